Background: an optimization exercise with open tools, aiming at small area, a short achievable clock period and few clock cycles. Do not read the settings as production practice.
RTL that was checked went through simulation tests only; none was proved equivalent to the original.
Order is by start time. A run may have started before the one above it ended, and the first run may already hold edits.
The series may have gaps, and a smaller design here may also do less where the tests do not look.
For runs 2, 6, 7, 9, 10, 12, 13, 18, 21, 27 and 28, only the layout was checked, not whether the RTL still works.

--- flow/run.sh ---
#!/bin/bash
# synth_recipe.tcl (not shown) runs the flow's synth.tcl, then flattens the netlist and writes it again
# the make line also repeats each setting of config.mk as NAME=value (left out here)
make -C /OpenROAD-flow-scripts/flow DESIGN_CONFIG=/design/flow/config.mk WORK_HOME=/design/flow/orfs CLKGATE_MAP_FILE= SYNTH_SCRIPT=/design/flow/synth_recipe.tcl finish
--- flow/config.mk ---
export PLATFORM = sky130hd
export DESIGN_NAME = LCD_CTRL
export DESIGN_NICKNAME = LCD_CTRL
export VERILOG_FILES = /design/flow/design.v
export SDC_FILE = /design/flow/constraint.sdc
export NUM_CORES = 8
export LEC_CHECK = 0
export CAP_MARGIN = 20
export CORE_MARGIN = 2
export CORE_UTILIZATION = 30
export SLEW_MARGIN = 20
--- flow/constraint.sdc ---
create_clock -name core_clock -period 11.0 [get_ports {clk}]
set_input_delay 2.2000 -clock core_clock [delete_from_list [all_inputs] [get_ports {clk}]]
set_output_delay 2.2000 -clock core_clock [all_outputs]
set_load 0.01 [all_outputs]
--- flow/design.v ---
module LCD_CTRL(clk, reset, IROM_Q, cmd, cmd_valid, IROM_EN, IROM_A, IRB_RW, IRB_D, IRB_A, busy, done);
input clk;
input reset;
input [7:0] IROM_Q;
input [2:0] cmd;
input cmd_valid;
output IROM_EN;
output [5:0] IROM_A;
output IRB_RW;
output [7:0] IRB_D;
output [5:0] IRB_A;
output busy;
output done;
reg busy;
reg IROM_EN;
reg IRB_RW;
reg done;
wire [5:0] IROM_A;
wire [5:0] IRB_A;
wire [7:0] IRB_D;
parameter	[1:0]	INIT=2'b00;
parameter	[1:0]	WORK=2'b01;
parameter	[1:0]	WRIT=2'b11;
parameter	[1:0]	DONE=2'b10;
parameter	[2:0]	WRTBK=3'd0;
parameter	[2:0]	OP_UP=3'd1;
parameter	[2:0]	OP_DN=3'd2;
parameter	[2:0]	OP_LF=3'd3;
parameter	[2:0]	OP_RT=3'd4;
parameter	[2:0]	AVRGE=3'd5;
parameter	[2:0]	MRR_X=3'd6;
parameter	[2:0]	MRR_Y=3'd7;
reg [6:0]pcnt;
reg [1:0]cs;
reg [1:0]ns;
always@(posedge clk or posedge reset)begin
	if(reset)	cs<=INIT;
	else		cs<=ns;
end
wire ini_done;
wire wrt_done;
assign ini_done=pcnt[6];	 
assign wrt_done=(pcnt[5:0]==6'd63)?1'b1:1'b0;		 
wire enterws;
assign enterws=(~|cmd)&cmd_valid;
always@(*)begin
	case(cs)
	INIT:	begin	ns=(ini_done)?WORK:INIT;
					busy=1'b1;
					IROM_EN=1'b0;
					IRB_RW=1'b1;
					done=1'b0;
			end
	WORK:	begin	ns=(enterws)?WRIT:WORK;
					busy=1'b0;
					IROM_EN=1'b1;
					IRB_RW=1'b1;
					done=1'b0;
			end
	WRIT:	begin	ns=(wrt_done)?DONE:WRIT;
					busy=1'b1;
					IROM_EN=1'b1;
					IRB_RW=1'b0;
					done=1'b0;
			end
	default:	begin	ns=DONE;
					busy=1'b0;
					IROM_EN=1'b1;
					IRB_RW=1'b1;
					done=1'b1;
			end
	endcase
end
wire cntzero;
wire workstate;
assign workstate=(~cs[1])&cs[0];
assign cntzero=workstate;
wire [6:0]pcnt1;
add1_7	a1(pcnt,pcnt1);
always@(posedge clk or posedge reset)begin
	if(reset)		begin pcnt<=0;			end
	else if(cntzero)	begin pcnt<=0;			end
	else 			begin pcnt<=pcnt1;		end
end
reg [2:0] 	opX,opY;
wire [2:0]	opXa1,opXs1,opYa1,opYs1;
add1_3	a2(opX,opXa1);
add1_3	a3(opY,opYa1);
sub1_3	a4(opX,opXs1);
sub1_3	a5(opY,opYs1);
wire op_valid;
assign op_valid=(~cs[1])&cs[0]&cmd_valid;
always@(posedge clk or posedge reset)begin
	if(reset)begin
		opX<=3'd4;
		opY<=3'd4;
		end
	else if(op_valid)begin
			case(cmd)
			OP_DN:	opY<=(&opY)?	opY:opYa1;
			OP_UP:	opY<=(opY==3'd1)?	opY:opYs1;
			OP_RT:	opX<=(&opX)?	opX:opXa1;
			OP_LF:	opX<=(opX==3'd1)?	opX:opXs1;
			default:	begin	opX<=opX;	opY<=opY;	end
			endcase
		end
end
reg  [7:0] img [0:63];
wire [5:0]pos1,pos2,pos3,pos4;
assign pos1={opY,opX}-6'd9;		 
assign pos2={opY,opX}-6'd8;		 
assign pos3={opY,opX}-6'd1;		 
assign pos4={opY,opX};
wire [9:0]sum;
assign sum=img[pos1]+img[pos2]+img[pos3]+img[pos4];
wire [6:0]pcnts1;
assign pcnts1=pcnt-7'd1;
always@(posedge clk)begin
	case(cs)
	INIT:	begin
			if(pcnt>7'd0 && pcnt<7'd65) begin img[pcnts1[5:0]]<=IROM_Q; end
			end
	WORK:	if (cmd_valid)begin
				case(cmd)
				MRR_X:	begin
				img[pos1]<=img[pos3];
				img[pos2]<=img[pos4];
				img[pos3]<=img[pos1];
				img[pos4]<=img[pos2];
				end
				MRR_Y:	begin
				img[pos1]<=img[pos2];
				img[pos2]<=img[pos1];
				img[pos3]<=img[pos4];
				img[pos4]<=img[pos3];
				end
				AVRGE:	begin
				img[pos1]<=sum[9:2];
				img[pos2]<=sum[9:2];
				img[pos3]<=sum[9:2];
				img[pos4]<=sum[9:2];
				end
				default:;
				endcase
			end
	default:	;
	endcase
end
assign IROM_A=pcnt[5:0];
assign IRB_A=pcnt[5:0];
assign IRB_D=img[pcnt[5:0]];
endmodule
module add1_7(A,S);
input [6:0]A;
output [6:0]S;
wire [6:0]C;
assign C[0]=1'b1;
assign C[1]=A[0];
assign C[2]=C[1]&A[1];
assign C[3]=C[2]&A[2];
assign C[4]=C[3]&A[3];
assign C[5]=C[4]&A[4];
assign C[6]=C[5]&A[5];
assign S=A^C;
endmodule
module add1_3(A,S);
input [2:0]A;
output [2:0]S;
wire [2:0]C;
assign C[0]=1'b1;
assign C[1]=A[0];
assign C[2]=C[1]&A[1];
assign S=A^C;
endmodule
module sub1_3(A,S);
input [2:0]A;
output [2:0]S;
wire [2:0]C;
assign C[0]=0;
assign C[1]=A[0];
assign C[2]=C[1]|A[1];
assign S=~(A^C);
endmodule
==> results of run 1 <==
==> through the flow <==
step                      hold slack [ns]  cell area (sq um)  setup slack [ns]
final                               0.658              56100              1.56
after global routing                0.661              55900              1.77
after CTS                           0.655              55800              2.06
after detailed placement            0.638              53500              2.07
after global placement              0.597              53500              2.14
after floorplan                     0.540              50300              3.12
==> sequential cells by signal, summed over array words and instances (netlist names) <==
signal and count:
opX 3, img 512, opY 3, cs 2, pcnt 7
==> Yosys cell counts (17+ instances only) <==
cell type,number
nand2b_1,28
mux4_2,232
o22a_1,87
nor3b_1,21
o21ai_1,21
mux2i_1,325
o221ai_1,120
buf_6,49
a21oi_1,250
ha_1,27
a2bb2oi_1,27
clkbuf_1,195
a21o_1,20
o211ai_1,93
buf_2,150
nand4_1,21
nand3_1,155
nor3_1,69
a32oi_1,30
nand2_1,652
nor2_1,567
buf_1,34
a221o_1,93
a211oi_1,31
a22oi_1,331
a22o_1,24
o22ai_1,166
and2_1,17
and3_1,18
buf_4,66
inv_1,47
a222oi_1,28
nand3b_1,41
edfxtp_1,512
nor2b_1,29
mux2_2,55
o21ai_0,191
a31oi_1,71
a221oi_1,147
==> cells in the final DEF (no fill, tap or decap), types with 153 or more instances in the layout <==
| master | n |
|---|---|
| nor2_1 | 539 |
| buf_4 | 200 |
| o22ai_1 | 166 |
| nand2_1 | 635 |
| mux2i_1 | 323 |
| a22oi_1 | 331 |
| mux4_2 | 232 |
| a21oi_1 | 247 |
| nand3_1 | 153 |
| o21ai_0 | 186 |
| edfxtp_1 | 512 |
==> layout make-up <==
cell class	count	area, sq um
antenna	75	188
clock buffer	75	1750
fill	17000	111000
inverter	51	193
timing repair buffer	278	2690
sequential	527	15800
multi-input combinational	4271	32200
clock inverter	47	512
tap	2204	2760
==> worst paths after layout <==
path / start / endpoint / slack [ns] / depth (start not counted)
worst min register to register: cs[0] / cs[1] / 0.66 / 1
worst min-delay path: cs[0] / cs[1] / 0.66 / 1
max in group asynchronous: reset / opX[1] / 8.49 / 2
worst max-delay path: opX[1] / img[18][2] / 1.56 / 23
min in group asynchronous: reset / opY[0] / 1.92 / 2
worst max register to register: opX[1] / img[18][2] / 1.56 / 23
==> metal layers <==
layer,vias up,global-route usage
met4,38,0.324
met3,1952,0.210
met5,-,0.0119
met1,28900,0.498
li1,21400,-
met2,6839,0.564
==> cell families after synthesis <==
kind of cell | after synthesis | share of synthesized area
AOI/OAI and AO/OA | 1889 | 0.278
xor gates and xnor gates | 21 | 0.00411
adders and majority gates | 43 | 0.0131
buffers and inverters | 552 | 0.0585
DFF | 527 | 0.313
muxes | 617 | 0.182
and+or+nand+nor | 1701 | 0.151
==> flow_summary_export.csv, run 1 <==
group,metric,value,unit
status,status,"timing/DRC/antenna clean",
finish,nNetsFinal,5254,
placement,dp_hpwl,257000,um
drt,highest_layer,"met5",
logic_synthesis,synth_seq_area_share,0.313,
worst_setup_path,critPathBufInv,6,
timing,worst_pin_slew,1.33,ns
clock_network,cts.clk_slew.worst_paths,0.06,ns
worst_setup_path,cp_top_family,"simple AND/OR/NAND/NOR gates",
timing,max_slew_margin,0.108,
drt,routed_wl,370000,um
finish,synthToLayoutAreaGrowth,11.5,%
placement,gp_congestion,1.14,
logic_synthesis,async_flop_share,0.0285,
worst_setup_path,worstPathCellList,"clkinv_1, ha_4, xor2_4, buf_12, mux2_2, a22oi_1, a21oi_1, nor4_1, nor2_1, fa_1, inv_1, fa_1, inv_1, ha_1, nand4b_1, a21boi_0, or3_1, mux2i_4, buf_4, nor3_4, buf_4, mux2i_1, a221o_1",
timing,setup_tns,0,ns
drt,via_per_inst,7.86,
global_route,grt_max_degree,111,
hold_path,hold_path_class,"flip-flop to flip-flop",
logic_synthesis,synth_area_leaders,"edfxtp_1 (31%), mux4_2 (10%), mux2i_1 (6.5%)",
worst_setup_path,critPathRequiredTime,11.46,ns
clock_network,cts_hold_buf,0,
logic_synthesis,synth_enable_flop_cells,512,
timing,final.setup_skew,0.0446,ns
drt,via_count,59100,
die,die-area,0.171,sq mm
drt,met3_wirelength,61600,um
run,drv_cap,0,
clock_network,htreeDepth,3,
timing,rsz0062_at_grt,"no",
logic_synthesis,yosys.area.top_type_share,0.306,
global_route,grt_pass1_vias,51200,
clock_network,cts_tree,"yes",
timing,hold_viol,0,
finish,drive_gt1_frac,0.157,
die,die_width,413,um
clock_network,worstSkewPairLatency,0.73,ns
global_route,grt-ovfl-total,0,
die,core_area,0.167,sq mm
timing,setup_viol,0,
clock_network,clk_path_buf_depth,3,
logic_synthesis,synth_seq_cells,527,
logic_synthesis,synth_area,0.0503,sq mm
logic_synthesis,syn-num-nets,5407,
drt,drt_iter0_drc,13700,
die,initial_core_util,0.301,
drt,wl_met1,129000,um
logic_synthesis,synth_top_flop_cell,"edfxtp_1",
die,die_h,413,um
clock_network,cts-root-buf,"clkbuf_16",
worst_setup_path,crit_type,"flip-flop to flip-flop",
timing,fin_crit,9.44,ns
worst_setup_path,slowest_stage,"dfrtp_4",
worst_setup_path,cp-end-kind,"flip-flop",
finish,fin_cells,7528,
global_route,gr-usage-all-layers,0.418,
logic_synthesis,yosysWarnings,1,
clock_network,ctsResizeCount,0,
timing,report.final.slew_viol_count,0,
drt,wire_per_inst,49.2,um
clock_network,post_cts_buffers,0,
logic_synthesis,netlist_instances,5350,
timing,min_period_over_period,0.858,
placement,dpl.cell_count,7327,
worst_setup_path,cp.arrival,9.89,ns
logic_synthesis,avgSynthCellArea,9.40,sq um
worst_setup_path,crit_fanout,50,
worst_setup_path,cp_slowest_stage_delay,0.83,ns
clock_network,cts_made_buffers,68,
worst_setup_path,cp-start-kind,"flip-flop",
drt,route.met2.wl,142000,um
timing,fmax,106,MHz
die,num_rows,150,
finish,utilization,0.336,
logic_synthesis,synth_cell_types,113,
logic_synthesis,synth_area_leader_cell,"edfxtp_1",
clock_network,cts.sinks,527,
global_route,grt_pass1_wl,482000,um
global_route,antenna_found_initial,49,
placement,io_buffers,37,
die,ios,38,
drt,first_pass_iters,14,
drt,drtAntennaViolNets,0,
drt,route.detailed.drc,0,
Testbench counts, summed over its fixed seeds: cycles 11,296.
Power of run 1 is not shown: the default activity estimate is doubtful for this run.
==> inputs of run 2 (changes only) <==
==> flow/design.v (replaced) <==
module LCD_CTRL(clk, reset, IROM_Q, cmd, cmd_valid, IROM_EN, IROM_A, IRB_RW, IRB_D, IRB_A, busy, done);
input clk;
input reset;
input [7:0] IROM_Q;
input [2:0] cmd;
input cmd_valid;
output IROM_EN;
output [5:0] IROM_A;
output IRB_RW;
output [7:0] IRB_D;
output [5:0] IRB_A;
output busy;
output done;
reg        IROM_EN;
reg  [5:0] IROM_A;
reg        IRB_RW;
reg  [7:0] IRB_D;
reg  [5:0] IRB_A;
reg        done;
localparam [383:0] SPIRAL = 384'hff81c0fb9df03c8181f7abe85d0142f3b9e07d8103db1389d72ba959134ad339a179930bb6a552b2b96275a51392371b;
reg  [511:0] img;         
reg  [63:0]  req;         
reg  [63:0]  pend;        
reg  [6:0]   rt;          
reg  [6:0]   cl;          
reg  [2:0]   c_r;         
reg          v_r;
reg          ok;          
reg          flush;       
reg  [5:0]   land_a;      
reg          land_v;
wire [7:0] rt8 = {1'b0, rt};
wire [7:0] rb8 = {rt, 1'b0};
wire [7:0] cl8 = {1'b0, cl};
wire [7:0] cr8 = {cl, 1'b0};
wire is_data = c_r[2] & (c_r[0] | c_r[1]);             
wire is_wr   = (c_r == 3'd0);
wire exec    = v_r & (~is_data | ok);
wire exec_d  = v_r & is_data & ok;
assign busy  = flush | (v_r & is_wr) | (v_r & is_data & ~ok);
wire accept  = cmd_valid & ~busy & ~done;
wire mv_up = exec & (c_r == 3'd1) & ~rt[0];
wire mv_dn = exec & (c_r == 3'd2) & ~rt[6];
wire mv_lf = exec & (c_r == 3'd3) & ~cl[0];
wire mv_rt = exec & (c_r == 3'd4) & ~cl[6];
wire [6:0] rt_n = mv_up ? {1'b0, rt[6:1]} : mv_dn ? {rt[5:0], 1'b0} : rt;
wire [6:0] cl_n = mv_lf ? {1'b0, cl[6:1]} : mv_rt ? {cl[5:0], 1'b0} : cl;
wire [7:0] rt8n = {1'b0, rt_n};
wire [7:0] rb8n = {rt_n, 1'b0};
wire [7:0] cl8n = {1'b0, cl_n};
wire [7:0] cr8n = {cl_n, 1'b0};
wire [63:0] rowT, rowB;   
genvar gr, gc, gi;
generate
for (gc = 0; gc < 8; gc = gc + 1) begin : rd
    wire [7:0] t [0:7];
    wire [7:0] b [0:7];
    for (gr = 0; gr < 8; gr = gr + 1) begin : rr
        if (gr == 0) begin : f
            assign t[gr] = {8{rt8[gr]}} & img[(gr*8+gc)*8 +: 8];
            assign b[gr] = {8{rb8[gr]}} & img[(gr*8+gc)*8 +: 8];
        end else begin : n
            assign t[gr] = t[gr-1] | ({8{rt8[gr]}} & img[(gr*8+gc)*8 +: 8]);
            assign b[gr] = b[gr-1] | ({8{rb8[gr]}} & img[(gr*8+gc)*8 +: 8]);
        end
    end
    assign rowT[gc*8 +: 8] = t[7];
    assign rowB[gc*8 +: 8] = b[7];
end
endgenerate
reg [7:0] w00, w01, w10, w11;
integer k;
always @(*) begin
    w00 = 8'd0; w01 = 8'd0; w10 = 8'd0; w11 = 8'd0;
    for (k = 0; k < 8; k = k + 1) begin
        w00 = w00 | ({8{cl8[k]}} & rowT[k*8 +: 8]);
        w01 = w01 | ({8{cr8[k]}} & rowT[k*8 +: 8]);
        w10 = w10 | ({8{cl8[k]}} & rowB[k*8 +: 8]);
        w11 = w11 | ({8{cr8[k]}} & rowB[k*8 +: 8]);
    end
end
wire [9:0] sum = {2'b00, w00} + {2'b00, w01} + {2'b00, w10} + {2'b00, w11};
wire [7:0] avg = sum[9:2];
wire m_x = c_r[1];                   
wire m_y = c_r[0];
reg [7:0] nv00, nv01, nv10, nv11;
always @(*) begin
    case (c_r[1:0])
    2'b10:   begin nv00 = w10; nv01 = w11; nv10 = w00; nv11 = w01; end    
    2'b11:   begin nv00 = w01; nv01 = w00; nv10 = w11; nv11 = w10; end    
    default: begin nv00 = avg; nv01 = avg; nv10 = avg; nv11 = avg; end    
    endcase
end
wire [63:0] win_c, win_n00, win_n01, win_n10, win_n11, land_dec, irom_dec;
generate
for (gi = 0; gi < 64; gi = gi + 1) begin : msk
    assign win_c[gi]   = (rt8[gi/8] | rb8[gi/8]) & (cl8[gi%8] | cr8[gi%8]);
    assign win_n00[gi] = rt8n[gi/8] & cl8n[gi%8];
    assign win_n01[gi] = rt8n[gi/8] & cr8n[gi%8];
    assign win_n10[gi] = rb8n[gi/8] & cl8n[gi%8];
    assign win_n11[gi] = rb8n[gi/8] & cr8n[gi%8];
    assign land_dec[gi] = land_v & (land_a == gi);
    assign irom_dec[gi] = ~IROM_EN & (IROM_A == gi);
end
endgenerate
wire [63:0] have = req & ~irom_dec;
wire ok_n = |(win_n00 & have) & |(win_n01 & have) & |(win_n10 & have) & |(win_n11 & have);
wire [63:0] win_n = win_n00 | win_n01 | win_n10 | win_n11;
wire [63:0] dem   = win_n & ~req;
wire [63:0] lc    = (|dem) ? dem : ~req;
wire [63:0] lc_p;         
wire [63:0] lg;           
wire [5:0]  la;
generate
for (gi = 0; gi < 64; gi = gi + 1) begin : lp
    assign lc_p[gi] = lc[SPIRAL[gi*6 +: 6]];
end
endgenerate
wire [63:0] lg_p = lc_p & ~pre_or(lc_p);
reg  [5:0]  la_r;
reg  [63:0] lg_r;
integer j;
always @(*) begin
    la_r = 6'd0; lg_r = 64'd0;
    for (j = 0; j < 64; j = j + 1) begin
        la_r = la_r | ({6{lg_p[j]}} & SPIRAL[j*6 +: 6]);
        lg_r[SPIRAL[j*6 +: 6]] = lg_p[j];
    end
end
wire issue = |lc;
wire [63:0] wc   = pend & ~(flush ? 64'd0 : win_c);
wire [63:0] wc_p;
generate
for (gi = 0; gi < 64; gi = gi + 1) begin : wp
    assign wc_p[gi] = wc[SPIRAL[(63-gi)*6 +: 6]];
end
endgenerate
wire [63:0] wg_p = wc_p & ~pre_or(wc_p);
reg  [5:0]  wa_r;
reg  [63:0] wg_r;
reg  [7:0]  wd_r;
integer j2;
always @(*) begin
    wa_r = 6'd0; wg_r = 64'd0; wd_r = 8'd0;
    for (j2 = 0; j2 < 64; j2 = j2 + 1) begin
        wa_r = wa_r | ({6{wg_p[j2]}} & SPIRAL[(63-j2)*6 +: 6]);
        wg_r[SPIRAL[(63-j2)*6 +: 6]] = wg_p[j2];
    end
    for (j2 = 0; j2 < 64; j2 = j2 + 1)
        wd_r = wd_r | ({8{wg_r[j2]}} & img[j2*8 +: 8]);
end
wire wany = |wc;
function [63:0] pre_or;
    input [63:0] v;
    reg [63:0] s;
    integer d, i;
    begin
        s = v;
        for (d = 1; d < 64; d = d * 2)
            for (i = 63; i >= 0; i = i - 1)
                if (i >= d) s[i] = s[i] | s[i-d];
        pre_or = {s[62:0], 1'b0};
    end
endfunction
always @(posedge clk or posedge reset) begin
    if (reset) begin
        rt <= 7'b0001000; cl <= 7'b0001000;
        c_r <= 3'd0; v_r <= 1'b0; ok <= 1'b0; flush <= 1'b0; done <= 1'b0;
        req <= 64'd1 << 27; pend <= 64'd0;
        IROM_A <= 6'd27; IROM_EN <= 1'b0;
        land_a <= 6'd0; land_v <= 1'b0;
        IRB_RW <= 1'b1; IRB_A <= 6'd0; IRB_D <= 8'd0;
    end else begin
        if (accept) begin c_r <= cmd; v_r <= 1'b1; end
        else if (exec) v_r <= 1'b0;
        rt <= rt_n; cl <= cl_n;
        ok <= ok_n;
        if (exec & is_wr) flush <= 1'b1;
        req <= req | (issue ? lg_r : 64'd0);
        IROM_A <= la_r; IROM_EN <= ~issue;
        land_a <= IROM_A; land_v <= ~IROM_EN;
        pend <= (pend & ~wg_r) | land_dec | (exec_d ? win_c : 64'd0);
        IRB_RW <= ~wany; IRB_A <= wa_r; IRB_D <= wd_r;
        done <= done | (flush & ~|pend & &req & IROM_EN & ~land_v);
    end
end
integer q;
always @(posedge clk) begin
    for (q = 0; q < 64; q = q + 1)
        if (land_dec[q]) img[q*8 +: 8] <= IROM_Q;
        else if (exec_d & win_c[q])
            img[q*8 +: 8] <= rt8[q/8] ? (cl8[q%8] ? nv00 : nv01) : (cl8[q%8] ? nv10 : nv11);
end
endmodule
==> flow_summary_export.csv, run 2 <==
group,metric,value,unit
status,status,"timing/DRC/antenna clean",
global_route,antenna_found_initial,68,
clock_network,worstSkewPairLatency,0.80,ns
die,num_rows,151,
clock_network,ctsResizeCount,0,
finish,synthToLayoutAreaGrowth,15.3,%
drt,first_pass_iters,13,
logic_synthesis,yosys.area.top_type_share,0.302,
finish,nFillCells,17500,
worst_setup_path,cp_slowest_stage_delay,1.29,ns
logic_synthesis,synth_seq_cells,690,
worst_setup_path,slowest_stage,"dfstp_4",
finish,multi_input_area,0.0293,sq mm
global_route,gr-usage-all-layers,0.468,
global_route,grt-ovfl-total,0,
logic_synthesis,yosysMostFrequentCell,"nor2_1",
clock_network,cts-root-buf,"clkbuf_16",
hold_path,hold_path_class,"flip-flop to flip-flop",
global_route,grt_pass1_wl,543000,um
worst_setup_path,critPathRequiredTime,11.39,ns
timing,fmax,124,MHz
logic_synthesis,avgSynthCellArea,8.33,sq um
logic_synthesis,synth_area,0.0510,sq mm
finish,nNetsFinal,6134,
logic_synthesis,synth_enable_flop_cells,512,
timing,setup_tns,0,ns
logic_synthesis,netlist_instances,6118,
drt,via_count,60700,
logic_synthesis,synth_cell_types,111,
logic_synthesis,synth_area_leaders,"edfxtp_1 (30%), dfrtp_1 (8.3%), nor2_1 (7.2%)",
clock_network,clk_path_buf_depth,3,
finish,final_common_cell,"nor2_1",
drt,met3_wirelength,61400,um
timing,fin_crit,8.07,ns
timing,final.setup_skew,0.0604,ns
worst_setup_path,cp_top_family,"compound AO/OA/AOI/OAI gates",
timing,min_period_over_period,0.733,
clock_network,cts_hold_buf,0,
timing,max_slew_margin,0.137,
global_route,grt_max_degree,113,
timing,worst_pin_slew,1.29,ns
worst_setup_path,crit_fanout,51,
logic_synthesis,syn-num-nets,6155,
drt,via_per_inst,7.20,
finish,largest_registers,"img (512), pend (64), req (64)",
timing,whs,0.488,ns
drt,route.detailed.drc,0,
timing,setup_viol,0,
finish,utilization,0.347,
drt,highest_layer,"met5",
die,core_area,0.169,sq mm
clock_network,cts_tree,"yes",
drt,route.met2.wl,166000,um
die,die_width,416,um
drt,wire_per_inst,49.9,um
die,die_h,416,um
worst_setup_path,cp-end-kind,"flip-flop",
run,drv_cap,0,
logic_synthesis,synth_common_cells,"nor2_1 (979), nand2_1 (659), edfxtp_1 (512)",
finish,largest_register,"img",
die,initial_core_util,0.301,
logic_synthesis,synth_seq_area_share,0.389,
worst_setup_path,critPathBufInv,5,
die,ios,38,
placement,gp_congestion,1.13,
logic_synthesis,async_flop_share,0.258,
logic_synthesis,yosysWarnings,1,
drt,drtAntennaViolNets,0,
clock_network,htreeDepth,3,
worst_setup_path,worstPathCellList,"buf_4, buf_4, a222oi_1, nand3_1, a21oi_1, nand3_1, inv_1, fa_1, inv_1, fa_1, ha_1, nor2b_1, o21ai_0, nand2b_1, a21o_1, a21o_1, a21o_1, a21oi_1, or2_2, nand2_1, buf_4, mux2i_1, mux2_2, o21ai_0",
drt,wl_met1,154000,um
global_route,grt_pass1_vias,53600,
timing,hold_viol,0,
clock_network,cts.sinks,690,
finish,register_area,0.0199,sq mm
timing,report.final.slew_viol_count,0,
clock_network,post_cts_buffers,0,
clock_network,cts_made_buffers,92,
finish,largest_register_ffs,512,
die,die-area,0.173,sq mm
placement,io_buffers,37,
timing,rsz0062_at_grt,"no",
drt,routed_wl,421000,um
worst_setup_path,cp-start-kind,"flip-flop",
finish,drive_gt1_frac,0.133,
worst_setup_path,cp.arrival,8.45,ns
logic_synthesis,synth_top_flop_cell,"edfxtp_1",
drt,drt_iter0_drc,14000,
placement,dp_hpwl,316000,um
clock_network,cts.clk_slew.worst_paths,0.06,ns
worst_setup_path,crit_type,"flip-flop to flip-flop",
logic_synthesis,synth_area_leader_cell,"edfxtp_1",
finish,final_cell_mix,"nor2_1 (963), nand2_1 (657), edfxtp_1 (512), a22oi_1 (407), o21ai_0 (362)",
[run 2: cells by family (layout without fill, tap and decap cells)]
| logic type | Yosys count | count (layout) | synth area share |
|---|---|---|---|
| buffers and inverters | 619 | 676 | 0.0472 |
| other | 0 | 41 | 0 |
| xor gates and xnor gates | 5 | 5 | 0.000859 |
| and+or+nand+nor | 2438 | 2438 | 0.215 |
| DFF | 690 | 690 | 0.389 |
| AOI/OAI and AO/OA | 1987 | 1987 | 0.267 |
| adders and majority gates | 23 | 23 | 0.00800 |
| muxes | 356 | 356 | 0.0729 |
[run 2: final timing paths]
| path | start | to | slack (ns) | depth (start not counted) |
|---|---|---|---|---|
| min in group asynchronous | reset | IRB_A[5] | 1.90 | 2 |
| min | IROM_A[4] | land_a[4] | 0.49 | 0 |
| min reg2reg | IROM_A[4] | land_a[4] | 0.49 | 0 |
| max reg2reg | rt[3] | img[367] | 2.93 | 24 |
| max in group asynchronous | reset | rt[0] | 7.59 | 3 |
| max | rt[3] | img[367] | 2.93 | 24 |
[run 2: metal layers]
metal  track usage  vias to the layer above
met4         0.341                       52
met1         0.577                    29800
met5             0                        -
li1              -                    23400
met3         0.199                     1493
met2         0.647                     5978
[run 2: through the flow]
step	cell area, sq um	cells	setup slack [ns]
floorplan	51000	6118	3.98
global placement	55200	8205	3.16
detailed placement	55300	8215	3.41
CTS	58600	8387	3.35
global route	58600	8393	2.97
finish	58700	8434	2.93
[run 2: final cells by class]
class,instances,share of cell area
multi-input cells,4809,0.498
flip-flops and latches,690,0.338
repair buffers,371,0.0508
well taps,2218,0.0472
clock buffers,112,0.0424
clock inverters,60,0.0126
inverters,133,0.00863
diodes,41,0.00175
Power of run 2 is left out: the tool's default activity adds up to more than one toggle a clock period on the data nets, which glitch-free logic cannot reach.
==> inputs of run 3 (changes only) <==
==> flow/design.v (replaced) <==
module LCD_CTRL(clk, reset, IROM_Q, cmd, cmd_valid, IROM_EN, IROM_A, IRB_RW, IRB_D, IRB_A, busy, done);
input clk;
input reset;
input [7:0] IROM_Q;
input [2:0] cmd;
input cmd_valid;
output IROM_EN;
output [5:0] IROM_A;
output IRB_RW;
output [7:0] IRB_D;
output [5:0] IRB_A;
output busy;
output done;
reg        IROM_EN;
reg  [5:0] IROM_A;
reg        IRB_RW;
reg  [7:0] IRB_D;
reg  [5:0] IRB_A;
reg        busy;
reg        done;
localparam [383:0] SPIRAL = 384'hff81c0fb9df03c8181f7abe85d0142f3b9e07d8103db1389d72ba959134ad339a179930bb6a552b2b96275a51392371b;
genvar gi, gj;
integer i, j;
reg  [511:0] img;         
reg  [6:0]   n;           
reg  [6:0]   ln;          
reg  [63:0]  pend;        
reg  [2:0]   X, Y;        
reg  [6:0]   rt;          
reg  [6:0]   cl;          
reg  [7:0]   wv [0:3];    
reg  [2:0]   c_r;         
reg          v_r;
reg          ok;          
reg          flush;       
reg  [5:0]   land_a;      
reg          land_v;
wire is_data = c_r[2] & (c_r[1] | c_r[0]);               
wire is_wr   = (c_r == 3'd0);
wire exec    = v_r & (~is_data | ok);
wire exec_d  = v_r & is_data & ok;
wire accept  = cmd_valid & ~busy & ~done;
wire mv_up = exec & (c_r == 3'd1) & ~rt[0];
wire mv_dn = exec & (c_r == 3'd2) & ~rt[6];
wire mv_lf = exec & (c_r == 3'd3) & ~cl[0];
wire mv_rt = exec & (c_r == 3'd4) & ~cl[6];
wire [6:0] rt_n = mv_up ? {1'b0, rt[6:1]} : mv_dn ? {rt[5:0], 1'b0} : rt;
wire [6:0] cl_n = mv_lf ? {1'b0, cl[6:1]} : mv_rt ? {cl[5:0], 1'b0} : cl;
wire [2:0] Y_n  = mv_up ? Y - 3'd1 : mv_dn ? Y + 3'd1 : Y;
wire [2:0] X_n  = mv_lf ? X - 3'd1 : mv_rt ? X + 3'd1 : X;
wire [7:0] rw  = {1'b0, rt} | {rt, 1'b0};                
wire [7:0] cw  = {1'b0, cl} | {cl, 1'b0};
wire [7:0] rwn = {1'b0, rt_n} | {rt_n, 1'b0};
wire [7:0] cwn = {1'b0, cl_n} | {cl_n, 1'b0};
wire [63:0] win_c, win_n, land_dec;
generate
for (gi = 0; gi < 64; gi = gi + 1) begin : msk
    assign win_c[gi]    = rw[gi/8] & cw[gi%8];
    assign win_n[gi]    = rwn[gi/8] & cwn[gi%8];
    assign land_dec[gi] = land_v & (land_a == gi);
end
endgenerate
function [3:0] cls_or;
    input [63:0] m;
    integer p;
    begin
        cls_or = 4'd0;
        for (p = 0; p < 64; p = p + 1)
            cls_or[{p[3], p[0]}] = cls_or[{p[3], p[0]}] | m[p];
    end
endfunction
wire [9:0] sum = {2'b00, wv[0]} + {2'b00, wv[1]} + {2'b00, wv[2]} + {2'b00, wv[3]};
reg  [7:0] nv [0:3];      
always @(*) begin
    for (i = 0; i < 4; i = i + 1)
        case (c_r[1:0])
        2'b10:   nv[i] = wv[i ^ 2];           
        2'b11:   nv[i] = wv[i ^ 1];           
        default: nv[i] = sum[9:2];            
        endcase
end
reg [7:0] rd [0:3];
always @(*) begin
    for (i = 0; i < 4; i = i + 1) rd[i] = 8'd0;
    for (j = 0; j < 64; j = j + 1)
        rd[{j[3], j[0]}] = rd[{j[3], j[0]}] | ({8{win_n[j]}} & img[j*8 +: 8]);
end
function [5:0] sp_addr;
    input [5:0] n;
    case (n)
    6'd0: sp_addr = 6'd27;
    6'd1: sp_addr = 6'd28;
    6'd2: sp_addr = 6'd35;
    6'd3: sp_addr = 6'd36;
    6'd4: sp_addr = 6'd19;
    6'd5: sp_addr = 6'd20;
    6'd6: sp_addr = 6'd26;
    6'd7: sp_addr = 6'd29;
    6'd8: sp_addr = 6'd34;
    6'd9: sp_addr = 6'd37;
    6'd10: sp_addr = 6'd43;
    6'd11: sp_addr = 6'd44;
    6'd12: sp_addr = 6'd18;
    6'd13: sp_addr = 6'd21;
    6'd14: sp_addr = 6'd42;
    6'd15: sp_addr = 6'd45;
    6'd16: sp_addr = 6'd11;
    6'd17: sp_addr = 6'd12;
    6'd18: sp_addr = 6'd25;
    6'd19: sp_addr = 6'd30;
    6'd20: sp_addr = 6'd33;
    6'd21: sp_addr = 6'd38;
    6'd22: sp_addr = 6'd51;
    6'd23: sp_addr = 6'd52;
    6'd24: sp_addr = 6'd10;
    6'd25: sp_addr = 6'd13;
    6'd26: sp_addr = 6'd17;
    6'd27: sp_addr = 6'd22;
    6'd28: sp_addr = 6'd41;
    6'd29: sp_addr = 6'd46;
    6'd30: sp_addr = 6'd50;
    6'd31: sp_addr = 6'd53;
    6'd32: sp_addr = 6'd9;
    6'd33: sp_addr = 6'd14;
    6'd34: sp_addr = 6'd49;
    6'd35: sp_addr = 6'd54;
    6'd36: sp_addr = 6'd3;
    6'd37: sp_addr = 6'd4;
    6'd38: sp_addr = 6'd24;
    6'd39: sp_addr = 6'd31;
    6'd40: sp_addr = 6'd32;
    6'd41: sp_addr = 6'd39;
    6'd42: sp_addr = 6'd59;
    6'd43: sp_addr = 6'd60;
    6'd44: sp_addr = 6'd2;
    6'd45: sp_addr = 6'd5;
    6'd46: sp_addr = 6'd16;
    6'd47: sp_addr = 6'd23;
    6'd48: sp_addr = 6'd40;
    6'd49: sp_addr = 6'd47;
    6'd50: sp_addr = 6'd58;
    6'd51: sp_addr = 6'd61;
    6'd52: sp_addr = 6'd1;
    6'd53: sp_addr = 6'd6;
    6'd54: sp_addr = 6'd8;
    6'd55: sp_addr = 6'd15;
    6'd56: sp_addr = 6'd48;
    6'd57: sp_addr = 6'd55;
    6'd58: sp_addr = 6'd57;
    6'd59: sp_addr = 6'd62;
    6'd60: sp_addr = 6'd0;
    6'd61: sp_addr = 6'd7;
    6'd62: sp_addr = 6'd56;
    6'd63: sp_addr = 6'd63;
    endcase
endfunction
function [5:0] rk_s;
    input [2:0] y, x;
    case ({y, x})
    {3'd1, 3'd1}: rk_s = 6'd60;
    {3'd1, 3'd2}: rk_s = 6'd52;
    {3'd1, 3'd3}: rk_s = 6'd44;
    {3'd1, 3'd4}: rk_s = 6'd37;
    {3'd1, 3'd5}: rk_s = 6'd45;
    {3'd1, 3'd6}: rk_s = 6'd53;
    {3'd1, 3'd7}: rk_s = 6'd61;
    {3'd2, 3'd1}: rk_s = 6'd54;
    {3'd2, 3'd2}: rk_s = 6'd32;
    {3'd2, 3'd3}: rk_s = 6'd24;
    {3'd2, 3'd4}: rk_s = 6'd17;
    {3'd2, 3'd5}: rk_s = 6'd25;
    {3'd2, 3'd6}: rk_s = 6'd33;
    {3'd2, 3'd7}: rk_s = 6'd55;
    {3'd3, 3'd1}: rk_s = 6'd46;
    {3'd3, 3'd2}: rk_s = 6'd26;
    {3'd3, 3'd3}: rk_s = 6'd12;
    {3'd3, 3'd4}: rk_s = 6'd5;
    {3'd3, 3'd5}: rk_s = 6'd13;
    {3'd3, 3'd6}: rk_s = 6'd27;
    {3'd3, 3'd7}: rk_s = 6'd47;
    {3'd4, 3'd1}: rk_s = 6'd40;
    {3'd4, 3'd2}: rk_s = 6'd20;
    {3'd4, 3'd3}: rk_s = 6'd8;
    {3'd4, 3'd4}: rk_s = 6'd3;
    {3'd4, 3'd5}: rk_s = 6'd9;
    {3'd4, 3'd6}: rk_s = 6'd21;
    {3'd4, 3'd7}: rk_s = 6'd41;
    {3'd5, 3'd1}: rk_s = 6'd48;
    {3'd5, 3'd2}: rk_s = 6'd28;
    {3'd5, 3'd3}: rk_s = 6'd14;
    {3'd5, 3'd4}: rk_s = 6'd11;
    {3'd5, 3'd5}: rk_s = 6'd15;
    {3'd5, 3'd6}: rk_s = 6'd29;
    {3'd5, 3'd7}: rk_s = 6'd49;
    {3'd6, 3'd1}: rk_s = 6'd56;
    {3'd6, 3'd2}: rk_s = 6'd34;
    {3'd6, 3'd3}: rk_s = 6'd30;
    {3'd6, 3'd4}: rk_s = 6'd23;
    {3'd6, 3'd5}: rk_s = 6'd31;
    {3'd6, 3'd6}: rk_s = 6'd35;
    {3'd6, 3'd7}: rk_s = 6'd57;
    {3'd7, 3'd1}: rk_s = 6'd62;
    {3'd7, 3'd2}: rk_s = 6'd58;
    {3'd7, 3'd3}: rk_s = 6'd50;
    {3'd7, 3'd4}: rk_s = 6'd43;
    {3'd7, 3'd5}: rk_s = 6'd51;
    {3'd7, 3'd6}: rk_s = 6'd59;
    {3'd7, 3'd7}: rk_s = 6'd63;
    default: rk_s = 6'bxxxxxx;
    endcase
endfunction
function [5:0] rk_u;
    input [2:0] y, x;
    case ({y, x})
    {3'd2, 3'd1}: rk_u = 6'd60;
    {3'd2, 3'd2}: rk_u = 6'd52;
    {3'd2, 3'd3}: rk_u = 6'd44;
    {3'd2, 3'd4}: rk_u = 6'd37;
    {3'd2, 3'd5}: rk_u = 6'd45;
    {3'd2, 3'd6}: rk_u = 6'd53;
    {3'd2, 3'd7}: rk_u = 6'd61;
    {3'd3, 3'd1}: rk_u = 6'd54;
    {3'd3, 3'd2}: rk_u = 6'd32;
    {3'd3, 3'd3}: rk_u = 6'd24;
    {3'd3, 3'd4}: rk_u = 6'd17;
    {3'd3, 3'd5}: rk_u = 6'd25;
    {3'd3, 3'd6}: rk_u = 6'd33;
    {3'd3, 3'd7}: rk_u = 6'd55;
    {3'd4, 3'd1}: rk_u = 6'd46;
    {3'd4, 3'd2}: rk_u = 6'd26;
    {3'd4, 3'd3}: rk_u = 6'd12;
    {3'd4, 3'd4}: rk_u = 6'd5;
    {3'd4, 3'd5}: rk_u = 6'd13;
    {3'd4, 3'd6}: rk_u = 6'd27;
    {3'd4, 3'd7}: rk_u = 6'd47;
    {3'd5, 3'd1}: rk_u = 6'd40;
    {3'd5, 3'd2}: rk_u = 6'd20;
    {3'd5, 3'd3}: rk_u = 6'd8;
    {3'd5, 3'd4}: rk_u = 6'd3;
    {3'd5, 3'd5}: rk_u = 6'd9;
    {3'd5, 3'd6}: rk_u = 6'd21;
    {3'd5, 3'd7}: rk_u = 6'd41;
    {3'd6, 3'd1}: rk_u = 6'd48;
    {3'd6, 3'd2}: rk_u = 6'd28;
    {3'd6, 3'd3}: rk_u = 6'd14;
    {3'd6, 3'd4}: rk_u = 6'd11;
    {3'd6, 3'd5}: rk_u = 6'd15;
    {3'd6, 3'd6}: rk_u = 6'd29;
    {3'd6, 3'd7}: rk_u = 6'd49;
    {3'd7, 3'd1}: rk_u = 6'd56;
    {3'd7, 3'd2}: rk_u = 6'd34;
    {3'd7, 3'd3}: rk_u = 6'd30;
    {3'd7, 3'd4}: rk_u = 6'd23;
    {3'd7, 3'd5}: rk_u = 6'd31;
    {3'd7, 3'd6}: rk_u = 6'd35;
    {3'd7, 3'd7}: rk_u = 6'd57;
    default: rk_u = 6'bxxxxxx;
    endcase
endfunction
function [5:0] rk_d;
    input [2:0] y, x;
    case ({y, x})
    {3'd1, 3'd1}: rk_d = 6'd54;
    {3'd1, 3'd2}: rk_d = 6'd32;
    {3'd1, 3'd3}: rk_d = 6'd24;
    {3'd1, 3'd4}: rk_d = 6'd17;
    {3'd1, 3'd5}: rk_d = 6'd25;
    {3'd1, 3'd6}: rk_d = 6'd33;
    {3'd1, 3'd7}: rk_d = 6'd55;
    {3'd2, 3'd1}: rk_d = 6'd46;
    {3'd2, 3'd2}: rk_d = 6'd26;
    {3'd2, 3'd3}: rk_d = 6'd12;
    {3'd2, 3'd4}: rk_d = 6'd5;
    {3'd2, 3'd5}: rk_d = 6'd13;
    {3'd2, 3'd6}: rk_d = 6'd27;
    {3'd2, 3'd7}: rk_d = 6'd47;
    {3'd3, 3'd1}: rk_d = 6'd40;
    {3'd3, 3'd2}: rk_d = 6'd20;
    {3'd3, 3'd3}: rk_d = 6'd8;
    {3'd3, 3'd4}: rk_d = 6'd3;
    {3'd3, 3'd5}: rk_d = 6'd9;
    {3'd3, 3'd6}: rk_d = 6'd21;
    {3'd3, 3'd7}: rk_d = 6'd41;
    {3'd4, 3'd1}: rk_d = 6'd48;
    {3'd4, 3'd2}: rk_d = 6'd28;
    {3'd4, 3'd3}: rk_d = 6'd14;
    {3'd4, 3'd4}: rk_d = 6'd11;
    {3'd4, 3'd5}: rk_d = 6'd15;
    {3'd4, 3'd6}: rk_d = 6'd29;
    {3'd4, 3'd7}: rk_d = 6'd49;
    {3'd5, 3'd1}: rk_d = 6'd56;
    {3'd5, 3'd2}: rk_d = 6'd34;
    {3'd5, 3'd3}: rk_d = 6'd30;
    {3'd5, 3'd4}: rk_d = 6'd23;
    {3'd5, 3'd5}: rk_d = 6'd31;
    {3'd5, 3'd6}: rk_d = 6'd35;
    {3'd5, 3'd7}: rk_d = 6'd57;
    {3'd6, 3'd1}: rk_d = 6'd62;
    {3'd6, 3'd2}: rk_d = 6'd58;
    {3'd6, 3'd3}: rk_d = 6'd50;
    {3'd6, 3'd4}: rk_d = 6'd43;
    {3'd6, 3'd5}: rk_d = 6'd51;
    {3'd6, 3'd6}: rk_d = 6'd59;
    {3'd6, 3'd7}: rk_d = 6'd63;
    default: rk_d = 6'bxxxxxx;
    endcase
endfunction
function [5:0] rk_l;
    input [2:0] y, x;
    case ({y, x})
    {3'd1, 3'd2}: rk_l = 6'd60;
    {3'd1, 3'd3}: rk_l = 6'd52;
    {3'd1, 3'd4}: rk_l = 6'd44;
    {3'd1, 3'd5}: rk_l = 6'd37;
    {3'd1, 3'd6}: rk_l = 6'd45;
    {3'd1, 3'd7}: rk_l = 6'd53;
    {3'd2, 3'd2}: rk_l = 6'd54;
    {3'd2, 3'd3}: rk_l = 6'd32;
    {3'd2, 3'd4}: rk_l = 6'd24;
    {3'd2, 3'd5}: rk_l = 6'd17;
    {3'd2, 3'd6}: rk_l = 6'd25;
    {3'd2, 3'd7}: rk_l = 6'd33;
    {3'd3, 3'd2}: rk_l = 6'd46;
    {3'd3, 3'd3}: rk_l = 6'd26;
    {3'd3, 3'd4}: rk_l = 6'd12;
    {3'd3, 3'd5}: rk_l = 6'd5;
    {3'd3, 3'd6}: rk_l = 6'd13;
    {3'd3, 3'd7}: rk_l = 6'd27;
    {3'd4, 3'd2}: rk_l = 6'd40;
    {3'd4, 3'd3}: rk_l = 6'd20;
    {3'd4, 3'd4}: rk_l = 6'd8;
    {3'd4, 3'd5}: rk_l = 6'd3;
    {3'd4, 3'd6}: rk_l = 6'd9;
    {3'd4, 3'd7}: rk_l = 6'd21;
    {3'd5, 3'd2}: rk_l = 6'd48;
    {3'd5, 3'd3}: rk_l = 6'd28;
    {3'd5, 3'd4}: rk_l = 6'd14;
    {3'd5, 3'd5}: rk_l = 6'd11;
    {3'd5, 3'd6}: rk_l = 6'd15;
    {3'd5, 3'd7}: rk_l = 6'd29;
    {3'd6, 3'd2}: rk_l = 6'd56;
    {3'd6, 3'd3}: rk_l = 6'd34;
    {3'd6, 3'd4}: rk_l = 6'd30;
    {3'd6, 3'd5}: rk_l = 6'd23;
    {3'd6, 3'd6}: rk_l = 6'd31;
    {3'd6, 3'd7}: rk_l = 6'd35;
    {3'd7, 3'd2}: rk_l = 6'd62;
    {3'd7, 3'd3}: rk_l = 6'd58;
    {3'd7, 3'd4}: rk_l = 6'd50;
    {3'd7, 3'd5}: rk_l = 6'd43;
    {3'd7, 3'd6}: rk_l = 6'd51;
    {3'd7, 3'd7}: rk_l = 6'd59;
    default: rk_l = 6'bxxxxxx;
    endcase
endfunction
function [5:0] rk_r;
    input [2:0] y, x;
    case ({y, x})
    {3'd1, 3'd1}: rk_r = 6'd52;
    {3'd1, 3'd2}: rk_r = 6'd44;
    {3'd1, 3'd3}: rk_r = 6'd37;
    {3'd1, 3'd4}: rk_r = 6'd45;
    {3'd1, 3'd5}: rk_r = 6'd53;
    {3'd1, 3'd6}: rk_r = 6'd61;
    {3'd2, 3'd1}: rk_r = 6'd32;
    {3'd2, 3'd2}: rk_r = 6'd24;
    {3'd2, 3'd3}: rk_r = 6'd17;
    {3'd2, 3'd4}: rk_r = 6'd25;
    {3'd2, 3'd5}: rk_r = 6'd33;
    {3'd2, 3'd6}: rk_r = 6'd55;
    {3'd3, 3'd1}: rk_r = 6'd26;
    {3'd3, 3'd2}: rk_r = 6'd12;
    {3'd3, 3'd3}: rk_r = 6'd5;
    {3'd3, 3'd4}: rk_r = 6'd13;
    {3'd3, 3'd5}: rk_r = 6'd27;
    {3'd3, 3'd6}: rk_r = 6'd47;
    {3'd4, 3'd1}: rk_r = 6'd20;
    {3'd4, 3'd2}: rk_r = 6'd8;
    {3'd4, 3'd3}: rk_r = 6'd3;
    {3'd4, 3'd4}: rk_r = 6'd9;
    {3'd4, 3'd5}: rk_r = 6'd21;
    {3'd4, 3'd6}: rk_r = 6'd41;
    {3'd5, 3'd1}: rk_r = 6'd28;
    {3'd5, 3'd2}: rk_r = 6'd14;
    {3'd5, 3'd3}: rk_r = 6'd11;
    {3'd5, 3'd4}: rk_r = 6'd15;
    {3'd5, 3'd5}: rk_r = 6'd29;
    {3'd5, 3'd6}: rk_r = 6'd49;
    {3'd6, 3'd1}: rk_r = 6'd34;
    {3'd6, 3'd2}: rk_r = 6'd30;
    {3'd6, 3'd3}: rk_r = 6'd23;
    {3'd6, 3'd4}: rk_r = 6'd31;
    {3'd6, 3'd5}: rk_r = 6'd35;
    {3'd6, 3'd6}: rk_r = 6'd57;
    {3'd7, 3'd1}: rk_r = 6'd58;
    {3'd7, 3'd2}: rk_r = 6'd50;
    {3'd7, 3'd3}: rk_r = 6'd43;
    {3'd7, 3'd4}: rk_r = 6'd51;
    {3'd7, 3'd5}: rk_r = 6'd59;
    {3'd7, 3'd6}: rk_r = 6'd63;
    default: rk_r = 6'bxxxxxx;
    endcase
endfunction
wire [3:0] ia_r = 4'b0001 << IROM_A[4:3];
wire [3:0] ia_c = 4'b0001 << IROM_A[1:0];
wire [3:0] wr4 = rw[3:0] | rw[7:4];                    
wire [3:0] wc4 = cw[3:0] | cw[7:4];
wire [3:0] wr4u = {wr4[0], wr4[3:1]}, wr4d = {wr4[2:0], wr4[3]};
wire [3:0] wc4l = {wc4[0], wc4[3:1]}, wc4r = {wc4[2:0], wc4[3]};
wire hr  = |(ia_r & wr4),  hc  = |(ia_c & wc4);
wire hru = |(ia_r & wr4u), hrd = |(ia_r & wr4d);
wire hcl = |(ia_c & wc4l), hcr = |(ia_c & wc4r);
wire ld  = ~IROM_EN;
wire ok_s = ({1'b0, rk_s(Y, X)} < ln) & ~(ld & hr  & hc);
wire ok_u = ({1'b0, rk_u(Y, X)} < ln) & ~(ld & hru & hc);
wire ok_d = ({1'b0, rk_d(Y, X)} < ln) & ~(ld & hrd & hc);
wire ok_l = ({1'b0, rk_l(Y, X)} < ln) & ~(ld & hr  & hcl);
wire ok_r = ({1'b0, rk_r(Y, X)} < ln) & ~(ld & hr  & hcr);
wire ok_n = mv_up ? ok_u : mv_dn ? ok_d : mv_lf ? ok_l : mv_rt ? ok_r : ok_s;
wire [3:0] fwd = cls_or(win_n & land_dec);
wire [63:0] wc = pend & ~(flush ? 64'd0 : win_c);
wire [63:0] wc_p;
generate
for (gi = 0; gi < 64; gi = gi + 1) begin : wp
    assign wc_p[gi] = wc[SPIRAL[(63-gi)*6 +: 6]];
end
endgenerate
wire [63:0] wg_p = wc_p & ~pre_or(wc_p);
reg  [5:0]  wa;
reg  [63:0] wg;
always @(*) begin
    wa = 6'd0; wg = 64'd0;
    for (j = 0; j < 64; j = j + 1) begin
        wa = wa | ({6{wg_p[j]}} & SPIRAL[(63-j)*6 +: 6]);
        wg[SPIRAL[(63-j)*6 +: 6]] = wg_p[j];
    end
end
reg  [5:0]  wa_r;
reg         wv_r;
reg  [7:0]  wd;
always @(*) begin
    wd = 8'd0;
    for (j = 0; j < 64; j = j + 1)
        wd = wd | ({8{wa_r == j}} & img[j*8 +: 8]);
end
wire wany = |wc;
function [63:0] pre_or;
    input [63:0] v;
    reg [63:0] s;
    integer d, q;
    begin
        s = v;
        for (d = 1; d < 64; d = d * 2)
            for (q = 63; q >= 0; q = q - 1)
                if (q >= d) s[q] = s[q] | s[q-d];
        pre_or = {s[62:0], 1'b0};
    end
endfunction
wire [3:0] r4 = rw[3:0] | rw[7:4];
wire [3:0] c4 = cw[3:0] | cw[7:4];
wire [7:0] wbus [0:15];
generate
for (gi = 0; gi < 4; gi = gi + 1) begin : wbr
    for (gj = 0; gj < 4; gj = gj + 1) begin : wbc
        wire s = exec_d & r4[gi] & c4[gj];
        assign wbus[gi*4+gj] = s ? nv[(gi%2)*2 + gj%2] : IROM_Q;
    end
end
endgenerate
always @(posedge clk) begin
    for (j = 0; j < 64; j = j + 1)
        if (land_dec[j] | (exec_d & win_c[j]))
            img[j*8 +: 8] <= wbus[((j/8)%4)*4 + (j%8)%4];
end
wire       flush_n = flush | (exec & is_wr);
wire       v_r_n   = accept | (v_r & ~exec);
wire [2:0] c_r_n   = accept ? cmd : c_r;
wire       busy_n  = flush_n | (v_r_n & ((c_r_n == 3'd0) | (c_r_n[2] & (c_r_n[1] | c_r_n[0]) & ~ok_n)));
always @(posedge clk or posedge reset) begin
    if (reset) begin
        X <= 3'd4; Y <= 3'd4; rt <= 7'b0001000; cl <= 7'b0001000;
        c_r <= 3'd0; v_r <= 1'b0; ok <= 1'b0; flush <= 1'b0;
        busy <= 1'b0; done <= 1'b0;
        n <= 7'd1; ln <= 7'd0; pend <= 64'd0;
        IROM_A <= 6'd27; IROM_EN <= 1'b0;
        land_a <= 6'd0; land_v <= 1'b0;
        IRB_RW <= 1'b1; wv_r <= 1'b0;
    end else begin
        c_r <= c_r_n; v_r <= v_r_n; flush <= flush_n; busy <= busy_n;
        X <= X_n; Y <= Y_n; rt <= rt_n; cl <= cl_n;
        ok <= ok_n;
        IROM_A <= sp_addr(n[5:0]);
        IROM_EN <= n[6];
        n <= n + {6'd0, ~n[6]}; ln <= n;
        land_a <= IROM_A; land_v <= ~IROM_EN;
        pend <= (pend & ~wg) | land_dec | (exec_d ? win_c : 64'd0);
        wv_r <= wany; IRB_RW <= ~wv_r;
        done <= done | (flush & ~|pend & ~wv_r & n[6] & IROM_EN & ~land_v);
    end
end
always @(posedge clk) begin
    wa_r <= wa; IRB_A <= wa_r; IRB_D <= wd;
    for (i = 0; i < 4; i = i + 1)
        wv[i] <= exec_d ? nv[i] : (fwd[i] ? IROM_Q : rd[i]);
end
endmodule
--- a/flow/config.mk
+++ b/flow/config.mk
@@ -9,3 +9,3 @@
 export CORE_MARGIN = 2
-export CORE_UTILIZATION = 30
+export CORE_UTILIZATION = 45
 export SLEW_MARGIN = 20
==> flow_summary_export.csv, run 3 <==
group,metric,value,unit
die,initial_core_util,0.455,
hold_path,hold_start,"IROM_A[5]",
worst_setup_path,cp_slowest_stage_delay,1.00,ns
timing,report.final.slew_viol_count,0,
logic_synthesis,synth_top_family_by_area,"compound AO/OA/AOI/OAI gates",
clock_network,clk_path_buf_depth,3,
timing,fin_crit,5.05,ns
logic_synthesis,yosysWarnings,4,
timing,hold_viol,0,
run,drv_cap,0,
worst_setup_path,timing.rr.start,"c_r[1]",
logic_synthesis,synth_cell_types,95,
finish,final_cell_mix,"edfxtp_1 (512), nand2_1 (260), nor2_1 (217), o21ai_0 (211), buf_4 (175)",
die,ios,38,
worst_setup_path,crit_type,"flip-flop to flip-flop",
logic_synthesis,synth_enable_flop_cells,512,
timing,setup_viol,0,
logic_synthesis,synth-simple-area-share,0.132,
clock_network,cts_tree,"yes",
timing,rsz0062_at_grt,"no",
worst_setup_path,critPathRequiredTime,11.51,ns
die,die_h,287,um
die,die-area,0.0823,sq mm
clock_network,cts_made_buffers,78,
logic_synthesis,synth_common_cells,"edfxtp_1 (512), nor2_1 (286), nand2_1 (261)",
hold_path,hold_depth,0,
logic_synthesis,avgSynthCellArea,10.9,sq um
global_route,grt_pass1_vias,33800,
drt,via_per_inst,8.15,
worst_setup_path,crit_path_frequent_cell,"o21ai_0",
logic_synthesis,synth_area_leaders,"edfxtp_1 (43%), dfrtp_1 (7.6%), a221oi_1 (3.6%)",
worst_setup_path,crit_fanout,55,
clock_network,post_cts_buffers,0,
global_route,antenna_found_initial,36,
die,core_area,0.0791,sq mm
logic_synthesis,synth_xor_xnor_area_share,0.00487,
clock_network,htreeDepth,3,
placement,dp_hpwl,157000,um
logic_synthesis,synth_compound_area_frac,0.240,
status,status,"timing/DRC/antenna clean",
drt,drtAntennaViolNets,0,
hold_path,hold_path_class,"flip-flop to flip-flop",
die,die_width,287,um
clock_network,cts.clk_slew.worst_paths,0.07,ns
logic_synthesis,netlist_instances,3306,
global_route,grt-ovfl-total,0,
timing,fmax,198,MHz
logic_synthesis,synth_area,0.0360,sq mm
global_route,grt_max_degree,66,
worst_setup_path,cp.arrival,5.55,ns
logic_synthesis,async_flop_share,0.175,
clock_network,ctsResizeCount,0,
logic_synthesis,syn-num-nets,3385,
placement,gp_congestion,1.12,
timing,final.setup_skew,0.0406,ns
logic_synthesis,yosysMostFrequentCell,"edfxtp_1",
drt,route.detailed.drc,0,
finish,final_common_cell,"edfxtp_1",
placement,io_buffers,37,
logic_synthesis,yosys.area.top_type_share,0.427,
finish,synthToLayoutAreaGrowth,15.1,%
worst_setup_path,cp-start-kind,"flip-flop",
logic_synthesis,synth_mux_area_frac,0.0267,
logic_synthesis,synth_top_flop_cell,"edfxtp_1",
finish,drive_gt1_frac,0.153,
clock_network,cts.sinks,684,
clock_network,cts-root-buf,"clkbuf_16",
worst_setup_path,ff2ff_setup_slack,5.95,ns
timing,setup_tns,0,ns
logic_synthesis,synth_seq_area_share,0.540,
die,num_rows,103,
worst_setup_path,cp.depth,10,
worst_setup_path,cp_top_family,"simple AND/OR/NAND/NOR gates",
drt,wire_per_inst,49.8,um
worst_setup_path,reg2reg_depth,10,
drt,first_pass_iters,15,
timing,max_slew_margin,0.103,
hold_path,min_to,"land_a[5]",
clock_network,worstSkewPairLatency,0.68,ns
logic_synthesis,yosys.area_share.adder,0.0264,
logic_synthesis,synth_seq_cells,684,
timing,worst_pin_slew,1.35,ns
drt,drt_iter0_drc,8308,
worst_setup_path,timing.rr.end,"wv[2][2]",
clock_network,cts_hold_buf,0,
finish,largest_register_ffs,512,
worst_setup_path,critPathBufInv,2,
worst_setup_path,worstPathCellList,"nor4bb_1, nand2_1, a22oi_1, buf_4, inv_2, a222oi_1, o21ai_0, nor4_1, a211o_1, o21ai_0",
finish,largest_register,"img",
timing,min_period_over_period,0.459,
worst_setup_path,cp-end-kind,"flip-flop",
drt,routed_wl,226000,um
finish,nNetsFinal,3478,
global_route,gr-usage-all-layers,0.546,
finish,largest_registers,"img (512), pend (64), wv (32)",
logic_synthesis,synth_area_leader_cell,"edfxtp_1",
worst_setup_path,slowest_stage,"nor4bb_1",
global_route,grt_pass1_wl,300000,um
drt,via_count,37000,
==> run 3: changes by cell type after synthesis, sizes merged, moves of 122 or more <==
cell | previous run | this run
a222oi | 200 | 71
nor2 | 981 | 286
nand3 | 283 | 96
a22oi | 409 | 85
a21oi | 358 | 149
a22o | 24 | 146
o21ai | 416 | 252
clkbuf | 367 | 162
mux2i | 236 | 42
nand2 | 660 | 261
a31oi | 167 | 15
==> run 3: per-layer routing <==
metal	wire (um)	share of wire	vias to the layer above	track usage
met5	338	0.0015	-	0.0279
met4	27400	0.12	32	0.492
li1	-	-	13400	-
met1	71100	0.31	17800	0.594
met3	37700	0.17	1450	0.308
met2	89900	0.40	4227	0.751
==> run 3: stage by stage <==
step	cell area (sq um)	util	std cells	hold slack (ns)	setup WS (ns)
after floorplan	36000	-	3306	0.352	5.63
after global placement	38600	0.488	4357	0.389	6.42
after detailed placement	38600	0.488	4359	0.385	6.29
after CTS	41200	0.521	4500	0.402	6.30
after global routing	41400	0.523	4513	0.405	5.92
final	41400	0.524	4541	0.412	5.95
==> run 3: kinds of logic after synthesis <==
logic type                 count (synthesis)
xor gates and xnor gates                  20
DFF                                      684
AOI/OAI and AO/OA                       1206
muxes                                     85
adders and majority gates                 65
and+or+nand+nor                          976
buffers and inverters                    270
==> run 3: cell type report <==
type                       instances  area [sq um]
timing repair buffer             220          1770
fill                            6963         37700
clock inverter                    36           410
antenna                           31          77.6
clock buffer                     105          2140
tap                             1050          1310
sequential                       684         19400
inverter                          63           241
multi-input combinational       2352         16000
==> run 3: worst max-delay path by stage <==
stage,start,end,slack [ns]
finish,c_r[1],wv[2][2],5.95
floorplan,reset,IROM_A[5],5.63
global placement,c_r[1],wv[2][6],6.42
detailed placement,c_r[1],wv[2][2],6.29
global route,c_r[1],wv[2][4],5.92
CTS,c_r[1],wv[2][2],6.30
Testbench counts for the RTL of run 3, summed over its fixed seeds: cycles 5,870.
Power of run 3 is not shown: the default activity estimate is doubtful for this run.
==> inputs of run 4 (changes only) <==
--- a/flow/design.v
+++ b/flow/design.v
@@ -26,2 +26,3 @@
 reg  [6:0]   ln;          
+reg  [5:0]   rks, rku, rkd, rkl, rkr;    
 reg  [63:0]  pend;        
@@ -71,3 +72,22 @@
 endfunction
-wire [9:0] sum = {2'b00, wv[0]} + {2'b00, wv[1]} + {2'b00, wv[2]} + {2'b00, wv[3]};
+wire [7:0] s1 = wv[0] ^ wv[1] ^ wv[2];
+wire [8:0] c1 = {(wv[0] & wv[1]) | (wv[0] & wv[2]) | (wv[1] & wv[2]), 1'b0};
+wire [8:0] s2 = {1'b0, s1} ^ c1 ^ {1'b0, wv[3]};
+wire [9:0] c2 = {({1'b0, s1} & c1) | ({1'b0, s1} & {1'b0, wv[3]}) | (c1 & {1'b0, wv[3]}), 1'b0};
+wire [9:0] sum = pfx_add({1'b0, s2}, c2);
+function [9:0] pfx_add;
+    input [9:0] a, b;
+    reg [9:0] g, p, gg, pp;
+    integer d, q;
+    begin
+        g = a & b; p = a ^ b; gg = g; pp = p;
+        for (d = 1; d < 10; d = d * 2)
+            for (q = 9; q >= 0; q = q - 1)
+                if (q >= d) begin
+                    gg[q] = gg[q] | (pp[q] & gg[q-d]);
+                    pp[q] = pp[q] & pp[q-d];
+                end
+        pfx_add = p ^ {gg[8:0], 1'b0};
+    end
+endfunction
 reg  [7:0] nv [0:3];      
@@ -208,3 +228,3 @@
     {3'd7, 3'd7}: rk_s = 6'd63;
-    default: rk_s = 6'bxxxxxx;
+    default: rk_s = 6'd63;
     endcase
@@ -256,3 +276,3 @@
     {3'd7, 3'd7}: rk_u = 6'd57;
-    default: rk_u = 6'bxxxxxx;
+    default: rk_u = 6'd63;
     endcase
@@ -304,3 +324,3 @@
     {3'd6, 3'd7}: rk_d = 6'd63;
-    default: rk_d = 6'bxxxxxx;
+    default: rk_d = 6'd63;
     endcase
@@ -352,3 +372,3 @@
     {3'd7, 3'd7}: rk_l = 6'd59;
-    default: rk_l = 6'bxxxxxx;
+    default: rk_l = 6'd63;
     endcase
@@ -400,3 +420,3 @@
     {3'd7, 3'd6}: rk_r = 6'd63;
-    default: rk_r = 6'bxxxxxx;
+    default: rk_r = 6'd63;
     endcase
@@ -413,7 +433,7 @@
 wire ld  = ~IROM_EN;
-wire ok_s = ({1'b0, rk_s(Y, X)} < ln) & ~(ld & hr  & hc);
-wire ok_u = ({1'b0, rk_u(Y, X)} < ln) & ~(ld & hru & hc);
-wire ok_d = ({1'b0, rk_d(Y, X)} < ln) & ~(ld & hrd & hc);
-wire ok_l = ({1'b0, rk_l(Y, X)} < ln) & ~(ld & hr  & hcl);
-wire ok_r = ({1'b0, rk_r(Y, X)} < ln) & ~(ld & hr  & hcr);
+wire ok_s = ({1'b0, rks} < ln) & ~(ld & hr  & hc);
+wire ok_u = ({1'b0, rku} < ln) & ~(ld & hru & hc);
+wire ok_d = ({1'b0, rkd} < ln) & ~(ld & hrd & hc);
+wire ok_l = ({1'b0, rkl} < ln) & ~(ld & hr  & hcl);
+wire ok_r = ({1'b0, rkr} < ln) & ~(ld & hr  & hcr);
 wire ok_n = mv_up ? ok_u : mv_dn ? ok_d : mv_lf ? ok_l : mv_rt ? ok_r : ok_s;
@@ -484,2 +504,4 @@
         n <= 7'd1; ln <= 7'd0; pend <= 64'd0;
+        rks <= rk_s(3'd4, 3'd4); rku <= rk_u(3'd4, 3'd4); rkd <= rk_d(3'd4, 3'd4);
+        rkl <= rk_l(3'd4, 3'd4); rkr <= rk_r(3'd4, 3'd4);
         IROM_A <= 6'd27; IROM_EN <= 1'b0;
@@ -490,2 +512,4 @@
         X <= X_n; Y <= Y_n; rt <= rt_n; cl <= cl_n;
+        rks <= rk_s(Y_n, X_n); rku <= rk_u(Y_n, X_n); rkd <= rk_d(Y_n, X_n);
+        rkl <= rk_l(Y_n, X_n); rkr <= rk_r(Y_n, X_n);
         ok <= ok_n;
==> flow/flow/run.sh (new file) <==
#!/bin/bash
# Layout: the standard flow (standard.sh), unchanged, except that its
# timing repair (floorplan, CTS and global-route repair_timing) aims at a
# setup margin of 7.5 ns instead of 0, so it sizes the critical paths for a
# shorter period. The SDC, the clock period and every other step are the
# standard ones. make's full output goes to flow.log here; each ORFS step
# writes its own log under orfs/logs/.
set -euo pipefail
bash standard.sh SETUP_SLACK_MARGIN=7.5 finish > flow.log 2>&1
==> flow/standard.sh (new file) <==
#!/bin/bash
# synth_recipe.tcl (not shown) runs the flow's synth.tcl, then flattens the netlist and writes it again
# the make line also repeats each setting of config.mk as NAME=value (left out here)
make -C /OpenROAD-flow-scripts/flow DESIGN_CONFIG=/design/flow/config.mk WORK_HOME=/design/flow/orfs CLKGATE_MAP_FILE= SYNTH_SCRIPT=/design/flow/synth_recipe.tcl "${@:-finish}"
--- a/flow/config.mk
+++ b/flow/config.mk
@@ -9,3 +9,6 @@
 export CORE_MARGIN = 2
-export CORE_UTILIZATION = 45
+export CORE_UTILIZATION = 40
+export CTS_BUF_LIST = sky130_fd_sc_hd__clkbuf_16
+export CTS_CLUSTER_DIAMETER = 80
+export CTS_CLUSTER_SIZE = 30
 export SLEW_MARGIN = 20
removed: flow/run.sh
==> flow_summary_export.csv, run 4 <==
group,metric,value,unit
status,status,"timing/DRC/antenna clean",
worst_setup_path,reg2reg_depth,13,
timing,report.final.slew_viol_count,0,
hold_path,hold_path_class,"flip-flop to flip-flop",
global_route,grt_pass1_wl,316000,um
finish,nNetsFinal,3607,
timing,fmax,254,MHz
logic_synthesis,yosysWarnings,4,
clock_network,cts.clk_slew.worst_paths,0.09,ns
global_route,grt-ovfl-total,0,
clock_network,cts_made_buffers,44,
timing,hold_viol,0,
logic_synthesis,synth_area_leader_cell,"edfxtp_1",
drt,drt_iter0_drc,6843,
worst_setup_path,timing.rr.end,"img[134]",
timing,fin_crit,3.94,ns
die,core_area,0.0917,sq mm
die,ios,38,
logic_synthesis,synth_top_flop_cell,"edfxtp_1",
logic_synthesis,yosysMostFrequentCell,"edfxtp_1",
global_route,grt_max_degree,151,
global_route,gr-usage-all-layers,0.504,
global_route,grt_pass1_vias,33600,
clock_network,cts-root-buf,"clkbuf_16",
drt,routed_wl,242000,um
logic_synthesis,synth_common_cells,"edfxtp_1 (512), nor2_1 (352), a21oi_1 (201)",
timing,max_slew_margin,0.115,
logic_synthesis,synth_enable_flop_cells,512,
worst_setup_path,cp-startpoint,"wv[0][2]",
worst_setup_path,crit_fanout,5,
clock_network,htreeDepth,2,
clock_network,clk_path_buf_depth,3,
clock_network,cts_hold_buf,0,
worst_setup_path,critPathRequiredTime,11.43,ns
logic_synthesis,synth_seq_cells,714,
die,die-area,0.0949,sq mm
timing,rsz0062_at_grt,"yes",
drt,first_pass_iters,7,
global_route,antenna_found_initial,17,
drt,wire_per_inst,51.0,um
die,die_width,308,um
worst_setup_path,cp.arrival,4.37,ns
finish,final_common_cell,"edfxtp_1",
timing,worst_pin_slew,1.33,ns
die,initial_core_util,0.404,
finish,largest_register,"img",
timing,final.setup_skew,0.0472,ns
logic_synthesis,syn-num-nets,3406,
drt,route.detailed.drc,0,
logic_synthesis,synth_area,0.0370,sq mm
clock_network,worstSkewPairLatency,0.71,ns
logic_synthesis,yosys.area.top_type_share,0.416,
logic_synthesis,synth_area_leaders,"edfxtp_1 (42%), dfrtp_1 (8.8%), a221oi_1 (3.7%)",
drt,via_per_inst,7.66,
timing,setup_viol,0,
placement,io_buffers,37,
timing,min_period_over_period,0.358,
drt,drtAntennaViolNets,0,
logic_synthesis,synth_cell_types,102,
worst_setup_path,timing.rr.start,"wv[0][2]",
placement,dp_hpwl,174000,um
logic_synthesis,avgSynthCellArea,11.1,sq um
logic_synthesis,async_flop_share,0.210,
finish,largest_registers,"img (512), pend (64), wv (32)",
die,num_rows,111,
worst_setup_path,crit_type,"flip-flop to flip-flop",
timing,setup_tns,0,ns
die,die_h,308,um
finish,largest_register_ffs,512,
finish,synthToLayoutAreaGrowth,21.0,%
clock_network,cts_tree,"yes",
run,drv_cap,0,
worst_setup_path,cp-end-kind,"flip-flop",
drt,via_count,36400,
worst_setup_path,cp-start-kind,"flip-flop",
finish,drive_gt1_frac,0.250,
finish,final_cell_mix,"edfxtp_1 (512), buf_4 (257), nor2_1 (254), nand2_1 (180), a22o_1 (142)",
logic_synthesis,synth_seq_area_share,0.546,
clock_network,cts.sinks,714,
worst_setup_path,ff2ff_setup_slack,7.06,ns
worst_setup_path,endpoint,"img[134]",
logic_synthesis,netlist_instances,3323,
placement,gp_congestion,1.09,
run 4: cell types whose count changed in the layout (fill, tap and decap cells not counted), sizes merged, moves of 25 or more:
cell	delta
buf	+136
nor2	+68
clkbuf	-60
nand2	-77
o21ai	-81
clkdlybuf4s50	-25
a21oi	+52
run 4: critical path, stage by stage, from the launching register on:
cell     delay, ns
dfxtp_4       0.40
fa_1          0.57
fa_1          0.47
ha_1          0.28
and4b_1       0.18
o21a_1        0.20
o21a_1        0.20
o21a_1        0.22
o21a_1        0.21
o21ai_2       0.13
mux2i_1       0.19
buf_4         0.15
and3_4        0.33
a21oi_4       0.11
run 4: repair_timing:
item                                    4_1_cts  5_1_grt
pin swaps                                    33       30
buffers inserted                             67       41
endpoints found under the setup margin      756      519
cloned                                        2        0
resized for setup                           374      165
run 4: worst min-delay path by stage:
stage                     cells past startpoint      to  start  slack [ns]
after floorplan                               0   ln[5]   n[5]        0.35
after detailed placement                      1  IRB_RW   wv_r        0.40
after CTS                                     1  IRB_RW   wv_r        0.42
after global routing                          1  IRB_RW   wv_r        0.45
final                                         1  IRB_RW   wv_r        0.43
after global placement                        1  IRB_RW   wv_r        0.41
run 4: cells by family (layout without fill, tap and decap cells):
logic type | Yosys count | count (layout) | synth area share
buffers and inverters | 249 | 484 | 0.0268
xor gates and xnor gates | 15 | 15 | 0.00355
adders and majority gates | 69 | 69 | 0.0266
DFF | 714 | 714 | 0.546
AOI/OAI and AO/OA | 1211 | 1211 | 0.238
muxes | 104 | 104 | 0.0320
other | 0 | 12 | 0
and+or+nand+nor | 961 | 961 | 0.127
run 4: layout make-up:
| type | instances | area (sq um) |
|---|---|---|
| Antenna cell | 12 | 30.0 |
| Clock buffer | 45 | 1130 |
| Clock inverter | 35 | 520 |
| Fill cell | 8238 | 46900 |
| Inverter | 58 | 249 |
| Multi-Input combinational cell | 2360 | 18100 |
| Sequential cell | 714 | 20200 |
| Tap cell | 1186 | 1480 |
| Timing Repair Buffer | 344 | 2960 |
| Timing Repair inverter | 2 | 10.0 |
run 4: through the flow:
step	instances	area (sq um)	util	hold slack, ns	worst slack (ns)
final	4756	44800	0.488	0.428	7.06
after global routing	4745	44700	0.488	0.447	7.01
after CTS	4697	43500	0.475	0.423	7.18
after detailed placement	4548	39900	0.436	0.403	5.90
after global placement	4544	39900	0.435	0.409	6.08
after floorplan	3323	37000	-	0.352	6.93
run 4: routing by layer:
| layer | part of all wire | routed length, um | vias up | global-route usage |
|---|---|---|---|---|
| met4 | 0.12 | 30100 | 4 | 0.478 |
| met2 | 0.41 | 99600 | 3454 | 0.728 |
| met3 | 0.13 | 31000 | 1074 | 0.176 |
| met5 | 0.00014 | 34 | - | 0.00568 |
| met1 | 0.34 | 81600 | 18100 | 0.581 |
| li1 | - | - | 13800 | - |
Testbench counts for the RTL of run 4, summed over its fixed seeds: cycles 5,870.
Power of run 4 is not shown: the default activity estimate is doubtful for this run.
==> inputs of run 5 (changes only) <==
==> flow/flow/run.sh (replaced) <==
#!/bin/bash
# Layout: the standard flow (standard.sh), unchanged, except that its
# timing repair (floorplan, CTS and global-route repair_timing) aims at a
# setup margin of 8.0 ns instead of 0, so it sizes the critical paths for a
# shorter period. The SDC, the clock period and every other step are the
# standard ones. make's full output goes to flow.log here; each ORFS step
# writes its own log under orfs/logs/.
set -euo pipefail
bash standard.sh SETUP_SLACK_MARGIN=8.0 finish > flow.log 2>&1
==> flow_summary_export.csv, run 5 <==
group,metric,value,unit
worst_setup_path,crit_path_frequent_cell,"buf_6",
clock_network,cts_made_buffers,45,
finish,largest_registers,"img (512), pend (64), wv (32)",
global_route,grt_pass1_wl,321000,um
global_route,grt_pass1_vias,35200,
drt,wire_per_inst,50.4,um
worst_setup_path,cp_slowest_stage_delay,0.63,ns
worst_setup_path,cp_top_family,"adder cells",
worst_setup_path,timing.rr.start,"wv[1][2]",
worst_setup_path,crit_type,"flip-flop to flip-flop",
logic_synthesis,synth_top_flop_cell,"edfxtp_1",
global_route,grt-ovfl-total,0,
die,initial_core_util,0.404,
clock_network,htreeDepth,2,
clock_network,cts_tree,"yes",
worst_setup_path,cp-end-kind,"flip-flop",
worst_setup_path,ff2ff_setup_slack,6.91,ns
logic_synthesis,avgSynthCellArea,11.1,sq um
worst_setup_path,crit_fanout,5,
global_route,use_met3,0.219,
global_route,gr-usage-met1,0.572,
drt,first_pass_iters,9,
timing,fmax,245,MHz
drt,drtAntennaViolNets,0,
die,num_rows,111,
logic_synthesis,synth_common_cells,"edfxtp_1 (512), nor2_1 (352), a21oi_1 (201)",
finish,final_cell_mix,"edfxtp_1 (512), buf_4 (355), nor2_1 (249), nand2_1 (162), a22o_1 (140)",
finish,synthToLayoutAreaGrowth,34.2,%
die,die_width,308,um
timing,min_period_over_period,0.372,
worst_setup_path,reg2reg_depth,17,
logic_synthesis,synth_enable_flop_cells,512,
logic_synthesis,synth_area_leader_cell,"edfxtp_1",
finish,final_common_cell,"edfxtp_1",
worst_setup_path,critPathRequiredTime,11.50,ns
worst_setup_path,critPathBufInv,5,
die,die_h,308,um
worst_setup_path,cp-startpoint,"wv[1][2]",
timing,hold_viol,0,
drt,drt_iter0_drc,7502,
worst_setup_path,cp.arrival,4.59,ns
die,core_area,0.0917,sq mm
worst_setup_path,cp-start-kind,"flip-flop",
die,ios,38,
clock_network,cts-root-buf,"clkbuf_16",
worst_setup_path,slowest_stage,"fa_2",
timing,fin_crit,4.09,ns
finish,largest_register_ffs,512,
worst_setup_path,worstPathCellList,"fa_1, fa_2, buf_6, buf_6, inv_2, fa_2, buf_6, nor2b_4, o21ai_2, a21boi_2, o21ai_2, a21boi_2, o21a_2, nor3_4, buf_4, a21o_4, mux2i_4",
worst_setup_path,cp.depth,17,
placement,dp_hpwl,170000,um
timing,setup_tns,0,ns
drt,via_count,39300,
status,status,"timing/DRC/antenna clean",
timing,rsz0062_at_grt,"yes",
clock_network,cts.sinks,714,
timing,worst_pin_slew,1.38,ns
worst_setup_path,endpoint,"img[135]",
drt,routed_wl,252000,um
clock_network,clk_path_buf_depth,3,
run,drv_cap,0,
logic_synthesis,yosysMostFrequentCell,"edfxtp_1",
worst_setup_path,timing.rr.end,"img[135]",
logic_synthesis,async_flop_share,0.210,
timing,report.final.slew_viol_count,0,
placement,gp_congestion,1.14,
timing,setup_viol,0,
logic_synthesis,synth_area,0.0370,sq mm
global_route,gr-usage-all-layers,0.511,
logic_synthesis,netlist_instances,3323,
clock_network,cts_hold_buf,0,
logic_synthesis,syn-num-nets,3406,
drt,route.detailed.drc,0,
placement,pre_cts_slack,6.19,ns
logic_synthesis,synth_cell_types,102,
logic_synthesis,yosys.area.top_type_share,0.416,
timing,max_slew_margin,0.0788,
logic_synthesis,synth_area_leaders,"edfxtp_1 (42%), dfrtp_1 (8.8%), a221oi_1 (3.7%)",
finish,utilization,0.542,
finish,nNetsFinal,3842,
logic_synthesis,synth_seq_cells,714,
clock_network,worstSkewPairLatency,0.70,ns
global_route,grt_max_degree,151,
drt,via_per_inst,7.85,
finish,drive_gt1_frac,0.353,
hold_path,hold_depth,0,
global_route,antenna_found_initial,21,
clock_network,cts.clk_slew.worst_paths,0.11,ns
logic_synthesis,yosysWarnings,4,
die,die-area,0.0949,sq mm
global_route,top_usage_layer,"met2",
placement,io_buffers,37,
finish,largest_register,"img",
logic_synthesis,synth_seq_area_share,0.546,
global_route,use_met2,0.728,
hold_path,hold_path_class,"flip-flop to flip-flop",
timing,layout_setup_ws,6.91,ns
timing,final.setup_skew,0.0681,ns
[run 5: kinds of logic after synthesis]
| logic type | Yosys count | synth area share |
|---|---|---|
| AOI/OAI and AO/OA | 1211 | 0.238 |
| buffers and inverters | 249 | 0.0268 |
| xor gates and xnor gates | 15 | 0.00355 |
| DFF | 714 | 0.546 |
| and+or+nand+nor | 961 | 0.127 |
| muxes | 104 | 0.0320 |
| adders and majority gates | 69 | 0.0266 |
[run 5: worst min-delay path by stage]
stage,start,endpoint,slack (ns)
CTS,IROM_A[5],land_a[5],0.39
global route,IROM_A[5],land_a[5],0.40
floorplan,n[5],ln[5],0.35
detailed placement,IROM_A[5],land_a[5],0.37
global placement,IROM_A[5],land_a[5],0.37
finish,IROM_A[5],land_a[5],0.39
[run 5: area by class of cell]
| cell class | count | area, sq um |
|---|---|---|
| timing repair inverter | 4 | 31.3 |
| clock inverter | 38 | 538 |
| timing repair buffer | 575 | 5810 |
| clock buffer | 45 | 1130 |
| antenna | 23 | 57.6 |
| fill | 7726 | 42000 |
| inverter | 58 | 270 |
| tap | 1186 | 1480 |
| multi-input combinational | 2361 | 20100 |
| sequential | 714 | 20300 |
[run 5: through the flow]
step / cells / hold slack, ns / instance area (sq um)
CTS: 4842 / 0.393 / 46800
floorplan: 3323 / 0.352 / 37400
finish: 5004 / 0.386 / 49600
global route: 4982 / 0.402 / 49600
detailed placement: 4528 / 0.371 / 40100
global placement: 4527 / 0.368 / 40100
[run 5: per-layer routing]
layer / wire (um) / share of wire
met4: 31600 / 0.13
met2: 102000 / 0.41
met3: 36900 / 0.15
met5: 77 / 0.00031
met1: 81200 / 0.32
[run 5: what timing repair did]
action / 4_1_cts / 5_1_grt
gates resized for setup: 703 / 334
setup endpoints to repair: 1185 / 694
gates cloned: 11 / 5
buffers inserted: 220 / 132
pin swaps: 71 / 99
Power of run 5 is not shown: the default activity estimate is doubtful for this run.
==> inputs of run 6 (changes only) <==
--- a/flow/design.v
+++ b/flow/design.v
@@ -34,3 +34,7 @@
 reg          v_r;
+reg          m_up, m_dn, m_lf, m_rt;    
+reg  [6:0]   rtm, clm;    
+reg  [2:0]   Xm, Ym;
 reg          ok;          
+reg          wb;          
 reg          flush;       
@@ -43,10 +47,15 @@
 wire accept  = cmd_valid & ~busy & ~done;
-wire mv_up = exec & (c_r == 3'd1) & ~rt[0];
-wire mv_dn = exec & (c_r == 3'd2) & ~rt[6];
-wire mv_lf = exec & (c_r == 3'd3) & ~cl[0];
-wire mv_rt = exec & (c_r == 3'd4) & ~cl[6];
-wire [6:0] rt_n = mv_up ? {1'b0, rt[6:1]} : mv_dn ? {rt[5:0], 1'b0} : rt;
-wire [6:0] cl_n = mv_lf ? {1'b0, cl[6:1]} : mv_rt ? {cl[5:0], 1'b0} : cl;
-wire [2:0] Y_n  = mv_up ? Y - 3'd1 : mv_dn ? Y + 3'd1 : Y;
-wire [2:0] X_n  = mv_lf ? X - 3'd1 : mv_rt ? X + 3'd1 : X;
+wire mv_up = v_r & m_up;
+wire mv_dn = v_r & m_dn;
+wire mv_lf = v_r & m_lf;
+wire mv_rt = v_r & m_rt;
+wire mv    = mv_up | mv_dn | mv_lf | mv_rt;
+wire [6:0] rt_n = mv ? rtm : rt;
+wire [6:0] cl_n = mv ? clm : cl;
+wire [2:0] Y_n  = mv ? Ym : Y;
+wire [2:0] X_n  = mv ? Xm : X;
+wire a_up = accept & (cmd == 3'd1) & ~rt_n[0];
+wire a_dn = accept & (cmd == 3'd2) & ~rt_n[6];
+wire a_lf = accept & (cmd == 3'd3) & ~cl_n[0];
+wire a_rt = accept & (cmd == 3'd4) & ~cl_n[6];
 wire [7:0] rw  = {1'b0, rt} | {rt, 1'b0};                
@@ -423,4 +432,5 @@
 endfunction
-wire [3:0] ia_r = 4'b0001 << IROM_A[4:3];
-wire [3:0] ia_c = 4'b0001 << IROM_A[1:0];
+wire [5:0] ia_nx = sp_addr(n[5:0]);
+wire [3:0] ia_r = 4'b0001 << ia_nx[4:3];
+wire [3:0] ia_c = 4'b0001 << ia_nx[1:0];
 wire [3:0] wr4 = rw[3:0] | rw[7:4];                    
@@ -432,3 +442,3 @@
 wire hcl = |(ia_c & wc4l), hcr = |(ia_c & wc4r);
-wire ld  = ~IROM_EN;
+wire ld  = ~n[6];
 wire ok_s = ({1'b0, rks} < ln) & ~(ld & hr  & hc);
@@ -440,3 +450,8 @@
 wire [3:0] fwd = cls_or(win_n & land_dec);
-wire [63:0] wc = pend & ~(flush ? 64'd0 : win_c);
+wire [3:0] enter = ({4{mv_up}} & (Y[0] ? 4'b1100 : 4'b0011))
+                 | ({4{mv_dn}} & (Y[0] ? 4'b0011 : 4'b1100))
+                 | ({4{mv_lf}} & (X[0] ? 4'b1010 : 4'b0101))
+                 | ({4{mv_rt}} & (X[0] ? 4'b0101 : 4'b1010));
+wire fin = flush | (v_r & is_wr);                      
+wire [63:0] wc = pend & ~(fin ? 64'd0 : win_c);
 wire [63:0] wc_p;
@@ -484,4 +499,4 @@
     for (gj = 0; gj < 4; gj = gj + 1) begin : wbc
-        wire s = exec_d & r4[gi] & c4[gj];
-        assign wbus[gi*4+gj] = s ? nv[(gi%2)*2 + gj%2] : IROM_Q;
+        wire s = wb & r4[gi] & c4[gj];
+        assign wbus[gi*4+gj] = s ? wv[(gi%2)*2 + gj%2] : IROM_Q;
     end
@@ -491,3 +506,3 @@
     for (j = 0; j < 64; j = j + 1)
-        if (land_dec[j] | (exec_d & win_c[j]))
+        if (land_dec[j] | (wb & win_c[j]))
             img[j*8 +: 8] <= wbus[((j/8)%4)*4 + (j%8)%4];
@@ -501,3 +516,5 @@
         X <= 3'd4; Y <= 3'd4; rt <= 7'b0001000; cl <= 7'b0001000;
-        c_r <= 3'd0; v_r <= 1'b0; ok <= 1'b0; flush <= 1'b0;
+        c_r <= 3'd0; v_r <= 1'b0; ok <= 1'b0; wb <= 1'b0; flush <= 1'b0;
+        m_up <= 1'b0; m_dn <= 1'b0; m_lf <= 1'b0; m_rt <= 1'b0;
+        rtm <= 7'b0001000; clm <= 7'b0001000; Xm <= 3'd4; Ym <= 3'd4;
         busy <= 1'b0; done <= 1'b0;
@@ -512,5 +529,10 @@
         X <= X_n; Y <= Y_n; rt <= rt_n; cl <= cl_n;
+        m_up <= a_up; m_dn <= a_dn; m_lf <= a_lf; m_rt <= a_rt;
+        rtm <= a_up ? {1'b0, rt_n[6:1]} : a_dn ? {rt_n[5:0], 1'b0} : rt_n;
+        clm <= a_lf ? {1'b0, cl_n[6:1]} : a_rt ? {cl_n[5:0], 1'b0} : cl_n;
+        Ym  <= a_up ? Y_n - 3'd1 : a_dn ? Y_n + 3'd1 : Y_n;
+        Xm  <= a_lf ? X_n - 3'd1 : a_rt ? X_n + 3'd1 : X_n;
         rks <= rk_s(Y_n, X_n); rku <= rk_u(Y_n, X_n); rkd <= rk_d(Y_n, X_n);
         rkl <= rk_l(Y_n, X_n); rkr <= rk_r(Y_n, X_n);
-        ok <= ok_n;
+        ok <= ok_n; wb <= exec_d;
         IROM_A <= sp_addr(n[5:0]);
@@ -527,3 +549,3 @@
     for (i = 0; i < 4; i = i + 1)
-        wv[i] <= exec_d ? nv[i] : (fwd[i] ? IROM_Q : rd[i]);
+        wv[i] <= exec_d ? nv[i] : fwd[i] ? IROM_Q : enter[i] ? rd[i] : wv[i];
 end
==> flow/flow/run.sh (replaced) <==
#!/bin/bash
# Layout: the standard flow (standard.sh), unchanged, except that its
# timing repair (floorplan, CTS and global-route repair_timing) aims at a
# setup margin of 7.5 ns instead of 0, so it sizes the critical paths for a
# shorter period. The SDC, the clock period and every other step are the
# standard ones. make's full output goes to flow.log here; each ORFS step
# writes its own log under orfs/logs/.
set -euo pipefail
bash standard.sh SETUP_SLACK_MARGIN=7.5 finish > flow.log 2>&1
==> flow_summary_export.csv, run 6 <==
group,metric,value,unit
global_route,grt_pass1_wl,337000,um
die,die_width,314,um
worst_setup_path,cp_slowest_stage_delay,0.55,ns
placement,gp_congestion,1.21,
finish,nNetsFinal,3685,
logic_synthesis,synth_area,0.0384,sq mm
worst_setup_path,reg2reg_depth,18,
logic_synthesis,netlist_instances,3272,
finish,largest_register_ffs,512,
logic_synthesis,avgSynthCellArea,11.7,sq um
worst_setup_path,timing.rr.end,"wv[0][2]",
global_route,antenna_found_initial,38,
clock_network,clk_path_buf_depth,3,
timing,max_slew_margin,0.0504,
logic_synthesis,yosysWarnings,4,
status,status,"timing/DRC/antenna clean",
finish,largest_register,"img",
worst_setup_path,crit_fanout,4,
timing,worst_pin_slew,1.42,ns
global_route,gr-usage-all-layers,0.522,
placement,io_buffers,37,
drt,wire_per_inst,53.8,um
global_route,grt-ovfl-total,0,
global_route,grt_pass1_vias,34000,
timing,fin_crit,3.93,ns
finish,final_common_cell,"edfxtp_1",
die,num_rows,113,
placement,dp_hpwl,194000,um
timing,report.final.slew_viol_count,0,
timing,min_period_over_period,0.357,
worst_setup_path,crit_type,"flip-flop to flip-flop",
timing,setup_tns,0,ns
die,initial_core_util,0.404,
worst_setup_path,cp-start-kind,"flip-flop",
die,core_area,0.0950,sq mm
logic_synthesis,synth_seq_area_share,0.551,
timing,fmax,254,MHz
timing,final.setup_skew,0.0492,ns
finish,fin_cells,4931,
worst_setup_path,cp-end-kind,"flip-flop",
drt,via_count,39200,
logic_synthesis,syn-num-nets,3353,
worst_setup_path,cp.arrival,4.34,ns
clock_network,worstSkewPairLatency,0.72,ns
drt,first_pass_iters,11,
drt,via_per_inst,7.95,
timing,setup_viol,0,
clock_network,cts-root-buf,"clkbuf_16",
hold_path,min_to,"land_a[4]",
hold_path,hold_start,"IROM_A[4]",
drt,drt_iter0_drc,8543,
timing,hold_viol,0,
logic_synthesis,synth_seq_cells,739,
logic_synthesis,synth_top_flop_cell,"edfxtp_1",
finish,largest_registers,"img (512), pend (64), wv (32)",
clock_network,cts_made_buffers,44,
drt,drtAntennaViolNets,0,
logic_synthesis,synth_area_leaders,"edfxtp_1 (43%), dfrtp_1 (9.8%), mux2_2 (4.8%)",
logic_synthesis,yosysMostFrequentCell,"edfxtp_1",
logic_synthesis,synth_enable_flop_cells,544,
worst_setup_path,slowest_stage,"fa_1",
worst_setup_path,critPathBufInv,8,
logic_synthesis,async_flop_share,0.237,
worst_setup_path,cp_top_family,"adder cells",
finish,utilization,0.494,
timing,rsz0062_at_grt,"yes",
run,drv_cap,0,
drt,route.detailed.drc,0,
logic_synthesis,yosys.area.top_type_share,0.426,
logic_synthesis,synth_common_cells,"edfxtp_1 (544), nor2_1 (331), nand2_1 (210)",
worst_setup_path,timing.rr.start,"wv[0][2]",
finish,drive_gt1_frac,0.287,
clock_network,htreeDepth,2,
worst_setup_path,ff2ff_setup_slack,7.07,ns
global_route,grt_max_degree,76,
clock_network,cts.sinks,739,
placement,dpl.cell_count,4614,
hold_path,hold_depth,0,
logic_synthesis,synth_area_leader_cell,"edfxtp_1",
worst_setup_path,worstPathCellList,"buf_6, fa_1, fa_1, ha_1, and4b_1, o21ai_2, nand2b_1, buf_4, buf_6, buf_6, buf_6, buf_6, buf_6, xnor2_2, nor2_1, nor2_1, buf_6, a22oi_2",
finish,final_cell_mix,"edfxtp_1 (544), buf_4 (331), nor2_1 (240), nand2_1 (202), a22o_1 (189)",
die,die-area,0.0985,sq mm
logic_synthesis,synth_cell_types,99,
worst_setup_path,crit_path_frequent_cell,"buf_6",
worst_setup_path,critPathRequiredTime,11.41,ns
clock_network,cts.clk_slew.worst_paths,0.11,ns
hold_path,hold_path_class,"flip-flop to flip-flop",
die,die_h,314,um
clock_network,cts_tree,"yes",
finish,synthToLayoutAreaGrowth,22.2,%
die,ios,38,
drt,routed_wl,265000,um
[run 6: cell count changes after synthesis, sizes merged, moves of 29 or more]
| cell | delta |
|---|---|
| a21o | -47 |
| mux2 | +112 |
| a221oi | +34 |
| a222oi | -41 |
| a22oi | +63 |
| a22o | +47 |
| a21oi | -120 |
| edfxtp | +32 |
| dfxtp | -32 |
| nor3 | -29 |
[run 6: metrics by stage]
stage	area, sq um	worst slack [ns]	hold WS [ns]
2_1_floorplan	38400	6.58	0.352
3_3_place_gp	41300	6.16	0.371
3_5_place_dp	41300	5.99	0.382
4_1_cts	45400	7.18	0.417
5_1_grt	46900	7.02	0.421
6_report	46900	7.07	0.412
[run 6: what timing repair did]
| action | CTS | global route |
|---|---|---|
| resized for setup | 345 | 163 |
| endpoints found under the setup margin | 298 | 194 |
| setup buffers | 108 | 87 |
| hold buffers | 0 | 0 |
| pin swaps | 50 | 58 |
| gates cloned | 9 | 5 |
[run 6: area by class of cell]
cell class | count | area, sq um
fill | 8441 | 48100
sequential | 739 | 21200
multi-input combinational | 2312 | 18100
timing repair buffer | 438 | 4020
tap | 1265 | 1580
clock buffer | 46 | 1150
clock inverter | 35 | 564
inverter | 66 | 277
antenna | 27 | 67.6
timing repair inverter | 3 | 17.5
[run 6: how the worst max path moves through the flow]
stage / startpoint / end / slack, ns / depth (start not counted)
after floorplan: reset / IROM_A[5] / 6.58 / 1
after global placement: m_up / wv[2][2] / 6.16 / 10
after detailed placement: m_dn / wv[2][6] / 5.99 / 12
after CTS: wv[0][2] / wv[2][6] / 7.18 / 15
after global routing: wv[0][2] / wv[2][6] / 7.02 / 15
final: wv[0][2] / wv[0][2] / 7.07 / 18
[run 6: worst register-to-register path, delay by kind of cell (launching register included)]
kind	cells	cell delay [ns]
adder cells (fa/ha/maj)	3	1.31
buffers and inverters	8	1.08
flip-flops	1	0.45
AND/OR/NAND/NOR	4	0.45
AO/OA/AOI/OAI	2	0.21
XOR/XNOR	1	0.15
[run 6: kinds of logic (layout without fill, tap and decap cells)]
group | Yosys count | in the layout | share of synthesized area
AOI/OAI and AO/OA | 1094 | 1094 | 0.218
buffers and inverters | 221 | 588 | 0.0233
DFF | 739 | 739 | 0.551
muxes | 210 | 210 | 0.0605
other | 0 | 27 | 0
xor gates and xnor gates | 17 | 17 | 0.00388
adders and majority gates | 67 | 67 | 0.0250
and+or+nand+nor | 924 | 924 | 0.119
[run 6: metal layers]
metal / wire length, um / track usage / vias up
li1: - / - / 14000
met5: 1310 / 0.0798 / -
met4: 24000 / 0.349 / 50
met2: 95800 / 0.644 / 4477
met1: 94600 / 0.649 / 19600
met3: 49600 / 0.332 / 1132
Power of run 6 is not shown: the default activity estimate is doubtful for this run.
==> inputs of run 7 (changes only) <==
==> flow/design.v (replaced) <==
module LCD_CTRL(clk, reset, IROM_Q, cmd, cmd_valid, IROM_EN, IROM_A, IRB_RW, IRB_D, IRB_A, busy, done);
input clk;
input reset;
input [7:0] IROM_Q;
input [2:0] cmd;
input cmd_valid;
output IROM_EN;
output [5:0] IROM_A;
output IRB_RW;
output [7:0] IRB_D;
output [5:0] IRB_A;
output busy;
output done;
reg        IROM_EN;
reg  [5:0] IROM_A;
reg        IRB_RW;
reg  [7:0] IRB_D;
reg  [5:0] IRB_A;
reg        busy;
reg        done;
localparam [383:0] SPIRAL = 384'hff8fb9df0f7abe8f3b9e07d85d01c03c8181142103db1d72ba9d339a179959138934a30bb6ab2b96275a55251392371b;
genvar gi, gj;
integer i, j;
reg  [511:0] img;         
reg  [6:0]   n;           
reg  [6:0]   ln;          
reg  [5:0]   rks, rku, rkd, rkl, rkr;    
reg          fx, fy, tr;  
reg  [63:0]  pend;        
reg  [2:0]   X, Y;        
reg  [6:0]   rt;          
reg  [6:0]   cl;          
reg  [7:0]   wv [0:3];    
reg  [2:0]   c_r;         
reg          v_r;
reg          ok;          
reg          flush;       
reg  [5:0]   land_a;      
reg          land_v;
wire is_data = c_r[2] & (c_r[1] | c_r[0]);               
wire is_wr   = (c_r == 3'd0);
wire exec    = v_r & (~is_data | ok);
wire exec_d  = v_r & is_data & ok;
wire accept  = cmd_valid & ~busy & ~done;
wire mv_up = exec & (c_r == 3'd1) & ~rt[0];
wire mv_dn = exec & (c_r == 3'd2) & ~rt[6];
wire mv_lf = exec & (c_r == 3'd3) & ~cl[0];
wire mv_rt = exec & (c_r == 3'd4) & ~cl[6];
wire [6:0] rt_n = mv_up ? {1'b0, rt[6:1]} : mv_dn ? {rt[5:0], 1'b0} : rt;
wire [6:0] cl_n = mv_lf ? {1'b0, cl[6:1]} : mv_rt ? {cl[5:0], 1'b0} : cl;
wire [2:0] Y_n  = mv_up ? Y - 3'd1 : mv_dn ? Y + 3'd1 : Y;
wire [2:0] X_n  = mv_lf ? X - 3'd1 : mv_rt ? X + 3'd1 : X;
wire [7:0] rw  = {1'b0, rt} | {rt, 1'b0};                
wire [7:0] cw  = {1'b0, cl} | {cl, 1'b0};
wire [7:0] rwn = {1'b0, rt_n} | {rt_n, 1'b0};
wire [7:0] cwn = {1'b0, cl_n} | {cl_n, 1'b0};
wire [63:0] win_c, win_n, land_dec;
generate
for (gi = 0; gi < 64; gi = gi + 1) begin : msk
    assign win_c[gi]    = rw[gi/8] & cw[gi%8];
    assign win_n[gi]    = rwn[gi/8] & cwn[gi%8];
    assign land_dec[gi] = land_v & (land_a == gi);
end
endgenerate
function [3:0] cls_or;
    input [63:0] m;
    integer p;
    begin
        cls_or = 4'd0;
        for (p = 0; p < 64; p = p + 1)
            cls_or[{p[3], p[0]}] = cls_or[{p[3], p[0]}] | m[p];
    end
endfunction
wire [7:0] s1 = wv[0] ^ wv[1] ^ wv[2];
wire [8:0] c1 = {(wv[0] & wv[1]) | (wv[0] & wv[2]) | (wv[1] & wv[2]), 1'b0};
wire [8:0] s2 = {1'b0, s1} ^ c1 ^ {1'b0, wv[3]};
wire [9:0] c2 = {({1'b0, s1} & c1) | ({1'b0, s1} & {1'b0, wv[3]}) | (c1 & {1'b0, wv[3]}), 1'b0};
wire [9:0] sum = pfx_add({1'b0, s2}, c2);
function [9:0] pfx_add;
    input [9:0] a, b;
    reg [9:0] g, p, gg, pp;
    integer d, q;
    begin
        g = a & b; p = a ^ b; gg = g; pp = p;
        for (d = 1; d < 10; d = d * 2)
            for (q = 9; q >= 0; q = q - 1)
                if (q >= d) begin
                    gg[q] = gg[q] | (pp[q] & gg[q-d]);
                    pp[q] = pp[q] & pp[q-d];
                end
        pfx_add = p ^ {gg[8:0], 1'b0};
    end
endfunction
reg  [7:0] nv [0:3];      
always @(*) begin
    for (i = 0; i < 4; i = i + 1)
        case (c_r[1:0])
        2'b10:   nv[i] = wv[i ^ 2];           
        2'b11:   nv[i] = wv[i ^ 1];           
        default: nv[i] = sum[9:2];            
        endcase
end
reg [7:0] rd [0:3];
always @(*) begin
    for (i = 0; i < 4; i = i + 1) rd[i] = 8'd0;
    for (j = 0; j < 64; j = j + 1)
        rd[{j[3], j[0]}] = rd[{j[3], j[0]}] | ({8{win_n[j]}} & img[j*8 +: 8]);
end
wire [2:0] dy = (Y > 3'd4) ? Y - 3'd4 : 3'd4 - Y;
wire [2:0] dx = (X > 3'd4) ? X - 3'd4 : 3'd4 - X;
wire dcd = (n == 7'd4) | (n == 7'd16) | (n == 7'd36);
wire trd = dcd ? (dx > dy) : tr;
wire fxd = dcd ? (X > 3'd4) : fx;
wire fyd = dcd ? (Y > 3'd4) : fy;
wire [5:0] sa = sp_addr(n[5:0]);
wire [2:0] ra_ = trd ? sa[2:0] : sa[5:3];
wire [2:0] ca_ = trd ? sa[5:3] : sa[2:0];
wire [5:0] ia_nx = {ra_ ^ {3{fyd}}, ca_ ^ {3{fxd}}};    
wire [2:0] Xf = fxd ? 3'd0 - X_n : X_n;       
wire [2:0] Yf = fyd ? 3'd0 - Y_n : Y_n;
wire [2:0] Xb = trd ? Yf : Xf;
wire [2:0] Yb = trd ? Xf : Yf;
function [5:0] sp_addr;
    input [5:0] n;
    case (n)
    6'd0: sp_addr = 6'd27;
    6'd1: sp_addr = 6'd28;
    6'd2: sp_addr = 6'd35;
    6'd3: sp_addr = 6'd36;
    6'd4: sp_addr = 6'd19;
    6'd5: sp_addr = 6'd20;
    6'd6: sp_addr = 6'd18;
    6'd7: sp_addr = 6'd21;
    6'd8: sp_addr = 6'd26;
    6'd9: sp_addr = 6'd29;
    6'd10: sp_addr = 6'd34;
    6'd11: sp_addr = 6'd37;
    6'd12: sp_addr = 6'd43;
    6'd13: sp_addr = 6'd44;
    6'd14: sp_addr = 6'd42;
    6'd15: sp_addr = 6'd45;
    6'd16: sp_addr = 6'd11;
    6'd17: sp_addr = 6'd12;
    6'd18: sp_addr = 6'd10;
    6'd19: sp_addr = 6'd13;
    6'd20: sp_addr = 6'd9;
    6'd21: sp_addr = 6'd14;
    6'd22: sp_addr = 6'd17;
    6'd23: sp_addr = 6'd22;
    6'd24: sp_addr = 6'd25;
    6'd25: sp_addr = 6'd30;
    6'd26: sp_addr = 6'd33;
    6'd27: sp_addr = 6'd38;
    6'd28: sp_addr = 6'd51;
    6'd29: sp_addr = 6'd52;
    6'd30: sp_addr = 6'd41;
    6'd31: sp_addr = 6'd46;
    6'd32: sp_addr = 6'd50;
    6'd33: sp_addr = 6'd53;
    6'd34: sp_addr = 6'd49;
    6'd35: sp_addr = 6'd54;
    6'd36: sp_addr = 6'd3;
    6'd37: sp_addr = 6'd4;
    6'd38: sp_addr = 6'd2;
    6'd39: sp_addr = 6'd5;
    6'd40: sp_addr = 6'd1;
    6'd41: sp_addr = 6'd6;
    6'd42: sp_addr = 6'd8;
    6'd43: sp_addr = 6'd15;
    6'd44: sp_addr = 6'd0;
    6'd45: sp_addr = 6'd7;
    6'd46: sp_addr = 6'd16;
    6'd47: sp_addr = 6'd23;
    6'd48: sp_addr = 6'd24;
    6'd49: sp_addr = 6'd31;
    6'd50: sp_addr = 6'd32;
    6'd51: sp_addr = 6'd39;
    6'd52: sp_addr = 6'd59;
    6'd53: sp_addr = 6'd60;
    6'd54: sp_addr = 6'd40;
    6'd55: sp_addr = 6'd47;
    6'd56: sp_addr = 6'd58;
    6'd57: sp_addr = 6'd61;
    6'd58: sp_addr = 6'd48;
    6'd59: sp_addr = 6'd55;
    6'd60: sp_addr = 6'd57;
    6'd61: sp_addr = 6'd62;
    6'd62: sp_addr = 6'd56;
    6'd63: sp_addr = 6'd63;
    endcase
endfunction
function [5:0] rk_s;
    input [2:0] y, x;
    case ({y, x})
    {3'd1, 3'd1}: rk_s = 6'd44;
    {3'd1, 3'd2}: rk_s = 6'd40;
    {3'd1, 3'd3}: rk_s = 6'd38;
    {3'd1, 3'd4}: rk_s = 6'd37;
    {3'd1, 3'd5}: rk_s = 6'd39;
    {3'd1, 3'd6}: rk_s = 6'd41;
    {3'd1, 3'd7}: rk_s = 6'd45;
    {3'd2, 3'd1}: rk_s = 6'd46;
    {3'd2, 3'd2}: rk_s = 6'd22;
    {3'd2, 3'd3}: rk_s = 6'd18;
    {3'd2, 3'd4}: rk_s = 6'd17;
    {3'd2, 3'd5}: rk_s = 6'd19;
    {3'd2, 3'd6}: rk_s = 6'd23;
    {3'd2, 3'd7}: rk_s = 6'd47;
    {3'd3, 3'd1}: rk_s = 6'd48;
    {3'd3, 3'd2}: rk_s = 6'd24;
    {3'd3, 3'd3}: rk_s = 6'd8;
    {3'd3, 3'd4}: rk_s = 6'd5;
    {3'd3, 3'd5}: rk_s = 6'd9;
    {3'd3, 3'd6}: rk_s = 6'd25;
    {3'd3, 3'd7}: rk_s = 6'd49;
    {3'd4, 3'd1}: rk_s = 6'd50;
    {3'd4, 3'd2}: rk_s = 6'd26;
    {3'd4, 3'd3}: rk_s = 6'd10;
    {3'd4, 3'd4}: rk_s = 6'd3;
    {3'd4, 3'd5}: rk_s = 6'd11;
    {3'd4, 3'd6}: rk_s = 6'd27;
    {3'd4, 3'd7}: rk_s = 6'd51;
    {3'd5, 3'd1}: rk_s = 6'd54;
    {3'd5, 3'd2}: rk_s = 6'd30;
    {3'd5, 3'd3}: rk_s = 6'd14;
    {3'd5, 3'd4}: rk_s = 6'd13;
    {3'd5, 3'd5}: rk_s = 6'd15;
    {3'd5, 3'd6}: rk_s = 6'd31;
    {3'd5, 3'd7}: rk_s = 6'd55;
    {3'd6, 3'd1}: rk_s = 6'd58;
    {3'd6, 3'd2}: rk_s = 6'd34;
    {3'd6, 3'd3}: rk_s = 6'd32;
    {3'd6, 3'd4}: rk_s = 6'd29;
    {3'd6, 3'd5}: rk_s = 6'd33;
    {3'd6, 3'd6}: rk_s = 6'd35;
    {3'd6, 3'd7}: rk_s = 6'd59;
    {3'd7, 3'd1}: rk_s = 6'd62;
    {3'd7, 3'd2}: rk_s = 6'd60;
    {3'd7, 3'd3}: rk_s = 6'd56;
    {3'd7, 3'd4}: rk_s = 6'd53;
    {3'd7, 3'd5}: rk_s = 6'd57;
    {3'd7, 3'd6}: rk_s = 6'd61;
    {3'd7, 3'd7}: rk_s = 6'd63;
    default: rk_s = 6'd63;
    endcase
endfunction
function [5:0] rk_u;
    input [2:0] y, x;
    case ({y, x})
    {3'd2, 3'd1}: rk_u = 6'd44;
    {3'd2, 3'd2}: rk_u = 6'd40;
    {3'd2, 3'd3}: rk_u = 6'd38;
    {3'd2, 3'd4}: rk_u = 6'd37;
    {3'd2, 3'd5}: rk_u = 6'd39;
    {3'd2, 3'd6}: rk_u = 6'd41;
    {3'd2, 3'd7}: rk_u = 6'd45;
    {3'd3, 3'd1}: rk_u = 6'd46;
    {3'd3, 3'd2}: rk_u = 6'd22;
    {3'd3, 3'd3}: rk_u = 6'd18;
    {3'd3, 3'd4}: rk_u = 6'd17;
    {3'd3, 3'd5}: rk_u = 6'd19;
    {3'd3, 3'd6}: rk_u = 6'd23;
    {3'd3, 3'd7}: rk_u = 6'd47;
    {3'd4, 3'd1}: rk_u = 6'd48;
    {3'd4, 3'd2}: rk_u = 6'd24;
    {3'd4, 3'd3}: rk_u = 6'd8;
    {3'd4, 3'd4}: rk_u = 6'd5;
    {3'd4, 3'd5}: rk_u = 6'd9;
    {3'd4, 3'd6}: rk_u = 6'd25;
    {3'd4, 3'd7}: rk_u = 6'd49;
    {3'd5, 3'd1}: rk_u = 6'd50;
    {3'd5, 3'd2}: rk_u = 6'd26;
    {3'd5, 3'd3}: rk_u = 6'd10;
    {3'd5, 3'd4}: rk_u = 6'd3;
    {3'd5, 3'd5}: rk_u = 6'd11;
    {3'd5, 3'd6}: rk_u = 6'd27;
    {3'd5, 3'd7}: rk_u = 6'd51;
    {3'd6, 3'd1}: rk_u = 6'd54;
    {3'd6, 3'd2}: rk_u = 6'd30;
    {3'd6, 3'd3}: rk_u = 6'd14;
    {3'd6, 3'd4}: rk_u = 6'd13;
    {3'd6, 3'd5}: rk_u = 6'd15;
    {3'd6, 3'd6}: rk_u = 6'd31;
    {3'd6, 3'd7}: rk_u = 6'd55;
    {3'd7, 3'd1}: rk_u = 6'd58;
    {3'd7, 3'd2}: rk_u = 6'd34;
    {3'd7, 3'd3}: rk_u = 6'd32;
    {3'd7, 3'd4}: rk_u = 6'd29;
    {3'd7, 3'd5}: rk_u = 6'd33;
    {3'd7, 3'd6}: rk_u = 6'd35;
    {3'd7, 3'd7}: rk_u = 6'd59;
    default: rk_u = 6'd63;
    endcase
endfunction
function [5:0] rk_d;
    input [2:0] y, x;
    case ({y, x})
    {3'd1, 3'd1}: rk_d = 6'd46;
    {3'd1, 3'd2}: rk_d = 6'd22;
    {3'd1, 3'd3}: rk_d = 6'd18;
    {3'd1, 3'd4}: rk_d = 6'd17;
    {3'd1, 3'd5}: rk_d = 6'd19;
    {3'd1, 3'd6}: rk_d = 6'd23;
    {3'd1, 3'd7}: rk_d = 6'd47;
    {3'd2, 3'd1}: rk_d = 6'd48;
    {3'd2, 3'd2}: rk_d = 6'd24;
    {3'd2, 3'd3}: rk_d = 6'd8;
    {3'd2, 3'd4}: rk_d = 6'd5;
    {3'd2, 3'd5}: rk_d = 6'd9;
    {3'd2, 3'd6}: rk_d = 6'd25;
    {3'd2, 3'd7}: rk_d = 6'd49;
    {3'd3, 3'd1}: rk_d = 6'd50;
    {3'd3, 3'd2}: rk_d = 6'd26;
    {3'd3, 3'd3}: rk_d = 6'd10;
    {3'd3, 3'd4}: rk_d = 6'd3;
    {3'd3, 3'd5}: rk_d = 6'd11;
    {3'd3, 3'd6}: rk_d = 6'd27;
    {3'd3, 3'd7}: rk_d = 6'd51;
    {3'd4, 3'd1}: rk_d = 6'd54;
    {3'd4, 3'd2}: rk_d = 6'd30;
    {3'd4, 3'd3}: rk_d = 6'd14;
    {3'd4, 3'd4}: rk_d = 6'd13;
    {3'd4, 3'd5}: rk_d = 6'd15;
    {3'd4, 3'd6}: rk_d = 6'd31;
    {3'd4, 3'd7}: rk_d = 6'd55;
    {3'd5, 3'd1}: rk_d = 6'd58;
    {3'd5, 3'd2}: rk_d = 6'd34;
    {3'd5, 3'd3}: rk_d = 6'd32;
    {3'd5, 3'd4}: rk_d = 6'd29;
    {3'd5, 3'd5}: rk_d = 6'd33;
    {3'd5, 3'd6}: rk_d = 6'd35;
    {3'd5, 3'd7}: rk_d = 6'd59;
    {3'd6, 3'd1}: rk_d = 6'd62;
    {3'd6, 3'd2}: rk_d = 6'd60;
    {3'd6, 3'd3}: rk_d = 6'd56;
    {3'd6, 3'd4}: rk_d = 6'd53;
    {3'd6, 3'd5}: rk_d = 6'd57;
    {3'd6, 3'd6}: rk_d = 6'd61;
    {3'd6, 3'd7}: rk_d = 6'd63;
    default: rk_d = 6'd63;
    endcase
endfunction
function [5:0] rk_l;
    input [2:0] y, x;
    case ({y, x})
    {3'd1, 3'd2}: rk_l = 6'd44;
    {3'd1, 3'd3}: rk_l = 6'd40;
    {3'd1, 3'd4}: rk_l = 6'd38;
    {3'd1, 3'd5}: rk_l = 6'd37;
    {3'd1, 3'd6}: rk_l = 6'd39;
    {3'd1, 3'd7}: rk_l = 6'd41;
    {3'd2, 3'd2}: rk_l = 6'd46;
    {3'd2, 3'd3}: rk_l = 6'd22;
    {3'd2, 3'd4}: rk_l = 6'd18;
    {3'd2, 3'd5}: rk_l = 6'd17;
    {3'd2, 3'd6}: rk_l = 6'd19;
    {3'd2, 3'd7}: rk_l = 6'd23;
    {3'd3, 3'd2}: rk_l = 6'd48;
    {3'd3, 3'd3}: rk_l = 6'd24;
    {3'd3, 3'd4}: rk_l = 6'd8;
    {3'd3, 3'd5}: rk_l = 6'd5;
    {3'd3, 3'd6}: rk_l = 6'd9;
    {3'd3, 3'd7}: rk_l = 6'd25;
    {3'd4, 3'd2}: rk_l = 6'd50;
    {3'd4, 3'd3}: rk_l = 6'd26;
    {3'd4, 3'd4}: rk_l = 6'd10;
    {3'd4, 3'd5}: rk_l = 6'd3;
    {3'd4, 3'd6}: rk_l = 6'd11;
    {3'd4, 3'd7}: rk_l = 6'd27;
    {3'd5, 3'd2}: rk_l = 6'd54;
    {3'd5, 3'd3}: rk_l = 6'd30;
    {3'd5, 3'd4}: rk_l = 6'd14;
    {3'd5, 3'd5}: rk_l = 6'd13;
    {3'd5, 3'd6}: rk_l = 6'd15;
    {3'd5, 3'd7}: rk_l = 6'd31;
    {3'd6, 3'd2}: rk_l = 6'd58;
    {3'd6, 3'd3}: rk_l = 6'd34;
    {3'd6, 3'd4}: rk_l = 6'd32;
    {3'd6, 3'd5}: rk_l = 6'd29;
    {3'd6, 3'd6}: rk_l = 6'd33;
    {3'd6, 3'd7}: rk_l = 6'd35;
    {3'd7, 3'd2}: rk_l = 6'd62;
    {3'd7, 3'd3}: rk_l = 6'd60;
    {3'd7, 3'd4}: rk_l = 6'd56;
    {3'd7, 3'd5}: rk_l = 6'd53;
    {3'd7, 3'd6}: rk_l = 6'd57;
    {3'd7, 3'd7}: rk_l = 6'd61;
    default: rk_l = 6'd63;
    endcase
endfunction
function [5:0] rk_r;
    input [2:0] y, x;
    case ({y, x})
    {3'd1, 3'd1}: rk_r = 6'd40;
    {3'd1, 3'd2}: rk_r = 6'd38;
    {3'd1, 3'd3}: rk_r = 6'd37;
    {3'd1, 3'd4}: rk_r = 6'd39;
    {3'd1, 3'd5}: rk_r = 6'd41;
    {3'd1, 3'd6}: rk_r = 6'd45;
    {3'd2, 3'd1}: rk_r = 6'd22;
    {3'd2, 3'd2}: rk_r = 6'd18;
    {3'd2, 3'd3}: rk_r = 6'd17;
    {3'd2, 3'd4}: rk_r = 6'd19;
    {3'd2, 3'd5}: rk_r = 6'd23;
    {3'd2, 3'd6}: rk_r = 6'd47;
    {3'd3, 3'd1}: rk_r = 6'd24;
    {3'd3, 3'd2}: rk_r = 6'd8;
    {3'd3, 3'd3}: rk_r = 6'd5;
    {3'd3, 3'd4}: rk_r = 6'd9;
    {3'd3, 3'd5}: rk_r = 6'd25;
    {3'd3, 3'd6}: rk_r = 6'd49;
    {3'd4, 3'd1}: rk_r = 6'd26;
    {3'd4, 3'd2}: rk_r = 6'd10;
    {3'd4, 3'd3}: rk_r = 6'd3;
    {3'd4, 3'd4}: rk_r = 6'd11;
    {3'd4, 3'd5}: rk_r = 6'd27;
    {3'd4, 3'd6}: rk_r = 6'd51;
    {3'd5, 3'd1}: rk_r = 6'd30;
    {3'd5, 3'd2}: rk_r = 6'd14;
    {3'd5, 3'd3}: rk_r = 6'd13;
    {3'd5, 3'd4}: rk_r = 6'd15;
    {3'd5, 3'd5}: rk_r = 6'd31;
    {3'd5, 3'd6}: rk_r = 6'd55;
    {3'd6, 3'd1}: rk_r = 6'd34;
    {3'd6, 3'd2}: rk_r = 6'd32;
    {3'd6, 3'd3}: rk_r = 6'd29;
    {3'd6, 3'd4}: rk_r = 6'd33;
    {3'd6, 3'd5}: rk_r = 6'd35;
    {3'd6, 3'd6}: rk_r = 6'd59;
    {3'd7, 3'd1}: rk_r = 6'd60;
    {3'd7, 3'd2}: rk_r = 6'd56;
    {3'd7, 3'd3}: rk_r = 6'd53;
    {3'd7, 3'd4}: rk_r = 6'd57;
    {3'd7, 3'd5}: rk_r = 6'd61;
    {3'd7, 3'd6}: rk_r = 6'd63;
    default: rk_r = 6'd63;
    endcase
endfunction
wire [3:0] ia_r = 4'b0001 << IROM_A[4:3];
wire [3:0] ia_c = 4'b0001 << IROM_A[1:0];
wire [3:0] wr4 = rw[3:0] | rw[7:4];                    
wire [3:0] wc4 = cw[3:0] | cw[7:4];
wire [3:0] wr4u = {wr4[0], wr4[3:1]}, wr4d = {wr4[2:0], wr4[3]};
wire [3:0] wc4l = {wc4[0], wc4[3:1]}, wc4r = {wc4[2:0], wc4[3]};
wire hr  = |(ia_r & wr4),  hc  = |(ia_c & wc4);
wire hru = |(ia_r & wr4u), hrd = |(ia_r & wr4d);
wire hcl = |(ia_c & wc4l), hcr = |(ia_c & wc4r);
wire ld  = ~IROM_EN;
wire ok_s = ({1'b0, rks} < ln) & ~(ld & hr  & hc);
wire ok_u = ({1'b0, rku} < ln) & ~(ld & hru & hc);
wire ok_d = ({1'b0, rkd} < ln) & ~(ld & hrd & hc);
wire ok_l = ({1'b0, rkl} < ln) & ~(ld & hr  & hcl);
wire ok_r = ({1'b0, rkr} < ln) & ~(ld & hr  & hcr);
wire ok_n = mv_up ? ok_u : mv_dn ? ok_d : mv_lf ? ok_l : mv_rt ? ok_r : ok_s;
wire [3:0] fwd = cls_or(win_n & land_dec);
wire [63:0] wc = pend & ~(flush ? 64'd0 : win_c);
wire [63:0] wc_p;
generate
for (gi = 0; gi < 64; gi = gi + 1) begin : wp
    assign wc_p[gi] = wc[SPIRAL[(63-gi)*6 +: 6]];
end
endgenerate
wire [63:0] wg_p = wc_p & ~pre_or(wc_p);
reg  [5:0]  wa;
reg  [63:0] wg;
always @(*) begin
    wa = 6'd0; wg = 64'd0;
    for (j = 0; j < 64; j = j + 1) begin
        wa = wa | ({6{wg_p[j]}} & SPIRAL[(63-j)*6 +: 6]);
        wg[SPIRAL[(63-j)*6 +: 6]] = wg_p[j];
    end
end
reg  [5:0]  wa_r;
reg         wv_r;
reg  [7:0]  wd;
always @(*) begin
    wd = 8'd0;
    for (j = 0; j < 64; j = j + 1)
        wd = wd | ({8{wa_r == j}} & img[j*8 +: 8]);
end
wire wany = |wc;
function [63:0] pre_or;
    input [63:0] v;
    reg [63:0] s;
    integer d, q;
    begin
        s = v;
        for (d = 1; d < 64; d = d * 2)
            for (q = 63; q >= 0; q = q - 1)
                if (q >= d) s[q] = s[q] | s[q-d];
        pre_or = {s[62:0], 1'b0};
    end
endfunction
wire [3:0] r4 = rw[3:0] | rw[7:4];
wire [3:0] c4 = cw[3:0] | cw[7:4];
wire [7:0] wbus [0:15];
generate
for (gi = 0; gi < 4; gi = gi + 1) begin : wbr
    for (gj = 0; gj < 4; gj = gj + 1) begin : wbc
        wire s = exec_d & r4[gi] & c4[gj];
        assign wbus[gi*4+gj] = s ? nv[(gi%2)*2 + gj%2] : IROM_Q;
    end
end
endgenerate
always @(posedge clk) begin
    for (j = 0; j < 64; j = j + 1)
        if (land_dec[j] | (exec_d & win_c[j]))
            img[j*8 +: 8] <= wbus[((j/8)%4)*4 + (j%8)%4];
end
wire       flush_n = flush | (exec & is_wr);
wire       v_r_n   = accept | (v_r & ~exec);
wire [2:0] c_r_n   = accept ? cmd : c_r;
wire       busy_n  = flush_n | (v_r_n & ((c_r_n == 3'd0) | (c_r_n[2] & (c_r_n[1] | c_r_n[0]) & ~ok_n)));
always @(posedge clk or posedge reset) begin
    if (reset) begin
        X <= 3'd4; Y <= 3'd4; rt <= 7'b0001000; cl <= 7'b0001000;
        c_r <= 3'd0; v_r <= 1'b0; ok <= 1'b0; flush <= 1'b0;
        busy <= 1'b0; done <= 1'b0;
        fx <= 1'b0; fy <= 1'b0; tr <= 1'b0;
        n <= 7'd1; ln <= 7'd0; pend <= 64'd0;
        rks <= rk_s(3'd4, 3'd4); rku <= rk_u(3'd4, 3'd4); rkd <= rk_d(3'd4, 3'd4);
        rkl <= rk_l(3'd4, 3'd4); rkr <= rk_r(3'd4, 3'd4);
        IROM_A <= 6'd27; IROM_EN <= 1'b0;
        land_a <= 6'd0; land_v <= 1'b0;
        IRB_RW <= 1'b1; wv_r <= 1'b0;
    end else begin
        c_r <= c_r_n; v_r <= v_r_n; flush <= flush_n; busy <= busy_n;
        X <= X_n; Y <= Y_n; rt <= rt_n; cl <= cl_n;
        fx <= fxd; fy <= fyd; tr <= trd;
        rks <= rk_s(Yb, Xb);
        rku <= trd ? (fyd ? rk_r(Yb, Xb) : rk_l(Yb, Xb)) : (fyd ? rk_d(Yb, Xb) : rk_u(Yb, Xb));
        rkd <= trd ? (fyd ? rk_l(Yb, Xb) : rk_r(Yb, Xb)) : (fyd ? rk_u(Yb, Xb) : rk_d(Yb, Xb));
        rkl <= trd ? (fxd ? rk_d(Yb, Xb) : rk_u(Yb, Xb)) : (fxd ? rk_r(Yb, Xb) : rk_l(Yb, Xb));
        rkr <= trd ? (fxd ? rk_u(Yb, Xb) : rk_d(Yb, Xb)) : (fxd ? rk_l(Yb, Xb) : rk_r(Yb, Xb));
        ok <= ok_n;
        IROM_A <= ia_nx;
        IROM_EN <= n[6];
        n <= n + {6'd0, ~n[6]}; ln <= n;
        land_a <= IROM_A; land_v <= ~IROM_EN;
        pend <= (pend & ~wg) | land_dec | (exec_d ? win_c : 64'd0);
        wv_r <= wany; IRB_RW <= ~wv_r;
        done <= done | (flush & ~|pend & ~wv_r & n[6] & IROM_EN & ~land_v);
    end
end
always @(posedge clk) begin
    wa_r <= wa; IRB_A <= wa_r; IRB_D <= wd;
    for (i = 0; i < 4; i = i + 1)
        wv[i] <= exec_d ? nv[i] : (fwd[i] ? IROM_Q : rd[i]);
end
endmodule
==> flow/flow/run.sh (replaced) <==
#!/bin/bash
# Layout: the standard flow (standard.sh), unchanged, except that its
# timing repair (floorplan, CTS and global-route repair_timing) aims at a
# setup margin of 7.0 ns instead of 0, so it sizes the critical paths for a
# shorter period. The SDC, the clock period and every other step are the
# standard ones. make's full output goes to flow.log here; each ORFS step
# writes its own log under orfs/logs/.
set -euo pipefail
bash standard.sh SETUP_SLACK_MARGIN=7.0 finish > flow.log 2>&1
--- a/flow/config.mk
+++ b/flow/config.mk
@@ -11,4 +11,4 @@
 export CTS_BUF_LIST = sky130_fd_sc_hd__clkbuf_16
-export CTS_CLUSTER_DIAMETER = 80
-export CTS_CLUSTER_SIZE = 30
+export CTS_CLUSTER_DIAMETER = 70
+export CTS_CLUSTER_SIZE = 25
 export SLEW_MARGIN = 20
==> flow_summary_export.csv, run 7 <==
group,metric,value,unit
status,status,"timing/DRC/antenna clean",
logic_synthesis,synth_compound_area_frac,0.233,
logic_synthesis,netlist_instances,3524,
placement,dp_hpwl,171000,um
logic_synthesis,yosys.area.top_type_share,0.399,
clock_network,clk_path_buf_depth,3,
timing,rsz0062_at_grt,"yes",
finish,largest_register_ffs,512,
die,num_rows,113,
timing,setup_viol,0,
drt,wire_per_inst,46.0,um
global_route,grt-ovfl-total,0,
logic_synthesis,yosysWarnings,4,
drt,via_per_inst,7.47,
logic_synthesis,avgSynthCellArea,10.9,sq um
drt,first_pass_iters,10,
logic_synthesis,yosys.area_share.adder,0.0284,
clock_network,cts.sinks,718,
logic_synthesis,synth_top_flop_cell,"edfxtp_1",
logic_synthesis,synth_top_family_by_area,"compound AO/OA/AOI/OAI gates",
global_route,antenna_found_initial,21,
worst_setup_path,timing.rr.start,"c_r[1]",
die,core_area,0.0953,sq mm
drt,via_count,38000,
clock_network,cts.clk_slew.worst_paths,0.08,ns
die,ios,38,
timing,hold_viol,0,
logic_synthesis,synth-simple-area-share,0.137,
logic_synthesis,synth_cell_types,119,
finish,largest_registers,"img (512), pend (64), wv (32)",
drt,drt_iter0_drc,7501,
die,initial_core_util,0.405,
timing,max_slew_margin,0.129,
worst_setup_path,crit_type,"flip-flop to flip-flop",
timing,report.final.slew_viol_count,0,
logic_synthesis,synth_area_leaders,"edfxtp_1 (40%), dfrtp_1 (8.6%), a221oi_1 (3.8%)",
logic_synthesis,yosysMostFrequentCell,"edfxtp_1",
logic_synthesis,synth_seq_cells,718,
drt,drtAntennaViolNets,0,
worst_setup_path,ff2ff_setup_slack,6.88,ns
placement,io_buffers,37,
worst_setup_path,critPathRequiredTime,11.57,ns
finish,nNetsFinal,3853,
logic_synthesis,async_flop_share,0.214,
drt,routed_wl,234000,um
hold_path,hold_start,"IROM_A[5]",
logic_synthesis,synth_xor_xnor_area_share,0.00620,
clock_network,worstSkewPairLatency,0.70,ns
finish,drive_gt1_frac,0.229,
clock_network,cts_made_buffers,52,
logic_synthesis,syn-num-nets,3616,
logic_synthesis,synth_mux_area_frac,0.0403,
hold_path,min_to,"land_a[5]",
die,die_h,314,um
logic_synthesis,synth_seq_area_share,0.526,
worst_setup_path,cp-end-kind,"flip-flop",
timing,fmax,243,MHz
die,die_width,314,um
worst_setup_path,cp-start-kind,"flip-flop",
timing,final.setup_skew,0.0311,ns
worst_setup_path,timing.rr.end,"rku[3]",
logic_synthesis,synth_common_cells,"edfxtp_1 (512), nor2_1 (352), nand2_1 (277)",
clock_network,htreeDepth,2,
finish,final_common_cell,"edfxtp_1",
logic_synthesis,synth_enable_flop_cells,512,
drt,route.detailed.drc,0,
hold_path,hold_depth,0,
clock_network,cts-root-buf,"clkbuf_16",
worst_setup_path,crit_fanout,12,
placement,gp_congestion,1.17,
global_route,grt_pass1_vias,34300,
logic_synthesis,synth_area_leader_cell,"edfxtp_1",
finish,synthToLayoutAreaGrowth,19.6,%
worst_setup_path,cp.arrival,4.68,ns
timing,setup_tns,0,ns
timing,fin_crit,4.12,ns
finish,final_cell_mix,"edfxtp_1 (512), nor2_1 (294), buf_4 (286), nand2_1 (266), a21oi_1 (170)",
clock_network,cts_tree,"yes",
global_route,grt_max_degree,155,
timing,worst_pin_slew,1.31,ns
finish,largest_register,"img",
global_route,gr-usage-all-layers,0.465,
hold_path,hold_path_class,"flip-flop to flip-flop",
die,die-area,0.0989,sq mm
worst_setup_path,reg2reg_depth,18,
timing,min_period_over_period,0.374,
run,drv_cap,0,
logic_synthesis,synth_area,0.0386,sq mm
global_route,grt_pass1_wl,310000,um
## run 7: cell count changes after synthesis, moves of 35 or more
cell      delta
a21oi_1    +120
mux2_2     -110
nand2_1     +67
a22oi_1     -55
a21o_1      +48
nand3_1     +45
a222oi_1    +36
o21ai_1     +36
mux2i_1     +35
## run 7: cell families after synthesis
family          count (synthesis)
fa+ha+maj                      78
compound gates               1216
simple gates                 1092
flops                         718
xor+xnor                       23
buf+inv                       257
mux                           140
## run 7: what timing repair did
action                                  CTS  global route
buffers inserted                         82            35
cloned                                    7             1
hold buffers                              0             0
pin swaps                                51            51
endpoints found under the setup margin  584           412
resized for setup                       212           129
## run 7: worst max-delay path by stage
stage	startpoint	to	slack, ns
finish	c_r[1]	rku[3]	6.88
global route	c_r[1]	rku[3]	6.86
CTS	wv[0][2]	img[134]	6.95
detailed placement	X[0]	rkl[4]	5.39
global placement	X[0]	rkl[4]	5.48
floorplan	reset	IROM_A[2]	6.87
## run 7: critical path, cell delays in order, from the launching register on
cell	delay, ns
dfrtp_2	0.43
buf_12	0.16
or4b_4	0.59
o21ai_1	0.17
o32a_2	0.20
inv_1	0.05
ha_1	0.31
mux2i_4	0.23
mux2i_4	0.14
buf_12	0.15
ha_4	0.17
inv_6	0.08
nor3_4	0.04
a22oi_2	0.29
o211ai_1	0.26
o21ai_1	0.19
a21o_1	0.12
o21ai_2	0.08
a221o_1	0.33
## run 7: layer usage
layer	global-route usage	part of all wire
met5	0.0392	0.0025
met4	0.375	0.11
met3	0.202	0.15
met2	0.656	0.40
met1	0.546	0.34
## run 7: layout make-up
class | count | area (sq um)
inverter | 82 | 359
clock inverter | 42 | 524
tap | 1265 | 1580
fill | 8632 | 49200
multi-input combinational | 2553 | 18900
antenna | 15 | 37.5
sequential | 718 | 20300
timing repair inverter | 1 | 8.76
timing repair buffer | 353 | 2980
clock buffer | 54 | 1350
## run 7: through the flow
stage / hold WS [ns] / cells / setup slack (ns) / area (sq um) / util
after floorplan: 0.349 / 3524 / 6.87 / 38600 / -
after global routing: 0.438 / 5070 / 6.86 / 46100 / 0.484
after global placement: 0.387 / 4843 / 5.48 / 41500 / 0.435
final: 0.422 / 5083 / 6.88 / 46100 / 0.484
after detailed placement: 0.394 / 4843 / 5.39 / 41500 / 0.435
after CTS: 0.416 / 5028 / 6.95 / 45100 / 0.473
Power of run 7 is not shown: the default activity estimate is doubtful for this run.
==> inputs of run 8 (changes only) <==
==> flow/design.v: back to that of run 4 <==
--- a/flow/config.mk
+++ b/flow/config.mk
@@ -11,4 +11,4 @@
 export CTS_BUF_LIST = sky130_fd_sc_hd__clkbuf_16
-export CTS_CLUSTER_DIAMETER = 70
-export CTS_CLUSTER_SIZE = 25
+export CTS_CLUSTER_DIAMETER = 80
+export CTS_CLUSTER_SIZE = 30
 export SLEW_MARGIN = 20
==> flow_summary_export.csv, run 8 <==
group,metric,value,unit
status,status,"timing/DRC/antenna clean",
drt,wire_per_inst,51.4,um
timing,fin_crit,4.05,ns
logic_synthesis,synth_top_flop_cell,"edfxtp_1",
finish,utilization,0.464,
drt,first_pass_iters,7,
clock_network,cts_hold_buf,0,
logic_synthesis,yosysWarnings,4,
global_route,grt_pass1_wl,312000,um
die,core_area,0.0917,sq mm
drt,drtAntennaViolNets,0,
timing,hold_viol,0,
die,die_width,308,um
logic_synthesis,yosys.area.top_type_share,0.416,
worst_setup_path,critPathRequiredTime,11.55,ns
drt,route.detailed.drc,0,
timing,setup_viol,0,
logic_synthesis,avgSynthCellArea,11.1,sq um
worst_setup_path,cp.arrival,4.61,ns
finish,final_cell_mix,"edfxtp_1 (512), nor2_1 (265), buf_4 (215), nand2_1 (181), a21oi_1 (176)",
logic_synthesis,synth_cell_types,102,
drt,routed_wl,241000,um
finish,final_common_cell,"edfxtp_1",
logic_synthesis,async_flop_share,0.210,
clock_network,cts_made_buffers,44,
die,die_h,308,um
timing,min_period_over_period,0.369,
placement,dpl.cell_count,4548,
logic_synthesis,synth_seq_area_share,0.546,
finish,largest_register,"img",
placement,gp_congestion,1.09,
clock_network,htreeDepth,2,
clock_network,cts.sinks,714,
worst_setup_path,cp-start-kind,"flip-flop",
worst_setup_path,worstPathCellList,"nand2b_1, nor2_2, buf_4, a22o_1, a221oi_1, nand4_1, or4_1",
clock_network,worstSkewPairLatency,0.71,ns
logic_synthesis,synth_area_leaders,"edfxtp_1 (42%), dfrtp_1 (8.8%), a221oi_1 (3.7%)",
logic_synthesis,synth_area_leader_cell,"edfxtp_1",
finish,largest_registers,"img (512), pend (64), wv (32)",
global_route,gr-usage-all-layers,0.500,
logic_synthesis,synth_seq_cells,714,
placement,io_buffers,37,
worst_setup_path,cp_slowest_stage_delay,1.03,ns
timing,setup_tns,0,ns
die,initial_core_util,0.404,
clock_network,cts_tree,"yes",
drt,via_count,36100,
timing,max_slew_margin,0.0997,
hold_path,hold_path_class,"flip-flop to flip-flop",
timing,report.final.slew_viol_count,0,
clock_network,clk_path_buf_depth,3,
finish,synthToLayoutAreaGrowth,14.9,%
timing,fmax,247,MHz
clock_network,cts-root-buf,"clkbuf_16",
finish,fin_cells,4684,
finish,drive_gt1_frac,0.183,
logic_synthesis,synth_area,0.0370,sq mm
worst_setup_path,crit_fanout,16,
logic_synthesis,syn-num-nets,3406,
timing,rsz0062_at_grt,"yes",
finish,largest_register_ffs,512,
global_route,grt_pass1_vias,33000,
global_route,grt-ovfl-total,0,
logic_synthesis,synth_enable_flop_cells,512,
run,drv_cap,0,
global_route,grt_max_degree,151,
placement,dp_hpwl,174000,um
global_route,antenna_found_initial,18,
logic_synthesis,synth_common_cells,"edfxtp_1 (512), nor2_1 (352), a21oi_1 (201)",
clock_network,cts.clk_slew.worst_paths,0.10,ns
drt,drt_iter0_drc,7014,
timing,worst_pin_slew,1.35,ns
worst_setup_path,ff2ff_setup_slack,6.95,ns
drt,via_per_inst,7.70,
logic_synthesis,yosysMostFrequentCell,"edfxtp_1",
worst_setup_path,cp-end-kind,"flip-flop",
die,ios,38,
worst_setup_path,crit_type,"flip-flop to flip-flop",
timing,final.setup_skew,0.0536,ns
worst_setup_path,slowest_stage,"a221oi_1",
die,die-area,0.0949,sq mm
finish,nNetsFinal,3531,
logic_synthesis,netlist_instances,3323,
die,num_rows,111,
-- run 8: final timing paths --
path                          from  depth (start not counted)  endpoint
setup / recovery           wa_r[5]                          7  IRB_D[1]
hold / removal                wv_r                          1    IRB_RW
setup reg to reg           wa_r[5]                          7  IRB_D[1]
hold reg to reg               wv_r                          1    IRB_RW
max in group asynchronous    reset                          3    c_r[1]
min in group asynchronous    reset                          3      n[4]
-- run 8: cell type report --
class / count / area (sq um)
clock inverters: 35 / 520
inverters: 58 / 234
well taps: 1186 / 1480
diodes: 16 / 40.0
repair inverters: 2 / 10.0
clock buffers: 45 / 1130
multi-input cells: 2360 / 16700
repair buffers: 268 / 2210
flip-flops and latches: 714 / 20200
fillers: 8417 / 49200
-- run 8: cells by family after synthesis --
logic type,count (synthesis),synth area share
AND/OR/NAND/NOR,961,0.127
XOR/XNOR,15,0.00355
adder cells (fa/ha/maj),69,0.0266
AO/OA/AOI/OAI,1211,0.238
buffers and inverters,249,0.0268
flip-flops,714,0.546
multiplexers,104,0.0320
-- run 8: metrics by stage --
stage	worst slack, ns	hold WS [ns]	cell area [sq um]
2_1_floorplan	6.93	0.352	37000
3_3_place_gp	6.08	0.409	39900
3_5_place_dp	5.90	0.403	39900
4_1_cts	6.99	0.423	42000
5_1_grt	6.98	0.447	42500
6_report	6.95	0.422	42500
-- run 8: per-layer routing --
layer	part of all wire	GRT usage	wire length (um)
met1	0.34	0.582	82000
met5	0.00012	0	30
met2	0.41	0.722	98300
met4	0.12	0.469	29500
met3	0.13	0.168	30800
-- run 8: critical path, delay by kind of cell, from the launching register on --
| kind | cells | cell delay (ns) |
|---|---|---|
| simple gates | 4 | 1.82 |
| compound gates | 2 | 1.32 |
| flops | 1 | 0.46 |
| buf+inv | 1 | 0.29 |
-- run 8: what timing repair did --
item | in CTS | in global routing
gates resized for setup | 61 | 78
cloned | 1 | 1
pin swaps | 4 | 9
endpoints found under the hold margin | 0 | 0
setup endpoints to repair | 379 | 368
setup buffers | 20 | 12
Testbench counts for the RTL of run 8, summed over its fixed seeds: cycles 5,870.
Power of run 8 is not shown: the default activity estimate is doubtful for this run.
==> inputs of run 9 (changes only) <==
--- a/flow/design.v
+++ b/flow/design.v
@@ -448,12 +448,17 @@
 wire [63:0] wg_p = wc_p & ~pre_or(wc_p);
-reg  [5:0]  wa;
 reg  [63:0] wg;
 always @(*) begin
-    wa = 6'd0; wg = 64'd0;
-    for (j = 0; j < 64; j = j + 1) begin
-        wa = wa | ({6{wg_p[j]}} & SPIRAL[(63-j)*6 +: 6]);
+    wg = 64'd0;
+    for (j = 0; j < 64; j = j + 1)
         wg[SPIRAL[(63-j)*6 +: 6]] = wg_p[j];
+end
+reg  [7:0]  wrow, wcol;
+always @(*) begin
+    wrow = 8'd0; wcol = 8'd0;
+    for (j = 0; j < 64; j = j + 1) begin
+        wrow[j/8] = wrow[j/8] | wg[j];
+        wcol[j%8] = wcol[j%8] | wg[j];
     end
 end
-reg  [5:0]  wa_r;
+reg  [7:0]  wr_r, wc_r;
 reg         wv_r;
@@ -463,4 +468,8 @@
     for (j = 0; j < 64; j = j + 1)
-        wd = wd | ({8{wa_r == j}} & img[j*8 +: 8]);
+        wd = wd | ({8{wr_r[j/8] & wc_r[j%8]}} & img[j*8 +: 8]);
 end
+function [2:0] enc8;
+    input [7:0] v;
+    enc8 = {|v[7:4], |{v[7:6], v[3:2]}, |{v[7], v[5], v[3], v[1]}};
+endfunction
 wire wany = |wc;
@@ -525,3 +534,3 @@
 always @(posedge clk) begin
-    wa_r <= wa; IRB_A <= wa_r; IRB_D <= wd;
+    wr_r <= wrow; wc_r <= wcol; IRB_A <= {enc8(wr_r), enc8(wc_r)}; IRB_D <= wd;
     for (i = 0; i < 4; i = i + 1)
==> flow_summary_export.csv, run 9 <==
group,metric,value,unit
worst_setup_path,worstPathCellList,"buf_6, nand4bb_1, or3_1, a21oi_2, or2_2, o22ai_1, nor2_1, a21oi_1, buf_4, nor3_1, o22ai_1",
die,initial_core_util,0.403,
logic_synthesis,synth_cell_types,100,
clock_network,cts-root-buf,"clkbuf_16",
logic_synthesis,syn-num-nets,3506,
global_route,grt_max_degree,151,
hold_path,hold_path_class,"flip-flop to flip-flop",
logic_synthesis,synth_area,0.0375,sq mm
die,die_width,310,um
drt,drtAntennaViolNets,0,
logic_synthesis,synth_top_flop_cell,"edfxtp_1",
logic_synthesis,avgSynthCellArea,10.9,sq um
logic_synthesis,synth_mux_area_frac,0.0309,
finish,synthToLayoutAreaGrowth,12.0,%
placement,gp_congestion,1.09,
timing,min_period_over_period,0.367,
timing,fin_crit,4.03,ns
worst_setup_path,cp.arrival,4.48,ns
die,die_h,310,um
worst_setup_path,cp-start-kind,"flip-flop",
global_route,grt_pass1_wl,277000,um
finish,final_cell_mix,"edfxtp_1 (512), nor2_1 (245), a22oi_1 (203), nand2_1 (201), a21oi_1 (182)",
clock_network,cts.sinks,724,
global_route,gr-usage-all-layers,0.425,
drt,via_count,35000,
finish,final_common_cell,"edfxtp_1",
worst_setup_path,crit_type,"flip-flop to flip-flop",
global_route,antenna_found_initial,26,
drt,drt_iter0_drc,7614,
drt,wire_per_inst,44.0,um
worst_setup_path,ff2ff_setup_slack,6.97,ns
logic_synthesis,synth_enable_flop_cells,512,
worst_setup_path,cp_slowest_stage_delay,0.47,ns
timing,final.setup_skew,0.0561,ns
drt,routed_wl,207000,um
timing,worst_pin_slew,1.23,ns
timing,setup_tns,0,ns
finish,nNetsFinal,3489,
logic_synthesis,yosys.area_share.adder,0.0268,
timing,max_slew_margin,0.174,
logic_synthesis,synth_seq_area_share,0.544,
die,num_rows,112,
timing,fmax,248,MHz
worst_setup_path,cp.depth,11,
placement,io_buffers,37,
clock_network,cts_hold_buf,0,
logic_synthesis,synth_area_leaders,"edfxtp_1 (41%), dfrtp_1 (8.7%), a22oi_1 (4.1%)",
global_route,grt_pass1_vias,31800,
finish,register_area,0.0204,sq mm
clock_network,cts_made_buffers,42,
finish,largest_register,"img",
logic_synthesis,synth_xor_xnor_area_share,0.00421,
logic_synthesis,synth-simple-area-share,0.125,
logic_synthesis,synth_top_family_by_area,"compound AO/OA/AOI/OAI gates",
clock_network,worstSkewPairLatency,0.69,ns
finish,drive_gt1_frac,0.153,
timing,setup_viol,0,
worst_setup_path,critPathRequiredTime,11.45,ns
logic_synthesis,synth_seq_cells,724,
timing,rsz0062_at_grt,"yes",
logic_synthesis,yosys.area.top_type_share,0.410,
finish,largest_registers,"img (512), pend (64), wv (32)",
global_route,grt-ovfl-total,0,
die,die-area,0.0961,sq mm
drt,route.detailed.drc,0,
hold_path,hold_depth,0,
finish,nFillCells,8729,
logic_synthesis,yosysWarnings,4,
finish,largest_register_ffs,512,
worst_setup_path,cp_top_family,"simple AND/OR/NAND/NOR gates",
clock_network,clk_path_buf_depth,3,
finish,multi_input_area,0.0165,sq mm
worst_setup_path,cp-end-kind,"flip-flop",
clock_network,htreeDepth,2,
worst_setup_path,slowest_stage,"nor3_1",
timing,hold_viol,0,
logic_synthesis,synth_compound_area_frac,0.234,
drt,first_pass_iters,12,
logic_synthesis,synth_common_cells,"edfxtp_1 (512), nor2_1 (256), a22oi_1 (206)",
status,status,"timing/DRC/antenna clean",
finish,utilization,0.451,
placement,dp_hpwl,151000,um
worst_setup_path,critPathBufInv,2,
logic_synthesis,synth_area_leader_cell,"edfxtp_1",
run,drv_cap,0,
logic_synthesis,async_flop_share,0.207,
logic_synthesis,netlist_instances,3423,
worst_setup_path,reg2reg_depth,11,
drt,via_per_inst,7.44,
clock_network,cts.clk_slew.worst_paths,0.10,ns
clock_network,cts_tree,"yes",
timing,report.final.slew_viol_count,0,
die,ios,38,
worst_setup_path,crit_fanout,40,
die,core_area,0.0930,sq mm
logic_synthesis,yosysMostFrequentCell,"edfxtp_1",
worst_setup_path,crit_path_frequent_cell,"o22ai_1",
run 9: kinds of logic after synthesis:
logic type / after synthesis
AO/OA/AOI/OAI: 1241
AND/OR/NAND/NOR: 932
flip-flops: 724
buffers and inverters: 331
multiplexers: 106
adder cells (fa/ha/maj): 71
XOR/XNOR: 18
run 9: final cells by class:
| class | instances | area share |
|---|---|---|
| Sequential cell | 724 | 0.487 |
| Multi-Input combinational cell | 2369 | 0.393 |
| Tap cell | 1254 | 0.0374 |
| Timing Repair Buffer | 192 | 0.0372 |
| Clock buffer | 43 | 0.0256 |
| Clock inverter | 34 | 0.0116 |
| Inverter | 77 | 0.00739 |
| Antenna cell | 18 | 0.00107 |
run 9: per-layer routing:
metal	share of wire	GRT usage
met1	0.35	0.517
met2	0.40	0.606
met3	0.14	0.156
met4	0.11	0.337
met5	0.00069	0
run 9: worst paths after layout:
path | from | end
setup reg to reg | c_r[1] | wv[2][4]
min in group asynchronous | reset | IROM_A[5]
setup / recovery | c_r[1] | wv[2][4]
hold / removal | IROM_A[5] | land_a[5]
max in group asynchronous | reset | cl[6]
hold reg to reg | IROM_A[5] | land_a[5]
run 9: metrics by stage:
step	area, sq um	cells	hold WS (ns)	setup WS, ns
final	42000	4711	0.391	6.97
after floorplan	37500	3423	0.352	6.93
after CTS	41400	4675	0.395	6.94
after global placement	39700	4592	0.362	6.19
after detailed placement	39700	4592	0.368	6.21
after global routing	41900	4694	0.415	6.88
run 9: repair_timing:
| action | 4_1_cts | 5_1_grt |
|---|---|---|
| gates resized for setup | 53 | 86 |
| pin swaps | 1 | 9 |
| endpoints found under the setup margin | 200 | 295 |
| buffers inserted | 6 | 15 |
| gates cloned | 0 | 1 |
Power of run 9 is not shown: the default activity estimate is doubtful for this run.
==> inputs of run 10 (changes only) <==
==> flow/design.v (replaced) <==
module LCD_CTRL(clk, reset, IROM_Q, cmd, cmd_valid, IROM_EN, IROM_A, IRB_RW, IRB_D, IRB_A, busy, done);
input clk;
input reset;
input [7:0] IROM_Q;
input [2:0] cmd;
input cmd_valid;
output IROM_EN;
output [5:0] IROM_A;
output IRB_RW;
output [7:0] IRB_D;
output [5:0] IRB_A;
output busy;
output done;
reg        IROM_EN;
reg  [5:0] IROM_A;
reg        IRB_RW;
reg  [7:0] IRB_D;
reg  [5:0] IRB_A;
reg        busy;
reg        done;
localparam [383:0] SPIRAL = 384'hff8fb9df0f7abe8f3b9e07d85d01c03c8181142103db1d72ba9d339a179959138934a30bb6ab2b96275a55251392371b;
genvar gi, gj;
integer i, j;
reg  [511:0] img;         
reg  [6:0]   n;           
reg  [6:0]   ln;          
reg  [5:0]   rks, rku, rkd, rkl, rkr;    
reg          fy;          
reg  [63:0]  pend;        
reg  [2:0]   X, Y;        
reg  [6:0]   rt;          
reg  [6:0]   cl;          
reg  [7:0]   wv [0:3];    
reg  [2:0]   c_r;         
reg          v_r;
reg          ok;          
reg          flush;       
reg  [5:0]   land_a;      
reg          land_v;
wire is_data = c_r[2] & (c_r[1] | c_r[0]);               
wire is_wr   = (c_r == 3'd0);
wire exec    = v_r & (~is_data | ok);
wire exec_d  = v_r & is_data & ok;
wire accept  = cmd_valid & ~busy & ~done;
wire mv_up = exec & (c_r == 3'd1) & ~rt[0];
wire mv_dn = exec & (c_r == 3'd2) & ~rt[6];
wire mv_lf = exec & (c_r == 3'd3) & ~cl[0];
wire mv_rt = exec & (c_r == 3'd4) & ~cl[6];
wire [6:0] rt_n = mv_up ? {1'b0, rt[6:1]} : mv_dn ? {rt[5:0], 1'b0} : rt;
wire [6:0] cl_n = mv_lf ? {1'b0, cl[6:1]} : mv_rt ? {cl[5:0], 1'b0} : cl;
wire [2:0] Y_n  = mv_up ? Y - 3'd1 : mv_dn ? Y + 3'd1 : Y;
wire [2:0] X_n  = mv_lf ? X - 3'd1 : mv_rt ? X + 3'd1 : X;
wire [7:0] rw  = {1'b0, rt} | {rt, 1'b0};                
wire [7:0] cw  = {1'b0, cl} | {cl, 1'b0};
wire [7:0] rwn = {1'b0, rt_n} | {rt_n, 1'b0};
wire [7:0] cwn = {1'b0, cl_n} | {cl_n, 1'b0};
wire [63:0] win_c, win_n, land_dec;
generate
for (gi = 0; gi < 64; gi = gi + 1) begin : msk
    assign win_c[gi]    = rw[gi/8] & cw[gi%8];
    assign win_n[gi]    = rwn[gi/8] & cwn[gi%8];
    assign land_dec[gi] = land_v & (land_a == gi);
end
endgenerate
function [3:0] cls_or;
    input [63:0] m;
    integer p;
    begin
        cls_or = 4'd0;
        for (p = 0; p < 64; p = p + 1)
            cls_or[{p[3], p[0]}] = cls_or[{p[3], p[0]}] | m[p];
    end
endfunction
wire [7:0] s1 = wv[0] ^ wv[1] ^ wv[2];
wire [8:0] c1 = {(wv[0] & wv[1]) | (wv[0] & wv[2]) | (wv[1] & wv[2]), 1'b0};
wire [8:0] s2 = {1'b0, s1} ^ c1 ^ {1'b0, wv[3]};
wire [9:0] c2 = {({1'b0, s1} & c1) | ({1'b0, s1} & {1'b0, wv[3]}) | (c1 & {1'b0, wv[3]}), 1'b0};
wire [9:0] sum = pfx_add({1'b0, s2}, c2);
function [9:0] pfx_add;
    input [9:0] a, b;
    reg [9:0] g, p, gg, pp;
    integer d, q;
    begin
        g = a & b; p = a ^ b; gg = g; pp = p;
        for (d = 1; d < 10; d = d * 2)
            for (q = 9; q >= 0; q = q - 1)
                if (q >= d) begin
                    gg[q] = gg[q] | (pp[q] & gg[q-d]);
                    pp[q] = pp[q] & pp[q-d];
                end
        pfx_add = p ^ {gg[8:0], 1'b0};
    end
endfunction
reg  [7:0] nv [0:3];      
always @(*) begin
    for (i = 0; i < 4; i = i + 1)
        case (c_r[1:0])
        2'b10:   nv[i] = wv[i ^ 2];           
        2'b11:   nv[i] = wv[i ^ 1];           
        default: nv[i] = sum[9:2];            
        endcase
end
reg [7:0] rd [0:3];
always @(*) begin
    for (i = 0; i < 4; i = i + 1) rd[i] = 8'd0;
    for (j = 0; j < 64; j = j + 1)
        rd[{j[3], j[0]}] = rd[{j[3], j[0]}] | ({8{win_n[j]}} & img[j*8 +: 8]);
end
wire fyd = ((n == 7'd4) | (n == 7'd16) | (n == 7'd36)) ? (Y > 3'd4) : fy;
wire [5:0] sa = sp_addr(n[5:0]);
wire [5:0] ia_nx = {sa[5:3] ^ {3{fyd}}, sa[2:0]};        
wire [2:0] Yb = fyd ? 3'd0 - Y_n : Y_n;                   
function [5:0] sp_addr;
    input [5:0] n;
    case (n)
    6'd0: sp_addr = 6'd27;
    6'd1: sp_addr = 6'd28;
    6'd2: sp_addr = 6'd35;
    6'd3: sp_addr = 6'd36;
    6'd4: sp_addr = 6'd19;
    6'd5: sp_addr = 6'd20;
    6'd6: sp_addr = 6'd18;
    6'd7: sp_addr = 6'd21;
    6'd8: sp_addr = 6'd26;
    6'd9: sp_addr = 6'd29;
    6'd10: sp_addr = 6'd34;
    6'd11: sp_addr = 6'd37;
    6'd12: sp_addr = 6'd43;
    6'd13: sp_addr = 6'd44;
    6'd14: sp_addr = 6'd42;
    6'd15: sp_addr = 6'd45;
    6'd16: sp_addr = 6'd11;
    6'd17: sp_addr = 6'd12;
    6'd18: sp_addr = 6'd10;
    6'd19: sp_addr = 6'd13;
    6'd20: sp_addr = 6'd9;
    6'd21: sp_addr = 6'd14;
    6'd22: sp_addr = 6'd17;
    6'd23: sp_addr = 6'd22;
    6'd24: sp_addr = 6'd25;
    6'd25: sp_addr = 6'd30;
    6'd26: sp_addr = 6'd33;
    6'd27: sp_addr = 6'd38;
    6'd28: sp_addr = 6'd51;
    6'd29: sp_addr = 6'd52;
    6'd30: sp_addr = 6'd41;
    6'd31: sp_addr = 6'd46;
    6'd32: sp_addr = 6'd50;
    6'd33: sp_addr = 6'd53;
    6'd34: sp_addr = 6'd49;
    6'd35: sp_addr = 6'd54;
    6'd36: sp_addr = 6'd3;
    6'd37: sp_addr = 6'd4;
    6'd38: sp_addr = 6'd2;
    6'd39: sp_addr = 6'd5;
    6'd40: sp_addr = 6'd1;
    6'd41: sp_addr = 6'd6;
    6'd42: sp_addr = 6'd8;
    6'd43: sp_addr = 6'd15;
    6'd44: sp_addr = 6'd0;
    6'd45: sp_addr = 6'd7;
    6'd46: sp_addr = 6'd16;
    6'd47: sp_addr = 6'd23;
    6'd48: sp_addr = 6'd24;
    6'd49: sp_addr = 6'd31;
    6'd50: sp_addr = 6'd32;
    6'd51: sp_addr = 6'd39;
    6'd52: sp_addr = 6'd59;
    6'd53: sp_addr = 6'd60;
    6'd54: sp_addr = 6'd40;
    6'd55: sp_addr = 6'd47;
    6'd56: sp_addr = 6'd58;
    6'd57: sp_addr = 6'd61;
    6'd58: sp_addr = 6'd48;
    6'd59: sp_addr = 6'd55;
    6'd60: sp_addr = 6'd57;
    6'd61: sp_addr = 6'd62;
    6'd62: sp_addr = 6'd56;
    6'd63: sp_addr = 6'd63;
    endcase
endfunction
function [5:0] rk_s;
    input [2:0] y, x;
    case ({y, x})
    {3'd1, 3'd1}: rk_s = 6'd44;
    {3'd1, 3'd2}: rk_s = 6'd40;
    {3'd1, 3'd3}: rk_s = 6'd38;
    {3'd1, 3'd4}: rk_s = 6'd37;
    {3'd1, 3'd5}: rk_s = 6'd39;
    {3'd1, 3'd6}: rk_s = 6'd41;
    {3'd1, 3'd7}: rk_s = 6'd45;
    {3'd2, 3'd1}: rk_s = 6'd46;
    {3'd2, 3'd2}: rk_s = 6'd22;
    {3'd2, 3'd3}: rk_s = 6'd18;
    {3'd2, 3'd4}: rk_s = 6'd17;
    {3'd2, 3'd5}: rk_s = 6'd19;
    {3'd2, 3'd6}: rk_s = 6'd23;
    {3'd2, 3'd7}: rk_s = 6'd47;
    {3'd3, 3'd1}: rk_s = 6'd48;
    {3'd3, 3'd2}: rk_s = 6'd24;
    {3'd3, 3'd3}: rk_s = 6'd8;
    {3'd3, 3'd4}: rk_s = 6'd5;
    {3'd3, 3'd5}: rk_s = 6'd9;
    {3'd3, 3'd6}: rk_s = 6'd25;
    {3'd3, 3'd7}: rk_s = 6'd49;
    {3'd4, 3'd1}: rk_s = 6'd50;
    {3'd4, 3'd2}: rk_s = 6'd26;
    {3'd4, 3'd3}: rk_s = 6'd10;
    {3'd4, 3'd4}: rk_s = 6'd3;
    {3'd4, 3'd5}: rk_s = 6'd11;
    {3'd4, 3'd6}: rk_s = 6'd27;
    {3'd4, 3'd7}: rk_s = 6'd51;
    {3'd5, 3'd1}: rk_s = 6'd54;
    {3'd5, 3'd2}: rk_s = 6'd30;
    {3'd5, 3'd3}: rk_s = 6'd14;
    {3'd5, 3'd4}: rk_s = 6'd13;
    {3'd5, 3'd5}: rk_s = 6'd15;
    {3'd5, 3'd6}: rk_s = 6'd31;
    {3'd5, 3'd7}: rk_s = 6'd55;
    {3'd6, 3'd1}: rk_s = 6'd58;
    {3'd6, 3'd2}: rk_s = 6'd34;
    {3'd6, 3'd3}: rk_s = 6'd32;
    {3'd6, 3'd4}: rk_s = 6'd29;
    {3'd6, 3'd5}: rk_s = 6'd33;
    {3'd6, 3'd6}: rk_s = 6'd35;
    {3'd6, 3'd7}: rk_s = 6'd59;
    {3'd7, 3'd1}: rk_s = 6'd62;
    {3'd7, 3'd2}: rk_s = 6'd60;
    {3'd7, 3'd3}: rk_s = 6'd56;
    {3'd7, 3'd4}: rk_s = 6'd53;
    {3'd7, 3'd5}: rk_s = 6'd57;
    {3'd7, 3'd6}: rk_s = 6'd61;
    {3'd7, 3'd7}: rk_s = 6'd63;
    default: rk_s = 6'd63;
    endcase
endfunction
function [5:0] rk_u;
    input [2:0] y, x;
    case ({y, x})
    {3'd2, 3'd1}: rk_u = 6'd44;
    {3'd2, 3'd2}: rk_u = 6'd40;
    {3'd2, 3'd3}: rk_u = 6'd38;
    {3'd2, 3'd4}: rk_u = 6'd37;
    {3'd2, 3'd5}: rk_u = 6'd39;
    {3'd2, 3'd6}: rk_u = 6'd41;
    {3'd2, 3'd7}: rk_u = 6'd45;
    {3'd3, 3'd1}: rk_u = 6'd46;
    {3'd3, 3'd2}: rk_u = 6'd22;
    {3'd3, 3'd3}: rk_u = 6'd18;
    {3'd3, 3'd4}: rk_u = 6'd17;
    {3'd3, 3'd5}: rk_u = 6'd19;
    {3'd3, 3'd6}: rk_u = 6'd23;
    {3'd3, 3'd7}: rk_u = 6'd47;
    {3'd4, 3'd1}: rk_u = 6'd48;
    {3'd4, 3'd2}: rk_u = 6'd24;
    {3'd4, 3'd3}: rk_u = 6'd8;
    {3'd4, 3'd4}: rk_u = 6'd5;
    {3'd4, 3'd5}: rk_u = 6'd9;
    {3'd4, 3'd6}: rk_u = 6'd25;
    {3'd4, 3'd7}: rk_u = 6'd49;
    {3'd5, 3'd1}: rk_u = 6'd50;
    {3'd5, 3'd2}: rk_u = 6'd26;
    {3'd5, 3'd3}: rk_u = 6'd10;
    {3'd5, 3'd4}: rk_u = 6'd3;
    {3'd5, 3'd5}: rk_u = 6'd11;
    {3'd5, 3'd6}: rk_u = 6'd27;
    {3'd5, 3'd7}: rk_u = 6'd51;
    {3'd6, 3'd1}: rk_u = 6'd54;
    {3'd6, 3'd2}: rk_u = 6'd30;
    {3'd6, 3'd3}: rk_u = 6'd14;
    {3'd6, 3'd4}: rk_u = 6'd13;
    {3'd6, 3'd5}: rk_u = 6'd15;
    {3'd6, 3'd6}: rk_u = 6'd31;
    {3'd6, 3'd7}: rk_u = 6'd55;
    {3'd7, 3'd1}: rk_u = 6'd58;
    {3'd7, 3'd2}: rk_u = 6'd34;
    {3'd7, 3'd3}: rk_u = 6'd32;
    {3'd7, 3'd4}: rk_u = 6'd29;
    {3'd7, 3'd5}: rk_u = 6'd33;
    {3'd7, 3'd6}: rk_u = 6'd35;
    {3'd7, 3'd7}: rk_u = 6'd59;
    default: rk_u = 6'd63;
    endcase
endfunction
function [5:0] rk_d;
    input [2:0] y, x;
    case ({y, x})
    {3'd1, 3'd1}: rk_d = 6'd46;
    {3'd1, 3'd2}: rk_d = 6'd22;
    {3'd1, 3'd3}: rk_d = 6'd18;
    {3'd1, 3'd4}: rk_d = 6'd17;
    {3'd1, 3'd5}: rk_d = 6'd19;
    {3'd1, 3'd6}: rk_d = 6'd23;
    {3'd1, 3'd7}: rk_d = 6'd47;
    {3'd2, 3'd1}: rk_d = 6'd48;
    {3'd2, 3'd2}: rk_d = 6'd24;
    {3'd2, 3'd3}: rk_d = 6'd8;
    {3'd2, 3'd4}: rk_d = 6'd5;
    {3'd2, 3'd5}: rk_d = 6'd9;
    {3'd2, 3'd6}: rk_d = 6'd25;
    {3'd2, 3'd7}: rk_d = 6'd49;
    {3'd3, 3'd1}: rk_d = 6'd50;
    {3'd3, 3'd2}: rk_d = 6'd26;
    {3'd3, 3'd3}: rk_d = 6'd10;
    {3'd3, 3'd4}: rk_d = 6'd3;
    {3'd3, 3'd5}: rk_d = 6'd11;
    {3'd3, 3'd6}: rk_d = 6'd27;
    {3'd3, 3'd7}: rk_d = 6'd51;
    {3'd4, 3'd1}: rk_d = 6'd54;
    {3'd4, 3'd2}: rk_d = 6'd30;
    {3'd4, 3'd3}: rk_d = 6'd14;
    {3'd4, 3'd4}: rk_d = 6'd13;
    {3'd4, 3'd5}: rk_d = 6'd15;
    {3'd4, 3'd6}: rk_d = 6'd31;
    {3'd4, 3'd7}: rk_d = 6'd55;
    {3'd5, 3'd1}: rk_d = 6'd58;
    {3'd5, 3'd2}: rk_d = 6'd34;
    {3'd5, 3'd3}: rk_d = 6'd32;
    {3'd5, 3'd4}: rk_d = 6'd29;
    {3'd5, 3'd5}: rk_d = 6'd33;
    {3'd5, 3'd6}: rk_d = 6'd35;
    {3'd5, 3'd7}: rk_d = 6'd59;
    {3'd6, 3'd1}: rk_d = 6'd62;
    {3'd6, 3'd2}: rk_d = 6'd60;
    {3'd6, 3'd3}: rk_d = 6'd56;
    {3'd6, 3'd4}: rk_d = 6'd53;
    {3'd6, 3'd5}: rk_d = 6'd57;
    {3'd6, 3'd6}: rk_d = 6'd61;
    {3'd6, 3'd7}: rk_d = 6'd63;
    default: rk_d = 6'd63;
    endcase
endfunction
function [5:0] rk_l;
    input [2:0] y, x;
    case ({y, x})
    {3'd1, 3'd2}: rk_l = 6'd44;
    {3'd1, 3'd3}: rk_l = 6'd40;
    {3'd1, 3'd4}: rk_l = 6'd38;
    {3'd1, 3'd5}: rk_l = 6'd37;
    {3'd1, 3'd6}: rk_l = 6'd39;
    {3'd1, 3'd7}: rk_l = 6'd41;
    {3'd2, 3'd2}: rk_l = 6'd46;
    {3'd2, 3'd3}: rk_l = 6'd22;
    {3'd2, 3'd4}: rk_l = 6'd18;
    {3'd2, 3'd5}: rk_l = 6'd17;
    {3'd2, 3'd6}: rk_l = 6'd19;
    {3'd2, 3'd7}: rk_l = 6'd23;
    {3'd3, 3'd2}: rk_l = 6'd48;
    {3'd3, 3'd3}: rk_l = 6'd24;
    {3'd3, 3'd4}: rk_l = 6'd8;
    {3'd3, 3'd5}: rk_l = 6'd5;
    {3'd3, 3'd6}: rk_l = 6'd9;
    {3'd3, 3'd7}: rk_l = 6'd25;
    {3'd4, 3'd2}: rk_l = 6'd50;
    {3'd4, 3'd3}: rk_l = 6'd26;
    {3'd4, 3'd4}: rk_l = 6'd10;
    {3'd4, 3'd5}: rk_l = 6'd3;
    {3'd4, 3'd6}: rk_l = 6'd11;
    {3'd4, 3'd7}: rk_l = 6'd27;
    {3'd5, 3'd2}: rk_l = 6'd54;
    {3'd5, 3'd3}: rk_l = 6'd30;
    {3'd5, 3'd4}: rk_l = 6'd14;
    {3'd5, 3'd5}: rk_l = 6'd13;
    {3'd5, 3'd6}: rk_l = 6'd15;
    {3'd5, 3'd7}: rk_l = 6'd31;
    {3'd6, 3'd2}: rk_l = 6'd58;
    {3'd6, 3'd3}: rk_l = 6'd34;
    {3'd6, 3'd4}: rk_l = 6'd32;
    {3'd6, 3'd5}: rk_l = 6'd29;
    {3'd6, 3'd6}: rk_l = 6'd33;
    {3'd6, 3'd7}: rk_l = 6'd35;
    {3'd7, 3'd2}: rk_l = 6'd62;
    {3'd7, 3'd3}: rk_l = 6'd60;
    {3'd7, 3'd4}: rk_l = 6'd56;
    {3'd7, 3'd5}: rk_l = 6'd53;
    {3'd7, 3'd6}: rk_l = 6'd57;
    {3'd7, 3'd7}: rk_l = 6'd61;
    default: rk_l = 6'd63;
    endcase
endfunction
function [5:0] rk_r;
    input [2:0] y, x;
    case ({y, x})
    {3'd1, 3'd1}: rk_r = 6'd40;
    {3'd1, 3'd2}: rk_r = 6'd38;
    {3'd1, 3'd3}: rk_r = 6'd37;
    {3'd1, 3'd4}: rk_r = 6'd39;
    {3'd1, 3'd5}: rk_r = 6'd41;
    {3'd1, 3'd6}: rk_r = 6'd45;
    {3'd2, 3'd1}: rk_r = 6'd22;
    {3'd2, 3'd2}: rk_r = 6'd18;
    {3'd2, 3'd3}: rk_r = 6'd17;
    {3'd2, 3'd4}: rk_r = 6'd19;
    {3'd2, 3'd5}: rk_r = 6'd23;
    {3'd2, 3'd6}: rk_r = 6'd47;
    {3'd3, 3'd1}: rk_r = 6'd24;
    {3'd3, 3'd2}: rk_r = 6'd8;
    {3'd3, 3'd3}: rk_r = 6'd5;
    {3'd3, 3'd4}: rk_r = 6'd9;
    {3'd3, 3'd5}: rk_r = 6'd25;
    {3'd3, 3'd6}: rk_r = 6'd49;
    {3'd4, 3'd1}: rk_r = 6'd26;
    {3'd4, 3'd2}: rk_r = 6'd10;
    {3'd4, 3'd3}: rk_r = 6'd3;
    {3'd4, 3'd4}: rk_r = 6'd11;
    {3'd4, 3'd5}: rk_r = 6'd27;
    {3'd4, 3'd6}: rk_r = 6'd51;
    {3'd5, 3'd1}: rk_r = 6'd30;
    {3'd5, 3'd2}: rk_r = 6'd14;
    {3'd5, 3'd3}: rk_r = 6'd13;
    {3'd5, 3'd4}: rk_r = 6'd15;
    {3'd5, 3'd5}: rk_r = 6'd31;
    {3'd5, 3'd6}: rk_r = 6'd55;
    {3'd6, 3'd1}: rk_r = 6'd34;
    {3'd6, 3'd2}: rk_r = 6'd32;
    {3'd6, 3'd3}: rk_r = 6'd29;
    {3'd6, 3'd4}: rk_r = 6'd33;
    {3'd6, 3'd5}: rk_r = 6'd35;
    {3'd6, 3'd6}: rk_r = 6'd59;
    {3'd7, 3'd1}: rk_r = 6'd60;
    {3'd7, 3'd2}: rk_r = 6'd56;
    {3'd7, 3'd3}: rk_r = 6'd53;
    {3'd7, 3'd4}: rk_r = 6'd57;
    {3'd7, 3'd5}: rk_r = 6'd61;
    {3'd7, 3'd6}: rk_r = 6'd63;
    default: rk_r = 6'd63;
    endcase
endfunction
wire [3:0] ia_r = 4'b0001 << IROM_A[4:3];
wire [3:0] ia_c = 4'b0001 << IROM_A[1:0];
wire [3:0] wr4 = rw[3:0] | rw[7:4];                    
wire [3:0] wc4 = cw[3:0] | cw[7:4];
wire [3:0] wr4u = {wr4[0], wr4[3:1]}, wr4d = {wr4[2:0], wr4[3]};
wire [3:0] wc4l = {wc4[0], wc4[3:1]}, wc4r = {wc4[2:0], wc4[3]};
wire hr  = |(ia_r & wr4),  hc  = |(ia_c & wc4);
wire hru = |(ia_r & wr4u), hrd = |(ia_r & wr4d);
wire hcl = |(ia_c & wc4l), hcr = |(ia_c & wc4r);
wire ld  = ~IROM_EN;
wire ok_s = ({1'b0, rks} < ln) & ~(ld & hr  & hc);
wire ok_u = ({1'b0, rku} < ln) & ~(ld & hru & hc);
wire ok_d = ({1'b0, rkd} < ln) & ~(ld & hrd & hc);
wire ok_l = ({1'b0, rkl} < ln) & ~(ld & hr  & hcl);
wire ok_r = ({1'b0, rkr} < ln) & ~(ld & hr  & hcr);
wire ok_n = mv_up ? ok_u : mv_dn ? ok_d : mv_lf ? ok_l : mv_rt ? ok_r : ok_s;
wire [3:0] fwd = cls_or(win_n & land_dec);
wire [63:0] wc = pend & ~(flush ? 64'd0 : win_c);
wire [63:0] wc_p;
generate
for (gi = 0; gi < 64; gi = gi + 1) begin : wp
    assign wc_p[gi] = wc[SPIRAL[(63-gi)*6 +: 6]];
end
endgenerate
wire [63:0] wg_p = wc_p & ~pre_or(wc_p);
reg  [63:0] wg;
always @(*) begin
    wg = 64'd0;
    for (j = 0; j < 64; j = j + 1)
        wg[SPIRAL[(63-j)*6 +: 6]] = wg_p[j];
end
reg  [7:0]  wrow, wcol;
always @(*) begin
    wrow = 8'd0; wcol = 8'd0;
    for (j = 0; j < 64; j = j + 1) begin
        wrow[j/8] = wrow[j/8] | wg[j];
        wcol[j%8] = wcol[j%8] | wg[j];
    end
end
reg  [7:0]  wr_r, wc_r;
reg         wv_r;
reg  [7:0]  wd;
always @(*) begin
    wd = 8'd0;
    for (j = 0; j < 64; j = j + 1)
        wd = wd | ({8{wr_r[j/8] & wc_r[j%8]}} & img[j*8 +: 8]);
end
function [2:0] enc8;
    input [7:0] v;
    enc8 = {|v[7:4], |{v[7:6], v[3:2]}, |{v[7], v[5], v[3], v[1]}};
endfunction
wire wany = |wc;
function [63:0] pre_or;
    input [63:0] v;
    reg [63:0] s;
    integer d, q;
    begin
        s = v;
        for (d = 1; d < 64; d = d * 2)
            for (q = 63; q >= 0; q = q - 1)
                if (q >= d) s[q] = s[q] | s[q-d];
        pre_or = {s[62:0], 1'b0};
    end
endfunction
wire [3:0] r4 = rw[3:0] | rw[7:4];
wire [3:0] c4 = cw[3:0] | cw[7:4];
wire [7:0] wbus [0:15];
generate
for (gi = 0; gi < 4; gi = gi + 1) begin : wbr
    for (gj = 0; gj < 4; gj = gj + 1) begin : wbc
        wire s = exec_d & r4[gi] & c4[gj];
        assign wbus[gi*4+gj] = s ? nv[(gi%2)*2 + gj%2] : IROM_Q;
    end
end
endgenerate
always @(posedge clk) begin
    for (j = 0; j < 64; j = j + 1)
        if (land_dec[j] | (exec_d & win_c[j]))
            img[j*8 +: 8] <= wbus[((j/8)%4)*4 + (j%8)%4];
end
wire       flush_n = flush | (exec & is_wr);
wire       v_r_n   = accept | (v_r & ~exec);
wire [2:0] c_r_n   = accept ? cmd : c_r;
wire       busy_n  = flush_n | (v_r_n & ((c_r_n == 3'd0) | (c_r_n[2] & (c_r_n[1] | c_r_n[0]) & ~ok_n)));
always @(posedge clk or posedge reset) begin
    if (reset) begin
        X <= 3'd4; Y <= 3'd4; rt <= 7'b0001000; cl <= 7'b0001000;
        c_r <= 3'd0; v_r <= 1'b0; ok <= 1'b0; flush <= 1'b0;
        busy <= 1'b0; done <= 1'b0;
        fy <= 1'b0;
        n <= 7'd1; ln <= 7'd0; pend <= 64'd0;
        rks <= rk_s(3'd4, 3'd4); rku <= rk_u(3'd4, 3'd4); rkd <= rk_d(3'd4, 3'd4);
        rkl <= rk_l(3'd4, 3'd4); rkr <= rk_r(3'd4, 3'd4);
        IROM_A <= 6'd27; IROM_EN <= 1'b0;
        land_a <= 6'd0; land_v <= 1'b0;
        IRB_RW <= 1'b1; wv_r <= 1'b0;
    end else begin
        c_r <= c_r_n; v_r <= v_r_n; flush <= flush_n; busy <= busy_n;
        X <= X_n; Y <= Y_n; rt <= rt_n; cl <= cl_n;
        fy <= fyd;
        rks <= rk_s(Yb, X_n);
        rku <= fyd ? rk_d(Yb, X_n) : rk_u(Yb, X_n);
        rkd <= fyd ? rk_u(Yb, X_n) : rk_d(Yb, X_n);
        rkl <= rk_l(Yb, X_n); rkr <= rk_r(Yb, X_n);
        ok <= ok_n;
        IROM_A <= ia_nx;
        IROM_EN <= n[6];
        n <= n + {6'd0, ~n[6]}; ln <= n;
        land_a <= IROM_A; land_v <= ~IROM_EN;
        pend <= (pend & ~wg) | land_dec | (exec_d ? win_c : 64'd0);
        wv_r <= wany; IRB_RW <= ~wv_r;
        done <= done | (flush & ~|pend & ~wv_r & n[6] & IROM_EN & ~land_v);
    end
end
always @(posedge clk) begin
    wr_r <= wrow; wc_r <= wcol; IRB_A <= {enc8(wr_r), enc8(wc_r)}; IRB_D <= wd;
    for (i = 0; i < 4; i = i + 1)
        wv[i] <= exec_d ? nv[i] : (fwd[i] ? IROM_Q : rd[i]);
end
endmodule
--- a/flow/config.mk
+++ b/flow/config.mk
@@ -11,4 +11,4 @@
 export CTS_BUF_LIST = sky130_fd_sc_hd__clkbuf_16
-export CTS_CLUSTER_DIAMETER = 80
-export CTS_CLUSTER_SIZE = 30
+export CTS_CLUSTER_DIAMETER = 70
+export CTS_CLUSTER_SIZE = 25
 export SLEW_MARGIN = 20
==> flow_summary_export.csv, run 10 <==
group,metric,value,unit
status,status,"timing/DRC/antenna clean",
finish,nNetsFinal,3542,
die,num_rows,112,
timing,min_period_over_period,0.370,
logic_synthesis,syn-num-nets,3535,
run,drv_cap,0,
finish,synthToLayoutAreaGrowth,13.1,%
worst_setup_path,crit_path_frequent_cell,"nand4_1",
die,die_h,311,um
clock_network,cts_made_buffers,55,
drt,via_per_inst,7.41,
timing,final.setup_skew,0.0453,ns
hold_path,hold_path_class,"flip-flop to flip-flop",
logic_synthesis,yosysMostFrequentCell,"edfxtp_1",
logic_synthesis,synth_cell_types,107,
finish,final_common_cell,"edfxtp_1",
worst_setup_path,critPathBufInv,1,
worst_setup_path,cp-start-kind,"flip-flop",
logic_synthesis,synth_common_cells,"edfxtp_1 (512), nor2_1 (276), nand2_1 (209)",
clock_network,worstSkewPairLatency,0.70,ns
finish,drive_gt1_frac,0.144,
finish,largest_register,"img",
timing,hold_viol,0,
worst_setup_path,worstPathCellList,"buf_4, and2_1, a32o_1, a21oi_1, nand4_1, nor3_1, nand4_1",
drt,drt_iter0_drc,6878,
timing,fmax,246,MHz
drt,drtAntennaViolNets,0,
drt,via_count,35300,
die,core_area,0.0935,sq mm
timing,setup_viol,0,
placement,io_buffers,37,
finish,final_cell_mix,"edfxtp_1 (512), nor2_1 (258), nand2_1 (206), a22oi_1 (200), a21oi_1 (165)",
worst_setup_path,crit_fanout,50,
worst_setup_path,slowest_stage,"nor3_1",
logic_synthesis,synth_area_leaders,"edfxtp_1 (41%), dfrtp_1 (8.5%), a22oi_1 (4.0%)",
global_route,grt_pass1_wl,271000,um
worst_setup_path,critPathRequiredTime,11.36,ns
finish,nFillCells,8725,
clock_network,cts_tree,"yes",
logic_synthesis,avgSynthCellArea,11.0,sq um
clock_network,clk_path_buf_depth,3,
worst_setup_path,cp_top_family,"simple AND/OR/NAND/NOR gates",
timing,rsz0062_at_grt,"yes",
placement,dp_hpwl,141000,um
logic_synthesis,synth_area,0.0378,sq mm
placement,gp_congestion,1.08,
finish,largest_register_ffs,512,
clock_network,htreeDepth,2,
timing,max_slew_margin,0.132,
logic_synthesis,yosysWarnings,4,
global_route,grt-ovfl-total,0,
logic_synthesis,synth_area_leader_cell,"edfxtp_1",
die,die_width,311,um
worst_setup_path,cp_slowest_stage_delay,0.77,ns
logic_synthesis,netlist_instances,3451,
worst_setup_path,crit_type,"flip-flop to flip-flop",
logic_synthesis,synth_seq_cells,725,
clock_network,cts.clk_slew.worst_paths,0.10,ns
worst_setup_path,cp.arrival,4.44,ns
timing,setup_tns,0,ns
clock_network,cts_hold_buf,0,
timing,report.final.slew_viol_count,0,
die,initial_core_util,0.405,
drt,route.detailed.drc,0,
global_route,grt_pass1_vias,32100,
clock_network,cts.sinks,725,
logic_synthesis,yosys.area.top_type_share,0.407,
drt,wire_per_inst,42.2,um
logic_synthesis,synth_enable_flop_cells,512,
logic_synthesis,synth_seq_area_share,0.540,
die,ios,38,
global_route,grt_max_degree,152,
logic_synthesis,synth_top_flop_cell,"edfxtp_1",
global_route,antenna_found_initial,15,
global_route,gr-usage-all-layers,0.402,
logic_synthesis,async_flop_share,0.208,
timing,fin_crit,4.07,ns
worst_setup_path,cp-end-kind,"flip-flop",
finish,largest_registers,"img (512), pend (64), wv (32)",
drt,first_pass_iters,14,
clock_network,cts-root-buf,"clkbuf_16",
drt,routed_wl,201000,um
timing,worst_pin_slew,1.30,ns
die,die-area,0.0970,sq mm
[run 10: cell types whose count changed after synthesis, moves of 12 or more]
cell | previous run | this run
a21o_1 | 50 | 62
a31oi_1 | 38 | 26
a22o_1 | 69 | 118
nor2_1 | 256 | 276
mux2i_1 | 47 | 62
clkbuf_1 | 200 | 180
a222oi_1 | 84 | 60
a221oi_1 | 38 | 57
buf_2 | 18 | 40
a21oi_1 | 203 | 179
a32oi_1 | 40 | 25
nand3_1 | 122 | 154
o22ai_1 | 110 | 87
[run 10: cell families (layout without fill, tap and decap cells)]
logic type	after synthesis	in the layout	synth area share
and+or+nand+nor	975	975	0.128
DFF	725	725	0.540
xor gates and xnor gates	18	19	0.00417
adders and majority gates	71	71	0.0266
muxes	121	121	0.0358
other	0	8	0
AOI/OAI and AO/OA	1217	1217	0.231
buffers and inverters	324	376	0.0339
[run 10: per-stage QoR]
| step | area, sq um | std cells | utilization | hold slack (ns) | setup WS (ns) |
|---|---|---|---|---|---|
| 5_1_grt | 42700 | 4758 | 0.457 | 0.432 | 6.96 |
| 3_5_place_dp | 39900 | 4622 | 0.427 | 0.400 | 5.95 |
| 4_1_cts | 42400 | 4743 | 0.453 | 0.409 | 6.97 |
| 6_report | 42800 | 4766 | 0.457 | 0.418 | 6.93 |
| 3_3_place_gp | 39900 | 4622 | 0.427 | 0.383 | 5.98 |
| 2_1_floorplan | 37800 | 3451 | - | 0.352 | 6.92 |
[run 10: metal layers]
metal	vias up	track usage	part of all wire
met4	24	0.271	0.091
li1	13700	-	-
met1	17200	0.478	0.34
met3	915	0.199	0.16
met5	-	0.0128	0.0016
met2	3521	0.567	0.40
[run 10: worst paths after layout]
kind	from	to	slack, ns	cells past startpoint
setup / recovery	wr_r[0]	IRB_D[0]	6.93	7
hold / removal	wv_r	IRB_RW	0.42	1
setup reg to reg	wr_r[0]	IRB_D[0]	6.93	7
hold reg to reg	wv_r	IRB_RW	0.42	1
max in group asynchronous	reset	cl[6]	8.16	3
min in group asynchronous	reset	n[4]	2.03	3
[run 10: area by class of cell]
type,instances,area (sq um),area share
Tap cell,1254,1570,0.0367
Multi-Input combinational cell,2403,16600,0.389
Antenna cell,8,20.0,0.000468
Clock inverter,45,707,0.0165
Timing Repair Buffer,195,1610,0.0377
Timing Repair inverter,1,5.00,0.000117
Clock buffer,58,1450,0.0339
Inverter,77,308,0.00720
Sequential cell,725,20500,0.478
[run 10: repair_timing]
action / in CTS / in global routing
resized for setup: 45 / 57
gates cloned: 1 / 1
endpoints found under the setup margin: 161 / 425
setup buffers: 17 / 13
pin swaps: 2 / 4
[run 10: worst register-to-register path, cell delays in order, from the launching register on]
cell and delay [ns]:
dfxtp_2 0.32, buf_4 0.38, and2_1 0.62, a32o_1 0.35, a21oi_1 0.54, nand4_1 0.17
nor3_1 0.77, nand4_1 0.62
Power of run 10 is not shown: the default activity estimate is doubtful for this run.
==> inputs of run 11 (changes only) <==
==> flow/design.v (replaced) <==
module LCD_CTRL(clk, reset, IROM_Q, cmd, cmd_valid, IROM_EN, IROM_A, IRB_RW, IRB_D, IRB_A, busy, done);
input clk;
input reset;
input [7:0] IROM_Q;
input [2:0] cmd;
input cmd_valid;
output IROM_EN;
output [5:0] IROM_A;
output IRB_RW;
output [7:0] IRB_D;
output [5:0] IRB_A;
output busy;
output done;
reg        IROM_EN;
reg  [5:0] IROM_A;
reg        IRB_RW;
reg  [7:0] IRB_D;
reg  [5:0] IRB_A;
reg        busy;
reg        done;
localparam [383:0] SPIRAL = 384'hff8fb9df0f7abe8f3b9e07d85d01c03c8181142103db1d72ba9d339a179959138934a30bb6ab2b96275a55251392371b;
genvar gi, gj;
integer i, j;
reg  [511:0] img;         
reg  [6:0]   n;           
reg  [6:0]   ln;          
reg          fy;          
reg  [63:0]  pend;        
reg  [2:0]   Xm, Ym;      
reg  [6:0]   rtm, clm;    
reg  [6:0]   rt, cl;      
reg  [7:0]   wv [0:3];    
reg  [2:0]   c_r;         
reg          v_r;
reg          ok;          
reg          flush;       
reg  [5:0]   land_a;      
reg          land_v;
wire is_data = c_r[2] & (c_r[1] | c_r[0]);               
wire is_wr   = (c_r == 3'd0);
wire exec    = v_r & (~is_data | ok);                    
wire exec_d  = v_r & is_data & ok;
wire accept  = cmd_valid & ~busy & ~done;
wire a_up = accept & (cmd == 3'd1) & ~rtm[0];
wire a_dn = accept & (cmd == 3'd2) & ~rtm[6];
wire a_lf = accept & (cmd == 3'd3) & ~clm[0];
wire a_rt = accept & (cmd == 3'd4) & ~clm[6];
wire [7:0] rw  = {1'b0, rt} | {rt, 1'b0};                
wire [7:0] cw  = {1'b0, cl} | {cl, 1'b0};
wire [7:0] rwn = {1'b0, rtm} | {rtm, 1'b0};              
wire [7:0] cwn = {1'b0, clm} | {clm, 1'b0};
wire [63:0] win_c, win_n, land_dec;
generate
for (gi = 0; gi < 64; gi = gi + 1) begin : msk
    assign win_c[gi]    = rw[gi/8] & cw[gi%8];
    assign win_n[gi]    = rwn[gi/8] & cwn[gi%8];
    assign land_dec[gi] = land_v & (land_a == gi);
end
endgenerate
function [3:0] cls_or;
    input [63:0] m;
    integer p;
    begin
        cls_or = 4'd0;
        for (p = 0; p < 64; p = p + 1)
            cls_or[{p[3], p[0]}] = cls_or[{p[3], p[0]}] | m[p];
    end
endfunction
wire [7:0] s1 = wv[0] ^ wv[1] ^ wv[2];
wire [8:0] c1 = {(wv[0] & wv[1]) | (wv[0] & wv[2]) | (wv[1] & wv[2]), 1'b0};
wire [8:0] s2 = {1'b0, s1} ^ c1 ^ {1'b0, wv[3]};
wire [9:0] c2 = {({1'b0, s1} & c1) | ({1'b0, s1} & {1'b0, wv[3]}) | (c1 & {1'b0, wv[3]}), 1'b0};
wire [9:0] sum = pfx_add({1'b0, s2}, c2);
function [9:0] pfx_add;
    input [9:0] a, b;
    reg [9:0] g, p, gg, pp;
    integer d, q;
    begin
        g = a & b; p = a ^ b; gg = g; pp = p;
        for (d = 1; d < 10; d = d * 2)
            for (q = 9; q >= 0; q = q - 1)
                if (q >= d) begin
                    gg[q] = gg[q] | (pp[q] & gg[q-d]);
                    pp[q] = pp[q] & pp[q-d];
                end
        pfx_add = p ^ {gg[8:0], 1'b0};
    end
endfunction
reg  [7:0] nv [0:3];      
always @(*) begin
    for (i = 0; i < 4; i = i + 1)
        case (c_r[1:0])
        2'b10:   nv[i] = wv[i ^ 2];           
        2'b11:   nv[i] = wv[i ^ 1];           
        default: nv[i] = sum[9:2];            
        endcase
end
reg [7:0] rd [0:3];
always @(*) begin
    for (i = 0; i < 4; i = i + 1) rd[i] = 8'd0;
    for (j = 0; j < 64; j = j + 1)
        rd[{j[3], j[0]}] = rd[{j[3], j[0]}] | ({8{win_n[j]}} & img[j*8 +: 8]);
end
wire fyd = ((n == 7'd4) | (n == 7'd16) | (n == 7'd36)) ? (Ym > 3'd4) : fy;
wire [5:0] sa = sp_addr(n[5:0]);
wire [5:0] ia_nx = {sa[5:3] ^ {3{fyd}}, sa[2:0]};        
function [5:0] sp_addr;
    input [5:0] n;
    case (n)
    6'd0: sp_addr = 6'd27;
    6'd1: sp_addr = 6'd28;
    6'd2: sp_addr = 6'd35;
    6'd3: sp_addr = 6'd36;
    6'd4: sp_addr = 6'd19;
    6'd5: sp_addr = 6'd20;
    6'd6: sp_addr = 6'd18;
    6'd7: sp_addr = 6'd21;
    6'd8: sp_addr = 6'd26;
    6'd9: sp_addr = 6'd29;
    6'd10: sp_addr = 6'd34;
    6'd11: sp_addr = 6'd37;
    6'd12: sp_addr = 6'd43;
    6'd13: sp_addr = 6'd44;
    6'd14: sp_addr = 6'd42;
    6'd15: sp_addr = 6'd45;
    6'd16: sp_addr = 6'd11;
    6'd17: sp_addr = 6'd12;
    6'd18: sp_addr = 6'd10;
    6'd19: sp_addr = 6'd13;
    6'd20: sp_addr = 6'd9;
    6'd21: sp_addr = 6'd14;
    6'd22: sp_addr = 6'd17;
    6'd23: sp_addr = 6'd22;
    6'd24: sp_addr = 6'd25;
    6'd25: sp_addr = 6'd30;
    6'd26: sp_addr = 6'd33;
    6'd27: sp_addr = 6'd38;
    6'd28: sp_addr = 6'd51;
    6'd29: sp_addr = 6'd52;
    6'd30: sp_addr = 6'd41;
    6'd31: sp_addr = 6'd46;
    6'd32: sp_addr = 6'd50;
    6'd33: sp_addr = 6'd53;
    6'd34: sp_addr = 6'd49;
    6'd35: sp_addr = 6'd54;
    6'd36: sp_addr = 6'd3;
    6'd37: sp_addr = 6'd4;
    6'd38: sp_addr = 6'd2;
    6'd39: sp_addr = 6'd5;
    6'd40: sp_addr = 6'd1;
    6'd41: sp_addr = 6'd6;
    6'd42: sp_addr = 6'd8;
    6'd43: sp_addr = 6'd15;
    6'd44: sp_addr = 6'd0;
    6'd45: sp_addr = 6'd7;
    6'd46: sp_addr = 6'd16;
    6'd47: sp_addr = 6'd23;
    6'd48: sp_addr = 6'd24;
    6'd49: sp_addr = 6'd31;
    6'd50: sp_addr = 6'd32;
    6'd51: sp_addr = 6'd39;
    6'd52: sp_addr = 6'd59;
    6'd53: sp_addr = 6'd60;
    6'd54: sp_addr = 6'd40;
    6'd55: sp_addr = 6'd47;
    6'd56: sp_addr = 6'd58;
    6'd57: sp_addr = 6'd61;
    6'd58: sp_addr = 6'd48;
    6'd59: sp_addr = 6'd55;
    6'd60: sp_addr = 6'd57;
    6'd61: sp_addr = 6'd62;
    6'd62: sp_addr = 6'd56;
    6'd63: sp_addr = 6'd63;
    endcase
endfunction
function [5:0] rk;
    input [2:0] y, x;
    case ({y, x})
    {3'd1, 3'd1}: rk = 6'd44;
    {3'd1, 3'd2}: rk = 6'd40;
    {3'd1, 3'd3}: rk = 6'd38;
    {3'd1, 3'd4}: rk = 6'd37;
    {3'd1, 3'd5}: rk = 6'd39;
    {3'd1, 3'd6}: rk = 6'd41;
    {3'd1, 3'd7}: rk = 6'd45;
    {3'd2, 3'd1}: rk = 6'd46;
    {3'd2, 3'd2}: rk = 6'd22;
    {3'd2, 3'd3}: rk = 6'd18;
    {3'd2, 3'd4}: rk = 6'd17;
    {3'd2, 3'd5}: rk = 6'd19;
    {3'd2, 3'd6}: rk = 6'd23;
    {3'd2, 3'd7}: rk = 6'd47;
    {3'd3, 3'd1}: rk = 6'd48;
    {3'd3, 3'd2}: rk = 6'd24;
    {3'd3, 3'd3}: rk = 6'd8;
    {3'd3, 3'd4}: rk = 6'd5;
    {3'd3, 3'd5}: rk = 6'd9;
    {3'd3, 3'd6}: rk = 6'd25;
    {3'd3, 3'd7}: rk = 6'd49;
    {3'd4, 3'd1}: rk = 6'd50;
    {3'd4, 3'd2}: rk = 6'd26;
    {3'd4, 3'd3}: rk = 6'd10;
    {3'd4, 3'd4}: rk = 6'd3;
    {3'd4, 3'd5}: rk = 6'd11;
    {3'd4, 3'd6}: rk = 6'd27;
    {3'd4, 3'd7}: rk = 6'd51;
    {3'd5, 3'd1}: rk = 6'd54;
    {3'd5, 3'd2}: rk = 6'd30;
    {3'd5, 3'd3}: rk = 6'd14;
    {3'd5, 3'd4}: rk = 6'd13;
    {3'd5, 3'd5}: rk = 6'd15;
    {3'd5, 3'd6}: rk = 6'd31;
    {3'd5, 3'd7}: rk = 6'd55;
    {3'd6, 3'd1}: rk = 6'd58;
    {3'd6, 3'd2}: rk = 6'd34;
    {3'd6, 3'd3}: rk = 6'd32;
    {3'd6, 3'd4}: rk = 6'd29;
    {3'd6, 3'd5}: rk = 6'd33;
    {3'd6, 3'd6}: rk = 6'd35;
    {3'd6, 3'd7}: rk = 6'd59;
    {3'd7, 3'd1}: rk = 6'd62;
    {3'd7, 3'd2}: rk = 6'd60;
    {3'd7, 3'd3}: rk = 6'd56;
    {3'd7, 3'd4}: rk = 6'd53;
    {3'd7, 3'd5}: rk = 6'd57;
    {3'd7, 3'd6}: rk = 6'd61;
    {3'd7, 3'd7}: rk = 6'd63;
    default: rk = 6'd63;
    endcase
endfunction
wire [2:0] Yb = fy ? 3'd0 - Ym : Ym;                     
wire [3:0] ia_r = 4'b0001 << IROM_A[4:3];
wire [3:0] ia_c = 4'b0001 << IROM_A[1:0];
wire conf_n = ~IROM_EN & |(ia_r & (rwn[3:0] | rwn[7:4])) & |(ia_c & (cwn[3:0] | cwn[7:4]));
wire ok_n = ({1'b0, rk(Yb, Xm)} < ln) & ~conf_n;
wire [3:0] fwd = cls_or(win_n & land_dec);
wire [63:0] wc = pend & ~((flush | (v_r & is_wr)) ? 64'd0 : win_c);
wire [63:0] wc_p;
generate
for (gi = 0; gi < 64; gi = gi + 1) begin : wp
    assign wc_p[gi] = wc[SPIRAL[(63-gi)*6 +: 6]];
end
endgenerate
wire [63:0] wg_p = wc_p & ~pre_or(wc_p);
reg  [63:0] wg;
always @(*) begin
    wg = 64'd0;
    for (j = 0; j < 64; j = j + 1)
        wg[SPIRAL[(63-j)*6 +: 6]] = wg_p[j];
end
reg  [7:0]  wrow, wcol;
always @(*) begin
    wrow = 8'd0; wcol = 8'd0;
    for (j = 0; j < 64; j = j + 1) begin
        wrow[j/8] = wrow[j/8] | wg[j];
        wcol[j%8] = wcol[j%8] | wg[j];
    end
end
reg  [7:0]  wr_r, wc_r;
reg         wv_r;
reg  [7:0]  wd;
always @(*) begin
    wd = 8'd0;
    for (j = 0; j < 64; j = j + 1)
        wd = wd | ({8{wr_r[j/8] & wc_r[j%8]}} & img[j*8 +: 8]);
end
function [2:0] enc8;
    input [7:0] v;
    enc8 = {|v[7:4], |{v[7:6], v[3:2]}, |{v[7], v[5], v[3], v[1]}};
endfunction
wire wany = |wc;
function [63:0] pre_or;
    input [63:0] v;
    reg [63:0] s;
    integer d, q;
    begin
        s = v;
        for (d = 1; d < 64; d = d * 2)
            for (q = 63; q >= 0; q = q - 1)
                if (q >= d) s[q] = s[q] | s[q-d];
        pre_or = {s[62:0], 1'b0};
    end
endfunction
wire [3:0] r4 = rw[3:0] | rw[7:4];
wire [3:0] c4 = cw[3:0] | cw[7:4];
wire [7:0] wbus [0:15];
generate
for (gi = 0; gi < 4; gi = gi + 1) begin : wbr
    for (gj = 0; gj < 4; gj = gj + 1) begin : wbc
        wire s = exec_d & r4[gi] & c4[gj];
        assign wbus[gi*4+gj] = s ? nv[(gi%2)*2 + gj%2] : IROM_Q;
    end
end
endgenerate
always @(posedge clk) begin
    for (j = 0; j < 64; j = j + 1)
        if (land_dec[j] | (exec_d & win_c[j]))
            img[j*8 +: 8] <= wbus[((j/8)%4)*4 + (j%8)%4];
end
wire       flush_n = flush | (exec & is_wr);
wire       v_r_n   = accept | (v_r & ~exec);
wire [2:0] c_r_n   = accept ? cmd : c_r;
wire       busy_n  = flush_n | (v_r_n & ((c_r_n == 3'd0) | (c_r_n[2] & (c_r_n[1] | c_r_n[0]) & ~ok_n)));
always @(posedge clk or posedge reset) begin
    if (reset) begin
        Xm <= 3'd4; Ym <= 3'd4; rtm <= 7'b0001000; clm <= 7'b0001000;
        rt <= 7'b0001000; cl <= 7'b0001000;
        c_r <= 3'd0; v_r <= 1'b0; ok <= 1'b0; flush <= 1'b0;
        busy <= 1'b0; done <= 1'b0;
        fy <= 1'b0;
        n <= 7'd1; ln <= 7'd0; pend <= 64'd0;
        IROM_A <= 6'd27; IROM_EN <= 1'b0;
        land_a <= 6'd0; land_v <= 1'b0;
        IRB_RW <= 1'b1; wv_r <= 1'b0;
    end else begin
        c_r <= c_r_n; v_r <= v_r_n; flush <= flush_n; busy <= busy_n;
        Ym  <= a_up ? Ym - 3'd1 : a_dn ? Ym + 3'd1 : Ym;
        Xm  <= a_lf ? Xm - 3'd1 : a_rt ? Xm + 3'd1 : Xm;
        rtm <= a_up ? {1'b0, rtm[6:1]} : a_dn ? {rtm[5:0], 1'b0} : rtm;
        clm <= a_lf ? {1'b0, clm[6:1]} : a_rt ? {clm[5:0], 1'b0} : clm;
        rt <= rtm; cl <= clm;
        fy <= fyd;
        ok <= ok_n;
        IROM_A <= ia_nx;
        IROM_EN <= n[6];
        n <= n + {6'd0, ~n[6]}; ln <= n;
        land_a <= IROM_A; land_v <= ~IROM_EN;
        pend <= (pend & ~wg) | land_dec | (exec_d ? win_c : 64'd0);
        wv_r <= wany; IRB_RW <= ~wv_r;
        done <= done | (flush & ~|pend & ~wv_r & n[6] & IROM_EN & ~land_v);
    end
end
always @(posedge clk) begin
    wr_r <= wrow; wc_r <= wcol; IRB_A <= {enc8(wr_r), enc8(wc_r)}; IRB_D <= wd;
    for (i = 0; i < 4; i = i + 1)
        wv[i] <= exec_d ? nv[i] : (fwd[i] ? IROM_Q : rd[i]);
end
endmodule
==> flow_summary_export.csv, run 11 <==
group,metric,value,unit
status,status,"timing/DRC/antenna clean",
timing,worst_pin_slew,1.36,ns
finish,largest_register,"img",
timing,setup_viol,0,
clock_network,cts-root-buf,"clkbuf_16",
run,drv_cap,0,
worst_setup_path,cp-start-kind,"flip-flop",
drt,met3_wirelength,30300,um
hold_path,hold_path_class,"flip-flop to flip-flop",
clock_network,cts_tree,"yes",
global_route,grt_pass1_vias,30600,
clock_network,cts.sinks,709,
die,core_area,0.0886,sq mm
logic_synthesis,syn-num-nets,3197,
die,num_rows,109,
placement,dp_hpwl,151000,um
clock_network,cts.clk_slew.worst_paths,0.10,ns
logic_synthesis,synth_seq_area_share,0.558,
drt,routed_wl,210000,um
timing,max_slew_margin,0.0833,
drt,wl_met1,73500,um
drt,drtAntennaViolNets,0,
global_route,antenna_found_initial,19,
logic_synthesis,yosys.area.top_type_share,0.429,
global_route,grt-ovfl-total,0,
worst_setup_path,cp-end-kind,"flip-flop",
logic_synthesis,avgSynthCellArea,11.4,sq um
logic_synthesis,yosysMostFrequentCell,"edfxtp_1",
timing,fmax,245,MHz
logic_synthesis,synth_common_cells,"edfxtp_1 (512), nor2_1 (281), a22o_1 (217)",
logic_synthesis,async_flop_share,0.190,
drt,highest_layer,"met5",
finish,largest_registers,"img (512), pend (64), wv (32)",
clock_network,cts_hold_buf,0,
drt,drt_iter0_drc,6795,
die,die-area,0.0920,sq mm
finish,drive_gt1_frac,0.147,
finish,synthToLayoutAreaGrowth,12.7,%
finish,final_cell_mix,"edfxtp_1 (512), nor2_1 (265), a22o_1 (216), a21oi_1 (176), buf_4 (165)",
drt,wire_per_inst,47.9,um
drt,via_per_inst,7.63,
global_route,grt_pass1_wl,278000,um
clock_network,cts_made_buffers,50,
drt,via_count,33500,
finish,final_common_cell,"edfxtp_1",
drt,route.met2.wl,84700,um
logic_synthesis,synth_area_leaders,"edfxtp_1 (43%), dfrtp_1 (8.6%), a22o_1 (5.3%)",
logic_synthesis,synth_top_flop_cell,"edfxtp_1",
clock_network,clk_path_buf_depth,3,
die,die_h,303,um
logic_synthesis,netlist_instances,3134,
clock_network,worstSkewPairLatency,0.71,ns
worst_setup_path,critPathRequiredTime,11.50,ns
finish,nFillCells,8166,
timing,report.final.slew_viol_count,0,
timing,final.setup_skew,0.0618,ns
finish,largest_register_ffs,512,
timing,min_period_over_period,0.371,
finish,nNetsFinal,3236,
global_route,gr-usage-all-layers,0.451,
worst_setup_path,crit_type,"flip-flop to flip-flop",
timing,setup_tns,0,ns
worst_setup_path,crit_fanout,15,
logic_synthesis,synth_area,0.0358,sq mm
clock_network,htreeDepth,2,
worst_setup_path,cp.arrival,4.58,ns
timing,fin_crit,4.08,ns
timing,rsz0062_at_grt,"yes",
logic_synthesis,yosysWarnings,4,
timing,hold_viol,0,
die,ios,38,
logic_synthesis,synth_enable_flop_cells,512,
drt,route.detailed.drc,0,
die,die_width,303,um
logic_synthesis,synth_cell_types,95,
die,initial_core_util,0.404,
placement,gp_congestion,1.08,
drt,first_pass_iters,9,
logic_synthesis,synth_seq_cells,709,
logic_synthesis,synth_area_leader_cell,"edfxtp_1",
global_route,grt_max_degree,59,
placement,io_buffers,37,
-- run 11: cell count changes in the layout (fill, tap and decap cells not counted), moves of 28 or more --
cell      before  now
a22o_1       117  216
a221oi_1      57  141
a22oi_1      200  104
o21ai_0      155   81
a222oi_1      60   32
nand2_1      206  139
o22ai_1       70   33
-- run 11: metal layers --
layer,up-vias,GRT usage
met5,-,0
met1,16500,0.557
met2,3470,0.643
li1,12600,-
met3,891,0.165
met4,8,0.344
-- run 11: final timing paths --
kind                       slack [ns]         to  cells after the start  startpoint
min in group asynchronous        2.07   pend[26]                      2       reset
setup reg to reg                 6.92   wv[2][2]                      8      clm[6]
hold / removal                   0.39  land_a[5]                      0   IROM_A[5]
setup / recovery                 6.92   wv[2][2]                      8      clm[6]
hold reg to reg                  0.39  land_a[5]                      0   IROM_A[5]
max in group asynchronous        7.34      Ym[2]                      4       reset
-- run 11: metrics by stage --
step	hold WS [ns]	worst slack [ns]	utilization	std cells	instance area, sq um
global route	0.415	6.85	0.455	4380	40400
CTS	0.397	6.98	0.453	4376	40200
global placement	0.375	6.28	0.432	4278	38300
finish	0.392	6.92	0.456	4390	40400
detailed placement	0.370	6.30	0.432	4280	38300
floorplan	0.352	6.87	-	3134	35900
-- run 11: cells by family (layout without fill, tap and decap cells) --
| family | count (synthesis) | count (layout) | share of synthesized area |
|---|---|---|---|
| adder cells (fa/ha/maj) | 50 | 50 | 0.0212 |
| buffers and inverters | 284 | 365 | 0.0317 |
| multiplexers | 140 | 140 | 0.0414 |
| flip-flops | 709 | 709 | 0.558 |
| other | 0 | 10 | 0 |
| AND/OR/NAND/NOR | 862 | 862 | 0.120 |
| XOR/XNOR | 17 | 17 | 0.00415 |
| AO/OA/AOI/OAI | 1072 | 1072 | 0.223 |
-- run 11: cell type report --
class	instances	area (sq um)	share of cell area
Sequential cell	709	20000	0.496
Clock buffer	52	1300	0.0322
Multi-Input combinational cell	2141	15200	0.376
Clock inverter	42	531	0.0131
Inverter	67	258	0.00638
Tap cell	1165	1460	0.0361
Antenna cell	10	25.0	0.000620
Timing Repair Buffer	204	1600	0.0397
-- run 11: timing repair --
action                     in CTS  in global routing
setup endpoints to repair      18                290
pin swaps                       0                  3
gates resized for setup         9                 24
setup buffers                   2                  3
-- run 11: worst max-delay path: stages (launching register included) --
cell and delay, ns:
dfrtp_1 0.70, nor2_2 0.70, nor2_2 0.41, a221oi_1 0.45, o22ai_1 0.17, a311oi_2 0.29
buf_4 0.29, mux2i_1 0.67, mux2i_1 0.19
Testbench counts for the RTL of run 11, summed over its fixed seeds: cycles 5,662.
Power of run 11 is not shown: the default activity estimate is doubtful for this run.
==> inputs of run 12 (changes only) <==
--- a/flow/design.v
+++ b/flow/design.v
@@ -35,3 +35,3 @@
 reg          ok;          
-reg          flush;       
+reg          fin;         
 reg  [5:0]   land_a;      
@@ -39,3 +39,2 @@
 wire is_data = c_r[2] & (c_r[1] | c_r[0]);               
-wire is_wr   = (c_r == 3'd0);
 wire exec    = v_r & (~is_data | ok);                    
@@ -236,3 +235,3 @@
 wire [3:0] fwd = cls_or(win_n & land_dec);
-wire [63:0] wc = pend & ~((flush | (v_r & is_wr)) ? 64'd0 : win_c);
+wire [63:0] wc = pend & ~(fin ? 64'd0 : win_c);
 wire [63:0] wc_p;
@@ -299,6 +298,6 @@
 end
-wire       flush_n = flush | (exec & is_wr);
+wire       fin_n   = fin | (accept & (cmd == 3'd0));
 wire       v_r_n   = accept | (v_r & ~exec);
 wire [2:0] c_r_n   = accept ? cmd : c_r;
-wire       busy_n  = flush_n | (v_r_n & ((c_r_n == 3'd0) | (c_r_n[2] & (c_r_n[1] | c_r_n[0]) & ~ok_n)));
+wire       busy_n  = fin_n | (v_r_n & c_r_n[2] & (c_r_n[1] | c_r_n[0]) & ~ok_n);
 always @(posedge clk or posedge reset) begin
@@ -307,3 +306,3 @@
         rt <= 7'b0001000; cl <= 7'b0001000;
-        c_r <= 3'd0; v_r <= 1'b0; ok <= 1'b0; flush <= 1'b0;
+        c_r <= 3'd0; v_r <= 1'b0; ok <= 1'b0; fin <= 1'b0;
         busy <= 1'b0; done <= 1'b0;
@@ -315,3 +314,3 @@
     end else begin
-        c_r <= c_r_n; v_r <= v_r_n; flush <= flush_n; busy <= busy_n;
+        c_r <= c_r_n; v_r <= v_r_n; fin <= fin_n; busy <= busy_n;
         Ym  <= a_up ? Ym - 3'd1 : a_dn ? Ym + 3'd1 : Ym;
@@ -329,3 +328,3 @@
         wv_r <= wany; IRB_RW <= ~wv_r;
-        done <= done | (flush & ~|pend & ~wv_r & n[6] & IROM_EN & ~land_v);
+        done <= done | (fin & ~|pend & ~wv_r & n[6] & IROM_EN & ~land_v);
     end
==> flow/flow/run.sh (replaced) <==
#!/bin/bash
# Layout: the standard flow (standard.sh), unchanged, except that its
# timing repair (floorplan, CTS and global-route repair_timing) aims at a
# setup margin of 7.5 ns instead of 0, so it sizes the critical paths for a
# shorter period. The SDC, the clock period and every other step are the
# standard ones. make's full output goes to flow.log here; each ORFS step
# writes its own log under orfs/logs/.
set -euo pipefail
bash standard.sh SETUP_SLACK_MARGIN=7.5 finish > flow.log 2>&1
==> flow_summary_export.csv, run 12 <==
group,metric,value,unit
logic_synthesis,synth_common_cells,"edfxtp_1 (512), nor2_1 (227), clkbuf_1 (196)",
timing,hold_viol,0,
logic_synthesis,yosys.area.top_type_share,0.431,
die,ios,38,
logic_synthesis,async_flop_share,0.190,
logic_synthesis,synth_cell_types,83,
timing,fmax,266,MHz
clock_network,cts_tree,"yes",
die,core_area,0.0884,sq mm
die,num_rows,109,
logic_synthesis,syn-num-nets,3185,
run,drv_cap,0,
finish,final_cell_mix,"edfxtp_1 (512), nor2_1 (200), buf_4 (196), a22o_1 (188), a221oi_1 (146)",
global_route,grt_pass1_vias,31300,
worst_setup_path,slowest_stage,"a21oi_1",
placement,io_buffers,37,
finish,drive_gt1_frac,0.210,
logic_synthesis,yosysWarnings,4,
drt,wire_per_inst,42.2,um
worst_setup_path,crit_fanout,5,
placement,dp_hpwl,128000,um
drt,first_pass_iters,17,
timing,final.setup_skew,0.0460,ns
clock_network,cts.clk_slew.worst_paths,0.10,ns
timing,whs,0.419,ns
die,die_width,303,um
logic_synthesis,synth_area_leader_cell,"edfxtp_1",
die,die_h,303,um
worst_setup_path,cp_slowest_stage_delay,0.90,ns
die,initial_core_util,0.403,
logic_synthesis,synth_top_flop_cell,"edfxtp_1",
global_route,antenna_found_initial,10,
worst_setup_path,crit_type,"flip-flop to flip-flop",
global_route,gr-usage-all-layers,0.397,
timing,rsz0062_at_grt,"yes",
timing,min_period_over_period,0.342,
logic_synthesis,synth_area_leaders,"edfxtp_1 (43%), dfrtp_1 (8.6%), a22o_1 (4.6%)",
placement,gp_congestion,1.11,
worst_setup_path,ff2ff_setup_slack,7.23,ns
finish,synthToLayoutAreaGrowth,17.6,%
drt,drtAntennaViolNets,0,
finish,nNetsFinal,3271,
timing,fin_crit,3.77,ns
timing,setup_viol,0,
timing,report.final.slew_viol_count,0,
drt,via_count,33200,
finish,largest_registers,"img (512), pend (64), wv (32)",
logic_synthesis,avgSynthCellArea,11.4,sq um
timing,worst_pin_slew,1.25,ns
finish,largest_register_ffs,512,
worst_setup_path,cp-start-kind,"flip-flop",
worst_setup_path,critPathRequiredTime,11.32,ns
worst_setup_path,cp.arrival,4.09,ns
hold_path,hold_path_class,"flip-flop to flip-flop",
drt,route.detailed.drc,0,
global_route,grt_max_degree,72,
logic_synthesis,synth_enable_flop_cells,512,
timing,layout_setup_ws,7.23,ns
worst_setup_path,worstPathCellList,"fa_1, fa_1, buf_4, inv_2, fa_2, xor2_1, nor2_1, a21oi_1, a21oi_1",
worst_setup_path,cp-end-kind,"flip-flop",
clock_network,htreeDepth,2,
logic_synthesis,synth_area,0.0357,sq mm
finish,largest_register,"img",
clock_network,cts.sinks,709,
global_route,grt_pass1_wl,252000,um
die,die-area,0.0915,sq mm
timing,setup_tns,0,ns
status,status,"timing/DRC/antenna clean",
global_route,grt-ovfl-total,0,
logic_synthesis,yosysMostFrequentCell,"edfxtp_1",
timing,max_slew_margin,0.164,
finish,final_common_cell,"edfxtp_1",
clock_network,worstSkewPairLatency,0.67,ns
placement,pre_cts_slack,6.16,ns
clock_network,cts_hold_buf,0,
logic_synthesis,synth_seq_cells,709,
clock_network,cts_made_buffers,45,
clock_network,cts-root-buf,"clkbuf_16",
logic_synthesis,netlist_instances,3122,
drt,routed_wl,186000,um
logic_synthesis,synth_seq_area_share,0.561,
clock_network,clk_path_buf_depth,3,
drt,via_per_inst,7.51,
drt,drt_iter0_drc,6898,
[run 12: cell types whose count changed in the layout (fill, tap and decap cells not counted), sizes merged, moves of 23 or more]
cell	before	now
o21ai	89	143
buf	171	238
a22o	217	188
a21oi	192	169
nor2	282	233
o31ai	26	3
[run 12: cell families (layout without fill, tap and decap cells)]
logic type      Yosys count  count (layout)  synth area share
other cells               0               6                 0
simple gates            832             832             0.119
fa+ha+maj                50              50            0.0213
flops                   709             709             0.561
compound gates         1068            1068             0.218
buf+inv                 298             421            0.0322
mux                     147             147            0.0440
xor+xnor                 18              18           0.00442
[run 12: per-stage QoR]
stage	utilization	instance area [sq um]	cells
6_report	0.474	41900	4416
5_1_grt	0.474	41900	4410
4_1_cts	0.460	40600	4357
3_5_place_dp	0.430	38000	4239
3_3_place_gp	0.430	38000	4238
2_1_floorplan	-	35700	3122
[run 12: final cells by class]
cell class / instances / area, sq um
fill: 7905 / 46500
sequential: 709 / 20000
multi-input combinational: 2115 / 16200
timing repair buffer: 268 / 2400
tap: 1165 / 1460
clock buffer: 48 / 1200
clock inverter: 36 / 370
inverter: 69 / 274
antenna: 6 / 15.0
[run 12: routing by layer]
layer  share of wire  track usage
met5        0.000070      0.00155
met3            0.15        0.149
met4            0.11        0.314
met2            0.41        0.583
met1            0.33        0.468
[run 12: path summary, 6_finish.rpt]
check | start | endpoint | cells after the start
worst max-delay path | wv[0][2] | img[17] | 9
worst min-delay path | clm[3] | cl[3] | 0
worst max register to register | wv[0][2] | img[17] | 9
worst min register to register | clm[3] | cl[3] | 0
max in group asynchronous | reset | Ym[0] | 4
min in group asynchronous | reset | pend[15] | 3
[run 12: timing repair]
item                                   CTS  global route
resized for setup                      229           121
endpoints found under the hold margin    0             0
setup buffers                           34            51
pin swaps                               24            32
setup endpoints to repair              688           798
[run 12: worst max-delay path, delay by kind of cell, from the launching register on]
kind | cells | cell delay (ns)
AO/OA/AOI/OAI | 2 | 1.21
XOR/XNOR | 1 | 0.24
adder cells (fa/ha/maj) | 3 | 1.42
buffers and inverters | 2 | 0.15
flip-flops | 1 | 0.34
AND/OR/NAND/NOR | 1 | 0.06
Power of run 12 is not shown: the default activity estimate is doubtful for this run.
==> inputs of run 13 (changes only) <==
==> flow/flow/run.sh (replaced) <==
#!/bin/bash
# Layout: the standard flow (standard.sh), unchanged, except that its
# timing repair (floorplan, CTS and global-route repair_timing) aims at a
# setup margin of 8.0 ns instead of 0, so it sizes the critical paths for a
# shorter period. The SDC, the clock period and every other step are the
# standard ones. make's full output goes to flow.log here; each ORFS step
# writes its own log under orfs/logs/.
set -euo pipefail
bash standard.sh SETUP_SLACK_MARGIN=8.0 finish > flow.log 2>&1
==> flow_summary_export.csv, run 13 <==
group,metric,value,unit
status,status,"timing/DRC/antenna clean",
placement,dp_hpwl,144000,um
worst_setup_path,crit_type,"flip-flop to flip-flop",
logic_synthesis,synth_top_flop_cell,"edfxtp_1",
finish,final_cell_mix,"edfxtp_1 (512), buf_4 (261), nor2_1 (200), a22o_1 (188), a221oi_1 (142)",
logic_synthesis,yosysMostFrequentCell,"edfxtp_1",
logic_synthesis,synth_compound_area_frac,0.218,
clock_network,cts_hold_buf,0,
global_route,grt_max_degree,81,
clock_network,cts_tree,"yes",
logic_synthesis,synth_area,0.0357,sq mm
logic_synthesis,netlist_instances,3122,
timing,setup_tns,0,ns
worst_setup_path,timing.rr.start,"wv[2][2]",
finish,synthToLayoutAreaGrowth,26.4,%
logic_synthesis,synth-simple-area-share,0.119,
logic_synthesis,yosys.area_share.adder,0.0213,
clock_network,cts.sinks,709,
finish,drive_gt1_frac,0.288,
die,die_width,303,um
finish,largest_register_ffs,512,
die,core_area,0.0884,sq mm
placement,gp_congestion,1.09,
logic_synthesis,synth_mux_area_frac,0.0440,
clock_network,cts-root-buf,"clkbuf_16",
global_route,antenna_found_initial,18,
drt,drt_iter0_drc,6381,
clock_network,cts.clk_slew.worst_paths,0.09,ns
hold_path,min_to,"IROM_EN",
logic_synthesis,yosys.area.top_type_share,0.431,
global_route,grt_pass1_wl,273000,um
logic_synthesis,synth_common_cells,"edfxtp_1 (512), nor2_1 (227), clkbuf_1 (196)",
worst_setup_path,crit_fanout,5,
die,initial_core_util,0.403,
logic_synthesis,syn-num-nets,3185,
clock_network,worstSkewPairLatency,0.69,ns
worst_setup_path,critPathRequiredTime,11.44,ns
drt,routed_wl,207000,um
logic_synthesis,synth_area_leaders,"edfxtp_1 (43%), dfrtp_1 (8.6%), a22o_1 (4.6%)",
global_route,gr-usage-all-layers,0.439,
drt,wire_per_inst,45.5,um
finish,nNetsFinal,3398,
die,die-area,0.0915,sq mm
logic_synthesis,synth_enable_flop_cells,512,
worst_setup_path,ff2ff_setup_slack,7.26,ns
logic_synthesis,synth_seq_area_share,0.561,
drt,route.detailed.drc,0,
logic_synthesis,async_flop_share,0.190,
worst_setup_path,reg2reg_depth,12,
die,num_rows,109,
worst_setup_path,cp-start-kind,"flip-flop",
finish,largest_registers,"img (512), pend (64), wv (32)",
worst_setup_path,timing.rr.end,"img[206]",
die,die_h,303,um
drt,first_pass_iters,10,
logic_synthesis,synth_seq_cells,709,
drt,via_count,34200,
timing,final.setup_skew,0.0461,ns
die,ios,38,
logic_synthesis,yosysWarnings,4,
clock_network,cts_made_buffers,53,
timing,worst_pin_slew,1.35,ns
logic_synthesis,synth_area_leader_cell,"edfxtp_1",
clock_network,htreeDepth,2,
finish,largest_register,"img",
finish,final_common_cell,"edfxtp_1",
timing,fmax,267,MHz
global_route,grt-ovfl-total,0,
timing,max_slew_margin,0.101,
timing,rsz0062_at_grt,"yes",
logic_synthesis,synth_top_family_by_area,"compound AO/OA/AOI/OAI gates",
hold_path,hold_start,"n[6]",
timing,fin_crit,3.74,ns
clock_network,clk_path_buf_depth,3,
logic_synthesis,synth_cell_types,83,
logic_synthesis,synth_xor_xnor_area_share,0.00442,
drt,drtAntennaViolNets,0,
timing,hold_viol,0,
placement,io_buffers,37,
worst_setup_path,cp.arrival,4.19,ns
timing,report.final.slew_viol_count,0,
logic_synthesis,avgSynthCellArea,11.4,sq um
hold_path,hold_path_class,"flip-flop to flip-flop",
hold_path,hold_depth,0,
global_route,grt_pass1_vias,31500,
worst_setup_path,cp-end-kind,"flip-flop",
timing,setup_viol,0,
timing,min_period_over_period,0.340,
drt,via_per_inst,7.50,
run,drv_cap,0,
-- run 13: cell counts after synthesis --
Identical to the previous run, type by type.
-- run 13: logic make-up after synthesis --
kind of cell	after synthesis
adders and majority gates	50
AOI/OAI and AO/OA	1068
muxes	147
DFF	709
buffers and inverters	298
and+or+nand+nor	832
xor gates and xnor gates	18
-- run 13: area by class of cell --
type                    instances  area (sq um)
repair buffers                387          3860
inverters                      69           277
diodes                         11          27.5
flip-flops and latches        709         20100
fillers                      7604         43300
clock inverters                44           508
clock buffers                  56          1400
well taps                    1165          1460
multi-input cells            2115         17500
-- run 13: per-layer routing --
layer	GRT usage	wire, um	vias up
met3	0.178	31600	1091
met1	0.517	68700	16700
met5	0	180	-
li1	-	-	12900
met2	0.639	85000	3495
met4	0.341	22000	16
-- run 13: stage by stage --
stage	setup WS, ns	hold WS (ns)	utilization	instances	instance area [sq um]
finish	7.26	0.462	0.510	4556	45100
global route	7.20	0.465	0.510	4545	45100
CTS	7.31	0.432	0.489	4460	43200
detailed placement	6.17	0.420	0.435	4251	38500
global placement	6.19	0.431	0.435	4250	38400
floorplan	7.13	0.352	-	3122	36100
-- run 13: timing repair --
item	CTS	global route
endpoints found under the setup margin	1289	872
gates resized for setup	435	231
pin swaps	43	61
setup buffers	108	82
cloned	1	3
-- run 13: worst max path at each step --
stage               from        end  slack, ns  cells past startpoint
2_1_floorplan      reset  IROM_A[5]       7.13                      1
3_3_place_gp   cmd_valid      Xm[2]       6.19                     10
3_5_place_dp   cmd_valid      Xm[2]       6.17                     10
4_1_cts         wv[0][2]   img[206]       7.31                     11
5_1_grt         wv[2][2]   img[382]       7.20                     12
6_report        wv[2][2]   img[206]       7.26                     12
-- run 13: worst max-delay path: stages (launching register included) --
cell and delay (ns):
dfxtp_2 0.35, fa_1 0.59, fa_1 0.47, ha_1 0.30
and4b_1 0.19, o211ai_1 0.21, buf_4 0.20, nand3_4 0.09
a31oi_4 0.24, xor2_2 0.22, nor2_4 0.10, a21o_4 0.24
mux2_4 0.30
Power of run 13 is not shown: the default activity estimate is doubtful for this run.
==> inputs of run 14 (changes only) <==
--- a/flow/design.v
+++ b/flow/design.v
@@ -35,3 +35,3 @@
 reg          ok;          
-reg          fin;         
+reg          flush;       
 reg  [5:0]   land_a;      
@@ -39,2 +39,3 @@
 wire is_data = c_r[2] & (c_r[1] | c_r[0]);               
+wire is_wr   = (c_r == 3'd0);
 wire exec    = v_r & (~is_data | ok);                    
@@ -235,3 +236,3 @@
 wire [3:0] fwd = cls_or(win_n & land_dec);
-wire [63:0] wc = pend & ~(fin ? 64'd0 : win_c);
+wire [63:0] wc = pend & ~((flush | (v_r & is_wr)) ? 64'd0 : win_c);
 wire [63:0] wc_p;
@@ -298,6 +299,6 @@
 end
-wire       fin_n   = fin | (accept & (cmd == 3'd0));
+wire       flush_n = flush | (exec & is_wr);
 wire       v_r_n   = accept | (v_r & ~exec);
 wire [2:0] c_r_n   = accept ? cmd : c_r;
-wire       busy_n  = fin_n | (v_r_n & c_r_n[2] & (c_r_n[1] | c_r_n[0]) & ~ok_n);
+wire       busy_n  = flush_n | (v_r_n & ((c_r_n == 3'd0) | (c_r_n[2] & (c_r_n[1] | c_r_n[0]) & ~ok_n)));
 always @(posedge clk or posedge reset) begin
@@ -306,3 +307,3 @@
         rt <= 7'b0001000; cl <= 7'b0001000;
-        c_r <= 3'd0; v_r <= 1'b0; ok <= 1'b0; fin <= 1'b0;
+        c_r <= 3'd0; v_r <= 1'b0; ok <= 1'b0; flush <= 1'b0;
         busy <= 1'b0; done <= 1'b0;
@@ -314,3 +315,3 @@
     end else begin
-        c_r <= c_r_n; v_r <= v_r_n; fin <= fin_n; busy <= busy_n;
+        c_r <= c_r_n; v_r <= v_r_n; flush <= flush_n; busy <= busy_n;
         Ym  <= a_up ? Ym - 3'd1 : a_dn ? Ym + 3'd1 : Ym;
@@ -328,3 +329,3 @@
         wv_r <= wany; IRB_RW <= ~wv_r;
-        done <= done | (fin & ~|pend & ~wv_r & n[6] & IROM_EN & ~land_v);
+        done <= done | (flush & ~|pend & ~wv_r & n[6] & IROM_EN & ~land_v);
     end
==> flow/flow/run.sh (replaced) <==
#!/bin/bash
# Layout: the standard flow (standard.sh), unchanged, except that its
# timing repair (floorplan, CTS and global-route repair_timing) aims at a
# setup margin of 7.5 ns instead of 0, so it sizes the critical paths for a
# shorter period. The SDC, the clock period and every other step are the
# standard ones. make's full output goes to flow.log here; each ORFS step
# writes its own log under orfs/logs/.
set -euo pipefail
bash standard.sh SETUP_SLACK_MARGIN=7.5 finish > flow.log 2>&1
==> flow_summary_export.csv, run 14 <==
group,metric,value,unit
timing,whs,0.393,ns
clock_network,clk_path_buf_depth,3,
drt,via_count,33600,
worst_setup_path,cp_slowest_stage_delay,0.78,ns
die,initial_core_util,0.404,
finish,drive_gt1_frac,0.206,
global_route,grt-ovfl-total,0,
clock_network,cts.clk_slew.worst_paths,0.09,ns
worst_setup_path,slowest_stage,"a221oi_1",
clock_network,cts_tree,"yes",
finish,largest_register,"img",
clock_network,cts-root-buf,"clkbuf_16",
die,num_rows,109,
worst_setup_path,cp-start-kind,"flip-flop",
timing,fin_crit,3.70,ns
hold_path,hold_start,"n[6]",
worst_setup_path,crit_path_frequent_cell,"mux2i_1",
logic_synthesis,yosysWarnings,4,
worst_setup_path,cp-end-kind,"flip-flop",
logic_synthesis,netlist_instances,3134,
logic_synthesis,synth_common_cells,"edfxtp_1 (512), nor2_1 (281), a22o_1 (217)",
finish,largest_registers,"img (512), pend (64), wv (32)",
worst_setup_path,cp.arrival,4.25,ns
run,drv_cap,0,
timing,report.final.slew_viol_count,0,
drt,via_per_inst,7.57,
finish,final_cell_mix,"edfxtp_1 (512), nor2_1 (252), a22o_1 (215), buf_4 (185), a221oi_1 (142)",
logic_synthesis,synth_cell_types,95,
global_route,gr-usage-all-layers,0.436,
drt,drtAntennaViolNets,0,
finish,largest_register_ffs,512,
timing,final.setup_skew,0.0573,ns
logic_synthesis,synth_area,0.0358,sq mm
clock_network,worstSkewPairLatency,0.68,ns
logic_synthesis,synth_enable_flop_cells,512,
drt,drt_iter0_drc,6861,
die,ios,38,
hold_path,min_to,"IROM_EN",
timing,setup_tns,0,ns
global_route,grt_pass1_vias,30900,
finish,nNetsFinal,3283,
die,die_h,303,um
drt,wire_per_inst,46.2,um
clock_network,cts_made_buffers,53,
hold_path,hold_path_class,"flip-flop to flip-flop",
logic_synthesis,async_flop_share,0.190,
timing,hold_viol,0,
logic_synthesis,synth_seq_area_share,0.558,
placement,gp_congestion,1.10,
logic_synthesis,synth_seq_cells,709,
worst_setup_path,critPathRequiredTime,11.55,ns
global_route,grt_max_degree,69,
timing,fmax,270,MHz
placement,io_buffers,37,
worst_setup_path,worstPathCellList,"nor2_4, nor2_1, buf_4, a22o_1, a221oi_1, nand4_1, mux2i_1, mux2i_1",
worst_setup_path,crit_fanout,14,
worst_setup_path,crit_type,"flip-flop to flip-flop",
logic_synthesis,avgSynthCellArea,11.4,sq um
timing,worst_pin_slew,1.31,ns
clock_network,cts.sinks,709,
drt,routed_wl,205000,um
logic_synthesis,yosysMostFrequentCell,"edfxtp_1",
clock_network,cts_hold_buf,0,
finish,fin_cells,4438,
placement,dpl.cell_count,4269,
logic_synthesis,yosys.area.top_type_share,0.429,
worst_setup_path,ff2ff_setup_slack,7.30,ns
global_route,grt_pass1_wl,271000,um
die,die-area,0.0920,sq mm
logic_synthesis,synth_top_flop_cell,"edfxtp_1",
logic_synthesis,synth_area_leaders,"edfxtp_1 (43%), dfrtp_1 (8.6%), a22o_1 (5.3%)",
worst_setup_path,timing.rr.start,"rtm[0]",
drt,route.detailed.drc,0,
clock_network,htreeDepth,2,
global_route,antenna_found_initial,14,
logic_synthesis,synth_area_leader_cell,"edfxtp_1",
die,core_area,0.0886,sq mm
timing,setup_viol,0,
finish,final_common_cell,"edfxtp_1",
hold_path,hold_depth,0,
worst_setup_path,reg2reg_depth,8,
finish,utilization,0.475,
timing,rsz0062_at_grt,"yes",
worst_setup_path,timing.rr.end,"wv[3][6]",
timing,max_slew_margin,0.125,
die,die_width,303,um
status,status,"timing/DRC/antenna clean",
finish,nFillCells,7961,
placement,dp_hpwl,146000,um
logic_synthesis,syn-num-nets,3197,
finish,synthToLayoutAreaGrowth,17.4,%
timing,min_period_over_period,0.336,
drt,first_pass_iters,9,
run 14: cell count changes after synthesis, moves of 18 or more:
cell | before | now
a21oi_1 | 169 | 192
mux2_2 | 78 | 57
o41ai_1 | 2 | 20
a22o_1 | 188 | 217
o21ai_0 | 131 | 83
nor2_1 | 227 | 281
o31ai_1 | 3 | 25
clkbuf_1 | 196 | 168
nand2b_1 | 10 | 30
run 14: per-layer routing:
layer | track usage | vias to the layer above | wire [um]
met5 | 0.000518 | - | 51
met3 | 0.173 | 891 | 30600
met1 | 0.521 | 16600 | 69400
met2 | 0.624 | 3365 | 83300
li1 | - | 12800 | -
met4 | 0.347 | 8 | 21600
run 14: final cells by class:
class | count | area [sq um] | area share
sequential | 709 | 20000 | 0.476
multi-input combinational | 2141 | 16200 | 0.385
antenna | 9 | 22.5 | 0.000535
clock buffer | 55 | 1380 | 0.0327
timing repair buffer | 248 | 2120 | 0.0504
inverter | 67 | 263 | 0.00624
tap | 1165 | 1460 | 0.0346
clock inverter | 44 | 583 | 0.0139
run 14: kinds of logic (layout without fill, tap and decap cells):
group	Yosys count	after routing	share of synthesized area
fa+ha+maj	50	50	0.0212
flops	709	709	0.558
mux	140	140	0.0414
xor+xnor	17	17	0.00415
other cells	0	9	0
compound gates	1072	1072	0.223
simple gates	862	862	0.120
buf+inv	284	414	0.0317
run 14: worst max-delay path: cells and delay by family (launching register included):
| kind | cells | cell delay (ns) |
|---|---|---|
| and+or+nand+nor | 3 | 1.10 |
| AOI/OAI and AO/OA | 2 | 1.02 |
| DFF | 1 | 0.67 |
| muxes | 2 | 0.52 |
| buffers and inverters | 1 | 0.23 |
run 14: repair_timing:
item / CTS / global route
setup endpoints to repair: 567 / 828
gates resized for setup: 200 / 142
setup buffers: 33 / 23
pin swaps: 18 / 33
gates cloned: 0 / 2
run 14: metrics by stage:
| stage | cell area, sq um | worst slack (ns) |
|---|---|---|
| 2_1_floorplan | 35900 | 6.87 |
| 3_3_place_gp | 38200 | 6.34 |
| 3_5_place_dp | 38200 | 6.30 |
| 4_1_cts | 41100 | 7.31 |
| 5_1_grt | 42100 | 7.34 |
| 6_report | 42100 | 7.30 |
run 14: worst max path at each step:
stage | startpoint | cells past startpoint | endpoint
global placement | cmd_valid | 9 | Xm[2]
floorplan | cmd_valid | 9 | Xm[2]
finish | rtm[0] | 8 | wv[3][6]
CTS | c_r[1] | 5 | img[199]
global route | wv[0][2] | 11 | img[334]
detailed placement | cmd_valid | 9 | Xm[2]
Testbench counts for the RTL of run 14, summed over its fixed seeds: cycles 5,662.
Power of run 14 is not shown: the default activity estimate is doubtful for this run.
==> inputs of run 15 (changes only) <==
--- a/flow/design.v
+++ b/flow/design.v
@@ -26,3 +26,3 @@
 reg  [6:0]   ln;          
-reg          fy;          
+reg          fx, fy, tr;  
 reg  [63:0]  pend;        
@@ -35,3 +35,3 @@
 reg          ok;          
-reg          flush;       
+reg          fin;         
 reg  [5:0]   land_a;      
@@ -39,3 +39,2 @@
 wire is_data = c_r[2] & (c_r[1] | c_r[0]);               
-wire is_wr   = (c_r == 3'd0);
 wire exec    = v_r & (~is_data | ok);                    
@@ -103,5 +102,12 @@
 end
-wire fyd = ((n == 7'd4) | (n == 7'd16) | (n == 7'd36)) ? (Ym > 3'd4) : fy;
+wire [2:0] dy = (Ym > 3'd4) ? Ym - 3'd4 : 3'd4 - Ym;
+wire [2:0] dx = (Xm > 3'd4) ? Xm - 3'd4 : 3'd4 - Xm;
+wire dcd = (n == 7'd4) | (n == 7'd16) | (n == 7'd36);
+wire trd = dcd ? (dx > dy) : tr;
+wire fxd = dcd ? (Xm > 3'd4) : fx;
+wire fyd = dcd ? (Ym > 3'd4) : fy;
 wire [5:0] sa = sp_addr(n[5:0]);
-wire [5:0] ia_nx = {sa[5:3] ^ {3{fyd}}, sa[2:0]};        
+wire [2:0] sr = trd ? sa[2:0] : sa[5:3];
+wire [2:0] sc = trd ? sa[5:3] : sa[2:0];
+wire [5:0] ia_nx = {sr ^ {3{fyd}}, sc ^ {3{fxd}}};       
 function [5:0] sp_addr;
@@ -230,3 +236,6 @@
 endfunction
-wire [2:0] Yb = fy ? 3'd0 - Ym : Ym;                     
+wire [2:0] Xf = fx ? 3'd0 - Xm : Xm;                     
+wire [2:0] Yf = fy ? 3'd0 - Ym : Ym;
+wire [2:0] Xb = tr ? Yf : Xf;
+wire [2:0] Yb = tr ? Xf : Yf;
 wire [3:0] ia_r = 4'b0001 << IROM_A[4:3];
@@ -234,5 +243,5 @@
 wire conf_n = ~IROM_EN & |(ia_r & (rwn[3:0] | rwn[7:4])) & |(ia_c & (cwn[3:0] | cwn[7:4]));
-wire ok_n = ({1'b0, rk(Yb, Xm)} < ln) & ~conf_n;
+wire ok_n = ({1'b0, rk(Yb, Xb)} < ln) & ~conf_n;
 wire [3:0] fwd = cls_or(win_n & land_dec);
-wire [63:0] wc = pend & ~((flush | (v_r & is_wr)) ? 64'd0 : win_c);
+wire [63:0] wc = pend & ~(fin ? 64'd0 : win_c);
 wire [63:0] wc_p;
@@ -299,6 +308,6 @@
 end
-wire       flush_n = flush | (exec & is_wr);
+wire       fin_n   = fin | (accept & (cmd == 3'd0));
 wire       v_r_n   = accept | (v_r & ~exec);
 wire [2:0] c_r_n   = accept ? cmd : c_r;
-wire       busy_n  = flush_n | (v_r_n & ((c_r_n == 3'd0) | (c_r_n[2] & (c_r_n[1] | c_r_n[0]) & ~ok_n)));
+wire       busy_n  = fin_n | (v_r_n & c_r_n[2] & (c_r_n[1] | c_r_n[0]) & ~ok_n);
 always @(posedge clk or posedge reset) begin
@@ -307,5 +316,5 @@
         rt <= 7'b0001000; cl <= 7'b0001000;
-        c_r <= 3'd0; v_r <= 1'b0; ok <= 1'b0; flush <= 1'b0;
+        c_r <= 3'd0; v_r <= 1'b0; ok <= 1'b0; fin <= 1'b0;
         busy <= 1'b0; done <= 1'b0;
-        fy <= 1'b0;
+        fx <= 1'b0; fy <= 1'b0; tr <= 1'b0;
         n <= 7'd1; ln <= 7'd0; pend <= 64'd0;
@@ -315,3 +324,3 @@
     end else begin
-        c_r <= c_r_n; v_r <= v_r_n; flush <= flush_n; busy <= busy_n;
+        c_r <= c_r_n; v_r <= v_r_n; fin <= fin_n; busy <= busy_n;
         Ym  <= a_up ? Ym - 3'd1 : a_dn ? Ym + 3'd1 : Ym;
@@ -321,3 +330,3 @@
         rt <= rtm; cl <= clm;
-        fy <= fyd;
+        fx <= fxd; fy <= fyd; tr <= trd;
         ok <= ok_n;
@@ -329,3 +338,3 @@
         wv_r <= wany; IRB_RW <= ~wv_r;
-        done <= done | (flush & ~|pend & ~wv_r & n[6] & IROM_EN & ~land_v);
+        done <= done | (fin & ~|pend & ~wv_r & n[6] & IROM_EN & ~land_v);
     end
--- a/flow/config.mk
+++ b/flow/config.mk
@@ -13,2 +13,3 @@
 export CTS_CLUSTER_SIZE = 25
+export PLACE_DENSITY = 0.75
 export SLEW_MARGIN = 20
==> flow_summary_export.csv, run 15 <==
group,metric,value,unit
hold_path,hold_path_class,"flip-flop to flip-flop",
clock_network,cts_made_buffers,41,
worst_setup_path,crit_type,"flip-flop to flip-flop",
worst_setup_path,ff2ff_setup_slack,7.15,ns
timing,fmax,260,MHz
hold_path,hold_start,"clm[3]",
logic_synthesis,yosysMostFrequentCell,"edfxtp_1",
worst_setup_path,timing.rr.start,"rtm[0]",
global_route,antenna_found_initial,18,
logic_synthesis,synth_enable_flop_cells,512,
placement,dp_hpwl,120000,um
logic_synthesis,yosys.area.top_type_share,0.427,
worst_setup_path,cp.arrival,4.37,ns
worst_setup_path,slowest_stage,"nor2_1",
worst_setup_path,reg2reg_depth,8,
logic_synthesis,synth_common_cells,"edfxtp_1 (512), nor2_1 (251), a22o_1 (200)",
hold_path,hold_depth,0,
global_route,gr-usage-all-layers,0.374,
hold_path,min_to,"cl[3]",
global_route,grt_pass1_wl,243000,um
drt,wire_per_inst,40.1,um
die,ios,38,
logic_synthesis,yosysWarnings,4,
die,die_width,304,um
clock_network,worstSkewPairLatency,0.69,ns
logic_synthesis,synth_top_flop_cell,"edfxtp_1",
clock_network,cts.clk_slew.worst_paths,0.10,ns
finish,largest_registers,"img (512), pend (64), wv (32)",
timing,layout_setup_ws,7.15,ns
die,initial_core_util,0.402,
drt,route.detailed.drc,0,
worst_setup_path,critPathRequiredTime,11.53,ns
finish,final_common_cell,"edfxtp_1",
clock_network,cts.sinks,712,
finish,largest_register,"img",
global_route,grt_max_degree,73,
placement,gp_congestion,1.13,
die,die_h,304,um
clock_network,cts-root-buf,"clkbuf_16",
worst_setup_path,cp_slowest_stage_delay,1.01,ns
clock_network,htreeDepth,2,
global_route,grt-ovfl-total,0,
drt,via_count,34100,
finish,drive_gt1_frac,0.191,
timing,final.setup_skew,0.0475,ns
run,drv_cap,0,
status,status,"timing/DRC/antenna clean",
placement,io_buffers,37,
global_route,grt_pass1_vias,31500,
die,die-area,0.0925,sq mm
logic_synthesis,synth_area,0.0360,sq mm
placement,dpl.cell_count,4315,
clock_network,cts_tree,"yes",
logic_synthesis,synth_cell_types,96,
clock_network,cts_hold_buf,0,
logic_synthesis,avgSynthCellArea,11.3,sq um
timing,fin_crit,3.85,ns
finish,largest_register_ffs,512,
logic_synthesis,synth_seq_cells,712,
drt,routed_wl,179000,um
logic_synthesis,syn-num-nets,3251,
die,num_rows,110,
finish,final_cell_mix,"edfxtp_1 (512), nor2_1 (234), a22o_1 (200), buf_4 (181), nand2_1 (156)",
logic_synthesis,async_flop_share,0.194,
timing,worst_pin_slew,1.41,ns
timing,whs,0.425,ns
drt,first_pass_iters,13,
timing,min_period_over_period,0.350,
finish,nFillCells,7950,
worst_setup_path,worstPathCellList,"inv_2, nor2_1, a221oi_1, o22ai_1, nor3_4, buf_4, mux2i_2, mux2i_1",
clock_network,clk_path_buf_depth,3,
worst_setup_path,timing.rr.end,"wv[1][5]",
die,core_area,0.0896,sq mm
logic_synthesis,netlist_instances,3182,
timing,hold_viol,0,
logic_synthesis,synth_seq_area_share,0.557,
drt,drt_iter0_drc,7889,
timing,setup_viol,0,
worst_setup_path,crit_fanout,10,
finish,fin_cells,4473,
timing,rsz0062_at_grt,"yes",
worst_setup_path,cp-end-kind,"flip-flop",
logic_synthesis,synth_area_leader_cell,"edfxtp_1",
finish,synthToLayoutAreaGrowth,16.1,%
finish,nNetsFinal,3321,
timing,setup_tns,0,ns
logic_synthesis,synth_area_leaders,"edfxtp_1 (43%), dfrtp_1 (8.7%), a22o_1 (4.9%)",
drt,via_per_inst,7.62,
worst_setup_path,cp-start-kind,"flip-flop",
timing,max_slew_margin,0.0537,
placement,pre_cts_slack,6.40,ns
timing,report.final.slew_viol_count,0,
drt,drtAntennaViolNets,0,
==> run 15: stage by stage <==
stage,util,area (sq um)
floorplan,-,36100
global placement,0.428,38400
detailed placement,0.429,38400
CTS,0.458,41100
global route,0.467,41800
finish,0.467,41900
==> run 15: worst max-delay path by stage <==
stage	from	endpoint	slack, ns
after global placement	cmd_valid	Ym[2]	6.43
after CTS	wv[1][2]	img[430]	7.32
final	rtm[0]	wv[1][5]	7.15
after global routing	rtm[0]	wv[1][5]	7.32
after floorplan	cmd_valid	Xm[1]	6.95
after detailed placement	cmd_valid	Xm[2]	6.40
==> run 15: layer usage <==
layer  share of wire  GRT usage  up-vias
met4            0.10      0.269       26
met2            0.39      0.512     3810
met1            0.32      0.431    16200
met5          0.0018     0.0196        -
met3            0.19      0.215     1263
li1                -          -    12800
==> run 15: layout make-up <==
| cell class | instances | area [sq um] | share of cell area |
|---|---|---|---|
| diodes | 12 | 30.0 | 0.000717 |
| clock buffers | 43 | 1080 | 0.0257 |
| clock inverters | 33 | 315 | 0.00753 |
| inverters | 72 | 279 | 0.00667 |
| multi-input cells | 2186 | 16500 | 0.395 |
| flip-flops and latches | 712 | 20100 | 0.480 |
| well taps | 1176 | 1470 | 0.0352 |
| repair buffers | 239 | 2040 | 0.0488 |
==> run 15: kinds of logic (layout without fill, tap and decap cells) <==
kind of cell,Yosys count,after routing,synth area share
buffers and inverters,284,387,0.0303
flip-flops,712,712,0.557
adder cells (fa/ha/maj),56,56,0.0231
AND/OR/NAND/NOR,893,893,0.126
XOR/XNOR,16,16,0.00389
other,0,12,0
AO/OA/AOI/OAI,1059,1059,0.212
multiplexers,162,162,0.0469
==> run 15: worst max-delay path, delay by kind of cell, from the launching register on <==
kind,cells,cell delay (ns)
buffers and inverters,2,0.49
DFF,1,0.78
and+or+nand+nor,2,1.09
AOI/OAI and AO/OA,2,0.52
muxes,2,0.82
==> run 15: repair_timing <==
item | 4_1_cts | 5_1_grt
pin swaps | 39 | 37
setup buffers | 44 | 25
setup endpoints to repair | 561 | 548
resized for setup | 251 | 81
Testbench counts for the RTL of run 15, summed over its fixed seeds: cycles 5,582.
Power of run 15 is not shown: the default activity estimate is doubtful for this run.
==> inputs of run 16 (changes only) <==
--- a/flow/config.mk
+++ b/flow/config.mk
@@ -13,3 +13,2 @@
 export CTS_CLUSTER_SIZE = 25
-export PLACE_DENSITY = 0.75
 export SLEW_MARGIN = 20
==> flow_summary_export.csv, run 16 <==
group,metric,value,unit
placement,gp_congestion,1.08,
clock_network,cts-root-buf,"clkbuf_16",
timing,whs,0.426,ns
worst_setup_path,ff2ff_setup_slack,7.34,ns
clock_network,worstSkewPairLatency,0.68,ns
finish,largest_registers,"img (512), pend (64), wv (32)",
worst_setup_path,cp.arrival,4.02,ns
finish,largest_register,"img",
timing,min_period_over_period,0.333,
drt,drtAntennaViolNets,0,
clock_network,cts_hold_buf,0,
logic_synthesis,syn-num-nets,3251,
placement,dp_hpwl,123000,um
timing,report.final.slew_viol_count,0,
hold_path,hold_depth,0,
drt,routed_wl,177000,um
worst_setup_path,timing.rr.end,"img[318]",
worst_setup_path,crit_type,"flip-flop to flip-flop",
drt,drt_iter0_drc,6070,
placement,io_buffers,37,
logic_synthesis,yosysMostFrequentCell,"edfxtp_1",
drt,wire_per_inst,39.4,um
clock_network,htreeDepth,2,
finish,nFillCells,8017,
finish,largest_register_ffs,512,
logic_synthesis,yosys.area.top_type_share,0.427,
timing,hold_viol,0,
die,die_width,304,um
clock_network,cts.sinks,712,
logic_synthesis,synth_area,0.0360,sq mm
hold_path,hold_path_class,"flip-flop to flip-flop",
finish,final_common_cell,"edfxtp_1",
worst_setup_path,timing.rr.start,"wv[0][2]",
logic_synthesis,synth_area_leaders,"edfxtp_1 (43%), dfrtp_1 (8.7%), a22o_1 (4.9%)",
clock_network,cts_tree,"yes",
finish,synthToLayoutAreaGrowth,17.5,%
logic_synthesis,avgSynthCellArea,11.3,sq um
clock_network,clk_path_buf_depth,3,
die,initial_core_util,0.402,
finish,utilization,0.473,
worst_setup_path,cp-start-kind,"flip-flop",
worst_setup_path,crit_fanout,5,
timing,final.setup_skew,0.0459,ns
logic_synthesis,yosysWarnings,4,
global_route,antenna_found_initial,6,
logic_synthesis,async_flop_share,0.194,
timing,worst_pin_slew,1.27,ns
timing,fin_crit,3.66,ns
logic_synthesis,synth_seq_cells,712,
worst_setup_path,critPathRequiredTime,11.36,ns
timing,setup_viol,0,
worst_setup_path,cp-end-kind,"flip-flop",
drt,via_count,32900,
die,ios,38,
hold_path,hold_start,"IROM_A[5]",
hold_path,min_to,"land_a[5]",
timing,rsz0062_at_grt,"yes",
global_route,grt_max_degree,56,
run,drv_cap,0,
timing,setup_tns,0,ns
status,status,"timing/DRC/antenna clean",
logic_synthesis,synth_cell_types,96,
finish,nNetsFinal,3343,
worst_setup_path,reg2reg_depth,11,
logic_synthesis,synth_top_flop_cell,"edfxtp_1",
die,die-area,0.0925,sq mm
timing,fmax,273,MHz
timing,max_slew_margin,0.155,
clock_network,cts.clk_slew.worst_paths,0.09,ns
drt,first_pass_iters,7,
global_route,gr-usage-all-layers,0.371,
logic_synthesis,synth_seq_area_share,0.557,
logic_synthesis,synth_common_cells,"edfxtp_1 (512), nor2_1 (251), a22o_1 (200)",
die,core_area,0.0896,sq mm
global_route,grt-ovfl-total,0,
global_route,grt_pass1_vias,30600,
finish,final_cell_mix,"edfxtp_1 (512), nor2_1 (223), a22o_1 (200), buf_4 (190), nand2_1 (157)",
drt,route.detailed.drc,0,
logic_synthesis,synth_enable_flop_cells,512,
logic_synthesis,synth_area_leader_cell,"edfxtp_1",
drt,via_per_inst,7.33,
die,die_h,304,um
die,num_rows,110,
global_route,grt_pass1_wl,242000,um
clock_network,cts_made_buffers,45,
finish,drive_gt1_frac,0.203,
logic_synthesis,netlist_instances,3182,
-- run 16: cell types whose count changed in the layout (fill, tap and decap cells not counted), moves of 5 or more --
cell,delta
a21oi_1,-11
a21oi_2,+11
buf_12,+6
buf_4,+9
clkbuf_16,+8
diode_2,-8
mux2i_2,-5
mux2i_4,+6
nor2_1,-11
nor2_2,+9
o22ai_1,+7
o22ai_4,-7
-- run 16: what timing repair did --
| item | CTS | global route |
|---|---|---|
| pin swaps | 42 | 45 |
| setup endpoints to repair | 456 | 456 |
| buffers inserted | 54 | 23 |
| gates resized for setup | 241 | 134 |
-- run 16: metrics by stage --
step | cells | worst slack (ns) | area (sq um)
4_1_cts | 4461 | 7.30 | 41400
3_5_place_dp | 4324 | 6.39 | 38400
5_1_grt | 4486 | 7.26 | 42300
3_3_place_gp | 4322 | 6.43 | 38400
2_1_floorplan | 3182 | 6.95 | 36100
6_report | 4490 | 7.34 | 42300
-- run 16: worst max-delay path by stage --
stage / endpoint / cells after the start / startpoint
floorplan: Xm[1] / 8 / cmd_valid
global placement: Ym[2] / 9 / cmd_valid
detailed placement: Ym[2] / 9 / cmd_valid
CTS: img[318] / 11 / wv[2][2]
global route: img[276] / 14 / wv[0][2]
finish: img[318] / 11 / wv[0][2]
-- run 16: cell type report --
cell class / instances / area, sq um / area share
sequential: 712 / 20100 / 0.475
inverter: 72 / 283 / 0.00668
timing repair buffer: 257 / 2280 / 0.0538
multi-input combinational: 2186 / 16600 / 0.392
clock inverter: 32 / 334 / 0.00789
tap: 1176 / 1470 / 0.0347
clock buffer: 51 / 1280 / 0.0301
antenna: 4 / 10.0 / 0.000236
-- run 16: worst max-delay path: stages, from the launching register on --
cell,delay (ns)
dfxtp_2,0.34
fa_1,0.59
fa_1,0.47
ha_1,0.29
and4b_1,0.18
o21ai_2,0.19
a21boi_4,0.09
o41ai_4,0.37
mux2i_1,0.23
buf_4,0.15
and3_4,0.34
a21oi_4,0.11
-- run 16: per-layer routing --
layer / global-route usage / vias to the layer above / share of wire
met4: 0.279 / 14 / 0.10
met3: 0.122 / 937 / 0.15
met5: 0 / - / 0.00085
met2: 0.541 / 3190 / 0.41
met1: 0.458 / 15900 / 0.34
li1: - / 12800 / -
-- run 16: kinds of logic (layout without fill, tap and decap cells) --
| logic type | count (synthesis) | count (layout) | share of synthesized area |
|---|---|---|---|
| AOI/OAI and AO/OA | 1059 | 1059 | 0.212 |
| DFF | 712 | 712 | 0.557 |
| buffers and inverters | 284 | 412 | 0.0303 |
| and+or+nand+nor | 893 | 893 | 0.126 |
| xor gates and xnor gates | 16 | 16 | 0.00389 |
| other | 0 | 4 | 0 |
| muxes | 162 | 162 | 0.0469 |
| adders and majority gates | 56 | 56 | 0.0231 |
Power of run 16 is not shown: the default activity estimate is doubtful for this run.
==> inputs of run 17 (changes only) <==
==> flow/flow/run.sh (replaced) <==
#!/bin/bash
# Layout: the standard flow (standard.sh), unchanged, except that its
# timing repair (floorplan, CTS and global-route repair_timing) aims at a
# setup margin of 7.75 ns instead of 0, so it sizes the critical paths for a
# shorter period. The SDC, the clock period and every other step are the
# standard ones. make's full output goes to flow.log here; each ORFS step
# writes its own log under orfs/logs/.
set -euo pipefail
bash standard.sh SETUP_SLACK_MARGIN=7.75 finish > flow.log 2>&1
==> flow_summary_export.csv, run 17 <==
group,metric,value,unit
status,status,"timing/DRC/antenna clean",
finish,final_common_cell,"edfxtp_1",
finish,final_cell_mix,"edfxtp_1 (512), buf_4 (234), nor2_1 (227), a22o_1 (199), nand2_1 (155)",
drt,via_count,33500,
logic_synthesis,synth_common_cells,"edfxtp_1 (512), nor2_1 (251), a22o_1 (200)",
finish,nFillCells,7898,
drt,first_pass_iters,10,
die,initial_core_util,0.402,
die,die_width,304,um
finish,register_area,0.0201,sq mm
finish,largest_registers,"img (512), pend (64), wv (32)",
finish,synthToLayoutAreaGrowth,21.6,%
clock_network,worstSkewPairLatency,0.68,ns
logic_synthesis,synth_seq_area_share,0.557,
logic_synthesis,netlist_instances,3182,
global_route,grt_pass1_wl,246000,um
global_route,grt_max_degree,74,
placement,gp_congestion,1.07,
logic_synthesis,yosysWarnings,4,
hold_path,hold_path_class,"flip-flop to flip-flop",
logic_synthesis,yosysMostFrequentCell,"edfxtp_1",
worst_setup_path,cp-start-kind,"flip-flop",
logic_synthesis,avgSynthCellArea,11.3,sq um
logic_synthesis,synth_seq_cells,712,
worst_setup_path,crit_type,"flip-flop to primary output",
clock_network,cts-root-buf,"clkbuf_16",
logic_synthesis,async_flop_share,0.194,
global_route,grt-ovfl-total,0,
worst_setup_path,worstPathCellList,"buf_6",
timing,setup_tns,0,ns
worst_setup_path,cp_slowest_stage_delay,0.59,ns
finish,largest_register,"img",
drt,via_per_inst,7.35,
drt,route.detailed.drc,0,
global_route,grt_pass1_vias,31500,
logic_synthesis,synth_area_leader_cell,"edfxtp_1",
timing,setup_viol,0,
clock_network,cts.clk_slew.worst_paths,0.09,ns
die,core_area,0.0896,sq mm
timing,report.final.slew_viol_count,0,
timing,rsz0062_at_grt,"yes",
placement,dp_hpwl,123000,um
worst_setup_path,cp.arrival,1.36,ns
logic_synthesis,synth_top_flop_cell,"edfxtp_1",
logic_synthesis,syn-num-nets,3251,
drt,drtAntennaViolNets,0,
logic_synthesis,yosys.area.top_type_share,0.427,
timing,fmax,281,MHz
worst_setup_path,slowest_stage,"dfstp_2",
worst_setup_path,critPathBufInv,1,
logic_synthesis,synth_enable_flop_cells,512,
worst_setup_path,critPathRequiredTime,8.80,ns
drt,wire_per_inst,39.6,um
die,ios,38,
finish,largest_register_ffs,512,
die,num_rows,110,
placement,io_buffers,37,
global_route,gr-usage-all-layers,0.379,
drt,routed_wl,181000,um
timing,hold_viol,0,
logic_synthesis,synth_area,0.0360,sq mm
clock_network,cts_made_buffers,47,
global_route,antenna_found_initial,10,
clock_network,cts.sinks,712,
drt,drt_iter0_drc,6407,
timing,max_slew_margin,0.134,
finish,drive_gt1_frac,0.243,
worst_setup_path,cp_top_family,"flip-flops",
timing,worst_pin_slew,1.29,ns
finish,nNetsFinal,3418,
die,die_h,304,um
worst_setup_path,cp-end-kind,"primary output",
logic_synthesis,synth_area_leaders,"edfxtp_1 (43%), dfrtp_1 (8.7%), a22o_1 (4.9%)",
run,drv_cap,0,
clock_network,cts_tree,"yes",
die,die-area,0.0925,sq mm
timing,final.setup_skew,0.0323,ns
timing,fin_crit,3.56,ns
timing,min_period_over_period,0.324,
clock_network,htreeDepth,2,
finish,multi_input_area,0.0172,sq mm
worst_setup_path,crit_fanout,2,
logic_synthesis,synth_cell_types,96,
clock_network,clk_path_buf_depth,3,
==> run 17: worst paths after layout <==
check / startpoint / to / slack (ns) / depth (start not counted)
hold reg to reg: n[6] / IROM_EN / 0.43 / 0
max in group asynchronous: reset / tr / 8.00 / 4
setup reg to reg: wv[0][2] / img[407] / 7.44 / 15
setup / recovery: IROM_A[1] / IROM_A[1] / 7.44 / 1
hold / removal: n[6] / IROM_EN / 0.43 / 0
min in group asynchronous: reset / n[3] / 2.04 / 3
==> run 17: routing by layer <==
layer,wire length (um),GRT usage
met1,59500,0.448
met3,28600,0.159
met2,73400,0.544
met4,18900,0.290
met5,288,0.0181
==> run 17: area by class of cell <==
class	count	share of cell area
flip-flops and latches	712	0.459
multi-input cells	2186	0.393
repair buffers	330	0.0695
well taps	1176	0.0336
clock buffers	50	0.0285
clock inverters	35	0.00953
inverters	72	0.00648
diodes	3	0.000171
==> run 17: timing repair <==
action                     CTS  global route
gates resized for setup    360           179
hold buffers                 0             0
setup endpoints to repair  746           667
pin swaps                   69            56
setup buffers              105            42
gates cloned                 0             0
==> run 17: cell families after synthesis <==
group / synth area share
xor gates and xnor gates: 0.00389
muxes: 0.0469
DFF: 0.557
buffers and inverters: 0.0303
adders and majority gates: 0.0231
and+or+nand+nor: 0.126
AOI/OAI and AO/OA: 0.212
==> run 17: metrics by stage <==
| step | instance area, sq um | cells | worst slack [ns] | utilization | hold WS, ns |
|---|---|---|---|---|---|
| global placement | 38600 | 4327 | 6.44 | 0.431 | 0.403 |
| CTS | 42500 | 4518 | 7.44 | 0.474 | 0.427 |
| global route | 43800 | 4561 | 7.31 | 0.489 | 0.449 |
| detailed placement | 38600 | 4328 | 6.42 | 0.431 | 0.406 |
| floorplan | 36300 | 3182 | 6.95 | - | 0.352 |
| finish | 43800 | 4564 | 7.44 | 0.489 | 0.425 |
Power of run 17 is not shown: the default activity estimate is doubtful for this run.
==> inputs of run 18 (changes only) <==
--- a/flow/design.v
+++ b/flow/design.v
@@ -35,2 +35,4 @@
 reg          ok;          
+reg          wb;          
+reg  [3:0]   ent;         
 reg          fin;         
@@ -240,5 +242,5 @@
 wire [2:0] Yb = tr ? Xf : Yf;
-wire [3:0] ia_r = 4'b0001 << IROM_A[4:3];
-wire [3:0] ia_c = 4'b0001 << IROM_A[1:0];
-wire conf_n = ~IROM_EN & |(ia_r & (rwn[3:0] | rwn[7:4])) & |(ia_c & (cwn[3:0] | cwn[7:4]));
+wire [3:0] ia_r = 4'b0001 << ia_nx[4:3];
+wire [3:0] ia_c = 4'b0001 << ia_nx[1:0];
+wire conf_n = ~n[6] & |(ia_r & (rwn[3:0] | rwn[7:4])) & |(ia_c & (cwn[3:0] | cwn[7:4]));
 wire ok_n = ({1'b0, rk(Yb, Xb)} < ln) & ~conf_n;
@@ -298,4 +300,4 @@
     for (gj = 0; gj < 4; gj = gj + 1) begin : wbc
-        wire s = exec_d & r4[gi] & c4[gj];
-        assign wbus[gi*4+gj] = s ? nv[(gi%2)*2 + gj%2] : IROM_Q;
+        wire s = wb & r4[gi] & c4[gj];
+        assign wbus[gi*4+gj] = s ? wv[(gi%2)*2 + gj%2] : IROM_Q;
     end
@@ -305,3 +307,3 @@
     for (j = 0; j < 64; j = j + 1)
-        if (land_dec[j] | (exec_d & win_c[j]))
+        if (land_dec[j] | (wb & win_c[j]))
             img[j*8 +: 8] <= wbus[((j/8)%4)*4 + (j%8)%4];
@@ -316,3 +318,3 @@
         rt <= 7'b0001000; cl <= 7'b0001000;
-        c_r <= 3'd0; v_r <= 1'b0; ok <= 1'b0; fin <= 1'b0;
+        c_r <= 3'd0; v_r <= 1'b0; ok <= 1'b0; fin <= 1'b0; wb <= 1'b0; ent <= 4'd0;
         busy <= 1'b0; done <= 1'b0;
@@ -331,3 +333,5 @@
         fx <= fxd; fy <= fyd; tr <= trd;
-        ok <= ok_n;
+        ok <= ok_n; wb <= exec_d;
+        ent <= ({4{a_up}} & (Ym[0] ? 4'b1100 : 4'b0011)) | ({4{a_dn}} & (Ym[0] ? 4'b0011 : 4'b1100))
+             | ({4{a_lf}} & (Xm[0] ? 4'b1010 : 4'b0101)) | ({4{a_rt}} & (Xm[0] ? 4'b0101 : 4'b1010));
         IROM_A <= ia_nx;
@@ -344,3 +348,3 @@
     for (i = 0; i < 4; i = i + 1)
-        wv[i] <= exec_d ? nv[i] : (fwd[i] ? IROM_Q : rd[i]);
+        wv[i] <= exec_d ? nv[i] : fwd[i] ? IROM_Q : ent[i] ? rd[i] : wv[i];
 end
==> flow/flow/run.sh (replaced) <==
#!/bin/bash
# Layout: the standard flow (standard.sh), unchanged, except that its
# timing repair (floorplan, CTS and global-route repair_timing) aims at a
# setup margin of 7.5 ns instead of 0, so it sizes the critical paths for a
# shorter period. The SDC, the clock period and every other step are the
# standard ones. make's full output goes to flow.log here; each ORFS step
# writes its own log under orfs/logs/.
set -euo pipefail
bash standard.sh SETUP_SLACK_MARGIN=7.5 finish > flow.log 2>&1
==> flow_summary_export.csv, run 18 <==
group,metric,value,unit
status,status,"timing/DRC/antenna clean",
timing,min_period_over_period,0.327,
logic_synthesis,netlist_instances,3126,
worst_setup_path,crit_type,"flip-flop to flip-flop",
logic_synthesis,synth_area_leader_cell,"edfxtp_1",
global_route,gr-usage-met1,0.579,
timing,worst_pin_slew,1.33,ns
finish,nFillCells,8210,
timing,final.setup_skew,0.0347,ns
timing,max_slew_margin,0.111,
clock_network,htreeDepth,2,
logic_synthesis,yosys.area_share.adder,0.0223,
timing,hold_viol,0,
finish,nNetsFinal,3294,
logic_synthesis,avgSynthCellArea,11.8,sq um
worst_setup_path,critPathBufInv,1,
drt,drt_iter0_drc,6709,
logic_synthesis,yosysMostFrequentCell,"edfxtp_1",
drt,via_per_inst,7.72,
placement,gp_congestion,1.07,
logic_synthesis,async_flop_share,0.199,
logic_synthesis,synth_common_cells,"edfxtp_1 (544), nor2_1 (209), clkbuf_1 (176)",
logic_synthesis,synth_seq_area_share,0.558,
logic_synthesis,synth_mux_area_frac,0.0653,
logic_synthesis,synth_seq_cells,717,
logic_synthesis,yosys.area.top_type_share,0.444,
timing,fmax,278,MHz
logic_synthesis,synth_top_flop_cell,"edfxtp_1",
worst_setup_path,slowest_stage,"or4_1",
clock_network,cts.clk_slew.worst_paths,0.10,ns
placement,dp_hpwl,151000,um
drt,first_pass_iters,10,
global_route,use_met2,0.585,
timing,setup_viol,0,
timing,fin_crit,3.59,ns
worst_setup_path,cp-start-kind,"flip-flop",
clock_network,cts_tree,"yes",
worst_setup_path,critPathRequiredTime,11.53,ns
clock_network,cts_made_buffers,53,
run,drv_cap,0,
finish,synthToLayoutAreaGrowth,16.3,%
finish,final_common_cell,"edfxtp_1",
logic_synthesis,syn-num-nets,3194,
worst_setup_path,cp_slowest_stage_delay,0.69,ns
finish,drive_gt1_frac,0.241,
logic_synthesis,synth_compound_area_frac,0.209,
drt,drtAntennaViolNets,0,
drt,route.detailed.drc,0,
finish,largest_register_ffs,512,
die,num_rows,111,
global_route,top_usage_layer,"met2",
worst_setup_path,worstPathCellList,"buf_4, and2_0, a32oi_1, nand4_1, nor3_1, nand3_1, or4_1",
logic_synthesis,synth_enable_flop_cells,544,
timing,report.final.slew_viol_count,0,
global_route,use_met3,0.231,
logic_synthesis,synth_xor_xnor_area_share,0.00476,
clock_network,cts.sinks,717,
worst_setup_path,cp_top_family,"simple AND/OR/NAND/NOR gates",
logic_synthesis,synth_cell_types,97,
global_route,grt-ovfl-total,0,
die,die-area,0.0944,sq mm
logic_synthesis,yosysWarnings,4,
clock_network,cts-root-buf,"clkbuf_16",
die,die_width,307,um
finish,largest_registers,"img (512), pend (64), wv (32)",
global_route,antenna_found_initial,24,
timing,rsz0062_at_grt,"yes",
die,initial_core_util,0.403,
logic_synthesis,synth_area_leaders,"edfxtp_1 (44%), dfrtp_1 (8.9%), mux2_2 (5.0%)",
finish,largest_register,"img",
global_route,grt_pass1_wl,284000,um
worst_setup_path,cp-end-kind,"flip-flop",
die,core_area,0.0914,sq mm
drt,routed_wl,216000,um
die,die_h,307,um
timing,setup_tns,0,ns
logic_synthesis,synth_area,0.0368,sq mm
hold_path,hold_path_class,"flip-flop to flip-flop",
global_route,grt_pass1_vias,31300,
global_route,grt_max_degree,83,
clock_network,clk_path_buf_depth,3,
clock_network,worstSkewPairLatency,0.72,ns
placement,io_buffers,37,
finish,final_cell_mix,"edfxtp_1 (544), buf_4 (203), nor2_1 (163)",
global_route,gr-usage-all-layers,0.447,
worst_setup_path,cp.arrival,4.13,ns
logic_synthesis,synth-simple-area-share,0.111,
drt,wire_per_inst,48.4,um
worst_setup_path,crit_fanout,36,
clock_network,cts_hold_buf,0,
logic_synthesis,synth_top_family_by_area,"compound AO/OA/AOI/OAI gates",
drt,via_count,34500,
die,ios,38,
==> run 18: changes by cell type in the layout (fill, tap and decap cells not counted), moves of 39 or more <==
cell,before,now
nor2_1,227,163
a21o_1,47,3
a22oi_1,99,161
a21oi_4,94,1
mux2_2,42,161
nand3_1,149,110
==> run 18: per-layer routing <==
layer	vias to the layer above	routed length, um
li1	12900	-
met1	17200	79600
met2	3469	82300
met3	849	37600
met4	34	16700
met5	-	314
==> run 18: area by class of cell <==
type	instances	area [sq um]	share of cell area
Clock buffer	55	1380	0.0322
Tap cell	1186	1480	0.0347
Antenna cell	10	25.0	0.000585
Inverter	80	315	0.00737
Clock inverter	44	591	0.0138
Timing Repair Buffer	253	2030	0.0473
Sequential cell	717	20600	0.481
Multi-Input combinational cell	2121	16400	0.383
==> run 18: worst reg2reg max path: stages, from the launching register on <==
cell	delay (ns)
dfxtp_2	0.49
buf_4	0.42
and2_0	0.71
a32oi_1	0.39
nand4_1	0.12
nor3_1	0.23
nand3_1	0.36
or4_1	0.69
==> run 18: cell families after synthesis <==
kind of cell	Yosys count
compound gates	1023
xor+xnor	20
fa+ha+maj	55
simple gates	804
mux	218
buf+inv	289
flops	717
==> run 18: worst paths after layout <==
path | start | to | slack [ns] | depth (start not counted)
setup / recovery | wr_r[1] | IRB_D[4] | 7.41 | 7
hold / removal | wv_r | IRB_RW | 0.41 | 1
setup reg to reg | wr_r[1] | IRB_D[4] | 7.41 | 7
hold reg to reg | wv_r | IRB_RW | 0.41 | 1
max in group asynchronous | reset | pend[24] | 7.93 | 4
min in group asynchronous | reset | busy | 1.99 | 3
==> run 18: metrics by stage <==
step	instance area, sq um	hold slack [ns]	worst slack, ns	cells	utilization
5_1_grt	42800	0.422	7.27	4458	0.468
4_1_cts	42100	0.406	7.36	4426	0.460
2_1_floorplan	36900	0.349	7.02	3126	-
6_report	42800	0.409	7.41	4466	0.468
3_5_place_dp	39500	0.395	6.23	4280	0.432
3_3_place_gp	39400	0.377	6.28	4278	0.432
==> run 18: timing repair <==
item	in CTS	in global routing
gates cloned	0	1
pin swaps	12	34
gates resized for setup	151	108
setup buffers	47	28
setup endpoints to repair	227	158
Power of run 18 is not shown: the default activity estimate is doubtful for this run.
==> inputs of run 19 (changes only) <==
--- a/flow/design.v
+++ b/flow/design.v
@@ -35,4 +35,2 @@
 reg          ok;          
-reg          wb;          
-reg  [3:0]   ent;         
 reg          fin;         
@@ -242,5 +240,5 @@
 wire [2:0] Yb = tr ? Xf : Yf;
-wire [3:0] ia_r = 4'b0001 << ia_nx[4:3];
-wire [3:0] ia_c = 4'b0001 << ia_nx[1:0];
-wire conf_n = ~n[6] & |(ia_r & (rwn[3:0] | rwn[7:4])) & |(ia_c & (cwn[3:0] | cwn[7:4]));
+wire [3:0] ia_r = 4'b0001 << IROM_A[4:3];
+wire [3:0] ia_c = 4'b0001 << IROM_A[1:0];
+wire conf_n = ~IROM_EN & |(ia_r & (rwn[3:0] | rwn[7:4])) & |(ia_c & (cwn[3:0] | cwn[7:4]));
 wire ok_n = ({1'b0, rk(Yb, Xb)} < ln) & ~conf_n;
@@ -300,4 +298,4 @@
     for (gj = 0; gj < 4; gj = gj + 1) begin : wbc
-        wire s = wb & r4[gi] & c4[gj];
-        assign wbus[gi*4+gj] = s ? wv[(gi%2)*2 + gj%2] : IROM_Q;
+        wire s = exec_d & r4[gi] & c4[gj];
+        assign wbus[gi*4+gj] = s ? nv[(gi%2)*2 + gj%2] : IROM_Q;
     end
@@ -307,3 +305,3 @@
     for (j = 0; j < 64; j = j + 1)
-        if (land_dec[j] | (wb & win_c[j]))
+        if (land_dec[j] | (exec_d & win_c[j]))
             img[j*8 +: 8] <= wbus[((j/8)%4)*4 + (j%8)%4];
@@ -318,3 +316,3 @@
         rt <= 7'b0001000; cl <= 7'b0001000;
-        c_r <= 3'd0; v_r <= 1'b0; ok <= 1'b0; fin <= 1'b0; wb <= 1'b0; ent <= 4'd0;
+        c_r <= 3'd0; v_r <= 1'b0; ok <= 1'b0; fin <= 1'b0;
         busy <= 1'b0; done <= 1'b0;
@@ -333,5 +331,3 @@
         fx <= fxd; fy <= fyd; tr <= trd;
-        ok <= ok_n; wb <= exec_d;
-        ent <= ({4{a_up}} & (Ym[0] ? 4'b1100 : 4'b0011)) | ({4{a_dn}} & (Ym[0] ? 4'b0011 : 4'b1100))
-             | ({4{a_lf}} & (Xm[0] ? 4'b1010 : 4'b0101)) | ({4{a_rt}} & (Xm[0] ? 4'b0101 : 4'b1010));
+        ok <= ok_n;
         IROM_A <= ia_nx;
@@ -348,3 +344,3 @@
     for (i = 0; i < 4; i = i + 1)
-        wv[i] <= exec_d ? nv[i] : fwd[i] ? IROM_Q : ent[i] ? rd[i] : wv[i];
+        wv[i] <= exec_d ? nv[i] : (fwd[i] ? IROM_Q : rd[i]);
 end
--- a/flow/config.mk
+++ b/flow/config.mk
@@ -9,3 +9,3 @@
 export CORE_MARGIN = 2
-export CORE_UTILIZATION = 40
+export CORE_UTILIZATION = 45
 export CTS_BUF_LIST = sky130_fd_sc_hd__clkbuf_16
==> flow_summary_export.csv, run 19 <==
group,metric,value,unit
status,status,"timing/DRC/antenna clean",
worst_setup_path,cp_slowest_stage_delay,0.89,ns
worst_setup_path,endpoint,"IRB_D[3]",
die,core_area,0.0791,sq mm
logic_synthesis,avgSynthCellArea,11.3,sq um
timing,worst_pin_slew,1.33,ns
worst_setup_path,crit_fanout,23,
die,num_rows,103,
logic_synthesis,yosysMostFrequentCell,"edfxtp_1",
logic_synthesis,yosys.area.top_type_share,0.427,
worst_setup_path,cp.depth,7,
finish,synthToLayoutAreaGrowth,16.7,%
drt,drtAntennaViolNets,0,
logic_synthesis,synth_common_cells,"edfxtp_1 (512), nor2_1 (251), a22o_1 (200)",
logic_synthesis,syn-num-nets,3251,
finish,largest_register_ffs,512,
finish,largest_registers,"img (512), pend (64), wv (32)",
placement,dp_hpwl,149000,um
worst_setup_path,critPathRequiredTime,11.44,ns
timing,hold_viol,0,
hold_path,hold_path_class,"flip-flop to flip-flop",
logic_synthesis,synth_seq_cells,712,
logic_synthesis,synth_xor_xnor_area_share,0.00389,
finish,nNetsFinal,3352,
drt,routed_wl,209000,um
drt,wire_per_inst,47.6,um
clock_network,cts-root-buf,"clkbuf_16",
logic_synthesis,synth_seq_area_share,0.557,
global_route,gr-usage-all-layers,0.497,
clock_network,cts_tree,"yes",
drt,via_count,34300,
clock_network,cts_hold_buf,0,
global_route,grt_max_degree,78,
die,ios,38,
logic_synthesis,synth_compound_area_frac,0.212,
die,die_h,287,um
clock_network,clk_path_buf_depth,3,
timing,max_slew_margin,0.116,
worst_setup_path,cp-startpoint,"wc_r[2]",
clock_network,cts.sinks,712,
worst_setup_path,reg2reg_depth,7,
run,drv_cap,0,
timing,rsz0062_at_grt,"yes",
worst_setup_path,crit_path_frequent_cell,"nand3_1",
worst_setup_path,cp.arrival,4.26,ns
worst_setup_path,cp_top_family,"compound AO/OA/AOI/OAI gates",
logic_synthesis,yosys.area_share.adder,0.0231,
timing,whs,0.409,ns
logic_synthesis,synth-simple-area-share,0.126,
clock_network,cts.clk_slew.worst_paths,0.09,ns
logic_synthesis,synth_area_leaders,"edfxtp_1 (43%), dfrtp_1 (8.7%), a22o_1 (4.9%)",
global_route,grt_pass1_vias,31600,
timing,fin_crit,3.83,ns
worst_setup_path,timing.rr.end,"IRB_D[3]",
worst_setup_path,crit_type,"flip-flop to flip-flop",
finish,final_common_cell,"edfxtp_1",
die,die-area,0.0824,sq mm
global_route,antenna_found_initial,21,
finish,final_cell_mix,"edfxtp_1 (512), nor2_1 (234), buf_4 (207), a22o_1 (200), nand2_1 (156)",
timing,setup_viol,0,
logic_synthesis,synth_area,0.0360,sq mm
logic_synthesis,netlist_instances,3182,
clock_network,htreeDepth,2,
clock_network,cts_made_buffers,49,
logic_synthesis,yosysWarnings,4,
worst_setup_path,cp-start-kind,"flip-flop",
worst_setup_path,cp-end-kind,"flip-flop",
drt,first_pass_iters,9,
drt,drt_iter0_drc,7376,
worst_setup_path,critPathBufInv,2,
logic_synthesis,synth_area_leader_cell,"edfxtp_1",
logic_synthesis,async_flop_share,0.194,
timing,fmax,261,MHz
worst_setup_path,slowest_stage,"a221oi_1",
drt,route.detailed.drc,0,
worst_setup_path,timing.rr.start,"wc_r[2]",
timing,report.final.slew_viol_count,0,
placement,io_buffers,37,
logic_synthesis,synth_top_family_by_area,"compound AO/OA/AOI/OAI gates",
die,initial_core_util,0.456,
logic_synthesis,synth_enable_flop_cells,512,
global_route,grt-ovfl-total,0,
drt,via_per_inst,7.81,
timing,final.setup_skew,0.0303,ns
logic_synthesis,synth_mux_area_frac,0.0469,
worst_setup_path,worstPathCellList,"buf_4, inv_1, o22ai_1, a221oi_1, nand3_1, a2111oi_0, nand3_1",
clock_network,worstSkewPairLatency,0.67,ns
finish,drive_gt1_frac,0.200,
finish,largest_register,"img",
worst_setup_path,ff2ff_setup_slack,7.17,ns
placement,gp_congestion,1.14,
global_route,grt_pass1_wl,276000,um
logic_synthesis,synth_top_flop_cell,"edfxtp_1",
logic_synthesis,synth_cell_types,96,
timing,setup_tns,0,ns
timing,min_period_over_period,0.348,
die,die_width,287,um
[run 19: cell count changes after synthesis, moves of 32 or more]
| cell | before | now |
|---|---|---|
| a21oi_1 | 79 | 183 |
| a22oi_1 | 165 | 99 |
| a22o_1 | 161 | 200 |
| edfxtp_1 | 544 | 512 |
| dfxtp_1 | 30 | 62 |
| mux2_2 | 162 | 56 |
| a221o_1 | 33 | 0 |
| nor2_1 | 209 | 251 |
| mux2i_1 | 54 | 106 |
| a21o_1 | 3 | 47 |
| nand3_1 | 117 | 153 |
[run 19: stage by stage]
step	instances	setup slack, ns	area, sq um	utilization
after floorplan	3182	6.95	36100	-
after detailed placement	4219	6.31	38400	0.485
after global placement	4218	6.36	38400	0.485
after global routing	4374	7.30	42000	0.531
after CTS	4347	7.44	41000	0.518
final	4387	7.17	42100	0.532
[run 19: layer usage]
metal	wire length [um]	part of all wire	track usage	vias up
li1	-	-	-	12900
met4	22600	0.11	0.386	18
met3	32700	0.16	0.229	1085
met5	258	0.0012	0.00523	-
met1	68400	0.33	0.575	16700
met2	85000	0.41	0.712	3604
[run 19: layout make-up]
cell class,instances,area [sq um]
antenna,13,32.5
clock buffer,53,1330
clock inverter,39,462
fill,6871,37100
tap,1050,1310
multi-input combinational,2186,16400
inverter,72,283
timing repair buffer,262,2160
sequential,712,20100
[run 19: logic make-up after synthesis]
family / Yosys count
xor+xnor: 16
fa+ha+maj: 56
mux: 162
simple gates: 893
buf+inv: 284
compound gates: 1059
flops: 712
[run 19: worst min path at each step]
stage	start	end	cells past startpoint
final	IROM_A[2]	land_a[2]	0
after global routing	IROM_A[2]	land_a[2]	0
after global placement	IROM_A[2]	land_a[2]	0
after floorplan	clm[1]	cl[1]	0
after CTS	IROM_A[2]	land_a[2]	0
after detailed placement	IROM_A[2]	land_a[2]	0
[run 19: timing repair]
| action | in CTS | in global routing |
|---|---|---|
| buffers inserted | 36 | 24 |
| pin swaps | 19 | 47 |
| endpoints found under the setup margin | 585 | 504 |
| resized for setup | 202 | 136 |
Testbench counts for the RTL of run 19, summed over its fixed seeds: cycles 5,582.
Power of run 19 is not shown: the default activity estimate is doubtful for this run.
==> inputs of run 20 (changes only) <==
==> flow/flow/run.sh (replaced) <==
#!/bin/bash
# Layout: the standard flow (standard.sh), unchanged, except that its
# timing repair (floorplan, CTS and global-route repair_timing) aims at a
# setup margin of 7.6 ns instead of 0, so it sizes the critical paths for a
# shorter period. The SDC, the clock period and every other step are the
# standard ones. make's full output goes to flow.log here; each ORFS step
# writes its own log under orfs/logs/.
set -euo pipefail
bash standard.sh SETUP_SLACK_MARGIN=7.6 finish > flow.log 2>&1
--- a/flow/config.mk
+++ b/flow/config.mk
@@ -9,3 +9,3 @@
 export CORE_MARGIN = 2
-export CORE_UTILIZATION = 45
+export CORE_UTILIZATION = 40
 export CTS_BUF_LIST = sky130_fd_sc_hd__clkbuf_16
==> flow_summary_export.csv, run 20 <==
group,metric,value,unit
logic_synthesis,synth_cell_types,96,
worst_setup_path,crit_path_frequent_cell,"fa_1",
status,status,"complete, but fails checks",
finish,largest_register_ffs,512,
status,violations,"max-capacitance violations, max-slew violations",
timing,final.setup_skew,0.0385,ns
clock_network,htreeDepth,2,
logic_synthesis,synth_common_cells,"edfxtp_1 (512), nor2_1 (251), a22o_1 (200)",
logic_synthesis,synth_enable_flop_cells,512,
logic_synthesis,yosysMostFrequentCell,"edfxtp_1",
hold_path,hold_path_class,"flip-flop to flip-flop",
worst_setup_path,ff2ff_setup_slack,7.39,ns
finish,largest_register,"img",
drt,drtAntennaViolNets,0,
logic_synthesis,netlist_instances,3182,
logic_synthesis,synth_area_leaders,"edfxtp_1 (43%), dfrtp_1 (8.7%), a22o_1 (4.9%)",
worst_setup_path,crit_type,"flip-flop to flip-flop",
drt,via_per_inst,7.33,
die,die-area,0.0925,sq mm
worst_setup_path,reg2reg_depth,12,
run,drv_cap,1,
worst_setup_path,crit_fanout,4,
timing,min_period_over_period,0.328,
clock_network,cts_made_buffers,45,
logic_synthesis,synth_area,0.0360,sq mm
drt,via_count,33100,
drt,first_pass_iters,10,
finish,nFillCells,8033,
die,die_h,304,um
worst_setup_path,endpoint,"img[94]",
timing,hold_viol,0,
drt,wire_per_inst,40.9,um
drt,routed_wl,185000,um
timing,max_slew_margin,-0.0640,
finish,final_cell_mix,"edfxtp_1 (512), nor2_1 (227), buf_4 (212), a22o_1 (200), nand2_1 (156)",
finish,largest_registers,"img (512), pend (64), wv (32)",
logic_synthesis,yosysWarnings,4,
logic_synthesis,synth_area_leader_cell,"edfxtp_1",
finish,multi_input_area,0.0167,sq mm
timing,worst_pin_slew,1.58,ns
finish,synthToLayoutAreaGrowth,18.8,%
drt,route.detailed.drc,0,
clock_network,cts-root-buf,"clkbuf_16",
global_route,grt-ovfl-total,0,
clock_network,cts_tree,"yes",
timing,setup_tns,0,ns
global_route,gr-usage-all-layers,0.390,
global_route,grt_max_degree,83,
clock_network,cts.sinks,712,
drt,drt_iter0_drc,6245,
timing,fmax,277,MHz
logic_synthesis,syn-num-nets,3251,
finish,register_area,0.0201,sq mm
worst_setup_path,cp_slowest_stage_delay,0.58,ns
logic_synthesis,avgSynthCellArea,11.3,sq um
logic_synthesis,async_flop_share,0.194,
worst_setup_path,slowest_stage,"fa_1",
worst_setup_path,cp-start-kind,"flip-flop",
worst_setup_path,worstPathCellList,"fa_1, fa_1, ha_1, and4b_1, o21ai_2, a21boi_2, o41ai_2, mux2i_1, buf_4, and3_4, buf_12, a21oi_4",
placement,dp_hpwl,127000,um
finish,nNetsFinal,3373,
logic_synthesis,synth_seq_area_share,0.557,
placement,gp_congestion,1.11,
worst_setup_path,critPathRequiredTime,11.40,ns
logic_synthesis,yosys.area.top_type_share,0.427,
global_route,antenna_found_initial,10,
worst_setup_path,cp-end-kind,"flip-flop",
die,ios,38,
finish,drive_gt1_frac,0.222,
finish,final_common_cell,"edfxtp_1",
die,core_area,0.0896,sq mm
die,initial_core_util,0.402,
worst_setup_path,cp.arrival,4.01,ns
timing,fin_crit,3.61,ns
worst_setup_path,timing.rr.end,"img[94]",
die,num_rows,110,
die,die_width,304,um
worst_setup_path,cp-startpoint,"wv[2][2]",
clock_network,worstSkewPairLatency,0.67,ns
timing,report.final.slew_viol_count,5,
clock_network,cts.clk_slew.worst_paths,0.10,ns
clock_network,cts_hold_buf,0,
global_route,grt_pass1_wl,252000,um
logic_synthesis,synth_top_flop_cell,"edfxtp_1",
timing,setup_viol,0,
hold_path,hold_depth,0,
worst_setup_path,timing.rr.start,"wv[2][2]",
timing,rsz0062_at_grt,"yes",
clock_network,clk_path_buf_depth,3,
logic_synthesis,synth_seq_cells,712,
placement,io_buffers,37,
global_route,grt_pass1_vias,31000,
[run 20: per-layer routing]
metal	global-route usage	up-vias	wire length, um	part of all wire
met5	0	-	28	0.00015
met4	0.295	4	18600	0.10
met3	0.148	957	27200	0.15
met2	0.569	3267	77300	0.42
met1	0.467	16000	61700	0.33
li1	-	12900	-	-
[run 20: cell families after synthesis]
family	share of synthesized area
fa+ha+maj	0.0231
buf+inv	0.0303
simple gates	0.126
flops	0.557
compound gates	0.212
mux	0.0469
xor+xnor	0.00389
[run 20: stage by stage]
stage / setup slack, ns / area (sq um) / instances / utilization / hold WS (ns)
floorplan: 6.95 / 36100 / 3182 / - / 0.352
global placement: 6.43 / 38500 / 4331 / 0.429 / 0.403
detailed placement: 6.39 / 38500 / 4331 / 0.429 / 0.403
CTS: 7.28 / 41600 / 4477 / 0.464 / 0.425
global route: 7.31 / 42800 / 4518 / 0.478 / 0.448
finish: 7.39 / 42800 / 4522 / 0.478 / 0.433
[run 20: worst min-delay path by stage]
| stage | from | slack, ns | to |
|---|---|---|---|
| CTS | n[6] | 0.43 | IROM_EN |
| finish | rtm[3] | 0.43 | rt[3] |
| detailed placement | clm[3] | 0.40 | cl[3] |
| global route | IROM_A[5] | 0.45 | land_a[5] |
| global placement | n[6] | 0.40 | IROM_EN |
| floorplan | clm[1] | 0.35 | cl[1] |
[run 20: layout make-up]
type	count	share of cell area
Timing Repair Buffer	287	0.0599
Multi-Input combinational cell	2186	0.391
Sequential cell	712	0.470
Tap cell	1176	0.0344
Antenna cell	5	0.000292
Clock inverter	36	0.0101
Inverter	72	0.00666
Clock buffer	48	0.0280
[run 20: critical path, delay by kind of cell, from the launching register on]
| family | cells | cell delay, ns |
|---|---|---|
| buffers and inverters | 2 | 0.29 |
| and+or+nand+nor | 2 | 0.49 |
| adders and majority gates | 3 | 1.34 |
| AOI/OAI and AO/OA | 4 | 0.64 |
| DFF | 1 | 0.35 |
| muxes | 1 | 0.22 |
[run 20: repair_timing]
action | 4_1_cts | 5_1_grt
endpoints found under the setup margin | 658 | 809
resized for setup | 301 | 150
setup buffers | 62 | 37
pin swaps | 38 | 52
Power of run 20 is not shown: the default activity estimate is doubtful for this run.
==> inputs of run 21 (changes only) <==
--- a/flow/design.v
+++ b/flow/design.v
@@ -280,2 +280,3 @@
 wire wany = |wc;
+wire wt = land_v & ~wv_r;
 function [63:0] pre_or;
@@ -336,4 +337,4 @@
         land_a <= IROM_A; land_v <= ~IROM_EN;
-        pend <= (pend & ~wg) | land_dec | (exec_d ? win_c : 64'd0);
-        wv_r <= wany; IRB_RW <= ~wv_r;
+        pend <= (pend & ~wg) | (wt ? 64'd0 : land_dec) | (exec_d ? win_c : 64'd0);
+        wv_r <= wany; IRB_RW <= ~(wv_r | wt);
         done <= done | (fin & ~|pend & ~wv_r & n[6] & IROM_EN & ~land_v);
@@ -342,3 +343,5 @@
 always @(posedge clk) begin
-    wr_r <= wrow; wc_r <= wcol; IRB_A <= {enc8(wr_r), enc8(wc_r)}; IRB_D <= wd;
+    wr_r <= wrow; wc_r <= wcol;
+    if (wv_r) begin IRB_A <= {enc8(wr_r), enc8(wc_r)}; IRB_D <= wd; end
+    else      begin IRB_A <= land_a; IRB_D <= IROM_Q; end
     for (i = 0; i < 4; i = i + 1)
==> flow/flow/run.sh (replaced) <==
#!/bin/bash
# Layout: the standard flow (standard.sh), unchanged, except that its
# timing repair (floorplan, CTS and global-route repair_timing) aims at a
# setup margin of 7.5 ns instead of 0, so it sizes the critical paths for a
# shorter period. The SDC, the clock period and every other step are the
# standard ones. make's full output goes to flow.log here; each ORFS step
# writes its own log under orfs/logs/.
set -euo pipefail
bash standard.sh SETUP_SLACK_MARGIN=7.5 finish > flow.log 2>&1
==> flow_summary_export.csv, run 21 <==
group,metric,value,unit
logic_synthesis,syn-num-nets,3314,
logic_synthesis,synth-simple-area-share,0.120,
clock_network,worstSkewPairLatency,0.68,ns
finish,synthToLayoutAreaGrowth,16.6,%
placement,io_buffers,37,
worst_setup_path,critPathRequiredTime,11.58,ns
drt,route.detailed.drc,0,
logic_synthesis,synth_common_cells,"edfxtp_1 (512), nor2_1 (267), clkbuf_1 (190)",
timing,final.setup_skew,0.0361,ns
logic_synthesis,yosys.area_share.adder,0.0232,
logic_synthesis,synth_top_flop_cell,"edfxtp_1",
clock_network,clk_path_buf_depth,3,
finish,register_area,0.0201,sq mm
logic_synthesis,synth_area,0.0365,sq mm
timing,whs,0.423,ns
logic_synthesis,yosysWarnings,4,
worst_setup_path,cp.arrival,4.30,ns
drt,drtAntennaViolNets,0,
drt,wire_per_inst,43.6,um
timing,max_slew_margin,0.126,
logic_synthesis,synth_seq_area_share,0.551,
drt,drt_iter0_drc,6982,
logic_synthesis,synth_area_leader_cell,"edfxtp_1",
logic_synthesis,netlist_instances,3244,
clock_network,cts_made_buffers,47,
die,num_rows,110,
timing,fmax,268,MHz
finish,stdcell_area,0.0425,sq mm
clock_network,cts_hold_buf,0,
finish,nFillCells,8051,
hold_path,hold_depth,0,
placement,gp_congestion,1.12,
die,die-area,0.0936,sq mm
hold_path,min_to,"land_a[5]",
hold_path,hold_path_class,"flip-flop to flip-flop",
clock_network,cts_tree,"yes",
drt,via_per_inst,7.58,
logic_synthesis,yosysMostFrequentCell,"edfxtp_1",
worst_setup_path,slowest_stage,"nor2_1",
global_route,gr-usage-all-layers,0.410,
placement,placed_area,0.0387,sq mm
finish,final_common_cell,"edfxtp_1",
worst_setup_path,cp_top_family,"simple AND/OR/NAND/NOR gates",
status,status,"timing/DRC/antenna clean",
logic_synthesis,synth_cell_types,96,
logic_synthesis,synth_mux_area_frac,0.0453,
logic_synthesis,synth_area_leaders,"edfxtp_1 (42%), dfrtp_1 (8.6%), a22o_1 (3.9%)",
die,die_h,306,um
worst_setup_path,critPathBufInv,2,
timing,worst_pin_slew,1.31,ns
timing,rsz0062_at_grt,"yes",
worst_setup_path,cp-start-kind,"flip-flop",
finish,largest_registers,"img (512), pend (64), wv (32)",
worst_setup_path,crit_fanout,27,
worst_setup_path,worstPathCellList,"buf_4, clkinv_1, nor2_1, a32oi_1, and3_1, nand3_1, nor4_1, nand4_1, o21a_1",
drt,via_count,34300,
timing,min_period_over_period,0.339,
logic_synthesis,avgSynthCellArea,11.2,sq um
worst_setup_path,cp-startpoint,"wr_r[2]",
logic_synthesis,async_flop_share,0.194,
finish,multi_input_area,0.0167,sq mm
finish,final_cell_mix,"edfxtp_1 (512), nor2_1 (243), buf_4 (173), a22o_1 (162), nand2_1 (156)",
global_route,grt_pass1_vias,31600,
die,die_width,306,um
drt,first_pass_iters,14,
worst_setup_path,cp_slowest_stage_delay,1.09,ns
clock_network,cts.sinks,712,
die,core_area,0.0901,sq mm
drt,routed_wl,197000,um
logic_synthesis,yosys.area.top_type_share,0.422,
timing,setup_tns,0,ns
timing,setup_viol,0,
worst_setup_path,cp.depth,9,
die,ios,38,
global_route,antenna_found_initial,22,
hold_path,hold_start,"IROM_A[5]",
finish,drive_gt1_frac,0.199,
clock_network,htreeDepth,2,
worst_setup_path,cp-end-kind,"flip-flop",
finish,largest_register_ffs,512,
logic_synthesis,synth_xor_xnor_area_share,0.00480,
logic_synthesis,synth_enable_flop_cells,512,
clock_network,cts.clk_slew.worst_paths,0.09,ns
placement,dp_hpwl,140000,um
finish,utilization,0.472,
worst_setup_path,reg2reg_depth,9,
finish,largest_register,"img",
worst_setup_path,timing.rr.end,"IRB_D[3]",
worst_setup_path,ff2ff_setup_slack,7.28,ns
timing,report.final.slew_viol_count,0,
clock_network,cts-root-buf,"clkbuf_16",
logic_synthesis,synth_seq_cells,712,
run,drv_cap,0,
global_route,grt_max_degree,72,
worst_setup_path,crit_type,"flip-flop to flip-flop",
global_route,grt_pass1_wl,265000,um
finish,nNetsFinal,3375,
timing,fin_crit,3.72,ns
logic_synthesis,synth_compound_area_frac,0.223,
die,initial_core_util,0.404,
global_route,grt-ovfl-total,0,
timing,hold_viol,0,
worst_setup_path,timing.rr.start,"wr_r[2]",
logic_synthesis,synth_top_family_by_area,"compound AO/OA/AOI/OAI gates",
## run 21: cell count changes in the layout (fill, tap and decap cells not counted), moves of 15 or more
cell,change
a21o_1,-30
a22o_1,-38
a22oi_1,+15
a32oi_1,+26
buf_4,-39
mux2i_4,-16
nand3_1,-24
nor2_1,+16
o21ai_0,+21
o21bai_1,-15
o221ai_1,+37
o22ai_1,+24
## run 21: how the worst max path moves through the flow
stage | endpoint
after CTS | img[444]
after floorplan | Xm[1]
final | IRB_D[3]
after global routing | img[100]
after detailed placement | c_r[0]
after global placement | c_r[0]
## run 21: worst register-to-register path: cells and delay by family (launching register included)
| family | cells | cell delay [ns] |
|---|---|---|
| AOI/OAI and AO/OA | 2 | 0.55 |
| buffers and inverters | 2 | 1.11 |
| DFF | 1 | 0.32 |
| and+or+nand+nor | 5 | 1.65 |
## run 21: cell type report
| type | count | share of cell area |
|---|---|---|
| multi-input cells | 2228 | 0.394 |
| well taps | 1176 | 0.0346 |
| clock inverters | 37 | 0.0105 |
| clock buffers | 50 | 0.0294 |
| flip-flops and latches | 712 | 0.473 |
| repair buffers | 245 | 0.0515 |
| inverters | 71 | 0.00671 |
| diodes | 6 | 0.000353 |
## run 21: kinds of logic after synthesis
kind of cell,after synthesis
and+or+nand+nor,869
muxes,158
adders and majority gates,57
xor gates and xnor gates,20
DFF,712
buffers and inverters,305
AOI/OAI and AO/OA,1123
## run 21: metal layers
| metal | track usage | part of all wire | vias up | wire length, um |
|---|---|---|---|---|
| li1 | - | - | 13100 | - |
| met1 | 0.504 | 0.34 | 16800 | 68000 |
| met2 | 0.575 | 0.40 | 3397 | 78300 |
| met3 | 0.179 | 0.16 | 977 | 31200 |
| met4 | 0.292 | 0.098 | 34 | 19200 |
| met5 | 0 | 0.0026 | - | 515 |
## run 21: through the flow
| step | worst slack (ns) | instances |
|---|---|---|
| after global placement | 6.33 | 4365 |
| after detailed placement | 6.31 | 4365 |
| after CTS | 7.29 | 4481 |
| after global routing | 7.21 | 4519 |
| final | 7.28 | 4525 |
| after floorplan | 6.95 | 3244 |
## run 21: what timing repair did
| action | CTS | global route |
|---|---|---|
| resized for setup | 174 | 180 |
| setup buffers | 29 | 35 |
| endpoints found under the setup margin | 604 | 704 |
| pin swaps | 18 | 39 |
| gates cloned | 0 | 1 |
Power of run 21 is not shown: the default activity estimate is doubtful for this run.
==> inputs of run 22 (changes only) <==
--- a/flow/design.v
+++ b/flow/design.v
@@ -280,3 +280,2 @@
 wire wany = |wc;
-wire wt = land_v & ~wv_r;
 function [63:0] pre_or;
@@ -337,4 +336,4 @@
         land_a <= IROM_A; land_v <= ~IROM_EN;
-        pend <= (pend & ~wg) | (wt ? 64'd0 : land_dec) | (exec_d ? win_c : 64'd0);
-        wv_r <= wany; IRB_RW <= ~(wv_r | wt);
+        pend <= (pend & ~wg) | land_dec | (exec_d ? win_c : 64'd0);
+        wv_r <= wany; IRB_RW <= ~wv_r;
         done <= done | (fin & ~|pend & ~wv_r & n[6] & IROM_EN & ~land_v);
@@ -343,5 +342,3 @@
 always @(posedge clk) begin
-    wr_r <= wrow; wc_r <= wcol;
-    if (wv_r) begin IRB_A <= {enc8(wr_r), enc8(wc_r)}; IRB_D <= wd; end
-    else      begin IRB_A <= land_a; IRB_D <= IROM_Q; end
+    wr_r <= wrow; wc_r <= wcol; IRB_A <= {enc8(wr_r), enc8(wc_r)}; IRB_D <= wd;
     for (i = 0; i < 4; i = i + 1)
==> flow/flow/run.sh (replaced) <==
#!/bin/bash
# Layout: the standard flow (standard.sh), unchanged, except that its
# timing repair (floorplan, CTS and global-route repair_timing) aims at a
# setup margin of 7.4 ns instead of 0, so it sizes the critical paths for a
# shorter period. The SDC, the clock period and every other step are the
# standard ones. make's full output goes to flow.log here; each ORFS step
# writes its own log under orfs/logs/.
set -euo pipefail
bash standard.sh SETUP_SLACK_MARGIN=7.4 finish > flow.log 2>&1
==> flow_summary_export.csv, run 22 <==
group,metric,value,unit
status,status,"timing/DRC/antenna clean",
clock_network,worstSkewPairLatency,0.68,ns
worst_setup_path,timing.rr.start,"wv[0][2]",
clock_network,clk_path_buf_depth,3,
timing,final.setup_skew,0.0635,ns
global_route,antenna_found_initial,11,
placement,gp_congestion,1.08,
logic_synthesis,synth_enable_flop_cells,512,
worst_setup_path,ff2ff_setup_slack,7.28,ns
hold_path,hold_depth,0,
worst_setup_path,worstPathCellList,"fa_1, fa_1, ha_1, and4b_1, o21ai_2, a21boi_2, o21a_1, o21a_1, nor3_4, buf_4, a21oi_2, a21oi_1",
hold_path,min_to,"land_a[5]",
timing,rsz0062_at_grt,"yes",
worst_setup_path,crit_fanout,5,
drt,route.detailed.drc,0,
worst_setup_path,crit_type,"flip-flop to flip-flop",
logic_synthesis,synth_area_leader_cell,"edfxtp_1",
die,num_rows,110,
logic_synthesis,synth_seq_area_share,0.557,
logic_synthesis,avgSynthCellArea,11.3,sq um
timing,hold_viol,0,
finish,utilization,0.464,
drt,drtAntennaViolNets,0,
clock_network,cts-root-buf,"clkbuf_16",
clock_network,cts.clk_slew.worst_paths,0.09,ns
timing,setup_tns,0,ns
global_route,grt_max_degree,78,
drt,routed_wl,188000,um
worst_setup_path,cp-end-kind,"flip-flop",
drt,first_pass_iters,11,
worst_setup_path,cp_top_family,"adder cells",
timing,whs,0.408,ns
timing,min_period_over_period,0.338,
hold_path,hold_path_class,"flip-flop to flip-flop",
global_route,grt_pass1_wl,255000,um
timing,worst_pin_slew,1.33,ns
placement,io_buffers,37,
logic_synthesis,yosysMostFrequentCell,"edfxtp_1",
finish,largest_register_ffs,512,
die,ios,38,
clock_network,cts_tree,"yes",
finish,stdcell_area,0.0416,sq mm
finish,drive_gt1_frac,0.182,
worst_setup_path,critPathBufInv,1,
worst_setup_path,slowest_stage,"fa_1",
logic_synthesis,syn-num-nets,3251,
die,die-area,0.0925,sq mm
worst_setup_path,critPathRequiredTime,11.37,ns
finish,final_common_cell,"edfxtp_1",
drt,via_count,32800,
finish,nFillCells,8237,
worst_setup_path,cp_slowest_stage_delay,0.57,ns
logic_synthesis,yosys.area.top_type_share,0.427,
global_route,grt-ovfl-total,0,
die,die_h,304,um
hold_path,hold_start,"IROM_A[5]",
finish,synthToLayoutAreaGrowth,15.4,%
die,die_width,304,um
die,core_area,0.0896,sq mm
clock_network,cts_made_buffers,47,
logic_synthesis,yosysWarnings,4,
logic_synthesis,synth_common_cells,"edfxtp_1 (512), nor2_1 (251), a22o_1 (200)",
clock_network,htreeDepth,2,
worst_setup_path,reg2reg_depth,12,
drt,drt_iter0_drc,6305,
timing,setup_viol,0,
logic_synthesis,synth_seq_cells,712,
worst_setup_path,timing.rr.end,"img[52]",
logic_synthesis,synth_area_leaders,"edfxtp_1 (43%), dfrtp_1 (8.7%), a22o_1 (4.9%)",
timing,max_slew_margin,0.108,
run,drv_cap,0,
finish,nNetsFinal,3322,
clock_network,cts_hold_buf,0,
worst_setup_path,cp-start-kind,"flip-flop",
finish,largest_register,"img",
placement,dp_hpwl,132000,um
worst_setup_path,cp.arrival,4.08,ns
global_route,gr-usage-all-layers,0.397,
logic_synthesis,synth_cell_types,96,
drt,via_per_inst,7.34,
logic_synthesis,synth_area,0.0360,sq mm
die,initial_core_util,0.402,
drt,wire_per_inst,42.0,um
logic_synthesis,async_flop_share,0.194,
logic_synthesis,synth_top_flop_cell,"edfxtp_1",
global_route,grt_pass1_vias,30800,
logic_synthesis,netlist_instances,3182,
finish,final_cell_mix,"edfxtp_1 (512), nor2_1 (230), a22o_1 (200), buf_4 (177), nand2_1 (156)",
timing,report.final.slew_viol_count,0,
timing,fin_crit,3.72,ns
clock_network,cts.sinks,712,
finish,largest_registers,"img (512), pend (64), wv (32)",
placement,placed_area,0.0384,sq mm
timing,fmax,269,MHz
run 22: layout make-up:
cell class | count | area, sq um | share of cell area
multi-input combinational | 2186 | 16000 | 0.386
antenna | 5 | 12.5 | 0.000301
inverter | 72 | 279 | 0.00671
clock buffer | 47 | 1180 | 0.0283
tap | 1176 | 1470 | 0.0354
timing repair buffer | 234 | 1970 | 0.0473
sequential | 712 | 20100 | 0.484
clock inverter | 37 | 534 | 0.0128
run 22: how the worst max path moves through the flow:
stage / cells past startpoint / startpoint / endpoint
after floorplan: 8 / cmd_valid / Xm[1]
after global placement: 9 / cmd_valid / Ym[2]
after detailed placement: 8 / cmd_valid / Xm[1]
after CTS: 12 / wv[0][1] / img[509]
after global routing: 12 / wv[0][2] / img[428]
final: 12 / wv[0][2] / img[52]
run 22: worst reg2reg max path, cell delays in order (launching register included):
cell and delay (ns):
dfxtp_2 0.34, fa_1 0.57, fa_1 0.47, ha_1 0.29, and4b_1 0.21, o21ai_2 0.07
a21boi_2 0.25, o21a_1 0.22, o21a_1 0.19, nor3_4 0.05, buf_4 0.18, a21oi_2 0.36
a21oi_1 0.23
run 22: routing by layer:
metal  global-route usage  part of all wire
met5                    0           0.00041
met3                0.111              0.13
met4                0.316              0.11
met1                0.484              0.34
met2                0.593              0.42
run 22: repair_timing:
| item | 4_1_cts | 5_1_grt |
|---|---|---|
| cloned | 0 | 0 |
| endpoints found under the setup margin | 562 | 444 |
| gates resized for setup | 156 | 107 |
| pin swaps | 12 | 28 |
| buffers inserted | 28 | 25 |
run 22: cells by family after synthesis:
group | count (synthesis) | synth area share
xor+xnor | 16 | 0.00389
mux | 162 | 0.0469
simple gates | 893 | 0.126
buf+inv | 284 | 0.0303
fa+ha+maj | 56 | 0.0231
compound gates | 1059 | 0.212
flops | 712 | 0.557
run 22: through the flow:
step                      setup WS, ns  cells
after floorplan                   6.95   3182
after global placement            6.45   4325
after detailed placement          6.38   4325
after CTS                         7.29   4437
after global routing              7.21   4464
final                             7.28   4469
Testbench counts for the RTL of run 22, summed over its fixed seeds: cycles 5,582.
Power of run 22 is not shown: the default activity estimate is doubtful for this run.
==> inputs of run 23 (changes only) <==
==> flow/flow/run.sh (replaced) <==
#!/bin/bash
# Layout: the standard flow (standard.sh), unchanged, except that its
# timing repair (floorplan, CTS and global-route repair_timing) aims at a
# setup margin of 7.5 ns instead of 0, so it sizes the critical paths for a
# shorter period. The SDC, the clock period and every other step are the
# standard ones. make's full output goes to flow.log here; each ORFS step
# writes its own log under orfs/logs/.
set -euo pipefail
bash standard.sh SETUP_SLACK_MARGIN=7.5 finish > flow.log 2>&1
--- a/flow/config.mk
+++ b/flow/config.mk
@@ -11,4 +11,4 @@
 export CTS_BUF_LIST = sky130_fd_sc_hd__clkbuf_16
-export CTS_CLUSTER_DIAMETER = 70
-export CTS_CLUSTER_SIZE = 25
+export CTS_CLUSTER_DIAMETER = 60
+export CTS_CLUSTER_SIZE = 20
 export SLEW_MARGIN = 20
==> flow_summary_export.csv, run 23 <==
group,metric,value,unit
status,status,"timing/DRC/antenna clean",
placement,dp_hpwl,123000,um
drt,wire_per_inst,39.4,um
timing,final.setup_skew,0.0318,ns
logic_synthesis,synth_seq_cells,712,
logic_synthesis,synth_common_cells,"edfxtp_1 (512), nor2_1 (251), a22o_1 (200)",
worst_setup_path,critPathRequiredTime,11.38,ns
finish,nNetsFinal,3345,
logic_synthesis,async_flop_share,0.194,
worst_setup_path,cp-start-kind,"flip-flop",
placement,io_buffers,37,
hold_path,hold_path_class,"flip-flop to flip-flop",
logic_synthesis,avgSynthCellArea,11.3,sq um
clock_network,cts_made_buffers,54,
hold_path,hold_start,"IROM_A[5]",
clock_network,cts.sinks,712,
placement,dpl.cell_count,4324,
timing,whs,0.420,ns
timing,worst_pin_slew,1.32,ns
worst_setup_path,crit_fanout,5,
clock_network,cts-root-buf,"clkbuf_16",
global_route,grt_pass1_vias,30600,
die,die_h,304,um
finish,drive_gt1_frac,0.198,
global_route,grt_max_degree,56,
drt,via_per_inst,7.32,
finish,final_common_cell,"edfxtp_1",
worst_setup_path,cp-startpoint,"wv[0][2]",
clock_network,cts.clk_slew.worst_paths,0.08,ns
global_route,gr-usage-all-layers,0.371,
timing,report.final.slew_viol_count,0,
finish,final_cell_mix,"edfxtp_1 (512), nor2_1 (225), a22o_1 (200), buf_4 (193), nand2_1 (157)",
logic_synthesis,synth_cell_types,96,
drt,route.detailed.drc,0,
global_route,antenna_found_initial,7,
drt,first_pass_iters,10,
finish,largest_register,"img",
finish,largest_register_ffs,512,
timing,setup_viol,0,
die,num_rows,110,
finish,fin_cells,4498,
logic_synthesis,yosysMostFrequentCell,"edfxtp_1",
worst_setup_path,crit_type,"flip-flop to flip-flop",
timing,setup_tns,0,ns
worst_setup_path,timing.rr.start,"wv[0][2]",
logic_synthesis,synth_seq_area_share,0.557,
logic_synthesis,yosys.area.top_type_share,0.427,
timing,hold_viol,0,
timing,rsz0062_at_grt,"yes",
logic_synthesis,synth_area_leader_cell,"edfxtp_1",
worst_setup_path,cp.arrival,3.98,ns
die,initial_core_util,0.402,
logic_synthesis,synth_top_flop_cell,"edfxtp_1",
drt,drtAntennaViolNets,0,
die,core_area,0.0896,sq mm
drt,routed_wl,177000,um
clock_network,clk_path_buf_depth,3,
timing,fmax,278,MHz
logic_synthesis,synth_enable_flop_cells,512,
logic_synthesis,netlist_instances,3182,
timing,max_slew_margin,0.118,
timing,min_period_over_period,0.327,
finish,largest_registers,"img (512), pend (64), wv (32)",
drt,drt_iter0_drc,6114,
logic_synthesis,yosysWarnings,4,
die,die-area,0.0925,sq mm
clock_network,worstSkewPairLatency,0.67,ns
drt,via_count,32900,
global_route,grt_pass1_wl,242000,um
logic_synthesis,synth_area,0.0360,sq mm
placement,gp_congestion,1.08,
clock_network,htreeDepth,2,
global_route,grt-ovfl-total,0,
run,drv_cap,0,
worst_setup_path,cp-end-kind,"flip-flop",
die,ios,38,
finish,synthToLayoutAreaGrowth,17.2,%
timing,fin_crit,3.60,ns
logic_synthesis,synth_area_leaders,"edfxtp_1 (43%), dfrtp_1 (8.7%), a22o_1 (4.9%)",
clock_network,cts_tree,"yes",
logic_synthesis,syn-num-nets,3251,
die,die_width,304,um
run 23: cell count changes in the layout (fill, tap and decap cells not counted), moves of 8 or more:
cell | previous run | this run
clkbuf_16 | 47 | 57
o22ai_1 | 65 | 52
o22ai_2 | 8 | 22
buf_4 | 177 | 193
a21oi_1 | 126 | 107
a21oi_2 | 27 | 19
a21oi_4 | 30 | 57
run 23: logic make-up (layout without fill, tap and decap cells):
group | after synthesis | in the layout | share of synthesized area
flops | 712 | 712 | 0.557
simple gates | 893 | 893 | 0.126
xor+xnor | 16 | 16 | 0.00389
fa+ha+maj | 56 | 56 | 0.0231
mux | 162 | 162 | 0.0469
buf+inv | 284 | 423 | 0.0303
compound gates | 1059 | 1059 | 0.212
other cells | 0 | 1 | 0
run 23: cell type report:
cell class / instances / area [sq um]
repair buffers: 250 / 2160
clock buffers: 57 / 1430
diodes: 1 / 2.50
clock inverters: 44 / 412
inverters: 72 / 283
multi-input cells: 2186 / 16400
fillers: 8083 / 47400
flip-flops and latches: 712 / 20100
well taps: 1176 / 1470
run 23: worst paths after layout:
kind                              to  slack [ns]  depth (start not counted)
max                          img[30]        7.40                         11
min                        land_a[5]        0.42                          0
max reg2reg                  img[30]        7.40                         11
min reg2reg                land_a[5]        0.42                          0
max in group asynchronous   pend[17]        7.77                          3
min in group asynchronous  land_a[4]        2.02                          2
run 23: worst max-delay path: stages, from the launching register on:
cell,delay [ns]
dfxtp_2,0.33
fa_1,0.59
fa_1,0.46
ha_1,0.28
and4b_1,0.18
o21ai_2,0.19
a21boi_4,0.10
o41ai_4,0.36
mux2i_1,0.23
buf_4,0.15
and3_4,0.34
a21oi_4,0.11
run 23: per-layer routing:
metal / vias to the layer above / part of all wire / track usage
li1: 12800 / - / -
met1: 15900 / 0.34 / 0.464
met2: 3275 / 0.42 / 0.543
met3: 913 / 0.14 / 0.114
met4: 18 / 0.098 / 0.274
met5: - / 0.00067 / 0.00207
run 23: stage by stage:
stage	util	setup WS (ns)	area [sq um]
2_1_floorplan	-	6.95	36100
6_report	0.471	7.40	42200
5_1_grt	0.471	7.30	42200
4_1_cts	0.463	7.33	41500
3_3_place_gp	0.429	6.43	38400
3_5_place_dp	0.429	6.39	38400
run 23: what timing repair did:
item,4_1_cts,5_1_grt
gates resized for setup,227,98
endpoints found under the hold margin,0,0
hold buffers,0,0
endpoints found under the setup margin,454,470
buffers inserted,50,22
pin swaps,37,38
Power of run 23 is not shown: the default activity estimate is doubtful for this run.
==> inputs of run 24 (changes only) <==
--- a/flow/config.mk
+++ b/flow/config.mk
@@ -11,4 +11,4 @@
 export CTS_BUF_LIST = sky130_fd_sc_hd__clkbuf_16
-export CTS_CLUSTER_DIAMETER = 60
-export CTS_CLUSTER_SIZE = 20
+export CTS_CLUSTER_DIAMETER = 50
+export CTS_CLUSTER_SIZE = 16
 export SLEW_MARGIN = 20
==> flow_summary_export.csv, run 24 <==
group,metric,value,unit
worst_setup_path,crit_path_frequent_cell,"fa_1",
logic_synthesis,netlist_instances,3182,
timing,final.setup_skew,0.0304,ns
hold_path,hold_path_class,"flip-flop to flip-flop",
global_route,grt_max_degree,56,
die,initial_core_util,0.402,
timing,setup_viol,0,
timing,rsz0062_at_grt,"yes",
logic_synthesis,synth_seq_cells,712,
clock_network,cts-root-buf,"clkbuf_16",
worst_setup_path,crit_fanout,5,
die,ios,38,
timing,hold_viol,0,
drt,routed_wl,178000,um
timing,setup_tns,0,ns
worst_setup_path,cp_slowest_stage_delay,0.59,ns
timing,report.final.slew_viol_count,0,
finish,largest_registers,"img (512), pend (64), wv (32)",
finish,drive_gt1_frac,0.210,
logic_synthesis,synth_common_cells,"edfxtp_1 (512), nor2_1 (251), a22o_1 (200)",
finish,nNetsFinal,3374,
die,die_width,304,um
worst_setup_path,crit_type,"flip-flop to flip-flop",
logic_synthesis,async_flop_share,0.194,
clock_network,cts.clk_slew.worst_paths,0.07,ns
drt,via_per_inst,7.32,
logic_synthesis,synth_enable_flop_cells,512,
global_route,grt_pass1_vias,30900,
clock_network,cts.sinks,712,
run,drv_cap,0,
timing,fin_crit,3.65,ns
clock_network,cts_made_buffers,78,
logic_synthesis,yosysMostFrequentCell,"edfxtp_1",
logic_synthesis,synth_top_flop_cell,"edfxtp_1",
global_route,grt-ovfl-total,0,
finish,synthToLayoutAreaGrowth,20.1,%
finish,largest_register,"img",
logic_synthesis,yosysWarnings,4,
timing,max_slew_margin,0.146,
logic_synthesis,synth_area_leaders,"edfxtp_1 (43%), dfrtp_1 (8.7%), a22o_1 (4.9%)",
finish,final_cell_mix,"edfxtp_1 (512), nor2_1 (223), a22o_1 (200), buf_4 (194), nand2_1 (157)",
global_route,gr-usage-all-layers,0.375,
finish,largest_register_ffs,512,
clock_network,cts_tree,"yes",
worst_setup_path,cp.arrival,4.03,ns
logic_synthesis,synth_seq_area_share,0.557,
die,die_h,304,um
placement,gp_congestion,1.08,
clock_network,cts_hold_buf,0,
logic_synthesis,synth_area_leader_cell,"edfxtp_1",
worst_setup_path,cp-end-kind,"flip-flop",
clock_network,worstSkewPairLatency,0.67,ns
placement,placed_area,0.0384,sq mm
global_route,grt_pass1_wl,244000,um
worst_setup_path,slowest_stage,"fa_1",
worst_setup_path,worstPathCellList,"fa_1, fa_1, ha_1, and4b_1, o21ai_2, a21boi_4, o41ai_4, mux2i_1, buf_4, and3_4, a21oi_4",
logic_synthesis,syn-num-nets,3251,
worst_setup_path,critPathRequiredTime,11.38,ns
drt,drtAntennaViolNets,0,
logic_synthesis,synth_cell_types,96,
die,die-area,0.0925,sq mm
drt,drt_iter0_drc,6162,
timing,fmax,274,MHz
drt,first_pass_iters,7,
finish,final_common_cell,"edfxtp_1",
clock_network,htreeDepth,3,
timing,worst_pin_slew,1.27,ns
clock_network,clk_path_buf_depth,3,
status,status,"timing/DRC/antenna clean",
logic_synthesis,avgSynthCellArea,11.3,sq um
placement,io_buffers,37,
global_route,antenna_found_initial,6,
die,core_area,0.0896,sq mm
drt,via_count,33300,
drt,wire_per_inst,39.1,um
finish,utilization,0.483,
die,num_rows,110,
placement,dp_hpwl,123000,um
logic_synthesis,synth_area,0.0360,sq mm
timing,min_period_over_period,0.332,
logic_synthesis,yosys.area.top_type_share,0.427,
finish,stdcell_area,0.0433,sq mm
worst_setup_path,cp-start-kind,"flip-flop",
drt,route.detailed.drc,0,
-- run 24: final timing paths --
kind	from	end	slack (ns)	cells after the start
min reg2reg	IROM_A[5]	land_a[5]	0.42	0
min	IROM_A[5]	land_a[5]	0.42	0
max in group asynchronous	reset	pend[60]	7.77	3
min in group asynchronous	reset	n[6]	2.03	2
max reg2reg	wv[0][2]	img[318]	7.35	11
max	wv[0][2]	img[318]	7.35	11
-- run 24: stage by stage --
step	setup slack (ns)	std cells	hold slack, ns
after floorplan	6.95	3182	0.352
after global placement	6.43	4322	0.401
after detailed placement	6.39	4324	0.403
after CTS	7.33	4517	0.416
after global routing	7.29	4546	0.424
final	7.35	4550	0.422
-- run 24: repair_timing --
action	4_1_cts	5_1_grt
pin swaps	38	34
gates cloned	0	0
resized for setup	228	101
setup buffers	48	28
endpoints found under the setup margin	454	471
endpoints found under the hold margin	0	0
-- run 24: worst max-delay path: cells and delay by family (launching register included) --
kind	cells	cell delay [ns]
fa+ha+maj	3	1.33
compound gates	4	0.78
simple gates	2	0.53
flops	1	0.33
mux	1	0.23
buf+inv	1	0.15
-- run 24: cells by family after synthesis --
| kind of cell | after synthesis | share of synthesized area |
|---|---|---|
| xor gates and xnor gates | 16 | 0.00389 |
| muxes | 162 | 0.0469 |
| adders and majority gates | 56 | 0.0231 |
| DFF | 712 | 0.557 |
| AOI/OAI and AO/OA | 1059 | 0.212 |
| buffers and inverters | 284 | 0.0303 |
| and+or+nand+nor | 893 | 0.126 |
-- run 24: cell type report --
| cell class | instances | area, sq um |
|---|---|---|
| diodes | 4 | 10.0 |
| clock buffers | 82 | 2050 |
| clock inverters | 63 | 706 |
| inverters | 72 | 283 |
| flip-flops and latches | 712 | 20100 |
| multi-input cells | 2186 | 16400 |
| fillers | 7949 | 46300 |
| well taps | 1176 | 1470 |
| repair buffers | 255 | 2240 |
-- run 24: per-layer routing --
| layer | track usage | routed length (um) | vias to the layer above |
|---|---|---|---|
| li1 | - | - | 12900 |
| met1 | 0.465 | 60700 | 16000 |
| met2 | 0.543 | 73600 | 3385 |
| met3 | 0.125 | 25600 | 968 |
| met4 | 0.278 | 17900 | 8 |
| met5 | 0 | 49 | - |
Power of run 24 is not shown: the default activity estimate is doubtful for this run.
==> inputs of run 25 (changes only) <==
--- a/flow/config.mk
+++ b/flow/config.mk
@@ -10,5 +10,2 @@
 export CORE_UTILIZATION = 40
-export CTS_BUF_LIST = sky130_fd_sc_hd__clkbuf_16
-export CTS_CLUSTER_DIAMETER = 50
-export CTS_CLUSTER_SIZE = 16
 export SLEW_MARGIN = 20
==> flow_summary_export.csv, run 25 <==
group,metric,value,unit
drt,routed_wl,178000,um
worst_setup_path,critPathBufInv,1,
finish,largest_registers,"img (512), pend (64), wv (32)",
logic_synthesis,syn-num-nets,3251,
worst_setup_path,cp-end-kind,"flip-flop",
drt,route.detailed.drc,0,
drt,drtAntennaViolNets,0,
worst_setup_path,ff2ff_setup_slack,7.34,ns
clock_network,cts-root-buf,"clkbuf_16",
worst_setup_path,slowest_stage,"fa_1",
timing,report.final.slew_viol_count,0,
drt,first_pass_iters,9,
timing,setup_viol,0,
worst_setup_path,worstPathCellList,"fa_1, fa_1, ha_1, and4b_1, o21ai_2, a21boi_4, o41ai_4, mux2i_1, buf_4, and3_4, a21oi_4",
worst_setup_path,timing.rr.end,"img[318]",
clock_network,cts.clk_slew.worst_paths,0.06,ns
finish,final_common_cell,"edfxtp_1",
worst_setup_path,crit_type,"flip-flop to flip-flop",
logic_synthesis,synth_area,0.0360,sq mm
run,drv_cap,0,
die,die_h,304,um
clock_network,cts_made_buffers,76,
hold_path,hold_start,"IROM_A[5]",
global_route,grt-ovfl-total,0,
timing,rsz0062_at_grt,"yes",
logic_synthesis,yosysMostFrequentCell,"edfxtp_1",
global_route,gr-usage-all-layers,0.374,
global_route,grt_pass1_vias,30800,
logic_synthesis,synth_common_cells,"edfxtp_1 (512), nor2_1 (251), a22o_1 (200)",
placement,dp_hpwl,123000,um
logic_synthesis,avgSynthCellArea,11.3,sq um
timing,hold_viol,0,
hold_path,min_to,"land_a[5]",
logic_synthesis,netlist_instances,3182,
placement,gp_congestion,1.08,
status,status,"timing/DRC/antenna clean",
hold_path,hold_path_class,"flip-flop to flip-flop",
worst_setup_path,critPathRequiredTime,11.36,ns
worst_setup_path,cp_slowest_stage_delay,0.59,ns
finish,final_cell_mix,"edfxtp_1 (512), nor2_1 (224), a22o_1 (200), buf_4 (186), nand2_1 (157)",
timing,final.setup_skew,0.0259,ns
placement,io_buffers,37,
timing,fin_crit,3.66,ns
hold_path,hold_depth,0,
logic_synthesis,yosysWarnings,4,
finish,largest_register_ffs,512,
drt,via_per_inst,7.33,
timing,min_period_over_period,0.332,
worst_setup_path,timing.rr.start,"wv[1][2]",
worst_setup_path,cp_top_family,"adder cells",
clock_network,cts_tree,"yes",
logic_synthesis,yosys.area.top_type_share,0.427,
worst_setup_path,crit_path_frequent_cell,"fa_1",
finish,register_area,0.0201,sq mm
timing,worst_pin_slew,1.29,ns
logic_synthesis,synth_seq_cells,712,
logic_synthesis,synth_top_flop_cell,"edfxtp_1",
finish,largest_register,"img",
global_route,grt_max_degree,56,
clock_network,cts.sinks,712,
worst_setup_path,crit_fanout,5,
die,ios,38,
worst_setup_path,cp.arrival,4.02,ns
logic_synthesis,synth_enable_flop_cells,512,
die,die_width,304,um
worst_setup_path,cp.depth,11,
drt,drt_iter0_drc,6174,
placement,dpl.cell_count,4324,
finish,fin_cells,4542,
clock_network,clk_path_buf_depth,3,
clock_network,worstSkewPairLatency,0.66,ns
die,num_rows,110,
drt,wire_per_inst,39.3,um
finish,nNetsFinal,3370,
timing,setup_tns,0,ns
timing,fmax,273,MHz
global_route,grt_pass1_wl,243000,um
global_route,antenna_found_initial,9,
drt,via_count,33300,
logic_synthesis,async_flop_share,0.194,
finish,multi_input_area,0.0165,sq mm
finish,synthToLayoutAreaGrowth,20.0,%
logic_synthesis,synth_area_leaders,"edfxtp_1 (43%), dfrtp_1 (8.7%), a22o_1 (4.9%)",
logic_synthesis,synth_area_leader_cell,"edfxtp_1",
logic_synthesis,synth_seq_area_share,0.557,
die,core_area,0.0896,sq mm
timing,max_slew_margin,0.140,
worst_setup_path,reg2reg_depth,11,
finish,drive_gt1_frac,0.208,
die,die-area,0.0925,sq mm
logic_synthesis,synth_cell_types,96,
clock_network,htreeDepth,3,
worst_setup_path,cp-start-kind,"flip-flop",
finish,nFillCells,7964,
die,initial_core_util,0.402,
run 25: cell families (layout without fill, tap and decap cells):
| logic type | Yosys count | after routing | share of synthesized area |
|---|---|---|---|
| multiplexers | 162 | 162 | 0.0469 |
| AO/OA/AOI/OAI | 1059 | 1059 | 0.212 |
| adder cells (fa/ha/maj) | 56 | 56 | 0.0231 |
| flip-flops | 712 | 712 | 0.557 |
| other | 0 | 5 | 0 |
| XOR/XNOR | 16 | 16 | 0.00389 |
| AND/OR/NAND/NOR | 893 | 893 | 0.126 |
| buffers and inverters | 284 | 463 | 0.0303 |
run 25: cell type report:
class	count	share of cell area
multi-input combinational	2186	0.382
inverter	72	0.00654
tap	1176	0.0340
sequential	712	0.465
clock inverter	44	0.0112
clock buffer	94	0.0494
timing repair buffer	253	0.0515
antenna	5	0.000289
run 25: how the worst max path moves through the flow:
stage / from / to / slack (ns)
floorplan: cmd_valid / Xm[1] / 6.95
global placement: cmd_valid / Ym[2] / 6.43
detailed placement: cmd_valid / Ym[2] / 6.39
CTS: wv[2][2] / img[30] / 7.31
global route: wv[1][2] / img[30] / 7.26
finish: wv[1][2] / img[318] / 7.34
run 25: through the flow:
stage	util	hold WS (ns)	setup slack, ns	cell area (sq um)
global route	0.482	0.420	7.26	43200
finish	0.483	0.420	7.34	43200
CTS	0.473	0.419	7.31	42400
global placement	0.429	0.401	6.43	38400
detailed placement	0.429	0.403	6.39	38400
floorplan	-	0.352	6.95	36100
run 25: metal layers:
metal	up-vias	track usage	wire, um
li1	12900	-	-
met1	16100	0.463	60300
met2	3313	0.544	73500
met3	982	0.129	26200
met4	8	0.273	18300
met5	-	0	46
run 25: what timing repair did:
item,4_1_cts,5_1_grt
hold endpoints to repair,0,0
resized for setup,236,120
hold buffers,0,0
buffers inserted,56,19
endpoints found under the setup margin,457,453
pin swaps,41,39
Power of run 25 is not shown: the default activity estimate is doubtful for this run.
==> inputs of run 26 (changes only) <==
--- a/flow/config.mk
+++ b/flow/config.mk
@@ -10,2 +10,5 @@
 export CORE_UTILIZATION = 40
+export CTS_BUF_LIST = sky130_fd_sc_hd__clkbuf_16
+export CTS_CLUSTER_DIAMETER = 60
+export CTS_CLUSTER_SIZE = 22
 export SLEW_MARGIN = 20
==> flow_summary_export.csv, run 26 <==
group,metric,value,unit
clock_network,cts-root-buf,"clkbuf_16",
finish,drive_gt1_frac,0.200,
clock_network,htreeDepth,2,
die,core_area,0.0896,sq mm
die,die-area,0.0925,sq mm
logic_synthesis,yosysWarnings,4,
die,ios,38,
logic_synthesis,synth_area,0.0360,sq mm
finish,largest_registers,"img (512), pend (64), wv (32)",
placement,gp_congestion,1.08,
global_route,grt_pass1_wl,243000,um
logic_synthesis,yosysMostFrequentCell,"edfxtp_1",
finish,final_common_cell,"edfxtp_1",
clock_network,cts_tree,"yes",
global_route,gr-usage-met1,0.464,
hold_path,hold_start,"IROM_A[5]",
logic_synthesis,synth_seq_cells,712,
drt,drt_iter0_drc,6213,
timing,worst_pin_slew,1.34,ns
timing,max_slew_margin,0.106,
timing,final.setup_skew,0.0355,ns
drt,wire_per_inst,39.4,um
worst_setup_path,critPathRequiredTime,11.40,ns
worst_setup_path,timing.rr.start,"wv[0][2]",
logic_synthesis,yosys.area.top_type_share,0.427,
clock_network,cts.sinks,712,
die,die_width,304,um
placement,dp_hpwl,123000,um
clock_network,worstSkewPairLatency,0.69,ns
run,drv_cap,0,
worst_setup_path,cp-end-kind,"flip-flop",
drt,via_per_inst,7.34,
global_route,grt_pass1_vias,30600,
worst_setup_path,crit_type,"flip-flop to flip-flop",
logic_synthesis,avgSynthCellArea,11.3,sq um
timing,rsz0062_at_grt,"yes",
finish,final_cell_mix,"edfxtp_1 (512), nor2_1 (225), a22o_1 (200), buf_4 (196), nand2_1 (157)",
finish,synthToLayoutAreaGrowth,17.8,%
drt,routed_wl,177000,um
logic_synthesis,syn-num-nets,3251,
worst_setup_path,cp.arrival,4.01,ns
status,status,"timing/DRC/antenna clean",
finish,largest_register,"img",
drt,first_pass_iters,9,
drt,drtAntennaViolNets,0,
die,die_h,304,um
global_route,gr-usage-all-layers,0.373,
logic_synthesis,synth_seq_area_share,0.557,
global_route,grt-ovfl-total,0,
logic_synthesis,netlist_instances,3182,
timing,report.final.slew_viol_count,0,
timing,setup_viol,0,
worst_setup_path,crit_fanout,5,
worst_setup_path,cp_slowest_stage_delay,0.59,ns
timing,fmax,277,MHz
worst_setup_path,critPathBufInv,1,
hold_path,hold_path_class,"flip-flop to flip-flop",
logic_synthesis,synth_top_flop_cell,"edfxtp_1",
logic_synthesis,synth_cell_types,96,
finish,largest_register_ffs,512,
logic_synthesis,synth_common_cells,"edfxtp_1 (512), nor2_1 (251), a22o_1 (200)",
global_route,use_met2,0.544,
worst_setup_path,cp-start-kind,"flip-flop",
worst_setup_path,cp_top_family,"adder cells",
logic_synthesis,async_flop_share,0.194,
clock_network,cts.clk_slew.worst_paths,0.08,ns
drt,route.detailed.drc,0,
worst_setup_path,worstPathCellList,"fa_1, fa_1, ha_1, and4b_1, o21ai_2, a21boi_4, o41ai_4, mux2i_1, buf_4, and3_4, a21oi_4",
clock_network,clk_path_buf_depth,3,
placement,io_buffers,37,
worst_setup_path,cp-startpoint,"wv[0][2]",
global_route,grt_max_degree,56,
timing,setup_tns,0,ns
worst_setup_path,slowest_stage,"fa_1",
timing,min_period_over_period,0.328,
worst_setup_path,crit_path_frequent_cell,"fa_1",
die,num_rows,110,
finish,nNetsFinal,3350,
logic_synthesis,synth_area_leader_cell,"edfxtp_1",
global_route,top_usage_layer,"met2",
die,initial_core_util,0.402,
global_route,antenna_found_initial,7,
logic_synthesis,synth_enable_flop_cells,512,
clock_network,cts_made_buffers,53,
logic_synthesis,synth_area_leaders,"edfxtp_1 (43%), dfrtp_1 (8.7%), a22o_1 (4.9%)",
timing,hold_viol,0,
timing,fin_crit,3.61,ns
global_route,use_met3,0.121,
drt,via_count,33000,
## run 26: cell counts after synthesis
No cell type changed its count.
## run 26: worst register-to-register path: cells and delay by family (launching register included)
kind | cells | cell delay [ns]
fa+ha+maj | 3 | 1.33
simple gates | 2 | 0.52
flops | 1 | 0.33
buf+inv | 1 | 0.16
mux | 1 | 0.23
compound gates | 4 | 0.77
## run 26: timing repair
action                                 4_1_cts  5_1_grt
endpoints found under the hold margin        0        0
setup buffers                               50       27
pin swaps                                   38       37
resized for setup                          229      107
hold buffers                                 0        0
setup endpoints to repair                  454      464
## run 26: path summary, 6_finish.rpt
path                              to  slack (ns)  cells after the start
setup / recovery             img[14]        7.39                     11
hold / removal             land_a[5]        0.42                      0
setup reg to reg             img[14]        7.39                     11
hold reg to reg            land_a[5]        0.42                      0
max in group asynchronous   pend[17]        7.77                      3
min in group asynchronous  land_a[4]        2.02                      2
## run 26: area by class of cell
type | instances | area (sq um)
Multi-Input combinational cell | 2186 | 16500
Timing Repair Buffer | 256 | 2210
Fill cell | 8032 | 47100
Inverter | 72 | 283
Antenna cell | 4 | 10.0
Clock inverter | 44 | 527
Tap cell | 1176 | 1470
Clock buffer | 55 | 1380
Sequential cell | 712 | 20100
## run 26: metrics by stage
step,utilization,hold WS (ns),setup WS [ns],cells,instance area [sq um]
6_report,0.474,0.423,7.39,4505,42500
5_1_grt,0.474,0.427,7.32,4501,42500
4_1_cts,0.464,0.422,7.33,4473,41600
3_5_place_dp,0.429,0.403,6.39,4324,38400
3_3_place_gp,0.429,0.401,6.43,4322,38400
2_1_floorplan,-,0.352,6.95,3182,36100
## run 26: kinds of logic after synthesis
logic type,count (synthesis),synth area share
AOI/OAI and AO/OA,1059,0.212
xor gates and xnor gates,16,0.00389
adders and majority gates,56,0.0231
muxes,162,0.0469
buffers and inverters,284,0.0303
DFF,712,0.557
and+or+nand+nor,893,0.126
## run 26: layer usage
| layer | part of all wire | routed length, um |
|---|---|---|
| met1 | 0.34 | 59900 |
| met2 | 0.42 | 73600 |
| met3 | 0.15 | 25800 |
| met4 | 0.10 | 17900 |
| met5 | 0.00030 | 54 |
Power of run 26 is not shown: the default activity estimate is doubtful for this run.
==> inputs of run 27 (changes only) <==
--- a/flow/design.v
+++ b/flow/design.v
@@ -245,3 +245,3 @@
 wire [3:0] fwd = cls_or(win_n & land_dec);
-wire [63:0] wc = pend & ~(fin ? 64'd0 : win_c);
+wire [63:0] wc = pend & ~(fin ? 64'd0 : (win_c | win_n));
 wire [63:0] wc_p;
--- a/flow/config.mk
+++ b/flow/config.mk
@@ -12,3 +12,3 @@
 export CTS_CLUSTER_DIAMETER = 60
-export CTS_CLUSTER_SIZE = 22
+export CTS_CLUSTER_SIZE = 20
 export SLEW_MARGIN = 20
==> flow_summary_export.csv, run 27 <==
group,metric,value,unit
status,status,"timing/DRC/antenna clean",
placement,dp_hpwl,139000,um
global_route,use_met2,0.583,
finish,final_common_cell,"edfxtp_1",
die,die_h,308,um
finish,drive_gt1_frac,0.214,
placement,gp_congestion,1.08,
clock_network,htreeDepth,3,
logic_synthesis,avgSynthCellArea,11.1,sq um
global_route,top_usage_layer,"met2",
timing,hold_viol,0,
timing,report.final.slew_viol_count,0,
logic_synthesis,yosys.area.top_type_share,0.416,
worst_setup_path,crit_type,"flip-flop to flip-flop",
drt,route.detailed.drc,0,
logic_synthesis,synth_area_leaders,"edfxtp_1 (42%), dfrtp_1 (8.5%), a22o_1 (4.2%)",
die,ios,38,
logic_synthesis,yosysMostFrequentCell,"edfxtp_1",
clock_network,cts_made_buffers,74,
die,num_rows,111,
timing,worst_pin_slew,1.35,ns
logic_synthesis,synth_area_leader_cell,"edfxtp_1",
drt,via_count,35100,
global_route,grt-ovfl-total,0,
timing,min_period_over_period,0.341,
logic_synthesis,netlist_instances,3336,
timing,rsz0062_at_grt,"yes",
global_route,use_met3,0.191,
worst_setup_path,crit_path_frequent_cell,"buf_4",
global_route,gr-usage-all-layers,0.420,
run,drv_cap,0,
timing,fin_crit,3.75,ns
drt,via_per_inst,7.52,
finish,nNetsFinal,3489,
worst_setup_path,cp-end-kind,"flip-flop",
clock_network,cts_hold_buf,0,
logic_synthesis,yosysWarnings,4,
logic_synthesis,synth_enable_flop_cells,512,
worst_setup_path,crit_fanout,22,
finish,register_area,0.0201,sq mm
timing,fmax,267,MHz
global_route,antenna_found_initial,14,
drt,wire_per_inst,43.3,um
finish,final_cell_mix,"edfxtp_1 (512), nor2_1 (233), buf_4 (204), a22o_1 (177), a21oi_1 (161)",
logic_synthesis,synth_common_cells,"edfxtp_1 (512), nor2_1 (254), a21oi_1 (239)",
global_route,grt_pass1_wl,273000,um
logic_synthesis,synth_seq_cells,712,
logic_synthesis,async_flop_share,0.194,
logic_synthesis,synth_top_flop_cell,"edfxtp_1",
clock_network,cts-root-buf,"clkbuf_16",
clock_network,cts.sinks,712,
die,core_area,0.0917,sq mm
timing,max_slew_margin,0.102,
finish,multi_input_area,0.0170,sq mm
worst_setup_path,slowest_stage,"nor2b_2",
clock_network,worstSkewPairLatency,0.69,ns
timing,setup_viol,0,
die,initial_core_util,0.403,
drt,routed_wl,202000,um
hold_path,hold_path_class,"flip-flop to flip-flop",
finish,largest_register_ffs,512,
logic_synthesis,synth_area,0.0370,sq mm
timing,setup_tns,0,ns
finish,largest_registers,"img (512), pend (64), wv (32)",
finish,largest_register,"img",
clock_network,cts_tree,"yes",
finish,nFillCells,8312,
global_route,gr-usage-met1,0.493,
die,die_width,308,um
die,die-area,0.0948,sq mm
worst_setup_path,worstPathCellList,"buf_4, nor2_1, nor2b_2, a21oi_1, o22ai_1, nor3_2, buf_4, mux2i_1, o21ai_0",
finish,synthToLayoutAreaGrowth,18.5,%
drt,drtAntennaViolNets,0,
timing,final.setup_skew,0.0492,ns
global_route,grt_max_degree,76,
placement,io_buffers,37,
logic_synthesis,syn-num-nets,3405,
worst_setup_path,critPathRequiredTime,11.46,ns
worst_setup_path,cp.arrival,4.21,ns
clock_network,cts.clk_slew.worst_paths,0.07,ns
logic_synthesis,synth_cell_types,94,
worst_setup_path,cp-start-kind,"flip-flop",
drt,first_pass_iters,11,
logic_synthesis,synth_seq_area_share,0.543,
worst_setup_path,cp_slowest_stage_delay,0.92,ns
drt,drt_iter0_drc,7115,
clock_network,clk_path_buf_depth,3,
global_route,grt_pass1_vias,32600,
run 27: changes by cell type in the layout (fill, tap and decap cells not counted), moves of 26 or more:
cell	change
a21oi_1	+51
a22oi_1	+29
a32oi_1	+26
mux2i_1	-29
nand3_1	-33
o21ai_0	+34
o21ai_1	-27
o22ai_1	+29
run 27: final timing paths:
path                             to  cells past startpoint  startpoint  slack, ns
hold / removal              IROM_EN                      0        n[6]       0.38
max in group asynchronous     cl[1]                      4       reset       7.77
min in group asynchronous    c_r[0]                      3       reset       2.06
hold reg to reg             IROM_EN                      0        n[6]       0.38
setup reg to reg           wv[1][1]                      9      rtm[5]       7.25
setup / recovery           wv[1][1]                      9      rtm[5]       7.25
run 27: logic make-up after synthesis:
group                      count (synthesis)  share of synthesized area
muxes                                    132                     0.0377
buffers and inverters                    345                     0.0386
xor gates and xnor gates                  16                    0.00379
DFF                                      712                      0.543
adders and majority gates                 56                     0.0225
AOI/OAI and AO/OA                       1205                      0.234
and+or+nand+nor                          870                      0.120
run 27: routing by layer:
| layer | share of wire | up-vias | routed length, um |
|---|---|---|---|
| met4 | 0.11 | 14 | 23000 |
| li1 | - | 13500 | - |
| met5 | 0.00047 | - | 96 |
| met1 | 0.33 | 16900 | 67000 |
| met2 | 0.40 | 3624 | 80500 |
| met3 | 0.16 | 1160 | 31900 |
run 27: final cells by class:
type	count	area share
diodes	4	0.000229
clock buffers	76	0.0434
clock inverters	61	0.0144
multi-input cells	2280	0.387
repair buffers	272	0.0543
inverters	80	0.00706
flip-flops and latches	712	0.460
well taps	1186	0.0339
run 27: through the flow:
step           setup slack [ns]  instance area [sq um]  hold WS, ns  utilization  std cells
3_3_place_gp               6.40                  39000        0.355        0.426       4442
3_5_place_dp               6.41                  39100        0.361        0.426       4443
2_1_floorplan              6.97                  37000        0.349            -       3336
5_1_grt                    7.34                  43800        0.393        0.478       4667
6_report                   7.25                  43800        0.378        0.478       4671
4_1_cts                    7.37                  42700        0.382        0.466       4634
run 27: critical path: cells and delay by family, from the launching register on:
family	cells	cell delay [ns]
AOI/OAI and AO/OA	3	1.12
and+or+nand+nor	3	1.21
DFF	1	0.42
buffers and inverters	2	0.58
muxes	1	0.20
run 27: repair_timing:
| item | in CTS | in global routing |
|---|---|---|
| gates resized for setup | 215 | 155 |
| cloned | 0 | 1 |
| hold endpoints to repair | 0 | 0 |
| buffers inserted | 54 | 30 |
| setup endpoints to repair | 687 | 686 |
| pin swaps | 20 | 42 |
Power of run 27 is not shown: the default activity estimate is doubtful for this run.
==> inputs of run 28 (changes only) <==
--- a/flow/design.v
+++ b/flow/design.v
@@ -245,3 +245,15 @@
 wire [3:0] fwd = cls_or(win_n & land_dec);
-wire [63:0] wc = pend & ~(fin ? 64'd0 : (win_c | win_n));
+wire [3:0] chg;
+generate
+for (gi = 0; gi < 4; gi = gi + 1) begin : cg
+    assign chg[gi] = (nv[gi] != wv[gi]);
+end
+endgenerate
+wire [63:0] chg_m;
+generate
+for (gi = 0; gi < 64; gi = gi + 1) begin : cgm
+    assign chg_m[gi] = chg[{gi[3], gi[0]}];
+end
+endgenerate
+wire [63:0] wc = pend & ~(fin ? 64'd0 : win_c);
 wire [63:0] wc_p;
@@ -336,3 +348,3 @@
         land_a <= IROM_A; land_v <= ~IROM_EN;
-        pend <= (pend & ~wg) | land_dec | (exec_d ? win_c : 64'd0);
+        pend <= (pend & ~wg) | land_dec | (exec_d ? (win_c & chg_m) : 64'd0);
         wv_r <= wany; IRB_RW <= ~wv_r;
==> flow_summary_export.csv, run 28 <==
group,metric,value,unit
finish,largest_register_ffs,512,
global_route,grt_pass1_wl,274000,um
global_route,antenna_found_initial,21,
run,drv_cap,0,
logic_synthesis,syn-num-nets,3499,
drt,wire_per_inst,41.2,um
logic_synthesis,synth_cell_types,98,
drt,first_pass_iters,13,
clock_network,cts_made_buffers,75,
logic_synthesis,synth_area_leaders,"edfxtp_1 (41%), dfrtp_1 (8.4%), a22o_1 (4.1%)",
hold_path,hold_start,"rtm[3]",
drt,routed_wl,203000,um
logic_synthesis,synth_seq_area_share,0.536,
timing,setup_viol,0,
logic_synthesis,synth_area,0.0375,sq mm
timing,fin_crit,4.23,ns
finish,largest_registers,"img (512), pend (64), wv (32)",
clock_network,cts-root-buf,"clkbuf_16",
logic_synthesis,yosysMostFrequentCell,"edfxtp_1",
drt,via_count,36200,
die,ios,38,
finish,final_common_cell,"edfxtp_1",
logic_synthesis,synth_area_leader_cell,"edfxtp_1",
global_route,grt_pass1_vias,32400,
logic_synthesis,synth_common_cells,"edfxtp_1 (512), nor2_1 (338), clkbuf_1 (197)",
placement,dp_hpwl,143000,um
timing,report.final.slew_viol_count,0,
worst_setup_path,crit_fanout,16,
logic_synthesis,synth_top_flop_cell,"edfxtp_1",
logic_synthesis,synth_seq_cells,712,
placement,dpl.cell_count,4628,
die,core_area,0.0930,sq mm
drt,drt_iter0_drc,7441,
timing,final.setup_skew,0.0363,ns
die,die_h,310,um
finish,synthToLayoutAreaGrowth,21.3,%
clock_network,clk_path_buf_depth,3,
worst_setup_path,crit_type,"flip-flop to flip-flop",
status,status,"timing/DRC/antenna clean",
timing,setup_tns,0,ns
timing,hold_viol,0,
global_route,gr-usage-all-layers,0.414,
timing,rsz0062_at_grt,"yes",
logic_synthesis,async_flop_share,0.194,
worst_setup_path,critPathRequiredTime,11.56,ns
logic_synthesis,synth_enable_flop_cells,512,
global_route,grt-ovfl-total,0,
placement,io_buffers,37,
worst_setup_path,cp-end-kind,"flip-flop",
clock_network,cts_tree,"yes",
timing,max_slew_margin,0.162,
die,die-area,0.0962,sq mm
clock_network,htreeDepth,3,
finish,drive_gt1_frac,0.238,
finish,nNetsFinal,3654,
logic_synthesis,avgSynthCellArea,10.9,sq um
worst_setup_path,cp-start-kind,"flip-flop",
logic_synthesis,yosysWarnings,4,
die,die_width,310,um
finish,largest_register,"img",
clock_network,worstSkewPairLatency,0.69,ns
logic_synthesis,netlist_instances,3430,
clock_network,cts.clk_slew.worst_paths,0.08,ns
timing,fmax,236,MHz
timing,worst_pin_slew,1.25,ns
placement,gp_congestion,1.09,
timing,min_period_over_period,0.385,
timing,whs,0.459,ns
die,num_rows,112,
worst_setup_path,cp-startpoint,"wv[1][2]",
logic_synthesis,yosys.area.top_type_share,0.410,
clock_network,cts.sinks,712,
drt,drtAntennaViolNets,0,
finish,fin_cells,4912,
die,initial_core_util,0.403,
drt,route.detailed.drc,0,
drt,via_per_inst,7.38,
finish,final_cell_mix,"edfxtp_1 (512), nor2_1 (302), buf_4 (248), a22o_1 (175), nand3_1 (160)",
worst_setup_path,timing.rr.start,"wv[1][2]",
worst_setup_path,cp.arrival,4.79,ns
global_route,grt_max_degree,56,
hold_path,hold_path_class,"flip-flop to flip-flop",
[run 28: cell count changes after synthesis, moves of 19 or more]
cell,before,now
nand3_1,118,165
xnor2_1,14,33
o21ai_0,124,149
a21o_1,55,12
a21oi_1,239,175
o22ai_1,106,77
clkbuf_1,174,197
a221o_1,2,32
nor2_1,254,338
[run 28: critical path: stages, from the launching register on]
cell	delay (ns)
dfxtp_4	0.35
fa_1	0.56
fa_1	0.45
ha_1	0.33
nand4_1	0.11
buf_6	0.17
buf_4	0.13
a211oi_2	0.36
o21ai_4	0.18
nor2_4	0.25
xnor2_1	0.10
or4_4	0.55
buf_12	0.18
buf_4	0.15
a31o_4	0.21
[run 28: metal layers]
metal	GRT usage	wire length, um	vias to the layer above
met1	0.522	71000	17700
met4	0.234	16100	30
met5	0.0248	590	-
li1	-	-	14000
met3	0.213	36100	902
met2	0.563	78600	3655
[run 28: timing repair]
action,CTS,global route
buffers inserted,79,53
pin swaps,46,38
setup endpoints to repair,679,530
hold buffers,0,0
gates cloned,1,0
gates resized for setup,283,141
[run 28: path summary, 6_finish.rpt]
check	to	slack [ns]	depth (start not counted)
min reg2reg	rt[3]	0.46	0
max	pend[32]	6.77	14
max in group asynchronous	pend[44]	7.98	4
max reg2reg	pend[32]	6.77	14
min in group asynchronous	tr	2.20	3
min	rt[3]	0.46	0
[run 28: through the flow]
| stage | utilization | instance area, sq um | setup slack (ns) |
|---|---|---|---|
| after floorplan | - | 37900 | 7.09 |
| after global placement | 0.432 | 40200 | 6.26 |
| after detailed placement | 0.432 | 40200 | 6.20 |
| after CTS | 0.478 | 44500 | 6.83 |
| after global routing | 0.488 | 45400 | 6.67 |
| final | 0.489 | 45500 | 6.77 |
[run 28: cells by family (layout without fill, tap and decap cells)]
kind of cell             count (synthesis)  count (layout)  synth area share
XOR/XNOR                                53              53            0.0124
buffers and inverters                  326             544            0.0343
other                                    0              10                 0
flip-flops                             712             712             0.536
AND/OR/NAND/NOR                       1012            1012             0.134
multiplexers                           157             157            0.0444
adder cells (fa/ha/maj)                 56              56            0.0222
AO/OA/AOI/OAI                         1114            1114             0.216
[run 28: layout make-up]
class	instances	area [sq um]
Timing Repair inverter	1	5.00
Antenna cell	10	25.0
Multi-Input combinational cell	2392	18000
Inverter	76	298
Fill cell	8371	47600
Clock inverter	63	741
Sequential cell	712	20200
Timing Repair Buffer	327	2770
Tap cell	1254	1570
Clock buffer	77	1930
Power of run 28 is not shown: the default activity estimate is doubtful for this run.

separate check: timing with driven ports:
How much do the figures lean on ideal ports? The routed layouts below were timed once more, with nothing changed but the port constraints.
Step 1 assumes that a clkbuf_16 drives the clock port and a buf_2 every other input.
Step 2 also shifts input and output timing later by t, the mid clock arrival at the registers, as if the neighbouring blocks saw the same clock.
a / b / c = ideal / step 1 / step 2; a / b = the first two.
| run | shift t [ns] | setup slack, ns | worst setup path after step 2 |
|---|---|---|---|
| run 1 | 0.797 | 1.565 / 1.565 / 1.565 | register to register |
| run 2 | 0.856 | 2.935 / 2.935 / 2.935 | register to register |
| run 3 | 0.736 | 5.953 / 5.953 / 5.953 | register to register |
| run 4 | 0.754 | 7.063 / 7.063 / 6.649 | input to register |
| run 5 | 0.742 | 6.911 / 6.911 / 6.911 | register to register |
| run 6 | 0.768 | 7.071 / 7.071 / 6.913 | input to register |
| run 7 | 0.755 | 6.881 / 6.881 / 6.272 | input to register |
| run 8 | 0.758 | 6.945 / 6.945 / 6.872 | input to register |
| run 9 | 0.734 | 6.968 / 6.968 / 6.536 | input to register |
| run 10 | 0.746 | 6.927 / 6.927 / 6.656 | input to register |
| run 11 | 0.754 | 6.920 / 6.920 / 6.420 | input to register |
| run 12 | 0.720 | 7.235 / 7.235 / 6.764 | input to register |
| run 13 | 0.738 | 7.255 / 7.255 / 7.179 | input to register |
| run 14 | 0.730 | 7.303 / 7.303 / 6.877 | input to register |
| run 15 | 0.736 | 7.154 / 7.154 / 6.699 | input to register |
| run 16 | 0.719 | 7.337 / 7.337 / 6.892 | input to register |
| run 17 | 0.730 | 7.437 / 7.367 / 7.053 | input to register |
| run 18 | 0.772 | 7.405 / 7.362 / 6.880 | input to register |
| run 19 | 0.727 | 7.175 / 7.175 / 6.911 | input to register |
| run 20 | 0.724 | 7.393 / 7.393 / 6.964 | input to register |
| run 21 | 0.730 | 7.276 / 7.276 / 6.969 | input to register |
| run 22 | 0.720 | 7.284 / 7.284 / 6.914 | input to register |
| run 23 | 0.728 | 7.398 / 7.380 / 6.925 | input to register |
| run 24 | 0.722 | 7.348 / 7.348 / 6.846 | input to register |
| run 25 | 0.714 | 7.344 / 7.344 / 6.940 | input to register |
| run 26 | 0.741 | 7.388 / 7.379 / 6.890 | input to register |
| run 27 | 0.740 | 7.251 / 7.251 / 6.773 | input to register |
| run 28 | 0.736 | 6.767 / 6.767 / 6.767 | register to register |
For run 7, which loses most, drivers alone change the setup slack by 0.000 ns; drivers and shift together by -0.609 ns.
